Context: an optimization exercise on an open-source flow, tuned for small area and a short achievable clock period. The choices shown serve that exercise and are no tape-out recipe.
RTL that was checked went through simulation tests only; none was proved equivalent to the original.
Order is by start time. A run may have started before the one above it ended, and the first run may already hold edits.
The series may have gaps, and a smaller design here may also do less where the tests do not look.
The RTL of runs 8, 9, 13 to 20, 22, 23, 25, 26, 32 to 37 and 40 to 42 was laid out without a check of its function.
The clock port is modelled as an ideal driver; clocking choices that lean on that would not hold on a real chip.

==> flow/constraint.sdc <==
create_clock -name core_clock -period 10.0 [get_ports {clk}]
set_input_delay 2.0000 -clock core_clock [delete_from_list [all_inputs] [get_ports {clk}]]
set_output_delay 2.0000 -clock core_clock [all_outputs]
set_load 0.01 [all_outputs]
==> flow/run.sh <==
#!/bin/bash
# synth_recipe.tcl (not shown) runs the flow's synth.tcl, then flattens the netlist and writes it again
# the make line also repeats each setting of config.mk as NAME=value (left out here)
make -C /OpenROAD-flow-scripts/flow DESIGN_CONFIG=/design/flow/config.mk WORK_HOME=/design/flow/orfs CLKGATE_MAP_FILE= SYNTH_SCRIPT=/design/flow/synth_recipe.tcl finish
==> flow/config.mk <==
export PLATFORM = sky130hd
export DESIGN_NAME = addmuladd_3_stage_signed_18_bit_xor_reduction
export DESIGN_NICKNAME = addmuladd_3_stage_signed_18_bit_xor_reduction
export VERILOG_FILES = /design/flow/design.v
export SDC_FILE = /design/flow/constraint.sdc
export NUM_CORES = 4
export LEC_CHECK = 0
export CAP_MARGIN = 20
export CORE_MARGIN = 2
export CORE_UTILIZATION = 40
export SLEW_MARGIN = 20
==> flow/design.v <==
(* use_dsp = "yes" *) module addmuladd_3_stage_signed_18_bit_xor_reduction(
	input signed [17:0] a,
	input signed [17:0] b,
	input signed [17:0] c,
	input signed [17:0] d,
	output [17:0] out,
	input clk);
	logic signed [35:0] stage0;
	logic signed [35:0] stage1;
	logic signed [35:0] stage2;
	always @(posedge clk) begin
	stage0 <= ((d + a) * b) + c;
	stage1 <= stage0;
	stage2 <= stage1;
	end
	assign out = ^(stage2);
endmodule
==> impl_metrics.py, run 1 <==
metrics = {
    "critical_path": {
        "required_ns": 10.24,
        "worstReg2RegEnd": "stage1[30]",
        "r2r-start": "stage0[30]",
        "crit_slowest_cell": "fa_1",
        "cp-start-kind": "input port",
        "critPathTopFamily": "adder cells",
        "crit_path_end_kind": "register",
        "crit_top_cell": "fa_1",
        "ff2ff_setup_slack_ns": 9.52,
        "rr_worst_depth": 0,
        "arrival_ns": 9.98,
        "max_stage_delay_ns": 0.55,
        "crit_buf_inv": 9,
        "worstPathMaxFanout": 7,
        "critical_path_class": "in2reg",
    },
    "sta": {
        "max_freq_mhz": 103,
        "finalCriticalPeriod_ns": 9.74,
        "slew_viol_final": 0,
        "max-slew-margin-rel": 0.391,
        "worst_pin_slew_ns": 0.911,
        "setup_viol": 0,
        "worst_slack_ns": 0.256,
        "period_share": 0.974,
        "hold_viol": 0,
        "skew_ns": 0.00843,
        "rsz0062_at_grt": "yes",
        "fin_setup_tns_ns": 0,
    },
    "clock_tree": {
        "cts.sinks": 108,
        "clk_pin_slew_ns": 0.08,
        "cts_tree": "done",
        "clockRootBuffer": "clkbuf_16",
        "htree_levels": 3,
        "hold_buffers": 0,
        "clk_path_buf_depth": 2,
        "clock_latency_ns": 0.36,
        "cts_buffers": 9,
    },
    "floorplan": {
        "io_pins": 91,
        "rows": 75,
        "core-area_mm2": 0.0420,
        "floorplan.die_area_mm2": 0.0444,
        "initial_utilization": 0.406,
        "die_w_um": 211,
        "die_h_um": 211,
    },
    "routing": {
        "post_drt_via_cell_ratio": 4.72,
        "routed_wl_um": 40500,
        "drtIter0Drc": 514,
        "drtAntennaViolNets": 0,
        "vias": 12100,
        "route.detailed.wl_per_inst_um": 15.7,
        "drc": 0,
        "dr.pass1.iters": 5,
    },
    "global_routing": {
        "grt_first_pass_wirelength_um": 68500,
        "grt_use_met1": 0.242,
        "use_met2": 0.367,
        "grt_usage": 0.196,
        "grt_util_met3": 0.0156,
        "top_usage_layer": "met2",
        "grt_pass1_vias": 13800,
        "antenna_found_initial": 0,
        "grt-ovfl-total": 0,
        "grt_max_degree": 22,
    },
    "cells_and_area": {
        "syn_to_final_growth_pct": 20.8,
        "fin_area_mm2": 0.0206,
        "n_antenna_cell": 0,
        "multi_input_area_mm2": 0.0134,
        "nets": 2593,
        "seqCellArea_mm2": 0.00216,
        "drive_gt1_frac": 0.159,
        "nFillCells": 3933,
    },
    "place": {
        "hpwl_um": 34600,
        "io_buffers": 73,
        "dpl_cell_area_mm2": 0.0198,
        "gp_congestion": 0.858,
        "dpl_worst_slack_ns": -0.801,
    },
    "synthesis": {
        "synth-edff-count": 0,
        "synthArstFlopShare": 0,
        "avgSynthCellArea_um2": 9.56,
        "synth-seq-cells": 108,
        "ys_types": 60,
        "synth-seq-area-share": 0.127,
        "syn-cell-area_mm2": 0.0171,
        "synthCells": 1787,
        "ys.flop_type": "dfxtp_1",
        "yosysWarnings": 1,
    },
    "min_path": {
        "holdCritStartpoint": "stage0[12]",
        "hold_depth": 0,
        "hold_end": "stage1[12]",
        "hold_path.class": "reg2reg",
    },
    "job": {
        "drv_cap": 0,
    },
    "outcome": {
        "status": "timing/DRC/antenna clean",
    },
}
cell usage after synthesis (all sizes together) (2+ instances only):
cell type  count  share of area
o41ai          2         0.0010
o21ai         19         0.0058
nand2        211          0.046
nor3           8         0.0023
o21a           4         0.0018
or4            4         0.0020
o211ai         5         0.0022
nand2b        11         0.0040
buf           23          0.010
ha           128          0.094
inv          431          0.095
fa           364           0.43
a21oi         46          0.014
o31ai          2        0.00088
nor2          23         0.0051
a2111oi        2         0.0021
a31oi          3         0.0011
clkbuf        59          0.013
mux2           9         0.0059
or3            3         0.0011
and3           6         0.0022
mux2i         11         0.0064
nand4          3         0.0011
nand3          7         0.0021
or2            5         0.0018
and2         131          0.048
nor2b         19         0.0074
a21o          17         0.0075
o21bai         6         0.0026
a41o           4         0.0023
o311a          3         0.0018
xnor2         70          0.036
xor2          17         0.0087
a31o           2         0.0010
o21ba          2         0.0012
dfxtp        108           0.13
a211oi         4         0.0018
layout make-up:
| class | instances | share of cell area |
|---|---|---|
| Timing Repair Buffer | 296 | 0.122 |
| Multi-Input combinational cell | 1181 | 0.647 |
| Tap cell | 539 | 0.0327 |
| Inverter | 432 | 0.0786 |
| Sequential cell | 108 | 0.105 |
| Clock buffer | 9 | 0.0109 |
| Clock inverter | 7 | 0.00394 |
registers in the layout (all words and copies together), names as in the netlist:
name	flops
stage1	36
stage0	36
stage2	36
how the worst max path moves through the flow:
stage / from / end / depth (start not counted)
5_1_grt: d[7] / stage0[35] / 33
3_5_place_dp: a[0] / stage0[34] / 31
6_report: d[7] / stage0[35] / 33
4_1_cts: a[3] / stage0[34] / 30
2_1_floorplan: a[0] / stage0[34] / 33
3_3_place_gp: a[0] / stage0[34] / 31
kinds of logic after synthesis:
kind of cell,share of synthesized area
other,0.000220
buffers and inverters,0.118
flip-flops,0.127
multiplexers,0.0124
AO/OA/AOI/OAI,0.0515
XOR/XNOR,0.0459
AND/OR/NAND/NOR,0.125
adder cells (fa/ha/maj),0.520
cells in the final DEF (no fill, tap or decap), types with 18 or more instances in the layout:
cell type	n
nand2_1	209
dfxtp_1	108
ha_1	111
inv_1	425
fa_1	356
and2_1	127
clkdlybuf4s50_1	57
nor2_1	23
buf_4	213
nor2b_1	18
xnor2_1	66
a21oi_1	41
metrics by stage:
stage | util | hold slack (ns) | instances
6_report | 0.491 | 0.326 | 2572
5_1_grt | 0.491 | 0.331 | 2572
4_1_cts | 0.480 | 0.329 | 2559
3_5_place_dp | 0.470 | 0.312 | 2537
3_3_place_gp | 0.470 | 0.311 | 2537
2_1_floorplan | - | 0.310 | 1803
per-layer routing:
metal	vias to the layer above	share of wire
met3	56	0.027
met1	6155	0.42
met5	-	0
li1	5712	-
met4	0	0.028
met2	204	0.53
repair_timing:
item | CTS | global route
setup buffers | 6 | 13
pin swaps | 32 | 35
setup endpoints to repair | 11 | 15
resized for setup | 25 | 76
Power of run 1 is left out: the tool's default activity adds up to more than one toggle a clock period on the data nets, which glitch-free logic cannot reach.
==> run 2: changes to the inputs <==
==> flow/design.v (replaced) <==
module addmuladd_3_stage_signed_18_bit_xor_reduction(
	input signed [17:0] a,
	input signed [17:0] b,
	input signed [17:0] c,
	input signed [17:0] d,
	output [17:0] out,
	input clk);
	reg [18:0] s_r;
	reg [17:0] b_r;
	reg [17:0] c_r;
	always @(posedge clk) begin
		s_r <= {d[17], d} + {a[17], a};
		b_r <= b;
		c_r <= c;
	end
	wire one0;
	wire two0;
	wire neg0;
	wire pp0_0;
	wire pp0_1;
	wire pp0_2;
	wire pp0_3;
	wire pp0_4;
	wire pp0_5;
	wire pp0_6;
	wire pp0_7;
	wire pp0_8;
	wire pp0_9;
	wire pp0_10;
	wire pp0_11;
	wire pp0_12;
	wire pp0_13;
	wire pp0_14;
	wire pp0_15;
	wire pp0_16;
	wire pp0_17;
	wire pp0_18;
	wire pp0_19;
	wire one1;
	wire two1;
	wire neg1;
	wire pp1_0;
	wire pp1_1;
	wire pp1_2;
	wire pp1_3;
	wire pp1_4;
	wire pp1_5;
	wire pp1_6;
	wire pp1_7;
	wire pp1_8;
	wire pp1_9;
	wire pp1_10;
	wire pp1_11;
	wire pp1_12;
	wire pp1_13;
	wire pp1_14;
	wire pp1_15;
	wire pp1_16;
	wire pp1_17;
	wire pp1_18;
	wire pp1_19;
	wire one2;
	wire two2;
	wire neg2;
	wire pp2_0;
	wire pp2_1;
	wire pp2_2;
	wire pp2_3;
	wire pp2_4;
	wire pp2_5;
	wire pp2_6;
	wire pp2_7;
	wire pp2_8;
	wire pp2_9;
	wire pp2_10;
	wire pp2_11;
	wire pp2_12;
	wire pp2_13;
	wire pp2_14;
	wire pp2_15;
	wire pp2_16;
	wire pp2_17;
	wire pp2_18;
	wire pp2_19;
	wire one3;
	wire two3;
	wire neg3;
	wire pp3_0;
	wire pp3_1;
	wire pp3_2;
	wire pp3_3;
	wire pp3_4;
	wire pp3_5;
	wire pp3_6;
	wire pp3_7;
	wire pp3_8;
	wire pp3_9;
	wire pp3_10;
	wire pp3_11;
	wire pp3_12;
	wire pp3_13;
	wire pp3_14;
	wire pp3_15;
	wire pp3_16;
	wire pp3_17;
	wire pp3_18;
	wire pp3_19;
	wire one4;
	wire two4;
	wire neg4;
	wire pp4_0;
	wire pp4_1;
	wire pp4_2;
	wire pp4_3;
	wire pp4_4;
	wire pp4_5;
	wire pp4_6;
	wire pp4_7;
	wire pp4_8;
	wire pp4_9;
	wire pp4_10;
	wire pp4_11;
	wire pp4_12;
	wire pp4_13;
	wire pp4_14;
	wire pp4_15;
	wire pp4_16;
	wire pp4_17;
	wire pp4_18;
	wire pp4_19;
	wire one5;
	wire two5;
	wire neg5;
	wire pp5_0;
	wire pp5_1;
	wire pp5_2;
	wire pp5_3;
	wire pp5_4;
	wire pp5_5;
	wire pp5_6;
	wire pp5_7;
	wire pp5_8;
	wire pp5_9;
	wire pp5_10;
	wire pp5_11;
	wire pp5_12;
	wire pp5_13;
	wire pp5_14;
	wire pp5_15;
	wire pp5_16;
	wire pp5_17;
	wire pp5_18;
	wire pp5_19;
	wire one6;
	wire two6;
	wire neg6;
	wire pp6_0;
	wire pp6_1;
	wire pp6_2;
	wire pp6_3;
	wire pp6_4;
	wire pp6_5;
	wire pp6_6;
	wire pp6_7;
	wire pp6_8;
	wire pp6_9;
	wire pp6_10;
	wire pp6_11;
	wire pp6_12;
	wire pp6_13;
	wire pp6_14;
	wire pp6_15;
	wire pp6_16;
	wire pp6_17;
	wire pp6_18;
	wire pp6_19;
	wire one7;
	wire two7;
	wire neg7;
	wire pp7_0;
	wire pp7_1;
	wire pp7_2;
	wire pp7_3;
	wire pp7_4;
	wire pp7_5;
	wire pp7_6;
	wire pp7_7;
	wire pp7_8;
	wire pp7_9;
	wire pp7_10;
	wire pp7_11;
	wire pp7_12;
	wire pp7_13;
	wire pp7_14;
	wire pp7_15;
	wire pp7_16;
	wire pp7_17;
	wire pp7_18;
	wire pp7_19;
	wire one8;
	wire two8;
	wire neg8;
	wire pp8_0;
	wire pp8_1;
	wire pp8_2;
	wire pp8_3;
	wire pp8_4;
	wire pp8_5;
	wire pp8_6;
	wire pp8_7;
	wire pp8_8;
	wire pp8_9;
	wire pp8_10;
	wire pp8_11;
	wire pp8_12;
	wire pp8_13;
	wire pp8_14;
	wire pp8_15;
	wire pp8_16;
	wire pp8_17;
	wire pp8_18;
	wire pp8_19;
	wire hs1;
	wire hc2;
	wire hs3;
	wire hc4;
	wire fs5;
	wire fc6;
	wire hs7;
	wire hc8;
	wire fs9;
	wire fc10;
	wire hs11;
	wire hc12;
	wire fs13;
	wire fc14;
	wire fs15;
	wire fc16;
	wire hs17;
	wire hc18;
	wire fs19;
	wire fc20;
	wire fs21;
	wire fc22;
	wire hs23;
	wire hc24;
	wire fs25;
	wire fc26;
	wire fs27;
	wire fc28;
	wire fs29;
	wire fc30;
	wire hs31;
	wire hc32;
	wire fs33;
	wire fc34;
	wire fs35;
	wire fc36;
	wire fs37;
	wire fc38;
	wire hs39;
	wire hc40;
	wire fs41;
	wire fc42;
	wire fs43;
	wire fc44;
	wire fs45;
	wire fc46;
	wire fs47;
	wire fc48;
	wire hs49;
	wire hc50;
	wire fs51;
	wire fc52;
	wire fs53;
	wire fc54;
	wire fs55;
	wire fc56;
	wire fs57;
	wire fc58;
	wire hs59;
	wire hc60;
	wire fs61;
	wire fc62;
	wire fs63;
	wire fc64;
	wire fs65;
	wire fc66;
	wire fs67;
	wire fc68;
	wire fs69;
	wire fc70;
	wire hs71;
	wire hc72;
	wire fs73;
	wire fc74;
	wire fs75;
	wire fc76;
	wire fs77;
	wire fc78;
	wire fs79;
	wire fc80;
	wire fs81;
	wire fc82;
	wire hs83;
	wire hc84;
	wire fs85;
	wire fc86;
	wire fs87;
	wire fc88;
	wire fs89;
	wire fc90;
	wire fs91;
	wire fc92;
	wire fs93;
	wire fc94;
	wire fs95;
	wire fc96;
	wire hs97;
	wire hc98;
	wire fs99;
	wire fc100;
	wire fs101;
	wire fc102;
	wire fs103;
	wire fc104;
	wire fs105;
	wire fc106;
	wire fs107;
	wire fc108;
	wire fs109;
	wire fc110;
	wire hs111;
	wire hc112;
	wire fs113;
	wire fc114;
	wire fs115;
	wire fc116;
	wire fs117;
	wire fc118;
	wire fs119;
	wire fc120;
	wire fs121;
	wire fc122;
	wire fs123;
	wire fc124;
	wire fs125;
	wire fc126;
	wire hs127;
	wire hc128;
	wire fs129;
	wire fc130;
	wire fs131;
	wire fc132;
	wire fs133;
	wire fc134;
	wire fs135;
	wire fc136;
	wire fs137;
	wire fc138;
	wire fs139;
	wire fc140;
	wire fs141;
	wire fc142;
	wire hs143;
	wire hc144;
	wire fs145;
	wire fc146;
	wire fs147;
	wire fc148;
	wire fs149;
	wire fc150;
	wire fs151;
	wire fc152;
	wire fs153;
	wire fc154;
	wire fs155;
	wire fc156;
	wire fs157;
	wire fc158;
	wire fs159;
	wire fc160;
	wire hs161;
	wire hc162;
	wire fs163;
	wire fc164;
	wire fs165;
	wire fc166;
	wire fs167;
	wire fc168;
	wire fs169;
	wire fc170;
	wire fs171;
	wire fc172;
	wire fs173;
	wire fc174;
	wire fs175;
	wire fc176;
	wire fs177;
	wire fc178;
	wire fs179;
	wire fc180;
	wire fs181;
	wire fc182;
	wire fs183;
	wire fc184;
	wire fs185;
	wire fc186;
	wire fs187;
	wire fc188;
	wire fs189;
	wire fc190;
	wire fs191;
	wire fc192;
	wire fs193;
	wire fc194;
	wire fs195;
	wire fc196;
	wire hs197;
	wire hc198;
	wire fs199;
	wire fc200;
	wire fs201;
	wire fc202;
	wire fs203;
	wire fc204;
	wire fs205;
	wire fc206;
	wire fs207;
	wire fc208;
	wire fs209;
	wire fc210;
	wire fs211;
	wire fc212;
	wire fs213;
	wire fc214;
	wire fs215;
	wire fc216;
	wire fs217;
	wire fc218;
	wire fs219;
	wire fc220;
	wire fs221;
	wire fc222;
	wire fs223;
	wire fc224;
	wire fs225;
	wire fc226;
	wire fs227;
	wire fc228;
	wire hs229;
	wire hc230;
	wire fs231;
	wire fc232;
	wire fs233;
	wire fc234;
	wire fs235;
	wire fc236;
	wire fs237;
	wire fc238;
	wire fs239;
	wire fc240;
	wire fs241;
	wire fc242;
	wire fs243;
	wire fc244;
	wire fs245;
	wire fc246;
	wire fs247;
	wire fc248;
	wire fs249;
	wire fc250;
	wire fs251;
	wire fc252;
	wire fs253;
	wire fc254;
	wire fs255;
	wire fc256;
	wire hs257;
	wire hc258;
	wire fs259;
	wire fc260;
	wire fs261;
	wire fc262;
	wire fs263;
	wire fc264;
	wire fs265;
	wire fc266;
	wire fs267;
	wire fc268;
	wire fs269;
	wire fc270;
	wire fs271;
	wire fc272;
	wire fs273;
	wire fc274;
	wire fs275;
	wire fc276;
	wire fs277;
	wire fc278;
	wire fs279;
	wire fc280;
	wire hs281;
	wire hc282;
	wire fs283;
	wire fc284;
	wire fs285;
	wire fc286;
	wire fs287;
	wire fc288;
	wire fs289;
	wire fc290;
	wire fs291;
	wire fc292;
	wire fs293;
	wire fc294;
	wire fs295;
	wire fc296;
	wire fs297;
	wire fc298;
	wire fs299;
	wire fc300;
	wire hs301;
	wire hc302;
	wire fs303;
	wire fc304;
	wire fs305;
	wire fc306;
	wire fs307;
	wire fc308;
	wire fs309;
	wire fc310;
	wire fs311;
	wire fc312;
	wire fs313;
	wire fc314;
	wire fs315;
	wire fc316;
	wire hs317;
	wire hc318;
	wire fs319;
	wire fc320;
	wire fs321;
	wire fc322;
	wire fs323;
	wire fc324;
	wire fs325;
	wire fc326;
	wire fs327;
	wire fc328;
	wire hs329;
	wire hc330;
	wire fs331;
	wire fc332;
	wire fs333;
	wire fc334;
	wire fs335;
	wire fc336;
	wire hs337;
	wire hc338;
	wire fs339;
	wire fc340;
	wire hs341;
	wire hc342;
	assign one0 = b_r[0] ^ 1'b0;
	assign two0 = (b_r[1] & ~b_r[0] & ~1'b0) | (~b_r[1] & b_r[0] & 1'b0);
	assign neg0 = b_r[1];
	assign pp0_0 = ((one0 & s_r[0])) ^ neg0;
	assign pp0_1 = ((one0 & s_r[1]) | (two0 & s_r[0])) ^ neg0;
	assign pp0_2 = ((one0 & s_r[2]) | (two0 & s_r[1])) ^ neg0;
	assign pp0_3 = ((one0 & s_r[3]) | (two0 & s_r[2])) ^ neg0;
	assign pp0_4 = ((one0 & s_r[4]) | (two0 & s_r[3])) ^ neg0;
	assign pp0_5 = ((one0 & s_r[5]) | (two0 & s_r[4])) ^ neg0;
	assign pp0_6 = ((one0 & s_r[6]) | (two0 & s_r[5])) ^ neg0;
	assign pp0_7 = ((one0 & s_r[7]) | (two0 & s_r[6])) ^ neg0;
	assign pp0_8 = ((one0 & s_r[8]) | (two0 & s_r[7])) ^ neg0;
	assign pp0_9 = ((one0 & s_r[9]) | (two0 & s_r[8])) ^ neg0;
	assign pp0_10 = ((one0 & s_r[10]) | (two0 & s_r[9])) ^ neg0;
	assign pp0_11 = ((one0 & s_r[11]) | (two0 & s_r[10])) ^ neg0;
	assign pp0_12 = ((one0 & s_r[12]) | (two0 & s_r[11])) ^ neg0;
	assign pp0_13 = ((one0 & s_r[13]) | (two0 & s_r[12])) ^ neg0;
	assign pp0_14 = ((one0 & s_r[14]) | (two0 & s_r[13])) ^ neg0;
	assign pp0_15 = ((one0 & s_r[15]) | (two0 & s_r[14])) ^ neg0;
	assign pp0_16 = ((one0 & s_r[16]) | (two0 & s_r[15])) ^ neg0;
	assign pp0_17 = ((one0 & s_r[17]) | (two0 & s_r[16])) ^ neg0;
	assign pp0_18 = ((one0 & s_r[18]) | (two0 & s_r[17])) ^ neg0;
	assign pp0_19 = ~(((one0 & s_r[18]) | (two0 & s_r[18])) ^ neg0);
	assign one1 = b_r[2] ^ b_r[1];
	assign two1 = (b_r[3] & ~b_r[2] & ~b_r[1]) | (~b_r[3] & b_r[2] & b_r[1]);
	assign neg1 = b_r[3];
	assign pp1_0 = ((one1 & s_r[0])) ^ neg1;
	assign pp1_1 = ((one1 & s_r[1]) | (two1 & s_r[0])) ^ neg1;
	assign pp1_2 = ((one1 & s_r[2]) | (two1 & s_r[1])) ^ neg1;
	assign pp1_3 = ((one1 & s_r[3]) | (two1 & s_r[2])) ^ neg1;
	assign pp1_4 = ((one1 & s_r[4]) | (two1 & s_r[3])) ^ neg1;
	assign pp1_5 = ((one1 & s_r[5]) | (two1 & s_r[4])) ^ neg1;
	assign pp1_6 = ((one1 & s_r[6]) | (two1 & s_r[5])) ^ neg1;
	assign pp1_7 = ((one1 & s_r[7]) | (two1 & s_r[6])) ^ neg1;
	assign pp1_8 = ((one1 & s_r[8]) | (two1 & s_r[7])) ^ neg1;
	assign pp1_9 = ((one1 & s_r[9]) | (two1 & s_r[8])) ^ neg1;
	assign pp1_10 = ((one1 & s_r[10]) | (two1 & s_r[9])) ^ neg1;
	assign pp1_11 = ((one1 & s_r[11]) | (two1 & s_r[10])) ^ neg1;
	assign pp1_12 = ((one1 & s_r[12]) | (two1 & s_r[11])) ^ neg1;
	assign pp1_13 = ((one1 & s_r[13]) | (two1 & s_r[12])) ^ neg1;
	assign pp1_14 = ((one1 & s_r[14]) | (two1 & s_r[13])) ^ neg1;
	assign pp1_15 = ((one1 & s_r[15]) | (two1 & s_r[14])) ^ neg1;
	assign pp1_16 = ((one1 & s_r[16]) | (two1 & s_r[15])) ^ neg1;
	assign pp1_17 = ((one1 & s_r[17]) | (two1 & s_r[16])) ^ neg1;
	assign pp1_18 = ((one1 & s_r[18]) | (two1 & s_r[17])) ^ neg1;
	assign pp1_19 = ~(((one1 & s_r[18]) | (two1 & s_r[18])) ^ neg1);
	assign one2 = b_r[4] ^ b_r[3];
	assign two2 = (b_r[5] & ~b_r[4] & ~b_r[3]) | (~b_r[5] & b_r[4] & b_r[3]);
	assign neg2 = b_r[5];
	assign pp2_0 = ((one2 & s_r[0])) ^ neg2;
	assign pp2_1 = ((one2 & s_r[1]) | (two2 & s_r[0])) ^ neg2;
	assign pp2_2 = ((one2 & s_r[2]) | (two2 & s_r[1])) ^ neg2;
	assign pp2_3 = ((one2 & s_r[3]) | (two2 & s_r[2])) ^ neg2;
	assign pp2_4 = ((one2 & s_r[4]) | (two2 & s_r[3])) ^ neg2;
	assign pp2_5 = ((one2 & s_r[5]) | (two2 & s_r[4])) ^ neg2;
	assign pp2_6 = ((one2 & s_r[6]) | (two2 & s_r[5])) ^ neg2;
	assign pp2_7 = ((one2 & s_r[7]) | (two2 & s_r[6])) ^ neg2;
	assign pp2_8 = ((one2 & s_r[8]) | (two2 & s_r[7])) ^ neg2;
	assign pp2_9 = ((one2 & s_r[9]) | (two2 & s_r[8])) ^ neg2;
	assign pp2_10 = ((one2 & s_r[10]) | (two2 & s_r[9])) ^ neg2;
	assign pp2_11 = ((one2 & s_r[11]) | (two2 & s_r[10])) ^ neg2;
	assign pp2_12 = ((one2 & s_r[12]) | (two2 & s_r[11])) ^ neg2;
	assign pp2_13 = ((one2 & s_r[13]) | (two2 & s_r[12])) ^ neg2;
	assign pp2_14 = ((one2 & s_r[14]) | (two2 & s_r[13])) ^ neg2;
	assign pp2_15 = ((one2 & s_r[15]) | (two2 & s_r[14])) ^ neg2;
	assign pp2_16 = ((one2 & s_r[16]) | (two2 & s_r[15])) ^ neg2;
	assign pp2_17 = ((one2 & s_r[17]) | (two2 & s_r[16])) ^ neg2;
	assign pp2_18 = ((one2 & s_r[18]) | (two2 & s_r[17])) ^ neg2;
	assign pp2_19 = ~(((one2 & s_r[18]) | (two2 & s_r[18])) ^ neg2);
	assign one3 = b_r[6] ^ b_r[5];
	assign two3 = (b_r[7] & ~b_r[6] & ~b_r[5]) | (~b_r[7] & b_r[6] & b_r[5]);
	assign neg3 = b_r[7];
	assign pp3_0 = ((one3 & s_r[0])) ^ neg3;
	assign pp3_1 = ((one3 & s_r[1]) | (two3 & s_r[0])) ^ neg3;
	assign pp3_2 = ((one3 & s_r[2]) | (two3 & s_r[1])) ^ neg3;
	assign pp3_3 = ((one3 & s_r[3]) | (two3 & s_r[2])) ^ neg3;
	assign pp3_4 = ((one3 & s_r[4]) | (two3 & s_r[3])) ^ neg3;
	assign pp3_5 = ((one3 & s_r[5]) | (two3 & s_r[4])) ^ neg3;
	assign pp3_6 = ((one3 & s_r[6]) | (two3 & s_r[5])) ^ neg3;
	assign pp3_7 = ((one3 & s_r[7]) | (two3 & s_r[6])) ^ neg3;
	assign pp3_8 = ((one3 & s_r[8]) | (two3 & s_r[7])) ^ neg3;
	assign pp3_9 = ((one3 & s_r[9]) | (two3 & s_r[8])) ^ neg3;
	assign pp3_10 = ((one3 & s_r[10]) | (two3 & s_r[9])) ^ neg3;
	assign pp3_11 = ((one3 & s_r[11]) | (two3 & s_r[10])) ^ neg3;
	assign pp3_12 = ((one3 & s_r[12]) | (two3 & s_r[11])) ^ neg3;
	assign pp3_13 = ((one3 & s_r[13]) | (two3 & s_r[12])) ^ neg3;
	assign pp3_14 = ((one3 & s_r[14]) | (two3 & s_r[13])) ^ neg3;
	assign pp3_15 = ((one3 & s_r[15]) | (two3 & s_r[14])) ^ neg3;
	assign pp3_16 = ((one3 & s_r[16]) | (two3 & s_r[15])) ^ neg3;
	assign pp3_17 = ((one3 & s_r[17]) | (two3 & s_r[16])) ^ neg3;
	assign pp3_18 = ((one3 & s_r[18]) | (two3 & s_r[17])) ^ neg3;
	assign pp3_19 = ~(((one3 & s_r[18]) | (two3 & s_r[18])) ^ neg3);
	assign one4 = b_r[8] ^ b_r[7];
	assign two4 = (b_r[9] & ~b_r[8] & ~b_r[7]) | (~b_r[9] & b_r[8] & b_r[7]);
	assign neg4 = b_r[9];
	assign pp4_0 = ((one4 & s_r[0])) ^ neg4;
	assign pp4_1 = ((one4 & s_r[1]) | (two4 & s_r[0])) ^ neg4;
	assign pp4_2 = ((one4 & s_r[2]) | (two4 & s_r[1])) ^ neg4;
	assign pp4_3 = ((one4 & s_r[3]) | (two4 & s_r[2])) ^ neg4;
	assign pp4_4 = ((one4 & s_r[4]) | (two4 & s_r[3])) ^ neg4;
	assign pp4_5 = ((one4 & s_r[5]) | (two4 & s_r[4])) ^ neg4;
	assign pp4_6 = ((one4 & s_r[6]) | (two4 & s_r[5])) ^ neg4;
	assign pp4_7 = ((one4 & s_r[7]) | (two4 & s_r[6])) ^ neg4;
	assign pp4_8 = ((one4 & s_r[8]) | (two4 & s_r[7])) ^ neg4;
	assign pp4_9 = ((one4 & s_r[9]) | (two4 & s_r[8])) ^ neg4;
	assign pp4_10 = ((one4 & s_r[10]) | (two4 & s_r[9])) ^ neg4;
	assign pp4_11 = ((one4 & s_r[11]) | (two4 & s_r[10])) ^ neg4;
	assign pp4_12 = ((one4 & s_r[12]) | (two4 & s_r[11])) ^ neg4;
	assign pp4_13 = ((one4 & s_r[13]) | (two4 & s_r[12])) ^ neg4;
	assign pp4_14 = ((one4 & s_r[14]) | (two4 & s_r[13])) ^ neg4;
	assign pp4_15 = ((one4 & s_r[15]) | (two4 & s_r[14])) ^ neg4;
	assign pp4_16 = ((one4 & s_r[16]) | (two4 & s_r[15])) ^ neg4;
	assign pp4_17 = ((one4 & s_r[17]) | (two4 & s_r[16])) ^ neg4;
	assign pp4_18 = ((one4 & s_r[18]) | (two4 & s_r[17])) ^ neg4;
	assign pp4_19 = ~(((one4 & s_r[18]) | (two4 & s_r[18])) ^ neg4);
	assign one5 = b_r[10] ^ b_r[9];
	assign two5 = (b_r[11] & ~b_r[10] & ~b_r[9]) | (~b_r[11] & b_r[10] & b_r[9]);
	assign neg5 = b_r[11];
	assign pp5_0 = ((one5 & s_r[0])) ^ neg5;
	assign pp5_1 = ((one5 & s_r[1]) | (two5 & s_r[0])) ^ neg5;
	assign pp5_2 = ((one5 & s_r[2]) | (two5 & s_r[1])) ^ neg5;
	assign pp5_3 = ((one5 & s_r[3]) | (two5 & s_r[2])) ^ neg5;
	assign pp5_4 = ((one5 & s_r[4]) | (two5 & s_r[3])) ^ neg5;
	assign pp5_5 = ((one5 & s_r[5]) | (two5 & s_r[4])) ^ neg5;
	assign pp5_6 = ((one5 & s_r[6]) | (two5 & s_r[5])) ^ neg5;
	assign pp5_7 = ((one5 & s_r[7]) | (two5 & s_r[6])) ^ neg5;
	assign pp5_8 = ((one5 & s_r[8]) | (two5 & s_r[7])) ^ neg5;
	assign pp5_9 = ((one5 & s_r[9]) | (two5 & s_r[8])) ^ neg5;
	assign pp5_10 = ((one5 & s_r[10]) | (two5 & s_r[9])) ^ neg5;
	assign pp5_11 = ((one5 & s_r[11]) | (two5 & s_r[10])) ^ neg5;
	assign pp5_12 = ((one5 & s_r[12]) | (two5 & s_r[11])) ^ neg5;
	assign pp5_13 = ((one5 & s_r[13]) | (two5 & s_r[12])) ^ neg5;
	assign pp5_14 = ((one5 & s_r[14]) | (two5 & s_r[13])) ^ neg5;
	assign pp5_15 = ((one5 & s_r[15]) | (two5 & s_r[14])) ^ neg5;
	assign pp5_16 = ((one5 & s_r[16]) | (two5 & s_r[15])) ^ neg5;
	assign pp5_17 = ((one5 & s_r[17]) | (two5 & s_r[16])) ^ neg5;
	assign pp5_18 = ((one5 & s_r[18]) | (two5 & s_r[17])) ^ neg5;
	assign pp5_19 = ~(((one5 & s_r[18]) | (two5 & s_r[18])) ^ neg5);
	assign one6 = b_r[12] ^ b_r[11];
	assign two6 = (b_r[13] & ~b_r[12] & ~b_r[11]) | (~b_r[13] & b_r[12] & b_r[11]);
	assign neg6 = b_r[13];
	assign pp6_0 = ((one6 & s_r[0])) ^ neg6;
	assign pp6_1 = ((one6 & s_r[1]) | (two6 & s_r[0])) ^ neg6;
	assign pp6_2 = ((one6 & s_r[2]) | (two6 & s_r[1])) ^ neg6;
	assign pp6_3 = ((one6 & s_r[3]) | (two6 & s_r[2])) ^ neg6;
	assign pp6_4 = ((one6 & s_r[4]) | (two6 & s_r[3])) ^ neg6;
	assign pp6_5 = ((one6 & s_r[5]) | (two6 & s_r[4])) ^ neg6;
	assign pp6_6 = ((one6 & s_r[6]) | (two6 & s_r[5])) ^ neg6;
	assign pp6_7 = ((one6 & s_r[7]) | (two6 & s_r[6])) ^ neg6;
	assign pp6_8 = ((one6 & s_r[8]) | (two6 & s_r[7])) ^ neg6;
	assign pp6_9 = ((one6 & s_r[9]) | (two6 & s_r[8])) ^ neg6;
	assign pp6_10 = ((one6 & s_r[10]) | (two6 & s_r[9])) ^ neg6;
	assign pp6_11 = ((one6 & s_r[11]) | (two6 & s_r[10])) ^ neg6;
	assign pp6_12 = ((one6 & s_r[12]) | (two6 & s_r[11])) ^ neg6;
	assign pp6_13 = ((one6 & s_r[13]) | (two6 & s_r[12])) ^ neg6;
	assign pp6_14 = ((one6 & s_r[14]) | (two6 & s_r[13])) ^ neg6;
	assign pp6_15 = ((one6 & s_r[15]) | (two6 & s_r[14])) ^ neg6;
	assign pp6_16 = ((one6 & s_r[16]) | (two6 & s_r[15])) ^ neg6;
	assign pp6_17 = ((one6 & s_r[17]) | (two6 & s_r[16])) ^ neg6;
	assign pp6_18 = ((one6 & s_r[18]) | (two6 & s_r[17])) ^ neg6;
	assign pp6_19 = ~(((one6 & s_r[18]) | (two6 & s_r[18])) ^ neg6);
	assign one7 = b_r[14] ^ b_r[13];
	assign two7 = (b_r[15] & ~b_r[14] & ~b_r[13]) | (~b_r[15] & b_r[14] & b_r[13]);
	assign neg7 = b_r[15];
	assign pp7_0 = ((one7 & s_r[0])) ^ neg7;
	assign pp7_1 = ((one7 & s_r[1]) | (two7 & s_r[0])) ^ neg7;
	assign pp7_2 = ((one7 & s_r[2]) | (two7 & s_r[1])) ^ neg7;
	assign pp7_3 = ((one7 & s_r[3]) | (two7 & s_r[2])) ^ neg7;
	assign pp7_4 = ((one7 & s_r[4]) | (two7 & s_r[3])) ^ neg7;
	assign pp7_5 = ((one7 & s_r[5]) | (two7 & s_r[4])) ^ neg7;
	assign pp7_6 = ((one7 & s_r[6]) | (two7 & s_r[5])) ^ neg7;
	assign pp7_7 = ((one7 & s_r[7]) | (two7 & s_r[6])) ^ neg7;
	assign pp7_8 = ((one7 & s_r[8]) | (two7 & s_r[7])) ^ neg7;
	assign pp7_9 = ((one7 & s_r[9]) | (two7 & s_r[8])) ^ neg7;
	assign pp7_10 = ((one7 & s_r[10]) | (two7 & s_r[9])) ^ neg7;
	assign pp7_11 = ((one7 & s_r[11]) | (two7 & s_r[10])) ^ neg7;
	assign pp7_12 = ((one7 & s_r[12]) | (two7 & s_r[11])) ^ neg7;
	assign pp7_13 = ((one7 & s_r[13]) | (two7 & s_r[12])) ^ neg7;
	assign pp7_14 = ((one7 & s_r[14]) | (two7 & s_r[13])) ^ neg7;
	assign pp7_15 = ((one7 & s_r[15]) | (two7 & s_r[14])) ^ neg7;
	assign pp7_16 = ((one7 & s_r[16]) | (two7 & s_r[15])) ^ neg7;
	assign pp7_17 = ((one7 & s_r[17]) | (two7 & s_r[16])) ^ neg7;
	assign pp7_18 = ((one7 & s_r[18]) | (two7 & s_r[17])) ^ neg7;
	assign pp7_19 = ~(((one7 & s_r[18]) | (two7 & s_r[18])) ^ neg7);
	assign one8 = b_r[16] ^ b_r[15];
	assign two8 = (b_r[17] & ~b_r[16] & ~b_r[15]) | (~b_r[17] & b_r[16] & b_r[15]);
	assign neg8 = b_r[17];
	assign pp8_0 = ((one8 & s_r[0])) ^ neg8;
	assign pp8_1 = ((one8 & s_r[1]) | (two8 & s_r[0])) ^ neg8;
	assign pp8_2 = ((one8 & s_r[2]) | (two8 & s_r[1])) ^ neg8;
	assign pp8_3 = ((one8 & s_r[3]) | (two8 & s_r[2])) ^ neg8;
	assign pp8_4 = ((one8 & s_r[4]) | (two8 & s_r[3])) ^ neg8;
	assign pp8_5 = ((one8 & s_r[5]) | (two8 & s_r[4])) ^ neg8;
	assign pp8_6 = ((one8 & s_r[6]) | (two8 & s_r[5])) ^ neg8;
	assign pp8_7 = ((one8 & s_r[7]) | (two8 & s_r[6])) ^ neg8;
	assign pp8_8 = ((one8 & s_r[8]) | (two8 & s_r[7])) ^ neg8;
	assign pp8_9 = ((one8 & s_r[9]) | (two8 & s_r[8])) ^ neg8;
	assign pp8_10 = ((one8 & s_r[10]) | (two8 & s_r[9])) ^ neg8;
	assign pp8_11 = ((one8 & s_r[11]) | (two8 & s_r[10])) ^ neg8;
	assign pp8_12 = ((one8 & s_r[12]) | (two8 & s_r[11])) ^ neg8;
	assign pp8_13 = ((one8 & s_r[13]) | (two8 & s_r[12])) ^ neg8;
	assign pp8_14 = ((one8 & s_r[14]) | (two8 & s_r[13])) ^ neg8;
	assign pp8_15 = ((one8 & s_r[15]) | (two8 & s_r[14])) ^ neg8;
	assign pp8_16 = ((one8 & s_r[16]) | (two8 & s_r[15])) ^ neg8;
	assign pp8_17 = ((one8 & s_r[17]) | (two8 & s_r[16])) ^ neg8;
	assign pp8_18 = ((one8 & s_r[18]) | (two8 & s_r[17])) ^ neg8;
	assign pp8_19 = ~(((one8 & s_r[18]) | (two8 & s_r[18])) ^ neg8);
	assign hs1 = c_r[0] ^ neg0;
	assign hc2 = c_r[0] & neg0;
	assign hs3 = c_r[1] ^ hc2;
	assign hc4 = c_r[1] & hc2;
	assign fs5 = c_r[2] ^ neg1 ^ hc4;
	assign fc6 = (c_r[2] & neg1) | (c_r[2] & hc4) | (neg1 & hc4);
	assign hs7 = pp0_2 ^ pp1_0;
	assign hc8 = pp0_2 & pp1_0;
	assign fs9 = c_r[3] ^ pp0_3 ^ pp1_1;
	assign fc10 = (c_r[3] & pp0_3) | (c_r[3] & pp1_1) | (pp0_3 & pp1_1);
	assign hs11 = hc8 ^ fc6;
	assign hc12 = hc8 & fc6;
	assign fs13 = c_r[4] ^ neg2 ^ pp0_4;
	assign fc14 = (c_r[4] & neg2) | (c_r[4] & pp0_4) | (neg2 & pp0_4);
	assign fs15 = pp1_2 ^ pp2_0 ^ fc10;
	assign fc16 = (pp1_2 & pp2_0) | (pp1_2 & fc10) | (pp2_0 & fc10);
	assign hs17 = fs13 ^ hc12;
	assign hc18 = fs13 & hc12;
	assign fs19 = c_r[5] ^ pp0_5 ^ pp1_3;
	assign fc20 = (c_r[5] & pp0_5) | (c_r[5] & pp1_3) | (pp0_5 & pp1_3);
	assign fs21 = pp2_1 ^ fc14 ^ fs19;
	assign fc22 = (pp2_1 & fc14) | (pp2_1 & fs19) | (fc14 & fs19);
	assign hs23 = hc18 ^ fc16;
	assign hc24 = hc18 & fc16;
	assign fs25 = c_r[6] ^ neg3 ^ pp0_6;
	assign fc26 = (c_r[6] & neg3) | (c_r[6] & pp0_6) | (neg3 & pp0_6);
	assign fs27 = pp1_4 ^ pp2_2 ^ pp3_0;
	assign fc28 = (pp1_4 & pp2_2) | (pp1_4 & pp3_0) | (pp2_2 & pp3_0);
	assign fs29 = fc20 ^ fs25 ^ fs27;
	assign fc30 = (fc20 & fs25) | (fc20 & fs27) | (fs25 & fs27);
	assign hs31 = fc22 ^ hc24;
	assign hc32 = fc22 & hc24;
	assign fs33 = c_r[7] ^ pp0_7 ^ pp1_5;
	assign fc34 = (c_r[7] & pp0_7) | (c_r[7] & pp1_5) | (pp0_7 & pp1_5);
	assign fs35 = pp2_3 ^ pp3_1 ^ fc26;
	assign fc36 = (pp2_3 & pp3_1) | (pp2_3 & fc26) | (pp3_1 & fc26);
	assign fs37 = fc28 ^ fs33 ^ fs35;
	assign fc38 = (fc28 & fs33) | (fc28 & fs35) | (fs33 & fs35);
	assign hs39 = fc30 ^ hc32;
	assign hc40 = fc30 & hc32;
	assign fs41 = c_r[8] ^ neg4 ^ pp0_8;
	assign fc42 = (c_r[8] & neg4) | (c_r[8] & pp0_8) | (neg4 & pp0_8);
	assign fs43 = pp1_6 ^ pp2_4 ^ pp3_2;
	assign fc44 = (pp1_6 & pp2_4) | (pp1_6 & pp3_2) | (pp2_4 & pp3_2);
	assign fs45 = pp4_0 ^ fc34 ^ fs41;
	assign fc46 = (pp4_0 & fc34) | (pp4_0 & fs41) | (fc34 & fs41);
	assign fs47 = fs43 ^ fc36 ^ fs45;
	assign fc48 = (fs43 & fc36) | (fs43 & fs45) | (fc36 & fs45);
	assign hs49 = fc38 ^ hc40;
	assign hc50 = fc38 & hc40;
	assign fs51 = c_r[9] ^ pp0_9 ^ pp1_7;
	assign fc52 = (c_r[9] & pp0_9) | (c_r[9] & pp1_7) | (pp0_9 & pp1_7);
	assign fs53 = pp2_5 ^ pp3_3 ^ pp4_1;
	assign fc54 = (pp2_5 & pp3_3) | (pp2_5 & pp4_1) | (pp3_3 & pp4_1);
	assign fs55 = fc42 ^ fc44 ^ fs51;
	assign fc56 = (fc42 & fc44) | (fc42 & fs51) | (fc44 & fs51);
	assign fs57 = fs53 ^ fc46 ^ fs55;
	assign fc58 = (fs53 & fc46) | (fs53 & fs55) | (fc46 & fs55);
	assign hs59 = fc48 ^ fs57;
	assign hc60 = fc48 & fs57;
	assign fs61 = c_r[10] ^ neg5 ^ pp0_10;
	assign fc62 = (c_r[10] & neg5) | (c_r[10] & pp0_10) | (neg5 & pp0_10);
	assign fs63 = pp1_8 ^ pp2_6 ^ pp3_4;
	assign fc64 = (pp1_8 & pp2_6) | (pp1_8 & pp3_4) | (pp2_6 & pp3_4);
	assign fs65 = pp4_2 ^ pp5_0 ^ fc52;
	assign fc66 = (pp4_2 & pp5_0) | (pp4_2 & fc52) | (pp5_0 & fc52);
	assign fs67 = fc54 ^ fs61 ^ fs63;
	assign fc68 = (fc54 & fs61) | (fc54 & fs63) | (fs61 & fs63);
	assign fs69 = fs65 ^ fc56 ^ fs67;
	assign fc70 = (fs65 & fc56) | (fs65 & fs67) | (fc56 & fs67);
	assign hs71 = fc58 ^ fs69;
	assign hc72 = fc58 & fs69;
	assign fs73 = c_r[11] ^ pp0_11 ^ pp1_9;
	assign fc74 = (c_r[11] & pp0_11) | (c_r[11] & pp1_9) | (pp0_11 & pp1_9);
	assign fs75 = pp2_7 ^ pp3_5 ^ pp4_3;
	assign fc76 = (pp2_7 & pp3_5) | (pp2_7 & pp4_3) | (pp3_5 & pp4_3);
	assign fs77 = pp5_1 ^ fc62 ^ fc64;
	assign fc78 = (pp5_1 & fc62) | (pp5_1 & fc64) | (fc62 & fc64);
	assign fs79 = fs73 ^ fs75 ^ fc66;
	assign fc80 = (fs73 & fs75) | (fs73 & fc66) | (fs75 & fc66);
	assign fs81 = fs77 ^ fc68 ^ fs79;
	assign fc82 = (fs77 & fc68) | (fs77 & fs79) | (fc68 & fs79);
	assign hs83 = fc70 ^ hc72;
	assign hc84 = fc70 & hc72;
	assign fs85 = c_r[12] ^ neg6 ^ pp0_12;
	assign fc86 = (c_r[12] & neg6) | (c_r[12] & pp0_12) | (neg6 & pp0_12);
	assign fs87 = pp1_10 ^ pp2_8 ^ pp3_6;
	assign fc88 = (pp1_10 & pp2_8) | (pp1_10 & pp3_6) | (pp2_8 & pp3_6);
	assign fs89 = pp4_4 ^ pp5_2 ^ pp6_0;
	assign fc90 = (pp4_4 & pp5_2) | (pp4_4 & pp6_0) | (pp5_2 & pp6_0);
	assign fs91 = fc74 ^ fc76 ^ fs85;
	assign fc92 = (fc74 & fc76) | (fc74 & fs85) | (fc76 & fs85);
	assign fs93 = fs87 ^ fs89 ^ fc78;
	assign fc94 = (fs87 & fs89) | (fs87 & fc78) | (fs89 & fc78);
	assign fs95 = fs91 ^ fc80 ^ fs93;
	assign fc96 = (fs91 & fc80) | (fs91 & fs93) | (fc80 & fs93);
	assign hs97 = fc82 ^ fs95;
	assign hc98 = fc82 & fs95;
	assign fs99 = c_r[13] ^ pp0_13 ^ pp1_11;
	assign fc100 = (c_r[13] & pp0_13) | (c_r[13] & pp1_11) | (pp0_13 & pp1_11);
	assign fs101 = pp2_9 ^ pp3_7 ^ pp4_5;
	assign fc102 = (pp2_9 & pp3_7) | (pp2_9 & pp4_5) | (pp3_7 & pp4_5);
	assign fs103 = pp5_3 ^ pp6_1 ^ fc86;
	assign fc104 = (pp5_3 & pp6_1) | (pp5_3 & fc86) | (pp6_1 & fc86);
	assign fs105 = fc88 ^ fc90 ^ fs99;
	assign fc106 = (fc88 & fc90) | (fc88 & fs99) | (fc90 & fs99);
	assign fs107 = fs101 ^ fs103 ^ fc92;
	assign fc108 = (fs101 & fs103) | (fs101 & fc92) | (fs103 & fc92);
	assign fs109 = fs105 ^ fc94 ^ fs107;
	assign fc110 = (fs105 & fc94) | (fs105 & fs107) | (fc94 & fs107);
	assign hs111 = fc96 ^ fs109;
	assign hc112 = fc96 & fs109;
	assign fs113 = c_r[14] ^ neg7 ^ pp0_14;
	assign fc114 = (c_r[14] & neg7) | (c_r[14] & pp0_14) | (neg7 & pp0_14);
	assign fs115 = pp1_12 ^ pp2_10 ^ pp3_8;
	assign fc116 = (pp1_12 & pp2_10) | (pp1_12 & pp3_8) | (pp2_10 & pp3_8);
	assign fs117 = pp4_6 ^ pp5_4 ^ pp6_2;
	assign fc118 = (pp4_6 & pp5_4) | (pp4_6 & pp6_2) | (pp5_4 & pp6_2);
	assign fs119 = pp7_0 ^ fc100 ^ fc102;
	assign fc120 = (pp7_0 & fc100) | (pp7_0 & fc102) | (fc100 & fc102);
	assign fs121 = fs113 ^ fs115 ^ fs117;
	assign fc122 = (fs113 & fs115) | (fs113 & fs117) | (fs115 & fs117);
	assign fs123 = fc104 ^ fs119 ^ fc106;
	assign fc124 = (fc104 & fs119) | (fc104 & fc106) | (fs119 & fc106);
	assign fs125 = fs121 ^ fc108 ^ fs123;
	assign fc126 = (fs121 & fc108) | (fs121 & fs123) | (fc108 & fs123);
	assign hs127 = fc110 ^ fs125;
	assign hc128 = fc110 & fs125;
	assign fs129 = c_r[15] ^ pp0_15 ^ pp1_13;
	assign fc130 = (c_r[15] & pp0_15) | (c_r[15] & pp1_13) | (pp0_15 & pp1_13);
	assign fs131 = pp2_11 ^ pp3_9 ^ pp4_7;
	assign fc132 = (pp2_11 & pp3_9) | (pp2_11 & pp4_7) | (pp3_9 & pp4_7);
	assign fs133 = pp5_5 ^ pp6_3 ^ pp7_1;
	assign fc134 = (pp5_5 & pp6_3) | (pp5_5 & pp7_1) | (pp6_3 & pp7_1);
	assign fs135 = fc114 ^ fc116 ^ fc118;
	assign fc136 = (fc114 & fc116) | (fc114 & fc118) | (fc116 & fc118);
	assign fs137 = fs129 ^ fs131 ^ fs133;
	assign fc138 = (fs129 & fs131) | (fs129 & fs133) | (fs131 & fs133);
	assign fs139 = fc120 ^ fs135 ^ fc122;
	assign fc140 = (fc120 & fs135) | (fc120 & fc122) | (fs135 & fc122);
	assign fs141 = fs137 ^ fc124 ^ fs139;
	assign fc142 = (fs137 & fc124) | (fs137 & fs139) | (fc124 & fs139);
	assign hs143 = fc126 ^ fs141;
	assign hc144 = fc126 & fs141;
	assign fs145 = c_r[16] ^ neg8 ^ pp0_16;
	assign fc146 = (c_r[16] & neg8) | (c_r[16] & pp0_16) | (neg8 & pp0_16);
	assign fs147 = pp1_14 ^ pp2_12 ^ pp3_10;
	assign fc148 = (pp1_14 & pp2_12) | (pp1_14 & pp3_10) | (pp2_12 & pp3_10);
	assign fs149 = pp4_8 ^ pp5_6 ^ pp6_4;
	assign fc150 = (pp4_8 & pp5_6) | (pp4_8 & pp6_4) | (pp5_6 & pp6_4);
	assign fs151 = pp7_2 ^ pp8_0 ^ fc130;
	assign fc152 = (pp7_2 & pp8_0) | (pp7_2 & fc130) | (pp8_0 & fc130);
	assign fs153 = fc132 ^ fc134 ^ fs145;
	assign fc154 = (fc132 & fc134) | (fc132 & fs145) | (fc134 & fs145);
	assign fs155 = fs147 ^ fs149 ^ fc136;
	assign fc156 = (fs147 & fs149) | (fs147 & fc136) | (fs149 & fc136);
	assign fs157 = fs151 ^ fc138 ^ fs153;
	assign fc158 = (fs151 & fc138) | (fs151 & fs153) | (fc138 & fs153);
	assign fs159 = fc140 ^ fs155 ^ fs157;
	assign fc160 = (fc140 & fs155) | (fc140 & fs157) | (fs155 & fs157);
	assign hs161 = fc142 ^ fs159;
	assign hc162 = fc142 & fs159;
	assign fs163 = ~(~c_r[17] ^ pp0_17);
	assign fc164 = ~c_r[17] | pp0_17;
	assign fs165 = pp1_15 ^ pp2_13 ^ pp3_11;
	assign fc166 = (pp1_15 & pp2_13) | (pp1_15 & pp3_11) | (pp2_13 & pp3_11);
	assign fs167 = pp4_9 ^ pp5_7 ^ pp6_5;
	assign fc168 = (pp4_9 & pp5_7) | (pp4_9 & pp6_5) | (pp5_7 & pp6_5);
	assign fs169 = pp7_3 ^ pp8_1 ^ fs163;
	assign fc170 = (pp7_3 & pp8_1) | (pp7_3 & fs163) | (pp8_1 & fs163);
	assign fs171 = fc146 ^ fc148 ^ fc150;
	assign fc172 = (fc146 & fc148) | (fc146 & fc150) | (fc148 & fc150);
	assign fs173 = fs165 ^ fs167 ^ fs169;
	assign fc174 = (fs165 & fs167) | (fs165 & fs169) | (fs167 & fs169);
	assign fs175 = fc152 ^ fs171 ^ fc154;
	assign fc176 = (fc152 & fs171) | (fc152 & fc154) | (fs171 & fc154);
	assign fs177 = fc156 ^ fs173 ^ fc158;
	assign fc178 = (fc156 & fs173) | (fc156 & fc158) | (fs173 & fc158);
	assign fs179 = fs175 ^ fc160 ^ fs177;
	assign fc180 = (fs175 & fc160) | (fs175 & fs177) | (fc160 & fs177);
	assign fs181 = ~(pp0_18 ^ pp1_16);
	assign fc182 = pp0_18 | pp1_16;
	assign fs183 = pp2_14 ^ pp3_12 ^ pp4_10;
	assign fc184 = (pp2_14 & pp3_12) | (pp2_14 & pp4_10) | (pp3_12 & pp4_10);
	assign fs185 = pp5_8 ^ pp6_6 ^ pp7_4;
	assign fc186 = (pp5_8 & pp6_6) | (pp5_8 & pp7_4) | (pp6_6 & pp7_4);
	assign fs187 = pp8_2 ^ fc164 ^ fs181;
	assign fc188 = (pp8_2 & fc164) | (pp8_2 & fs181) | (fc164 & fs181);
	assign fs189 = fc166 ^ fc168 ^ fs183;
	assign fc190 = (fc166 & fc168) | (fc166 & fs183) | (fc168 & fs183);
	assign fs191 = fs185 ^ fc170 ^ fs187;
	assign fc192 = (fs185 & fc170) | (fs185 & fs187) | (fc170 & fs187);
	assign fs193 = fc172 ^ fs189 ^ fc174;
	assign fc194 = (fc172 & fs189) | (fc172 & fc174) | (fs189 & fc174);
	assign fs195 = fs191 ^ fc176 ^ fs193;
	assign fc196 = (fs191 & fc176) | (fs191 & fs193) | (fc176 & fs193);
	assign hs197 = fc178 ^ fs195;
	assign hc198 = fc178 & fs195;
	assign fs199 = pp0_19 ^ pp1_17 ^ pp2_15;
	assign fc200 = (pp0_19 & pp1_17) | (pp0_19 & pp2_15) | (pp1_17 & pp2_15);
	assign fs201 = pp3_13 ^ pp4_11 ^ pp5_9;
	assign fc202 = (pp3_13 & pp4_11) | (pp3_13 & pp5_9) | (pp4_11 & pp5_9);
	assign fs203 = pp6_7 ^ pp7_5 ^ pp8_3;
	assign fc204 = (pp6_7 & pp7_5) | (pp6_7 & pp8_3) | (pp7_5 & pp8_3);
	assign fs205 = fc182 ^ fc184 ^ fc186;
	assign fc206 = (fc182 & fc184) | (fc182 & fc186) | (fc184 & fc186);
	assign fs207 = fs199 ^ fs201 ^ fs203;
	assign fc208 = (fs199 & fs201) | (fs199 & fs203) | (fs201 & fs203);
	assign fs209 = fc188 ^ fs205 ^ fc190;
	assign fc210 = (fc188 & fs205) | (fc188 & fc190) | (fs205 & fc190);
	assign fs211 = fs207 ^ fc192 ^ fs209;
	assign fc212 = (fs207 & fc192) | (fs207 & fs209) | (fc192 & fs209);
	assign fs213 = fc194 ^ fs211 ^ fc196;
	assign fc214 = (fc194 & fs211) | (fc194 & fc196) | (fs211 & fc196);
	assign fs215 = ~(pp1_18 ^ pp2_16);
	assign fc216 = pp1_18 | pp2_16;
	assign fs217 = pp3_14 ^ pp4_12 ^ pp5_10;
	assign fc218 = (pp3_14 & pp4_12) | (pp3_14 & pp5_10) | (pp4_12 & pp5_10);
	assign fs219 = pp6_8 ^ pp7_6 ^ pp8_4;
	assign fc220 = (pp6_8 & pp7_6) | (pp6_8 & pp8_4) | (pp7_6 & pp8_4);
	assign fs221 = fs215 ^ fc200 ^ fc202;
	assign fc222 = (fs215 & fc200) | (fs215 & fc202) | (fc200 & fc202);
	assign fs223 = fc204 ^ fs217 ^ fs219;
	assign fc224 = (fc204 & fs217) | (fc204 & fs219) | (fs217 & fs219);
	assign fs225 = fc206 ^ fs221 ^ fc208;
	assign fc226 = (fc206 & fs221) | (fc206 & fc208) | (fs221 & fc208);
	assign fs227 = fs223 ^ fc210 ^ fs225;
	assign fc228 = (fs223 & fc210) | (fs223 & fs225) | (fc210 & fs225);
	assign hs229 = fc212 ^ fs227;
	assign hc230 = fc212 & fs227;
	assign fs231 = pp1_19 ^ pp2_17 ^ pp3_15;
	assign fc232 = (pp1_19 & pp2_17) | (pp1_19 & pp3_15) | (pp2_17 & pp3_15);
	assign fs233 = pp4_13 ^ pp5_11 ^ pp6_9;
	assign fc234 = (pp4_13 & pp5_11) | (pp4_13 & pp6_9) | (pp5_11 & pp6_9);
	assign fs235 = pp7_7 ^ pp8_5 ^ fc216;
	assign fc236 = (pp7_7 & pp8_5) | (pp7_7 & fc216) | (pp8_5 & fc216);
	assign fs237 = fc218 ^ fc220 ^ fs231;
	assign fc238 = (fc218 & fc220) | (fc218 & fs231) | (fc220 & fs231);
	assign fs239 = fs233 ^ fs235 ^ fc222;
	assign fc240 = (fs233 & fs235) | (fs233 & fc222) | (fs235 & fc222);
	assign fs241 = fc224 ^ fs237 ^ fc226;
	assign fc242 = (fc224 & fs237) | (fc224 & fc226) | (fs237 & fc226);
	assign fs243 = fs239 ^ fc228 ^ fs241;
	assign fc244 = (fs239 & fc228) | (fs239 & fs241) | (fc228 & fs241);
	assign fs245 = ~(pp2_18 ^ pp3_16);
	assign fc246 = pp2_18 | pp3_16;
	assign fs247 = pp4_14 ^ pp5_12 ^ pp6_10;
	assign fc248 = (pp4_14 & pp5_12) | (pp4_14 & pp6_10) | (pp5_12 & pp6_10);
	assign fs249 = pp7_8 ^ pp8_6 ^ fs245;
	assign fc250 = (pp7_8 & pp8_6) | (pp7_8 & fs245) | (pp8_6 & fs245);
	assign fs251 = fc232 ^ fc234 ^ fs247;
	assign fc252 = (fc232 & fc234) | (fc232 & fs247) | (fc234 & fs247);
	assign fs253 = fc236 ^ fs249 ^ fc238;
	assign fc254 = (fc236 & fs249) | (fc236 & fc238) | (fs249 & fc238);
	assign fs255 = fs251 ^ fc240 ^ fs253;
	assign fc256 = (fs251 & fc240) | (fs251 & fs253) | (fc240 & fs253);
	assign hs257 = fc242 ^ fs255;
	assign hc258 = fc242 & fs255;
	assign fs259 = pp2_19 ^ pp3_17 ^ pp4_15;
	assign fc260 = (pp2_19 & pp3_17) | (pp2_19 & pp4_15) | (pp3_17 & pp4_15);
	assign fs261 = pp5_13 ^ pp6_11 ^ pp7_9;
	assign fc262 = (pp5_13 & pp6_11) | (pp5_13 & pp7_9) | (pp6_11 & pp7_9);
	assign fs263 = pp8_7 ^ fc246 ^ fc248;
	assign fc264 = (pp8_7 & fc246) | (pp8_7 & fc248) | (fc246 & fc248);
	assign fs265 = fs259 ^ fs261 ^ fc250;
	assign fc266 = (fs259 & fs261) | (fs259 & fc250) | (fs261 & fc250);
	assign fs267 = fs263 ^ fc252 ^ fs265;
	assign fc268 = (fs263 & fc252) | (fs263 & fs265) | (fc252 & fs265);
	assign fs269 = fc254 ^ fs267 ^ fc256;
	assign fc270 = (fc254 & fs267) | (fc254 & fc256) | (fs267 & fc256);
	assign fs271 = ~(pp3_18 ^ pp4_16);
	assign fc272 = pp3_18 | pp4_16;
	assign fs273 = pp5_14 ^ pp6_12 ^ pp7_10;
	assign fc274 = (pp5_14 & pp6_12) | (pp5_14 & pp7_10) | (pp6_12 & pp7_10);
	assign fs275 = pp8_8 ^ fs271 ^ fc260;
	assign fc276 = (pp8_8 & fs271) | (pp8_8 & fc260) | (fs271 & fc260);
	assign fs277 = fc262 ^ fs273 ^ fc264;
	assign fc278 = (fc262 & fs273) | (fc262 & fc264) | (fs273 & fc264);
	assign fs279 = fs275 ^ fc266 ^ fs277;
	assign fc280 = (fs275 & fc266) | (fs275 & fs277) | (fc266 & fs277);
	assign hs281 = fc268 ^ fs279;
	assign hc282 = fc268 & fs279;
	assign fs283 = pp3_19 ^ pp4_17 ^ pp5_15;
	assign fc284 = (pp3_19 & pp4_17) | (pp3_19 & pp5_15) | (pp4_17 & pp5_15);
	assign fs285 = pp6_13 ^ pp7_11 ^ pp8_9;
	assign fc286 = (pp6_13 & pp7_11) | (pp6_13 & pp8_9) | (pp7_11 & pp8_9);
	assign fs287 = fc272 ^ fc274 ^ fs283;
	assign fc288 = (fc272 & fc274) | (fc272 & fs283) | (fc274 & fs283);
	assign fs289 = fs285 ^ fc276 ^ fs287;
	assign fc290 = (fs285 & fc276) | (fs285 & fs287) | (fc276 & fs287);
	assign fs291 = fc278 ^ fs289 ^ fc280;
	assign fc292 = (fc278 & fs289) | (fc278 & fc280) | (fs289 & fc280);
	assign fs293 = ~(pp4_18 ^ pp5_16);
	assign fc294 = pp4_18 | pp5_16;
	assign fs295 = pp6_14 ^ pp7_12 ^ pp8_10;
	assign fc296 = (pp6_14 & pp7_12) | (pp6_14 & pp8_10) | (pp7_12 & pp8_10);
	assign fs297 = fs293 ^ fc284 ^ fc286;
	assign fc298 = (fs293 & fc284) | (fs293 & fc286) | (fc284 & fc286);
	assign fs299 = fs295 ^ fs297 ^ fc288;
	assign fc300 = (fs295 & fs297) | (fs295 & fc288) | (fs297 & fc288);
	assign hs301 = fc290 ^ fs299;
	assign hc302 = fc290 & fs299;
	assign fs303 = pp4_19 ^ pp5_17 ^ pp6_15;
	assign fc304 = (pp4_19 & pp5_17) | (pp4_19 & pp6_15) | (pp5_17 & pp6_15);
	assign fs305 = pp7_13 ^ pp8_11 ^ fc294;
	assign fc306 = (pp7_13 & pp8_11) | (pp7_13 & fc294) | (pp8_11 & fc294);
	assign fs307 = fc296 ^ fs303 ^ fs305;
	assign fc308 = (fc296 & fs303) | (fc296 & fs305) | (fs303 & fs305);
	assign fs309 = fc298 ^ fs307 ^ fc300;
	assign fc310 = (fc298 & fs307) | (fc298 & fc300) | (fs307 & fc300);
	assign fs311 = ~(pp5_18 ^ pp6_16);
	assign fc312 = pp5_18 | pp6_16;
	assign fs313 = pp7_14 ^ pp8_12 ^ fs311;
	assign fc314 = (pp7_14 & pp8_12) | (pp7_14 & fs311) | (pp8_12 & fs311);
	assign fs315 = fc304 ^ fc306 ^ fs313;
	assign fc316 = (fc304 & fc306) | (fc304 & fs313) | (fc306 & fs313);
	assign hs317 = fc308 ^ fs315;
	assign hc318 = fc308 & fs315;
	assign fs319 = pp5_19 ^ pp6_17 ^ pp7_15;
	assign fc320 = (pp5_19 & pp6_17) | (pp5_19 & pp7_15) | (pp6_17 & pp7_15);
	assign fs321 = pp8_13 ^ fc312 ^ fs319;
	assign fc322 = (pp8_13 & fc312) | (pp8_13 & fs319) | (fc312 & fs319);
	assign fs323 = fc314 ^ fs321 ^ fc316;
	assign fc324 = (fc314 & fs321) | (fc314 & fc316) | (fs321 & fc316);
	assign fs325 = ~(pp6_18 ^ pp7_16);
	assign fc326 = pp6_18 | pp7_16;
	assign fs327 = pp8_14 ^ fs325 ^ fc320;
	assign fc328 = (pp8_14 & fs325) | (pp8_14 & fc320) | (fs325 & fc320);
	assign hs329 = fs327 ^ fc322;
	assign hc330 = fs327 & fc322;
	assign fs331 = pp6_19 ^ pp7_17 ^ pp8_15;
	assign fc332 = (pp6_19 & pp7_17) | (pp6_19 & pp8_15) | (pp7_17 & pp8_15);
	assign fs333 = fc326 ^ fs331 ^ fc328;
	assign fc334 = (fc326 & fs331) | (fc326 & fc328) | (fs331 & fc328);
	assign fs335 = ~(pp7_18 ^ pp8_16);
	assign fc336 = pp7_18 | pp8_16;
	assign hs337 = fs335 ^ fc332;
	assign hc338 = fs335 & fc332;
	assign fs339 = pp7_19 ^ pp8_17 ^ fc336;
	assign fc340 = (pp7_19 & pp8_17) | (pp7_19 & fc336) | (pp8_17 & fc336);
	assign hs341 = pp8_18 ^ fc340;
	assign hc342 = pp8_18 & fc340;
	reg r2_0_0;
	reg r2_0_1;
	reg r2_1_0;
	reg r2_1_1;
	reg r2_2_0;
	reg r2_2_1;
	reg r2_3_0;
	reg r2_3_1;
	reg r2_4_0;
	reg r2_4_1;
	reg r2_5_0;
	reg r2_5_1;
	reg r2_6_0;
	reg r2_6_1;
	reg r2_7_0;
	reg r2_7_1;
	reg r2_8_0;
	reg r2_8_1;
	reg r2_9_0;
	reg r2_9_1;
	reg r2_10_0;
	reg r2_10_1;
	reg r2_11_0;
	reg r2_11_1;
	reg r2_12_0;
	reg r2_12_1;
	reg r2_13_0;
	reg r2_13_1;
	reg r2_14_0;
	reg r2_14_1;
	reg r2_15_0;
	reg r2_15_1;
	reg r2_16_0;
	reg r2_16_1;
	reg r2_17_0;
	reg r2_17_1;
	reg r2_18_0;
	reg r2_18_1;
	reg r2_19_0;
	reg r2_19_1;
	reg r2_20_0;
	reg r2_20_1;
	reg r2_21_0;
	reg r2_21_1;
	reg r2_22_0;
	reg r2_22_1;
	reg r2_23_0;
	reg r2_23_1;
	reg r2_24_0;
	reg r2_24_1;
	reg r2_25_0;
	reg r2_25_1;
	reg r2_26_0;
	reg r2_26_1;
	reg r2_27_0;
	reg r2_27_1;
	reg r2_28_0;
	reg r2_28_1;
	reg r2_29_0;
	reg r2_29_1;
	reg r2_30_0;
	reg r2_30_1;
	reg r2_31_0;
	reg r2_31_1;
	reg r2_32_0;
	reg r2_32_1;
	reg r2_33_0;
	reg r2_33_1;
	reg r2_34_0;
	reg r2_35_0;
	reg r2_35_1;
	always @(posedge clk) begin
		r2_0_0 <= pp0_0;
		r2_0_1 <= hs1;
		r2_1_0 <= pp0_1;
		r2_1_1 <= hs3;
		r2_2_0 <= fs5;
		r2_2_1 <= hs7;
		r2_3_0 <= fs9;
		r2_3_1 <= hs11;
		r2_4_0 <= fs15;
		r2_4_1 <= hs17;
		r2_5_0 <= fs21;
		r2_5_1 <= hs23;
		r2_6_0 <= fs29;
		r2_6_1 <= hs31;
		r2_7_0 <= fs37;
		r2_7_1 <= hs39;
		r2_8_0 <= fs47;
		r2_8_1 <= hs49;
		r2_9_0 <= hc50;
		r2_9_1 <= hs59;
		r2_10_0 <= hc60;
		r2_10_1 <= hs71;
		r2_11_0 <= fs81;
		r2_11_1 <= hs83;
		r2_12_0 <= hc84;
		r2_12_1 <= hs97;
		r2_13_0 <= hc98;
		r2_13_1 <= hs111;
		r2_14_0 <= hc112;
		r2_14_1 <= hs127;
		r2_15_0 <= hc128;
		r2_15_1 <= hs143;
		r2_16_0 <= hc144;
		r2_16_1 <= hs161;
		r2_17_0 <= hc162;
		r2_17_1 <= fs179;
		r2_18_0 <= fc180;
		r2_18_1 <= hs197;
		r2_19_0 <= hc198;
		r2_19_1 <= fs213;
		r2_20_0 <= fc214;
		r2_20_1 <= hs229;
		r2_21_0 <= hc230;
		r2_21_1 <= fs243;
		r2_22_0 <= fc244;
		r2_22_1 <= hs257;
		r2_23_0 <= hc258;
		r2_23_1 <= fs269;
		r2_24_0 <= fc270;
		r2_24_1 <= hs281;
		r2_25_0 <= hc282;
		r2_25_1 <= fs291;
		r2_26_0 <= fc292;
		r2_26_1 <= hs301;
		r2_27_0 <= hc302;
		r2_27_1 <= fs309;
		r2_28_0 <= fc310;
		r2_28_1 <= hs317;
		r2_29_0 <= hc318;
		r2_29_1 <= fs323;
		r2_30_0 <= fc324;
		r2_30_1 <= hs329;
		r2_31_0 <= hc330;
		r2_31_1 <= fs333;
		r2_32_0 <= fc334;
		r2_32_1 <= hs337;
		r2_33_0 <= hc338;
		r2_33_1 <= fs339;
		r2_34_0 <= hs341;
		r2_35_0 <= pp8_19;
		r2_35_1 <= hc342;
	end
	wire [35:0] x = {r2_35_0, 1'b1, r2_33_0, r2_32_0, r2_31_0, r2_30_0, r2_29_0, r2_28_0, r2_27_0, r2_26_0, r2_25_0, r2_24_0, r2_23_0, r2_22_0, r2_21_0, r2_20_0, r2_19_0, r2_18_0, r2_17_0, r2_16_0, r2_15_0, r2_14_0, r2_13_0, r2_12_0, r2_11_0, r2_10_0, r2_9_0, r2_8_0, r2_7_0, r2_6_0, r2_5_0, r2_4_0, r2_3_0, r2_2_0, r2_1_0, r2_0_0};
	wire [35:0] y = {r2_35_1, r2_34_0, r2_33_1, r2_32_1, r2_31_1, r2_30_1, r2_29_1, r2_28_1, r2_27_1, r2_26_1, r2_25_1, r2_24_1, r2_23_1, r2_22_1, r2_21_1, r2_20_1, r2_19_1, r2_18_1, r2_17_1, r2_16_1, r2_15_1, r2_14_1, r2_13_1, r2_12_1, r2_11_1, r2_10_1, r2_9_1, r2_8_1, r2_7_1, r2_6_1, r2_5_1, r2_4_1, r2_3_1, r2_2_1, r2_1_1, r2_0_1};
	wire [35:0] r = x + y;
	reg par_r;
	always @(posedge clk) par_r <= ^r;
	assign out = {17'd0, par_r};
endmodule
==> run 2 against run 1 <==
Effect of this change:
- still clean
- register-to-register slack lost 4.4 ns
- core utilization down 4.9 points
- maximum frequency rose by 89%
- non-clock buffer count shrank 186
- design area decreased by 20%
- critical path depth fell by 14
- sequential share of layout area up 4.9 points
- synthesized cell count rose by 7.8%
- via count up 10%
- critical endpoint is now s_r[18]
- highest routed layer unchanged
==> impl_metrics.py, run 2 <==
metrics = {
    "global_routing": {
        "grt_usage": 0.225,
        "grt_max_degree": 99,
        "grt-ovfl-total": 0,
        "grt_pass1_vias": 12200,
        "antenna_found_initial": 0,
        "grt_first_pass_wirelength_um": 68700,
    },
    "floorplan": {
        "floorplan.die_area_mm2": 0.0393,
        "initial_utilization": 0.403,
        "core-area_mm2": 0.0374,
        "die_h_um": 198,
        "io_pins": 91,
        "rows": 71,
        "die_w_um": 198,
    },
    "cells_and_area": {
        "final_common_cell": "nand2_1",
        "drive_gt1_frac": 0.0453,
        "regMostFlops": "s_r",
        "largestRegisters": "s_r (19), b_r (18), c_r (18)",
        "largest_reg_flops": 19,
        "syn_to_final_growth_pct": 9.72,
        "final_cell_mix": "nand2_1, inv_1, a21oi_1",
        "nets": 2163,
        "n_antenna_cell": 0,
    },
    "clock_tree": {
        "cts_tree": "done",
        "cts.repair.resized": 0,
        "htree_levels": 4,
        "hold_buffers": 0,
        "clockRootBuffer": "clkbuf_16",
        "clk_path_buf_depth": 2,
        "cts_buffers": 17,
        "clock_latency_ns": 0.45,
        "clk_pin_slew_ns": 0.06,
        "cts.sinks": 127,
        "cts_setup_buffers": 0,
    },
    "routing": {
        "dr.pass1.iters": 6,
        "route.detailed.wl_per_inst_um": 18.3,
        "routed_wl_um": 43600,
        "drtAntennaViolNets": 0,
        "drtIter0Drc": 1518,
        "drc": 0,
        "post_drt_via_cell_ratio": 5.60,
        "vias": 13400,
    },
    "critical_path": {
        "critPathLaunch": "a[0]",
        "worstPathCellList": "clkdlybuf4s50_1 -> ha_1 -> inv_1 -> fa_1 -> nor2b_1 -> o21ai_0 -> a21boi_0 -> o21ai_0 -> a21boi_0 -> o21ai_0 -> a21boi_0 -> o21ai_0 -> a21boi_0 -> o21a_1 -> o21ai_0 -> nand2b_1 -> a21oi_1 -> o211ai_1 -> o21ai_0",
        "worstPathMaxFanout": 2,
        "crit_slowest_cell": "clkdlybuf4s50_1",
        "ff2ff_setup_slack_ns": 5.08,
        "required_ns": 10.32,
        "max_stage_delay_ns": 0.46,
        "crit_path_end_kind": "register",
        "rr_worst_depth": 10,
        "cp-start-kind": "input port",
        "critical_path_class": "in2reg",
        "worstReg2RegEnd": "r2_19_1",
        "r2r-start": "b_r[10]",
        "crit_top_cell": "o21ai_0",
        "arrival_ns": 5.48,
        "crit_end": "s_r[18]",
    },
    "synthesis": {
        "synth-seq-cells": 127,
        "ys.flop_type": "dfxtp_1",
        "syn-cell-area_mm2": 0.0151,
        "yosysWarnings": 1,
        "yosys.area.top_type": "fa_1",
        "yosys-top-cells-area": "fa_1, dfxtp_1, ha_1",
        "ys_types": 61,
        "yosys.cell_count.top_type": "nand2_1",
        "synth-edff-count": 0,
        "synthArstFlopShare": 0,
        "synth_top_area_share": 0.183,
        "synthCells": 1926,
        "synth-seq-area-share": 0.169,
        "avgSynthCellArea_um2": 7.83,
        "synthTopCellsByCount": "nand2_1, inv_1, a21oi_1, clkbuf_1, fa_1",
    },
    "sta": {
        "worst_pin_slew_ns": 1.09,
        "max-slew-margin-rel": 0.269,
        "setup_viol": 0,
        "finalCriticalPeriod_ns": 5.16,
        "rsz0062_at_grt": "no",
        "slew_viol_final": 0,
        "holdWs_ns": 0.460,
        "skew_ns": 0.0187,
        "max_freq_mhz": 194,
        "period_share": 0.516,
        "hold_viol": 0,
        "fin_setup_tns_ns": 0,
    },
    "outcome": {
        "status": "timing/DRC/antenna clean",
    },
    "job": {
        "drv_cap": 0,
    },
    "place": {
        "hpwl_um": 31000,
        "gp_congestion": 0.907,
        "io_buffers": 73,
    },
    "min_path": {
        "hold_path.class": "reg2reg",
    },
}
==> run 2: changes by cell type after synthesis, sizes merged, moves of 51 or more <==
cell	before	now
fa	364	138
nor2	23	95
maj3	0	51
and2	131	13
a21oi	46	173
a22oi	0	97
inv	431	177
clkbuf	59	156
o21ai	19	125
==> run 2: layer usage <==
| metal | up-vias | GRT usage | share of wire |
|---|---|---|---|
| li1 | 6442 | - | - |
| met1 | 6332 | 0.323 | 0.46 |
| met2 | 525 | 0.347 | 0.45 |
| met3 | 70 | 0.0283 | 0.070 |
| met4 | 0 | 0.0738 | 0.027 |
| met5 | - | 0 | 0 |
==> run 2: cells by family after synthesis <==
family                     count (synthesis)  synth area share
other                                      1          0.000249
muxes                                     29            0.0194
adders and majority gates                276             0.289
DFF                                      127             0.169
AOI/OAI and AO/OA                        591             0.250
xor gates and xnor gates                  86            0.0518
buffers and inverters                    384             0.100
and+or+nand+nor                          432             0.120
==> run 2: worst min path at each step <==
stage / from / endpoint / cells past startpoint
2_1_floorplan: c_r[1] / r2_1_1 / 1
3_5_place_dp: c_r[0] / r2_0_1 / 1
4_1_cts: c_r[0] / r2_0_1 / 1
5_1_grt: c_r[1] / r2_1_1 / 1
6_report: c_r[0] / r2_0_1 / 1
3_3_place_gp: c_r[0] / r2_0_1 / 1
==> run 2: per-stage QoR <==
| step | util | setup slack, ns | instance area (um^2) | instances |
|---|---|---|---|---|
| after detailed placement | 0.427 | 4.37 | 16000 | 2357 |
| after CTS | 0.442 | 4.82 | 16500 | 2389 |
| after global routing | 0.442 | 4.20 | 16500 | 2389 |
| final | 0.442 | 4.84 | 16500 | 2389 |
| after global placement | 0.427 | 4.48 | 16000 | 2357 |
| after floorplan | - | 5.25 | 15100 | 1942 |
==> run 2: final cells by class <==
cell class / instances / area [um^2]
flip-flops and latches: 127 / 2550
repair buffers: 110 / 1010
clock buffers: 17 / 425
inverters: 178 / 668
well taps: 511 / 639
multi-input cells: 1431 / 11100
clock inverters: 15 / 161
fillers: 3683 / 20900
==> run 2: worst max-delay path, delay by kind of cell <==
kind,cells,cell delay (ns)
fa+ha+maj,2,0.56
simple gates,2,0.20
buf+inv,2,0.51
compound gates,13,2.20
Power of run 2 is not shown: the default activity estimate is doubtful for this run.
==> run 3: changes to the inputs <==
--- a/flow/config.mk
+++ b/flow/config.mk
@@ -6,4 +6,5 @@
 export NUM_CORES = 4
 export LEC_CHECK = 0
+export ABC_AREA = 1
 export CAP_MARGIN = 20
 export CORE_MARGIN = 2
==> run 3 against run 2 <==
Effect of this change:
- area after synthesis down 8.3%
- still clean
- clock skew decreased by 0.0017 ns
- critical endpoint is now r2_19_1
- setup slack got worse by 0.17 ns
- count of clock-buffer cells in the layout is the same
- maximum frequency down 3.2%
- sequential share of layout area grew 0.99 points
==> impl_metrics.py, run 3 <==
metrics = {
    "outcome": {
        "status": "timing/DRC/antenna clean",
    },
    "synthesis": {
        "synth-adder-area-share": 0.279,
        "syn-cell-area_mm2": 0.0138,
        "synth-edff-count": 0,
        "yosysWarnings": 1,
        "synthArstFlopShare": 0,
        "synth_xor_area_frac": 0.125,
        "synthCells": 1812,
        "synth-seq-cells": 127,
        "synthMuxAreaShare": 0,
        "avgSynthCellArea_um2": 7.63,
        "synthTopCellsByCount": "nand2_1, inv_1, xor2_1, o22ai_1, fa_1",
        "yosys-top-cells-area": "fa_1, dfxtp_1, xor2_1",
        "yosys.area.top_type": "fa_1",
        "synth_top_area_share": 0.200,
        "yosys.cell_count.top_type": "nand2_1",
        "ys_types": 44,
        "synth-seq-area-share": 0.184,
        "synthSimpleGateAreaFrac": 0.180,
        "synth_top_family_by_area": "adder cells",
        "ys.flop_type": "dfxtp_1",
        "synth_compound_area_frac": 0.111,
    },
    "clock_tree": {
        "cts.repair.resized": 0,
        "cts_tree": "done",
        "clk_path_buf_depth": 2,
        "cts_buffers": 17,
        "hold_buffers": 0,
        "clock_latency_ns": 0.45,
        "clockRootBuffer": "clkbuf_16",
        "htree_levels": 4,
        "cts.sinks": 127,
        "cts_setup_buffers": 0,
        "clk_pin_slew_ns": 0.07,
    },
    "routing": {
        "drtAntennaViolNets": 0,
        "post_drt_via_cell_ratio": 5.08,
        "dr.pass1.iters": 5,
        "drc": 0,
        "route.detailed.wl_per_inst_um": 16.6,
        "routed_wl_um": 38500,
        "vias": 11800,
        "drtIter0Drc": 914,
    },
    "sta": {
        "max-slew-margin-rel": 0.379,
        "worst_pin_slew_ns": 0.930,
        "hold_viol": 0,
        "max_freq_mhz": 187,
        "rsz0062_at_grt": "no",
        "period_share": 0.534,
        "skew_ns": 0.0170,
        "slew_viol_final": 0,
        "holdWs_ns": 0.464,
        "fin_setup_tns_ns": 0,
        "setup_viol": 0,
        "finalCriticalPeriod_ns": 5.34,
    },
    "cells_and_area": {
        "largestRegisters": "s_r (19), b_r (18), c_r (18)",
        "final_common_cell": "nand2_1",
        "nFillCells": 3450,
        "final_util": 0.453,
        "drive_gt1_frac": 0.0546,
        "fin_area_mm2": 0.0155,
        "nets": 2153,
        "n_antenna_cell": 0,
        "largest_reg_flops": 19,
        "regMostFlops": "s_r",
        "syn_to_final_growth_pct": 12.3,
        "final_cell_mix": "nand2_1, inv_1, xor2_1",
    },
    "global_routing": {
        "grt_pass1_vias": 11700,
        "grt_max_degree": 20,
        "grt_first_pass_wirelength_um": 61800,
        "grt_usage": 0.220,
        "grt-ovfl-total": 0,
        "antenna_found_initial": 0,
    },
    "critical_path": {
        "worstPathMaxFanout": 18,
        "critPathLaunch": "b_r[13]",
        "crit_end": "r2_19_1",
        "ff2ff_setup_slack_ns": 4.66,
        "worstReg2RegEnd": "r2_19_1",
        "arrival_ns": 5.65,
        "cp-start-kind": "register",
        "crit_path_end_kind": "register",
        "critical_path_class": "reg2reg",
        "rr_worst_depth": 9,
        "r2r-start": "b_r[13]",
        "required_ns": 10.31,
    },
    "job": {
        "drv_cap": 0,
    },
    "place": {
        "dpl_cell_area_mm2": 0.0149,
        "hpwl_um": 30100,
        "io_buffers": 73,
        "gp_congestion": 0.921,
    },
    "floorplan": {
        "io_pins": 91,
        "floorplan.die_area_mm2": 0.0361,
        "die_h_um": 190,
        "initial_utilization": 0.403,
        "rows": 68,
        "core-area_mm2": 0.0343,
        "die_w_um": 190,
    },
    "min_path": {
        "holdCritStartpoint": "c_r[0]",
        "hold_path.class": "reg2reg",
    },
}
run 3: final cells by class:
type	instances	area, um^2	area share
inverter	352	1320	0.0851
clock inverter	15	193	0.0124
clock buffer	17	425	0.0274
timing repair buffer	81	791	0.0509
sequential	127	2540	0.164
tap	455	569	0.0367
multi-input combinational	1276	9680	0.624
run 3: metal layers:
metal | global-route usage | wire length (um)
met1 | 0.286 | 16900
met2 | 0.364 | 17900
met3 | 0.0391 | 2580
met4 | 0.0820 | 1100
met5 | 0 | 0
run 3: cell families after synthesis:
logic type	Yosys count
AOI/OAI and AO/OA	255
and+or+nand+nor	581
xor gates and xnor gates	198
other	1
adders and majority gates	225
buffers and inverters	425
DFF	127
run 3: worst min-delay path by stage:
stage | to | slack [ns] | cells past startpoint
after floorplan | r2_1_1 | 0.43 | 1
after global placement | r2_0_1 | 0.45 | 1
after detailed placement | r2_0_1 | 0.45 | 1
after CTS | r2_1_1 | 0.47 | 1
after global routing | r2_0_1 | 0.48 | 1
final | r2_0_1 | 0.46 | 1
run 3: critical path: stages, from the launching register on:
cell      delay, ns
dfxtp_1        0.70
clkinv_1       0.71
o21ai_2        0.90
o22ai_1        0.18
xor2_1         0.20
fa_1           0.48
fa_1           0.58
fa_1           0.45
fa_1           0.58
fa_1           0.42
run 3: stage by stage:
step / cells / setup WS, ns
global route: 2323 / 4.45
floorplan: 1828 / 5.79
global placement: 2291 / 4.50
detailed placement: 2291 / 4.73
CTS: 2323 / 4.73
finish: 2323 / 4.66
Power of run 3 is not shown: the default activity estimate is doubtful for this run.
==> run 4: changes to the inputs <==
==> flow/flow/run.sh (new file) <==
#!/bin/bash
set -o pipefail
export SETUP_SLACK_MARGIN=6.0
bash standard.sh > standard_flow.log 2>&1
==> flow/standard.sh (new file) <==
#!/bin/bash
# synth_recipe.tcl (not shown) runs the flow's synth.tcl, then flattens the netlist and writes it again
# the make line also repeats each setting of config.mk as NAME=value (left out here)
make -C /OpenROAD-flow-scripts/flow DESIGN_CONFIG=/design/flow/config.mk WORK_HOME=/design/flow/orfs CLKGATE_MAP_FILE= SYNTH_SCRIPT=/design/flow/synth_recipe.tcl "${@:-finish}"
removed: flow/run.sh
==> run 4 against run 3 <==
Effect of this change:
- sequential share of layout area shrank 0.51 points
- highest routed layer unchanged
- largest cell class unchanged
- flip-flop and latch count is the same
- synthesized cell count is the same
- via count grew 0.92%
- area after synthesis is the same
- non-clock buffer count grew 52
- setup slack gained 1.4 ns
- core utilization grew 2.0 points
- hold slack gained 0.0011 ns
- first-iteration DRC count shrank 8.6%
- die area is the same
==> impl_metrics.py, run 4 <==
metrics = {
    "floorplan": {
        "floorplan.die_area_mm2": 0.0361,
        "rows": 68,
        "io_pins": 91,
        "die_h_um": 190,
        "die_w_um": 190,
        "core-area_mm2": 0.0343,
        "initial_utilization": 0.403,
    },
    "global_routing": {
        "grt_usage": 0.221,
        "top_usage_layer": "met2",
        "use_met2": 0.372,
        "grt-ovfl-total": 0,
        "antenna_found_initial": 0,
        "grt_use_met1": 0.280,
        "grt_first_pass_wirelength_um": 62000,
        "grt_pass1_vias": 12000,
        "grt_max_degree": 20,
        "grt_util_met3": 0.0380,
    },
    "clock_tree": {
        "cts_tree": "done",
        "clk_pin_slew_ns": 0.07,
        "cts.sinks": 127,
        "clockRootBuffer": "clkbuf_16",
        "cts_buffers": 17,
        "clk_path_buf_depth": 2,
        "htree_levels": 4,
        "clock_latency_ns": 0.44,
    },
    "critical_path": {
        "ff2ff_setup_slack_ns": 6.07,
        "required_ns": 10.32,
        "critPathLaunch": "b_r[1]",
        "critical_path_class": "reg2reg",
        "cp-start-kind": "register",
        "worstPathMaxFanout": 13,
        "rr_worst_depth": 11,
        "crit_path_end_kind": "register",
        "worstReg2RegEnd": "r2_19_1",
        "arrival_ns": 4.25,
        "r2r-start": "b_r[1]",
    },
    "synthesis": {
        "synthCells": 1812,
        "syn-cell-area_mm2": 0.0138,
        "synthArstFlopShare": 0,
        "yosys.cell_count.top_type": "nand2_1",
        "synth-seq-cells": 127,
        "synth_top_area_share": 0.200,
        "avgSynthCellArea_um2": 7.63,
        "yosysWarnings": 1,
        "synth-edff-count": 0,
        "synth-seq-area-share": 0.184,
        "ys_types": 44,
        "yosys.area.top_type": "fa_1",
        "synthTopCellsByCount": "nand2_1, inv_1, xor2_1, o22ai_1, fa_1",
        "ys.flop_type": "dfxtp_1",
        "yosys-top-cells-area": "fa_1, dfxtp_1, xor2_1",
    },
    "cells_and_area": {
        "drive_gt1_frac": 0.110,
        "final_common_cell": "nand2_1",
        "multi_input_area_mm2": 0.00985,
        "largest_reg_flops": 19,
        "regMostFlops": "s_r",
        "n_antenna_cell": 0,
        "nFillCells": 3376,
        "seqCellArea_mm2": 0.00257,
        "final_cell_mix": "nand2_1, inv_1, xor2_1",
        "syn_to_final_growth_pct": 17.2,
        "largestRegisters": "s_r (19), b_r (18), c_r (18)",
        "nets": 2205,
    },
    "sta": {
        "setup_viol": 0,
        "max-slew-margin-rel": 0.516,
        "rsz0062_at_grt": "yes",
        "max_freq_mhz": 255,
        "fin_setup_tns_ns": 0,
        "finalCriticalPeriod_ns": 3.93,
        "skew_ns": 0.0144,
        "slew_viol_final": 0,
        "period_share": 0.393,
        "hold_viol": 0,
        "worst_pin_slew_ns": 0.726,
    },
    "routing": {
        "routed_wl_um": 39300,
        "route.detailed.wl_per_inst_um": 16.6,
        "dr.pass1.iters": 7,
        "vias": 11900,
        "drc": 0,
        "drtAntennaViolNets": 0,
        "post_drt_via_cell_ratio": 5.01,
        "drtIter0Drc": 835,
    },
    "place": {
        "io_buffers": 73,
        "gp_congestion": 0.932,
        "hpwl_um": 30600,
    },
    "min_path": {
        "hold_end": "r2_0_1",
        "holdCritStartpoint": "c_r[0]",
        "hold_path.class": "reg2reg",
        "hold_depth": 1,
    },
    "outcome": {
        "status": "timing/DRC/antenna clean",
    },
    "job": {
        "drv_cap": 0,
    },
}
[run 4: cell counts after synthesis]
Identical to the previous run, type by type.
[run 4: stage by stage]
| stage | utilization | setup WS [ns] | cell area (um^2) | instances | hold slack (ns) |
|---|---|---|---|---|---|
| 3_5_place_dp | 0.434 | 4.91 | 14900 | 2286 | 0.445 |
| 2_1_floorplan | - | 6.00 | 13900 | 1828 | 0.432 |
| 3_3_place_gp | 0.434 | 5.02 | 14900 | 2286 | 0.445 |
| 4_1_cts | 0.463 | 5.98 | 15900 | 2345 | 0.470 |
| 5_1_grt | 0.473 | 5.94 | 16200 | 2375 | 0.478 |
| 6_report | 0.473 | 6.07 | 16200 | 2375 | 0.465 |
[run 4: kinds of logic after synthesis]
logic type	synth area share
simple gates	0.180
buf+inv	0.121
compound gates	0.111
fa+ha+maj	0.279
xor+xnor	0.125
flops	0.184
other cells	0.000271
[run 4: per-layer routing]
metal | wire length [um] | vias up
met5 | 0 | -
met4 | 1270 | 0
met3 | 2250 | 92
met2 | 18400 | 422
met1 | 17400 | 5513
li1 | - | 5882
[run 4: critical path, stage by stage (launching register included)]
cell and delay [ns]:
dfxtp_4 0.41, inv_1 0.55, xor2_1 0.25, ha_1 0.29, fa_1 0.55, inv_1 0.06
fa_1 0.35, inv_1 0.07, fa_1 0.43, fa_1 0.37, inv_1 0.07, fa_1 0.39
[run 4: how the worst max path moves through the flow]
stage / endpoint / cells after the start
3_3_place_gp: r2_19_1 / 9
3_5_place_dp: r2_19_1 / 9
5_1_grt: r2_19_1 / 11
6_report: r2_19_1 / 11
2_1_floorplan: r2_19_1 / 13
4_1_cts: r2_19_1 / 10
[run 4: layout make-up]
class,count,share of cell area
multi-input combinational,1276,0.608
sequential,127,0.159
inverter,352,0.0871
timing repair buffer,133,0.0733
tap,455,0.0351
clock buffer,17,0.0262
clock inverter,15,0.0117
[run 4: what timing repair did]
action,4_1_cts,5_1_grt
endpoints found under the setup margin,45,20
hold buffers,0,0
pin swaps,7,4
buffers inserted,27,30
gates resized for setup,59,35
Power of run 4 is not shown: the default activity estimate is doubtful for this run.
--- run 5: outline of the changes from run 4 ---
flow/design.v: 1264 -> 1175 lines; modules unchanged: 0
  addmuladd_3_stage_signed_18_bit_xor_reduction: edited, 1264 -> 1175 lines, not shown
==> flow/flow/run.sh (replaced) <==
#!/bin/bash
set -o pipefail
export SETUP_SLACK_MARGIN=6.5
bash standard.sh > standard_flow.log 2>&1
==> run 5 against run 4 <==
Effect of this change:
- still clean on timing, DRC and antenna
- global-route usage fell by 0.60 points
- setup slack better by 0.46 ns
- critical path depth up 2
- first-iteration DRC count shrank 11%
- maximum frequency up 13%
- synthesized cell count is 4.7% lower
- core utilization is 0.19 points lower
- die area up 2.1%
- area after synthesis rose by 2.2%
- via count shrank 5.6%
- critical path type is now in2reg
- critical endpoint is now s_r[14]
- largest cell class unchanged
==> impl_metrics.py, run 5 <==
metrics = {
    "global_routing": {
        "grt_max_degree": 19,
        "grt_pass1_vias": 11400,
        "grt_usage": 0.215,
        "grt_first_pass_wirelength_um": 60700,
        "antenna_found_initial": 1,
        "grt-ovfl-total": 0,
    },
    "floorplan": {
        "io_pins": 91,
        "die_w_um": 192,
        "floorplan.die_area_mm2": 0.0368,
        "die_h_um": 192,
        "core-area_mm2": 0.0346,
        "rows": 68,
        "initial_utilization": 0.408,
    },
    "routing": {
        "vias": 11200,
        "dr.pass1.iters": 5,
        "drc": 0,
        "drtIter0Drc": 747,
        "drtAntennaViolNets": 0,
        "post_drt_via_cell_ratio": 4.99,
        "route.detailed.wl_per_inst_um": 17.1,
        "routed_wl_um": 38600,
    },
    "clock_tree": {
        "cts_buffers": 17,
        "clk_pin_slew_ns": 0.06,
        "clockRootBuffer": "clkbuf_16",
        "cts_tree": "done",
        "clk_path_buf_depth": 2,
        "clock_latency_ns": 0.45,
        "cts.sinks": 158,
        "htree_levels": 4,
    },
    "synthesis": {
        "synthTopCellsByCount": "inv_1, nand2_1, xor2_1, o22ai_1, dfxtp_1",
        "synth-seq-cells": 158,
        "syn-cell-area_mm2": 0.0141,
        "ys_types": 42,
        "synthCells": 1726,
        "synth_top_area_share": 0.224,
        "synthArstFlopShare": 0,
        "yosysWarnings": 1,
        "avgSynthCellArea_um2": 8.18,
        "yosys.cell_count.top_type": "inv_1",
        "synth-edff-count": 0,
        "yosys.area.top_type": "dfxtp_1",
        "synth-seq-area-share": 0.224,
        "yosys-top-cells-area": "dfxtp_1, fa_1, xor2_1",
        "ys.flop_type": "dfxtp_1",
    },
    "cells_and_area": {
        "nFillCells": 3385,
        "nets": 2084,
        "multi_input_area_mm2": 0.00969,
        "drive_gt1_frac": 0.0978,
        "final_cell_mix": "inv_1, nand2_1, xor2_1",
        "regMostFlops": "q_r",
        "syn_to_final_growth_pct": 15.4,
        "largestRegisters": "q_r (90), s_r (19), c_r (18)",
        "seqCellArea_mm2": 0.00317,
        "largest_reg_flops": 90,
        "fin_cells": 2254,
        "n_antenna_cell": 0,
        "final_common_cell": "inv_1",
    },
    "sta": {
        "rsz0062_at_grt": "yes",
        "worst_pin_slew_ns": 1.04,
        "finalCriticalPeriod_ns": 3.47,
        "period_share": 0.347,
        "setup_viol": 0,
        "max-slew-margin-rel": 0.306,
        "hold_viol": 0,
        "skew_ns": 0.0174,
        "fin_setup_tns_ns": 0,
        "slew_viol_final": 0,
        "max_freq_mhz": 289,
        "worst_slack_ns": 6.53,
    },
    "place": {
        "io_buffers": 73,
        "hpwl_um": 29000,
        "dpl_worst_slack_ns": 5.51,
        "gp_congestion": 0.903,
        "dp.cells": 2201,
    },
    "min_path": {
        "hold_path.class": "reg2reg",
    },
    "critical_path": {
        "critical_path_class": "in2reg",
        "worstPathMaxFanout": 4,
        "crit_path_end_kind": "register",
        "arrival_ns": 3.80,
        "required_ns": 10.33,
        "cp-start-kind": "input port",
    },
    "job": {
        "drv_cap": 0,
    },
    "outcome": {
        "status": "timing/DRC/antenna clean",
    },
}
==> run 5: changes by cell type in the layout (fill, tap and decap cells not counted), sizes merged, moves of 22 or more <==
cell,delta
nand2,-94
xor2,+27
inv,-22
buf,-37
dfxtp,+31
nand3,-33
==> run 5: repair_timing <==
action                     CTS  global route
pin swaps                    8            16
setup endpoints to repair   17            20
buffers inserted            14             7
hold buffers                 0             0
resized for setup           30            73
==> run 5: final cells by class <==
type,instances,share of cell area
Timing Repair Buffer,96,0.0556
Multi-Input combinational cell,1170,0.594
Clock inverter,13,0.0104
Tap cell,455,0.0349
Sequential cell,158,0.194
Clock buffer,19,0.0272
Inverter,343,0.0838
==> run 5: layer usage <==
metal / track usage / up-vias / wire length (um) / share of wire
met4: 0.0772 / 0 / 1050 / 0.027
met5: 0 / - / 0 / 0
met3: 0.0510 / 77 / 2810 / 0.073
li1: - / 5500 / - / -
met2: 0.345 / 436 / 17400 / 0.45
met1: 0.283 / 5232 / 17400 / 0.45
==> run 5: cell families after synthesis <==
group / after synthesis / synth area share
AND/OR/NAND/NOR: 437 / 0.129
multiplexers: 8 / 0.00638
flip-flops: 158 / 0.224
other: 1 / 0.000265
XOR/XNOR: 234 / 0.147
buffers and inverters: 414 / 0.115
adder cells (fa/ha/maj): 225 / 0.273
AO/OA/AOI/OAI: 249 / 0.106
==> run 5: critical path, stage by stage <==
cell           delay (ns)
dlygate4sd2_1        0.26
ha_4                 0.29
inv_2                0.06
nor4_4               0.27
nor2_2               0.09
o21ai_2              0.17
a21oi_2              0.07
o21bai_1             0.20
nand3_1              0.11
nand2_2              0.09
nand2_1              0.07
nand3_1              0.07
nand2_1              0.05
==> run 5: path summary, 6_finish.rpt <==
kind         startpoint  endpoint  slack [ns]  cells after the start
max                a[3]   s_r[14]        6.53                     13
min              c_r[0]    q_r[1]        0.46                      1
max reg2reg    one_r[6]   q_r[78]        6.56                     10
min reg2reg      c_r[0]    q_r[1]        0.46                      1
==> run 5: metrics by stage <==
step	instance area (um^2)	util	hold WS (ns)
floorplan	14200	-	0.420
global placement	15200	0.438	0.448
detailed placement	15200	0.438	0.451
CTS	16000	0.461	0.469
global route	16300	0.471	0.481
finish	16300	0.471	0.455
Power of run 5 is not shown: default switching activity piles up to over one toggle a cycle in this logic, so the estimate is an artifact.
==> run 6: changes to the inputs <==
==> flow/flow/run.sh (replaced) <==
#!/bin/bash
# The standard layout, with two changes:
#  - after the standard synthesis, inverters around full-adder cells are removed by
#    flipping the polarity of full adders (invopt.py; registers are not touched);
#  - timing repair aims at a larger setup margin than the design's clock needs.
set -euo pipefail
MARGIN=6.5
R=$PWD/orfs/results/sky130hd/addmuladd_3_stage_signed_18_bit_xor_reduction/base
bash standard.sh $R/1_2_yosys.v > synth.log 2>&1
cp $R/1_2_yosys.v $R/1_2_yosys_std.v
python3 flow/invopt.py $R/1_2_yosys_std.v $R/1_2_yosys.v > invopt.log 2>&1
bash standard.sh SETUP_SLACK_MARGIN=$MARGIN finish > layout.log 2>&1
==> flow/flow/invopt.py (new file) <==
#!/usr/bin/env python3
"""Remove inverters around full adders in a flat Yosys netlist.

A full adder is self-dual: FA(~a, ~b, ~c) = (~sum, ~cout). Flipping a full adder
(feeding it the complements of its inputs and taking the complements of its outputs)
leaves the function of the netlist unchanged. Greedily flip the sky130 fa cells
where this lowers the number of inverter cells. Registers are left untouched.
usage: invopt.py IN.v OUT.v
"""
import re, sys

src = open(sys.argv[1]).read()
m_first = re.search(r'^\s*sky130_fd_sc_hd__\w+\s', src, re.M)
m_end = src.rfind('endmodule')
head = src[:m_first.start()]
cell_txt = src[m_first.start():m_end]
assert 'assign' not in cell_txt, 'assign statements are not handled'

cell_re = re.compile(r'(sky130_fd_sc_hd__\w+)\s+(\\\S+\s|\S+)\s*\((.*?)\);', re.S)
pin_re = re.compile(r'\.(\w+)\(\s*(\\\S+\s|[^()\s]+)\s*\)')
OUTPINS = {'X', 'Y', 'Q', 'Q_N', 'SUM', 'COUT', 'HI', 'LO'}

cells = {}   # name -> [type, {pin: net}]
order = []
for m in cell_re.finditer(cell_txt):
    typ, name, body = m.group(1), m.group(2).strip(), m.group(3)
    pins = {p: n.strip() for p, n in pin_re.findall(body)}
    cells[name] = [typ, pins]
    order.append(name)

# ports and other fixed loads
ports_out = set()
for m in re.finditer(r'^\s*output\s+(\[(\d+):(\d+)\]\s*)?(\S+);', head, re.M):
    if m.group(1):
        hi, lo = int(m.group(2)), int(m.group(3))
        for i in range(min(hi, lo), max(hi, lo) + 1): ports_out.add(f"{m.group(4)}[{i}]")
    else:
        ports_out.add(m.group(4))

def is_inv(t): return re.match(r'sky130_fd_sc_hd__(clk)?inv_\d+$', t) is not None
def is_fa(t): return re.match(r'sky130_fd_sc_hd__fa_\d+$', t) is not None

driver = {}
loads = {}
def rebuild():
    driver.clear(); loads.clear()
    for name, (typ, pins) in cells.items():
        for p, n in pins.items():
            if p in OUTPINS: driver[n] = (name, p)
            else: loads.setdefault(n, []).append((name, p))
rebuild()

def nloads(n):
    return len(loads.get(n, [])) + (1 if n in ports_out else 0)

newid = [0]
new_wires = []
def fresh():
    newid[0] += 1
    n = f"_invopt_{newid[0]}_"
    new_wires.append(n)
    return n

def connect(cell, pin, net):
    old = cells[cell][1][pin]
    if old == net: return
    loads[old].remove((cell, pin))
    cells[cell][1][pin] = net
    loads.setdefault(net, []).append((cell, pin))

def inverted_of(net):
    """Net carrying ~net, and the number of inverters this adds (0 or 1)."""
    d = driver.get(net)
    if d and is_inv(cells[d[0]][0]):
        return cells[d[0]][1]['A'], 0
    for (c, p) in loads.get(net, []):
        if is_inv(cells[c][0]):
            return cells[c][1]['Y'], 0
    return None, 1

def add_inv(a, y):
    newid[0] += 1
    name = f"_invopt_cell_{newid[0]}_"
    cells[name] = ['sky130_fd_sc_hd__inv_1', {'A': a, 'Y': y}]
    order.append(name)
    driver[y] = (name, 'Y')
    loads.setdefault(a, []).append((name, 'A'))

def remove_dead_invs():
    removed = 0
    changed = True
    while changed:
        changed = False
        for name in list(cells):
            typ, pins = cells[name]
            if is_inv(typ) and nloads(pins['Y']) == 0:
                loads[pins['A']].remove((name, 'A'))
                del driver[pins['Y']]
                del cells[name]
                removed += 1
                changed = True
    return removed

def count_invs():
    return sum(1 for t, _ in cells.values() if is_inv(t))

def flip_cost(f):
    """Estimated change in inverter count if full adder f is flipped."""
    typ, pins = cells[f]
    delta = 0
    seen = {}
    for p in ('A', 'B', 'CIN'):
        n = pins[p]
        if n in seen: continue
        seen[n] = 1
        d = driver.get(n)
        if d and is_inv(cells[d[0]][0]):
            users = sum(1 for q in ('A', 'B', 'CIN') if pins[q] == n)
            if nloads(n) == users: delta -= 1
        else:
            _, c = inverted_of(n)
            delta += c
    for p in ('SUM', 'COUT'):
        n = pins[p]
        ls = loads.get(n, [])
        inv_loads = [c for c, q in ls if is_inv(cells[c][0]) and cells[c][1]['Y'] not in ports_out]
        others = len(ls) - len(inv_loads) + (1 if n in ports_out else 0)
        delta -= len(inv_loads)
        if others: delta += 1
    return delta

def flip(f):
    typ, pins = cells[f]
    for p in ('A', 'B', 'CIN'):
        n = pins[p]
        m, c = inverted_of(n)
        if m is None:
            m = fresh()
            add_inv(n, m)
        connect(f, p, m)
    for p in ('SUM', 'COUT'):
        n = pins[p]
        ls = list(loads.get(n, []))
        inv_loads = [c for c, q in ls if is_inv(cells[c][0]) and cells[c][1]['Y'] not in ports_out]
        others = [(c, q) for c, q in ls if c not in inv_loads]
        newn = fresh()
        del driver[n]
        pins[p] = newn
        driver[newn] = (f, p)
        # inverters on the old output now just pass the new output through
        for ic in inv_loads:
            y = cells[ic][1]['Y']
            for (c, q) in list(loads.get(y, [])):
                connect(c, q, newn)
            if y in ports_out:
                # keep the inverter's output net (port); drive it from newn via a buffer-free path:
                # leave the inverter, it now must invert the new net twice -> keep original structure
                pass
        if others or n in ports_out:
            add_inv(newn, n)
        else:
            loads.pop(n, None)
        for ic in inv_loads:
            y = cells[ic][1]['Y']
            if y in ports_out:
                continue
            # the inverter reads the old net n; drop it
            if ic in cells:
                a = cells[ic][1]['A']
                if (ic, 'A') in loads.get(a, []): loads[a].remove((ic, 'A'))
                del driver[y]
                del cells[ic]
    remove_dead_invs()

before = count_invs()
remove_dead_invs()
fas = [n for n in order if n in cells and is_fa(cells[n][0])]
for it in range(10):
    improved = 0
    for f in fas:
        if flip_cost(f) < 0:
            b = count_invs()
            flip(f)
            a = count_invs()
            improved += b - a
    if improved <= 0: break
after = count_invs()
sys.stderr.write(f"invopt: inverters {before} -> {after}\n")

def fmt(n): return n + ' ' if n.startswith('\\') else n
out = [head.rstrip('\n') + '\n']
for w in new_wires:
    out.append(f"  wire {w};\n")
for name in order:
    if name not in cells: continue
    typ, pins = cells[name]
    pl = ",\n".join(f"    .{p}({fmt(n)})" for p, n in pins.items())
    out.append(f"  {typ} {fmt(name)} (\n{pl}\n  );\n")
out.append("endmodule\n")
open(sys.argv[2], 'w').write(''.join(out))
==> run 6 against run 5 <==
Effect of this change:
- setup slack better by 0.071 ns
- area after synthesis fell by 2.3%
- hold slack improved by 0.012 ns
- via count is 2.5% lower
- maximum frequency increased by 2.1%
- register-to-register slack better by 0.05 ns
- global-route usage down 0.52 points
- count of clock-buffer cells in the layout decreased by 1
- sequential share of layout area rose by 0.50 points
- core utilization fell by 0.70 points
- flip-flop and latch count is the same
- final cell count is 4.0% lower
==> impl_metrics.py, run 6 <==
metrics = {
    "sta": {
        "hold_viol": 0,
        "skew_ns": 0.0171,
        "setup_viol": 0,
        "fin_setup_tns_ns": 0,
        "finalCriticalPeriod_ns": 3.39,
        "max-slew-margin-rel": 0.379,
        "rsz0062_at_grt": "no",
        "period_share": 0.339,
        "slew_viol_final": 0,
        "max_freq_mhz": 295,
        "worst_pin_slew_ns": 0.930,
    },
    "cells_and_area": {
        "nFillCells": 3366,
        "n_antenna_cell": 0,
        "nets": 1994,
        "final_cell_mix": "nand2_1, xor2_1, inv_1",
        "syn_to_final_growth_pct": 15.3,
        "drive_gt1_frac": 0.0954,
        "largestRegisters": "q_r (90), s_r (19), c_r (18)",
        "regMostFlops": "q_r",
        "seqCellArea_mm2": 0.00317,
        "final_common_cell": "nand2_1",
        "multi_input_area_mm2": 0.00959,
        "largest_reg_flops": 90,
    },
    "critical_path": {
        "cp-start-kind": "register",
        "arrival_ns": 3.72,
        "crit_top_cell": "fa_1",
        "crit_path_end_kind": "register",
        "critPathTopFamily": "adder cells",
        "worstPathCellList": "clkinv_1 -> o22ai_1 -> xor2_1 -> fa_1 -> inv_1 -> fa_1 -> fa_1 -> ha_1",
        "critPathLaunch": "s_r[5]",
        "critical_path_class": "reg2reg",
        "max_stage_delay_ns": 0.54,
        "worstReg2RegEnd": "q_r[21]",
        "crit_slowest_cell": "clkinv_1",
        "r2r-start": "s_r[5]",
        "ff2ff_setup_slack_ns": 6.61,
        "worstPathMaxFanout": 18,
        "crit_buf_inv": 2,
        "rr_worst_depth": 8,
        "required_ns": 10.32,
    },
    "floorplan": {
        "io_pins": 91,
        "floorplan.die_area_mm2": 0.0360,
        "core-area_mm2": 0.0343,
        "die_h_um": 190,
        "die_w_um": 190,
        "initial_utilization": 0.402,
        "rows": 68,
    },
    "min_path": {
        "hold_end": "q_r[1]",
        "hold_path.class": "reg2reg",
        "holdCritStartpoint": "c_r[0]",
        "hold_depth": 1,
    },
    "place": {
        "io_buffers": 73,
        "gp_congestion": 0.894,
        "hpwl_um": 28200,
    },
    "clock_tree": {
        "clk_path_buf_depth": 2,
        "clock_latency_ns": 0.44,
        "cts_buffers": 17,
        "hold_buffers": 0,
        "cts_tree": "done",
        "htree_levels": 4,
        "clk_pin_slew_ns": 0.07,
        "cts.sinks": 158,
        "clockRootBuffer": "clkbuf_16",
    },
    "global_routing": {
        "antenna_found_initial": 0,
        "grt_usage": 0.210,
        "grt_pass1_vias": 10900,
        "grt_max_degree": 19,
        "grt_first_pass_wirelength_um": 58900,
        "grt-ovfl-total": 0,
    },
    "routing": {
        "vias": 11000,
        "route.detailed.wl_per_inst_um": 17.3,
        "routed_wl_um": 37400,
        "drc": 0,
        "drtIter0Drc": 1031,
        "drtAntennaViolNets": 0,
        "dr.pass1.iters": 6,
        "post_drt_via_cell_ratio": 5.07,
    },
    "outcome": {
        "status": "timing/DRC/antenna clean",
    },
    "synthesis": {
        "syn-cell-area_mm2": 0.0138,
        "avgSynthCellArea_um2": 8.42,
        "synthCells": 1639,
        "yosysWarnings": 1,
    },
    "job": {
        "drv_cap": 0,
    },
}
[run 6: worst register-to-register path, cell delays in order, from the launching register on]
cell	delay [ns]
dfxtp_1	0.31
clkinv_1	0.54
o22ai_1	0.36
xor2_1	0.13
fa_1	0.52
inv_1	0.06
fa_1	0.51
fa_1	0.53
ha_1	0.32
[run 6: worst max path at each step]
stage,to,slack [ns],depth (start not counted)
2_1_floorplan,s_r[14],6.41,12
3_3_place_gp,s_r[14],5.70,14
3_5_place_dp,s_r[14],5.72,14
4_1_cts,s_r[14],6.40,13
5_1_grt,s_r[14],6.47,14
6_report,q_r[21],6.61,8
[run 6: final cells by class]
| cell class | count | share of cell area |
|---|---|---|
| multi-input cells | 1170 | 0.603 |
| flip-flops and latches | 158 | 0.199 |
| inverters | 256 | 0.0670 |
| repair buffers | 93 | 0.0568 |
| well taps | 455 | 0.0358 |
| clock buffers | 18 | 0.0270 |
| clock inverters | 14 | 0.0113 |
[run 6: what timing repair did]
item,in CTS,in global routing
buffers inserted,10,9
pin swaps,9,15
setup endpoints to repair,13,22
gates resized for setup,15,76
[run 6: per-stage QoR]
stage          hold WS (ns)  instance area, um^2  worst slack, ns  std cells   util
5_1_grt               0.483                15900             6.47       2164  0.464
4_1_cts               0.473                15600             6.40       2155  0.455
2_1_floorplan         0.420                13900             6.41       1655      -
3_3_place_gp          0.452                14900             5.70       2113  0.434
3_5_place_dp          0.452                14900             5.72       2113  0.434
6_report              0.467                15900             6.61       2164  0.464
[run 6: per-layer routing]
layer,part of all wire,global-route usage,routed length (um),vias up
met5,0,0,0,-
met4,0.033,0.0751,1220,0
met3,0.072,0.0349,2690,82
met2,0.44,0.328,16400,454
met1,0.46,0.294,17100,5110
li1,-,-,-,5317
Power of run 6 is left out for the same reason.
==> run 7: changes to the inputs <==
--- a/flow/flow/run.sh
+++ b/flow/flow/run.sh
@@ -5,5 +5,5 @@
 #  - timing repair aims at a larger setup margin than the design's clock needs.
 set -euo pipefail
-MARGIN=6.5
+MARGIN=7.0
 R=$PWD/orfs/results/sky130hd/addmuladd_3_stage_signed_18_bit_xor_reduction/base
 bash standard.sh $R/1_2_yosys.v > synth.log 2>&1
==> run 7 against run 6 <==
Effect of this change:
- maximum frequency grew 1.9%
- flip-flop and latch count is the same
- count of clock-buffer cells in the layout shrank 1
- die area is the same
- synthesized cell count is the same
- design area grew 8.6%
- global-route usage grew 1.1 points
- critical endpoint is now s_r[10]
- non-clock buffer count grew 98
==> impl_metrics.py, run 7 <==
metrics = {
    "outcome": {
        "status": "timing/DRC/antenna clean",
    },
    "floorplan": {
        "rows": 68,
        "die_w_um": 190,
        "core-area_mm2": 0.0343,
        "floorplan.die_area_mm2": 0.0360,
        "initial_utilization": 0.402,
        "io_pins": 91,
        "die_h_um": 190,
    },
    "sta": {
        "setup_viol": 0,
        "period_share": 0.333,
        "finalCriticalPeriod_ns": 3.33,
        "skew_ns": 0.0103,
        "hold_viol": 0,
        "worst_slack_ns": 6.67,
        "rsz0062_at_grt": "yes",
        "fin_setup_tns_ns": 0,
        "slew_viol_final": 0,
        "max_freq_mhz": 300,
    },
    "global_routing": {
        "grt-ovfl-total": 0,
        "grt_pass1_vias": 11600,
        "antenna_found_initial": 0,
        "grt_max_degree": 19,
        "grt_first_pass_wirelength_um": 62000,
        "grt_usage": 0.221,
    },
    "clock_tree": {
        "clockRootBuffer": "clkbuf_16",
        "clk_pin_slew_ns": 0.07,
        "cts_buffers": 17,
        "clock_latency_ns": 0.44,
        "cts_tree": "done",
        "cts.sinks": 158,
        "clk_path_buf_depth": 2,
        "hold_buffers": 0,
        "htree_levels": 4,
    },
    "routing": {
        "vias": 11600,
        "dr.pass1.iters": 5,
        "route.detailed.wl_per_inst_um": 17.6,
        "drc": 0,
        "routed_wl_um": 39800,
        "post_drt_via_cell_ratio": 5.11,
        "drtAntennaViolNets": 0,
        "drtIter0Drc": 816,
    },
    "cells_and_area": {
        "syn_to_final_growth_pct": 25.2,
        "final_common_cell": "nand2_1",
        "n_antenna_cell": 0,
        "largest_reg_flops": 90,
        "largestRegisters": "q_r (90), s_r (19), c_r (18)",
        "nets": 2092,
        "final_cell_mix": "nand2_1, xor2_1, inv_1",
        "nFillCells": 3178,
        "fin_cells": 2261,
        "drive_gt1_frac": 0.202,
        "regMostFlops": "q_r",
    },
    "critical_path": {
        "worstPathMaxFanout": 2,
        "worstReg2RegEnd": "par_r[3]",
        "r2r-start": "q_r[56]",
        "critical_path_class": "in2reg",
        "critPathLaunch": "a[0]",
        "cp-start-kind": "input port",
        "arrival_ns": 3.67,
        "crit_top_cell": "buf_6",
        "crit_path_end_kind": "register",
        "crit_slowest_cell": "fa_2",
        "max_stage_delay_ns": 0.33,
        "required_ns": 10.33,
        "crit_end": "s_r[10]",
        "worstPathCellList": "buf_6 -> ha_4 -> fa_2 -> inv_2 -> nor4_4 -> nor2_2 -> o21ai_2 -> a21oi_2 -> o21bai_1 -> buf_4 -> buf_6 -> buf_6 -> xor2_1",
        "ff2ff_setup_slack_ns": 6.89,
        "rr_worst_depth": 21,
    },
    "synthesis": {
        "syn-cell-area_mm2": 0.0138,
        "avgSynthCellArea_um2": 8.42,
        "yosysWarnings": 1,
        "synthCells": 1639,
    },
    "min_path": {
        "hold_path.class": "reg2reg",
        "hold_depth": 1,
    },
    "place": {
        "hpwl_um": 28600,
        "dpl_worst_slack_ns": 5.75,
        "dp.cells": 2115,
        "gp_congestion": 0.903,
        "io_buffers": 73,
    },
    "job": {
        "drv_cap": 0,
    },
}
## run 7: cell types whose count changed in the layout (fill, tap and decap cells not counted), sizes merged
cell / previous run / this run
buf: 22 / 131
clkbuf: 21 / 17
clkdlybuf4s15: 0 / 6
clkdlybuf4s50: 54 / 38
clkinv: 15 / 32
clkinvlp: 30 / 5
dlygate4sd2: 1 / 16
dlymetal6s2s: 13 / 0
inv: 223 / 231
## run 7: worst max-delay path: cells and delay by family
family	cells	cell delay, ns
AOI/OAI and AO/OA	3	0.33
xor gates and xnor gates	1	0.12
adders and majority gates	2	0.49
buffers and inverters	5	0.54
and+or+nand+nor	2	0.19
## run 7: through the flow
stage / instance area [um^2] / hold WS [ns] / util
after floorplan: 14000 / 0.420 / -
after global placement: 15000 / 0.449 / 0.438
after detailed placement: 15000 / 0.448 / 0.438
after CTS: 16400 / 0.467 / 0.478
after global routing: 17300 / 0.472 / 0.504
final: 17300 / 0.457 / 0.504
## run 7: metal layers
layer  global-route usage  vias up  wire (um)
li1                     -     5522          -
met1                0.294     5476      17300
met2                0.363      490      18400
met3               0.0391       76       2900
met4               0.0766        0       1200
met5                    0        -          0
## run 7: what timing repair did
action	CTS	global route
resized for setup	250	66
pin swaps	70	32
setup buffers	38	77
endpoints found under the setup margin	58	27
## run 7: layout make-up
type,instances,area [um^2],share of cell area
multi-input cells,1170,10100,0.583
flip-flops and latches,158,3200,0.185
repair buffers,191,1680,0.0972
inverters,256,1140,0.0659
well taps,455,569,0.0330
clock buffers,17,425,0.0246
clock inverters,14,185,0.0107
## run 7: worst min-delay path by stage
stage | slack, ns | start | endpoint
after floorplan | 0.42 | c_r[0] | q_r[1]
after global placement | 0.45 | c_r[0] | q_r[1]
after detailed placement | 0.45 | c_r[0] | q_r[1]
after CTS | 0.47 | c_r[0] | q_r[1]
after global routing | 0.47 | c_r[0] | q_r[1]
final | 0.46 | c_r[0] | q_r[1]
Power of run 7 is left out for the same reason.
==> run 8: changes to the inputs <==
--- a/flow/design.v
+++ b/flow/design.v
@@ -875,6 +875,6 @@
 	assign fs57 = fs53 ^ fc46 ^ fs55;
 	assign fc58 = (fs53 & fc46) | (fs53 & fs55) | (fc46 & fs55);
-	assign hs59 = fc48 ^ fs57;
-	assign hc60 = fc48 & fs57;
+	assign hs59 = q18 ^ q19;
+	assign hc60 = q18 & q19;
 	assign fs61 = c_r[10] ^ neg_r[5] ^ pp0_10;
 	assign fc62 = (c_r[10] & neg_r[5]) | (c_r[10] & pp0_10) | (neg_r[5] & pp0_10);
@@ -887,6 +887,6 @@
 	assign fs69 = fc56 ^ fs65 ^ fs67;
 	assign fc70 = (fc56 & fs65) | (fc56 & fs67) | (fs65 & fs67);
-	assign hs71 = fc58 ^ fs69;
-	assign hc72 = fc58 & fs69;
+	assign hs71 = q21 ^ q22;
+	assign hc72 = q21 & q22;
 	assign fs73 = c_r[11] ^ pp0_11 ^ pp1_9;
 	assign fc74 = (c_r[11] & pp0_11) | (c_r[11] & pp1_9) | (pp0_11 & pp1_9);
@@ -897,8 +897,8 @@
 	assign fs79 = fs73 ^ fs75 ^ fc66;
 	assign fc80 = (fs73 & fs75) | (fs73 & fc66) | (fs75 & fc66);
-	assign fs81 = q22 ^ q23 ^ q24;
-	assign fc82 = (q22 & q23) | (q22 & q24) | (q23 & q24);
-	assign hs83 = q25 ^ q26;
-	assign hc84 = q25 & q26;
+	assign fs81 = q23 ^ q24 ^ q25;
+	assign fc82 = (q23 & q24) | (q23 & q25) | (q24 & q25);
+	assign hs83 = q26 ^ hc72;
+	assign hc84 = q26 & hc72;
 	assign fs85 = c_r[12] ^ neg_r[6] ^ pp0_12;
 	assign fc86 = (c_r[12] & neg_r[6]) | (c_r[12] & pp0_12) | (neg_r[6] & pp0_12);
@@ -1117,6 +1117,6 @@
 	assign fs299 = fs295 ^ fc288 ^ fs297;
 	assign fc300 = (fs295 & fc288) | (fs295 & fs297) | (fc288 & fs297);
-	assign hs301 = fc290 ^ fs299;
-	assign hc302 = fc290 & fs299;
+	assign hs301 = q71 ^ q72;
+	assign hc302 = q71 & q72;
 	assign fs303 = pp4_19 ^ pp5_17 ^ pp6_15;
 	assign fc304 = (pp4_19 & pp5_17) | (pp4_19 & pp6_15) | (pp5_17 & pp6_15);
@@ -1125,6 +1125,6 @@
 	assign fs307 = fc296 ^ fs303 ^ fs305;
 	assign fc308 = (fc296 & fs303) | (fc296 & fs305) | (fs303 & fs305);
-	assign fs309 = q72 ^ q73 ^ q74;
-	assign fc310 = (q72 & q73) | (q72 & q74) | (q73 & q74);
+	assign fs309 = q73 ^ q74 ^ q75;
+	assign fc310 = (q73 & q74) | (q73 & q75) | (q74 & q75);
 	assign fs311 = ~(pp5_18 ^ pp6_16);
 	assign fc312 = pp5_18 | pp6_16;
@@ -1160,15 +1160,12 @@
 	assign hc342 = pp8_18 & fc340;
 	always @(posedge clk) begin
-		q_r <= {hc342, pp8_19, hs341, fs339, hc338, hs337, fc334, fs333, hc330, hs329, fc324, fs323, hc318, hs317, hc302, fc300, fs307, fc298, hs301, fs289, fc278, fc268, fs277, fc266, fs275, fs267, fc254, fs253, fc240, fs251, fs239, fc226, fs237, fc224, fs225, fc210, fs223, fc194, fs209, fc192, fs207, fs193, fc176, fs191, fs175, fc158, fs173, fc156, fs157, fs155, fc140, fs139, fc124, fs137, fs123, fc108, fs121, fs107, fc94, fs105, fs93, fc80, fs91, hc72, fc70, fs79, fs77, fc68, hs71, hc60, hs59, hc50, hs49, fs47, hs39, fs37, hs31, fs29, hs23, fs21, hs17, fs15, hs11, fs9, hs7, fs5, hs3, pp0_1, hs1, pp0_0};
+		q_r <= {hc342, pp8_19, hs341, fs339, hc338, hs337, fc334, fs333, hc330, hs329, fc324, fs323, hc318, hs317, fc300, fs307, fc298, fs299, fc290, fs289, fc278, fc268, fs277, fc266, fs275, fs267, fc254, fs253, fc240, fs251, fs239, fc226, fs237, fc224, fs225, fc210, fs223, fc194, fs209, fc192, fs207, fs193, fc176, fs191, fs175, fc158, fs173, fc156, fs157, fs155, fc140, fs139, fc124, fs137, fs123, fc108, fs121, fs107, fc94, fs105, fs93, fc80, fs91, fc70, fs79, fs77, fc68, fs69, fc58, hc50, fs57, fc48, hs49, fs47, hs39, fs37, hs31, fs29, hs23, fs21, hs17, fs15, hs11, fs9, hs7, fs5, hs3, pp0_1, hs1, pp0_0};
 	end
-	wire [35:0] x = {q88, 1'b1, q85, q83, q81, q79, q77, fc310, q75, fc292, hc282, fc270, hc258, fc244, hc230, fc214, hc198, fc180, hc162, hc144, hc128, hc112, hc98, fs95, fs81, q20, q18, q16, q14, q12, q10, q8, q6, q4, q2, q0};
-	wire [35:0] y = {q89, q87, q86, q84, q82, q80, q78, q76, fs309, q71, fs291, hs281, fs269, hs257, fs243, hs229, fs213, hs197, fs179, hs161, hs143, hs127, hs111, hs97, hs83, q21, q19, q17, q15, q13, q11, q9, q7, q5, q3, q1};
+	wire [35:0] x = {q88, 1'b1, q85, q83, q81, q79, q77, fc310, hc302, fc292, hc282, fc270, hc258, fc244, hc230, fc214, hc198, fc180, hc162, hc144, hc128, hc112, hc98, fs95, fs81, hc60, q20, q16, q14, q12, q10, q8, q6, q4, q2, q0};
+	wire [35:0] y = {q89, q87, q86, q84, q82, q80, q78, q76, fs309, hs301, fs291, hs281, fs269, hs257, fs243, hs229, fs213, hs197, fs179, hs161, hs143, hs127, hs111, hs97, hs83, hs71, hs59, q17, q15, q13, q11, q9, q7, q5, q3, q1};
 	wire [35:0] r = x + y;
-	reg [3:0] par_r;
+	reg [0:0] par_r;
 	always @(posedge clk) begin
-		par_r[0] <= ^r[8:0];
-		par_r[1] <= ^r[17:9];
-		par_r[2] <= ^r[26:18];
-		par_r[3] <= ^r[35:27];
+		par_r[0] <= ^r[35:0];
 	end
 	assign out = {17'd0, ^par_r};
--- a/flow/flow/invopt.py
+++ b/flow/flow/invopt.py
@@ -173,4 +173,53 @@
     remove_dead_invs()
 
+XOR_TOGGLE = {}
+for k in ('xor2', 'xor3'):
+    for sz in ('1', '2', '4'):
+        XOR_TOGGLE[f'sky130_fd_sc_hd__{k}_{sz}'] = f'sky130_fd_sc_hd__x{"n" + k[1:]}_{sz}'
+        XOR_TOGGLE[f'sky130_fd_sc_hd__x{"n" + k[1:]}_{sz}'] = f'sky130_fd_sc_hd__{k}_{sz}'
+
+def outpin(t):
+    return 'Y' if re.match(r'sky130_fd_sc_hd__xnor2_', t) else 'X'
+
+def toggle(x):
+    typ, pins = cells[x]
+    o = outpin(typ)
+    net = pins.pop(o)
+    cells[x][0] = XOR_TOGGLE[typ]
+    o2 = outpin(cells[x][0])
+    pins[o2] = net
+    driver[net] = (x, o2)
+
+def absorb_xor():
+    """Fold inverters into xor/xnor gates that drive them or that they drive."""
+    n = 0
+    for name in list(cells):
+        if name not in cells: continue
+        typ, pins = cells[name]
+        if not is_inv(typ): continue
+        a, y = pins['A'], pins['Y']
+        if y in ports_out: continue
+        d = driver.get(a)
+        # xor gate driving only this inverter: toggle it and drop the inverter
+        if d and cells[d[0]][0] in XOR_TOGGLE and nloads(a) == 1:
+            x = d[0]
+            loads[a].remove((name, 'A'))
+            del driver[y]
+            del cells[name]
+            cells[x][1][d[1]] = y
+            del driver[a]
+            driver[y] = (x, d[1])
+            toggle(x)
+            n += 1
+            continue
+        # xor gates read the inverter's output: read its input and toggle
+        for (c, p) in list(loads.get(y, [])):
+            if cells[c][0] in XOR_TOGGLE:
+                toggle(c)
+                connect(c, p, a)
+                n += 1
+    remove_dead_invs()
+    return n
+
 before = count_invs()
 remove_dead_invs()
@@ -184,4 +233,7 @@
             a = count_invs()
             improved += b - a
+    b = count_invs()
+    absorb_xor()
+    improved += b - count_invs()
     if improved <= 0: break
 after = count_invs()
--- a/flow/config.mk
+++ b/flow/config.mk
@@ -6,5 +6,5 @@
 export NUM_CORES = 4
 export LEC_CHECK = 0
-export ABC_AREA = 1
+export ABC_AREA = 0
 export CAP_MARGIN = 20
 export CORE_MARGIN = 2
==> run 8 against run 7 <==
Effect of this change:
- count of clock-buffer cells in the layout increased by 1
- critical path type unchanged
- still clean
- critical path depth increased by 3
- sequential share of layout area increased by 2.5 points
- final cell count decreased by 24%
- flip-flop and latch count decreased by 3
==> impl_metrics.py, run 8 <==
metrics = {
    "outcome": {
        "status": "timing/DRC/antenna clean",
    },
    "cells_and_area": {
        "regMostFlops": "q_r",
        "final_common_cell": "xnor2_1",
        "n_antenna_cell": 0,
        "final_util": 0.476,
        "fin_area_mm2": 0.0150,
        "drive_gt1_frac": 0.138,
        "largestRegisters": "q_r (90), s_r (19), c_r (18)",
        "nets": 1607,
        "final_cell_mix": "xnor2_1, a22oi_1, fa_1",
        "syn_to_final_growth_pct": 17.0,
        "largest_reg_flops": 90,
    },
    "critical_path": {
        "worstPathMaxFanout": 3,
        "crit_path_end_kind": "register",
        "cp-start-kind": "input port",
        "required_ns": 10.35,
        "r2r-start": "q_r[33]",
        "critical_path_class": "in2reg",
        "critPathLaunch": "d[0]",
        "arrival_ns": 4.46,
    },
    "synthesis": {
        "avgSynthCellArea_um2": 10.1,
        "synthCells": 1266,
        "syn-cell-area_mm2": 0.0128,
        "yosysWarnings": 1,
    },
    "global_routing": {
        "grt_first_pass_wirelength_um": 52900,
        "grt_usage": 0.204,
        "grt_pass1_vias": 9593,
        "antenna_found_initial": 0,
        "grt_max_degree": 22,
        "grt-ovfl-total": 0,
    },
    "routing": {
        "route.detailed.wl_per_inst_um": 19.2,
        "drtIter0Drc": 1065,
        "drtAntennaViolNets": 0,
        "wl_met2_um": 15000,
        "vias": 9246,
        "post_drt_via_cell_ratio": 5.36,
        "routed_wl_um": 33200,
        "drt-met1-wl_um": 14800,
        "wl_met3_um": 2580,
        "drc": 0,
        "highest_layer": "met4",
        "dr.pass1.iters": 6,
    },
    "floorplan": {
        "die_h_um": 183,
        "floorplan.die_area_mm2": 0.0335,
        "rows": 65,
        "die_w_um": 183,
        "initial_utilization": 0.406,
        "io_pins": 91,
        "core-area_mm2": 0.0316,
    },
    "clock_tree": {
        "clockRootBuffer": "clkbuf_16",
        "clk_pin_slew_ns": 0.07,
        "clock_latency_ns": 0.44,
        "hold_buffers": 0,
        "clk_path_buf_depth": 2,
        "cts_buffers": 17,
        "cts_tree": "done",
        "cts.sinks": 155,
        "htree_levels": 4,
    },
    "place": {
        "gp_congestion": 0.833,
        "dpl_cell_area_mm2": 0.0138,
        "io_buffers": 73,
        "hpwl_um": 23500,
    },
    "sta": {
        "worst_pin_slew_ns": 0.826,
        "setup_viol": 0,
        "max_freq_mhz": 243,
        "rsz0062_at_grt": "yes",
        "hold_viol": 0,
        "fin_setup_tns_ns": 0,
        "period_share": 0.411,
        "finalCriticalPeriod_ns": 4.11,
        "max-slew-margin-rel": 0.449,
        "slew_viol_final": 0,
        "skew_ns": 0.0149,
    },
    "job": {
        "drv_cap": 0,
    },
    "min_path": {
        "hold_path.class": "reg2reg",
        "holdCritStartpoint": "c_r[0]",
    },
}
## run 8: worst paths after layout
path	endpoint	slack [ns]	depth (start not counted)
worst max-delay path	s_r[16]	5.89	16
worst min-delay path	q_r[1]	0.45	1
worst max register to register	par_r	6.08	15
worst min register to register	q_r[1]	0.45	1
## run 8: per-stage QoR
step | setup WS, ns | instances | hold slack (ns)
5_1_grt | 5.67 | 1724 | 0.466
3_3_place_gp | 5.06 | 1654 | 0.443
6_report | 5.89 | 1724 | 0.452
3_5_place_dp | 5.00 | 1654 | 0.435
2_1_floorplan | 5.79 | 1282 | 0.420
4_1_cts | 5.99 | 1718 | 0.458
## run 8: area by class of cell
cell class / instances / area (um^2)
timing repair buffer: 122 / 1150
inverter: 88 / 345
clock inverter: 14 / 129
clock buffer: 18 / 439
tap: 402 / 503
sequential: 155 / 3150
multi-input combinational: 925 / 9290
fill: 2874 / 16500
## run 8: worst max-delay path: stages
cell and delay (ns):
buf_6 0.10, ha_4 0.15, fa_2 0.34, inv_2 0.08
nor2b_4 0.04, o21ai_2 0.15, a21boi_2 0.09, o21ai_2 0.17
a21boi_2 0.10, o21ai_2 0.18, a21boi_2 0.10, o21ai_2 0.17
a21oi_2 0.09, o211ai_1 0.30, nand2_1 0.16, o311ai_2 0.26
## run 8: timing repair
item,4_1_cts,5_1_grt
resized for setup,102,30
pin swaps,33,16
buffers inserted,32,6
endpoints found under the setup margin,75,30
## run 8: routing by layer
layer / GRT usage / vias to the layer above
li1: - / 4347
met1: 0.285 / 4456
met2: 0.314 / 391
met3: 0.0417 / 52
met4: 0.0717 / 0
met5: 0 / -
Power of run 8 is left out for the same reason.
==> run 9: changes to the inputs <==
--- a/flow/config.mk
+++ b/flow/config.mk
@@ -6,5 +6,5 @@
 export NUM_CORES = 4
 export LEC_CHECK = 0
-export ABC_AREA = 0
+export ABC_AREA = 1
 export CAP_MARGIN = 20
 export CORE_MARGIN = 2
==> run 9 against run 8 <==
Effect of this change:
- design area increased by 14%
- non-clock buffer count increased by 11
- first-iteration DRC count decreased by 30%
- clock skew fell by 0.0023 ns
- hold slack improved by 0.015 ns
- register-to-register slack improved by 0.56 ns
- count of clock-buffer cells in the layout fell by 1
- sequential share of layout area fell by 2.7 points
- area after synthesis increased by 8.6%
- largest cell class unchanged
- highest routed layer unchanged
==> impl_metrics.py, run 9 <==
metrics = {
    "place": {
        "gp_congestion": 0.905,
        "hpwl_um": 28800,
        "io_buffers": 73,
    },
    "floorplan": {
        "floorplan.die_area_mm2": 0.0363,
        "io_pins": 91,
        "die_w_um": 191,
        "initial_utilization": 0.404,
        "rows": 68,
        "core-area_mm2": 0.0345,
        "die_h_um": 191,
    },
    "outcome": {
        "status": "timing/DRC/antenna clean",
    },
    "critical_path": {
        "critical_path_class": "reg2reg",
        "required_ns": 10.34,
        "crit_path_end_kind": "register",
        "arrival_ns": 3.69,
        "cp-start-kind": "register",
        "worstPathMaxFanout": 4,
    },
    "routing": {
        "routed_wl_um": 38400,
        "route.detailed.wl_per_inst_um": 17.0,
        "drc": 0,
        "vias": 11500,
        "drtAntennaViolNets": 0,
        "drtIter0Drc": 743,
        "dr.pass1.iters": 7,
        "post_drt_via_cell_ratio": 5.09,
    },
    "cells_and_area": {
        "regMostFlops": "q_r",
        "drive_gt1_frac": 0.202,
        "final_cell_mix": "nand2_1, inv_1, o22ai_1",
        "largest_reg_flops": 90,
        "nets": 2090,
        "largestRegisters": "q_r (90), s_r (19), c_r (18)",
        "syn_to_final_growth_pct": 22.4,
        "final_common_cell": "nand2_1",
        "n_antenna_cell": 0,
    },
    "clock_tree": {
        "clk_pin_slew_ns": 0.08,
        "clk_path_buf_depth": 2,
        "clock_latency_ns": 0.44,
        "htree_levels": 4,
        "cts_tree": "done",
        "clockRootBuffer": "clkbuf_16",
        "cts.sinks": 155,
        "cts_buffers": 17,
    },
    "sta": {
        "rsz0062_at_grt": "yes",
        "skew_ns": 0.0127,
        "setup_viol": 0,
        "max-slew-margin-rel": 0.616,
        "finalCriticalPeriod_ns": 3.36,
        "holdWs_ns": 0.466,
        "hold_viol": 0,
        "slew_viol_final": 0,
        "worst_pin_slew_ns": 0.574,
        "fin_setup_tns_ns": 0,
        "period_share": 0.336,
        "max_freq_mhz": 298,
    },
    "synthesis": {
        "avgSynthCellArea_um2": 8.22,
        "yosysWarnings": 1,
        "synthCells": 1696,
        "syn-cell-area_mm2": 0.0139,
    },
    "job": {
        "drv_cap": 0,
    },
    "global_routing": {
        "grt_usage": 0.214,
        "grt-ovfl-total": 0,
        "grt_pass1_vias": 11300,
        "antenna_found_initial": 0,
        "grt_first_pass_wirelength_um": 60700,
        "grt_max_degree": 22,
    },
    "min_path": {
        "hold_path.class": "reg2reg",
    },
}
## run 9: cell types whose count changed in the layout (fill, tap and decap cells not counted), sizes merged, moves of 25 or more
| cell | previous run | this run |
|---|---|---|
| inv | 94 | 245 |
| nand3 | 10 | 57 |
| xor2 | 63 | 152 |
| o21ai | 42 | 17 |
| nor2 | 31 | 87 |
| a22oi | 162 | 0 |
| o22ai | 0 | 163 |
| nand2 | 28 | 341 |
| xnor2 | 188 | 65 |
## run 9: stage by stage
step | cells | util | setup WS, ns | area (um^2)
after floorplan | 1712 | - | 6.49 | 14200
after global placement | 2172 | 0.441 | 5.86 | 15200
after detailed placement | 2172 | 0.441 | 5.85 | 15200
after CTS | 2240 | 0.479 | 6.62 | 16500
after global routing | 2260 | 0.495 | 6.39 | 17100
final | 2260 | 0.495 | 6.64 | 17100
## run 9: worst max-delay path, stage by stage, from the launching register on
cell	delay (ns)
dfxtp_2	0.33
fa_1	0.54
fa_1	0.45
ha_4	0.26
nand2_2	0.13
inv_1	0.08
a21oi_1	0.17
nand2_1	0.12
nand2_2	0.09
nand3_2	0.10
buf_4	0.15
a21oi_1	0.15
xor2_1	0.19
xnor2_1	0.16
nand3_1	0.09
nand2_1	0.09
inv_1	0.04
nand2_1	0.05
nand2_1	0.05
## run 9: cell type report
type                    count  area [um^2]
well taps                 455          569
clock buffers              17          425
clock inverters            15          184
flip-flops and latches    155         3130
multi-input cells        1220        10400
fillers                  3265        17400
inverters                 265         1100
repair buffers            133         1210
## run 9: what timing repair did
action | in CTS | in global routing
hold buffers | 0 | 0
pin swaps | 47 | 70
resized for setup | 224 | 126
setup endpoints to repair | 69 | 32
setup buffers | 36 | 20
## run 9: metal layers
layer / track usage / up-vias / share of wire
li1: - / 5590 / -
met1: 0.296 / 5423 / 0.45
met2: 0.337 / 404 / 0.45
met3: 0.0350 / 79 / 0.064
met4: 0.0751 / 0 / 0.034
met5: 0 / - / 0
## run 9: final timing paths
path | from | to | slack, ns | cells after the start
max reg2reg | q_r[42] | par_r | 6.64 | 18
max | q_r[42] | par_r | 6.64 | 18
min reg2reg | c_r[0] | q_r[1] | 0.47 | 1
min | c_r[0] | q_r[1] | 0.47 | 1
Power of run 9 is left out for the same reason.
==> run 10: changes to the inputs <==
==> flow/design.v: back to that of run 5 <==
==> flow/flow/run.sh (replaced) <==
#!/bin/bash
# The standard layout (standard.sh), with these changes:
#  - after the standard synthesis, inverters around full-adder cells are removed by
#    flipping the polarity of full adders (invopt.py); registers are not touched;
#  - ports are buffered with buf_1 cells (the resizer upsizes them where timing needs it);
#  - timing repair aims at a larger setup margin than the design's clock needs, so
#    the layout is optimised for the period it achieves.
set -euo pipefail
MARGIN=6.5
R=$PWD/orfs/results/sky130hd/addmuladd_3_stage_signed_18_bit_xor_reduction/base
bash standard.sh $R/1_2_yosys.v > synth.log 2>&1
cp $R/1_2_yosys.v $R/1_2_yosys_std.v
python3 flow/invopt.py $R/1_2_yosys_std.v $R/1_2_yosys.v > invopt.log 2>&1
bash standard.sh SETUP_SLACK_MARGIN=$MARGIN "BUFFER_PORTS_ARGS=-buffer_cell sky130_fd_sc_hd__buf_1" finish > layout.log 2>&1
--- a/flow/config.mk
+++ b/flow/config.mk
@@ -10,3 +10,4 @@
 export CORE_MARGIN = 2
 export CORE_UTILIZATION = 40
+export CTS_BUF_LIST = sky130_fd_sc_hd__clkbuf_4 sky130_fd_sc_hd__clkbuf_8
 export SLEW_MARGIN = 20
==> run 10 against run 9 <==
Effect of this change:
- maximum frequency down 1.8%
- clock skew up 0.0049 ns
- via count down 6.1%
- design area down 13%
- final cell count down 6.1%
- hold slack better by 0.0096 ns
- register-to-register slack worse by 0.06 ns
- sequential share of layout area up 2.9 points
- first-iteration DRC count up 23%
- count of clock-buffer cells in the layout up 3
==> impl_metrics.py, run 10 <==
metrics = {
    "floorplan": {
        "die_h_um": 189,
        "initial_utilization": 0.407,
        "rows": 67,
        "die_w_um": 189,
        "core-area_mm2": 0.0337,
        "floorplan.die_area_mm2": 0.0358,
        "io_pins": 91,
    },
    "clock_tree": {
        "cts_buffers": 17,
        "hold_buffers": 0,
        "clock_latency_ns": 0.48,
        "clockRootBuffer": "clkbuf_8",
        "clk_pin_slew_ns": 0.10,
        "cts_setup_buffers": 0,
        "cts.sinks": 158,
        "cts_tree": "done",
        "clk_path_buf_depth": 2,
        "htree_levels": 4,
    },
    "critical_path": {
        "rr_worst_depth": 8,
        "max_stage_delay_ns": 0.55,
        "required_ns": 10.34,
        "cp-start-kind": "register",
        "arrival_ns": 3.76,
        "crit_slowest_cell": "clkinv_1",
        "worstReg2RegEnd": "q_r[78]",
        "crit_top_cell": "fa_1",
        "crit_path_end_kind": "register",
        "worstPathCellList": "clkinv_1 -> o22ai_1 -> xor2_1 -> ha_1 -> inv_1 -> fa_1 -> fa_1 -> fa_1",
        "critPathLaunch": "one_r[6]",
        "r2r-start": "one_r[6]",
        "critical_path_class": "reg2reg",
        "ff2ff_setup_slack_ns": 6.58,
        "worstPathMaxFanout": 18,
    },
    "cells_and_area": {
        "nets": 1960,
        "n_antenna_cell": 0,
        "regMostFlops": "q_r",
        "final_cell_mix": "nand2_1, inv_1, o22ai_1",
        "largest_reg_flops": 90,
        "multi_input_area_mm2": 0.00952,
        "drive_gt1_frac": 0.0723,
        "largestRegisters": "q_r (90), s_r (19), c_r (18)",
        "nFillCells": 3429,
        "seqCellArea_mm2": 0.00317,
        "syn_to_final_growth_pct": 8.61,
        "final_common_cell": "nand2_1",
    },
    "global_routing": {
        "antenna_found_initial": 0,
        "grt_first_pass_wirelength_um": 58900,
        "grt_pass1_vias": 11100,
        "grt-ovfl-total": 0,
        "grt_usage": 0.209,
        "grt_max_degree": 22,
    },
    "routing": {
        "route.detailed.wl_per_inst_um": 17.1,
        "post_drt_via_cell_ratio": 5.09,
        "dr.pass1.iters": 7,
        "drtAntennaViolNets": 0,
        "routed_wl_um": 36300,
        "vias": 10800,
        "drtIter0Drc": 915,
        "drc": 0,
    },
    "sta": {
        "hold_viol": 0,
        "worst_pin_slew_ns": 0.701,
        "skew_ns": 0.0176,
        "max_freq_mhz": 293,
        "max-slew-margin-rel": 0.530,
        "finalCriticalPeriod_ns": 3.42,
        "slew_viol_final": 0,
        "fin_setup_tns_ns": 0,
        "worst_slack_ns": 6.58,
        "rsz0062_at_grt": "yes",
        "period_share": 0.342,
        "setup_viol": 0,
    },
    "min_path": {
        "hold_depth": 1,
        "hold_end": "q_r[1]",
        "hold_path.class": "reg2reg",
        "holdCritStartpoint": "c_r[0]",
    },
    "job": {
        "drv_cap": 0,
    },
    "synthesis": {
        "synthCells": 1619,
        "avgSynthCellArea_um2": 8.48,
        "syn-cell-area_mm2": 0.0137,
        "yosysWarnings": 1,
    },
    "outcome": {
        "status": "timing/DRC/antenna clean",
    },
    "place": {
        "io_buffers": 73,
        "hpwl_um": 28000,
        "dpl_worst_slack_ns": 6.08,
        "gp_congestion": 0.885,
    },
}
## run 10: cell type report
class,instances,share of cell area
clock buffer,20,0.0185
clock inverter,11,0.00814
inverter,236,0.0629
multi-input combinational,1170,0.639
sequential,158,0.213
tap,448,0.0376
timing repair buffer,79,0.0214
## run 10: per-layer routing
layer	share of wire	track usage
met5	0	0
met4	0.026	0.0719
met3	0.072	0.0399
met2	0.44	0.330
met1	0.46	0.288
## run 10: metrics by stage
step	std cells	instance area (um^2)	hold WS (ns)	utilization
after floorplan	1635	13800	0.420	-
after global placement	2091	14400	0.452	0.427
after detailed placement	2091	14400	0.456	0.427
after CTS	2122	14800	0.487	0.439
after global routing	2122	14900	0.516	0.442
final	2122	14900	0.476	0.442
## run 10: worst max path at each step
stage / cells after the start / end / slack [ns]
after global routing: 15 / s_r[14] / 6.44
after detailed placement: 15 / s_r[14] / 6.08
after global placement: 14 / s_r[14] / 6.06
after CTS: 7 / q_r[48] / 6.51
after floorplan: 14 / s_r[14] / 6.39
final: 8 / q_r[78] / 6.58
## run 10: critical path: cells and delay by family, from the launching register on
| family | cells | cell delay [ns] |
|---|---|---|
| AO/OA/AOI/OAI | 1 | 0.41 |
| XOR/XNOR | 1 | 0.11 |
| flip-flops | 1 | 0.41 |
| adder cells (fa/ha/maj) | 4 | 1.74 |
| buffers and inverters | 2 | 0.60 |
## run 10: timing repair
action	4_1_cts	5_1_grt
endpoints found under the hold margin	0	0
resized for setup	3	31
setup endpoints to repair	3	13
Power of run 10 is left out for the same reason.
==> run 11: changes to the inputs <==
--- a/flow/config.mk
+++ b/flow/config.mk
@@ -10,4 +10,3 @@
 export CORE_MARGIN = 2
 export CORE_UTILIZATION = 40
-export CTS_BUF_LIST = sky130_fd_sc_hd__clkbuf_4 sky130_fd_sc_hd__clkbuf_8
 export SLEW_MARGIN = 20
==> run 11 against run 10 <==
Effect of this change:
- flip-flop and latch count stayed put
- critical path depth fell by 1
- maximum frequency fell by 0.73%
- register-to-register slack worse by 0.03 ns
- design area grew 1.3%
- synthesized cell count did not move
- via count is 0.29% higher
- global-route usage increased by 0.19 points
==> impl_metrics.py, run 11 <==
metrics = {
    "floorplan": {
        "rows": 67,
        "initial_utilization": 0.407,
        "die_h_um": 189,
        "core-area_mm2": 0.0337,
        "io_pins": 91,
        "floorplan.die_area_mm2": 0.0358,
        "die_w_um": 189,
    },
    "cells_and_area": {
        "nets": 1960,
        "regMostFlops": "q_r",
        "final_cell_mix": "nand2_1, inv_1, o22ai_1",
        "largestRegisters": "q_r (90), s_r (19), c_r (18)",
        "n_antenna_cell": 0,
        "final_common_cell": "nand2_1",
        "largest_reg_flops": 90,
        "syn_to_final_growth_pct": 10.0,
        "drive_gt1_frac": 0.0723,
        "final_util": 0.448,
    },
    "clock_tree": {
        "clk_path_buf_depth": 2,
        "cts_buffers": 17,
        "clockRootBuffer": "clkbuf_16",
        "cts_tree": "done",
        "clk_pin_slew_ns": 0.07,
        "htree_levels": 4,
        "hold_buffers": 0,
        "cts_setup_buffers": 0,
        "clock_latency_ns": 0.44,
        "cts.sinks": 158,
    },
    "critical_path": {
        "rr_worst_depth": 7,
        "crit_top_cell": "fa_1",
        "cp-start-kind": "register",
        "crit_slowest_cell": "clkinv_1",
        "critPathLaunch": "two_r[5]",
        "worstReg2RegEnd": "q_r[71]",
        "max_stage_delay_ns": 0.56,
        "ff2ff_setup_slack_ns": 6.56,
        "critical_path_class": "reg2reg",
        "required_ns": 10.31,
        "arrival_ns": 3.75,
        "r2r-start": "two_r[5]",
        "crit_path_end_kind": "register",
        "worstPathCellList": "clkinv_1 -> o22ai_1 -> xor2_1 -> fa_1 -> fa_1 -> fa_1 -> ha_1",
        "worstPathMaxFanout": 18,
    },
    "routing": {
        "drtIter0Drc": 866,
        "routed_wl_um": 36600,
        "vias": 10800,
        "route.detailed.wl_per_inst_um": 17.2,
        "drtAntennaViolNets": 0,
        "post_drt_via_cell_ratio": 5.10,
        "dr.pass1.iters": 6,
        "drc": 0,
    },
    "sta": {
        "hold_viol": 0,
        "setup_viol": 0,
        "worst_pin_slew_ns": 0.737,
        "finalCriticalPeriod_ns": 3.44,
        "rsz0062_at_grt": "yes",
        "fin_setup_tns_ns": 0,
        "period_share": 0.344,
        "holdWs_ns": 0.469,
        "slew_viol_final": 0,
        "max-slew-margin-rel": 0.508,
        "skew_ns": 0.0186,
        "max_freq_mhz": 290,
    },
    "global_routing": {
        "grt_first_pass_wirelength_um": 59500,
        "grt-ovfl-total": 0,
        "grt_pass1_vias": 11100,
        "antenna_found_initial": 0,
        "grt_usage": 0.211,
        "grt_max_degree": 22,
    },
    "outcome": {
        "status": "timing/DRC/antenna clean",
    },
    "min_path": {
        "holdCritStartpoint": "c_r[0]",
        "hold_path.class": "reg2reg",
        "hold_depth": 1,
        "hold_end": "q_r[1]",
    },
    "job": {
        "drv_cap": 0,
    },
    "place": {
        "io_buffers": 73,
        "gp_congestion": 0.885,
        "hpwl_um": 28000,
    },
    "synthesis": {
        "avgSynthCellArea_um2": 8.48,
        "synthCells": 1619,
        "syn-cell-area_mm2": 0.0137,
        "yosysWarnings": 1,
    },
}
[run 11: cell types whose count changed in the layout (fill, tap and decap cells not counted), sizes merged]
| cell | before | now |
|---|---|---|
| clkinv | 24 | 23 |
| clkinvlp | 16 | 17 |
[run 11: worst max-delay path by stage]
| stage | slack, ns | endpoint | depth (start not counted) |
|---|---|---|---|
| floorplan | 6.39 | s_r[14] | 14 |
| global placement | 6.06 | s_r[14] | 14 |
| detailed placement | 6.08 | s_r[14] | 15 |
| CTS | 6.51 | q_r[17] | 9 |
| global route | 6.41 | s_r[14] | 15 |
| finish | 6.56 | q_r[71] | 7 |
[run 11: per-stage QoR]
step | cells | area (um^2) | setup WS [ns]
CTS | 2122 | 15000 | 6.51
finish | 2122 | 15100 | 6.56
global placement | 2091 | 14400 | 6.06
global route | 2122 | 15100 | 6.41
detailed placement | 2091 | 14400 | 6.08
floorplan | 1635 | 13800 | 6.39
[run 11: layer usage]
layer | vias to the layer above | global-route usage | share of wire | wire length [um]
met2 | 410 | 0.335 | 0.45 | 16300
met3 | 60 | 0.0335 | 0.066 | 2430
li1 | 5257 | - | - | -
met1 | 5097 | 0.293 | 0.46 | 16900
met5 | - | 0 | 0 | 0
met4 | 0 | 0.0736 | 0.027 | 972
[run 11: worst max-delay path: cells and delay by family, from the launching register on]
| kind | cells | cell delay [ns] |
|---|---|---|
| AOI/OAI and AO/OA | 1 | 0.40 |
| DFF | 1 | 0.33 |
| adders and majority gates | 4 | 1.78 |
| xor gates and xnor gates | 1 | 0.24 |
| buffers and inverters | 1 | 0.56 |
[run 11: area by class of cell]
class	instances	area, um^2
flip-flops and latches	158	3170
well taps	448	561
repair buffers	79	319
clock buffers	20	467
inverters	236	940
fillers	3399	18600
multi-input cells	1170	9520
clock inverters	11	121
[run 11: repair_timing]
| item | CTS | global route |
|---|---|---|
| pin swaps | 0 | 2 |
| setup endpoints to repair | 2 | 15 |
| gates resized for setup | 2 | 32 |
Power of run 11 is left out for the same reason.
## Run 12: large edit since run 11, in outline
flow/design.v: 1175 -> 1175 lines; modules unchanged: 0
  addmuladd_3_stage_signed_18_bit_xor_reduction: edited, 1175 -> 1175 lines, not shown
--- a/flow/config.mk
+++ b/flow/config.mk
@@ -10,3 +10,4 @@
 export CORE_MARGIN = 2
 export CORE_UTILIZATION = 40
+export CTS_BUF_LIST = sky130_fd_sc_hd__clkbuf_4 sky130_fd_sc_hd__clkbuf_8
 export SLEW_MARGIN = 20
==> run 12 against run 11 <==
Effect of this change:
- wire length is 4.6% lower
- setup slack better by 0.033 ns
- critical endpoint is now q_r[21]
- design area is 3.9% lower
- area after synthesis down 0.49%
- die area decreased by 0.48%
- register-to-register slack improved by 0.03 ns
- still clean on timing, DRC and antenna
- flip-flop and latch count is the same
- largest cell class unchanged
- core utilization down 1.6 points
- critical path type unchanged
- first-iteration DRC count up 19%
- global-route usage shrank 1.1 points
- critical path depth did not move
- count of clock-buffer cells in the layout decreased by 1
==> impl_metrics.py, run 12 <==
metrics = {
    "place": {
        "gp_congestion": 0.881,
        "io_buffers": 73,
        "hpwl_um": 26200,
        "dpl_cell_area_mm2": 0.0141,
    },
    "min_path": {
        "hold_path.class": "reg2reg",
        "hold_depth": 1,
        "holdCritStartpoint": "c_r[0]",
    },
    "routing": {
        "wl_met2_um": 15100,
        "drtIter0Drc": 1027,
        "drtAntennaViolNets": 0,
        "routed_wl_um": 34900,
        "drc": 0,
        "vias": 10700,
        "wl_met3_um": 2690,
        "highest_layer": "met4",
        "post_drt_via_cell_ratio": 5.13,
        "dr.pass1.iters": 6,
        "route.detailed.wl_per_inst_um": 16.8,
        "drt-met1-wl_um": 16300,
    },
    "cells_and_area": {
        "seqCellArea_mm2": 0.00316,
        "syn_to_final_growth_pct": 6.24,
        "largestRegisters": "q_r (90), sn_r (19), c_r (18)",
        "final_cell_mix": "nand2_1, inv_1, o22ai_1",
        "nFillCells": 3340,
        "fin_area_mm2": 0.0145,
        "final_common_cell": "nand2_1",
        "final_util": 0.432,
        "largest_reg_flops": 90,
        "n_antenna_cell": 0,
        "drive_gt1_frac": 0.0502,
        "regMostFlops": "q_r",
        "multi_input_area_mm2": 0.00940,
        "nets": 1918,
    },
    "clock_tree": {
        "htree_levels": 4,
        "clockRootBuffer": "clkbuf_8",
        "clk_path_buf_depth": 2,
        "clock_latency_ns": 0.47,
        "cts_tree": "done",
        "cts_buffers": 17,
        "cts.sinks": 158,
        "clk_pin_slew_ns": 0.09,
    },
    "sta": {
        "rsz0062_at_grt": "no",
        "finalCriticalPeriod_ns": 3.41,
        "fin_setup_tns_ns": 0,
        "hold_viol": 0,
        "skew_ns": 0.0212,
        "setup_viol": 0,
        "period_share": 0.341,
        "holdWs_ns": 0.482,
        "max_freq_mhz": 293,
        "max-slew-margin-rel": 0.351,
        "worst_pin_slew_ns": 0.973,
        "slew_viol_final": 0,
    },
    "global_routing": {
        "grt_pass1_vias": 10600,
        "grt_max_degree": 22,
        "grt_usage": 0.200,
        "grt-ovfl-total": 0,
        "antenna_found_initial": 0,
        "grt_first_pass_wirelength_um": 56300,
    },
    "critical_path": {
        "cp-start-kind": "register",
        "worstPathMaxFanout": 12,
        "rr_worst_depth": 7,
        "worstPathCellList": "clkinv_2 -> xor2_1 -> fa_1 -> inv_1 -> fa_1 -> fa_1 -> ha_1",
        "crit_slowest_cell": "dfxtp_1",
        "critPathLaunch": "neg_r[2]",
        "crit_path_end_kind": "register",
        "crit_top_cell": "fa_1",
        "required_ns": 10.34,
        "arrival_ns": 3.75,
        "max_stage_delay_ns": 0.77,
        "critical_path_class": "reg2reg",
        "r2r-start": "neg_r[2]",
    },
    "floorplan": {
        "floorplan.die_area_mm2": 0.0356,
        "die_h_um": 189,
        "initial_utilization": 0.406,
        "io_pins": 91,
        "core-area_mm2": 0.0336,
        "rows": 67,
        "die_w_um": 189,
    },
    "synthesis": {
        "syn-cell-area_mm2": 0.0137,
        "yosysWarnings": 1,
        "synthCells": 1615,
        "avgSynthCellArea_um2": 8.46,
    },
    "outcome": {
        "status": "timing/DRC/antenna clean",
    },
    "job": {
        "drv_cap": 0,
    },
}
[run 12: routing by layer]
layer	up-vias	track usage
li1	5173	-
met3	70	0.0322
met4	0	0.0634
met5	-	0
met2	460	0.303
met1	4961	0.291
[run 12: final cells by class]
type	instances	area share
clock buffer	19	0.0180
clock inverter	12	0.00604
inverter	193	0.0501
multi-input combinational	1172	0.648
sequential	158	0.218
tap	448	0.0386
timing repair buffer	78	0.0215
[run 12: what timing repair did]
action,CTS,global route
endpoints found under the hold margin,0,0
gates resized for setup,2,9
pin swaps,0,0
hold buffers,0,0
setup buffers,0,0
endpoints found under the setup margin,4,9
[run 12: path summary, 6_finish.rpt]
path | end | slack, ns
setup / recovery | q_r[21] | 6.59
hold / removal | q_r[1] | 0.48
setup reg to reg | q_r[21] | 6.59
hold reg to reg | q_r[1] | 0.48
[run 12: worst max-delay path: cells and delay by family, from the launching register on]
family     cells  cell delay, ns
fa+ha+maj      4            1.80
xor+xnor       1            0.27
buf+inv        2            0.47
flops          1            0.77
[run 12: stage by stage]
stage,setup WS [ns],std cells
2_1_floorplan,6.48,1631
3_3_place_gp,6.23,2049
3_5_place_dp,6.20,2049
4_1_cts,6.49,2080
5_1_grt,6.50,2080
6_report,6.59,2080
Power of run 12 is left out for the same reason.
## Run 13: large edit since run 12, in outline
flow/design.v: 1175 -> 1266 lines; modules unchanged: 0
  addmuladd_3_stage_signed_18_bit_xor_reduction: edited, 1175 -> 1266 lines, not shown
==> run 13 against run 12 <==
Effect of this change:
- critical path depth fell by 1
- setup slack improved by 0.049 ns
- area after synthesis rose by 3.9%
- register-to-register slack improved by 0.05 ns
- wire length rose by 6.2%
- design area rose by 4.3%
- synthesized cell count rose by 3.5%
==> impl_metrics.py, run 13 <==
metrics = {
    "outcome": {
        "status": "timing/DRC/antenna clean",
    },
    "global_routing": {
        "grt_first_pass_wirelength_um": 59200,
        "antenna_found_initial": 0,
        "use_met2": 0.331,
        "top_usage_layer": "met2",
        "grt-ovfl-total": 0,
        "grt_max_degree": 24,
        "grt_util_met3": 0.0398,
        "grt_use_met1": 0.286,
        "grt_usage": 0.208,
        "grt_pass1_vias": 11000,
    },
    "critical_path": {
        "cp-start-kind": "register",
        "r2r-start": "twon_r[3]",
        "crit_buf_inv": 0,
        "worstPathMaxFanout": 19,
        "crit_top_cell": "fa_1",
        "max_stage_delay_ns": 0.98,
        "critPathLaunch": "twon_r[3]",
        "arrival_ns": 3.74,
        "crit_slowest_cell": "dfxtp_1",
        "worstPathCellList": "o22ai_1 -> xor2_1 -> fa_1 -> fa_1 -> fa_1 -> ha_1",
        "critPathTopFamily": "adder cells",
        "required_ns": 10.38,
        "crit_path_end_kind": "register",
        "critical_path_class": "reg2reg",
    },
    "min_path": {
        "holdCritStartpoint": "c_r[1]",
        "hold_path.class": "reg2reg",
    },
    "sta": {
        "slew_viol_final": 0,
        "setup_viol": 0,
        "finalCriticalPeriod_ns": 3.36,
        "max-slew-margin-rel": 0.319,
        "fin_setup_tns_ns": 0,
        "worst_pin_slew_ns": 1.02,
        "rsz0062_at_grt": "no",
        "period_share": 0.336,
        "skew_ns": 0.0182,
        "max_freq_mhz": 298,
        "hold_viol": 0,
    },
    "floorplan": {
        "die_w_um": 192,
        "io_pins": 91,
        "die_h_um": 192,
        "initial_utilization": 0.409,
        "core-area_mm2": 0.0347,
        "rows": 68,
        "floorplan.die_area_mm2": 0.0370,
    },
    "routing": {
        "post_drt_via_cell_ratio": 5.13,
        "drtAntennaViolNets": 0,
        "drc": 0,
        "routed_wl_um": 37000,
        "route.detailed.wl_per_inst_um": 17.3,
        "dr.pass1.iters": 6,
        "vias": 11000,
        "drtIter0Drc": 908,
    },
    "place": {
        "io_buffers": 73,
        "gp_congestion": 0.893,
        "hpwl_um": 27800,
    },
    "cells_and_area": {
        "final_cell_mix": "nand2_1, inv_1, xor2_1",
        "largestRegisters": "q_r (93), sn_r (19), c_r (18)",
        "n_antenna_cell": 0,
        "syn_to_final_growth_pct": 6.62,
        "nets": 1986,
        "drive_gt1_frac": 0.0598,
        "largest_reg_flops": 93,
        "final_common_cell": "nand2_1",
        "regMostFlops": "q_r",
    },
    "clock_tree": {
        "clockRootBuffer": "clkbuf_8",
        "clk_path_buf_depth": 2,
        "cts.sinks": 162,
        "cts_tree": "done",
        "clk_pin_slew_ns": 0.11,
        "cts_buffers": 17,
        "clock_latency_ns": 0.48,
        "hold_buffers": 0,
        "htree_levels": 4,
    },
    "synthesis": {
        "synthCells": 1671,
        "syn-cell-area_mm2": 0.0142,
        "avgSynthCellArea_um2": 8.49,
        "yosysWarnings": 1,
    },
    "job": {
        "drv_cap": 0,
    },
}
-- run 13: per-layer routing --
metal,up-vias,routed length [um]
met2,506,16600
met1,5162,16700
li1,5261,-
met3,73,3010
met4,0,802
met5,-,0
-- run 13: final timing paths --
kind / depth (start not counted) / end / slack, ns
setup reg to reg: 6 / q_r[19] / 6.64
hold reg to reg: 1 / q_r[3] / 0.49
hold / removal: 1 / q_r[3] / 0.49
setup / recovery: 6 / q_r[19] / 6.64
-- run 13: what timing repair did --
item,CTS,global route
buffers inserted,0,0
resized for setup,4,12
endpoints found under the setup margin,12,7
pin swaps,0,2
gates cloned,0,0
hold endpoints to repair,0,0
-- run 13: cell type report --
cell class | instances | area (um^2)
clock buffers | 17 | 234
well taps | 455 | 569
fillers | 3497 | 19600
flip-flops and latches | 162 | 3250
inverters | 230 | 870
clock inverters | 15 | 189
multi-input cells | 1183 | 9690
repair buffers | 81 | 334
-- run 13: per-stage QoR --
step / hold slack (ns) / instances / cell area (um^2) / utilization / setup WS [ns]
floorplan: 0.420 / 1687 / 14300 / - / 6.57
global placement: 0.449 / 2111 / 14700 / 0.423 / 6.12
detailed placement: 0.462 / 2111 / 14700 / 0.423 / 6.04
CTS: 0.490 / 2143 / 15100 / 0.435 / 6.52
global route: 0.494 / 2143 / 15100 / 0.436 / 6.50
finish: 0.486 / 2143 / 15100 / 0.436 / 6.64
Power of run 13 is left out for the same reason.
## Run 14: large edit since run 13, in outline
flow/design.v: 1266 -> 1268 lines; modules unchanged: 0
  addmuladd_3_stage_signed_18_bit_xor_reduction: edited, 1266 -> 1268 lines, shown in part
==> module addmuladd_3_stage_signed_18_bit_xor_reduction, changes in run 14, first 18 of 1382 lines <==
@@ -6,21 +6,52 @@
 	output [17:0] out,
 	input clk);
-	wire [8:0] one, two, neg;
-	wire [18:0] bx = {b, 1'b0};
-	genvar gj;
-	generate for (gj = 0; gj < 9; gj = gj + 1) begin : enc
-		assign one[gj] = bx[2*gj+1] ^ bx[2*gj];
-		assign two[gj] = (bx[2*gj+2] & ~bx[2*gj+1] & ~bx[2*gj]) | (~bx[2*gj+2] & bx[2*gj+1] & bx[2*gj]);
-		assign neg[gj] = bx[2*gj+2];
-	end endgenerate
-	reg [18:0] sn_r;
-	reg [8:0] onen_r, twon_r, neg_r;
+	wire [17:0] h = a ^ d;
+	wire [18:0] k = {a & d, 1'b0};
+	wire [9:0] t, one, two, neg;
+	assign t[0] = 1'b0;
+	assign t[1] = h[1] | k[1] | (h[0] & k[0]);
==> run 14 against run 13 <==
Effect of this change:
- still clean
- maximum frequency up 0.62%
- clock skew hardly changed
- wire length is 2.0% lower
- count of clock-buffer cells in the layout is 1 higher
- register-to-register slack better by 0.03 ns
- critical path depth down 3
- core utilization shrank 0.52 points
- flip-flop and latch count grew 1
- via count rose by 2.6%
- hold slack better by 0.0011 ns
- synthesized cell count rose by 3.5%
- die area is 0.96% higher
==> impl_metrics.py, run 14 <==
metrics = {
    "outcome": {
        "status": "timing/DRC/antenna clean",
    },
    "synthesis": {
        "yosysWarnings": 1,
        "synthCells": 1730,
        "syn-cell-area_mm2": 0.0143,
        "avgSynthCellArea_um2": 8.29,
    },
    "cells_and_area": {
        "regMostFlops": "q_r",
        "n_antenna_cell": 0,
        "nets": 2047,
        "fin_area_mm2": 0.0152,
        "final_cell_mix": "nand2_1, inv_1, dfxtp_1",
        "final_common_cell": "nand2_1",
        "drive_gt1_frac": 0.0588,
        "largestRegisters": "q_r (94), bn_r (18), c_r (18)",
        "syn_to_final_growth_pct": 6.38,
        "final_util": 0.431,
        "largest_reg_flops": 94,
    },
    "place": {
        "io_buffers": 73,
        "hpwl_um": 27600,
        "dpl_cell_area_mm2": 0.0148,
        "gp_congestion": 0.911,
    },
    "clock_tree": {
        "cts.sinks": 163,
        "cts_buffers": 17,
        "cts_setup_buffers": 0,
        "clk_pin_slew_ns": 0.11,
        "htree_levels": 4,
        "hold_buffers": 0,
        "clock_latency_ns": 0.50,
        "clockRootBuffer": "clkbuf_8",
        "cts_tree": "done",
        "cts.repair.resized": 0,
        "clk_path_buf_depth": 2,
    },
    "floorplan": {
        "core-area_mm2": 0.0354,
        "die_w_um": 193,
        "die_h_um": 193,
        "floorplan.die_area_mm2": 0.0374,
        "rows": 69,
        "initial_utilization": 0.405,
        "io_pins": 91,
    },
    "critical_path": {
        "critical_path_class": "reg2out",
        "worstPathMaxFanout": 1,
        "max_stage_delay_ns": 0.33,
        "crit_path_end_kind": "output pin",
        "crit_slowest_cell": "dfxtp_1",
        "worstPathCellList": "xnor2_1 -> xnor2_1 -> buf_1",
        "ff2ff_setup_slack_ns": 6.67,
        "critPathTopFamily": "XOR/XNOR gates",
        "arrival_ns": 1.34,
        "crit_buf_inv": 1,
        "cp-start-kind": "register",
        "required_ns": 8.00,
        "crit_top_cell": "xnor2_1",
    },
    "routing": {
        "drc": 0,
        "post_drt_via_cell_ratio": 5.10,
        "vias": 11300,
        "routed_wl_um": 36300,
        "dr.pass1.iters": 5,
        "drtIter0Drc": 964,
        "drtAntennaViolNets": 0,
        "route.detailed.wl_per_inst_um": 16.4,
    },
    "sta": {
        "holdWs_ns": 0.487,
        "fin_setup_tns_ns": 0,
        "setup_viol": 0,
        "max_freq_mhz": 299,
        "worst_pin_slew_ns": 0.989,
        "slew_viol_final": 0,
        "skew_ns": 0.0181,
        "rsz0062_at_grt": "no",
        "hold_viol": 0,
        "finalCriticalPeriod_ns": 3.34,
        "period_share": 0.334,
        "max-slew-margin-rel": 0.340,
    },
    "job": {
        "drv_cap": 0,
    },
    "min_path": {
        "hold_path.class": "reg2reg",
    },
    "global_routing": {
        "antenna_found_initial": 0,
        "grt_usage": 0.197,
        "grt_first_pass_wirelength_um": 58800,
        "grt_util_met3": 0.0452,
        "top_usage_layer": "met2",
        "grt-ovfl-total": 0,
        "grt_max_degree": 21,
        "use_met2": 0.305,
        "grt_use_met1": 0.272,
        "grt_pass1_vias": 11100,
    },
}
-- run 14: metrics by stage --
step / cells / worst slack [ns]
4_1_cts: 2212 / 6.58
5_1_grt: 2212 / 6.51
3_3_place_gp: 2181 / 6.64
6_report: 2212 / 6.66
3_5_place_dp: 2181 / 6.57
2_1_floorplan: 1746 / 6.77
-- run 14: layout make-up --
type,count,area [um^2]
tap,461,577
timing repair buffer,80,327
clock inverter,13,169
fill,3508,20100
inverter,236,886
clock buffer,18,248
multi-input combinational,1241,9780
sequential,163,3260
-- run 14: final timing paths --
kind,from,to,depth (start not counted)
max,par_r[3],out[0],3
min,c_r[0],q_r[1],1
min reg2reg,c_r[0],q_r[1],1
max reg2reg,neg_r[6],q_r[81],7
-- run 14: metal layers --
metal,part of all wire,up-vias
met2,0.44,464
li1,-,5479
met3,0.080,64
met1,0.46,5282
met5,0,-
met4,0.025,0
-- run 14: worst register-to-register path, stage by stage, from the launching register on --
cell and delay, ns:
dfxtp_1 0.74, clkinv_1 0.64, xor2_1 0.32, ha_1 0.30, inv_1 0.05, fa_1 0.50
fa_1 0.41, ha_1 0.28
Power of run 14 is left out for the same reason.
--- run 15: outline of the changes from run 14 ---
flow/design.v: 1268 -> 1275 lines; modules unchanged: 0
  addmuladd_3_stage_signed_18_bit_xor_reduction: edited, 1268 -> 1275 lines, not shown
==> run 15 against run 14 <==
Effect of this change:
- area after synthesis down 0.64%
- first-iteration DRC count down 1.2%
- wire length up 1.3%
- critical path depth up 3
- via count down 1.7%
- setup slack worse by 0.0077 ns
- non-clock buffer count up 4
- die area down 0.62%
- hold slack worse by 0.016 ns
- core utilization up 0.69 points
- design area up 1.4%
- synthesized cell count down 1.6%
- largest cell class unchanged
- highest routed layer unchanged
==> impl_metrics.py, run 15 <==
metrics = {
    "outcome": {
        "status": "timing/DRC/antenna clean",
    },
    "floorplan": {
        "die_w_um": 193,
        "floorplan.die_area_mm2": 0.0371,
        "rows": 69,
        "io_pins": 91,
        "die_h_um": 193,
        "core-area_mm2": 0.0353,
        "initial_utilization": 0.403,
    },
    "global_routing": {
        "grt-ovfl-total": 0,
        "grt_max_degree": 21,
        "grt_first_pass_wirelength_um": 58800,
        "grt_pass1_vias": 11100,
        "antenna_found_initial": 0,
        "grt_usage": 0.205,
    },
    "critical_path": {
        "critical_path_class": "reg2reg",
        "crit_path_end_kind": "register",
        "arrival_ns": 3.70,
        "max_stage_delay_ns": 0.84,
        "worstPathMaxFanout": 11,
        "cp-start-kind": "register",
        "worstPathCellList": "clkinv_1 -> xor2_1 -> fa_1 -> inv_1 -> fa_1 -> fa_1",
        "critPathTopFamily": "adder cells",
        "crit_top_cell": "fa_1",
        "crit_buf_inv": 2,
        "required_ns": 10.36,
        "crit_slowest_cell": "dfxtp_1",
    },
    "routing": {
        "drtAntennaViolNets": 0,
        "wl_met2_um": 16900,
        "drc": 0,
        "post_drt_via_cell_ratio": 5.07,
        "vias": 11100,
        "drtIter0Drc": 952,
        "dr.pass1.iters": 6,
        "route.detailed.wl_per_inst_um": 16.8,
        "wl_met3_um": 2300,
        "highest_layer": "met4",
        "drt-met1-wl_um": 16900,
        "routed_wl_um": 36800,
    },
    "clock_tree": {
        "clk_path_buf_depth": 2,
        "clk_pin_slew_ns": 0.10,
        "cts_tree": "done",
        "htree_levels": 4,
        "hold_buffers": 0,
        "clockRootBuffer": "clkbuf_8",
        "clock_latency_ns": 0.47,
        "cts.sinks": 170,
        "cts_buffers": 17,
    },
    "sta": {
        "slew_viol_final": 0,
        "hold_viol": 0,
        "rsz0062_at_grt": "yes",
        "max-slew-margin-rel": 0.302,
        "max_freq_mhz": 299,
        "worst_pin_slew_ns": 1.05,
        "period_share": 0.335,
        "fin_setup_tns_ns": 0,
        "skew_ns": 0.0163,
        "finalCriticalPeriod_ns": 3.35,
        "setup_viol": 0,
    },
    "synthesis": {
        "avgSynthCellArea_um2": 8.37,
        "syn-cell-area_mm2": 0.0142,
        "synthCells": 1702,
        "yosysWarnings": 1,
    },
    "cells_and_area": {
        "largest_reg_flops": 101,
        "syn_to_final_growth_pct": 8.51,
        "nets": 2021,
        "final_common_cell": "nand2_1",
        "drive_gt1_frac": 0.0840,
        "largestRegisters": "q_r (101), bn_r (18), c_r (18)",
        "n_antenna_cell": 0,
        "final_cell_mix": "nand2_1, inv_1, dfxtp_1",
        "regMostFlops": "q_r",
        "nFillCells": 3471,
    },
    "place": {
        "hpwl_um": 27000,
        "gp_congestion": 0.866,
        "io_buffers": 73,
    },
    "min_path": {
        "hold_path.class": "reg2reg",
    },
    "job": {
        "drv_cap": 0,
    },
}
run 15: area by class of cell:
type | instances | area, um^2 | area share
Inverter | 239 | 901 | 0.0583
Tap cell | 461 | 577 | 0.0373
Sequential cell | 170 | 3410 | 0.220
Multi-Input combinational cell | 1201 | 9800 | 0.634
Clock inverter | 13 | 160 | 0.0104
Timing Repair Buffer | 84 | 357 | 0.0231
Clock buffer | 19 | 255 | 0.0165
run 15: path summary, 6_finish.rpt:
| path | start | to | slack (ns) | cells after the start |
|---|---|---|---|---|
| max | neg_r[5] | q_r[65] | 6.65 | 6 |
| min | c_r[0] | q_r[1] | 0.47 | 1 |
| max reg2reg | neg_r[5] | q_r[65] | 6.65 | 6 |
| min reg2reg | c_r[0] | q_r[1] | 0.47 | 1 |
run 15: stage by stage:
stage	hold WS (ns)	std cells	worst slack (ns)	util	instance area, um^2
floorplan	0.420	1718	6.80	-	14300
global placement	0.446	2154	6.44	0.418	14800
detailed placement	0.447	2154	6.46	0.418	14800
CTS	0.476	2186	6.49	0.430	15200
global route	0.505	2187	6.46	0.438	15500
finish	0.471	2187	6.65	0.438	15500
run 15: per-layer routing:
metal | global-route usage | vias up
li1 | - | 5374
met1 | 0.284 | 5284
met2 | 0.331 | 392
met3 | 0.0300 | 45
met4 | 0.0599 | 0
met5 | 0 | -
run 15: timing repair:
| action | in CTS | in global routing |
|---|---|---|
| endpoints found under the setup margin | 2 | 4 |
| resized for setup | 3 | 72 |
| setup buffers | 0 | 1 |
| pin swaps | 0 | 28 |
Power of run 15 is left out for the same reason.
==> run 16: changes to the inputs <==
==> flow/design.v: back to that of run 14 <==
--- a/flow/flow/run.sh
+++ b/flow/flow/run.sh
@@ -7,5 +7,5 @@
 #    the layout is optimised for the period it achieves.
 set -euo pipefail
-MARGIN=6.5
+MARGIN=6.8
 R=$PWD/orfs/results/sky130hd/addmuladd_3_stage_signed_18_bit_xor_reduction/base
 bash standard.sh $R/1_2_yosys.v > synth.log 2>&1
==> run 16 against run 15 <==
Effect of this change:
- first-iteration DRC count is 3.7% higher
- count of clock-buffer cells in the layout down 2
- design area fell by 0.35%
- critical path type is now reg2out
- flip-flop and latch count is 7 lower
- die area increased by 0.63%
- setup slack improved by 0.070 ns
- wire length is 1.2% higher
- maximum frequency is 2.1% higher
- global-route usage fell by 0.36 points
- via count increased by 3.0%
- synthesized cell count rose by 1.6%
- area after synthesis increased by 0.64%
==> impl_metrics.py, run 16 <==
metrics = {
    "outcome": {
        "status": "timing/DRC/antenna clean",
    },
    "global_routing": {
        "grt_max_degree": 21,
        "grt_first_pass_wirelength_um": 60000,
        "grt_pass1_vias": 11400,
        "antenna_found_initial": 0,
        "grt-ovfl-total": 0,
        "grt_usage": 0.201,
    },
    "synthesis": {
        "yosysWarnings": 1,
        "syn-cell-area_mm2": 0.0143,
        "synthCells": 1730,
        "avgSynthCellArea_um2": 8.29,
    },
    "critical_path": {
        "crit_slowest_cell": "dfxtp_2",
        "worstPathCellList": "xnor2_2 -> xnor2_1 -> buf_2",
        "arrival_ns": 1.28,
        "crit_path_end_kind": "output pin",
        "required_ns": 8.00,
        "max_stage_delay_ns": 0.34,
        "critical_path_class": "reg2out",
        "worstPathMaxFanout": 1,
        "cp-start-kind": "register",
    },
    "cells_and_area": {
        "largest_reg_flops": 94,
        "nets": 2048,
        "largestRegisters": "q_r (94), bn_r (18), c_r (18)",
        "syn_to_final_growth_pct": 7.45,
        "n_antenna_cell": 0,
        "regMostFlops": "q_r",
        "final_common_cell": "nand2_1",
        "drive_gt1_frac": 0.0776,
        "final_cell_mix": "nand2_1, inv_1, dfxtp_1",
    },
    "floorplan": {
        "io_pins": 91,
        "floorplan.die_area_mm2": 0.0374,
        "initial_utilization": 0.405,
        "die_h_um": 193,
        "core-area_mm2": 0.0354,
        "die_w_um": 193,
        "rows": 69,
    },
    "place": {
        "hpwl_um": 27800,
        "io_buffers": 73,
        "gp_congestion": 0.906,
    },
    "sta": {
        "worst_pin_slew_ns": 1.06,
        "max-slew-margin-rel": 0.295,
        "setup_viol": 0,
        "fin_setup_tns_ns": 0,
        "max_freq_mhz": 305,
        "slew_viol_final": 0,
        "hold_viol": 0,
        "finalCriticalPeriod_ns": 3.28,
        "skew_ns": 0.0212,
        "rsz0062_at_grt": "yes",
        "period_share": 0.328,
    },
    "clock_tree": {
        "cts_tree": "done",
        "cts.sinks": 163,
        "clk_path_buf_depth": 2,
        "htree_levels": 4,
        "hold_buffers": 0,
        "clock_latency_ns": 0.50,
        "clockRootBuffer": "clkbuf_8",
        "cts_buffers": 17,
        "clk_pin_slew_ns": 0.11,
    },
    "min_path": {
        "hold_path.class": "reg2reg",
    },
    "routing": {
        "post_drt_via_cell_ratio": 5.16,
        "drtAntennaViolNets": 0,
        "dr.pass1.iters": 5,
        "route.detailed.wl_per_inst_um": 16.8,
        "routed_wl_um": 37200,
        "drtIter0Drc": 987,
        "vias": 11400,
        "drc": 0,
    },
    "job": {
        "drv_cap": 0,
    },
}
-- run 16: critical path, delay by kind of cell, from the launching register on --
kind | cells | cell delay [ns]
flip-flops | 1 | 0.34
buffers and inverters | 1 | 0.14
XOR/XNOR | 2 | 0.30
-- run 16: per-layer routing --
metal,global-route usage,part of all wire,up-vias
li1,-,-,5489
met4,0.0729,0.025,0
met1,0.283,0.46,5388
met2,0.315,0.45,475
met3,0.0303,0.064,74
met5,0,0,-
-- run 16: worst paths after layout --
kind                  from      end  slack (ns)  cells past startpoint
setup / recovery  par_r[2]   out[0]        6.72                      3
hold / removal      c_r[0]   q_r[1]        0.46                      1
setup reg to reg  bn_r[13]  q_r[52]        6.91                      6
hold reg to reg     c_r[0]   q_r[1]        0.46                      1
-- run 16: metrics by stage --
| step | cell area, um^2 | hold WS, ns | instances | setup slack (ns) | utilization |
|---|---|---|---|---|---|
| after floorplan | 14400 | 0.420 | 1746 | 6.82 | - |
| after global placement | 14800 | 0.443 | 2181 | 6.64 | 0.419 |
| after detailed placement | 14800 | 0.433 | 2181 | 6.62 | 0.419 |
| after CTS | 15200 | 0.461 | 2213 | 6.67 | 0.431 |
| after global routing | 15400 | 0.470 | 2214 | 6.63 | 0.435 |
| final | 15400 | 0.458 | 2214 | 6.72 | 0.435 |
-- run 16: final cells by class --
class | count | area, um^2
inverter | 236 | 887
clock buffer | 17 | 234
multi-input combinational | 1241 | 9940
sequential | 163 | 3270
tap | 461 | 577
timing repair buffer | 81 | 335
fill | 3534 | 20000
clock inverter | 15 | 164
-- run 16: timing repair --
action	4_1_cts	5_1_grt
endpoints found under the hold margin	0	0
buffers inserted	0	1
endpoints found under the setup margin	5	4
resized for setup	7	28
pin swaps	1	4
Power of run 16 is left out for the same reason.
--- run 17: outline of the changes from run 16 ---
flow/design.v: 1268 -> 1173 lines; modules unchanged: 0
  addmuladd_3_stage_signed_18_bit_xor_reduction: edited, 1268 -> 1173 lines, not shown
new, not shown: flow/flow/invopt2.py
removed: flow/flow/invopt.py
--- a/flow/flow/run.sh
+++ b/flow/flow/run.sh
@@ -7,8 +7,8 @@
 #    the layout is optimised for the period it achieves.
 set -euo pipefail
-MARGIN=6.8
+MARGIN=6.9
 R=$PWD/orfs/results/sky130hd/addmuladd_3_stage_signed_18_bit_xor_reduction/base
 bash standard.sh $R/1_2_yosys.v > synth.log 2>&1
 cp $R/1_2_yosys.v $R/1_2_yosys_std.v
-python3 flow/invopt.py $R/1_2_yosys_std.v $R/1_2_yosys.v > invopt.log 2>&1
+python3 flow/invopt2.py $R/1_2_yosys_std.v $R/1_2_yosys.v > invopt.log 2>&1
 bash standard.sh SETUP_SLACK_MARGIN=$MARGIN "BUFFER_PORTS_ARGS=-buffer_cell sky130_fd_sc_hd__buf_1" finish > layout.log 2>&1
==> run 17 against run 16 <==
Effect of this change:
- via count shrank 3.3%
- count of clock-buffer cells in the layout is 2 higher
- flip-flop and latch count is 7 lower
- maximum frequency grew 1.7%
- non-clock buffer count is 42 higher
- final cell count is 3.1% lower
- critical path type is now reg2reg
==> impl_metrics.py, run 17 <==
metrics = {
    "routing": {
        "drtIter0Drc": 943,
        "drtAntennaViolNets": 0,
        "route.detailed.wl_per_inst_um": 17.2,
        "drc": 0,
        "routed_wl_um": 36900,
        "post_drt_via_cell_ratio": 5.15,
        "dr.pass1.iters": 5,
        "vias": 11000,
    },
    "clock_tree": {
        "clk_pin_slew_ns": 0.10,
        "cts_buffers": 17,
        "cts_tree": "done",
        "cts.sinks": 156,
        "clock_latency_ns": 0.47,
        "clk_path_buf_depth": 2,
        "htree_levels": 4,
        "clockRootBuffer": "clkbuf_8",
        "hold_buffers": 0,
    },
    "cells_and_area": {
        "nets": 1982,
        "final_common_cell": "nand2_1",
        "drive_gt1_frac": 0.181,
        "final_cell_mix": "nand2_1, inv_1, o22ai_1",
        "syn_to_final_growth_pct": 15.8,
        "largestRegisters": "q_r (90), sn_r (19), c_r (18)",
        "largest_reg_flops": 90,
        "n_antenna_cell": 0,
        "nFillCells": 3288,
        "regMostFlops": "q_r",
    },
    "critical_path": {
        "worstReg2RegEnd": "par_r[1]",
        "arrival_ns": 3.59,
        "max_stage_delay_ns": 0.56,
        "crit_top_cell": "nand2_1",
        "ff2ff_setup_slack_ns": 6.78,
        "r2r-start": "q_r[42]",
        "rr_worst_depth": 22,
        "cp-start-kind": "register",
        "worstPathCellList": "fa_1 -> fa_1 -> ha_4 -> nand2_4 -> nor2_4 -> inv_2 -> nor2_2 -> nand2_2 -> nand2_2 -> nand2_1 -> nand3_1 -> nand2_1 -> inv_1 -> nand2_1 -> nand2_1 -> nand3_1 -> nand2_2 -> inv_2 -> nand2_2 -> nand2_1 -> nand2_1 -> nand2_1",
        "crit_slowest_cell": "fa_1",
        "crit_path_end_kind": "register",
        "required_ns": 10.37,
        "worstPathMaxFanout": 4,
        "critical_path_class": "reg2reg",
    },
    "floorplan": {
        "die_w_um": 189,
        "rows": 67,
        "initial_utilization": 0.406,
        "io_pins": 91,
        "floorplan.die_area_mm2": 0.0355,
        "die_h_um": 189,
        "core-area_mm2": 0.0335,
    },
    "sta": {
        "hold_viol": 0,
        "setup_viol": 0,
        "max-slew-margin-rel": 0.636,
        "period_share": 0.322,
        "worst_pin_slew_ns": 0.545,
        "slew_viol_final": 0,
        "fin_setup_tns_ns": 0,
        "holdWs_ns": 0.476,
        "rsz0062_at_grt": "yes",
        "skew_ns": 0.0190,
        "finalCriticalPeriod_ns": 3.22,
        "max_freq_mhz": 310,
    },
    "job": {
        "drv_cap": 0,
    },
    "min_path": {
        "hold_depth": 1,
        "hold_path.class": "reg2reg",
        "holdCritStartpoint": "c_r[1]",
        "hold_end": "q_r[3]",
    },
    "outcome": {
        "status": "timing/DRC/antenna clean",
    },
    "global_routing": {
        "grt_pass1_vias": 11100,
        "grt_max_degree": 22,
        "grt-ovfl-total": 0,
        "grt_first_pass_wirelength_um": 59700,
        "antenna_found_initial": 0,
        "grt_usage": 0.212,
    },
    "synthesis": {
        "synthCells": 1634,
        "yosysWarnings": 1,
        "syn-cell-area_mm2": 0.0136,
        "avgSynthCellArea_um2": 8.34,
    },
    "place": {
        "hpwl_um": 26900,
        "gp_congestion": 0.883,
        "io_buffers": 73,
    },
}
==> run 17: layout make-up <==
type                            instances  area (um^2)  area share
Timing Repair Buffer                  123          719      0.0456
Inverter                              179          694      0.0440
Clock buffer                           19          262      0.0166
Tap cell                              448          561      0.0355
Sequential cell                       156         3190       0.202
Multi-Input combinational cell       1207        10200       0.649
Clock inverter                         13          106     0.00674
==> run 17: worst max path at each step <==
stage,start,end,slack [ns],depth (start not counted)
after floorplan,a[0],sn_r[18],6.51,12
after global placement,a[0],sn_r[18],6.21,13
after detailed placement,a[0],sn_r[18],6.20,13
after CTS,q_r[51],par_r[1],6.74,22
after global routing,q_r[42],par_r[1],6.52,23
final,q_r[42],par_r[1],6.78,22
==> run 17: per-stage QoR <==
| step | instances | setup WS, ns | cell area (um^2) | utilization |
|---|---|---|---|---|
| 2_1_floorplan | 1650 | 6.51 | 13900 | - |
| 3_3_place_gp | 2070 | 6.21 | 14300 | 0.425 |
| 3_5_place_dp | 2070 | 6.20 | 14300 | 0.425 |
| 4_1_cts | 2122 | 6.74 | 15300 | 0.456 |
| 5_1_grt | 2145 | 6.52 | 15800 | 0.470 |
| 6_report | 2145 | 6.78 | 15800 | 0.470 |
==> run 17: metal layers <==
layer	global-route usage	routed length, um
met5	0	0
met4	0.0595	649
met3	0.0374	2750
met2	0.330	16500
met1	0.302	17000
==> run 17: worst max-delay path: cells and delay by family (launching register included) <==
| kind | cells | cell delay, ns |
|---|---|---|
| adders and majority gates | 3 | 1.35 |
| buffers and inverters | 3 | 0.19 |
| DFF | 1 | 0.33 |
| and+or+nand+nor | 16 | 1.25 |
==> run 17: repair_timing <==
action	CTS	global route
pin swaps	46	47
endpoints found under the setup margin	36	25
cloned	0	0
gates resized for setup	144	84
buffers inserted	20	23
Power of run 17 is left out for the same reason.
==> run 18: too many edits to list; what changed since run 17 <==
flow/design.v: 1173 -> 1266 lines; modules unchanged: 0
  addmuladd_3_stage_signed_18_bit_xor_reduction: edited, 1173 -> 1266 lines, shown in part
==> module addmuladd_3_stage_signed_18_bit_xor_reduction, changes in run 18, first 18 of 1034 lines <==
@@ -6,17 +6,52 @@
 	output [17:0] out,
 	input clk);
-	wire [8:0] one, two, neg;
-	wire [18:0] bx = {b, 1'b0};
-	genvar gj;
-	generate for (gj = 0; gj < 9; gj = gj + 1) begin : enc
-		assign one[gj] = bx[2*gj+1] ^ bx[2*gj];
-		assign two[gj] = (bx[2*gj+2] & ~bx[2*gj+1] & ~bx[2*gj]) | (~bx[2*gj+2] & bx[2*gj+1] & bx[2*gj]);
-		assign neg[gj] = bx[2*gj+2];
-	end endgenerate
-	reg [18:0] sn_r;
-	reg [8:0] onen_r, twon_r, neg_r;
+	wire [17:0] h = a ^ d;
+	wire [18:0] k = {a & d, 1'b0};
+	wire [9:0] t, one, two, neg;
+	assign t[0] = 1'b0;
+	assign t[1] = h[1] | k[1] | (h[0] & k[0]);
--- a/flow/flow/run.sh
+++ b/flow/flow/run.sh
@@ -7,5 +7,5 @@
 #    the layout is optimised for the period it achieves.
 set -euo pipefail
-MARGIN=6.9
+MARGIN=7.0
 R=$PWD/orfs/results/sky130hd/addmuladd_3_stage_signed_18_bit_xor_reduction/base
 bash standard.sh $R/1_2_yosys.v > synth.log 2>&1
==> run 18 against run 17 <==
Effect of this change:
- first-iteration DRC count fell by 7.7%
- design area rose by 1.9%
- flip-flop and latch count rose by 5
- core utilization fell by 1.7 points
- wire length rose by 0.24%
- die area rose by 5.3%
==> impl_metrics.py, run 18 <==
metrics = {
    "critical_path": {
        "crit_path_end_kind": "register",
        "arrival_ns": 3.56,
        "crit_top_cell": "nand2_1",
        "worstPathCellList": "fa_1 -> fa_1 -> ha_4 -> nand2_4 -> nor2_4 -> nand2_4 -> nor2_4 -> nand2_2 -> nand3_2 -> nand2_1 -> nand2_2 -> inv_2 -> nand2_1 -> nand3_1 -> nand2_2 -> inv_2 -> nand2_1 -> nand3_1 -> nand2_1 -> nand2_1 -> nand2_1 -> inv_1",
        "ff2ff_setup_slack_ns": 6.83,
        "critical_path_class": "reg2reg",
        "max_stage_delay_ns": 0.54,
        "crit_slowest_cell": "fa_1",
        "cp-start-kind": "register",
        "required_ns": 10.38,
        "rr_worst_depth": 22,
        "worstPathMaxFanout": 4,
    },
    "synthesis": {
        "syn-cell-area_mm2": 0.0144,
        "yosysWarnings": 1,
        "avgSynthCellArea_um2": 8.14,
        "synthCells": 1763,
    },
    "sta": {
        "slew_viol_final": 0,
        "skew_ns": 0.0261,
        "finalCriticalPeriod_ns": 3.17,
        "fin_setup_tns_ns": 0,
        "max-slew-margin-rel": 0.398,
        "rsz0062_at_grt": "yes",
        "max_freq_mhz": 315,
        "hold_viol": 0,
        "setup_viol": 0,
        "worst_pin_slew_ns": 0.902,
        "period_share": 0.317,
    },
    "cells_and_area": {
        "final_common_cell": "nand2_1",
        "largest_reg_flops": 94,
        "nets": 2088,
        "drive_gt1_frac": 0.146,
        "largestRegisters": "q_r (94), bn_r (18), c_r (18)",
        "syn_to_final_growth_pct": 11.9,
        "regMostFlops": "q_r",
        "fin_cells": 2254,
        "final_cell_mix": "nand2_1, inv_1, o22ai_1",
        "n_antenna_cell": 0,
    },
    "min_path": {
        "hold_depth": 1,
        "hold_path.class": "reg2reg",
    },
    "floorplan": {
        "core-area_mm2": 0.0355,
        "io_pins": 91,
        "rows": 69,
        "die_w_um": 193,
        "floorplan.die_area_mm2": 0.0374,
        "die_h_um": 193,
        "initial_utilization": 0.405,
    },
    "place": {
        "io_buffers": 73,
        "hpwl_um": 27800,
        "dp.cells": 2214,
        "gp_congestion": 0.915,
    },
    "job": {
        "drv_cap": 0,
    },
    "routing": {
        "drtAntennaViolNets": 0,
        "dr.pass1.iters": 5,
        "routed_wl_um": 37000,
        "vias": 11400,
        "route.detailed.wl_per_inst_um": 16.4,
        "post_drt_via_cell_ratio": 5.08,
        "drtIter0Drc": 870,
        "drc": 0,
    },
    "clock_tree": {
        "cts_tree": "done",
        "cts.sinks": 161,
        "clockRootBuffer": "clkbuf_8",
        "clock_latency_ns": 0.48,
        "clk_pin_slew_ns": 0.10,
        "htree_levels": 4,
        "clk_path_buf_depth": 2,
        "cts_buffers": 17,
        "hold_buffers": 0,
    },
    "global_routing": {
        "grt_first_pass_wirelength_um": 60600,
        "antenna_found_initial": 1,
        "grt_max_degree": 21,
        "grt_usage": 0.199,
        "grt-ovfl-total": 0,
        "grt_pass1_vias": 11800,
    },
    "outcome": {
        "status": "timing/DRC/antenna clean",
    },
}
-- run 18: worst paths after layout --
kind / startpoint / end
max: q_r[62] / par_r[1]
min: c_r[0] / q_r[1]
max reg2reg: q_r[62] / par_r[1]
min reg2reg: c_r[0] / q_r[1]
-- run 18: area by class of cell --
type	count	area, um^2
fill	3417	19400
sequential	161	3270
timing repair buffer	88	392
tap	461	577
inverter	223	841
clock buffer	17	234
clock inverter	15	190
multi-input combinational	1289	10600
-- run 18: timing repair --
action	in CTS	in global routing
buffers inserted	1	7
endpoints found under the setup margin	34	22
gates resized for setup	65	129
pin swaps	28	75
-- run 18: layer usage --
metal / global-route usage / part of all wire / vias to the layer above
met5: 0 / 0 / -
met4: 0.0738 / 0.026 / 0
met3: 0.0321 / 0.065 / 69
met2: 0.324 / 0.46 / 415
met1: 0.266 / 0.45 / 5340
li1: - / - / 5617
-- run 18: worst max-delay path: cells and delay by family, from the launching register on --
kind / cells / cell delay (ns)
fa+ha+maj: 3 / 1.35
simple gates: 16 / 1.29
flops: 1 / 0.33
buf+inv: 3 / 0.12
-- run 18: stage by stage --
| stage | hold WS, ns | setup WS [ns] | cell area (um^2) | utilization |
|---|---|---|---|---|
| after global placement | 0.443 | 6.56 | 14900 | 0.421 |
| final | 0.470 | 6.83 | 16100 | 0.453 |
| after CTS | 0.473 | 6.82 | 15600 | 0.440 |
| after global routing | 0.483 | 6.62 | 16100 | 0.453 |
| after floorplan | 0.420 | 6.91 | 14500 | - |
| after detailed placement | 0.442 | 6.57 | 14900 | 0.421 |
Power of run 18 is left out for the same reason.
--- run 19: outline of the changes from run 18 ---
flow/design.v: 1266 -> 1175 lines; modules unchanged: 0
  addmuladd_3_stage_signed_18_bit_xor_reduction: edited, 1266 -> 1175 lines, not shown
--- a/flow/flow/run.sh
+++ b/flow/flow/run.sh
@@ -2,5 +2,5 @@
 # The standard layout (standard.sh), with these changes:
 #  - after the standard synthesis, inverters around full-adder cells are removed by
-#    flipping the polarity of full adders (invopt.py); registers are not touched;
+#    flipping the polarity of full adders (invopt2.py); registers are not touched;
 #  - ports are buffered with buf_1 cells (the resizer upsizes them where timing needs it);
 #  - timing repair aims at a larger setup margin than the design's clock needs, so
==> run 19 against run 18 <==
Effect of this change:
- maximum frequency down 4.2%
- synthesized cell count down 7.5%
- register-to-register slack worse by 0.05 ns
- global-route usage up 1.3 points
- clock skew down 0.013 ns
- critical path depth down 10
- via count down 1.7%
- design area down 1.1%
- die area down 4.0%
- core utilization up 1.9 points
- setup slack worse by 0.14 ns
- sequential share of layout area up 0.37 points
==> impl_metrics.py, run 19 <==
metrics = {
    "floorplan": {
        "die_w_um": 190,
        "io_pins": 91,
        "initial_utilization": 0.409,
        "die_h_um": 190,
        "floorplan.die_area_mm2": 0.0359,
        "core-area_mm2": 0.0337,
        "rows": 67,
    },
    "routing": {
        "drc": 0,
        "vias": 11200,
        "drtIter0Drc": 1119,
        "post_drt_via_cell_ratio": 5.25,
        "route.detailed.wl_per_inst_um": 17.6,
        "drtAntennaViolNets": 0,
        "dr.pass1.iters": 5,
        "routed_wl_um": 37600,
    },
    "clock_tree": {
        "clk_path_buf_depth": 2,
        "cts.sinks": 162,
        "clk_pin_slew_ns": 0.11,
        "htree_levels": 4,
        "clockRootBuffer": "clkbuf_8",
        "clock_latency_ns": 0.48,
        "hold_buffers": 0,
        "cts_tree": "done",
        "cts_buffers": 17,
    },
    "synthesis": {
        "yosysWarnings": 1,
        "synthCells": 1631,
        "syn-cell-area_mm2": 0.0138,
        "avgSynthCellArea_um2": 8.44,
    },
    "place": {
        "io_buffers": 73,
        "gp_congestion": 0.899,
        "hpwl_um": 27200,
        "dpl_worst_slack_ns": 6.14,
    },
    "sta": {
        "period_share": 0.331,
        "slew_viol_final": 0,
        "hold_viol": 0,
        "skew_ns": 0.0135,
        "rsz0062_at_grt": "yes",
        "setup_viol": 0,
        "max_freq_mhz": 302,
        "worst_pin_slew_ns": 0.902,
        "worst_slack_ns": 6.69,
        "finalCriticalPeriod_ns": 3.31,
        "max-slew-margin-rel": 0.398,
        "holdWs_ns": 0.476,
        "fin_setup_tns_ns": 0,
    },
    "critical_path": {
        "cp-start-kind": "input port",
        "crit_slowest_cell": "fa_2",
        "worstPathCellList": "buf_6 -> ha_4 -> fa_2 -> a21oi_2 -> o21bai_2 -> a21oi_2 -> o21ai_2 -> nand3_2 -> a31oi_4 -> nand4_1 -> nand3_2 -> xnor2_1",
        "worstPathMaxFanout": 2,
        "crit_path_end_kind": "register",
        "arrival_ns": 3.68,
        "max_stage_delay_ns": 0.35,
        "required_ns": 10.37,
        "rr_worst_depth": 21,
        "critical_path_class": "in2reg",
    },
    "outcome": {
        "status": "timing/DRC/antenna clean",
    },
    "min_path": {
        "hold_depth": 1,
        "hold_path.class": "reg2reg",
    },
    "cells_and_area": {
        "syn_to_final_growth_pct": 15.4,
        "regMostFlops": "q_r",
        "n_antenna_cell": 0,
        "final_cell_mix": "nand2_1, o22ai_1, inv_1",
        "largestRegisters": "q_r (92), sn_r (19), c_r (18)",
        "largest_reg_flops": 92,
        "drive_gt1_frac": 0.166,
        "final_common_cell": "nand2_1",
        "nets": 1979,
    },
    "global_routing": {
        "grt-ovfl-total": 0,
        "grt_max_degree": 22,
        "grt_first_pass_wirelength_um": 59900,
        "grt_pass1_vias": 11400,
        "antenna_found_initial": 0,
        "grt_usage": 0.211,
    },
    "job": {
        "drv_cap": 0,
    },
}
run 19: worst paths after layout:
path / from / to / slack, ns
setup reg to reg: q_r[42] / par_r[1] / 6.78
hold reg to reg: c_r[0] / q_r[1] / 0.48
hold / removal: c_r[0] / q_r[1] / 0.48
setup / recovery: a[0] / sn_r[18] / 6.69
run 19: what timing repair did:
item | CTS | global route
setup buffers | 20 | 20
setup endpoints to repair | 43 | 39
resized for setup | 82 | 107
pin swaps | 34 | 52
run 19: cell type report:
cell class                      count  area (um^2)
Sequential cell                   162         3290
Fill cell                        3238        17800
Multi-Input combinational cell   1210        10200
Clock buffer                       17          234
Tap cell                          448          561
Inverter                          167          644
Clock inverter                     15          201
Timing Repair Buffer              123          727
run 19: per-layer routing:
metal,global-route usage,up-vias,wire [um]
met5,0,-,0
met4,0.0883,0,1450
met3,0.0362,125,2730
met2,0.345,511,17500
met1,0.277,5258,15900
li1,-,5347,-
run 19: critical path: cells and delay by family:
family	cells	cell delay, ns
xor gates and xnor gates	1	0.14
buffers and inverters	1	0.09
and+or+nand+nor	3	0.33
adders and majority gates	2	0.50
AOI/OAI and AO/OA	5	0.61
run 19: metrics by stage:
step                std cells  utilization  area (um^2)
global placement         2070        0.428        14400
floorplan                1647            -        14000
CTS                      2122        0.456        15400
finish                   2142        0.472        15900
detailed placement       2070        0.428        14400
global route             2142        0.472        15900
Power of run 19 is left out for the same reason.
==> run 20: changes to the inputs <==
--- a/flow/flow/run.sh
+++ b/flow/flow/run.sh
@@ -7,5 +7,5 @@
 #    the layout is optimised for the period it achieves.
 set -euo pipefail
-MARGIN=7.0
+MARGIN=6.8
 R=$PWD/orfs/results/sky130hd/addmuladd_3_stage_signed_18_bit_xor_reduction/base
 bash standard.sh $R/1_2_yosys.v > synth.log 2>&1
==> run 20 against run 19 <==
Effect of this change:
- first-iteration DRC count increased by 0.89%
- non-clock buffer count decreased by 25
- global-route usage decreased by 0.23 points
- setup slack improved by 0.061 ns
- sequential share of layout area increased by 0.55 points
- count of clock-buffer cells in the layout unchanged
- maximum frequency increased by 1.9%
- critical path depth decreased by 1
- area after synthesis unchanged
- final cell count decreased by 1.2%
- register-to-register slack about the same
- clock skew increased by 0.0082 ns
==> impl_metrics.py, run 20 <==
metrics = {
    "cells_and_area": {
        "syn_to_final_growth_pct": 11.1,
        "nets": 1954,
        "largest_reg_flops": 92,
        "n_antenna_cell": 0,
        "seqCellArea_mm2": 0.00325,
        "nFillCells": 3373,
        "final_cell_mix": "nand2_1, inv_1, o22ai_1",
        "multi_input_area_mm2": 0.00994,
        "drive_gt1_frac": 0.111,
        "regMostFlops": "q_r",
        "final_common_cell": "nand2_1",
        "fin_area_mm2": 0.0153,
        "largestRegisters": "q_r (92), sn_r (19), c_r (18)",
    },
    "sta": {
        "fin_setup_tns_ns": 0,
        "rsz0062_at_grt": "yes",
        "max_freq_mhz": 308,
        "period_share": 0.325,
        "max-slew-margin-rel": 0.299,
        "hold_viol": 0,
        "setup_viol": 0,
        "finalCriticalPeriod_ns": 3.25,
        "worst_pin_slew_ns": 1.05,
        "slew_viol_final": 0,
        "skew_ns": 0.0217,
    },
    "min_path": {
        "hold_path.class": "reg2reg",
    },
    "clock_tree": {
        "cts.sinks": 162,
        "clk_pin_slew_ns": 0.11,
        "cts_buffers": 17,
        "htree_levels": 4,
        "clk_path_buf_depth": 2,
        "clock_latency_ns": 0.49,
        "clockRootBuffer": "clkbuf_8",
        "hold_buffers": 0,
        "cts_tree": "done",
    },
    "routing": {
        "drtAntennaViolNets": 0,
        "dr.pass1.iters": 5,
        "drc": 0,
        "route.detailed.wl_per_inst_um": 17.6,
        "vias": 11100,
        "drtIter0Drc": 1129,
        "routed_wl_um": 37300,
        "post_drt_via_cell_ratio": 5.25,
    },
    "floorplan": {
        "die_w_um": 190,
        "core-area_mm2": 0.0337,
        "initial_utilization": 0.409,
        "rows": 67,
        "die_h_um": 190,
        "floorplan.die_area_mm2": 0.0359,
        "io_pins": 91,
    },
    "critical_path": {
        "worstPathMaxFanout": 3,
        "crit_path_end_kind": "register",
        "required_ns": 10.42,
        "critical_path_class": "in2reg",
        "arrival_ns": 3.67,
        "cp-start-kind": "input port",
    },
    "job": {
        "drv_cap": 0,
    },
    "place": {
        "io_buffers": 73,
        "gp_congestion": 0.902,
        "dpl_cell_area_mm2": 0.0143,
        "hpwl_um": 27300,
    },
    "global_routing": {
        "grt_max_degree": 22,
        "grt_usage": 0.209,
        "grt_first_pass_wirelength_um": 58400,
        "grt_pass1_vias": 11000,
        "antenna_found_initial": 0,
        "grt-ovfl-total": 0,
    },
    "synthesis": {
        "avgSynthCellArea_um2": 8.44,
        "yosysWarnings": 1,
        "syn-cell-area_mm2": 0.0138,
        "synthCells": 1631,
    },
    "outcome": {
        "status": "timing/DRC/antenna clean",
    },
}
==> run 20: stage by stage <==
stage / hold slack (ns) / setup slack [ns] / std cells / util
final: 0.472 / 6.75 / 2117 / 0.454
after global routing: 0.499 / 6.55 / 2117 / 0.454
after CTS: 0.489 / 6.63 / 2108 / 0.440
after detailed placement: 0.459 / 6.17 / 2069 / 0.424
after global placement: 0.451 / 6.20 / 2069 / 0.424
after floorplan: 0.420 / 6.45 / 1647 / -
==> run 20: path summary, 6_finish.rpt <==
check	start	to	slack, ns	cells after the start
setup / recovery	a[0]	sn_r[6]	6.75	11
hold / removal	c_r[0]	q_r[1]	0.47	1
setup reg to reg	q_r[44]	par_r[1]	6.79	19
hold reg to reg	c_r[0]	q_r[1]	0.47	1
==> run 20: cell type report <==
cell class | instances | area share
Multi-Input combinational cell | 1210 | 0.650
Sequential cell | 162 | 0.212
Inverter | 167 | 0.0411
Tap cell | 448 | 0.0366
Timing Repair Buffer | 98 | 0.0322
Clock buffer | 17 | 0.0153
Clock inverter | 15 | 0.0125
==> run 20: critical path, stage by stage <==
cell and delay, ns:
clkbuf_2 0.10, ha_4 0.17, fa_2 0.34, a21oi_2 0.15, o21bai_2 0.09, buf_4 0.14
buf_4 0.13, a21oi_1 0.18, nor2_1 0.08, nor2_1 0.12, xor2_1 0.17
==> run 20: repair_timing <==
item	CTS	global route
pin swaps	5	33
cloned	0	0
gates resized for setup	12	98
setup buffers	7	9
endpoints found under the setup margin	22	8
endpoints found under the hold margin	0	0
==> run 20: routing by layer <==
layer,vias to the layer above,part of all wire,track usage
met5,-,0,0
met4,0,0.030,0.0730
li1,5290,-,-
met3,105,0.063,0.0308
met2,471,0.47,0.354
met1,5239,0.43,0.272
Power of run 20 is left out for the same reason.
==> run 21: changes to the inputs <==
==> flow/design.v: back to that of run 12 <==
==> flow/flow/run.sh (replaced) <==
#!/bin/bash
# The standard layout (standard.sh), with these changes:
#  - after the standard synthesis, inverters around full-adder cells are removed by
#    flipping the polarity of full adders (invopt.py); registers are not touched;
#  - ports are buffered with buf_1 cells (the resizer upsizes them where timing needs it);
#  - timing repair aims at a larger setup margin than the design's clock needs, so
#    the layout is optimised for the period it achieves.
set -euo pipefail
MARGIN=6.8
R=$PWD/orfs/results/sky130hd/addmuladd_3_stage_signed_18_bit_xor_reduction/base
bash standard.sh $R/1_2_yosys.v > synth.log 2>&1
cp $R/1_2_yosys.v $R/1_2_yosys_std.v
python3 flow/invopt.py $R/1_2_yosys_std.v $R/1_2_yosys.v > invopt.log 2>&1
bash standard.sh SETUP_SLACK_MARGIN=$MARGIN "BUFFER_PORTS_ARGS=-buffer_cell sky130_fd_sc_hd__buf_1" finish > layout.log 2>&1
==> flow/flow/invopt.py: back to that of run 8 <==
removed: flow/flow/invopt2.py
==> run 21 against run 20 <==
Effect of this change:
- still clean on timing, DRC and antenna
- final cell count is 1.1% lower
- maximum frequency decreased by 0.41%
- global-route usage fell by 0.43 points
- setup slack worse by 0.013 ns
- register-to-register slack improved by 0.03 ns
- die area decreased by 0.80%
- area after synthesis decreased by 0.82%
- core utilization shrank 0.45 points
- clock skew grew 0.0084 ns
- wire length is 4.7% lower
- critical endpoint is now out[0]
- largest cell class unchanged
==> impl_metrics.py, run 21 <==
metrics = {
    "cells_and_area": {
        "largest_reg_flops": 90,
        "final_cell_mix": "nand2_1, inv_1, o22ai_1",
        "largestRegisters": "q_r (90), sn_r (19), c_r (18)",
        "nFillCells": 3340,
        "final_common_cell": "nand2_1",
        "nets": 1930,
        "n_antenna_cell": 0,
        "syn_to_final_growth_pct": 10.6,
        "drive_gt1_frac": 0.117,
        "regMostFlops": "q_r",
    },
    "sta": {
        "skew_ns": 0.0301,
        "worst_pin_slew_ns": 0.865,
        "period_share": 0.326,
        "setup_viol": 0,
        "holdWs_ns": 0.463,
        "hold_viol": 0,
        "finalCriticalPeriod_ns": 3.26,
        "max_freq_mhz": 306,
        "slew_viol_final": 0,
        "fin_setup_tns_ns": 0,
        "max-slew-margin-rel": 0.423,
        "rsz0062_at_grt": "yes",
    },
    "floorplan": {
        "initial_utilization": 0.406,
        "io_pins": 91,
        "floorplan.die_area_mm2": 0.0356,
        "die_w_um": 189,
        "core-area_mm2": 0.0336,
        "die_h_um": 189,
        "rows": 67,
    },
    "clock_tree": {
        "clock_latency_ns": 0.49,
        "htree_levels": 4,
        "clk_pin_slew_ns": 0.11,
        "clockRootBuffer": "clkbuf_8",
        "cts_tree": "done",
        "cts.sinks": 158,
        "clk_path_buf_depth": 2,
        "cts_buffers": 17,
    },
    "synthesis": {
        "synthCells": 1615,
        "syn-cell-area_mm2": 0.0137,
        "yosysWarnings": 1,
        "avgSynthCellArea_um2": 8.46,
    },
    "routing": {
        "route.detailed.wl_per_inst_um": 17.0,
        "post_drt_via_cell_ratio": 5.13,
        "drc": 0,
        "vias": 10700,
        "drtIter0Drc": 969,
        "dr.pass1.iters": 8,
        "routed_wl_um": 35600,
        "drtAntennaViolNets": 0,
    },
    "critical_path": {
        "critPathLaunch": "par_r[3]",
        "cp-start-kind": "register",
        "worstPathCellList": "xnor2_2 -> xnor2_1 -> buf_2",
        "crit_slowest_cell": "dfxtp_4",
        "r2r-start": "sn_r[17]",
        "crit_path_end_kind": "output pin",
        "critical_path_class": "reg2out",
        "max_stage_delay_ns": 0.37,
        "arrival_ns": 1.26,
        "crit_end": "out[0]",
        "ff2ff_setup_slack_ns": 6.82,
        "rr_worst_depth": 6,
        "worstPathMaxFanout": 1,
        "worstReg2RegEnd": "q_r[71]",
        "required_ns": 8.00,
    },
    "outcome": {
        "status": "timing/DRC/antenna clean",
    },
    "global_routing": {
        "grt_usage": 0.205,
        "grt_pass1_vias": 10800,
        "grt_first_pass_wirelength_um": 57600,
        "grt_max_degree": 22,
        "grt-ovfl-total": 0,
        "antenna_found_initial": 0,
    },
    "place": {
        "hpwl_um": 26600,
        "io_buffers": 73,
        "gp_congestion": 0.854,
    },
    "job": {
        "drv_cap": 0,
    },
    "min_path": {
        "hold_path.class": "reg2reg",
    },
}
==> run 21: area by class of cell <==
cell class,instances,area (um^2),share of cell area
well taps,448,561,0.0371
multi-input cells,1172,9800,0.649
inverters,193,733,0.0485
repair buffers,90,430,0.0285
clock inverters,13,106,0.00704
flip-flops and latches,158,3210,0.213
clock buffers,19,262,0.0173
==> run 21: worst max-delay path: cells and delay by family, from the launching register on <==
family	cells	cell delay (ns)
flops	1	0.37
xor+xnor	2	0.25
buf+inv	1	0.14
==> run 21: per-stage QoR <==
step                area (um^2)  setup slack (ns)  utilization  cells
floorplan                 13900              6.50            -   1631
global route              15100              6.68        0.449   2093
CTS                       14700              6.70        0.438   2084
finish                    15100              6.74        0.449   2093
global placement          14300              6.21        0.425   2051
detailed placement        14300              6.19        0.425   2051
==> run 21: worst min-delay path by stage <==
stage / from / endpoint / slack [ns] / cells after the start
global placement: c_r[0] / q_r[1] / 0.46 / 1
floorplan: c_r[0] / q_r[1] / 0.42 / 1
global route: c_r[0] / q_r[1] / 0.48 / 1
finish: c_r[0] / q_r[1] / 0.46 / 1
CTS: c_r[0] / q_r[1] / 0.47 / 1
detailed placement: c_r[0] / q_r[1] / 0.44 / 1
==> run 21: metal layers <==
| metal | vias up | part of all wire | global-route usage | wire length (um) |
|---|---|---|---|---|
| met5 | - | 0 | 0 | 0 |
| met4 | 0 | 0.019 | 0.0607 | 661 |
| met2 | 394 | 0.45 | 0.320 | 15800 |
| met3 | 55 | 0.068 | 0.0386 | 2430 |
| met1 | 5089 | 0.47 | 0.288 | 16700 |
| li1 | 5190 | - | - | - |
==> run 21: timing repair <==
action | 4_1_cts | 5_1_grt
cloned | 0 | 0
hold endpoints to repair | 0 | 0
setup endpoints to repair | 30 | 16
resized for setup | 30 | 82
hold buffers | 0 | 0
pin swaps | 6 | 18
buffers inserted | 1 | 9
Power of run 21 is left out for the same reason.
## Run 22: large edit since run 21, in outline
flow/design.v: 1175 -> 1266 lines; modules unchanged: 0
  addmuladd_3_stage_signed_18_bit_xor_reduction: edited, 1175 -> 1266 lines, not shown
removed: flow/flow/invopt.py
==> flow/flow/run.sh (replaced) <==
#!/bin/bash
# The standard layout (standard.sh), with these changes:
#  - after the standard synthesis, inverters around full-adder cells are removed by
#    flipping the polarity of full adders (invopt2.py); registers are not touched;
#  - ports are buffered with buf_1 cells (the resizer upsizes them where timing needs it);
#  - timing repair aims at a larger setup margin than the design's clock needs, so
#    the layout is optimised for the period it achieves.
set -euo pipefail
MARGIN=6.7
R=$PWD/orfs/results/sky130hd/addmuladd_3_stage_signed_18_bit_xor_reduction/base
bash standard.sh $R/1_2_yosys.v > synth.log 2>&1
cp $R/1_2_yosys.v $R/1_2_yosys_std.v
python3 flow/invopt2.py $R/1_2_yosys_std.v $R/1_2_yosys.v > invopt.log 2>&1
bash standard.sh SETUP_SLACK_MARGIN=$MARGIN "BUFFER_PORTS_ARGS=-buffer_cell sky130_fd_sc_hd__buf_1" finish > layout.log 2>&1
==> flow/flow/invopt2.py: back to that of run 17 <==
==> run 22 against run 21 <==
Effect of this change:
- still clean on timing, DRC and antenna
- design area is 5.5% higher
- flip-flop and latch count is 9 higher
- area after synthesis is 7.4% higher
- setup slack better by 0.013 ns
- die area is 7.3% higher
- critical endpoint is now q_r[52]
- highest routed layer is now met5
==> impl_metrics.py, run 22 <==
metrics = {
    "clock_tree": {
        "cts.sinks": 167,
        "cts_tree": "done",
        "cts_buffers": 17,
        "hold_buffers": 0,
        "clk_pin_slew_ns": 0.10,
        "clockRootBuffer": "clkbuf_8",
        "clock_latency_ns": 0.49,
        "htree_levels": 4,
        "clk_path_buf_depth": 2,
    },
    "sta": {
        "worst_pin_slew_ns": 1.10,
        "max_freq_mhz": 308,
        "skew_ns": 0.0183,
        "rsz0062_at_grt": "yes",
        "slew_viol_final": 0,
        "setup_viol": 0,
        "finalCriticalPeriod_ns": 3.25,
        "period_share": 0.325,
        "fin_setup_tns_ns": 0,
        "max-slew-margin-rel": 0.265,
        "hold_viol": 0,
    },
    "global_routing": {
        "grt_use_met1": 0.275,
        "grt-ovfl-total": 0,
        "grt_pass1_vias": 11700,
        "antenna_found_initial": 1,
        "grt_util_met3": 0.0402,
        "grt_max_degree": 21,
        "grt_first_pass_wirelength_um": 61600,
        "top_usage_layer": "met2",
        "use_met2": 0.326,
        "grt_usage": 0.203,
    },
    "critical_path": {
        "critical_path_class": "reg2reg",
        "worstPathMaxFanout": 11,
        "cp-start-kind": "register",
        "crit_path_end_kind": "register",
        "required_ns": 10.35,
        "arrival_ns": 3.60,
    },
    "cells_and_area": {
        "regMostFlops": "q_r",
        "final_cell_mix": "nand2_1, inv_1, dfxtp_1",
        "syn_to_final_growth_pct": 8.61,
        "final_common_cell": "nand2_1",
        "n_antenna_cell": 0,
        "drive_gt1_frac": 0.0894,
        "nets": 2118,
        "largestRegisters": "q_r (94), bn_r (18), c_r (18)",
        "largest_reg_flops": 94,
    },
    "floorplan": {
        "core-area_mm2": 0.0363,
        "io_pins": 91,
        "die_h_um": 196,
        "rows": 70,
        "die_w_um": 196,
        "floorplan.die_area_mm2": 0.0382,
        "initial_utilization": 0.404,
    },
    "place": {
        "hpwl_um": 28500,
        "io_buffers": 73,
        "gp_congestion": 0.881,
    },
    "routing": {
        "routed_wl_um": 37800,
        "route.detailed.wl_per_inst_um": 16.5,
        "post_drt_via_cell_ratio": 5.11,
        "drtIter0Drc": 889,
        "drtAntennaViolNets": 0,
        "dr.pass1.iters": 5,
        "vias": 11700,
        "drc": 0,
    },
    "synthesis": {
        "synthCells": 1804,
        "syn-cell-area_mm2": 0.0147,
        "avgSynthCellArea_um2": 8.13,
        "yosysWarnings": 1,
    },
    "min_path": {
        "hold_path.class": "reg2reg",
    },
    "outcome": {
        "status": "timing/DRC/antenna clean",
    },
    "job": {
        "drv_cap": 0,
    },
}
run 22: cell count changes in the layout (fill, tap and decap cells not counted), moves of 13 or more:
cell | before | now
a21oi_1 | 63 | 36
dfxtp_1 | 121 | 165
dfxtp_2 | 35 | 2
inv_1 | 181 | 239
nand2_1 | 236 | 325
nand2_2 | 22 | 50
nor2_1 | 83 | 116
xnor2_1 | 90 | 76
xor2_1 | 146 | 133
run 22: final timing paths:
kind,start,to,slack [ns],cells after the start
hold / removal,c_r[0],q_r[1],0.47,1
setup / recovery,neg_r[3],q_r[52],6.75,5
setup reg to reg,neg_r[3],q_r[52],6.75,5
hold reg to reg,c_r[0],q_r[1],0.47,1
run 22: layout make-up:
type	instances	area [um^2]
Fill cell	3585	20400
Sequential cell	167	3350
Clock inverter	15	203
Multi-Input combinational cell	1307	10400
Tap cell	468	586
Timing Repair Buffer	77	304
Inverter	240	901
Clock buffer	17	234
run 22: per-stage QoR:
step	cells	area [um^2]	utilization	hold slack (ns)	setup slack [ns]
detailed placement	2258	15200	0.417	0.445	6.48
finish	2291	15900	0.438	0.469	6.75
floorplan	1820	14700	-	0.420	6.71
CTS	2290	15600	0.430	0.475	6.72
global route	2291	15900	0.438	0.495	6.57
global placement	2258	15200	0.417	0.439	6.54
run 22: critical path, stage by stage (launching register included):
cell and delay, ns:
dfxtp_1 0.80, inv_1 0.56, xnor2_1 0.35, fa_1 0.47, fa_1 0.41, fa_1 0.53
run 22: timing repair:
item / CTS / global route
setup buffers: 0 / 1
endpoints found under the setup margin: 1 / 7
pin swaps: 0 / 18
gates resized for setup: 10 / 66
run 22: per-layer routing:
| metal | vias to the layer above | share of wire |
|---|---|---|
| li1 | 5711 | - |
| met1 | 5454 | 0.45 |
| met2 | 443 | 0.45 |
| met3 | 102 | 0.073 |
| met4 | 2 | 0.027 |
| met5 | - | 0.00026 |
Power of run 22 is left out for the same reason.
--- run 23: outline of the changes from run 22 ---
flow/design.v: 1266 -> 1301 lines; modules unchanged: 0
  addmuladd_3_stage_signed_18_bit_xor_reduction: edited, 1266 -> 1301 lines, not shown
==> run 23 against run 22 <==
Effect of this change:
- register-to-register slack worse by 0.39 ns
- synthesized cell count fell by 25%
- global-route usage is 0.47 points lower
- highest routed layer is now met4
- clock skew grew 0.012 ns
- critical endpoint is now par_r[1]
- sequential share of layout area is 0.13 points lower
- first-iteration DRC count fell by 9.7%
- non-clock buffer count grew 43
==> impl_metrics.py, run 23 <==
metrics = {
    "outcome": {
        "status": "timing/DRC/antenna clean",
    },
    "critical_path": {
        "worstPathMaxFanout": 5,
        "ff2ff_setup_slack_ns": 6.36,
        "crit_path_end_kind": "register",
        "critical_path_class": "reg2reg",
        "r2r-start": "q_r[55]",
        "cp-start-kind": "register",
        "worstReg2RegEnd": "par_r[1]",
        "arrival_ns": 4.00,
        "required_ns": 10.36,
        "rr_worst_depth": 20,
    },
    "cells_and_area": {
        "nFillCells": 2890,
        "syn_to_final_growth_pct": 14.2,
        "nets": 1705,
        "n_antenna_cell": 0,
        "final_cell_mix": "o22ai_1, xor2_1, fa_1",
        "drive_gt1_frac": 0.168,
        "largest_reg_flops": 76,
        "fin_area_mm2": 0.0143,
        "final_common_cell": "o22ai_1",
        "regMostFlops": "q_r",
        "largestRegisters": "q_r (76), sn_r (19), c_r (18)",
    },
    "floorplan": {
        "io_pins": 91,
        "floorplan.die_area_mm2": 0.0328,
        "initial_utilization": 0.408,
        "die_w_um": 181,
        "core-area_mm2": 0.0307,
        "rows": 64,
        "die_h_um": 181,
    },
    "sta": {
        "slew_viol_final": 0,
        "worst_pin_slew_ns": 0.536,
        "max-slew-margin-rel": 0.642,
        "holdWs_ns": 0.470,
        "skew_ns": 0.0306,
        "setup_viol": 0,
        "hold_viol": 0,
        "period_share": 0.364,
        "finalCriticalPeriod_ns": 3.64,
        "fin_setup_tns_ns": 0,
        "worst_slack_ns": 6.36,
        "max_freq_mhz": 274,
        "rsz0062_at_grt": "yes",
    },
    "global_routing": {
        "antenna_found_initial": 0,
        "grt_pass1_vias": 10000,
        "grt_max_degree": 22,
        "grt-ovfl-total": 0,
        "grt_usage": 0.199,
        "grt_first_pass_wirelength_um": 52200,
    },
    "clock_tree": {
        "cts.sinks": 146,
        "clk_path_buf_depth": 2,
        "cts_buffers": 17,
        "clockRootBuffer": "clkbuf_8",
        "cts_tree": "done",
        "clk_pin_slew_ns": 0.12,
        "clock_latency_ns": 0.47,
        "htree_levels": 4,
    },
    "job": {
        "drv_cap": 0,
    },
    "place": {
        "dpl_cell_area_mm2": 0.0131,
        "dpl_worst_slack_ns": 6.02,
        "hpwl_um": 22400,
        "gp_congestion": 0.844,
        "io_buffers": 73,
    },
    "routing": {
        "vias": 9639,
        "dr.pass1.iters": 5,
        "route.detailed.wl_per_inst_um": 17.4,
        "drtIter0Drc": 803,
        "post_drt_via_cell_ratio": 5.32,
        "drc": 0,
        "routed_wl_um": 31500,
        "drtAntennaViolNets": 0,
    },
    "min_path": {
        "holdCritStartpoint": "c_r[0]",
        "hold_path.class": "reg2reg",
        "hold_depth": 1,
        "hold_end": "q_r[1]",
    },
    "synthesis": {
        "synthCells": 1355,
        "syn-cell-area_mm2": 0.0126,
        "yosysWarnings": 1,
        "avgSynthCellArea_um2": 9.27,
    },
}
run 23: how the worst max path moves through the flow:
| stage | start | to | slack (ns) | depth (start not counted) |
|---|---|---|---|---|
| 2_1_floorplan | a[0] | sn_r[18] | 6.37 | 11 |
| 3_3_place_gp | a[0] | sn_r[18] | 6.03 | 12 |
| 3_5_place_dp | a[0] | sn_r[18] | 6.02 | 12 |
| 4_1_cts | q_r[40] | par_r[1] | 6.30 | 21 |
| 5_1_grt | q_r[55] | par_r[1] | 6.11 | 20 |
| 6_report | q_r[55] | par_r[1] | 6.36 | 20 |
run 23: timing repair:
action                                  CTS  global route
pin swaps                                27            25
endpoints found under the hold margin     0             0
endpoints found under the setup margin   45            29
resized for setup                        89            41
buffers inserted                         23            19
hold buffers                              0             0
run 23: layout make-up:
cell class	instances	area, um^2	share of cell area
multi-input combinational	1015	9340	0.651
sequential	146	2990	0.209
clock buffer	17	234	0.0163
inverter	103	412	0.0287
tap	396	495	0.0345
timing repair buffer	120	683	0.0476
clock inverter	15	185	0.0129
run 23: worst max-delay path, cell delays in order, from the launching register on:
cell	delay (ns)
dfxtp_2	0.33
fa_1	0.52
ha_4	0.32
nand2_4	0.06
inv_4	0.06
nand2_4	0.07
nor3_4	0.20
nand2_1	0.09
o21ai_2	0.20
fa_1	0.45
xnor2_1	0.17
xor2_1	0.26
buf_4	0.17
nand2_4	0.05
nand2_4	0.06
xor2_2	0.17
nand3_1	0.09
nand2_1	0.08
nand3_1	0.07
nand3_1	0.08
nand2_1	0.05
run 23: metrics by stage:
step | std cells | utilization
detailed placement | 1738 | 0.426
floorplan | 1371 | -
global placement | 1738 | 0.426
finish | 1812 | 0.467
global route | 1812 | 0.467
CTS | 1793 | 0.456
run 23: layer usage:
metal  GRT usage  part of all wire
met5           0                 0
met4      0.0572             0.017
met3      0.0435             0.081
met2       0.312              0.45
met1       0.274              0.45
Power of run 23 is not shown: the default activity estimate is doubtful for this run.
==> run 24: changes to the inputs <==
--- a/flow/design.v
+++ b/flow/design.v
@@ -1186,111 +1186,63 @@
 	wire cg18 = fg0[35] | (fp0[35] & fg0[34]);
 	wire cp18 = fp0[35] & fp0[34];
-	wire cg19 = fg0[2] | (fp0[2] & cg1);
-	wire cg20 = cg2 | (cp2 & cg1);
-	wire cg21 = fg0[6] | (fp0[6] & cg3);
-	wire cp21 = fp0[6] & cp3;
-	wire cg22 = cg4 | (cp4 & cg3);
-	wire cp22 = cp4 & cp3;
-	wire cg23 = fg0[10] | (fp0[10] & cg5);
-	wire cp23 = fp0[10] & cp5;
-	wire cg24 = cg6 | (cp6 & cg5);
-	wire cp24 = cp6 & cp5;
-	wire cg25 = fg0[14] | (fp0[14] & cg7);
-	wire cp25 = fp0[14] & cp7;
-	wire cg26 = cg8 | (cp8 & cg7);
-	wire cp26 = cp8 & cp7;
-	wire cg27 = fg0[18] | (fp0[18] & cg9);
-	wire cp27 = fp0[18] & cp9;
-	wire cg28 = cg10 | (cp10 & cg9);
-	wire cp28 = cp10 & cp9;
-	wire cg29 = fg0[22] | (fp0[22] & cg11);
-	wire cp29 = fp0[22] & cp11;
-	wire cg30 = cg12 | (cp12 & cg11);
-	wire cp30 = cp12 & cp11;
-	wire cg31 = fg0[26] | (fp0[26] & cg13);
-	wire cp31 = fp0[26] & cp13;
-	wire cg32 = cg14 | (cp14 & cg13);
-	wire cp32 = cp14 & cp13;
-	wire cg33 = fg0[30] | (fp0[30] & cg15);
-	wire cp33 = fp0[30] & cp15;
-	wire cg34 = cg16 | (cp16 & cg15);
-	wire cp34 = cp16 & cp15;
-	wire cg35 = fg0[34] | (fp0[34] & cg17);
-	wire cp35 = fp0[34] & cp17;
-	wire cg36 = cg18 | (cp18 & cg17);
-	wire cp36 = cp18 & cp17;
-	wire cg37 = fg0[4] | (fp0[4] & cg20);
-	wire cg38 = cg3 | (cp3 & cg20);
-	wire cg39 = cg21 | (cp21 & cg20);
-	wire cg40 = cg22 | (cp22 & cg20);
-	wire cg41 = fg0[12] | (fp0[12] & cg24);
-	wire cp41 = fp0[12] & cp24;
-	wire cg42 = cg7 | (cp7 & cg24);
-	wire cp42 = cp7 & cp24;
-	wire cg43 = cg25 | (cp25 & cg24);
-	wire cp43 = cp25 & cp24;
-	wire cg44 = cg26 | (cp26 & cg24);
-	wire cp44 = cp26 & cp24;
-	wire cg45 = fg0[20] | (fp0[20] & cg28);
-	wire cp45 = fp0[20] & cp28;
-	wire cg46 = cg11 | (cp11 & cg28);
-	wire cp46 = cp11 & cp28;
-	wire cg47 = cg29 | (cp29 & cg28);
-	wire cp47 = cp29 & cp28;
-	wire cg48 = cg30 | (cp30 & cg28);
-	wire cp48 = cp30 & cp28;
-	wire cg49 = fg0[28] | (fp0[28] & cg32);
-	wire cp49 = fp0[28] & cp32;
-	wire cg50 = cg15 | (cp15 & cg32);
-	wire cp50 = cp15 & cp32;
-	wire cg51 = cg33 | (cp33 & cg32);
-	wire cp51 = cp33 & cp32;
-	wire cg52 = cg34 | (cp34 & cg32);
-	wire cp52 = cp34 & cp32;
-	wire cg53 = fg0[8] | (fp0[8] & cg40);
-	wire cg54 = cg5 | (cp5 & cg40);
-	wire cg55 = cg23 | (cp23 & cg40);
-	wire cg56 = cg24 | (cp24 & cg40);
-	wire cg57 = cg41 | (cp41 & cg40);
-	wire cg58 = cg42 | (cp42 & cg40);
-	wire cg59 = cg43 | (cp43 & cg40);
-	wire cg60 = cg44 | (cp44 & cg40);
-	wire cg61 = fg0[24] | (fp0[24] & cg48);
-	wire cp61 = fp0[24] & cp48;
-	wire cg62 = cg13 | (cp13 & cg48);
-	wire cp62 = cp13 & cp48;
-	wire cg63 = cg31 | (cp31 & cg48);
-	wire cp63 = cp31 & cp48;
-	wire cg64 = cg32 | (cp32 & cg48);
-	wire cp64 = cp32 & cp48;
-	wire cg65 = cg49 | (cp49 & cg48);
-	wire cp65 = cp49 & cp48;
-	wire cg66 = cg50 | (cp50 & cg48);
-	wire cp66 = cp50 & cp48;
-	wire cg67 = cg51 | (cp51 & cg48);
-	wire cp67 = cp51 & cp48;
-	wire cg68 = cg52 | (cp52 & cg48);
-	wire cp68 = cp52 & cp48;
-	wire cg69 = fg0[16] | (fp0[16] & cg60);
-	wire cg70 = cg9 | (cp9 & cg60);
-	wire cg71 = cg27 | (cp27 & cg60);
-	wire cg72 = cg28 | (cp28 & cg60);
-	wire cg73 = cg45 | (cp45 & cg60);
-	wire cg74 = cg46 | (cp46 & cg60);
-	wire cg75 = cg47 | (cp47 & cg60);
-	wire cg76 = cg48 | (cp48 & cg60);
-	wire cg77 = cg61 | (cp61 & cg60);
-	wire cg78 = cg62 | (cp62 & cg60);
-	wire cg79 = cg63 | (cp63 & cg60);
-	wire cg80 = cg64 | (cp64 & cg60);
-	wire cg81 = cg65 | (cp65 & cg60);
-	wire cg82 = cg66 | (cp66 & cg60);
-	wire cg83 = cg67 | (cp67 & cg60);
-	wire cg84 = cg68 | (cp68 & cg60);
-	wire cg85 = fg0[32] | (fp0[32] & cg84);
-	wire cg86 = cg17 | (cp17 & cg84);
-	wire cg87 = cg35 | (cp35 & cg84);
-	wire cg88 = cg36 | (cp36 & cg84);
-	wire [35:0] r = {fp0[35] ^ cg87, fp0[34] ^ cg86, fp0[33] ^ cg85, fp0[32] ^ cg84, fp0[31] ^ cg83, fp0[30] ^ cg82, fp0[29] ^ cg81, fp0[28] ^ cg80, fp0[27] ^ cg79, fp0[26] ^ cg78, fp0[25] ^ cg77, fp0[24] ^ cg76, fp0[23] ^ cg75, fp0[22] ^ cg74, fp0[21] ^ cg73, fp0[20] ^ cg72, fp0[19] ^ cg71, fp0[18] ^ cg70, fp0[17] ^ cg69, fp0[16] ^ cg60, fp0[15] ^ cg59, fp0[14] ^ cg58, fp0[13] ^ cg57, fp0[12] ^ cg56, fp0[11] ^ cg55, fp0[10] ^ cg54, fp0[9] ^ cg53, fp0[8] ^ cg40, fp0[7] ^ cg39, fp0[6] ^ cg38, fp0[5] ^ cg37, fp0[4] ^ cg20, fp0[3] ^ cg19, fp0[2] ^ cg1, fp0[1] ^ fg0[0], fp0[0]};
+	wire cg19 = cg2 | (cp2 & cg1);
+	wire cg20 = cg4 | (cp4 & cg3);
+	wire cp20 = cp4 & cp3;
+	wire cg21 = cg6 | (cp6 & cg5);
+	wire cp21 = cp6 & cp5;
+	wire cg22 = cg8 | (cp8 & cg7);
+	wire cp22 = cp8 & cp7;
+	wire cg23 = cg10 | (cp10 & cg9);
+	wire cp23 = cp10 & cp9;
+	wire cg24 = cg12 | (cp12 & cg11);
+	wire cp24 = cp12 & cp11;
+	wire cg25 = cg14 | (cp14 & cg13);
+	wire cp25 = cp14 & cp13;
+	wire cg26 = cg16 | (cp16 & cg15);
+	wire cp26 = cp16 & cp15;
+	wire cg27 = cg18 | (cp18 & cg17);
+	wire cp27 = cp18 & cp17;
+	wire cg28 = cg20 | (cp20 & cg19);
+	wire cg29 = cg22 | (cp22 & cg21);
+	wire cp29 = cp22 & cp21;
+	wire cg30 = cg24 | (cp24 & cg23);
+	wire cp30 = cp24 & cp23;
+	wire cg31 = cg26 | (cp26 & cg25);
+	wire cp31 = cp26 & cp25;
+	wire cg32 = cg29 | (cp29 & cg28);
+	wire cg33 = cg31 | (cp31 & cg30);
+	wire cp33 = cp31 & cp30;
+	wire cg34 = cg33 | (cp33 & cg32);
+	wire cg35 = cg30 | (cp30 & cg32);
+	wire cg36 = cg21 | (cp21 & cg28);
+	wire cg37 = cg23 | (cp23 & cg32);
+	wire cg38 = cg25 | (cp25 & cg35);
+	wire cg39 = cg27 | (cp27 & cg34);
+	wire cg40 = cg3 | (cp3 & cg19);
+	wire cg41 = cg5 | (cp5 & cg28);
+	wire cg42 = cg7 | (cp7 & cg36);
+	wire cg43 = cg9 | (cp9 & cg32);
+	wire cg44 = cg11 | (cp11 & cg37);
+	wire cg45 = cg13 | (cp13 & cg35);
+	wire cg46 = cg15 | (cp15 & cg38);
+	wire cg47 = cg17 | (cp17 & cg34);
+	wire cg48 = fg0[2] | (fp0[2] & cg1);
+	wire cg49 = fg0[4] | (fp0[4] & cg19);
+	wire cg50 = fg0[6] | (fp0[6] & cg40);
+	wire cg51 = fg0[8] | (fp0[8] & cg28);
+	wire cg52 = fg0[10] | (fp0[10] & cg41);
+	wire cg53 = fg0[12] | (fp0[12] & cg36);
+	wire cg54 = fg0[14] | (fp0[14] & cg42);
+	wire cg55 = fg0[16] | (fp0[16] & cg32);
+	wire cg56 = fg0[18] | (fp0[18] & cg43);
+	wire cg57 = fg0[20] | (fp0[20] & cg37);
+	wire cg58 = fg0[22] | (fp0[22] & cg44);
+	wire cg59 = fg0[24] | (fp0[24] & cg35);
+	wire cg60 = fg0[26] | (fp0[26] & cg45);
+	wire cg61 = fg0[28] | (fp0[28] & cg38);
+	wire cg62 = fg0[30] | (fp0[30] & cg46);
+	wire cg63 = fg0[32] | (fp0[32] & cg34);
+	wire cg64 = fg0[34] | (fp0[34] & cg47);
+	wire [35:0] r = {fp0[35] ^ cg64, fp0[34] ^ cg47, fp0[33] ^ cg63, fp0[32] ^ cg34, fp0[31] ^ cg62, fp0[30] ^ cg46, fp0[29] ^ cg61, fp0[28] ^ cg38, fp0[27] ^ cg60, fp0[26] ^ cg45, fp0[25] ^ cg59, fp0[24] ^ cg35, fp0[23] ^ cg58, fp0[22] ^ cg44, fp0[21] ^ cg57, fp0[20] ^ cg37, fp0[19] ^ cg56, fp0[18] ^ cg43, fp0[17] ^ cg55, fp0[16] ^ cg32, fp0[15] ^ cg54, fp0[14] ^ cg42, fp0[13] ^ cg53, fp0[12] ^ cg36, fp0[11] ^ cg52, fp0[10] ^ cg41, fp0[9] ^ cg51, fp0[8] ^ cg28, fp0[7] ^ cg50, fp0[6] ^ cg40, fp0[5] ^ cg49, fp0[4] ^ cg19, fp0[3] ^ cg48, fp0[2] ^ cg1, fp0[1] ^ fg0[0], fp0[0]};
 	reg [1:0] par_r;
 	always @(posedge clk) begin
==> run 24 against run 23 <==
Effect of this change:
- clock skew fell by 0.0089 ns
- synthesized cell count increased by 5.3%
- design area is 3.0% lower
- count of clock-buffer cells in the layout grew 1
- setup slack improved by 0.30 ns
- area after synthesis grew 2.7%
==> impl_metrics.py, run 24 <==
metrics = {
    "outcome": {
        "status": "timing/DRC/antenna clean",
    },
    "floorplan": {
        "floorplan.die_area_mm2": 0.0337,
        "io_pins": 91,
        "rows": 65,
        "die_w_um": 184,
        "initial_utilization": 0.408,
        "core-area_mm2": 0.0316,
        "die_h_um": 184,
    },
    "critical_path": {
        "cp-start-kind": "register",
        "crit_buf_inv": 4,
        "critPathTopFamily": "adder cells",
        "worstPathCellList": "fa_1 -> ha_4 -> a21o_1 -> nand2_1 -> nand2_1 -> nand2_1 -> nand2_2 -> inv_2 -> nand2_2 -> a31oi_1 -> inv_1 -> fa_1 -> inv_1 -> nand2_1 -> nand2_1 -> nand2_1 -> nand2_1 -> nor2_1 -> nor2_1 -> and2_4 -> nor2_4 -> inv_1 -> nand2_1 -> nand2_1",
        "crit_top_cell": "nand2_1",
        "r2r-start": "q_r[37]",
        "critPathLaunch": "q_r[37]",
        "crit_path_end_kind": "register",
        "critical_path_class": "reg2reg",
        "required_ns": 10.37,
        "crit_slowest_cell": "fa_1",
        "worstPathMaxFanout": 3,
        "arrival_ns": 3.71,
        "max_stage_delay_ns": 0.58,
    },
    "cells_and_area": {
        "nets": 1761,
        "largest_reg_flops": 76,
        "drive_gt1_frac": 0.0938,
        "multi_input_area_mm2": 0.00913,
        "syn_to_final_growth_pct": 7.90,
        "n_antenna_cell": 0,
        "regMostFlops": "q_r",
        "nFillCells": 3094,
        "final_common_cell": "nand2_1",
        "seqCellArea_mm2": 0.00299,
        "final_cell_mix": "nand2_1, o22ai_1, fa_1",
        "final_util": 0.440,
        "largestRegisters": "q_r (76), sn_r (19), c_r (18)",
    },
    "routing": {
        "post_drt_via_cell_ratio": 5.28,
        "drc": 0,
        "routed_wl_um": 32900,
        "dr.pass1.iters": 6,
        "drtIter0Drc": 811,
        "drtAntennaViolNets": 0,
        "vias": 9827,
        "route.detailed.wl_per_inst_um": 17.7,
    },
    "clock_tree": {
        "clockRootBuffer": "clkbuf_8",
        "cts.sinks": 146,
        "clk_path_buf_depth": 2,
        "hold_buffers": 0,
        "clk_pin_slew_ns": 0.09,
        "cts_buffers": 17,
        "cts_tree": "done",
        "clock_latency_ns": 0.48,
        "htree_levels": 4,
    },
    "sta": {
        "hold_viol": 0,
        "finalCriticalPeriod_ns": 3.34,
        "period_share": 0.334,
        "rsz0062_at_grt": "yes",
        "max-slew-margin-rel": 0.640,
        "slew_viol_final": 0,
        "setup_viol": 0,
        "skew_ns": 0.0217,
        "fin_setup_tns_ns": 0,
        "worst_pin_slew_ns": 0.541,
        "max_freq_mhz": 299,
    },
    "synthesis": {
        "syn-cell-area_mm2": 0.0129,
        "avgSynthCellArea_um2": 9.04,
        "synthCells": 1427,
        "yosysWarnings": 1,
    },
    "place": {
        "hpwl_um": 24500,
        "gp_congestion": 0.922,
        "io_buffers": 73,
    },
    "global_routing": {
        "grt-ovfl-total": 0,
        "grt_first_pass_wirelength_um": 53100,
        "antenna_found_initial": 0,
        "grt_max_degree": 22,
        "grt_usage": 0.203,
        "grt_pass1_vias": 10000,
    },
    "min_path": {
        "holdCritStartpoint": "c_r[0]",
        "hold_path.class": "reg2reg",
    },
    "job": {
        "drv_cap": 0,
    },
}
## run 24: final cells by class
cell class | count | area share
timing repair buffer | 95 | 0.0315
tap | 402 | 0.0361
clock inverter | 14 | 0.00935
inverter | 126 | 0.0356
clock buffer | 18 | 0.0173
sequential | 146 | 0.214
multi-input combinational | 1061 | 0.656
## run 24: routing by layer
metal	up-vias	routed length, um	GRT usage	part of all wire
met3	68	2440	0.0370	0.074
met1	4679	14200	0.268	0.43
met4	0	951	0.0733	0.029
met2	415	15400	0.335	0.47
li1	4665	-	-	-
met5	-	0	0	0
## run 24: worst register-to-register path, stage by stage, from the launching register on
cell     delay [ns]
dfxtp_2        0.33
fa_1           0.58
ha_4           0.22
a21o_1         0.17
nand2_1        0.06
nand2_1        0.06
nand2_1        0.09
nand2_2        0.08
inv_2          0.06
nand2_2        0.08
a31oi_1        0.13
inv_1          0.07
fa_1           0.51
inv_1          0.05
nand2_1        0.07
nand2_1        0.05
nand2_1        0.05
nand2_1        0.06
nor2_1         0.09
nor2_1         0.06
and2_4         0.14
nor2_4         0.12
inv_1          0.05
nand2_1        0.05
nand2_1        0.04
## run 24: metrics by stage
step	worst slack, ns	area [um^2]	std cells	hold slack [ns]
floorplan	6.72	13000	1443	0.420
global placement	6.26	13200	1810	0.433
detailed placement	6.24	13200	1810	0.438
CTS	6.61	13800	1850	0.453
global route	6.28	13900	1862	0.469
finish	6.66	13900	1862	0.447
## run 24: final timing paths
path                                  to  slack [ns]  cells past startpoint
worst max-delay path            par_r[1]        6.66                     24
worst min-delay path              q_r[1]        0.45                      1
worst max register to register  par_r[1]        6.66                     24
worst min register to register    q_r[1]        0.45                      1
## run 24: repair_timing
item | 4_1_cts | 5_1_grt
pin swaps | 8 | 0
hold endpoints to repair | 0 | 0
endpoints found under the setup margin | 38 | 22
buffers inserted | 8 | 12
resized for setup | 61 | 14
Power of run 24 is not shown: the default activity estimate is doubtful for this run.
## Run 25: large edit since run 24, in outline
flow/design.v: 1253 -> 1229 lines; modules unchanged: 0
  addmuladd_3_stage_signed_18_bit_xor_reduction: edited, 1253 -> 1229 lines, not shown
==> run 25 against run 24 <==
Effect of this change:
- final cell count decreased by 8.6%
- still clean on timing, DRC and antenna
- highest routed layer unchanged
- count of clock-buffer cells in the layout stayed put
- clock skew down 0.0054 ns
- setup slack lost 0.25 ns
- largest cell class unchanged
- critical endpoint unchanged
- flip-flop and latch count down 10
==> impl_metrics.py, run 25 <==
metrics = {
    "outcome": {
        "status": "timing/DRC/antenna clean",
    },
    "synthesis": {
        "avgSynthCellArea_um2": 9.63,
        "yosysWarnings": 1,
        "syn-cell-area_mm2": 0.0122,
        "synthCells": 1269,
    },
    "floorplan": {
        "initial_utilization": 0.409,
        "die_h_um": 179,
        "die_w_um": 179,
        "io_pins": 91,
        "core-area_mm2": 0.0299,
        "rows": 63,
        "floorplan.die_area_mm2": 0.0320,
    },
    "place": {
        "io_buffers": 73,
        "dpl_cell_area_mm2": 0.0126,
        "hpwl_um": 22300,
        "gp_congestion": 0.914,
        "dp.cells": 1644,
    },
    "cells_and_area": {
        "final_cell_mix": "o22ai_1, xor2_1, fa_1",
        "nets": 1611,
        "final_common_cell": "o22ai_1",
        "drive_gt1_frac": 0.134,
        "largest_reg_flops": 66,
        "syn_to_final_growth_pct": 10.4,
        "n_antenna_cell": 0,
        "largestRegisters": "q_r (66), sn_r (19), c_r (18)",
        "fin_area_mm2": 0.0135,
        "regMostFlops": "q_r",
        "nFillCells": 2786,
        "fin_cells": 1701,
    },
    "clock_tree": {
        "cts.sinks": 136,
        "clockRootBuffer": "clkbuf_8",
        "cts_tree": "done",
        "clk_path_buf_depth": 2,
        "clk_pin_slew_ns": 0.09,
        "htree_levels": 4,
        "cts_buffers": 17,
        "hold_buffers": 0,
        "clock_latency_ns": 0.46,
    },
    "min_path": {
        "hold_path.class": "reg2reg",
    },
    "sta": {
        "rsz0062_at_grt": "yes",
        "finalCriticalPeriod_ns": 3.60,
        "max_freq_mhz": 278,
        "fin_setup_tns_ns": 0,
        "hold_viol": 0,
        "max-slew-margin-rel": 0.511,
        "period_share": 0.360,
        "worst_pin_slew_ns": 0.732,
        "holdWs_ns": 0.612,
        "skew_ns": 0.0163,
        "slew_viol_final": 0,
        "setup_viol": 0,
    },
    "critical_path": {
        "arrival_ns": 3.95,
        "crit_path_end_kind": "register",
        "ff2ff_setup_slack_ns": 6.40,
        "cp-start-kind": "register",
        "crit_cells": 26,
        "crit_end": "par_r[1]",
        "rr_worst_depth": 26,
        "required_ns": 10.36,
        "worstReg2RegEnd": "par_r[1]",
        "critPathTopFamily": "adder cells",
        "r2r-start": "q_r[29]",
        "worstPathMaxFanout": 4,
        "critical_path_class": "reg2reg",
        "crit_buf_inv": 4,
        "crit_slowest_cell": "fa_1",
        "critPathLaunch": "q_r[29]",
        "max_stage_delay_ns": 0.50,
        "crit_top_cell": "nand2_1",
    },
    "routing": {
        "dr.pass1.iters": 5,
        "drtAntennaViolNets": 0,
        "routed_wl_um": 30300,
        "drtIter0Drc": 811,
        "post_drt_via_cell_ratio": 5.24,
        "vias": 8920,
        "drc": 0,
        "route.detailed.wl_per_inst_um": 17.8,
    },
    "global_routing": {
        "grt_usage": 0.199,
        "grt_first_pass_wirelength_um": 48900,
        "grt_pass1_vias": 9022,
        "grt_max_degree": 22,
        "antenna_found_initial": 0,
        "grt-ovfl-total": 0,
    },
    "job": {
        "drv_cap": 0,
    },
}
-- run 25: cell count changes in the layout (fill, tap and decap cells not counted), sizes merged, moves of 11 or more --
cell,change
nand2,-91
inv,-39
nor2,-17
nand3,-16
xor2,+11
-- run 25: through the flow --
stage	setup slack, ns	utilization
after floorplan	6.69	-
after global placement	6.40	0.422
after detailed placement	6.33	0.422
after CTS	6.41	0.440
after global routing	6.12	0.451
final	6.40	0.451
-- run 25: final cells by class --
class | count | area (um^2) | area share
Clock buffer | 18 | 248 | 0.0184
Multi-Input combinational cell | 953 | 8940 | 0.663
Tap cell | 390 | 488 | 0.0362
Inverter | 88 | 353 | 0.0262
Timing Repair Buffer | 103 | 503 | 0.0373
Sequential cell | 136 | 2810 | 0.208
Clock inverter | 13 | 145 | 0.0108
-- run 25: worst register-to-register path, delay by kind of cell (launching register included) --
kind | cells | cell delay, ns
AO/OA/AOI/OAI | 3 | 0.40
XOR/XNOR | 1 | 0.12
adder cells (fa/ha/maj) | 3 | 1.30
buffers and inverters | 4 | 0.26
flip-flops | 1 | 0.35
AND/OR/NAND/NOR | 15 | 1.05
-- run 25: layer usage --
| metal | vias up | share of wire | track usage |
|---|---|---|---|
| met4 | 0 | 0.025 | 0.0742 |
| met1 | 4261 | 0.45 | 0.282 |
| li1 | 4222 | - | - |
| met2 | 385 | 0.44 | 0.309 |
| met5 | - | 0 | 0 |
| met3 | 52 | 0.076 | 0.0303 |
-- run 25: repair_timing --
| action | CTS | global route |
|---|---|---|
| gates resized for setup | 44 | 48 |
| pin swaps | 3 | 25 |
| setup buffers | 9 | 17 |
| endpoints found under the hold margin | 0 | 0 |
| cloned | 0 | 0 |
| setup endpoints to repair | 40 | 18 |
-- run 25: how the worst min path moves through the flow --
stage	startpoint	endpoint	slack, ns	cells after the start
floorplan	q_r[61]	par_r[1]	0.53	3
global placement	q_r[61]	par_r[1]	0.56	3
detailed placement	q_r[61]	par_r[1]	0.57	3
CTS	q_r[61]	par_r[1]	0.59	3
global route	q_r[61]	par_r[1]	0.66	3
finish	q_r[61]	par_r[1]	0.61	3
Power of run 25 is not shown: the default activity estimate is doubtful for this run.
--- run 26: outline of the changes from run 25 ---
flow/design.v: 1229 -> 1262 lines; modules unchanged: 0
  addmuladd_3_stage_signed_18_bit_xor_reduction: edited, 1229 -> 1262 lines, not shown
==> run 26 against run 25 <==
Effect of this change:
- synthesized cell count grew 8.3%
- count of clock-buffer cells in the layout down 1
- sequential share of layout area rose by 2.4 points
- flip-flop and latch count grew 26
- core utilization decreased by 0.51 points
- area after synthesis grew 3.7%
- critical path depth shrank 11
- highest routed layer unchanged
==> impl_metrics.py, run 26 <==
metrics = {
    "outcome": {
        "status": "timing/DRC/antenna clean",
    },
    "critical_path": {
        "arrival_ns": 3.91,
        "critical_path_class": "in2reg",
        "worstPathMaxFanout": 2,
        "crit_path_end_kind": "register",
        "cp-start-kind": "input port",
        "required_ns": 10.38,
    },
    "floorplan": {
        "io_pins": 91,
        "die_h_um": 182,
        "die_w_um": 182,
        "floorplan.die_area_mm2": 0.0331,
        "core-area_mm2": 0.0314,
        "initial_utilization": 0.403,
        "rows": 65,
    },
    "place": {
        "io_buffers": 73,
        "gp_congestion": 0.908,
        "hpwl_um": 22800,
    },
    "routing": {
        "drtIter0Drc": 832,
        "route.detailed.wl_per_inst_um": 17.6,
        "drtAntennaViolNets": 0,
        "dr.pass1.iters": 6,
        "drc": 0,
        "post_drt_via_cell_ratio": 5.28,
        "routed_wl_um": 32000,
        "vias": 9599,
    },
    "cells_and_area": {
        "largestRegisters": "q_r (92), sn_r (19), c_r (18)",
        "final_cell_mix": "nand2_1, o22ai_1, xor2_1",
        "nets": 1698,
        "final_common_cell": "nand2_1",
        "syn_to_final_growth_pct": 10.6,
        "largest_reg_flops": 92,
        "regMostFlops": "q_r",
        "drive_gt1_frac": 0.0941,
    },
    "clock_tree": {
        "cts.sinks": 162,
        "clk_pin_slew_ns": 0.11,
        "cts_tree": "done",
        "hold_buffers": 0,
        "clk_path_buf_depth": 2,
        "cts_buffers": 17,
        "htree_levels": 4,
        "clockRootBuffer": "clkbuf_8",
        "clock_latency_ns": 0.49,
    },
    "sta": {
        "finalCriticalPeriod_ns": 3.54,
        "max-slew-margin-rel": 0.350,
        "setup_viol": 0,
        "skew_ns": 0.0188,
        "rsz0062_at_grt": "yes",
        "period_share": 0.354,
        "hold_viol": 0,
        "holdWs_ns": 0.468,
        "fin_setup_tns_ns": 0,
        "max_freq_mhz": 283,
        "worst_pin_slew_ns": 0.974,
        "slew_viol_final": 0,
    },
    "global_routing": {
        "grt-ovfl-total": 0,
        "grt_max_degree": 22,
        "grt_usage": 0.199,
        "grt_first_pass_wirelength_um": 51700,
        "grt_pass1_vias": 9686,
        "antenna_found_initial": 1,
    },
    "synthesis": {
        "synthCells": 1374,
        "yosysWarnings": 1,
        "syn-cell-area_mm2": 0.0127,
        "avgSynthCellArea_um2": 9.22,
    },
    "job": {
        "drv_cap": 0,
    },
    "min_path": {
        "hold_path.class": "reg2reg",
    },
}
==> run 26: area by class of cell <==
class | instances | area, um^2
diodes | 1 | 2.50
clock buffers | 17 | 234
clock inverters | 15 | 176
fillers | 2982 | 17400
inverters | 114 | 428
multi-input cells | 1006 | 8910
flip-flops and latches | 162 | 3250
well taps | 402 | 503
repair buffers | 100 | 504
==> run 26: repair_timing <==
| item | 4_1_cts | 5_1_grt |
|---|---|---|
| resized for setup | 10 | 57 |
| pin swaps | 13 | 33 |
| buffers inserted | 11 | 7 |
| setup endpoints to repair | 19 | 9 |
==> run 26: metrics by stage <==
step                setup WS, ns  cells  area [um^2]  utilization
detailed placement          5.88   1766        13200        0.421
CTS                         6.50   1809        13700        0.438
global route                6.36   1816        14000        0.446
floorplan                   6.23   1390        12800            -
finish                      6.46   1817        14000        0.446
global placement            5.93   1766        13200        0.421
==> run 26: routing by layer <==
metal,vias to the layer above,track usage,part of all wire
li1,4534,-,-
met1,4540,0.253,0.42
met2,448,0.325,0.47
met3,77,0.0453,0.081
met4,0,0.0887,0.031
met5,-,0,0
==> run 26: worst paths after layout <==
path             start  slack [ns]  cells after the start      end
min reg2reg     c_r[0]        0.47                      1   q_r[1]
max               d[0]        6.46                     15  sn_r[8]
min             c_r[0]        0.47                      1   q_r[1]
max reg2reg  twon_r[6]        6.84                      7  q_r[77]
==> run 26: worst max-delay path, cell delays in order <==
cell and delay (ns):
buf_6 0.10, ha_4 0.15, fa_2 0.36, a21oi_2 0.16, o21bai_2 0.08, nand2_1 0.07
nand2_2 0.06, buf_4 0.13, buf_6 0.10, buf_4 0.12, buf_6 0.10, buf_4 0.12
buf_4 0.12, buf_6 0.11, xnor2_2 0.12
Power of run 26 is left out: the tool's default activity adds up to more than one toggle a clock period on the data nets, which glitch-free logic cannot reach.
## Run 27: large edit since run 26, in outline
flow/design.v: 1262 -> 1351 lines; modules unchanged: 0
  addmuladd_3_stage_signed_18_bit_xor_reduction: edited, 1262 -> 1351 lines, not shown
--- a/flow/flow/run.sh
+++ b/flow/flow/run.sh
@@ -7,5 +7,5 @@
 #    the layout is optimised for the period it achieves.
 set -euo pipefail
-MARGIN=6.7
+MARGIN=6.6
 R=$PWD/orfs/results/sky130hd/addmuladd_3_stage_signed_18_bit_xor_reduction/base
 bash standard.sh $R/1_2_yosys.v > synth.log 2>&1
==> run 27 against run 26 <==
Effect of this change:
- setup slack improved by 0.20 ns
- core utilization down 0.71 points
- hold slack got worse by 0.0069 ns
- count of clock-buffer cells in the layout is the same
- final cell count is 7.1% higher
- area after synthesis increased by 4.3%
- synthesized cell count is 6.9% higher
- clock skew fell by 0.0053 ns
- wire length is 3.6% higher
==> impl_metrics.py, run 27 <==
metrics = {
    "critical_path": {
        "rr_worst_depth": 6,
        "crit_path_end_kind": "register",
        "crit_slowest_cell": "dfxtp_1",
        "cp-start-kind": "register",
        "worstReg2RegEnd": "q_r[75]",
        "max_stage_delay_ns": 0.76,
        "worstPathCellList": "inv_1 -> xor2_1 -> fa_1 -> fa_1 -> fa_1 -> ha_1",
        "r2r-start": "neg_r[4]",
        "ff2ff_setup_slack_ns": 6.66,
        "worstPathMaxFanout": 11,
        "crit_top_cell": "fa_1",
        "required_ns": 10.36,
        "arrival_ns": 3.70,
        "critical_path_class": "reg2reg",
    },
    "cells_and_area": {
        "syn_to_final_growth_pct": 8.14,
        "final_cell_mix": "nand2_1, inv_1, dfxtp_1",
        "largest_reg_flops": 92,
        "regMostFlops": "q_r",
        "largestRegisters": "q_r (92), bn_r (18), c_r (18)",
        "n_antenna_cell": 0,
        "drive_gt1_frac": 0.0665,
        "final_util": 0.439,
        "final_common_cell": "nand2_1",
        "nFillCells": 3177,
        "nets": 1798,
    },
    "global_routing": {
        "grt_util_met3": 0.0364,
        "grt_usage": 0.198,
        "antenna_found_initial": 1,
        "grt_use_met1": 0.267,
        "grt_max_degree": 21,
        "grt_first_pass_wirelength_um": 52700,
        "use_met2": 0.323,
        "grt_pass1_vias": 10000,
        "grt-ovfl-total": 0,
        "top_usage_layer": "met2",
    },
    "routing": {
        "post_drt_via_cell_ratio": 5.09,
        "dr.pass1.iters": 6,
        "drtIter0Drc": 835,
        "vias": 9912,
        "route.detailed.wl_per_inst_um": 17.0,
        "drtAntennaViolNets": 0,
        "drc": 0,
        "routed_wl_um": 33100,
    },
    "sta": {
        "holdWs_ns": 0.461,
        "fin_setup_tns_ns": 0,
        "worst_slack_ns": 6.66,
        "max_freq_mhz": 300,
        "hold_viol": 0,
        "max-slew-margin-rel": 0.272,
        "setup_viol": 0,
        "period_share": 0.334,
        "rsz0062_at_grt": "yes",
        "finalCriticalPeriod_ns": 3.34,
        "skew_ns": 0.0135,
        "slew_viol_final": 0,
        "worst_pin_slew_ns": 1.09,
    },
    "clock_tree": {
        "cts_buffers": 17,
        "clockRootBuffer": "clkbuf_8",
        "htree_levels": 4,
        "hold_buffers": 0,
        "cts_tree": "done",
        "clock_latency_ns": 0.47,
        "cts.sinks": 165,
        "clk_path_buf_depth": 2,
        "clk_pin_slew_ns": 0.10,
    },
    "synthesis": {
        "avgSynthCellArea_um2": 8.99,
        "yosysWarnings": 1,
        "syn-cell-area_mm2": 0.0132,
        "synthCells": 1469,
    },
    "min_path": {
        "holdCritStartpoint": "c_r[0]",
        "hold_depth": 1,
        "hold_path.class": "reg2reg",
        "hold_end": "q_r[1]",
    },
    "floorplan": {
        "core-area_mm2": 0.0325,
        "initial_utilization": 0.406,
        "floorplan.die_area_mm2": 0.0345,
        "rows": 66,
        "io_pins": 91,
        "die_h_um": 186,
        "die_w_um": 186,
    },
    "place": {
        "dpl_worst_slack_ns": 6.26,
        "hpwl_um": 24300,
        "io_buffers": 73,
        "gp_congestion": 0.883,
    },
    "outcome": {
        "status": "timing/DRC/antenna clean",
    },
    "job": {
        "drv_cap": 0,
    },
}
-- run 27: changes by cell type in the layout (fill, tap and decap cells not counted), sizes merged, moves of 6 or more --
cell | before | now
inv | 126 | 175
nand2 | 194 | 231
nor2 | 40 | 71
a21oi | 44 | 22
xor2 | 162 | 147
o22ai | 162 | 153
fa | 137 | 145
o211ai | 1 | 9
nor3 | 9 | 2
o311ai | 0 | 6
-- run 27: worst max-delay path, delay by kind of cell (launching register included) --
kind | cells | cell delay [ns]
xor+xnor | 1 | 0.30
flops | 1 | 0.76
fa+ha+maj | 4 | 1.69
buf+inv | 1 | 0.48
-- run 27: layout make-up --
class / instances / area (um^2) / share of cell area
multi-input combinational: 1045 / 8960 / 0.627
clock inverter: 15 / 178 / 0.0124
timing repair buffer: 94 / 432 / 0.0302
tap: 442 / 553 / 0.0387
sequential: 165 / 3310 / 0.231
clock buffer: 17 / 234 / 0.0164
inverter: 168 / 631 / 0.0441
-- run 27: what timing repair did --
item                       CTS  global route
setup buffers                0             1
resized for setup            0            23
setup endpoints to repair    0             2
-- run 27: how the worst max path moves through the flow --
stage	from	end	slack [ns]	cells after the start
floorplan	d[17]	pr8_r[1]	6.53	11
CTS	neg_r[4]	q_r[75]	6.72	6
finish	neg_r[4]	q_r[75]	6.66	6
global route	q_r[44]	par_r[1]	6.58	26
global placement	a[17]	pr8_r[1]	6.32	12
detailed placement	d[17]	pr8_r[1]	6.26	12
-- run 27: metal layers --
layer  share of wire  vias up
li1                -     4750
met1            0.44     4618
met2            0.45      462
met3           0.079       80
met4           0.025        2
met5         0.00039        -
-- run 27: stage by stage --
| stage | cell area [um^2] | instances |
|---|---|---|
| after floorplan | 13300 | 1485 |
| after global placement | 13800 | 1913 |
| after detailed placement | 13800 | 1913 |
| after CTS | 14200 | 1945 |
| after global routing | 14300 | 1946 |
| final | 14300 | 1946 |
Power of run 27 is left out for the same reason.
==> run 28: changes to the inputs <==
--- a/flow/flow/run.sh
+++ b/flow/flow/run.sh
@@ -7,5 +7,5 @@
 #    the layout is optimised for the period it achieves.
 set -euo pipefail
-MARGIN=6.6
+MARGIN=7.0
 R=$PWD/orfs/results/sky130hd/addmuladd_3_stage_signed_18_bit_xor_reduction/base
 bash standard.sh $R/1_2_yosys.v > synth.log 2>&1
==> run 28 against run 27 <==
Effect of this change:
- setup slack improved by 0.16 ns
- wire length shrank 0.11%
- hold slack gained 0.0075 ns
- critical path type unchanged
- largest cell class unchanged
==> impl_metrics.py, run 28 <==
metrics = {
    "synthesis": {
        "avgSynthCellArea_um2": 8.99,
        "syn-cell-area_mm2": 0.0132,
        "synthCells": 1469,
        "yosysWarnings": 1,
    },
    "sta": {
        "max_freq_mhz": 314,
        "setup_viol": 0,
        "rsz0062_at_grt": "yes",
        "period_share": 0.318,
        "skew_ns": 0.0207,
        "worst_pin_slew_ns": 0.875,
        "finalCriticalPeriod_ns": 3.18,
        "max-slew-margin-rel": 0.416,
        "slew_viol_final": 0,
        "hold_viol": 0,
        "fin_setup_tns_ns": 0,
    },
    "min_path": {
        "hold_depth": 1,
        "hold_path.class": "reg2reg",
    },
    "clock_tree": {
        "clk_path_buf_depth": 2,
        "clk_pin_slew_ns": 0.11,
        "clock_latency_ns": 0.47,
        "hold_buffers": 0,
        "cts.sinks": 165,
        "clockRootBuffer": "clkbuf_8",
        "htree_levels": 4,
        "cts_buffers": 17,
        "cts_tree": "done",
    },
    "routing": {
        "drtIter0Drc": 815,
        "vias": 10000,
        "routed_wl_um": 33100,
        "drtAntennaViolNets": 0,
        "route.detailed.wl_per_inst_um": 16.9,
        "post_drt_via_cell_ratio": 5.11,
        "dr.pass1.iters": 6,
        "drc": 0,
    },
    "critical_path": {
        "rr_worst_depth": 23,
        "critical_path_class": "reg2reg",
        "arrival_ns": 3.57,
        "worstReg2RegEnd": "par_r[1]",
        "required_ns": 10.38,
        "crit_path_end_kind": "register",
        "cp-start-kind": "register",
        "critPathLaunch": "q_r[44]",
        "crit_end": "par_r[1]",
        "ff2ff_setup_slack_ns": 6.82,
        "worstPathMaxFanout": 2,
        "r2r-start": "q_r[44]",
    },
    "floorplan": {
        "floorplan.die_area_mm2": 0.0345,
        "die_w_um": 186,
        "core-area_mm2": 0.0325,
        "initial_utilization": 0.406,
        "die_h_um": 186,
        "rows": 66,
        "io_pins": 91,
    },
    "job": {
        "drv_cap": 0,
    },
    "outcome": {
        "status": "timing/DRC/antenna clean",
    },
    "place": {
        "io_buffers": 73,
        "gp_congestion": 0.877,
        "hpwl_um": 24300,
    },
    "cells_and_area": {
        "n_antenna_cell": 0,
        "largestRegisters": "q_r (92), bn_r (18), c_r (18)",
        "largest_reg_flops": 92,
        "final_common_cell": "nand2_1",
        "final_cell_mix": "nand2_1, inv_1, o22ai_1",
        "syn_to_final_growth_pct": 11.2,
        "regMostFlops": "q_r",
        "nets": 1816,
        "drive_gt1_frac": 0.120,
    },
    "global_routing": {
        "grt_max_degree": 21,
        "grt_pass1_vias": 9845,
        "grt_first_pass_wirelength_um": 52300,
        "antenna_found_initial": 0,
        "grt-ovfl-total": 0,
        "grt_usage": 0.197,
    },
}
==> run 28: final cells by class <==
type                            count  area (um^2)
Multi-Input combinational cell   1045         9120
Timing Repair Buffer              112          591
Fill cell                        3141        17800
Tap cell                          442          553
Clock inverter                     15          188
Sequential cell                   165         3350
Clock buffer                       17          234
Inverter                          168          658
==> run 28: worst min path at each step <==
| stage | start | endpoint | slack [ns] |
|---|---|---|---|
| 3_5_place_dp | c_r[1] | q_r[3] | 0.45 |
| 4_1_cts | c_r[1] | q_r[3] | 0.47 |
| 2_1_floorplan | c_r[0] | q_r[1] | 0.42 |
| 6_report | c_r[1] | q_r[3] | 0.47 |
| 3_3_place_gp | c_r[1] | q_r[3] | 0.44 |
| 5_1_grt | c_r[1] | q_r[3] | 0.47 |
==> run 28: metal layers <==
metal / vias to the layer above / track usage / wire [um]
li1: 4789 / - / -
met1: 4719 / 0.263 / 14400
met2: 458 / 0.313 / 14900
met3: 77 / 0.0395 / 2750
met4: 0 / 0.0831 / 989
met5: - / 0 / 0
==> run 28: critical path, stage by stage (launching register included) <==
cell and delay [ns]:
dfxtp_2 0.34, fa_1 0.56, fa_1 0.46, ha_4 0.28
nand2_4 0.06, nand2_2 0.06, a21oi_1 0.17, nand2_1 0.09
nand2_1 0.09, nand2_1 0.05, nand2_1 0.08, inv_1 0.04
nand2_1 0.06, nand2_1 0.06, nand2_2 0.07, nand3_1 0.11
nand2_4 0.10, nand3_2 0.08, nand2_1 0.07, nand2_1 0.06
nand2_1 0.06, nand2_1 0.05, nand2_1 0.05, inv_1 0.03
==> run 28: metrics by stage <==
stage          area (um^2)  instances  setup WS [ns]  utilization  hold WS, ns
2_1_floorplan        13300       1485           6.53            -        0.420
3_5_place_dp         13700       1906           6.26        0.422        0.448
5_1_grt              14700       1964           6.60        0.452        0.474
4_1_cts              14300       1942           6.84        0.440        0.470
6_report             14700       1964           6.82        0.452        0.469
3_3_place_gp         13700       1906           6.30        0.422        0.445
==> run 28: repair_timing <==
item,in CTS,in global routing
endpoints found under the setup margin,37,21
endpoints found under the hold margin,0,0
resized for setup,47,58
buffers inserted,4,22
pin swaps,8,22
Power of run 28 is left out for the same reason.
==> run 29: changes to the inputs <==
--- a/flow/flow/run.sh
+++ b/flow/flow/run.sh
@@ -7,5 +7,5 @@
 #    the layout is optimised for the period it achieves.
 set -euo pipefail
-MARGIN=7.0
+MARGIN=6.8
 R=$PWD/orfs/results/sky130hd/addmuladd_3_stage_signed_18_bit_xor_reduction/base
 bash standard.sh $R/1_2_yosys.v > synth.log 2>&1
==> run 29 against run 28 <==
Effect of this change:
- synthesized cell count unchanged
- register-to-register slack about the same
- critical path depth down 15
==> impl_metrics.py, run 29 <==
metrics = {
    "synthesis": {
        "syn-cell-area_mm2": 0.0132,
        "yosysWarnings": 1,
        "avgSynthCellArea_um2": 8.99,
        "synthCells": 1469,
    },
    "clock_tree": {
        "cts_buffers": 17,
        "htree_levels": 4,
        "cts_tree": "done",
        "clock_latency_ns": 0.47,
        "clk_path_buf_depth": 2,
        "clockRootBuffer": "clkbuf_8",
        "clk_pin_slew_ns": 0.09,
        "cts.sinks": 165,
    },
    "cells_and_area": {
        "syn_to_final_growth_pct": 8.57,
        "largestRegisters": "q_r (92), bn_r (18), c_r (18)",
        "final_cell_mix": "nand2_1, inv_1, o22ai_1, dfxtp_1, xor2_1",
        "nFillCells": 3169,
        "fin_area_mm2": 0.0143,
        "final_common_cell": "nand2_1",
        "regMostFlops": "q_r",
        "nets": 1794,
        "drive_gt1_frac": 0.0847,
        "largest_reg_flops": 92,
        "n_antenna_cell": 0,
    },
    "global_routing": {
        "grt-ovfl-total": 0,
        "top_usage_layer": "met2",
        "grt_use_met1": 0.277,
        "grt_max_degree": 21,
        "grt_usage": 0.198,
        "grt_pass1_vias": 9933,
        "antenna_found_initial": 0,
        "use_met2": 0.302,
        "grt_util_met3": 0.0393,
        "grt_first_pass_wirelength_um": 52800,
    },
    "floorplan": {
        "core-area_mm2": 0.0325,
        "floorplan.die_area_mm2": 0.0345,
        "die_h_um": 186,
        "io_pins": 91,
        "initial_utilization": 0.406,
        "rows": 66,
        "die_w_um": 186,
    },
    "critical_path": {
        "crit_slowest_cell": "dfxtp_1",
        "cp-start-kind": "register",
        "max_stage_delay_ns": 0.97,
        "arrival_ns": 3.53,
        "crit_path_end_kind": "register",
        "worstPathMaxFanout": 19,
        "required_ns": 10.36,
        "crit_top_cell": "ha_1",
        "worstPathCellList": "o22ai_1 -> xor2_1 -> fa_1 -> fa_1 -> ha_1 -> ha_1 -> ha_1 -> ha_1",
        "critical_path_class": "reg2reg",
    },
    "sta": {
        "max_freq_mhz": 315,
        "period_share": 0.317,
        "slew_viol_final": 0,
        "hold_viol": 0,
        "max-slew-margin-rel": 0.288,
        "skew_ns": 0.0210,
        "finalCriticalPeriod_ns": 3.17,
        "rsz0062_at_grt": "yes",
        "fin_setup_tns_ns": 0,
        "worst_pin_slew_ns": 1.07,
        "setup_viol": 0,
    },
    "routing": {
        "routed_wl_um": 32800,
        "drtAntennaViolNets": 0,
        "route.detailed.wl_per_inst_um": 16.9,
        "drtIter0Drc": 968,
        "drc": 0,
        "post_drt_via_cell_ratio": 5.11,
        "vias": 9926,
        "dr.pass1.iters": 6,
    },
    "place": {
        "io_buffers": 73,
        "hpwl_um": 24100,
        "gp_congestion": 0.872,
        "dpl_cell_area_mm2": 0.0138,
    },
    "job": {
        "drv_cap": 0,
    },
    "min_path": {
        "hold_path.class": "reg2reg",
    },
    "outcome": {
        "status": "timing/DRC/antenna clean",
    },
}
==> run 29: cell type report <==
| cell class | count | area, um^2 | share of cell area |
|---|---|---|---|
| Multi-Input combinational cell | 1045 | 9060 | 0.632 |
| Sequential cell | 165 | 3320 | 0.231 |
| Inverter | 168 | 631 | 0.0440 |
| Tap cell | 442 | 553 | 0.0386 |
| Timing Repair Buffer | 90 | 405 | 0.0283 |
| Clock buffer | 17 | 234 | 0.0163 |
| Clock inverter | 15 | 141 | 0.00986 |
==> run 29: what timing repair did <==
action | in CTS | in global routing
pin swaps | 0 | 23
setup endpoints to repair | 8 | 10
setup buffers | 0 | 2
resized for setup | 10 | 47
hold buffers | 0 | 0
==> run 29: per-stage QoR <==
| step | util | setup slack [ns] | hold slack, ns | std cells |
|---|---|---|---|---|
| final | 0.441 | 6.83 | 0.479 | 1942 |
| after global routing | 0.441 | 6.62 | 0.482 | 1942 |
| after CTS | 0.435 | 6.81 | 0.470 | 1940 |
| after detailed placement | 0.423 | 6.28 | 0.441 | 1908 |
| after global placement | 0.423 | 6.30 | 0.441 | 1908 |
| after floorplan | - | 6.53 | 0.420 | 1485 |
==> run 29: critical path, delay by kind of cell, from the launching register on <==
family / cells / cell delay, ns
xor+xnor: 1 / 0.20
compound gates: 1 / 0.23
flops: 1 / 0.97
fa+ha+maj: 6 / 1.66
==> run 29: routing by layer <==
layer,part of all wire,up-vias
met5,0,-
met4,0.030,0
met3,0.083,88
met2,0.43,461
met1,0.45,4640
li1,-,4737
==> run 29: path summary, 6_finish.rpt <==
| kind | start | end | slack, ns | cells after the start |
|---|---|---|---|---|
| min reg2reg | c_r[1] | q_r[3] | 0.48 | 1 |
| max | bn_r[3] | q_r[17] | 6.83 | 8 |
| min | c_r[1] | q_r[3] | 0.48 | 1 |
| max reg2reg | bn_r[3] | q_r[17] | 6.83 | 8 |
Power of run 29 is left out for the same reason.
==> run 30: changes to the inputs <==
--- a/flow/config.mk
+++ b/flow/config.mk
@@ -9,5 +9,5 @@
 export CAP_MARGIN = 20
 export CORE_MARGIN = 2
-export CORE_UTILIZATION = 40
+export CORE_UTILIZATION = 55
 export CTS_BUF_LIST = sky130_fd_sc_hd__clkbuf_4 sky130_fd_sc_hd__clkbuf_8
 export SLEW_MARGIN = 20
==> run 30 against run 29 <==
Effect of this change:
- still clean
- global-route usage is 6.4 points higher
- core utilization is 16 points higher
- via count is 0.28% lower
- critical path depth grew 10
==> impl_metrics.py, run 30 <==
metrics = {
    "outcome": {
        "status": "timing/DRC/antenna clean",
    },
    "critical_path": {
        "arrival_ns": 3.57,
        "worstPathCellList": "fa_1 -> fa_1 -> ha_4 -> buf_4 -> nand4_1 -> inv_2 -> a211oi_1 -> nand2_2 -> nand2_1 -> nand3_1 -> nand2_1 -> nand2_1 -> nand3_1 -> nand2_1 -> inv_1 -> nand3_1 -> nand2_1 -> inv_1",
        "critical_path_class": "reg2reg",
        "critPathTopFamily": "adder cells",
        "worstPathMaxFanout": 3,
        "max_stage_delay_ns": 0.55,
        "cp-start-kind": "register",
        "crit_buf_inv": 4,
        "crit_path_end_kind": "register",
        "crit_top_cell": "nand2_1",
        "required_ns": 10.38,
        "crit_slowest_cell": "fa_1",
    },
    "clock_tree": {
        "cts_tree": "done",
        "clock_latency_ns": 0.47,
        "htree_levels": 4,
        "clockRootBuffer": "clkbuf_8",
        "cts.sinks": 165,
        "cts_buffers": 17,
        "clk_pin_slew_ns": 0.09,
        "clk_path_buf_depth": 2,
    },
    "global_routing": {
        "grt_max_degree": 21,
        "grt_usage": 0.261,
        "grt_first_pass_wirelength_um": 51400,
        "antenna_found_initial": 1,
        "grt-ovfl-total": 0,
        "grt_pass1_vias": 9547,
    },
    "synthesis": {
        "syn-cell-area_mm2": 0.0132,
        "avgSynthCellArea_um2": 8.99,
        "yosysWarnings": 1,
        "synthCells": 1469,
    },
    "sta": {
        "worst_slack_ns": 6.81,
        "max-slew-margin-rel": 0.374,
        "finalCriticalPeriod_ns": 3.19,
        "rsz0062_at_grt": "yes",
        "worst_pin_slew_ns": 0.937,
        "max_freq_mhz": 313,
        "slew_viol_final": 0,
        "period_share": 0.319,
        "fin_setup_tns_ns": 0,
        "skew_ns": 0.0221,
        "setup_viol": 0,
        "hold_viol": 0,
    },
    "place": {
        "gp_congestion": 0.889,
        "hpwl_um": 24000,
        "dpl_worst_slack_ns": 6.23,
        "io_buffers": 73,
    },
    "job": {
        "drv_cap": 0,
    },
    "routing": {
        "post_drt_via_cell_ratio": 5.44,
        "routed_wl_um": 32800,
        "dr.pass1.iters": 6,
        "drc": 0,
        "vias": 9898,
        "drtAntennaViolNets": 0,
        "route.detailed.wl_per_inst_um": 18.0,
        "drtIter0Drc": 889,
    },
    "cells_and_area": {
        "final_common_cell": "nand2_1",
        "drive_gt1_frac": 0.0826,
        "final_cell_mix": "nand2_1, inv_1, o22ai_1, dfxtp_1, xor2_1",
        "n_antenna_cell": 0,
        "nets": 1797,
        "regMostFlops": "q_r",
        "largestRegisters": "q_r (92), bn_r (18), c_r (18)",
        "largest_reg_flops": 92,
        "syn_to_final_growth_pct": 7.30,
    },
    "floorplan": {
        "initial_utilization": 0.561,
        "core-area_mm2": 0.0235,
        "io_pins": 91,
        "die_h_um": 159,
        "rows": 56,
        "floorplan.die_area_mm2": 0.0253,
        "die_w_um": 159,
    },
    "min_path": {
        "hold_path.class": "reg2reg",
    },
}
-- run 30: cell type report --
cell class | count | area, um^2
multi-input cells | 1045 | 9030
clock inverters | 14 | 139
flip-flops and latches | 165 | 3320
fillers | 2140 | 9370
clock buffers | 17 | 234
repair buffers | 93 | 427
well taps | 319 | 399
inverters | 168 | 631
-- run 30: worst paths after layout --
kind / from / end / slack [ns] / cells past startpoint
min reg2reg: c_r[0] / q_r[1] / 0.47 / 1
min: c_r[0] / q_r[1] / 0.47 / 1
max: q_r[44] / par_r[1] / 6.81 / 18
max reg2reg: q_r[44] / par_r[1] / 6.81 / 18
-- run 30: stage by stage --
stage	cells	hold WS, ns	cell area, um^2	utilization
global placement	1784	0.449	13600	0.578
CTS	1815	0.471	14000	0.595
global route	1821	0.484	14200	0.602
detailed placement	1784	0.445	13600	0.578
finish	1821	0.468	14200	0.602
floorplan	1485	0.420	13300	-
-- run 30: metal layers --
metal	global-route usage	up-vias	wire length, um
met4	0.0864	2	836
met3	0.0656	73	3060
met2	0.391	479	14400
li1	-	4748	-
met1	0.373	4596	14600
met5	0	-	13
-- run 30: what timing repair did --
action / CTS / global route
gates resized for setup: 7 / 43
pin swaps: 0 / 21
setup endpoints to repair: 7 / 11
buffers inserted: 0 / 6
hold buffers: 0 / 0
Power of run 30 is left out for the same reason.
==> run 31: changes to the inputs <==
--- a/flow/flow/run.sh
+++ b/flow/flow/run.sh
@@ -12,3 +12,3 @@
 cp $R/1_2_yosys.v $R/1_2_yosys_std.v
 python3 flow/invopt2.py $R/1_2_yosys_std.v $R/1_2_yosys.v > invopt.log 2>&1
-bash standard.sh SETUP_SLACK_MARGIN=$MARGIN "BUFFER_PORTS_ARGS=-buffer_cell sky130_fd_sc_hd__buf_1" finish > layout.log 2>&1
+bash standard.sh PRE_CTS_TCL=$PWD/flow/pre_cts.tcl SETUP_SLACK_MARGIN=$MARGIN "BUFFER_PORTS_ARGS=-buffer_cell sky130_fd_sc_hd__buf_1" finish > layout.log 2>&1
==> flow/flow/pre_cts.tcl (new file) <==
set_max_fanout 10 [current_design]
repair_design
--- a/flow/config.mk
+++ b/flow/config.mk
@@ -9,5 +9,5 @@
 export CAP_MARGIN = 20
 export CORE_MARGIN = 2
-export CORE_UTILIZATION = 55
+export CORE_UTILIZATION = 40
 export CTS_BUF_LIST = sky130_fd_sc_hd__clkbuf_4 sky130_fd_sc_hd__clkbuf_8
 export SLEW_MARGIN = 20
==> run 31 against run 30 <==
Effect of this change:
- still clean on timing, DRC and antenna
- critical path depth shrank 8
- flip-flop and latch count is the same
- setup slack lost 0.0098 ns
- sequential share of layout area shrank 2.2 points
- maximum frequency shrank 0.30%
- register-to-register slack is essentially flat
- area after synthesis is the same
- hold slack lost 0.013 ns
- via count grew 8.2%
- clock skew grew 0.019 ns
- critical endpoint is now q_r[17]
- highest routed layer unchanged
==> impl_metrics.py, run 31 <==
metrics = {
    "outcome": {
        "status": "timing/DRC/antenna clean",
    },
    "routing": {
        "routed_wl_um": 37200,
        "drtAntennaViolNets": 0,
        "vias": 10700,
        "post_drt_via_cell_ratio": 5.18,
        "drc": 0,
        "drtIter0Drc": 1080,
        "dr.pass1.iters": 5,
        "route.detailed.wl_per_inst_um": 18.0,
    },
    "sta": {
        "period_share": 0.320,
        "holdWs_ns": 0.455,
        "skew_ns": 0.0412,
        "rsz0062_at_grt": "yes",
        "fin_setup_tns_ns": 0,
        "setup_viol": 0,
        "finalCriticalPeriod_ns": 3.20,
        "max_freq_mhz": 312,
        "worst_slack_ns": 6.80,
        "worst_pin_slew_ns": 0.733,
        "max-slew-margin-rel": 0.511,
        "slew_viol_final": 0,
        "hold_viol": 0,
    },
    "clock_tree": {
        "cts_tree": "done",
        "cts.sinks": 165,
        "clk_pin_slew_ns": 0.06,
        "clock_latency_ns": 0.59,
        "cts_buffers": 49,
    },
    "cells_and_area": {
        "drive_gt1_frac": 0.115,
        "regMostFlops": "q_r",
        "syn_to_final_growth_pct": 17.8,
        "nets": 1928,
        "final_cell_mix": "nand2_1, dfxtp_1, inv_1",
        "fin_cells": 2066,
        "final_common_cell": "nand2_1",
        "nFillCells": 3034,
        "largest_reg_flops": 92,
        "n_antenna_cell": 0,
        "largestRegisters": "q_r (92), bn_r (18), c_r (18)",
    },
    "floorplan": {
        "rows": 66,
        "initial_utilization": 0.406,
        "io_pins": 91,
        "die_h_um": 186,
        "core-area_mm2": 0.0325,
        "die_w_um": 186,
        "floorplan.die_area_mm2": 0.0345,
    },
    "synthesis": {
        "syn-cell-area_mm2": 0.0132,
        "synthCells": 1469,
        "yosysWarnings": 1,
        "avgSynthCellArea_um2": 8.99,
    },
    "min_path": {
        "hold_path.class": "reg2reg",
        "holdCritStartpoint": "c_r[0]",
    },
    "place": {
        "hpwl_um": 24100,
        "dpl_worst_slack_ns": 6.28,
        "io_buffers": 73,
        "gp_congestion": 0.872,
        "dp.cells": 1908,
    },
    "global_routing": {
        "grt_max_degree": 17,
        "grt-ovfl-total": 0,
        "grt_pass1_vias": 10900,
        "grt_first_pass_wirelength_um": 58500,
        "antenna_found_initial": 1,
        "grt_usage": 0.223,
    },
    "critical_path": {
        "critical_path_class": "reg2reg",
        "arrival_ns": 3.64,
        "critPathLaunch": "bn_r[3]",
        "worstPathMaxFanout": 10,
        "crit_path_end_kind": "register",
        "required_ns": 10.44,
        "cp-start-kind": "register",
        "r2r-start": "bn_r[3]",
    },
    "job": {
        "drv_cap": 0,
    },
}
[run 31: cell type report]
| cell class | count | area (um^2) | area share |
|---|---|---|---|
| tap | 442 | 553 | 0.0355 |
| multi-input combinational | 1045 | 9020 | 0.580 |
| clock buffer | 54 | 712 | 0.0458 |
| inverter | 168 | 653 | 0.0420 |
| timing repair buffer | 192 | 1320 | 0.0846 |
| sequential | 165 | 3310 | 0.212 |
[run 31: critical path: stages (launching register included)]
cell             delay (ns)
dfxtp_1                0.31
clkdlybuf4s15_2        0.41
buf_2                  0.36
o22ai_1                0.15
xor2_1                 0.18
fa_1                   0.42
fa_1                   0.40
ha_1                   0.20
ha_1                   0.18
ha_1                   0.18
ha_1                   0.28
[run 31: metrics by stage]
stage,utilization,area [um^2]
floorplan,-,13300
global placement,0.423,13800
detailed placement,0.423,13800
CTS,0.474,15400
global route,0.478,15600
finish,0.478,15600
[run 31: path summary, 6_finish.rpt]
| kind | depth (start not counted) | end | slack, ns |
|---|---|---|---|
| max | 10 | q_r[17] | 6.80 |
| min | 1 | q_r[1] | 0.45 |
| max reg2reg | 10 | q_r[17] | 6.80 |
| min reg2reg | 1 | q_r[1] | 0.45 |
[run 31: per-layer routing]
layer | vias to the layer above | track usage | routed length [um]
met2 | 610 | 0.339 | 16000
met1 | 4943 | 0.293 | 15600
met3 | 151 | 0.0581 | 3680
met5 | - | 0 | 10
met4 | 2 | 0.110 | 1860
li1 | 5005 | - | -
[run 31: timing repair]
item / CTS / global route
gates resized for setup: 141 / 101
hold buffers: 0 / 0
setup buffers: 11 / 5
endpoints found under the setup margin: 85 / 30
cloned: 0 / 0
pin swaps: 0 / 21
Power of run 31 is left out for the same reason.
## Run 32: large edit since run 31, in outline
flow/design.v: 1351 -> 1343 lines; modules unchanged: 0
  addmuladd_3_stage_signed_18_bit_xor_reduction: edited, 1351 -> 1343 lines, not shown
removed: flow/flow/pre_cts.tcl
--- a/flow/flow/run.sh
+++ b/flow/flow/run.sh
@@ -12,3 +12,3 @@
 cp $R/1_2_yosys.v $R/1_2_yosys_std.v
 python3 flow/invopt2.py $R/1_2_yosys_std.v $R/1_2_yosys.v > invopt.log 2>&1
-bash standard.sh PRE_CTS_TCL=$PWD/flow/pre_cts.tcl SETUP_SLACK_MARGIN=$MARGIN "BUFFER_PORTS_ARGS=-buffer_cell sky130_fd_sc_hd__buf_1" finish > layout.log 2>&1
+bash standard.sh SETUP_SLACK_MARGIN=$MARGIN "BUFFER_PORTS_ARGS=-buffer_cell sky130_fd_sc_hd__buf_1" finish > layout.log 2>&1
==> run 32 against run 31 <==
Effect of this change:
- final cell count fell by 9.5%
- global-route usage is 1.9 points lower
- flip-flop and latch count shrank 8
- first-iteration DRC count is 27% lower
- highest routed layer is now met4
==> impl_metrics.py, run 32 <==
metrics = {
    "critical_path": {
        "required_ns": 10.35,
        "crit_cells": 12,
        "max_stage_delay_ns": 0.31,
        "critical_path_class": "in2reg",
        "crit_top_cell": "inv_2",
        "critPathTopFamily": "multiplexers",
        "worstPathMaxFanout": 3,
        "arrival_ns": 3.50,
        "crit_path_end_kind": "register",
        "rr_worst_depth": 8,
        "worstPathCellList": "buf_2 -> ha_4 -> inv_2 -> nand2_2 -> inv_2 -> nor2_4 -> mux2_4 -> inv_2 -> nor2_2 -> a31oi_4 -> o22ai_2 -> xor2_1",
        "cp-start-kind": "input port",
        "crit_slowest_cell": "mux2_4",
        "crit_buf_inv": 4,
    },
    "cells_and_area": {
        "syn_to_final_growth_pct": 10.1,
        "nets": 1761,
        "final_cell_mix": "nand2_1, o22ai_1, inv_1",
        "largestRegisters": "q_r (84), bn_r (18), c_r (18)",
        "final_common_cell": "nand2_1",
        "drive_gt1_frac": 0.108,
        "largest_reg_flops": 84,
        "fin_cells": 1869,
        "nFillCells": 3057,
        "final_util": 0.450,
        "n_antenna_cell": 0,
        "seqCellArea_mm2": 0.00320,
        "regMostFlops": "q_r",
        "multi_input_area_mm2": 0.00897,
    },
    "sta": {
        "finalCriticalPeriod_ns": 3.15,
        "skew_ns": 0.0236,
        "max-slew-margin-rel": 0.494,
        "rsz0062_at_grt": "yes",
        "max_freq_mhz": 318,
        "hold_viol": 0,
        "period_share": 0.315,
        "slew_viol_final": 0,
        "setup_viol": 0,
        "worst_pin_slew_ns": 0.758,
        "fin_setup_tns_ns": 0,
    },
    "floorplan": {
        "io_pins": 91,
        "floorplan.die_area_mm2": 0.0338,
        "initial_utilization": 0.408,
        "rows": 65,
        "die_w_um": 184,
        "die_h_um": 184,
        "core-area_mm2": 0.0317,
    },
    "routing": {
        "route.detailed.wl_per_inst_um": 17.9,
        "post_drt_via_cell_ratio": 5.19,
        "vias": 9698,
        "drtAntennaViolNets": 0,
        "drc": 0,
        "dr.pass1.iters": 7,
        "routed_wl_um": 33400,
        "drtIter0Drc": 791,
    },
    "min_path": {
        "hold_path.class": "reg2reg",
        "hold_depth": 1,
    },
    "synthesis": {
        "yosysWarnings": 1,
        "synthCells": 1419,
        "avgSynthCellArea_um2": 9.13,
        "syn-cell-area_mm2": 0.0129,
    },
    "place": {
        "gp_congestion": 0.902,
        "hpwl_um": 24000,
        "io_buffers": 73,
        "dp.cells": 1811,
    },
    "global_routing": {
        "grt-ovfl-total": 0,
        "antenna_found_initial": 0,
        "grt_first_pass_wirelength_um": 53300,
        "grt_usage": 0.203,
        "grt_max_degree": 21,
        "grt_pass1_vias": 10100,
    },
    "clock_tree": {
        "cts_tree": "done",
        "cts_buffers": 17,
        "clk_pin_slew_ns": 0.10,
        "htree_levels": 4,
        "clock_latency_ns": 0.48,
        "cts.sinks": 157,
        "hold_buffers": 0,
        "clk_path_buf_depth": 2,
        "clockRootBuffer": "clkbuf_8",
    },
    "outcome": {
        "status": "timing/DRC/antenna clean",
    },
    "job": {
        "drv_cap": 0,
    },
}
run 32: per-layer routing:
metal	vias to the layer above	part of all wire	GRT usage
met1	4560	0.43	0.270
met4	0	0.030	0.0806
met5	-	0	0
li1	4622	-	-
met2	436	0.46	0.327
met3	80	0.080	0.0386
run 32: cell type report:
class | count | area share
inverters | 159 | 0.0432
multi-input cells | 1016 | 0.629
clock buffers | 17 | 0.0164
flip-flops and latches | 157 | 0.225
repair buffers | 103 | 0.0362
clock inverters | 15 | 0.0155
well taps | 402 | 0.0353
run 32: timing repair:
item / 4_1_cts / 5_1_grt
endpoints found under the setup margin: 25 / 28
buffers inserted: 1 / 25
pin swaps: 1 / 12
gates resized for setup: 26 / 57
run 32: worst paths after layout:
check            from        to  slack [ns]
max reg2reg  neg_r[4]   q_r[44]        6.89
min            c_r[0]    q_r[1]        0.47
max             d[17]  pr8_r[1]        6.85
min reg2reg    c_r[0]    q_r[1]        0.47
run 32: per-stage QoR:
stage	instance area, um^2	hold slack [ns]	setup slack [ns]
after floorplan	13000	0.420	6.53
after global routing	14300	0.500	6.74
after global placement	13400	0.446	6.32
after CTS	13900	0.480	6.79
after detailed placement	13400	0.445	6.28
final	14300	0.468	6.85
Power of run 32 is left out for the same reason.
--- run 33: outline of the changes from run 32 ---
flow/design.v: 1343 -> 1336 lines; modules unchanged: 0
  addmuladd_3_stage_signed_18_bit_xor_reduction: edited, 1343 -> 1336 lines, not shown
==> run 33 against run 32 <==
Effect of this change:
- wire length decreased by 0.45%
- area after synthesis shrank 1.1%
- count of clock-buffer cells in the layout unchanged
- synthesized cell count fell by 0.35%
- setup slack worse by 0.032 ns
- clock skew is 0.0035 ns higher
- highest routed layer unchanged
- critical endpoint is now q_r[34]
==> impl_metrics.py, run 33 <==
metrics = {
    "sta": {
        "setup_viol": 0,
        "period_share": 0.318,
        "slew_viol_final": 0,
        "worst_pin_slew_ns": 0.771,
        "fin_setup_tns_ns": 0,
        "finalCriticalPeriod_ns": 3.18,
        "max_freq_mhz": 315,
        "skew_ns": 0.0270,
        "rsz0062_at_grt": "yes",
        "hold_viol": 0,
        "max-slew-margin-rel": 0.485,
    },
    "cells_and_area": {
        "regMostFlops": "q_r",
        "n_antenna_cell": 0,
        "final_cell_mix": "nand2_1, inv_1, o22ai_1",
        "final_common_cell": "nand2_1",
        "largest_reg_flops": 77,
        "syn_to_final_growth_pct": 8.58,
        "largestRegisters": "q_r (77), bn_r (18), c_r (18)",
        "drive_gt1_frac": 0.0907,
        "nets": 1749,
    },
    "clock_tree": {
        "cts_tree": "done",
        "cts_buffers": 17,
        "clk_pin_slew_ns": 0.10,
        "clockRootBuffer": "clkbuf_8",
        "hold_buffers": 0,
        "htree_levels": 4,
        "cts.sinks": 150,
        "clock_latency_ns": 0.49,
        "clk_path_buf_depth": 2,
    },
    "floorplan": {
        "die_w_um": 183,
        "io_pins": 91,
        "core-area_mm2": 0.0316,
        "die_h_um": 183,
        "initial_utilization": 0.406,
        "rows": 65,
        "floorplan.die_area_mm2": 0.0335,
    },
    "global_routing": {
        "grt_max_degree": 21,
        "antenna_found_initial": 0,
        "grt_first_pass_wirelength_um": 52500,
        "grt_usage": 0.204,
        "grt_pass1_vias": 9797,
        "grt-ovfl-total": 0,
    },
    "critical_path": {
        "cp-start-kind": "register",
        "arrival_ns": 3.56,
        "required_ns": 10.38,
        "critical_path_class": "reg2reg",
        "worstPathMaxFanout": 19,
        "crit_slowest_cell": "dfxtp_2",
        "crit_top_cell": "fa_1",
        "crit_buf_inv": 0,
        "crit_path_end_kind": "register",
        "critPathTopFamily": "adder cells",
        "worstPathCellList": "o22ai_1 -> xnor2_1 -> fa_1 -> fa_1 -> fa_1 -> fa_1",
        "max_stage_delay_ns": 0.69,
    },
    "synthesis": {
        "syn-cell-area_mm2": 0.0128,
        "yosysWarnings": 1,
        "synthCells": 1414,
        "avgSynthCellArea_um2": 9.05,
    },
    "place": {
        "hpwl_um": 24800,
        "io_buffers": 73,
        "gp_congestion": 0.923,
    },
    "routing": {
        "route.detailed.wl_per_inst_um": 17.9,
        "drtAntennaViolNets": 0,
        "post_drt_via_cell_ratio": 5.21,
        "vias": 9674,
        "dr.pass1.iters": 8,
        "routed_wl_um": 33200,
        "drtIter0Drc": 1028,
        "drc": 0,
    },
    "outcome": {
        "status": "timing/DRC/antenna clean",
    },
    "job": {
        "drv_cap": 0,
    },
    "min_path": {
        "hold_path.class": "reg2reg",
    },
}
==> run 33: what timing repair did <==
item | CTS | global route
setup buffers | 16 | 1
hold endpoints to repair | 0 | 0
cloned | 0 | 0
resized for setup | 40 | 9
setup endpoints to repair | 36 | 9
==> run 33: area by class of cell <==
cell class,instances,area (um^2)
flip-flops and latches,150,3060
multi-input cells,1011,8800
well taps,402,503
fillers,3071,17700
repair buffers,98,469
clock inverters,15,203
clock buffers,17,234
inverters,164,638
==> run 33: stage by stage <==
step | area [um^2] | hold WS, ns | cells | utilization | worst slack, ns
after floorplan | 12900 | 0.420 | 1430 | - | 6.80
after global placement | 13300 | 0.456 | 1808 | 0.420 | 6.26
after detailed placement | 13300 | 0.459 | 1808 | 0.420 | 6.32
after CTS | 13900 | 0.485 | 1856 | 0.440 | 6.85
after global routing | 13900 | 0.502 | 1857 | 0.441 | 6.78
final | 13900 | 0.473 | 1857 | 0.441 | 6.82
==> run 33: final timing paths <==
check	start	to	slack [ns]	cells after the start
max	bn_r[7]	q_r[34]	6.82	6
min	c_r[0]	q_r[1]	0.47	1
max reg2reg	bn_r[7]	q_r[34]	6.82	6
min reg2reg	c_r[0]	q_r[1]	0.47	1
==> run 33: per-layer routing <==
metal,vias up,part of all wire,GRT usage
li1,4610,-,-
met1,4532,0.42,0.264
met2,453,0.47,0.342
met3,79,0.083,0.0439
met4,0,0.024,0.0650
met5,-,0,0
==> run 33: worst reg2reg max path, stage by stage (launching register included) <==
cell and delay, ns:
dfxtp_2 0.69, o22ai_1 0.20, xnor2_1 0.30, fa_1 0.50, fa_1 0.44, fa_1 0.54, fa_1 0.40
Power of run 33 is not shown: the default activity estimate is doubtful for this run.
==> run 34: changes to the inputs <==
==> flow/design.v: back to that of run 32 <==
--- a/flow/flow/run.sh
+++ b/flow/flow/run.sh
@@ -7,5 +7,5 @@
 #    the layout is optimised for the period it achieves.
 set -euo pipefail
-MARGIN=6.8
+MARGIN=6.9
 R=$PWD/orfs/results/sky130hd/addmuladd_3_stage_signed_18_bit_xor_reduction/base
 bash standard.sh $R/1_2_yosys.v > synth.log 2>&1
==> run 34 against run 33 <==
Effect of this change:
- still clean on timing, DRC and antenna
- clock skew fell by 0.0045 ns
- critical path depth shrank 4
- register-to-register slack improved by 0.15 ns
==> impl_metrics.py, run 34 <==
metrics = {
    "outcome": {
        "status": "timing/DRC/antenna clean",
    },
    "floorplan": {
        "core-area_mm2": 0.0317,
        "floorplan.die_area_mm2": 0.0338,
        "rows": 65,
        "die_w_um": 184,
        "initial_utilization": 0.408,
        "io_pins": 91,
        "die_h_um": 184,
    },
    "place": {
        "io_buffers": 73,
        "gp_congestion": 0.897,
        "hpwl_um": 23800,
        "dpl_worst_slack_ns": 6.30,
    },
    "cells_and_area": {
        "final_cell_mix": "nand2_1, o22ai_1, inv_1",
        "drive_gt1_frac": 0.113,
        "nets": 1758,
        "largestRegisters": "q_r (84), bn_r (18), c_r (18)",
        "nFillCells": 3016,
        "seqCellArea_mm2": 0.00323,
        "n_antenna_cell": 0,
        "largest_reg_flops": 84,
        "syn_to_final_growth_pct": 10.4,
        "final_common_cell": "nand2_1",
        "multi_input_area_mm2": 0.00901,
        "regMostFlops": "q_r",
    },
    "critical_path": {
        "required_ns": 8.00,
        "worstPathMaxFanout": 1,
        "crit_slowest_cell": "dfxtp_2",
        "max_stage_delay_ns": 0.33,
        "critical_path_class": "reg2out",
        "worstPathCellList": "xor2_1 -> buf_2",
        "cp-start-kind": "register",
        "crit_path_end_kind": "output pin",
        "arrival_ns": 1.10,
    },
    "clock_tree": {
        "cts_tree": "done",
        "clockRootBuffer": "clkbuf_8",
        "cts.sinks": 157,
        "htree_levels": 4,
        "clk_pin_slew_ns": 0.10,
        "clk_path_buf_depth": 2,
        "hold_buffers": 0,
        "clock_latency_ns": 0.48,
        "cts_buffers": 17,
    },
    "sta": {
        "slew_viol_final": 0,
        "worst_slack_ns": 6.90,
        "finalCriticalPeriod_ns": 3.10,
        "max_freq_mhz": 323,
        "skew_ns": 0.0225,
        "holdWs_ns": 0.458,
        "max-slew-margin-rel": 0.548,
        "setup_viol": 0,
        "fin_setup_tns_ns": 0,
        "period_share": 0.310,
        "worst_pin_slew_ns": 0.678,
        "hold_viol": 0,
        "rsz0062_at_grt": "yes",
    },
    "global_routing": {
        "grt-ovfl-total": 0,
        "grt_use_met1": 0.268,
        "grt_first_pass_wirelength_um": 52100,
        "grt_pass1_vias": 9826,
        "top_usage_layer": "met2",
        "grt_util_met3": 0.0446,
        "use_met2": 0.317,
        "antenna_found_initial": 0,
        "grt_usage": 0.199,
        "grt_max_degree": 21,
    },
    "routing": {
        "dr.pass1.iters": 5,
        "post_drt_via_cell_ratio": 5.24,
        "route.detailed.wl_per_inst_um": 17.6,
        "routed_wl_um": 32900,
        "vias": 9770,
        "drtAntennaViolNets": 0,
        "drc": 0,
        "drtIter0Drc": 942,
    },
    "synthesis": {
        "syn-cell-area_mm2": 0.0129,
        "synthCells": 1419,
        "yosysWarnings": 1,
        "avgSynthCellArea_um2": 9.13,
    },
    "job": {
        "drv_cap": 0,
    },
    "min_path": {
        "hold_path.class": "reg2reg",
    },
}
run 34: area by class of cell:
| type | count | share of cell area |
|---|---|---|
| Multi-Input combinational cell | 1016 | 0.630 |
| Sequential cell | 157 | 0.226 |
| Inverter | 159 | 0.0434 |
| Tap cell | 402 | 0.0352 |
| Timing Repair Buffer | 100 | 0.0345 |
| Clock buffer | 17 | 0.0164 |
| Clock inverter | 15 | 0.0143 |
run 34: routing by layer:
metal | vias up | share of wire
met1 | 4638 | 0.44
met4 | 0 | 0.022
li1 | 4641 | -
met3 | 58 | 0.080
met5 | - | 0
met2 | 433 | 0.46
run 34: worst max-delay path: cells and delay by family (launching register included):
family	cells	cell delay [ns]
flip-flops	1	0.33
buffers and inverters	1	0.16
XOR/XNOR	1	0.14
run 34: final timing paths:
| kind | from | endpoint | slack [ns] | cells past startpoint |
|---|---|---|---|---|
| max | par_r[1] | out[0] | 6.90 | 2 |
| min reg2reg | c_r[0] | q_r[1] | 0.46 | 1 |
| max reg2reg | bn_r[14] | q_r[41] | 6.97 | 6 |
| min | c_r[0] | q_r[1] | 0.46 | 1 |
run 34: timing repair:
item                                    in CTS  in global routing
resized for setup                           49                 60
hold endpoints to repair                     0                  0
pin swaps                                    3                 11
endpoints found under the setup margin      41                 21
gates cloned                                 0                  0
setup buffers                                6                 17
run 34: per-stage QoR:
| step | std cells | cell area (um^2) | util |
|---|---|---|---|
| 2_1_floorplan | 1435 | 13000 | - |
| 4_1_cts | 1849 | 13900 | 0.440 |
| 6_report | 1866 | 14300 | 0.451 |
| 3_3_place_gp | 1811 | 13400 | 0.422 |
| 5_1_grt | 1866 | 14300 | 0.451 |
| 3_5_place_dp | 1811 | 13400 | 0.422 |
Power of run 34 is not shown: default switching activity piles up to over one toggle a cycle in this logic, so the estimate is an artifact.
==> run 35: changes to the inputs <==
==> flow/design.v: back to that of run 33 <==
==> run 35 against run 34 <==
Effect of this change:
- non-clock buffer count increased by 7
- setup slack improved by 0.022 ns
- still clean on timing, DRC and antenna
- largest cell class unchanged
- global-route usage increased by 0.81 points
- wire length increased by 1.9%
- core utilization decreased by 0.59 points
- register-to-register slack improved by 0.02 ns
- sequential share of layout area decreased by 0.29 points
- maximum frequency increased by 0.72%
- first-iteration DRC count increased by 11%
- clock skew decreased by 0.0070 ns
- count of clock-buffer cells in the layout unchanged
- hold slack improved by 0.0027 ns
==> impl_metrics.py, run 35 <==
metrics = {
    "global_routing": {
        "grt_usage": 0.207,
        "grt-ovfl-total": 0,
        "grt_first_pass_wirelength_um": 53600,
        "antenna_found_initial": 0,
        "grt_max_degree": 21,
        "grt_pass1_vias": 9961,
    },
    "routing": {
        "dr.pass1.iters": 8,
        "route.detailed.wl_per_inst_um": 17.9,
        "post_drt_via_cell_ratio": 5.22,
        "vias": 9745,
        "routed_wl_um": 33500,
        "drc": 0,
        "drtAntennaViolNets": 0,
        "drtIter0Drc": 1050,
    },
    "sta": {
        "skew_ns": 0.0156,
        "worst_pin_slew_ns": 0.606,
        "max-slew-margin-rel": 0.596,
        "rsz0062_at_grt": "yes",
        "finalCriticalPeriod_ns": 3.08,
        "period_share": 0.308,
        "worst_slack_ns": 6.92,
        "setup_viol": 0,
        "slew_viol_final": 0,
        "fin_setup_tns_ns": 0,
        "holdWs_ns": 0.460,
        "hold_viol": 0,
        "max_freq_mhz": 325,
    },
    "place": {
        "io_buffers": 73,
        "gp_congestion": 0.948,
        "hpwl_um": 24900,
        "dpl_worst_slack_ns": 6.33,
    },
    "cells_and_area": {
        "final_util": 0.445,
        "drive_gt1_frac": 0.102,
        "nets": 1758,
        "syn_to_final_growth_pct": 9.60,
        "n_antenna_cell": 0,
        "largestRegisters": "q_r (77), bn_r (18), c_r (18)",
        "nFillCells": 3021,
        "final_cell_mix": "nand2_1, inv_1, o22ai_1",
        "seqCellArea_mm2": 0.00313,
        "final_common_cell": "nand2_1",
        "multi_input_area_mm2": 0.00881,
        "largest_reg_flops": 77,
        "regMostFlops": "q_r",
    },
    "synthesis": {
        "avgSynthCellArea_um2": 9.05,
        "synthCells": 1414,
        "yosysWarnings": 1,
        "syn-cell-area_mm2": 0.0128,
    },
    "floorplan": {
        "die_h_um": 183,
        "initial_utilization": 0.406,
        "io_pins": 91,
        "rows": 65,
        "floorplan.die_area_mm2": 0.0335,
        "die_w_um": 183,
        "core-area_mm2": 0.0316,
    },
    "clock_tree": {
        "clk_pin_slew_ns": 0.09,
        "cts.sinks": 150,
        "htree_levels": 4,
        "clock_latency_ns": 0.49,
        "cts_buffers": 17,
        "clk_path_buf_depth": 2,
        "cts_tree": "done",
        "clockRootBuffer": "clkbuf_8",
    },
    "critical_path": {
        "crit_slowest_cell": "dfxtp_2",
        "arrival_ns": 1.08,
        "crit_path_end_kind": "output pin",
        "max_stage_delay_ns": 0.32,
        "worstPathCellList": "xor2_1 -> buf_2",
        "cp-start-kind": "register",
        "worstPathMaxFanout": 1,
        "rr_worst_depth": 8,
        "required_ns": 8.00,
        "critical_path_class": "reg2out",
    },
    "min_path": {
        "hold_path.class": "reg2reg",
        "hold_depth": 1,
    },
    "outcome": {
        "status": "timing/DRC/antenna clean",
    },
    "job": {
        "drv_cap": 0,
    },
}
-- run 35: what timing repair did --
item | 4_1_cts | 5_1_grt
pin swaps | 0 | 2
gates resized for setup | 51 | 36
hold buffers | 0 | 0
setup buffers | 17 | 11
setup endpoints to repair | 46 | 18
-- run 35: final timing paths --
path                            startpoint      end  slack (ns)
worst max-delay path              par_r[0]   out[0]        6.92
worst min-delay path                c_r[0]   q_r[1]        0.46
worst max register to register    neg_r[5]  q_r[42]        6.99
worst min register to register      c_r[0]   q_r[1]        0.46
-- run 35: cell type report --
type,instances,area share
Clock inverter,15,0.0115
Sequential cell,150,0.223
Timing Repair Buffer,107,0.0394
Multi-Input combinational cell,1011,0.628
Clock buffer,17,0.0167
Tap cell,402,0.0358
Inverter,164,0.0455
-- run 35: routing by layer --
layer | GRT usage | up-vias | share of wire
li1 | - | 4636 | -
met3 | 0.0397 | 93 | 0.081
met1 | 0.270 | 4533 | 0.43
met5 | 0 | - | 0
met4 | 0.0851 | 0 | 0.036
met2 | 0.340 | 483 | 0.46
-- run 35: critical path: cells and delay by family (launching register included) --
kind	cells	cell delay, ns
flip-flops	1	0.32
XOR/XNOR	1	0.14
buffers and inverters	1	0.13
-- run 35: stage by stage --
stage	cells	area [um^2]
after CTS	1855	13800
after floorplan	1430	12900
final	1866	14000
after global routing	1866	14000
after detailed placement	1806	13200
after global placement	1806	13200
Power of run 35 is not shown: the default activity estimate is doubtful for this run.
==> run 36: too many edits to list; what changed since run 35 <==
flow/design.v: 1336 -> 1343 lines; modules unchanged: 0
  addmuladd_3_stage_signed_18_bit_xor_reduction: edited, 1336 -> 1343 lines, not shown
==> run 36 against run 35 <==
Effect of this change:
- still clean
- via count up 1.7%
- global-route usage shrank 0.71 points
- die area increased by 2.4%
- critical path type unchanged
==> impl_metrics.py, run 36 <==
metrics = {
    "job": {
        "drv_cap": 0,
    },
    "cells_and_area": {
        "final_cell_mix": "nand2_1, inv_1, o22ai_1",
        "nets": 1802,
        "n_antenna_cell": 0,
        "syn_to_final_growth_pct": 9.61,
        "regMostFlops": "q_r",
        "final_common_cell": "nand2_1",
        "final_util": 0.443,
        "fin_area_mm2": 0.0144,
        "largest_reg_flops": 84,
        "largestRegisters": "q_r (84), bn_r (18), c_r (18)",
        "drive_gt1_frac": 0.115,
    },
    "sta": {
        "fin_setup_tns_ns": 0,
        "max_freq_mhz": 323,
        "max-slew-margin-rel": 0.583,
        "worst_pin_slew_ns": 0.625,
        "worst_slack_ns": 6.90,
        "finalCriticalPeriod_ns": 3.10,
        "rsz0062_at_grt": "yes",
        "period_share": 0.310,
        "skew_ns": 0.0184,
        "slew_viol_final": 0,
        "setup_viol": 0,
        "hold_viol": 0,
    },
    "critical_path": {
        "required_ns": 8.00,
        "crit_slowest_cell": "dfxtp_2",
        "crit_end": "out[0]",
        "critPathTopFamily": "flip-flops",
        "crit_path_end_kind": "output pin",
        "crit_buf_inv": 1,
        "max_stage_delay_ns": 0.33,
        "critPathLaunch": "par_r[0]",
        "r2r-start": "neg_r[7]",
        "ff2ff_setup_slack_ns": 6.97,
        "cp-start-kind": "register",
        "worstReg2RegEnd": "q_r[41]",
        "critical_path_class": "reg2out",
        "crit_cells": 2,
        "rr_worst_depth": 6,
        "worstPathCellList": "xor2_1 -> buf_2",
        "arrival_ns": 1.10,
        "worstPathMaxFanout": 1,
    },
    "place": {
        "dpl_worst_slack_ns": 6.50,
        "dpl_cell_area_mm2": 0.0137,
        "io_buffers": 73,
        "gp_congestion": 0.889,
        "hpwl_um": 25000,
    },
    "synthesis": {
        "synthCells": 1463,
        "avgSynthCellArea_um2": 8.97,
        "syn-cell-area_mm2": 0.0131,
        "yosysWarnings": 1,
    },
    "floorplan": {
        "initial_utilization": 0.404,
        "die_w_um": 185,
        "rows": 66,
        "io_pins": 91,
        "core-area_mm2": 0.0325,
        "die_h_um": 185,
        "floorplan.die_area_mm2": 0.0343,
    },
    "outcome": {
        "status": "timing/DRC/antenna clean",
    },
    "global_routing": {
        "grt_util_met3": 0.0482,
        "grt_max_degree": 21,
        "grt_first_pass_wirelength_um": 52400,
        "grt-ovfl-total": 0,
        "use_met2": 0.309,
        "top_usage_layer": "met2",
        "antenna_found_initial": 0,
        "grt_usage": 0.200,
        "grt_pass1_vias": 9828,
        "grt_use_met1": 0.260,
    },
    "clock_tree": {
        "clockRootBuffer": "clkbuf_8",
        "hold_buffers": 0,
        "clock_latency_ns": 0.49,
        "clk_path_buf_depth": 2,
        "cts_buffers": 17,
        "cts.sinks": 157,
        "htree_levels": 4,
        "cts_tree": "done",
        "clk_pin_slew_ns": 0.10,
    },
    "min_path": {
        "hold_path.class": "reg2reg",
    },
    "routing": {
        "post_drt_via_cell_ratio": 5.08,
        "routed_wl_um": 32800,
        "drtIter0Drc": 787,
        "route.detailed.wl_per_inst_um": 16.8,
        "dr.pass1.iters": 5,
        "vias": 9906,
        "drc": 0,
        "drtAntennaViolNets": 0,
    },
}
run 36: cell count changes in the layout (fill, tap and decap cells not counted), sizes merged, moves of 4 or more:
cell    change
a21oi       +4
buf         -7
xnor2      +13
o311ai      -5
xor2       -17
inv         +7
dfxtp       +7
nand2      +39
o21ai       -4
clkinv      -4
run 36: how the worst min path moves through the flow:
stage            from  endpoint  slack (ns)  cells after the start
3_3_place_gp   c_r[0]    q_r[1]        0.44                      1
3_5_place_dp   c_r[0]    q_r[1]        0.45                      1
2_1_floorplan  c_r[0]    q_r[1]        0.42                      1
5_1_grt        c_r[1]    q_r[3]        0.50                      1
6_report       c_r[0]    q_r[1]        0.48                      1
4_1_cts        c_r[0]    q_r[1]        0.48                      1
run 36: cell type report:
class | instances | area [um^2]
multi-input cells | 1051 | 9090
well taps | 442 | 553
fillers | 3144 | 18100
flip-flops and latches | 157 | 3210
inverters | 168 | 653
clock inverters | 15 | 159
repair buffers | 100 | 478
clock buffers | 17 | 234
run 36: routing by layer:
metal,part of all wire,vias to the layer above,wire [um]
met4,0.043,0,1410
met2,0.44,408,14300
met1,0.43,4646,14200
met5,0,-,0
li1,-,4774,-
met3,0.086,78,2820
run 36: what timing repair did:
item                       in CTS  in global routing
resized for setup              41                 26
buffers inserted                4                 20
pin swaps                       1                  5
setup endpoints to repair      29                 24
run 36: stage by stage:
step	hold slack (ns)	std cells
detailed placement	0.446	1894
global placement	0.438	1894
CTS	0.478	1930
floorplan	0.420	1479
finish	0.482	1950
global route	0.497	1950
run 36: worst reg2reg max path, delay by kind of cell, from the launching register on:
kind | cells | cell delay, ns
xor gates and xnor gates | 1 | 0.30
adders and majority gates | 4 | 1.73
buffers and inverters | 1 | 0.32
DFF | 1 | 0.58
Power of run 36 is not shown: default switching activity piles up to over one toggle a cycle in this logic, so the estimate is an artifact.
## Run 37: large edit since run 36, in outline
flow/design.v: 1343 -> 1336 lines; modules unchanged: 0
  addmuladd_3_stage_signed_18_bit_xor_reduction: edited, 1343 -> 1336 lines, not shown
==> run 37 against run 36 <==
Effect of this change:
- still clean
- die area decreased by 1.7%
- area after synthesis down 1.7%
- final cell count increased by 1.4%
- register-to-register slack worse by 0.13 ns
- sequential share of layout area shrank 1.6 points
- clock skew is 0.0011 ns lower
- design area grew 6.2%
- flip-flop and latch count is 7 lower
- critical path type is now reg2reg
==> impl_metrics.py, run 37 <==
metrics = {
    "place": {
        "dpl_worst_slack_ns": 5.94,
        "dpl_cell_area_mm2": 0.0133,
        "hpwl_um": 24900,
        "io_buffers": 73,
        "gp_congestion": 0.916,
    },
    "cells_and_area": {
        "final_common_cell": "nand2_1",
        "largestRegisters": "q_r (77), bn_r (18), c_r (18)",
        "syn_to_final_growth_pct": 18.4,
        "n_antenna_cell": 0,
        "fin_area_mm2": 0.0153,
        "regMostFlops": "q_r",
        "final_cell_mix": "nand2_1, inv_1, o22ai_1",
        "nets": 1869,
        "drive_gt1_frac": 0.190,
        "largest_reg_flops": 77,
    },
    "critical_path": {
        "arrival_ns": 3.52,
        "worstPathCellList": "buf_6 -> o22ai_1 -> xor2_1 -> fa_1 -> fa_1 -> fa_2 -> fa_1 -> ha_1",
        "crit_path_end_kind": "register",
        "r2r-start": "onen_r[2]",
        "critPathLaunch": "onen_r[2]",
        "rr_worst_depth": 8,
        "worstPathMaxFanout": 9,
        "max_stage_delay_ns": 0.51,
        "crit_end": "q_r[41]",
        "crit_buf_inv": 1,
        "critPathTopFamily": "adder cells",
        "critical_path_class": "reg2reg",
        "worstReg2RegEnd": "q_r[41]",
        "ff2ff_setup_slack_ns": 6.84,
        "crit_cells": 8,
        "crit_top_cell": "fa_1",
        "crit_slowest_cell": "fa_1",
        "required_ns": 10.36,
        "cp-start-kind": "register",
    },
    "global_routing": {
        "grt_usage": 0.218,
        "grt_max_degree": 20,
        "grt_first_pass_wirelength_um": 56300,
        "antenna_found_initial": 0,
        "grt_pass1_vias": 10400,
        "grt-ovfl-total": 0,
    },
    "synthesis": {
        "synthCells": 1440,
        "avgSynthCellArea_um2": 8.95,
        "syn-cell-area_mm2": 0.0129,
        "yosysWarnings": 1,
    },
    "clock_tree": {
        "clk_path_buf_depth": 2,
        "htree_levels": 4,
        "clk_pin_slew_ns": 0.09,
        "cts_tree": "done",
        "cts_buffers": 17,
        "clockRootBuffer": "clkbuf_8",
        "clock_latency_ns": 0.48,
        "cts.sinks": 150,
    },
    "routing": {
        "vias": 10400,
        "drtAntennaViolNets": 0,
        "post_drt_via_cell_ratio": 5.26,
        "drtIter0Drc": 1001,
        "routed_wl_um": 36600,
        "route.detailed.wl_per_inst_um": 18.5,
        "drc": 0,
        "dr.pass1.iters": 6,
    },
    "floorplan": {
        "io_pins": 91,
        "core-area_mm2": 0.0316,
        "initial_utilization": 0.408,
        "rows": 65,
        "die_h_um": 184,
        "floorplan.die_area_mm2": 0.0337,
        "die_w_um": 184,
    },
    "sta": {
        "slew_viol_final": 0,
        "skew_ns": 0.0172,
        "setup_viol": 0,
        "finalCriticalPeriod_ns": 3.16,
        "period_share": 0.316,
        "hold_viol": 0,
        "max_freq_mhz": 316,
        "rsz0062_at_grt": "yes",
        "worst_slack_ns": 6.84,
        "fin_setup_tns_ns": 0,
    },
    "min_path": {
        "holdCritStartpoint": "c_r[0]",
        "hold_path.class": "reg2reg",
    },
    "outcome": {
        "status": "timing/DRC/antenna clean",
    },
    "job": {
        "drv_cap": 0,
    },
}
==> run 37: metrics by stage <==
stage | hold slack (ns) | utilization | instances
2_1_floorplan | 0.420 | - | 1456
3_3_place_gp | 0.449 | 0.422 | 1829
3_5_place_dp | 0.454 | 0.422 | 1829
4_1_cts | 0.477 | 0.468 | 1954
5_1_grt | 0.492 | 0.483 | 1977
6_report | 0.469 | 0.483 | 1977
==> run 37: how the worst min path moves through the flow <==
stage               depth (start not counted)  slack (ns)      to
floorplan                                   1        0.42  q_r[1]
global placement                            1        0.45  q_r[1]
detailed placement                          1        0.45  q_r[1]
finish                                      1        0.47  q_r[1]
CTS                                         1        0.48  q_r[1]
global route                                1        0.49  q_r[3]
==> run 37: worst reg2reg max path, cell delays in order, from the launching register on <==
cell and delay [ns]:
dfxtp_4 0.47, buf_6 0.21, o22ai_1 0.12, xor2_1 0.16
fa_1 0.45, fa_1 0.45, fa_2 0.39, fa_1 0.51
ha_1 0.31
==> run 37: final cells by class <==
| cell class | instances | area [um^2] |
|---|---|---|
| Tap cell | 402 | 503 |
| Fill cell | 2898 | 16400 |
| Multi-Input combinational cell | 1038 | 9230 |
| Timing Repair Buffer | 192 | 1290 |
| Sequential cell | 150 | 3170 |
| Inverter | 163 | 634 |
| Clock inverter | 15 | 214 |
| Clock buffer | 17 | 234 |
==> run 37: repair_timing <==
| action | 4_1_cts | 5_1_grt |
|---|---|---|
| gates resized for setup | 129 | 59 |
| hold buffers | 0 | 0 |
| pin swaps | 12 | 16 |
| endpoints found under the setup margin | 45 | 22 |
| setup buffers | 93 | 23 |
==> run 37: metal layers <==
| layer | up-vias | share of wire | global-route usage |
|---|---|---|---|
| li1 | 4875 | - | - |
| met1 | 4811 | 0.42 | 0.292 |
| met2 | 573 | 0.43 | 0.341 |
| met3 | 148 | 0.091 | 0.0400 |
| met4 | 0 | 0.054 | 0.104 |
| met5 | - | 0 | 0 |
Power of run 37 is not shown: the default activity estimate is doubtful for this run.
==> run 38: changes to the inputs <==
--- a/flow/design.v
+++ b/flow/design.v
@@ -971,6 +971,6 @@
 	assign fs95 = fs91 ^ fc80 ^ fs93;
 	assign fc96 = (fs91 & fc80) | (fs91 & fs93) | (fc80 & fs93);
-	assign hs97 = fc82 ^ fs95;
-	assign hc98 = fc82 & fs95;
+	assign hs97 = q24 ^ q25;
+	assign hc98 = q24 & q25;
 	assign fs99 = c_r[13] ^ pp0_13 ^ pp1_11;
 	assign fc100 = (c_r[13] & pp0_13) | (c_r[13] & pp1_11) | (pp0_13 & pp1_11);
@@ -985,6 +985,6 @@
 	assign fs109 = fs105 ^ fc94 ^ fs107;
 	assign fc110 = (fs105 & fc94) | (fs105 & fs107) | (fc94 & fs107);
-	assign hs111 = fc96 ^ fs109;
-	assign hc112 = fc96 & fs109;
+	assign hs111 = q27 ^ q28;
+	assign hc112 = q27 & q28;
 	assign fs113 = c_r[14] ^ neg_r[7] ^ pp0_14;
 	assign fc114 = (c_r[14] & neg_r[7]) | (c_r[14] & pp0_14) | (neg_r[7] & pp0_14);
@@ -1001,6 +1001,6 @@
 	assign fs125 = fs121 ^ fc108 ^ fs123;
 	assign fc126 = (fs121 & fc108) | (fs121 & fs123) | (fc108 & fs123);
-	assign hs127 = fc110 ^ fs125;
-	assign hc128 = fc110 & fs125;
+	assign hs127 = q29 ^ q30;
+	assign hc128 = q29 & q30;
 	assign fs129 = c_r[15] ^ pp0_15 ^ pp1_13;
 	assign fc130 = (c_r[15] & pp0_15) | (c_r[15] & pp1_13) | (pp0_15 & pp1_13);
@@ -1017,6 +1017,6 @@
 	assign fs141 = fs137 ^ fc124 ^ fs139;
 	assign fc142 = (fs137 & fc124) | (fs137 & fs139) | (fc124 & fs139);
-	assign hs143 = fc126 ^ fs141;
-	assign hc144 = fc126 & fs141;
+	assign hs143 = q31 ^ q32;
+	assign hc144 = q31 & q32;
 	assign fs145 = c_r[16] ^ pr8_r[0] ^ neg_r[8];
 	assign fc146 = (c_r[16] & pr8_r[0]) | (c_r[16] & neg_r[8]) | (pr8_r[0] & neg_r[8]);
@@ -1035,6 +1035,6 @@
 	assign fs159 = fs155 ^ fc140 ^ fs157;
 	assign fc160 = (fs155 & fc140) | (fs155 & fs157) | (fc140 & fs157);
-	assign hs161 = fc142 ^ fs159;
-	assign hc162 = fc142 & fs159;
+	assign hs161 = q33 ^ q34;
+	assign hc162 = q33 & q34;
 	assign fs163 = ~(~c_r[17] ^ pr8_r[1]);
 	assign fc164 = ~c_r[17] | pr8_r[1];
@@ -1053,6 +1053,6 @@
 	assign fs177 = fc156 ^ fs173 ^ fc158;
 	assign fc178 = (fc156 & fs173) | (fc156 & fc158) | (fs173 & fc158);
-	assign fs179 = q34 ^ q35 ^ q36;
-	assign fc180 = (q34 & q35) | (q34 & q36) | (q35 & q36);
+	assign fs179 = q35 ^ q36 ^ q37;
+	assign fc180 = (q35 & q36) | (q35 & q37) | (q36 & q37);
 	assign fs181 = pr8_r[2] ^ pr9_r[0] ^ neg_r[9];
 	assign fc182 = (pr8_r[2] & pr9_r[0]) | (pr8_r[2] & neg_r[9]) | (pr9_r[0] & neg_r[9]);
@@ -1089,6 +1089,6 @@
 	assign fs213 = fs209 ^ fc194 ^ fs211;
 	assign fc214 = (fs209 & fc194) | (fs209 & fs211) | (fc194 & fs211);
-	assign hs215 = fc196 ^ fs213;
-	assign hc216 = fc196 & fs213;
+	assign hs215 = q41 ^ q42;
+	assign hc216 = q41 & q42;
 	assign fs217 = pr9_r[2] ^ pp1_18 ^ pp2_16;
 	assign fc218 = (pr9_r[2] & pp1_18) | (pr9_r[2] & pp2_16) | (pp1_18 & pp2_16);
@@ -1105,6 +1105,6 @@
 	assign fs229 = fs225 ^ fc210 ^ fc212;
 	assign fc230 = (fs225 & fc210) | (fs225 & fc212) | (fc210 & fc212);
-	assign fs231 = q42 ^ q43 ^ q44;
-	assign fc232 = (q42 & q43) | (q42 & q44) | (q43 & q44);
+	assign fs231 = q43 ^ q44 ^ q45;
+	assign fc232 = (q43 & q44) | (q43 & q45) | (q44 & q45);
 	assign fs233 = ~(pp2_17 ^ pp3_15);
 	assign fc234 = pp2_17 | pp3_15;
@@ -1121,6 +1121,6 @@
 	assign fs245 = fs241 ^ fc228 ^ fs243;
 	assign fc246 = (fs241 & fc228) | (fs241 & fs243) | (fc228 & fs243);
-	assign hs247 = fc230 ^ fs245;
-	assign hc248 = fc230 & fs245;
+	assign hs247 = q46 ^ q47;
+	assign hc248 = q46 & q47;
 	assign fs249 = pp2_18 ^ pp3_16 ^ pp4_14;
 	assign fc250 = (pp2_18 & pp3_16) | (pp2_18 & pp4_14) | (pp3_16 & pp4_14);
@@ -1135,6 +1135,6 @@
 	assign fs259 = fc242 ^ fs255 ^ fc244;
 	assign fc260 = (fc242 & fs255) | (fc242 & fc244) | (fs255 & fc244);
-	assign fs261 = q47 ^ q48 ^ q49;
-	assign fc262 = (q47 & q48) | (q47 & q49) | (q48 & q49);
+	assign fs261 = q48 ^ q49 ^ q50;
+	assign fc262 = (q48 & q49) | (q48 & q50) | (q49 & q50);
 	assign fs263 = ~(pp3_17 ^ pp4_15);
 	assign fc264 = pp3_17 | pp4_15;
@@ -1149,6 +1149,6 @@
 	assign fs273 = fs269 ^ fc258 ^ fs271;
 	assign fc274 = (fs269 & fc258) | (fs269 & fs271) | (fc258 & fs271);
-	assign hs275 = fc260 ^ fs273;
-	assign hc276 = fc260 & fs273;
+	assign hs275 = q51 ^ q52;
+	assign hc276 = q51 & q52;
 	assign fs277 = pp3_18 ^ pp4_16 ^ pp5_14;
 	assign fc278 = (pp3_18 & pp4_16) | (pp3_18 & pp5_14) | (pp4_16 & pp5_14);
@@ -1161,6 +1161,6 @@
 	assign fs285 = fc270 ^ fs281 ^ fs283;
 	assign fc286 = (fc270 & fs281) | (fc270 & fs283) | (fs281 & fs283);
-	assign fs287 = q52 ^ q53 ^ q54;
-	assign fc288 = (q52 & q53) | (q52 & q54) | (q53 & q54);
+	assign fs287 = q53 ^ q54 ^ q55;
+	assign fc288 = (q53 & q54) | (q53 & q55) | (q54 & q55);
 	assign fs289 = ~(pp4_17 ^ pp5_15);
 	assign fc290 = pp4_17 | pp5_15;
@@ -1173,6 +1173,6 @@
 	assign fs297 = fs293 ^ fc284 ^ fs295;
 	assign fc298 = (fs293 & fc284) | (fs293 & fs295) | (fc284 & fs295);
-	assign hs299 = fc286 ^ fs297;
-	assign hc300 = fc286 & fs297;
+	assign hs299 = q56 ^ q57;
+	assign hc300 = q56 & q57;
 	assign fs301 = pp4_18 ^ pp5_16 ^ pp6_14;
 	assign fc302 = (pp4_18 & pp5_16) | (pp4_18 & pp6_14) | (pp5_16 & pp6_14);
@@ -1183,6 +1183,6 @@
 	assign fs307 = fs303 ^ fc294 ^ fs305;
 	assign fc308 = (fs303 & fc294) | (fs303 & fs305) | (fc294 & fs305);
-	assign fs309 = q57 ^ q58 ^ q59;
-	assign fc310 = (q57 & q58) | (q57 & q59) | (q58 & q59);
+	assign fs309 = q58 ^ q59 ^ q60;
+	assign fc310 = (q58 & q59) | (q58 & q60) | (q59 & q60);
 	assign fs311 = ~(pp5_17 ^ pp6_15);
 	assign fc312 = pp5_17 | pp6_15;
@@ -1236,8 +1236,8 @@
 	assign hc360 = pp9_17 & fc358;
 	always @(posedge clk) begin
-		q_r <= {hs359, fs357, hc356, hs355, fc352, fs351, hc348, hs347, fc342, fs341, hc336, hs335, fc328, fs327, hc320, hs319, hc300, fc298, fs307, fc296, hs299, hc276, fc274, fs285, fc272, hs275, hc248, fs259, fc246, fs257, hs247, hc216, fs229, fc214, fs227, hs215, fs195, fc178, fs193, hc162, fs177, fc160, fs175, hs161, hc144, hs143, hc128, hs127, hc112, hs111, hc98, hs97, hc84, hs83, fs81, hs71, hc60, hs59, hc50, hs49, fs47, hs39, fs37, hs31, fs29, hs23, fs21, hs17, fs15, hs11, fs9, hs7, fs5, hs3, pp0_1, hs1, pp0_0};
+		q_r <= {hs359, fs357, hc356, hs355, fc352, fs351, hc348, hs347, fc342, fs341, hc336, hs335, fc328, fs327, hc320, hs319, fc298, fs307, fc296, fs297, fc286, fc274, fs285, fc272, fs273, fc260, fs259, fc246, fs257, fs245, fc230, fs229, fc214, fs227, fs213, fc196, fs195, fc178, fs193, fs177, fc160, fs175, fs159, fc142, fs141, fc126, fs125, fc110, fs109, fc96, hc84, fs95, fc82, hs83, fs81, hs71, hc60, hs59, hc50, hs49, fs47, hs39, fs37, hs31, fs29, hs23, fs21, hs17, fs15, hs11, fs9, hs7, fs5, hs3, pp0_1, hs1, pp0_0};
 	end
-	wire [35:0] x = {1'b1, q74, q72, q70, q68, q66, q64, q62, fc310, q60, fc288, q55, fc262, q50, fc232, q45, fc198, fc180, q37, q32, q30, q28, q26, q24, q22, q20, q18, q16, q14, q12, q10, q8, q6, q4, q2, q0};
-	wire [35:0] y = {q76, q75, q73, q71, q69, q67, q65, q63, q61, fs309, q56, fs287, q51, fs261, q46, fs231, q41, fs197, fs179, q33, q31, q29, q27, q25, q23, q21, q19, q17, q15, q13, q11, q9, q7, q5, q3, q1};
+	wire [35:0] x = {1'b1, q74, q72, q70, q68, q66, q64, q62, fc310, hc300, fc288, hc276, fc262, hc248, fc232, hc216, fc198, fc180, hc162, hc144, hc128, hc112, hc98, q26, q22, q20, q18, q16, q14, q12, q10, q8, q6, q4, q2, q0};
+	wire [35:0] y = {q76, q75, q73, q71, q69, q67, q65, q63, q61, fs309, hs299, fs287, hs275, fs261, hs247, fs231, hs215, fs197, fs179, hs161, hs143, hs127, hs111, hs97, q23, q21, q19, q17, q15, q13, q11, q9, q7, q5, q3, q1};
 	wire [35:0] qg = x & y, qp = x ^ y;
 	wire qG0_0 = qg[0], qP0_0 = qp[0];
==> run 38 against run 37 <==
Effect of this change:
- critical path depth is 6 lower
- sequential share of layout area increased by 1.6 points
- first-iteration DRC count up 4.9%
- non-clock buffer count decreased by 85
- global-route usage down 1.1 points
- count of clock-buffer cells in the layout did not move
- core utilization shrank 3.8 points
- setup slack better by 0.084 ns
==> impl_metrics.py, run 38 <==
metrics = {
    "routing": {
        "post_drt_via_cell_ratio": 5.22,
        "drtAntennaViolNets": 0,
        "drc": 0,
        "routed_wl_um": 33500,
        "drtIter0Drc": 1050,
        "dr.pass1.iters": 8,
        "route.detailed.wl_per_inst_um": 17.9,
        "vias": 9745,
    },
    "floorplan": {
        "die_w_um": 183,
        "die_h_um": 183,
        "core-area_mm2": 0.0316,
        "rows": 65,
        "io_pins": 91,
        "floorplan.die_area_mm2": 0.0335,
        "initial_utilization": 0.406,
    },
    "sta": {
        "setup_viol": 0,
        "finalCriticalPeriod_ns": 3.08,
        "rsz0062_at_grt": "yes",
        "slew_viol_final": 0,
        "max-slew-margin-rel": 0.596,
        "hold_viol": 0,
        "period_share": 0.308,
        "skew_ns": 0.0156,
        "worst_pin_slew_ns": 0.606,
        "max_freq_mhz": 325,
        "fin_setup_tns_ns": 0,
    },
    "place": {
        "io_buffers": 73,
        "hpwl_um": 24900,
        "gp_congestion": 0.948,
    },
    "critical_path": {
        "critical_path_class": "reg2out",
        "worstReg2RegEnd": "q_r[42]",
        "crit_slowest_cell": "dfxtp_2",
        "crit_path_end_kind": "output pin",
        "worstPathCellList": "xor2_1 -> buf_2",
        "max_stage_delay_ns": 0.32,
        "rr_worst_depth": 8,
        "r2r-start": "neg_r[5]",
        "critPathTopFamily": "flip-flops",
        "required_ns": 8.00,
        "worstPathMaxFanout": 1,
        "arrival_ns": 1.08,
        "cp-start-kind": "register",
        "crit_buf_inv": 1,
        "ff2ff_setup_slack_ns": 6.99,
    },
    "clock_tree": {
        "clk_pin_slew_ns": 0.09,
        "clk_path_buf_depth": 2,
        "cts.sinks": 150,
        "cts_tree": "done",
        "clockRootBuffer": "clkbuf_8",
        "clock_latency_ns": 0.49,
        "htree_levels": 4,
        "cts_buffers": 17,
    },
    "global_routing": {
        "grt_pass1_vias": 9961,
        "grt_max_degree": 21,
        "grt_usage": 0.207,
        "grt_first_pass_wirelength_um": 53600,
        "grt-ovfl-total": 0,
        "antenna_found_initial": 0,
    },
    "cells_and_area": {
        "drive_gt1_frac": 0.102,
        "largestRegisters": "q_r (77), bn_r (18), c_r (18)",
        "nets": 1758,
        "final_cell_mix": "nand2_1, inv_1, o22ai_1",
        "n_antenna_cell": 0,
        "regMostFlops": "q_r",
        "syn_to_final_growth_pct": 9.60,
        "largest_reg_flops": 77,
        "final_common_cell": "nand2_1",
    },
    "synthesis": {
        "avgSynthCellArea_um2": 9.05,
        "yosysWarnings": 1,
        "syn-cell-area_mm2": 0.0128,
        "synthCells": 1414,
    },
    "job": {
        "drv_cap": 0,
    },
    "min_path": {
        "holdCritStartpoint": "c_r[0]",
        "hold_path.class": "reg2reg",
        "hold_depth": 1,
        "hold_end": "q_r[1]",
    },
    "outcome": {
        "status": "timing/DRC/antenna clean",
    },
}
-- run 38: routing by layer --
| metal | vias up | share of wire | track usage |
|---|---|---|---|
| met3 | 93 | 0.081 | 0.0397 |
| met2 | 483 | 0.46 | 0.340 |
| met5 | - | 0 | 0 |
| met4 | 0 | 0.036 | 0.0851 |
| li1 | 4636 | - | - |
| met1 | 4533 | 0.43 | 0.270 |
-- run 38: layout make-up --
| type | instances | area (um^2) |
|---|---|---|
| fillers | 3021 | 17500 |
| multi-input cells | 1011 | 8810 |
| clock inverters | 15 | 161 |
| inverters | 164 | 638 |
| flip-flops and latches | 150 | 3130 |
| well taps | 402 | 503 |
| clock buffers | 17 | 234 |
| repair buffers | 107 | 553 |
-- run 38: worst max-delay path by stage --
stage                  start        to  slack [ns]  cells after the start
floorplan              d[17]  pr8_r[1]        6.80                     11
global placement    neg_r[2]   q_r[34]        6.38                      6
detailed placement  neg_r[2]   q_r[32]        6.33                      6
CTS                 par_r[0]    out[0]        6.90                      2
global route        neg_r[5]   q_r[42]        6.89                      8
finish              par_r[0]    out[0]        6.92                      2
-- run 38: metrics by stage --
stage | worst slack, ns | area (um^2) | utilization | cells | hold WS (ns)
3_5_place_dp | 6.33 | 13200 | 0.420 | 1806 | 0.446
6_report | 6.92 | 14000 | 0.445 | 1866 | 0.460
3_3_place_gp | 6.38 | 13200 | 0.420 | 1806 | 0.441
2_1_floorplan | 6.80 | 12900 | - | 1430 | 0.420
4_1_cts | 6.90 | 13800 | 0.439 | 1855 | 0.468
5_1_grt | 6.89 | 14000 | 0.445 | 1866 | 0.495
-- run 38: what timing repair did --
| item | CTS | global route |
|---|---|---|
| cloned | 0 | 0 |
| endpoints found under the hold margin | 0 | 0 |
| pin swaps | 0 | 2 |
| gates resized for setup | 51 | 36 |
| setup buffers | 17 | 11 |
| hold buffers | 0 | 0 |
| setup endpoints to repair | 46 | 18 |
Power of run 38 is not shown: the default activity estimate is doubtful for this run.
==> run 39: changes to the inputs <==
--- a/flow/flow/run.sh
+++ b/flow/flow/run.sh
@@ -7,5 +7,5 @@
 #    the layout is optimised for the period it achieves.
 set -euo pipefail
-MARGIN=6.9
+MARGIN=7.0
 R=$PWD/orfs/results/sky130hd/addmuladd_3_stage_signed_18_bit_xor_reduction/base
 bash standard.sh $R/1_2_yosys.v > synth.log 2>&1
==> run 39 against run 38 <==
Effect of this change:
- sequential share of layout area decreased by 0.57 points
- via count increased by 3.5%
- hold slack got worse by 0.0070 ns
- highest routed layer unchanged
- core utilization increased by 1.7 points
- area after synthesis unchanged
- critical path depth unchanged
- global-route usage about the same
- non-clock buffer count increased by 47
- register-to-register slack improved by 0.02 ns
- first-iteration DRC count decreased by 3.7%
- setup slack improved by 0.0021 ns
==> impl_metrics.py, run 39 <==
metrics = {
    "outcome": {
        "status": "timing/DRC/antenna clean",
    },
    "sta": {
        "hold_viol": 0,
        "max-slew-margin-rel": 0.644,
        "finalCriticalPeriod_ns": 3.07,
        "worst_slack_ns": 6.93,
        "max_freq_mhz": 325,
        "period_share": 0.307,
        "skew_ns": 0.0303,
        "holdWs_ns": 0.453,
        "slew_viol_final": 0,
        "worst_pin_slew_ns": 0.528,
        "fin_setup_tns_ns": 0,
        "rsz0062_at_grt": "yes",
        "setup_viol": 0,
    },
    "clock_tree": {
        "clockRootBuffer": "clkbuf_8",
        "cts_buffers": 17,
        "clk_pin_slew_ns": 0.10,
        "cts_tree": "done",
        "htree_levels": 4,
        "cts.sinks": 150,
        "clock_latency_ns": 0.49,
        "clk_path_buf_depth": 2,
    },
    "synthesis": {
        "yosysWarnings": 1,
        "synthCells": 1414,
        "avgSynthCellArea_um2": 9.05,
        "syn-cell-area_mm2": 0.0128,
    },
    "critical_path": {
        "arrival_ns": 1.07,
        "worstPathMaxFanout": 1,
        "crit_slowest_cell": "dfxtp_2",
        "rr_worst_depth": 7,
        "cp-start-kind": "register",
        "worstPathCellList": "xor2_1 -> buf_2",
        "crit_buf_inv": 1,
        "crit_path_end_kind": "output pin",
        "ff2ff_setup_slack_ns": 7.01,
        "r2r-start": "bn_r[11]",
        "critPathTopFamily": "flip-flops",
        "worstReg2RegEnd": "q_r[52]",
        "critical_path_class": "reg2out",
        "max_stage_delay_ns": 0.33,
        "required_ns": 8.00,
    },
    "cells_and_area": {
        "drive_gt1_frac": 0.144,
        "final_cell_mix": "nand2_1, inv_1, xor2_1",
        "n_antenna_cell": 0,
        "nFillCells": 3021,
        "nets": 1805,
        "largestRegisters": "q_r (77), bn_r (18), c_r (18)",
        "seqCellArea_mm2": 0.00317,
        "regMostFlops": "q_r",
        "final_common_cell": "nand2_1",
        "syn_to_final_growth_pct": 13.9,
        "multi_input_area_mm2": 0.00890,
        "fin_area_mm2": 0.0146,
        "largest_reg_flops": 77,
    },
    "job": {
        "drv_cap": 0,
    },
    "routing": {
        "drc": 0,
        "drtIter0Drc": 1011,
        "routed_wl_um": 34700,
        "drtAntennaViolNets": 0,
        "post_drt_via_cell_ratio": 5.27,
        "vias": 10100,
        "route.detailed.wl_per_inst_um": 18.1,
        "dr.pass1.iters": 5,
    },
    "floorplan": {
        "floorplan.die_area_mm2": 0.0335,
        "die_w_um": 183,
        "core-area_mm2": 0.0316,
        "die_h_um": 183,
        "io_pins": 91,
        "rows": 65,
        "initial_utilization": 0.406,
    },
    "global_routing": {
        "use_met2": 0.340,
        "grt-ovfl-total": 0,
        "antenna_found_initial": 0,
        "grt_usage": 0.208,
        "grt_max_degree": 21,
        "top_usage_layer": "met2",
        "grt_first_pass_wirelength_um": 53400,
        "grt_use_met1": 0.269,
        "grt_pass1_vias": 9847,
        "grt_util_met3": 0.0451,
    },
    "place": {
        "dpl_worst_slack_ns": 6.46,
        "io_buffers": 73,
        "hpwl_um": 24900,
        "gp_congestion": 0.885,
        "dpl_cell_area_mm2": 0.0132,
    },
    "min_path": {
        "hold_path.class": "reg2reg",
        "hold_end": "q_r[1]",
        "holdCritStartpoint": "c_r[0]",
        "hold_depth": 1,
    },
}
[run 39: area by class of cell]
cell class | instances | area share
inverters | 164 | 0.0438
multi-input cells | 1011 | 0.610
flip-flops and latches | 150 | 0.217
clock inverters | 15 | 0.0122
clock buffers | 17 | 0.0160
well taps | 402 | 0.0345
repair buffers | 154 | 0.0662
[run 39: repair_timing]
action | 4_1_cts | 5_1_grt
buffers inserted | 17 | 62
gates resized for setup | 87 | 38
hold buffers | 0 | 0
cloned | 0 | 0
pin swaps | 1 | 6
setup endpoints to repair | 50 | 34
[run 39: worst reg2reg max path, delay by kind of cell (launching register included)]
family	cells	cell delay [ns]
flops	1	0.46
compound gates	1	0.12
fa+ha+maj	4	1.90
buf+inv	1	0.23
xor+xnor	1	0.17
[run 39: per-stage QoR]
stage	std cells	util
after floorplan	1430	-
after global placement	1802	0.419
after detailed placement	1802	0.419
after CTS	1851	0.442
after global routing	1913	0.462
final	1913	0.462
[run 39: worst max path at each step]
stage,startpoint,endpoint,slack [ns],cells after the start
2_1_floorplan,d[17],pr8_r[1],6.80,11
4_1_cts,par_r[0],out[0],6.90,2
6_report,par_r[0],out[0],6.93,2
5_1_grt,par_r[1],out[0],6.88,2
3_5_place_dp,a[3],neg_r[2],6.46,5
3_3_place_gp,a[3],neg_r[2],6.43,5
[run 39: metal layers]
metal / share of wire / vias to the layer above / routed length (um)
met3: 0.095 / 120 / 3290
met2: 0.45 / 593 / 15600
li1: - / 4734 / -
met1: 0.41 / 4635 / 14200
met4: 0.046 / 0 / 1580
met5: 0 / - / 0
Power of run 39 is not shown: the default activity estimate is doubtful for this run.
--- run 40: outline of the changes from run 39 ---
flow/design.v: 1336 -> 1336 lines; modules unchanged: 0
  addmuladd_3_stage_signed_18_bit_xor_reduction: edited, 1336 -> 1336 lines, not shown
--- a/flow/flow/run.sh
+++ b/flow/flow/run.sh
@@ -7,5 +7,5 @@
 #    the layout is optimised for the period it achieves.
 set -euo pipefail
-MARGIN=7.0
+MARGIN=6.9
 R=$PWD/orfs/results/sky130hd/addmuladd_3_stage_signed_18_bit_xor_reduction/base
 bash standard.sh $R/1_2_yosys.v > synth.log 2>&1
==> run 40 against run 39 <==
Effect of this change:
- still clean on timing, DRC and antenna
- core utilization decreased by 1.8 points
- die area decreased by 0.68%
- setup slack worse by 0.0010 ns
- highest routed layer unchanged
==> impl_metrics.py, run 40 <==
metrics = {
    "routing": {
        "wl_met3_um": 2260,
        "drtIter0Drc": 743,
        "highest_layer": "met4",
        "drc": 0,
        "post_drt_via_cell_ratio": 5.13,
        "wl_met2_um": 13700,
        "route.detailed.wl_per_inst_um": 16.5,
        "routed_wl_um": 30300,
        "vias": 9416,
        "drt-met1-wl_um": 13700,
        "drtAntennaViolNets": 0,
        "dr.pass1.iters": 5,
    },
    "global_routing": {
        "grt-ovfl-total": 0,
        "grt_usage": 0.186,
        "antenna_found_initial": 0,
        "grt_pass1_vias": 9160,
        "grt_first_pass_wirelength_um": 48400,
        "grt_max_degree": 21,
    },
    "cells_and_area": {
        "largest_reg_flops": 77,
        "largestRegisters": "q_r (77), bn_r (18), c_r (18)",
        "nFillCells": 3078,
        "regMostFlops": "q_r",
        "seqCellArea_mm2": 0.00310,
        "nets": 1729,
        "syn_to_final_growth_pct": 9.72,
        "multi_input_area_mm2": 0.00884,
        "drive_gt1_frac": 0.109,
        "final_cell_mix": "xor2_1, nand2_1, o22ai_1",
        "n_antenna_cell": 0,
    },
    "clock_tree": {
        "cts_buffers": 17,
        "clock_latency_ns": 0.48,
        "cts_tree": "done",
        "clockRootBuffer": "clkbuf_8",
        "clk_pin_slew_ns": 0.09,
        "htree_levels": 4,
        "clk_path_buf_depth": 2,
        "cts.sinks": 150,
    },
    "sta": {
        "slew_viol_final": 0,
        "rsz0062_at_grt": "yes",
        "worst_pin_slew_ns": 0.652,
        "max_freq_mhz": 325,
        "max-slew-margin-rel": 0.565,
        "finalCriticalPeriod_ns": 3.08,
        "hold_viol": 0,
        "period_share": 0.308,
        "setup_viol": 0,
        "fin_setup_tns_ns": 0,
        "skew_ns": 0.0171,
    },
    "place": {
        "io_buffers": 73,
        "gp_congestion": 0.912,
        "hpwl_um": 23300,
    },
    "synthesis": {
        "avgSynthCellArea_um2": 9.14,
        "synthCells": 1391,
        "yosysWarnings": 1,
        "syn-cell-area_mm2": 0.0127,
    },
    "outcome": {
        "status": "timing/DRC/antenna clean",
    },
    "floorplan": {
        "core-area_mm2": 0.0314,
        "rows": 65,
        "floorplan.die_area_mm2": 0.0332,
        "die_h_um": 182,
        "io_pins": 91,
        "die_w_um": 182,
        "initial_utilization": 0.405,
    },
    "min_path": {
        "hold_path.class": "reg2reg",
        "holdCritStartpoint": "c_r[0]",
    },
    "critical_path": {
        "arrival_ns": 1.08,
        "crit_slowest_cell": "dfxtp_2",
        "max_stage_delay_ns": 0.33,
        "crit_buf_inv": 1,
        "crit_path_end_kind": "output pin",
        "critPathLaunch": "par_r[1]",
        "r2r-start": "bn_r[9]",
        "critPathTopFamily": "flip-flops",
        "worstPathMaxFanout": 1,
        "cp-start-kind": "register",
        "required_ns": 8.00,
        "worstPathCellList": "xor2_1 -> buf_2",
        "critical_path_class": "reg2out",
    },
    "job": {
        "drv_cap": 0,
    },
}
==> run 40: worst paths after layout <==
kind / end / slack (ns) / cells after the start
max: out[0] / 6.92 / 2
min: q_r[1] / 0.46 / 1
max reg2reg: q_r[32] / 6.96 / 6
min reg2reg: q_r[1] / 0.46 / 1
==> run 40: layout make-up <==
type	instances	area share
clock buffers	18	0.0178
clock inverters	14	0.0116
inverters	154	0.0430
multi-input cells	1000	0.634
flip-flops and latches	150	0.222
well taps	402	0.0361
repair buffers	99	0.0354
==> run 40: stage by stage <==
stage	cells	utilization	setup WS (ns)	hold WS (ns)	cell area, um^2
after CTS	1828	0.440	6.89	0.469	13800
after detailed placement	1782	0.421	6.53	0.440	13200
after floorplan	1407	-	6.89	0.420	12900
final	1837	0.444	6.92	0.461	14000
after global routing	1837	0.444	6.86	0.475	14000
after global placement	1782	0.421	6.54	0.436	13200
==> run 40: worst reg2reg max path: stages, from the launching register on <==
cell and delay (ns):
dfxtp_2 0.63, o22ai_1 0.19, xor2_1 0.18, fa_1 0.51
fa_1 0.44, fa_1 0.58, fa_1 0.40
==> run 40: per-layer routing <==
metal | vias to the layer above | track usage
li1 | 4547 | -
met2 | 348 | 0.291
met4 | 0 | 0.0632
met5 | - | 0
met3 | 47 | 0.0407
met1 | 4474 | 0.256
==> run 40: repair_timing <==
| action | CTS | global route |
|---|---|---|
| endpoints found under the setup margin | 42 | 19 |
| gates resized for setup | 52 | 24 |
| hold buffers | 0 | 0 |
| setup buffers | 14 | 9 |
| pin swaps | 1 | 2 |
Power of run 40 is not shown: the default activity estimate is doubtful for this run.
--- run 41: outline of the changes from run 40 ---
flow/design.v: 1336 -> 1335 lines; modules unchanged: 0
  addmuladd_3_stage_signed_18_bit_xor_reduction: edited, 1336 -> 1335 lines, not shown
==> run 41 against run 40 <==
Effect of this change:
- clock skew decreased by 0.0023 ns
- flip-flop and latch count decreased by 1
- design area increased by 3.0%
- global-route usage up 1.4 points
- die area grew 1.1%
- final cell count is 3.5% higher
- register-to-register slack about the same
- wire length rose by 8.2%
- setup slack gained 0.047 ns
- count of clock-buffer cells in the layout unchanged
- synthesized cell count is 4.2% higher
- critical path type is now reg2reg
==> impl_metrics.py, run 41 <==
metrics = {
    "global_routing": {
        "grt_usage": 0.200,
        "grt_first_pass_wirelength_um": 52300,
        "grt_pass1_vias": 9913,
        "antenna_found_initial": 0,
        "grt_max_degree": 21,
        "grt-ovfl-total": 0,
    },
    "sta": {
        "finalCriticalPeriod_ns": 3.03,
        "period_share": 0.303,
        "fin_setup_tns_ns": 0,
        "slew_viol_final": 0,
        "worst_pin_slew_ns": 0.671,
        "skew_ns": 0.0148,
        "setup_viol": 0,
        "max_freq_mhz": 330,
        "rsz0062_at_grt": "yes",
        "max-slew-margin-rel": 0.552,
        "hold_viol": 0,
    },
    "clock_tree": {
        "clk_pin_slew_ns": 0.09,
        "clock_latency_ns": 0.46,
        "hold_buffers": 0,
        "htree_levels": 4,
        "cts_tree": "done",
        "cts.sinks": 149,
        "clk_path_buf_depth": 2,
        "cts_buffers": 17,
        "clockRootBuffer": "clkbuf_8",
    },
    "critical_path": {
        "rr_worst_depth": 6,
        "crit_path_end_kind": "register",
        "arrival_ns": 3.37,
        "required_ns": 10.34,
        "r2r-start": "twon_r[6]",
        "worstPathMaxFanout": 18,
        "ff2ff_setup_slack_ns": 6.97,
        "cp-start-kind": "register",
        "critical_path_class": "reg2reg",
        "worstReg2RegEnd": "q_r[34]",
        "crit_end": "q_r[34]",
        "critPathLaunch": "twon_r[6]",
    },
    "floorplan": {
        "rows": 65,
        "die_h_um": 183,
        "io_pins": 91,
        "core-area_mm2": 0.0316,
        "initial_utilization": 0.406,
        "floorplan.die_area_mm2": 0.0336,
        "die_w_um": 183,
    },
    "outcome": {
        "status": "timing/DRC/antenna clean",
    },
    "min_path": {
        "hold_path.class": "reg2reg",
    },
    "cells_and_area": {
        "final_common_cell": "nand2_1",
        "syn_to_final_growth_pct": 11.7,
        "drive_gt1_frac": 0.121,
        "regMostFlops": "q_r",
        "largestRegisters": "q_r (77), bn_r (18), c_r (18)",
        "fin_cells": 1901,
        "n_antenna_cell": 0,
        "largest_reg_flops": 77,
        "nets": 1794,
        "final_cell_mix": "nand2_1, inv_1, o22ai_1",
    },
    "routing": {
        "route.detailed.wl_per_inst_um": 17.3,
        "post_drt_via_cell_ratio": 5.20,
        "vias": 9886,
        "drc": 0,
        "drtIter0Drc": 719,
        "drtAntennaViolNets": 0,
        "routed_wl_um": 32800,
        "dr.pass1.iters": 5,
    },
    "synthesis": {
        "yosysWarnings": 1,
        "avgSynthCellArea_um2": 8.87,
        "syn-cell-area_mm2": 0.0129,
        "synthCells": 1450,
    },
    "place": {
        "io_buffers": 73,
        "dp.cells": 1840,
        "hpwl_um": 23900,
        "gp_congestion": 0.895,
    },
    "job": {
        "drv_cap": 0,
    },
}
## run 41: metrics by stage
| stage | instance area, um^2 | setup slack [ns] | utilization | hold WS, ns |
|---|---|---|---|---|
| 6_report | 14400 | 6.97 | 0.454 | 0.461 |
| 5_1_grt | 14400 | 6.75 | 0.454 | 0.493 |
| 4_1_cts | 13900 | 6.89 | 0.439 | 0.461 |
| 3_5_place_dp | 13300 | 6.50 | 0.420 | 0.437 |
| 3_3_place_gp | 13300 | 6.56 | 0.420 | 0.442 |
| 2_1_floorplan | 13000 | 6.80 | - | 0.420 |
## run 41: routing by layer
metal	wire length, um	global-route usage	vias up
li1	-	-	4741
met5	0	0	-
met4	969	0.0797	0
met2	15300	0.323	362
met3	2040	0.0375	63
met1	14500	0.265	4720
## run 41: worst max-delay path, stage by stage, from the launching register on
cell	delay, ns
dfxtp_2	0.63
o22ai_1	0.22
xnor2_2	0.24
fa_1	0.47
fa_1	0.41
fa_1	0.53
fa_1	0.40
## run 41: repair_timing
action	in CTS	in global routing
setup endpoints to repair	41	27
pin swaps	0	15
gates resized for setup	45	96
setup buffers	12	18
endpoints found under the hold margin	0	0
## run 41: cell type report
| class | count | area [um^2] |
|---|---|---|
| multi-input cells | 1047 | 9150 |
| flip-flops and latches | 149 | 3100 |
| fillers | 2976 | 17300 |
| clock inverters | 13 | 171 |
| inverters | 164 | 638 |
| well taps | 402 | 503 |
| repair buffers | 108 | 552 |
| clock buffers | 18 | 248 |
## run 41: worst min path at each step
stage / from / end / slack (ns) / cells past startpoint
after detailed placement: c_r[0] / q_r[1] / 0.44 / 1
after global routing: c_r[0] / q_r[1] / 0.49 / 1
after floorplan: c_r[0] / q_r[1] / 0.42 / 1
after CTS: c_r[0] / q_r[1] / 0.46 / 1
final: c_r[0] / q_r[1] / 0.46 / 1
after global placement: c_r[1] / q_r[3] / 0.44 / 1
Power of run 41 is left out: the tool's default activity adds up to more than one toggle a clock period on the data nets, which glitch-free logic cannot reach.
==> run 42: too many edits to list; what changed since run 41 <==
flow/design.v: 1335 -> 1363 lines; modules unchanged: 0
  addmuladd_3_stage_signed_18_bit_xor_reduction: edited, 1335 -> 1363 lines, not shown
==> run 42 against run 41 <==
Effect of this change:
- final cell count is 2.4% lower
- flip-flop and latch count grew 1
- still clean on timing, DRC and antenna
- via count fell by 3.7%
- non-clock buffer count down 10
- die area is 0.34% lower
- hold slack better by 0.013 ns
- global-route usage down 0.17 points
- critical path depth grew 6
- largest cell class unchanged
- area after synthesis down 0.35%
- clock skew up 0.0075 ns
- setup slack worse by 0.082 ns
- first-iteration DRC count is 7.6% higher
==> impl_metrics.py, run 42 <==
metrics = {
    "routing": {
        "drc": 0,
        "routed_wl_um": 32300,
        "route.detailed.wl_per_inst_um": 17.4,
        "drtIter0Drc": 774,
        "drtAntennaViolNets": 0,
        "dr.pass1.iters": 6,
        "vias": 9525,
        "post_drt_via_cell_ratio": 5.13,
    },
    "critical_path": {
        "crit_slowest_cell": "mux2_4",
        "critPathTopFamily": "multiplexers",
        "required_ns": 10.35,
        "worstPathCellList": "buf_6 -> ha_4 -> inv_4 -> nand2_2 -> inv_2 -> nor2_4 -> mux2_4 -> inv_4 -> nor2_4 -> a31oi_4 -> o22ai_2 -> xor2_1",
        "arrival_ns": 3.46,
        "crit_buf_inv": 4,
        "worstPathMaxFanout": 3,
        "critical_path_class": "in2reg",
        "crit_path_end_kind": "register",
        "crit_cells": 12,
        "rr_worst_depth": 6,
        "cp-start-kind": "input port",
        "max_stage_delay_ns": 0.32,
    },
    "cells_and_area": {
        "syn_to_final_growth_pct": 10.3,
        "final_cell_mix": "nand2_1, o22ai_1, xor2_1",
        "fin_area_mm2": 0.0141,
        "largestRegisters": "q_r (77), bn_r (18), c_r (18)",
        "nets": 1747,
        "largest_reg_flops": 77,
        "regMostFlops": "q_r",
        "nFillCells": 3015,
        "n_antenna_cell": 0,
        "drive_gt1_frac": 0.0977,
        "final_common_cell": "nand2_1",
    },
    "job": {
        "drv_cap": 0,
    },
    "global_routing": {
        "grt_usage": 0.198,
        "antenna_found_initial": 0,
        "grt_pass1_vias": 9692,
        "grt-ovfl-total": 0,
        "grt_first_pass_wirelength_um": 51600,
        "grt_max_degree": 21,
    },
    "sta": {
        "fin_setup_tns_ns": 0,
        "rsz0062_at_grt": "yes",
        "skew_ns": 0.0223,
        "worst_pin_slew_ns": 0.660,
        "slew_viol_final": 0,
        "finalCriticalPeriod_ns": 3.11,
        "setup_viol": 0,
        "max-slew-margin-rel": 0.559,
        "period_share": 0.311,
        "hold_viol": 0,
        "max_freq_mhz": 322,
    },
    "floorplan": {
        "floorplan.die_area_mm2": 0.0335,
        "io_pins": 91,
        "rows": 65,
        "die_w_um": 183,
        "die_h_um": 183,
        "initial_utilization": 0.406,
        "core-area_mm2": 0.0316,
    },
    "place": {
        "gp_congestion": 0.897,
        "io_buffers": 73,
        "hpwl_um": 23800,
        "dpl_cell_area_mm2": 0.0132,
    },
    "clock_tree": {
        "cts_buffers": 17,
        "cts_tree": "done",
        "htree_levels": 4,
        "hold_buffers": 0,
        "clockRootBuffer": "clkbuf_8",
        "cts.sinks": 150,
        "clock_latency_ns": 0.47,
        "clk_path_buf_depth": 2,
        "clk_pin_slew_ns": 0.10,
    },
    "min_path": {
        "hold_path.class": "reg2reg",
        "hold_depth": 1,
    },
    "synthesis": {
        "syn-cell-area_mm2": 0.0128,
        "synthCells": 1412,
        "yosysWarnings": 1,
        "avgSynthCellArea_um2": 9.08,
    },
    "outcome": {
        "status": "timing/DRC/antenna clean",
    },
}
[run 42: cell type report]
cell class	instances	area (um^2)	area share
inverters	151	594	0.0420
flip-flops and latches	150	3130	0.221
well taps	402	503	0.0356
repair buffers	98	490	0.0347
clock buffers	17	234	0.0165
multi-input cells	1022	8930	0.632
clock inverters	15	255	0.0181
[run 42: layer usage]
metal	track usage	share of wire	vias to the layer above
li1	-	-	4608
met1	0.264	0.45	4475
met2	0.321	0.46	394
met3	0.0361	0.069	48
met4	0.0758	0.026	0
met5	0	0	-
[run 42: repair_timing]
action                     4_1_cts  5_1_grt
setup endpoints to repair       48       26
resized for setup               63       38
buffers inserted                17        4
pin swaps                        5        4
[run 42: stage by stage]
step | instances | hold slack [ns] | utilization | worst slack, ns
2_1_floorplan | 1428 | 0.420 | - | 6.53
3_3_place_gp | 1802 | 0.456 | 0.420 | 6.34
3_5_place_dp | 1802 | 0.447 | 0.420 | 6.30
4_1_cts | 1851 | 0.482 | 0.443 | 6.87
5_1_grt | 1855 | 0.495 | 0.448 | 6.84
6_report | 1855 | 0.474 | 0.448 | 6.89
[run 42: final timing paths]
path                            slack, ns      from       end
worst min-delay path                 0.47    c_r[0]    q_r[1]
worst max register to register       6.96  neg_r[8]   q_r[42]
worst min register to register       0.47    c_r[0]    q_r[1]
worst max-delay path                 6.89     d[17]  pr8_r[1]
Power of run 42 is not shown: the default activity estimate is doubtful for this run.

what the ideal ports hide:
The flow's constraints put no driver on any port. The routed layouts listed below were extracted and timed again, unchanged, in two steps.
Step 1 sets driving cells, clkbuf_16 on the clock port and buf_2 on the other inputs (assumed; they add their load-dependent delay and slew).
Step 2 adds t to the input delays and takes it off the output delays; t is the mean of the earliest and latest rising clock arrival at the registers after step 1. Input paths then give back, and output paths get back, about the clock's delay inside the block.
a / b / c = ideal ports / drivers / drivers and shift; a / b = the first two.
| run | shift t [ns] | setup WS [ns] | slew at the worst register clock pin (ns) |
|---|---|---|---|
| run 1 | 0.403 | 0.256 / 0.272 / -0.131 | 0.08 / 0.08 |
| run 2 | 0.488 | 4.837 / 4.863 / 4.374 | 0.07 / 0.07 |
| run 3 | 0.490 | 4.664 / 4.664 / 4.664 | 0.07 / 0.07 |
| run 4 | 0.492 | 6.071 / 6.071 / 5.678 | 0.07 / 0.07 |
| run 5 | 0.485 | 6.534 / 6.563 / 6.078 | 0.08 / 0.08 |
| run 6 | 0.483 | 6.605 / 6.586 / 6.163 | 0.08 / 0.08 |
| run 7 | 0.483 | 6.668 / 6.683 / 6.200 | 0.07 / 0.07 |
| run 8 | 0.480 | 5.890 / 5.908 / 5.428 | 0.07 / 0.07 |
| run 9 | 0.487 | 6.642 / 6.642 / 6.232 | 0.08 / 0.08 |
| run 10 | 0.512 | 6.582 / 6.582 / 6.108 | 0.10 / 0.10 |
| run 11 | 0.476 | 6.557 / 6.557 / 6.128 | 0.07 / 0.07 |
| run 12 | 0.493 | 6.591 / 6.591 / 6.200 | 0.10 / 0.10 |
| run 13 | 0.513 | 6.639 / 6.620 / 6.307 | 0.11 / 0.11 |
| run 14 | 0.530 | 6.660 / 6.616 / 6.518 | 0.11 / 0.11 |
| run 15 | 0.514 | 6.652 / 6.619 / 6.652 | 0.10 / 0.10 |
| run 16 | 0.533 | 6.722 / 6.681 / 6.560 | 0.11 / 0.11 |
| run 17 | 0.505 | 6.777 / 6.777 / 6.311 | 0.10 / 0.10 |
| run 18 | 0.514 | 6.826 / 6.826 / 6.687 | 0.11 / 0.11 |
| run 19 | 0.514 | 6.689 / 6.697 / 6.182 | 0.11 / 0.11 |
| run 20 | 0.525 | 6.749 / 6.769 / 6.244 | 0.11 / 0.11 |
| run 21 | 0.514 | 6.736 / 6.697 / 6.308 | 0.11 / 0.11 |
| run 22 | 0.516 | 6.749 / 6.749 / 6.463 | 0.11 / 0.11 |
| run 23 | 0.500 | 6.357 / 6.357 / 6.178 | 0.12 / 0.12 |
| run 24 | 0.517 | 6.656 / 6.656 / 6.457 | 0.10 / 0.10 |
| run 25 | 0.498 | 6.404 / 6.404 / 6.395 | 0.09 / 0.09 |
| run 26 | 0.522 | 6.461 / 6.474 / 5.952 | 0.11 / 0.11 |
| run 27 | 0.506 | 6.661 / 6.661 / 6.279 | 0.10 / 0.10 |
| run 28 | 0.506 | 6.818 / 6.818 / 6.374 | 0.11 / 0.11 |
| run 29 | 0.510 | 6.830 / 6.830 / 6.352 | 0.11 / 0.11 |
| run 30 | 0.501 | 6.806 / 6.806 / 6.339 | 0.10 / 0.10 |
| run 31 | 0.614 | 6.796 / 6.796 / 6.290 | 0.08 / 0.08 |
| run 32 | 0.518 | 6.853 / 6.858 / 6.361 | 0.11 / 0.11 |
| run 33 | 0.524 | 6.821 / 6.821 / 6.541 | 0.12 / 0.12 |
| run 34 | 0.514 | 6.901 / 6.857 / 6.416 | 0.11 / 0.11 |
| run 35 | 0.528 | 6.924 / 6.880 / 6.567 | 0.10 / 0.10 |
| run 36 | 0.522 | 6.899 / 6.858 / 6.609 | 0.11 / 0.11 |
| run 37 | 0.516 | 6.840 / 6.840 / 6.527 | 0.10 / 0.10 |
| run 38 | 0.528 | 6.924 / 6.880 / 6.567 | 0.10 / 0.10 |
| run 39 | 0.514 | 6.926 / 6.883 / 6.603 | 0.11 / 0.11 |
| run 40 | 0.520 | 6.925 / 6.880 / 6.617 | 0.10 / 0.10 |
| run 41 | 0.499 | 6.971 / 6.971 / 6.597 | 0.09 / 0.09 |
| run 42 | 0.499 | 6.890 / 6.894 / 6.401 | 0.11 / 0.11 |
Met with ideal ports but missed after step 2: setup timing in run 1. The setup slack of run 26, which loses most, moves by +0.013 ns with the drivers and by -0.509 ns with both steps.
